From an optimization exercise on the open Yosys and OpenROAD flow, aimed at small area, a short achievable clock period and few clock cycles per item; shortcuts taken in it are not production practice.
Where RTL was checked, it was by simulation tests only, not by an equivalence proof against the original.
Order is by start time. A run may have started before the one above it ended, and the first run may already hold edits.
Some runs may be left out. An edit can pass the tests and still lose a function that they never use.
Only the layout flow was run in runs 2 to 9, 11 to 13 and 26; the RTL was not checked for function there.
No activity file was given, so power comes from the tool's default toggle rates.

==> config.mk <==
export PLATFORM = sky130hd
export DESIGN_NAME = proc
export DESIGN_NICKNAME = proc
export VERILOG_FILES = /design/flow/design.v
export SDC_FILE = /design/flow/constraint.sdc
export NUM_CORES = 4
export LEC_CHECK = 0
export CAP_MARGIN = 20
export CORE_MARGIN = 2
export CORE_UTILIZATION = 40
export SLEW_MARGIN = 20
==> constraint.sdc <==
create_clock -name core_clock -period 11.0 [get_ports {i_clk}]
set_input_delay 2.2000 -clock core_clock [delete_from_list [all_inputs] [get_ports {i_clk}]]
set_output_delay 2.2000 -clock core_clock [all_outputs]
set_load 0.01 [all_outputs]
==> design.v <==
module simd_arr#(parameter width = 4, parameter operand_width = 32) (  
    opcode,  
    i_in1,  
    i_in2, 
    o_res
); 
    localparam ow = operand_width; 
    localparam w = width;
    localparam op_add = 2'b00 ; 
    localparam op_sub = 2'b01 ; 
    localparam op_mul = 2'b10 ; 
    input  logic [(w*ow-1):0] i_in1 ; 
    input  logic [(w*ow-1):0] i_in2 ;    
    input  logic [1:0] opcode;   
    output logic [(w*ow-1):0] o_res ;  
    logic signed [ow-1:0] w_adder_out [w-1:0];  
    logic signed [ow-1:0] w_mul_out   [w-1:0]; 
    logic signed [ow-1:0] operands_0 [w-1:0];  
    logic signed [ow-1:0] operands_1 [w-1:0]; 
    generate  
        for (genvar i = w-1 ;  i>=0; i--) begin 
            assign operands_0[i] = i_in1[((i+1)*ow-1):((i)*ow)] ;
            assign operands_1[i] = i_in2[((i+1)*ow-1):((i)*ow)] ;
        end
    endgenerate
    generate 
        for (genvar i = 0 ; i < w ; i++)begin 
            always_comb begin 
                if (opcode == op_add) begin 
                    w_adder_out[i] = operands_0[i] + operands_1[i]; 
                end else begin 
                    w_adder_out[i] = operands_0[i] - operands_1[i]; 
                end 
            end
        end
    endgenerate 
    assign w_mul_out[3]   = i_in1[(w*ow-1):((w-1)*ow)]     * i_in2[(w*ow-1):((w-1)*ow)]     ;  
    assign w_mul_out[2]   = i_in1[((w-1)*ow-1):((w-2)*ow)] * i_in2[((w-1)*ow-1):((w-2)*ow)] ; 
    assign w_mul_out[1]   = i_in1[((w-2)*ow-1):((w-3)*ow)] * i_in2[((w-2)*ow-1):((w-3)*ow)] ; 
    assign w_mul_out[0]   = i_in1[((w-3)*ow-1):((w-4)*ow)] * i_in2[((w-3)*ow-1):((w-4)*ow)] ; 
    assign o_res = (opcode==op_mul) ? {w_mul_out[3], w_mul_out[2], w_mul_out[1], w_mul_out[0]} : 
                                    {w_adder_out[3], w_adder_out[2], w_adder_out[1], w_adder_out[0]} ;   
endmodule 
module proc(
    i_clk    ,
    i_rstn   ,
    i_en     ,
    i_grant_rd  ,
    i_grant_wr  ,
    i_valid  ,
    i_instr ,
    i_data ,
    o_addr  ,
    o_finish ,
    o_req_rd,
    o_req_wr,
    o_ack    ,
    o_data   ,
    o_wr_size ,
    o_busy
);
    localparam IDLE      = 4'd0;
    localparam LD1       = 4'd1;
    localparam LD2       = 4'd2;
    localparam SET_INFO  = 4'd3 ;
    localparam STORE     = 4'd4;
    localparam FETCH1    = 4'd5;
    localparam FETCH2    = 4'd6;
    localparam WRITE     = 4'd7;
    localparam FINISHED  = 4'd8;
    localparam INSTR_LD    = 2'd0;
    localparam INSTR_INFO  = 2'd1;
    localparam INSTR_STORE = 2'd2;
    input  [25:0] i_instr;
    input i_clk  ;
    input i_rstn ;
    input i_en   ;
    input i_grant_rd ;
    input i_grant_wr ;
    input i_valid ;  
    output o_finish;
    output logic o_req_rd;
    output logic o_req_wr;
    output o_busy;
    output logic o_ack ;
    output logic [23:0] o_addr ;  
    output logic[2:0] o_wr_size;
    input logic [127:0] i_data  ;  
    output logic [127:0]  o_data;
logic [3:0] state ;
logic [23:0] addr_0 , addr_1 , next_addr_0 ,next_addr_1 , next_wr_addr , wr_addr ;
wire  [1:0]  instr_opcode  = i_instr[25:24];
wire  [23:0] instr_payload = i_instr[23:0];
logic [127:0] reg0 , reg1 ;
logic [21:0] info_count ;
logic [1:0]  info_op ;
simd_arr u_simd_arr (
    .i_in1                   ( reg0    ),
    .i_in2                   ( reg1 ),
    .opcode                  ( info_op  ),
    .o_res                   ( o_data )
);
always_comb begin
    next_addr_0  = addr_0 + 128 ;
    next_addr_1  = addr_1 + 128 ;
    next_wr_addr = wr_addr + 128 ;
end
    always_ff @(posedge i_clk or negedge i_rstn) begin
        if (!i_rstn) begin
            state <= IDLE;
            o_ack <= 0 ;
        end else begin
            case (state)
            IDLE: begin
                if (i_en) begin
                    state <= LD1 ;
                end
                o_ack <= 0 ;
            end
            LD1: begin
                if (instr_opcode == INSTR_LD && i_valid) begin
                    state <= LD2 ;
                    o_ack <= 1;
                end
                else  begin
                    state <= LD1;
                end
            end
            LD2: begin
                if (instr_opcode == INSTR_LD && i_valid) begin
                    state <= SET_INFO;
                    o_ack <= 1 ;
                end
                else begin
                    o_ack <= 0 ;
                    state <= LD2;
                end
            end
            SET_INFO: begin
                if (instr_opcode == INSTR_INFO && i_valid) begin
                    state <= STORE;
                    o_ack <= 1 ;
                end
                else begin
                    o_ack <= 0 ;
                    state <= SET_INFO;
                end
            end
            STORE: begin
                if(instr_opcode == INSTR_STORE && i_valid) begin
                    state <= FETCH1 ;
                    o_ack <= 1 ;
                end else begin
                    o_ack <= 0 ;
                    state <= STORE;
                end
            end
            FETCH1: begin
                if(i_grant_rd) begin
                        state <= FETCH2 ;
                end
            end
            FETCH2: begin
                    state <= WRITE;
            end
            WRITE: begin
                if (i_grant_wr)   begin
                        if(info_count <= 4) begin   
                            state <= FINISHED ;
                        end else  begin
                            state <= FETCH1;
                        end
                end
            end
            FINISHED: begin
                 if (i_valid) begin
                    state <= IDLE ;
                 end
            end
            default:
                state <= IDLE ;
            endcase
        end
    end
    always_ff @(posedge i_clk) begin
        if (i_rstn) begin
            case (state)
            LD1: begin
                if (instr_opcode == INSTR_LD && i_valid) begin
                    addr_0 <= instr_payload ;
                end
            end
            LD2: begin
                if (instr_opcode == INSTR_LD && i_valid) begin
                    addr_1 <= instr_payload ;
                end
            end
            SET_INFO: begin
                if (instr_opcode == INSTR_INFO && i_valid) begin
                    {info_count, info_op} <= instr_payload;
                end
            end
            STORE: begin
                if(instr_opcode == INSTR_STORE && i_valid) begin
                    wr_addr <= instr_payload;
                end
            end
            FETCH1: begin
                if(i_grant_rd) begin
                        reg0 <= i_data ;
                end
            end
            FETCH2: begin
                    reg1 <= i_data ;
            end
            WRITE: begin
                if (i_grant_wr)   begin
                        addr_0  <= next_addr_0;  
                        addr_1  <= next_addr_1;
                        wr_addr <= next_wr_addr;
                        if(info_count > 4) begin
                            info_count <= info_count - 4 ;  
                        end
                end
            end
            default: ;
            endcase
        end
    end
    assign o_addr   =  (state==FETCH1) ? addr_0 : ((state==FETCH2) ? addr_1 : wr_addr);
    assign o_req_rd =  ((state==FETCH1)|| (state==FETCH2) ) ? 1 : 0 ;
    assign o_req_wr =  (state==WRITE) ? 1 : 0 ;
    assign o_busy   =  (state==IDLE) ? 0 : 1 ;
    assign o_finish =  (state==FINISHED) ? 1 : 0 ;
    assign o_wr_size=  (info_count <= 4 ) ? info_count[2:0] : 3'd4;
endmodule
==> run.sh <==
#!/bin/bash
# synth_recipe.tcl (not shown) runs the flow's synth.tcl, then flattens the netlist and writes it again
# the make line also repeats each setting of config.mk as NAME=value (left out here)
make -C /OpenROAD-flow-scripts/flow DESIGN_CONFIG=/design/flow/config.mk WORK_HOME=/design/flow/orfs CLKGATE_MAP_FILE= SYNTH_SCRIPT=/design/flow/synth_recipe.tcl finish
==> impl_metrics.json, run 1 <==
{
  "status": "complete, no violations",
  "synth_area_um2": 85300,
  "drt_iter0_drc": 4737,
  "ys_warn_count": 6,
  "hold_viol_final": 0,
  "crit_path_start_kind": "flop",
  "fmax_mhz": 92.3,
  "drv_slew": 0,
  "fin_skew_ns": 0.0945,
  "cp_max_fo": 11,
  "tightest_slew_ns": 1.02,
  "grt_pass1_wl_um": 441000,
  "fin_util_pct": 45.4,
  "crit_arrival_ns": 8.63,
  "final_cell_mix": "fa_1, inv_1, nand2_1",
  "cts_made_buffers": 50,
  "clockBufferDepth": 3,
  "vias": 66106,
  "start_util_pct": 40.2,
  "tritoncts": "done",
  "synth-edff-count": 352,
  "row_count": 169,
  "clk_pin_slew_ns": 0.07,
  "clk_latency_ns": 0.73,
  "grt_max_degree": 99,
  "drc": 0,
  "core_um2": 212000,
  "gr-total-overflow": 0,
  "grt_pass1_vias": 71466,
  "syn_inst": 9233,
  "syn_avg_cell_area_um2": 9.24,
  "drt-wirelength-per-cell_um": 22.9,
  "fillerInstances": 20347,
  "synthToLayoutAreaGrowth_pct": 13.0,
  "clkSinkCount": 357,
  "maxCapViolations": 0,
  "cts_root_buffer": "clkbuf_16",
  "ys_seq_area_share_pct": 12.5,
  "dp_hpwl_um": 228000,
  "via_per_inst": 5.30,
  "layout_commonest_cell": "fa_1",
  "endpoint_kind": "primary output",
  "nets": 12027,
  "synthFlopType": "edfxtp_1",
  "ios": 320,
  "critPathRequiredTime_ns": 8.80,
  "fin_crit_sh_pct": 98.5,
  "cts_hold_buf": 0,
  "layout-drive-gt1-share_pct": 6.78,
  "die_x_um": 466,
  "antenna_found_initial": 23,
  "multiInputGateArea_um2": 67000,
  "ys_ff_latch": 357,
  "hp-class": "flop to flop",
  "synth_cell_types": 81,
  "wl_um": 286000,
  "place_congestion": 0.944,
  "regArea_um2": 10700,
  "min_period_ns": 10.83,
  "critical_path_class": "flop to primary output",
  "dr.pass1.iters": 31,
  "grtUsageTotal_pct": 26.7,
  "die-area_um2": 217000,
  "tns_ns": 0,
  "drtAntennaViolNets": 0,
  "setup_violations": 0,
  "reg2regPathDepth": 5,
  "async_flop_share_pct": 1.40,
  "h-tree-depth": 2,
  "holdPathStages": 2,
  "io_buffer_count": 319,
  "relSlewSlack_pct": 31.9,
  "die_h_um": 466
}
==> registers in the layout (all words and copies together), names as in the netlist <==
| signal | flops |
|---|---|
| reg0 | 128 |
| reg1 | 128 |
| addr_0 | 24 |
| addr_1 | 24 |
| wr_addr | 24 |
| info_count | 22 |
| state | 4 |
| info_op | 2 |
| o_ack | 1 |
==> cell families (layout without fill, tap and decap cells) <==
group / after synthesis / count (layout) / synth area share, %
adder cells (fa/ha/maj): 2261 / 2261 / 47.6
XOR/XNOR: 619 / 619 / 6.36
flip-flops: 357 / 357 / 12.5
AO/OA/AOI/OAI: 924 / 924 / 6.73
other: 0 / 15 / 0
multiplexers: 7 / 7 / 0.0851
AND/OR/NAND/NOR: 2989 / 2989 / 17.6
buffers and inverters: 2076 / 2489 / 9.16
==> cell type report <==
cell class,instances,share of cell area (%)
timing repair buffer,804,7.59
inverter,1593,6.20
clock buffer,55,1.34
multi-input combinational,6800,69.6
sequential,357,11.1
tap,2821,3.66
clock inverter,37,0.513
antenna,15,0.0389
==> cells in the mapped netlist, types with 8 or more instances <==
library cell | instances | area share (%)
nor2_1 | 242 | 1.1
or2_2 | 12 | 0.088
o21ai_0 | 203 | 1.2
or3_1 | 20 | 0.15
a21o_1 | 93 | 0.82
o21bai_1 | 39 | 0.34
xnor2_1 | 399 | 4.1
o21a_1 | 31 | 0.27
a31oi_1 | 29 | 0.21
ha_1 | 625 | 9.2
fa_1 | 1636 | 38
xor2_1 | 219 | 2.2
buf_1 | 9 | 0.040
nand2b_1 | 36 | 0.26
inv_1 | 1593 | 7.0
nand2_1 | 1229 | 5.4
o31ai_1 | 29 | 0.26
clkbuf_1 | 471 | 2.1
nor3_1 | 62 | 0.36
edfxtp_1 | 352 | 12
o211ai_1 | 15 | 0.13
nand4_1 | 22 | 0.16
o41ai_1 | 16 | 0.16
nor2b_1 | 24 | 0.18
and2_1 | 1182 | 8.7
a22oi_1 | 27 | 0.24
o31a_1 | 8 | 0.082
nor4_1 | 30 | 0.22
and3_1 | 28 | 0.21
a21oi_1 | 317 | 1.9
nand3_1 | 56 | 0.33
a211o_1 | 13 | 0.13
or4_1 | 8 | 0.070
a31o_2 | 11 | 0.11
and4_1 | 10 | 0.10
a211oi_1 | 34 | 0.30
==> worst max-delay path, stage by stage, from the launching register on <==
cell,delay [ns]
edfxtp_1,0.56
buf_4,0.28
and2_1,0.17
fa_1,0.50
fa_1,0.52
inv_1,0.05
fa_1,0.46
fa_1,0.50
fa_1,0.55
inv_1,0.07
fa_1,0.46
fa_1,0.52
fa_1,0.45
ha_1,0.36
a21o_1,0.19
a21o_1,0.23
nor3_2,0.17
o211ai_1,0.28
a31oi_2,0.32
buf_4,0.15
xnor2_1,0.10
nand2_1,0.07
o21ai_1,0.35
clkdlybuf4s50_1,0.67
==> metrics by stage <==
stage                     hold WS, ns  cells  cell area (um^2)  setup WS, ns
after floorplan                 0.580   9233             85300          1.67
after global placement          0.569  12144             92200         0.444
after detailed placement        0.548  12145             92200         0.317
after CTS                       0.574  12416             95700       0.00135
after global routing            0.628  12477             96400       -0.0594
final                           0.583  12482             96400         0.168
==> final timing paths <==
kind / startpoint / end / slack, ns
setup / recovery: reg0[74] / o_data[92] / 0.17
setup reg to reg: state[1] / reg0[2] / 7.42
hold reg to reg: o_ack / o_ack / 0.58
hold / removal: o_ack / o_ack / 0.58
min in group asynchronous: i_rstn / o_ack / 1.82
max in group asynchronous: i_rstn / state[1] / 8.82
==> routing by layer <==
layer,routed length [um],vias up,track usage [%],share of wire (%)
met2,139000,2418,45.8,49
met1,115000,33983,34.1,40
met5,23,-,0,0.0080
met4,15500,4,12.2,5.4
met3,15700,596,2.62,5.5
li1,-,29105,-,-
==> repair_timing <==
item / CTS / global route
gates resized for setup: 19 / 51
buffers inserted: 179 / 51
setup endpoints to repair: 18 / 28
pin swaps: 1 / 6
Testbench counts, summed over its fixed seeds: cycles 18,765, items 15,905.
Power of run 1 is not shown: default switching activity piles up to over one toggle a cycle in this logic, so the estimate is an artifact.
==> run 2: changes to the inputs <==
==> design.v (replaced) <==
module mul_tree(input [31:0] a, input [31:0] b, output [31:0] r0, r1);
wire p1;
wire p2;
wire p3;
wire p4;
wire p5;
wire p6;
wire p7;
wire p8;
wire p9;
wire p10;
wire p11;
wire p12;
wire p13;
wire p14;
wire p15;
wire p16;
wire p17;
wire p18;
wire p19;
wire p20;
wire p21;
wire p22;
wire p23;
wire p24;
wire p25;
wire p26;
wire p27;
wire p28;
wire p29;
wire p30;
wire p31;
wire p32;
wire p33;
wire p34;
wire p35;
wire p36;
wire p37;
wire p38;
wire p39;
wire p40;
wire p41;
wire p42;
wire p43;
wire p44;
wire p45;
wire p46;
wire p47;
wire p48;
wire p49;
wire p50;
wire p51;
wire p52;
wire p53;
wire p54;
wire p55;
wire p56;
wire p57;
wire p58;
wire p59;
wire p60;
wire p61;
wire p62;
wire p63;
wire p64;
wire p65;
wire p66;
wire p67;
wire p68;
wire p69;
wire p70;
wire p71;
wire p72;
wire p73;
wire p74;
wire p75;
wire p76;
wire p77;
wire p78;
wire p79;
wire p80;
wire p81;
wire p82;
wire p83;
wire p84;
wire p85;
wire p86;
wire p87;
wire p88;
wire p89;
wire p90;
wire p91;
wire p92;
wire p93;
wire p94;
wire p95;
wire p96;
wire p97;
wire p98;
wire p99;
wire p100;
wire p101;
wire p102;
wire p103;
wire p104;
wire p105;
wire p106;
wire p107;
wire p108;
wire p109;
wire p110;
wire p111;
wire p112;
wire p113;
wire p114;
wire p115;
wire p116;
wire p117;
wire p118;
wire p119;
wire p120;
wire p121;
wire p122;
wire p123;
wire p124;
wire p125;
wire p126;
wire p127;
wire p128;
wire p129;
wire p130;
wire p131;
wire p132;
wire p133;
wire p134;
wire p135;
wire p136;
wire p137;
wire p138;
wire p139;
wire p140;
wire p141;
wire p142;
wire p143;
wire p144;
wire p145;
wire p146;
wire p147;
wire p148;
wire p149;
wire p150;
wire p151;
wire p152;
wire p153;
wire p154;
wire p155;
wire p156;
wire p157;
wire p158;
wire p159;
wire p160;
wire p161;
wire p162;
wire p163;
wire p164;
wire p165;
wire p166;
wire p167;
wire p168;
wire p169;
wire p170;
wire p171;
wire p172;
wire p173;
wire p174;
wire p175;
wire p176;
wire p177;
wire p178;
wire p179;
wire p180;
wire p181;
wire p182;
wire p183;
wire p184;
wire p185;
wire p186;
wire p187;
wire p188;
wire p189;
wire p190;
wire p191;
wire p192;
wire p193;
wire p194;
wire p195;
wire p196;
wire p197;
wire p198;
wire p199;
wire p200;
wire p201;
wire p202;
wire p203;
wire p204;
wire p205;
wire p206;
wire p207;
wire p208;
wire p209;
wire p210;
wire p211;
wire p212;
wire p213;
wire p214;
wire p215;
wire p216;
wire p217;
wire p218;
wire p219;
wire p220;
wire p221;
wire p222;
wire p223;
wire p224;
wire p225;
wire p226;
wire p227;
wire p228;
wire p229;
wire p230;
wire p231;
wire p232;
wire p233;
wire p234;
wire p235;
wire p236;
wire p237;
wire p238;
wire p239;
wire p240;
wire p241;
wire p242;
wire p243;
wire p244;
wire p245;
wire p246;
wire p247;
wire p248;
wire p249;
wire p250;
wire p251;
wire p252;
wire p253;
wire p254;
wire p255;
wire p256;
wire p257;
wire p258;
wire p259;
wire p260;
wire p261;
wire p262;
wire p263;
wire p264;
wire p265;
wire p266;
wire p267;
wire p268;
wire p269;
wire p270;
wire p271;
wire p272;
wire s273;
wire c274;
wire s275;
wire c276;
wire s277;
wire c278;
wire s279;
wire c280;
wire s281;
wire c282;
wire s283;
wire c284;
wire s285;
wire c286;
wire s287;
wire c288;
wire s289;
wire c290;
wire s291;
wire c292;
wire s293;
wire c294;
wire s295;
wire c296;
wire s297;
wire c298;
wire s299;
wire c300;
wire s301;
wire c302;
wire s303;
wire c304;
wire s305;
wire c306;
wire s307;
wire c308;
wire s309;
wire c310;
wire s311;
wire c312;
wire s313;
wire c314;
wire s315;
wire c316;
wire s317;
wire c318;
wire s319;
wire c320;
wire s321;
wire c322;
wire s323;
wire c324;
wire s325;
wire c326;
wire s327;
wire c328;
wire s329;
wire c330;
wire s331;
wire c332;
wire s333;
wire c334;
wire s335;
wire c336;
wire s337;
wire c338;
wire s339;
wire c340;
wire s341;
wire c342;
wire s343;
wire c344;
wire s345;
wire c346;
wire s347;
wire c348;
wire s349;
wire c350;
wire s351;
wire c352;
wire s353;
wire c354;
wire s355;
wire c356;
wire s357;
wire c358;
wire s359;
wire c360;
wire s361;
wire c362;
wire s363;
wire c364;
wire s365;
wire c366;
wire s367;
wire c368;
wire s369;
wire c370;
wire s371;
wire c372;
wire s373;
wire c374;
wire s375;
wire c376;
wire s377;
wire c378;
wire s379;
wire c380;
wire s381;
wire c382;
wire s383;
wire c384;
wire s385;
wire c386;
wire s387;
wire c388;
wire s389;
wire c390;
wire s391;
wire c392;
wire s393;
wire c394;
wire s395;
wire c396;
wire s397;
wire c398;
wire s399;
wire c400;
wire s401;
wire c402;
wire s403;
wire c404;
wire s405;
wire c406;
wire s407;
wire c408;
wire s409;
wire c410;
wire s411;
wire c412;
wire s413;
wire c414;
wire s415;
wire c416;
wire s417;
wire c418;
wire s419;
wire c420;
wire s421;
wire c422;
wire s423;
wire c424;
wire s425;
wire c426;
wire s427;
wire c428;
wire s429;
wire c430;
wire s431;
wire c432;
wire s433;
wire c434;
wire s435;
wire c436;
wire s437;
wire c438;
wire s439;
wire c440;
wire s441;
wire c442;
wire s443;
wire c444;
wire s445;
wire c446;
wire s447;
wire c448;
wire s449;
wire c450;
wire s451;
wire c452;
wire s453;
wire c454;
wire s455;
wire c456;
wire s457;
wire c458;
wire s459;
wire c460;
wire s461;
wire c462;
wire s463;
wire c464;
wire s465;
wire c466;
wire s467;
wire c468;
wire s469;
wire c470;
wire s471;
wire c472;
wire s473;
wire c474;
wire s475;
wire c476;
wire s477;
wire c478;
wire s479;
wire c480;
wire s481;
wire c482;
wire s483;
wire c484;
wire s485;
wire c486;
wire s487;
wire c488;
wire s489;
wire c490;
wire s491;
wire c492;
wire s493;
wire c494;
wire s495;
wire c496;
wire s497;
wire c498;
wire s499;
wire c500;
wire s501;
wire c502;
wire s503;
wire c504;
wire s505;
wire c506;
wire s507;
wire c508;
wire s509;
wire c510;
wire s511;
wire c512;
wire s513;
wire c514;
wire s515;
wire c516;
wire s517;
wire c518;
wire s519;
wire c520;
wire s521;
wire c522;
wire s523;
wire c524;
wire s525;
wire c526;
wire s527;
wire c528;
wire s529;
wire c530;
wire s531;
wire c532;
wire s533;
wire c534;
wire s535;
wire c536;
wire s537;
wire c538;
wire s539;
wire c540;
wire s541;
wire c542;
wire s543;
wire c544;
wire s545;
wire c546;
wire s547;
wire c548;
wire s549;
wire c550;
wire s551;
wire c552;
wire s553;
wire c554;
wire s555;
wire c556;
wire s557;
wire c558;
wire s559;
wire c560;
wire s561;
wire c562;
wire s563;
wire c564;
wire s565;
wire c566;
wire s567;
wire c568;
wire s569;
wire c570;
wire s571;
wire c572;
wire s573;
wire c574;
wire s575;
wire c576;
wire s577;
wire c578;
wire s579;
wire c580;
wire s581;
wire c582;
wire s583;
wire c584;
wire s585;
wire c586;
wire s587;
wire c588;
wire s589;
wire c590;
wire s591;
wire c592;
wire s593;
wire c594;
wire s595;
wire c596;
wire s597;
wire c598;
wire s599;
wire c600;
wire s601;
wire c602;
wire s603;
wire c604;
wire s605;
wire c606;
wire s607;
wire c608;
wire s609;
wire c610;
wire s611;
wire c612;
wire s613;
wire c614;
wire s615;
wire c616;
wire s617;
wire c618;
wire s619;
wire c620;
wire s621;
wire c622;
wire s623;
wire c624;
wire s625;
wire c626;
wire s627;
wire c628;
wire s629;
wire c630;
wire s631;
wire c632;
wire s633;
wire c634;
wire s635;
wire c636;
wire s637;
wire c638;
wire s639;
wire c640;
wire s641;
wire c642;
wire s643;
wire c644;
wire s645;
wire c646;
wire s647;
wire c648;
wire s649;
wire c650;
wire s651;
wire c652;
wire s653;
wire c654;
wire s655;
wire c656;
wire s657;
wire c658;
wire s659;
wire c660;
wire s661;
wire c662;
wire s663;
wire c664;
wire s665;
wire c666;
wire s667;
wire c668;
wire s669;
wire c670;
wire s671;
wire c672;
wire s673;
wire c674;
wire s675;
wire c676;
wire s677;
wire c678;
wire s679;
wire c680;
wire s681;
wire c682;
wire s683;
wire c684;
wire s685;
wire c686;
wire s687;
wire c688;
wire s689;
wire c690;
wire s691;
wire c692;
wire s693;
wire c694;
wire s695;
wire c696;
wire s697;
wire c698;
wire s699;
wire c700;
wire s701;
wire c702;
wire s703;
wire c704;
wire s705;
wire c706;
wire s707;
wire c708;
wire s709;
wire c710;
wire s711;
wire c712;
wire s713;
wire c714;
wire s715;
wire c716;
wire s717;
wire c718;
wire s719;
wire c720;
wire s721;
wire c722;
wire x723;
wire x724;
wire x725;
wire x726;
wire x727;
wire x728;
wire x729;
wire x730;
wire x731;
wire x732;
wire x733;
wire x734;
wire x735;
wire x736;
wire x737;
wire one0 = b[0] ^ 1'b0;
wire two0 = (b[1] & ~b[0] & ~1'b0) | (~b[1] & b[0] & 1'b0);
wire neg0 = b[1];
bpp u_p1(.a1(a[0]), .a0(1'b0), .one(one0), .two(two0), .neg(neg0), .p(p1));
bpp u_p2(.a1(a[1]), .a0(a[0]), .one(one0), .two(two0), .neg(neg0), .p(p2));
bpp u_p3(.a1(a[2]), .a0(a[1]), .one(one0), .two(two0), .neg(neg0), .p(p3));
bpp u_p4(.a1(a[3]), .a0(a[2]), .one(one0), .two(two0), .neg(neg0), .p(p4));
bpp u_p5(.a1(a[4]), .a0(a[3]), .one(one0), .two(two0), .neg(neg0), .p(p5));
bpp u_p6(.a1(a[5]), .a0(a[4]), .one(one0), .two(two0), .neg(neg0), .p(p6));
bpp u_p7(.a1(a[6]), .a0(a[5]), .one(one0), .two(two0), .neg(neg0), .p(p7));
bpp u_p8(.a1(a[7]), .a0(a[6]), .one(one0), .two(two0), .neg(neg0), .p(p8));
bpp u_p9(.a1(a[8]), .a0(a[7]), .one(one0), .two(two0), .neg(neg0), .p(p9));
bpp u_p10(.a1(a[9]), .a0(a[8]), .one(one0), .two(two0), .neg(neg0), .p(p10));
bpp u_p11(.a1(a[10]), .a0(a[9]), .one(one0), .two(two0), .neg(neg0), .p(p11));
bpp u_p12(.a1(a[11]), .a0(a[10]), .one(one0), .two(two0), .neg(neg0), .p(p12));
bpp u_p13(.a1(a[12]), .a0(a[11]), .one(one0), .two(two0), .neg(neg0), .p(p13));
bpp u_p14(.a1(a[13]), .a0(a[12]), .one(one0), .two(two0), .neg(neg0), .p(p14));
bpp u_p15(.a1(a[14]), .a0(a[13]), .one(one0), .two(two0), .neg(neg0), .p(p15));
bpp u_p16(.a1(a[15]), .a0(a[14]), .one(one0), .two(two0), .neg(neg0), .p(p16));
bpp u_p17(.a1(a[16]), .a0(a[15]), .one(one0), .two(two0), .neg(neg0), .p(p17));
bpp u_p18(.a1(a[17]), .a0(a[16]), .one(one0), .two(two0), .neg(neg0), .p(p18));
bpp u_p19(.a1(a[18]), .a0(a[17]), .one(one0), .two(two0), .neg(neg0), .p(p19));
bpp u_p20(.a1(a[19]), .a0(a[18]), .one(one0), .two(two0), .neg(neg0), .p(p20));
bpp u_p21(.a1(a[20]), .a0(a[19]), .one(one0), .two(two0), .neg(neg0), .p(p21));
bpp u_p22(.a1(a[21]), .a0(a[20]), .one(one0), .two(two0), .neg(neg0), .p(p22));
bpp u_p23(.a1(a[22]), .a0(a[21]), .one(one0), .two(two0), .neg(neg0), .p(p23));
bpp u_p24(.a1(a[23]), .a0(a[22]), .one(one0), .two(two0), .neg(neg0), .p(p24));
bpp u_p25(.a1(a[24]), .a0(a[23]), .one(one0), .two(two0), .neg(neg0), .p(p25));
bpp u_p26(.a1(a[25]), .a0(a[24]), .one(one0), .two(two0), .neg(neg0), .p(p26));
bpp u_p27(.a1(a[26]), .a0(a[25]), .one(one0), .two(two0), .neg(neg0), .p(p27));
bpp u_p28(.a1(a[27]), .a0(a[26]), .one(one0), .two(two0), .neg(neg0), .p(p28));
bpp u_p29(.a1(a[28]), .a0(a[27]), .one(one0), .two(two0), .neg(neg0), .p(p29));
bpp u_p30(.a1(a[29]), .a0(a[28]), .one(one0), .two(two0), .neg(neg0), .p(p30));
bpp u_p31(.a1(a[30]), .a0(a[29]), .one(one0), .two(two0), .neg(neg0), .p(p31));
bpp u_p32(.a1(a[31]), .a0(a[30]), .one(one0), .two(two0), .neg(neg0), .p(p32));
wire one1 = b[2] ^ b[1];
wire two1 = (b[3] & ~b[2] & ~b[1]) | (~b[3] & b[2] & b[1]);
wire neg1 = b[3];
bpp u_p33(.a1(a[0]), .a0(1'b0), .one(one1), .two(two1), .neg(neg1), .p(p33));
bpp u_p34(.a1(a[1]), .a0(a[0]), .one(one1), .two(two1), .neg(neg1), .p(p34));
bpp u_p35(.a1(a[2]), .a0(a[1]), .one(one1), .two(two1), .neg(neg1), .p(p35));
bpp u_p36(.a1(a[3]), .a0(a[2]), .one(one1), .two(two1), .neg(neg1), .p(p36));
bpp u_p37(.a1(a[4]), .a0(a[3]), .one(one1), .two(two1), .neg(neg1), .p(p37));
bpp u_p38(.a1(a[5]), .a0(a[4]), .one(one1), .two(two1), .neg(neg1), .p(p38));
bpp u_p39(.a1(a[6]), .a0(a[5]), .one(one1), .two(two1), .neg(neg1), .p(p39));
bpp u_p40(.a1(a[7]), .a0(a[6]), .one(one1), .two(two1), .neg(neg1), .p(p40));
bpp u_p41(.a1(a[8]), .a0(a[7]), .one(one1), .two(two1), .neg(neg1), .p(p41));
bpp u_p42(.a1(a[9]), .a0(a[8]), .one(one1), .two(two1), .neg(neg1), .p(p42));
bpp u_p43(.a1(a[10]), .a0(a[9]), .one(one1), .two(two1), .neg(neg1), .p(p43));
bpp u_p44(.a1(a[11]), .a0(a[10]), .one(one1), .two(two1), .neg(neg1), .p(p44));
bpp u_p45(.a1(a[12]), .a0(a[11]), .one(one1), .two(two1), .neg(neg1), .p(p45));
bpp u_p46(.a1(a[13]), .a0(a[12]), .one(one1), .two(two1), .neg(neg1), .p(p46));
bpp u_p47(.a1(a[14]), .a0(a[13]), .one(one1), .two(two1), .neg(neg1), .p(p47));
bpp u_p48(.a1(a[15]), .a0(a[14]), .one(one1), .two(two1), .neg(neg1), .p(p48));
bpp u_p49(.a1(a[16]), .a0(a[15]), .one(one1), .two(two1), .neg(neg1), .p(p49));
bpp u_p50(.a1(a[17]), .a0(a[16]), .one(one1), .two(two1), .neg(neg1), .p(p50));
bpp u_p51(.a1(a[18]), .a0(a[17]), .one(one1), .two(two1), .neg(neg1), .p(p51));
bpp u_p52(.a1(a[19]), .a0(a[18]), .one(one1), .two(two1), .neg(neg1), .p(p52));
bpp u_p53(.a1(a[20]), .a0(a[19]), .one(one1), .two(two1), .neg(neg1), .p(p53));
bpp u_p54(.a1(a[21]), .a0(a[20]), .one(one1), .two(two1), .neg(neg1), .p(p54));
bpp u_p55(.a1(a[22]), .a0(a[21]), .one(one1), .two(two1), .neg(neg1), .p(p55));
bpp u_p56(.a1(a[23]), .a0(a[22]), .one(one1), .two(two1), .neg(neg1), .p(p56));
bpp u_p57(.a1(a[24]), .a0(a[23]), .one(one1), .two(two1), .neg(neg1), .p(p57));
bpp u_p58(.a1(a[25]), .a0(a[24]), .one(one1), .two(two1), .neg(neg1), .p(p58));
bpp u_p59(.a1(a[26]), .a0(a[25]), .one(one1), .two(two1), .neg(neg1), .p(p59));
bpp u_p60(.a1(a[27]), .a0(a[26]), .one(one1), .two(two1), .neg(neg1), .p(p60));
bpp u_p61(.a1(a[28]), .a0(a[27]), .one(one1), .two(two1), .neg(neg1), .p(p61));
bpp u_p62(.a1(a[29]), .a0(a[28]), .one(one1), .two(two1), .neg(neg1), .p(p62));
wire one2 = b[4] ^ b[3];
wire two2 = (b[5] & ~b[4] & ~b[3]) | (~b[5] & b[4] & b[3]);
wire neg2 = b[5];
bpp u_p63(.a1(a[0]), .a0(1'b0), .one(one2), .two(two2), .neg(neg2), .p(p63));
bpp u_p64(.a1(a[1]), .a0(a[0]), .one(one2), .two(two2), .neg(neg2), .p(p64));
bpp u_p65(.a1(a[2]), .a0(a[1]), .one(one2), .two(two2), .neg(neg2), .p(p65));
bpp u_p66(.a1(a[3]), .a0(a[2]), .one(one2), .two(two2), .neg(neg2), .p(p66));
bpp u_p67(.a1(a[4]), .a0(a[3]), .one(one2), .two(two2), .neg(neg2), .p(p67));
bpp u_p68(.a1(a[5]), .a0(a[4]), .one(one2), .two(two2), .neg(neg2), .p(p68));
bpp u_p69(.a1(a[6]), .a0(a[5]), .one(one2), .two(two2), .neg(neg2), .p(p69));
bpp u_p70(.a1(a[7]), .a0(a[6]), .one(one2), .two(two2), .neg(neg2), .p(p70));
bpp u_p71(.a1(a[8]), .a0(a[7]), .one(one2), .two(two2), .neg(neg2), .p(p71));
bpp u_p72(.a1(a[9]), .a0(a[8]), .one(one2), .two(two2), .neg(neg2), .p(p72));
bpp u_p73(.a1(a[10]), .a0(a[9]), .one(one2), .two(two2), .neg(neg2), .p(p73));
bpp u_p74(.a1(a[11]), .a0(a[10]), .one(one2), .two(two2), .neg(neg2), .p(p74));
bpp u_p75(.a1(a[12]), .a0(a[11]), .one(one2), .two(two2), .neg(neg2), .p(p75));
bpp u_p76(.a1(a[13]), .a0(a[12]), .one(one2), .two(two2), .neg(neg2), .p(p76));
bpp u_p77(.a1(a[14]), .a0(a[13]), .one(one2), .two(two2), .neg(neg2), .p(p77));
bpp u_p78(.a1(a[15]), .a0(a[14]), .one(one2), .two(two2), .neg(neg2), .p(p78));
bpp u_p79(.a1(a[16]), .a0(a[15]), .one(one2), .two(two2), .neg(neg2), .p(p79));
bpp u_p80(.a1(a[17]), .a0(a[16]), .one(one2), .two(two2), .neg(neg2), .p(p80));
bpp u_p81(.a1(a[18]), .a0(a[17]), .one(one2), .two(two2), .neg(neg2), .p(p81));
bpp u_p82(.a1(a[19]), .a0(a[18]), .one(one2), .two(two2), .neg(neg2), .p(p82));
bpp u_p83(.a1(a[20]), .a0(a[19]), .one(one2), .two(two2), .neg(neg2), .p(p83));
bpp u_p84(.a1(a[21]), .a0(a[20]), .one(one2), .two(two2), .neg(neg2), .p(p84));
bpp u_p85(.a1(a[22]), .a0(a[21]), .one(one2), .two(two2), .neg(neg2), .p(p85));
bpp u_p86(.a1(a[23]), .a0(a[22]), .one(one2), .two(two2), .neg(neg2), .p(p86));
bpp u_p87(.a1(a[24]), .a0(a[23]), .one(one2), .two(two2), .neg(neg2), .p(p87));
bpp u_p88(.a1(a[25]), .a0(a[24]), .one(one2), .two(two2), .neg(neg2), .p(p88));
bpp u_p89(.a1(a[26]), .a0(a[25]), .one(one2), .two(two2), .neg(neg2), .p(p89));
bpp u_p90(.a1(a[27]), .a0(a[26]), .one(one2), .two(two2), .neg(neg2), .p(p90));
wire one3 = b[6] ^ b[5];
wire two3 = (b[7] & ~b[6] & ~b[5]) | (~b[7] & b[6] & b[5]);
wire neg3 = b[7];
bpp u_p91(.a1(a[0]), .a0(1'b0), .one(one3), .two(two3), .neg(neg3), .p(p91));
bpp u_p92(.a1(a[1]), .a0(a[0]), .one(one3), .two(two3), .neg(neg3), .p(p92));
bpp u_p93(.a1(a[2]), .a0(a[1]), .one(one3), .two(two3), .neg(neg3), .p(p93));
bpp u_p94(.a1(a[3]), .a0(a[2]), .one(one3), .two(two3), .neg(neg3), .p(p94));
bpp u_p95(.a1(a[4]), .a0(a[3]), .one(one3), .two(two3), .neg(neg3), .p(p95));
bpp u_p96(.a1(a[5]), .a0(a[4]), .one(one3), .two(two3), .neg(neg3), .p(p96));
bpp u_p97(.a1(a[6]), .a0(a[5]), .one(one3), .two(two3), .neg(neg3), .p(p97));
bpp u_p98(.a1(a[7]), .a0(a[6]), .one(one3), .two(two3), .neg(neg3), .p(p98));
bpp u_p99(.a1(a[8]), .a0(a[7]), .one(one3), .two(two3), .neg(neg3), .p(p99));
bpp u_p100(.a1(a[9]), .a0(a[8]), .one(one3), .two(two3), .neg(neg3), .p(p100));
bpp u_p101(.a1(a[10]), .a0(a[9]), .one(one3), .two(two3), .neg(neg3), .p(p101));
bpp u_p102(.a1(a[11]), .a0(a[10]), .one(one3), .two(two3), .neg(neg3), .p(p102));
bpp u_p103(.a1(a[12]), .a0(a[11]), .one(one3), .two(two3), .neg(neg3), .p(p103));
bpp u_p104(.a1(a[13]), .a0(a[12]), .one(one3), .two(two3), .neg(neg3), .p(p104));
bpp u_p105(.a1(a[14]), .a0(a[13]), .one(one3), .two(two3), .neg(neg3), .p(p105));
bpp u_p106(.a1(a[15]), .a0(a[14]), .one(one3), .two(two3), .neg(neg3), .p(p106));
bpp u_p107(.a1(a[16]), .a0(a[15]), .one(one3), .two(two3), .neg(neg3), .p(p107));
bpp u_p108(.a1(a[17]), .a0(a[16]), .one(one3), .two(two3), .neg(neg3), .p(p108));
bpp u_p109(.a1(a[18]), .a0(a[17]), .one(one3), .two(two3), .neg(neg3), .p(p109));
bpp u_p110(.a1(a[19]), .a0(a[18]), .one(one3), .two(two3), .neg(neg3), .p(p110));
bpp u_p111(.a1(a[20]), .a0(a[19]), .one(one3), .two(two3), .neg(neg3), .p(p111));
bpp u_p112(.a1(a[21]), .a0(a[20]), .one(one3), .two(two3), .neg(neg3), .p(p112));
bpp u_p113(.a1(a[22]), .a0(a[21]), .one(one3), .two(two3), .neg(neg3), .p(p113));
bpp u_p114(.a1(a[23]), .a0(a[22]), .one(one3), .two(two3), .neg(neg3), .p(p114));
bpp u_p115(.a1(a[24]), .a0(a[23]), .one(one3), .two(two3), .neg(neg3), .p(p115));
bpp u_p116(.a1(a[25]), .a0(a[24]), .one(one3), .two(two3), .neg(neg3), .p(p116));
wire one4 = b[8] ^ b[7];
wire two4 = (b[9] & ~b[8] & ~b[7]) | (~b[9] & b[8] & b[7]);
wire neg4 = b[9];
bpp u_p117(.a1(a[0]), .a0(1'b0), .one(one4), .two(two4), .neg(neg4), .p(p117));
bpp u_p118(.a1(a[1]), .a0(a[0]), .one(one4), .two(two4), .neg(neg4), .p(p118));
bpp u_p119(.a1(a[2]), .a0(a[1]), .one(one4), .two(two4), .neg(neg4), .p(p119));
bpp u_p120(.a1(a[3]), .a0(a[2]), .one(one4), .two(two4), .neg(neg4), .p(p120));
bpp u_p121(.a1(a[4]), .a0(a[3]), .one(one4), .two(two4), .neg(neg4), .p(p121));
bpp u_p122(.a1(a[5]), .a0(a[4]), .one(one4), .two(two4), .neg(neg4), .p(p122));
bpp u_p123(.a1(a[6]), .a0(a[5]), .one(one4), .two(two4), .neg(neg4), .p(p123));
bpp u_p124(.a1(a[7]), .a0(a[6]), .one(one4), .two(two4), .neg(neg4), .p(p124));
bpp u_p125(.a1(a[8]), .a0(a[7]), .one(one4), .two(two4), .neg(neg4), .p(p125));
bpp u_p126(.a1(a[9]), .a0(a[8]), .one(one4), .two(two4), .neg(neg4), .p(p126));
bpp u_p127(.a1(a[10]), .a0(a[9]), .one(one4), .two(two4), .neg(neg4), .p(p127));
bpp u_p128(.a1(a[11]), .a0(a[10]), .one(one4), .two(two4), .neg(neg4), .p(p128));
bpp u_p129(.a1(a[12]), .a0(a[11]), .one(one4), .two(two4), .neg(neg4), .p(p129));
bpp u_p130(.a1(a[13]), .a0(a[12]), .one(one4), .two(two4), .neg(neg4), .p(p130));
bpp u_p131(.a1(a[14]), .a0(a[13]), .one(one4), .two(two4), .neg(neg4), .p(p131));
bpp u_p132(.a1(a[15]), .a0(a[14]), .one(one4), .two(two4), .neg(neg4), .p(p132));
bpp u_p133(.a1(a[16]), .a0(a[15]), .one(one4), .two(two4), .neg(neg4), .p(p133));
bpp u_p134(.a1(a[17]), .a0(a[16]), .one(one4), .two(two4), .neg(neg4), .p(p134));
bpp u_p135(.a1(a[18]), .a0(a[17]), .one(one4), .two(two4), .neg(neg4), .p(p135));
bpp u_p136(.a1(a[19]), .a0(a[18]), .one(one4), .two(two4), .neg(neg4), .p(p136));
bpp u_p137(.a1(a[20]), .a0(a[19]), .one(one4), .two(two4), .neg(neg4), .p(p137));
bpp u_p138(.a1(a[21]), .a0(a[20]), .one(one4), .two(two4), .neg(neg4), .p(p138));
bpp u_p139(.a1(a[22]), .a0(a[21]), .one(one4), .two(two4), .neg(neg4), .p(p139));
bpp u_p140(.a1(a[23]), .a0(a[22]), .one(one4), .two(two4), .neg(neg4), .p(p140));
wire one5 = b[10] ^ b[9];
wire two5 = (b[11] & ~b[10] & ~b[9]) | (~b[11] & b[10] & b[9]);
wire neg5 = b[11];
bpp u_p141(.a1(a[0]), .a0(1'b0), .one(one5), .two(two5), .neg(neg5), .p(p141));
bpp u_p142(.a1(a[1]), .a0(a[0]), .one(one5), .two(two5), .neg(neg5), .p(p142));
bpp u_p143(.a1(a[2]), .a0(a[1]), .one(one5), .two(two5), .neg(neg5), .p(p143));
bpp u_p144(.a1(a[3]), .a0(a[2]), .one(one5), .two(two5), .neg(neg5), .p(p144));
bpp u_p145(.a1(a[4]), .a0(a[3]), .one(one5), .two(two5), .neg(neg5), .p(p145));
bpp u_p146(.a1(a[5]), .a0(a[4]), .one(one5), .two(two5), .neg(neg5), .p(p146));
bpp u_p147(.a1(a[6]), .a0(a[5]), .one(one5), .two(two5), .neg(neg5), .p(p147));
bpp u_p148(.a1(a[7]), .a0(a[6]), .one(one5), .two(two5), .neg(neg5), .p(p148));
bpp u_p149(.a1(a[8]), .a0(a[7]), .one(one5), .two(two5), .neg(neg5), .p(p149));
bpp u_p150(.a1(a[9]), .a0(a[8]), .one(one5), .two(two5), .neg(neg5), .p(p150));
bpp u_p151(.a1(a[10]), .a0(a[9]), .one(one5), .two(two5), .neg(neg5), .p(p151));
bpp u_p152(.a1(a[11]), .a0(a[10]), .one(one5), .two(two5), .neg(neg5), .p(p152));
bpp u_p153(.a1(a[12]), .a0(a[11]), .one(one5), .two(two5), .neg(neg5), .p(p153));
bpp u_p154(.a1(a[13]), .a0(a[12]), .one(one5), .two(two5), .neg(neg5), .p(p154));
bpp u_p155(.a1(a[14]), .a0(a[13]), .one(one5), .two(two5), .neg(neg5), .p(p155));
bpp u_p156(.a1(a[15]), .a0(a[14]), .one(one5), .two(two5), .neg(neg5), .p(p156));
bpp u_p157(.a1(a[16]), .a0(a[15]), .one(one5), .two(two5), .neg(neg5), .p(p157));
bpp u_p158(.a1(a[17]), .a0(a[16]), .one(one5), .two(two5), .neg(neg5), .p(p158));
bpp u_p159(.a1(a[18]), .a0(a[17]), .one(one5), .two(two5), .neg(neg5), .p(p159));
bpp u_p160(.a1(a[19]), .a0(a[18]), .one(one5), .two(two5), .neg(neg5), .p(p160));
bpp u_p161(.a1(a[20]), .a0(a[19]), .one(one5), .two(two5), .neg(neg5), .p(p161));
bpp u_p162(.a1(a[21]), .a0(a[20]), .one(one5), .two(two5), .neg(neg5), .p(p162));
wire one6 = b[12] ^ b[11];
wire two6 = (b[13] & ~b[12] & ~b[11]) | (~b[13] & b[12] & b[11]);
wire neg6 = b[13];
bpp u_p163(.a1(a[0]), .a0(1'b0), .one(one6), .two(two6), .neg(neg6), .p(p163));
bpp u_p164(.a1(a[1]), .a0(a[0]), .one(one6), .two(two6), .neg(neg6), .p(p164));
bpp u_p165(.a1(a[2]), .a0(a[1]), .one(one6), .two(two6), .neg(neg6), .p(p165));
bpp u_p166(.a1(a[3]), .a0(a[2]), .one(one6), .two(two6), .neg(neg6), .p(p166));
bpp u_p167(.a1(a[4]), .a0(a[3]), .one(one6), .two(two6), .neg(neg6), .p(p167));
bpp u_p168(.a1(a[5]), .a0(a[4]), .one(one6), .two(two6), .neg(neg6), .p(p168));
bpp u_p169(.a1(a[6]), .a0(a[5]), .one(one6), .two(two6), .neg(neg6), .p(p169));
bpp u_p170(.a1(a[7]), .a0(a[6]), .one(one6), .two(two6), .neg(neg6), .p(p170));
bpp u_p171(.a1(a[8]), .a0(a[7]), .one(one6), .two(two6), .neg(neg6), .p(p171));
bpp u_p172(.a1(a[9]), .a0(a[8]), .one(one6), .two(two6), .neg(neg6), .p(p172));
bpp u_p173(.a1(a[10]), .a0(a[9]), .one(one6), .two(two6), .neg(neg6), .p(p173));
bpp u_p174(.a1(a[11]), .a0(a[10]), .one(one6), .two(two6), .neg(neg6), .p(p174));
bpp u_p175(.a1(a[12]), .a0(a[11]), .one(one6), .two(two6), .neg(neg6), .p(p175));
bpp u_p176(.a1(a[13]), .a0(a[12]), .one(one6), .two(two6), .neg(neg6), .p(p176));
bpp u_p177(.a1(a[14]), .a0(a[13]), .one(one6), .two(two6), .neg(neg6), .p(p177));
bpp u_p178(.a1(a[15]), .a0(a[14]), .one(one6), .two(two6), .neg(neg6), .p(p178));
bpp u_p179(.a1(a[16]), .a0(a[15]), .one(one6), .two(two6), .neg(neg6), .p(p179));
bpp u_p180(.a1(a[17]), .a0(a[16]), .one(one6), .two(two6), .neg(neg6), .p(p180));
bpp u_p181(.a1(a[18]), .a0(a[17]), .one(one6), .two(two6), .neg(neg6), .p(p181));
bpp u_p182(.a1(a[19]), .a0(a[18]), .one(one6), .two(two6), .neg(neg6), .p(p182));
wire one7 = b[14] ^ b[13];
wire two7 = (b[15] & ~b[14] & ~b[13]) | (~b[15] & b[14] & b[13]);
wire neg7 = b[15];
bpp u_p183(.a1(a[0]), .a0(1'b0), .one(one7), .two(two7), .neg(neg7), .p(p183));
bpp u_p184(.a1(a[1]), .a0(a[0]), .one(one7), .two(two7), .neg(neg7), .p(p184));
bpp u_p185(.a1(a[2]), .a0(a[1]), .one(one7), .two(two7), .neg(neg7), .p(p185));
bpp u_p186(.a1(a[3]), .a0(a[2]), .one(one7), .two(two7), .neg(neg7), .p(p186));
bpp u_p187(.a1(a[4]), .a0(a[3]), .one(one7), .two(two7), .neg(neg7), .p(p187));
bpp u_p188(.a1(a[5]), .a0(a[4]), .one(one7), .two(two7), .neg(neg7), .p(p188));
bpp u_p189(.a1(a[6]), .a0(a[5]), .one(one7), .two(two7), .neg(neg7), .p(p189));
bpp u_p190(.a1(a[7]), .a0(a[6]), .one(one7), .two(two7), .neg(neg7), .p(p190));
bpp u_p191(.a1(a[8]), .a0(a[7]), .one(one7), .two(two7), .neg(neg7), .p(p191));
bpp u_p192(.a1(a[9]), .a0(a[8]), .one(one7), .two(two7), .neg(neg7), .p(p192));
bpp u_p193(.a1(a[10]), .a0(a[9]), .one(one7), .two(two7), .neg(neg7), .p(p193));
bpp u_p194(.a1(a[11]), .a0(a[10]), .one(one7), .two(two7), .neg(neg7), .p(p194));
bpp u_p195(.a1(a[12]), .a0(a[11]), .one(one7), .two(two7), .neg(neg7), .p(p195));
bpp u_p196(.a1(a[13]), .a0(a[12]), .one(one7), .two(two7), .neg(neg7), .p(p196));
bpp u_p197(.a1(a[14]), .a0(a[13]), .one(one7), .two(two7), .neg(neg7), .p(p197));
bpp u_p198(.a1(a[15]), .a0(a[14]), .one(one7), .two(two7), .neg(neg7), .p(p198));
bpp u_p199(.a1(a[16]), .a0(a[15]), .one(one7), .two(two7), .neg(neg7), .p(p199));
bpp u_p200(.a1(a[17]), .a0(a[16]), .one(one7), .two(two7), .neg(neg7), .p(p200));
wire one8 = b[16] ^ b[15];
wire two8 = (b[17] & ~b[16] & ~b[15]) | (~b[17] & b[16] & b[15]);
wire neg8 = b[17];
bpp u_p201(.a1(a[0]), .a0(1'b0), .one(one8), .two(two8), .neg(neg8), .p(p201));
bpp u_p202(.a1(a[1]), .a0(a[0]), .one(one8), .two(two8), .neg(neg8), .p(p202));
bpp u_p203(.a1(a[2]), .a0(a[1]), .one(one8), .two(two8), .neg(neg8), .p(p203));
bpp u_p204(.a1(a[3]), .a0(a[2]), .one(one8), .two(two8), .neg(neg8), .p(p204));
bpp u_p205(.a1(a[4]), .a0(a[3]), .one(one8), .two(two8), .neg(neg8), .p(p205));
bpp u_p206(.a1(a[5]), .a0(a[4]), .one(one8), .two(two8), .neg(neg8), .p(p206));
bpp u_p207(.a1(a[6]), .a0(a[5]), .one(one8), .two(two8), .neg(neg8), .p(p207));
bpp u_p208(.a1(a[7]), .a0(a[6]), .one(one8), .two(two8), .neg(neg8), .p(p208));
bpp u_p209(.a1(a[8]), .a0(a[7]), .one(one8), .two(two8), .neg(neg8), .p(p209));
bpp u_p210(.a1(a[9]), .a0(a[8]), .one(one8), .two(two8), .neg(neg8), .p(p210));
bpp u_p211(.a1(a[10]), .a0(a[9]), .one(one8), .two(two8), .neg(neg8), .p(p211));
bpp u_p212(.a1(a[11]), .a0(a[10]), .one(one8), .two(two8), .neg(neg8), .p(p212));
bpp u_p213(.a1(a[12]), .a0(a[11]), .one(one8), .two(two8), .neg(neg8), .p(p213));
bpp u_p214(.a1(a[13]), .a0(a[12]), .one(one8), .two(two8), .neg(neg8), .p(p214));
bpp u_p215(.a1(a[14]), .a0(a[13]), .one(one8), .two(two8), .neg(neg8), .p(p215));
bpp u_p216(.a1(a[15]), .a0(a[14]), .one(one8), .two(two8), .neg(neg8), .p(p216));
wire one9 = b[18] ^ b[17];
wire two9 = (b[19] & ~b[18] & ~b[17]) | (~b[19] & b[18] & b[17]);
wire neg9 = b[19];
bpp u_p217(.a1(a[0]), .a0(1'b0), .one(one9), .two(two9), .neg(neg9), .p(p217));
bpp u_p218(.a1(a[1]), .a0(a[0]), .one(one9), .two(two9), .neg(neg9), .p(p218));
bpp u_p219(.a1(a[2]), .a0(a[1]), .one(one9), .two(two9), .neg(neg9), .p(p219));
bpp u_p220(.a1(a[3]), .a0(a[2]), .one(one9), .two(two9), .neg(neg9), .p(p220));
bpp u_p221(.a1(a[4]), .a0(a[3]), .one(one9), .two(two9), .neg(neg9), .p(p221));
bpp u_p222(.a1(a[5]), .a0(a[4]), .one(one9), .two(two9), .neg(neg9), .p(p222));
bpp u_p223(.a1(a[6]), .a0(a[5]), .one(one9), .two(two9), .neg(neg9), .p(p223));
bpp u_p224(.a1(a[7]), .a0(a[6]), .one(one9), .two(two9), .neg(neg9), .p(p224));
bpp u_p225(.a1(a[8]), .a0(a[7]), .one(one9), .two(two9), .neg(neg9), .p(p225));
bpp u_p226(.a1(a[9]), .a0(a[8]), .one(one9), .two(two9), .neg(neg9), .p(p226));
bpp u_p227(.a1(a[10]), .a0(a[9]), .one(one9), .two(two9), .neg(neg9), .p(p227));
bpp u_p228(.a1(a[11]), .a0(a[10]), .one(one9), .two(two9), .neg(neg9), .p(p228));
bpp u_p229(.a1(a[12]), .a0(a[11]), .one(one9), .two(two9), .neg(neg9), .p(p229));
bpp u_p230(.a1(a[13]), .a0(a[12]), .one(one9), .two(two9), .neg(neg9), .p(p230));
wire one10 = b[20] ^ b[19];
wire two10 = (b[21] & ~b[20] & ~b[19]) | (~b[21] & b[20] & b[19]);
wire neg10 = b[21];
bpp u_p231(.a1(a[0]), .a0(1'b0), .one(one10), .two(two10), .neg(neg10), .p(p231));
bpp u_p232(.a1(a[1]), .a0(a[0]), .one(one10), .two(two10), .neg(neg10), .p(p232));
bpp u_p233(.a1(a[2]), .a0(a[1]), .one(one10), .two(two10), .neg(neg10), .p(p233));
bpp u_p234(.a1(a[3]), .a0(a[2]), .one(one10), .two(two10), .neg(neg10), .p(p234));
bpp u_p235(.a1(a[4]), .a0(a[3]), .one(one10), .two(two10), .neg(neg10), .p(p235));
bpp u_p236(.a1(a[5]), .a0(a[4]), .one(one10), .two(two10), .neg(neg10), .p(p236));
bpp u_p237(.a1(a[6]), .a0(a[5]), .one(one10), .two(two10), .neg(neg10), .p(p237));
bpp u_p238(.a1(a[7]), .a0(a[6]), .one(one10), .two(two10), .neg(neg10), .p(p238));
bpp u_p239(.a1(a[8]), .a0(a[7]), .one(one10), .two(two10), .neg(neg10), .p(p239));
bpp u_p240(.a1(a[9]), .a0(a[8]), .one(one10), .two(two10), .neg(neg10), .p(p240));
bpp u_p241(.a1(a[10]), .a0(a[9]), .one(one10), .two(two10), .neg(neg10), .p(p241));
bpp u_p242(.a1(a[11]), .a0(a[10]), .one(one10), .two(two10), .neg(neg10), .p(p242));
wire one11 = b[22] ^ b[21];
wire two11 = (b[23] & ~b[22] & ~b[21]) | (~b[23] & b[22] & b[21]);
wire neg11 = b[23];
bpp u_p243(.a1(a[0]), .a0(1'b0), .one(one11), .two(two11), .neg(neg11), .p(p243));
bpp u_p244(.a1(a[1]), .a0(a[0]), .one(one11), .two(two11), .neg(neg11), .p(p244));
bpp u_p245(.a1(a[2]), .a0(a[1]), .one(one11), .two(two11), .neg(neg11), .p(p245));
bpp u_p246(.a1(a[3]), .a0(a[2]), .one(one11), .two(two11), .neg(neg11), .p(p246));
bpp u_p247(.a1(a[4]), .a0(a[3]), .one(one11), .two(two11), .neg(neg11), .p(p247));
bpp u_p248(.a1(a[5]), .a0(a[4]), .one(one11), .two(two11), .neg(neg11), .p(p248));
bpp u_p249(.a1(a[6]), .a0(a[5]), .one(one11), .two(two11), .neg(neg11), .p(p249));
bpp u_p250(.a1(a[7]), .a0(a[6]), .one(one11), .two(two11), .neg(neg11), .p(p250));
bpp u_p251(.a1(a[8]), .a0(a[7]), .one(one11), .two(two11), .neg(neg11), .p(p251));
bpp u_p252(.a1(a[9]), .a0(a[8]), .one(one11), .two(two11), .neg(neg11), .p(p252));
wire one12 = b[24] ^ b[23];
wire two12 = (b[25] & ~b[24] & ~b[23]) | (~b[25] & b[24] & b[23]);
wire neg12 = b[25];
bpp u_p253(.a1(a[0]), .a0(1'b0), .one(one12), .two(two12), .neg(neg12), .p(p253));
bpp u_p254(.a1(a[1]), .a0(a[0]), .one(one12), .two(two12), .neg(neg12), .p(p254));
bpp u_p255(.a1(a[2]), .a0(a[1]), .one(one12), .two(two12), .neg(neg12), .p(p255));
bpp u_p256(.a1(a[3]), .a0(a[2]), .one(one12), .two(two12), .neg(neg12), .p(p256));
bpp u_p257(.a1(a[4]), .a0(a[3]), .one(one12), .two(two12), .neg(neg12), .p(p257));
bpp u_p258(.a1(a[5]), .a0(a[4]), .one(one12), .two(two12), .neg(neg12), .p(p258));
bpp u_p259(.a1(a[6]), .a0(a[5]), .one(one12), .two(two12), .neg(neg12), .p(p259));
bpp u_p260(.a1(a[7]), .a0(a[6]), .one(one12), .two(two12), .neg(neg12), .p(p260));
wire one13 = b[26] ^ b[25];
wire two13 = (b[27] & ~b[26] & ~b[25]) | (~b[27] & b[26] & b[25]);
wire neg13 = b[27];
bpp u_p261(.a1(a[0]), .a0(1'b0), .one(one13), .two(two13), .neg(neg13), .p(p261));
bpp u_p262(.a1(a[1]), .a0(a[0]), .one(one13), .two(two13), .neg(neg13), .p(p262));
bpp u_p263(.a1(a[2]), .a0(a[1]), .one(one13), .two(two13), .neg(neg13), .p(p263));
bpp u_p264(.a1(a[3]), .a0(a[2]), .one(one13), .two(two13), .neg(neg13), .p(p264));
bpp u_p265(.a1(a[4]), .a0(a[3]), .one(one13), .two(two13), .neg(neg13), .p(p265));
bpp u_p266(.a1(a[5]), .a0(a[4]), .one(one13), .two(two13), .neg(neg13), .p(p266));
wire one14 = b[28] ^ b[27];
wire two14 = (b[29] & ~b[28] & ~b[27]) | (~b[29] & b[28] & b[27]);
wire neg14 = b[29];
bpp u_p267(.a1(a[0]), .a0(1'b0), .one(one14), .two(two14), .neg(neg14), .p(p267));
bpp u_p268(.a1(a[1]), .a0(a[0]), .one(one14), .two(two14), .neg(neg14), .p(p268));
bpp u_p269(.a1(a[2]), .a0(a[1]), .one(one14), .two(two14), .neg(neg14), .p(p269));
bpp u_p270(.a1(a[3]), .a0(a[2]), .one(one14), .two(two14), .neg(neg14), .p(p270));
wire one15 = b[30] ^ b[29];
wire two15 = (b[31] & ~b[30] & ~b[29]) | (~b[31] & b[30] & b[29]);
wire neg15 = b[31];
bpp u_p271(.a1(a[0]), .a0(1'b0), .one(one15), .two(two15), .neg(neg15), .p(p271));
bpp u_p272(.a1(a[1]), .a0(a[0]), .one(one15), .two(two15), .neg(neg15), .p(p272));
ha u_s273(.a(neg1), .b(p3), .s(s273), .co(c274));
ha u_s275(.a(p34), .b(p4), .s(s275), .co(c276));
fa u_s277(.a(neg2), .b(p35), .c(p5), .s(s277), .co(c278));
ha u_s279(.a(p63), .b(c276), .s(s279), .co(c280));
fa u_s281(.a(p36), .b(p6), .c(p64), .s(s281), .co(c282));
ha u_s283(.a(c278), .b(c280), .s(s283), .co(c284));
fa u_s285(.a(neg3), .b(p37), .c(p65), .s(s285), .co(c286));
fa u_s287(.a(p7), .b(p91), .c(c282), .s(s287), .co(c288));
ha u_s289(.a(s285), .b(c284), .s(s289), .co(c290));
fa u_s291(.a(p38), .b(p66), .c(p8), .s(s291), .co(c292));
fa u_s293(.a(p92), .b(c286), .c(s291), .s(s293), .co(c294));
ha u_s295(.a(c288), .b(c290), .s(s295), .co(c296));
fa u_s297(.a(neg4), .b(p117), .c(p39), .s(s297), .co(c298));
fa u_s299(.a(p67), .b(p9), .c(p93), .s(s299), .co(c300));
fa u_s301(.a(c292), .b(s297), .c(s299), .s(s301), .co(c302));
ha u_s303(.a(c294), .b(s301), .s(s303), .co(c304));
fa u_s305(.a(p10), .b(p118), .c(p40), .s(s305), .co(c306));
fa u_s307(.a(p68), .b(p94), .c(c298), .s(s307), .co(c308));
fa u_s309(.a(c300), .b(s305), .c(s307), .s(s309), .co(c310));
ha u_s311(.a(c302), .b(c304), .s(s311), .co(c312));
fa u_s313(.a(neg5), .b(p11), .c(p119), .s(s313), .co(c314));
fa u_s315(.a(p141), .b(p41), .c(p69), .s(s315), .co(c316));
fa u_s317(.a(p95), .b(c306), .c(s313), .s(s317), .co(c318));
fa u_s319(.a(s315), .b(c308), .c(s317), .s(s319), .co(c320));
ha u_s321(.a(c310), .b(c312), .s(s321), .co(c322));
fa u_s323(.a(p12), .b(p120), .c(p142), .s(s323), .co(c324));
fa u_s325(.a(p42), .b(p70), .c(p96), .s(s325), .co(c326));
fa u_s327(.a(c314), .b(c316), .c(s323), .s(s327), .co(c328));
fa u_s329(.a(s325), .b(c318), .c(s327), .s(s329), .co(c330));
ha u_s331(.a(c320), .b(s329), .s(s331), .co(c332));
fa u_s333(.a(neg6), .b(p121), .c(p13), .s(s333), .co(c334));
fa u_s335(.a(p143), .b(p163), .c(p43), .s(s335), .co(c336));
fa u_s337(.a(p71), .b(p97), .c(c324), .s(s337), .co(c338));
fa u_s339(.a(c326), .b(s333), .c(s335), .s(s339), .co(c340));
fa u_s341(.a(s337), .b(c328), .c(s339), .s(s341), .co(c342));
ha u_s343(.a(c330), .b(s341), .s(s343), .co(c344));
fa u_s345(.a(p122), .b(p14), .c(p144), .s(s345), .co(c346));
fa u_s347(.a(p164), .b(p44), .c(p72), .s(s347), .co(c348));
fa u_s349(.a(p98), .b(c334), .c(c336), .s(s349), .co(c350));
fa u_s351(.a(s345), .b(s347), .c(c338), .s(s351), .co(c352));
fa u_s353(.a(s349), .b(c340), .c(s351), .s(s353), .co(c354));
ha u_s355(.a(c342), .b(c344), .s(s355), .co(c356));
fa u_s357(.a(neg7), .b(p123), .c(p145), .s(s357), .co(c358));
fa u_s359(.a(p15), .b(p165), .c(p183), .s(s359), .co(c360));
fa u_s361(.a(p45), .b(p73), .c(p99), .s(s361), .co(c362));
fa u_s363(.a(c346), .b(c348), .c(s357), .s(s363), .co(c364));
fa u_s365(.a(s359), .b(s361), .c(c350), .s(s365), .co(c366));
fa u_s367(.a(s363), .b(c352), .c(s365), .s(s367), .co(c368));
ha u_s369(.a(c354), .b(s367), .s(s369), .co(c370));
fa u_s371(.a(p100), .b(p124), .c(p146), .s(s371), .co(c372));
fa u_s373(.a(p16), .b(p166), .c(p184), .s(s373), .co(c374));
fa u_s375(.a(p46), .b(p74), .c(c358), .s(s375), .co(c376));
fa u_s377(.a(c360), .b(c362), .c(s371), .s(s377), .co(c378));
fa u_s379(.a(s373), .b(s375), .c(c364), .s(s379), .co(c380));
fa u_s381(.a(s377), .b(c366), .c(s379), .s(s381), .co(c382));
ha u_s383(.a(c368), .b(s381), .s(s383), .co(c384));
fa u_s385(.a(neg8), .b(p101), .c(p125), .s(s385), .co(c386));
fa u_s387(.a(p147), .b(p167), .c(p17), .s(s387), .co(c388));
fa u_s389(.a(p185), .b(p201), .c(p47), .s(s389), .co(c390));
fa u_s391(.a(p75), .b(c372), .c(c374), .s(s391), .co(c392));
fa u_s393(.a(s385), .b(s387), .c(s389), .s(s393), .co(c394));
fa u_s395(.a(c376), .b(s391), .c(c378), .s(s395), .co(c396));
fa u_s397(.a(s393), .b(c380), .c(s395), .s(s397), .co(c398));
ha u_s399(.a(c382), .b(s397), .s(s399), .co(c400));
fa u_s401(.a(p102), .b(p126), .c(p148), .s(s401), .co(c402));
fa u_s403(.a(p168), .b(p18), .c(p186), .s(s403), .co(c404));
fa u_s405(.a(p202), .b(p48), .c(p76), .s(s405), .co(c406));
fa u_s407(.a(c386), .b(c388), .c(c390), .s(s407), .co(c408));
fa u_s409(.a(s401), .b(s403), .c(s405), .s(s409), .co(c410));
fa u_s411(.a(c392), .b(s407), .c(c394), .s(s411), .co(c412));
fa u_s413(.a(s409), .b(c396), .c(s411), .s(s413), .co(c414));
ha u_s415(.a(c398), .b(s413), .s(s415), .co(c416));
fa u_s417(.a(neg9), .b(p103), .c(p127), .s(s417), .co(c418));
fa u_s419(.a(p149), .b(p169), .c(p187), .s(s419), .co(c420));
fa u_s421(.a(p19), .b(p203), .c(p217), .s(s421), .co(c422));
fa u_s423(.a(p49), .b(p77), .c(c402), .s(s423), .co(c424));
fa u_s425(.a(c404), .b(c406), .c(s417), .s(s425), .co(c426));
fa u_s427(.a(s419), .b(s421), .c(c408), .s(s427), .co(c428));
fa u_s429(.a(s423), .b(c410), .c(s425), .s(s429), .co(c430));
fa u_s431(.a(c412), .b(s427), .c(s429), .s(s431), .co(c432));
ha u_s433(.a(c414), .b(s431), .s(s433), .co(c434));
fa u_s435(.a(p104), .b(p128), .c(p150), .s(s435), .co(c436));
fa u_s437(.a(p170), .b(p188), .c(p20), .s(s437), .co(c438));
fa u_s439(.a(p204), .b(p218), .c(p50), .s(s439), .co(c440));
fa u_s441(.a(p78), .b(c418), .c(c420), .s(s441), .co(c442));
fa u_s443(.a(c422), .b(s435), .c(s437), .s(s443), .co(c444));
fa u_s445(.a(s439), .b(c424), .c(s441), .s(s445), .co(c446));
fa u_s447(.a(c426), .b(s443), .c(c428), .s(s447), .co(c448));
fa u_s449(.a(c430), .b(s445), .c(s447), .s(s449), .co(c450));
ha u_s451(.a(c432), .b(c434), .s(s451), .co(c452));
fa u_s453(.a(neg10), .b(p105), .c(p129), .s(s453), .co(c454));
fa u_s455(.a(p151), .b(p171), .c(p189), .s(s455), .co(c456));
fa u_s457(.a(p205), .b(p21), .c(p219), .s(s457), .co(c458));
fa u_s459(.a(p231), .b(p51), .c(p79), .s(s459), .co(c460));
fa u_s461(.a(c436), .b(c438), .c(c440), .s(s461), .co(c462));
fa u_s463(.a(s453), .b(s455), .c(s457), .s(s463), .co(c464));
fa u_s465(.a(s459), .b(c442), .c(s461), .s(s465), .co(c466));
fa u_s467(.a(c444), .b(s463), .c(c446), .s(s467), .co(c468));
fa u_s469(.a(s465), .b(c448), .c(s467), .s(s469), .co(c470));
ha u_s471(.a(c450), .b(s469), .s(s471), .co(c472));
fa u_s473(.a(p106), .b(p130), .c(p152), .s(s473), .co(c474));
fa u_s475(.a(p172), .b(p190), .c(p206), .s(s475), .co(c476));
fa u_s477(.a(p22), .b(p220), .c(p232), .s(s477), .co(c478));
fa u_s479(.a(p52), .b(p80), .c(c454), .s(s479), .co(c480));
fa u_s481(.a(c456), .b(c458), .c(c460), .s(s481), .co(c482));
fa u_s483(.a(s473), .b(s475), .c(s477), .s(s483), .co(c484));
fa u_s485(.a(c462), .b(s479), .c(s481), .s(s485), .co(c486));
fa u_s487(.a(c464), .b(s483), .c(c466), .s(s487), .co(c488));
fa u_s489(.a(s485), .b(c468), .c(s487), .s(s489), .co(c490));
ha u_s491(.a(c470), .b(s489), .s(s491), .co(c492));
fa u_s493(.a(neg11), .b(p107), .c(p131), .s(s493), .co(c494));
fa u_s495(.a(p153), .b(p173), .c(p191), .s(s495), .co(c496));
fa u_s497(.a(p207), .b(p221), .c(p23), .s(s497), .co(c498));
fa u_s499(.a(p233), .b(p243), .c(p53), .s(s499), .co(c500));
fa u_s501(.a(p81), .b(c474), .c(c476), .s(s501), .co(c502));
fa u_s503(.a(c478), .b(s493), .c(s495), .s(s503), .co(c504));
fa u_s505(.a(s497), .b(s499), .c(c480), .s(s505), .co(c506));
fa u_s507(.a(c482), .b(s501), .c(c484), .s(s507), .co(c508));
fa u_s509(.a(s503), .b(c486), .c(s505), .s(s509), .co(c510));
fa u_s511(.a(s507), .b(c488), .c(s509), .s(s511), .co(c512));
ha u_s513(.a(c490), .b(s511), .s(s513), .co(c514));
fa u_s515(.a(p108), .b(p132), .c(p154), .s(s515), .co(c516));
fa u_s517(.a(p174), .b(p192), .c(p208), .s(s517), .co(c518));
fa u_s519(.a(p222), .b(p234), .c(p24), .s(s519), .co(c520));
fa u_s521(.a(p244), .b(p54), .c(p82), .s(s521), .co(c522));
fa u_s523(.a(c494), .b(c496), .c(c498), .s(s523), .co(c524));
fa u_s525(.a(c500), .b(s515), .c(s517), .s(s525), .co(c526));
fa u_s527(.a(s519), .b(s521), .c(c502), .s(s527), .co(c528));
fa u_s529(.a(s523), .b(c504), .c(s525), .s(s529), .co(c530));
fa u_s531(.a(c506), .b(c508), .c(s527), .s(s531), .co(c532));
fa u_s533(.a(s529), .b(c510), .c(s531), .s(s533), .co(c534));
ha u_s535(.a(c512), .b(s533), .s(s535), .co(c536));
fa u_s537(.a(neg12), .b(p109), .c(p133), .s(s537), .co(c538));
fa u_s539(.a(p155), .b(p175), .c(p193), .s(s539), .co(c540));
fa u_s541(.a(p209), .b(p223), .c(p235), .s(s541), .co(c542));
fa u_s543(.a(p245), .b(p25), .c(p253), .s(s543), .co(c544));
fa u_s545(.a(p55), .b(p83), .c(c516), .s(s545), .co(c546));
fa u_s547(.a(c518), .b(c520), .c(c522), .s(s547), .co(c548));
fa u_s549(.a(s537), .b(s539), .c(s541), .s(s549), .co(c550));
fa u_s551(.a(s543), .b(c524), .c(s545), .s(s551), .co(c552));
fa u_s553(.a(s547), .b(c526), .c(s549), .s(s553), .co(c554));
fa u_s555(.a(c528), .b(c530), .c(s551), .s(s555), .co(c556));
fa u_s557(.a(s553), .b(c532), .c(s555), .s(s557), .co(c558));
ha u_s559(.a(c534), .b(s557), .s(s559), .co(c560));
fa u_s561(.a(p110), .b(p134), .c(p156), .s(s561), .co(c562));
fa u_s563(.a(p176), .b(p194), .c(p210), .s(s563), .co(c564));
fa u_s565(.a(p224), .b(p236), .c(p246), .s(s565), .co(c566));
fa u_s567(.a(p254), .b(p26), .c(p56), .s(s567), .co(c568));
fa u_s569(.a(p84), .b(c538), .c(c540), .s(s569), .co(c570));
fa u_s571(.a(c542), .b(c544), .c(s561), .s(s571), .co(c572));
fa u_s573(.a(s563), .b(s565), .c(s567), .s(s573), .co(c574));
fa u_s575(.a(c546), .b(c548), .c(s569), .s(s575), .co(c576));
fa u_s577(.a(c550), .b(s571), .c(s573), .s(s577), .co(c578));
fa u_s579(.a(c552), .b(c554), .c(s575), .s(s579), .co(c580));
fa u_s581(.a(s577), .b(c556), .c(s579), .s(s581), .co(c582));
ha u_s583(.a(c558), .b(s581), .s(s583), .co(c584));
fa u_s585(.a(neg13), .b(p111), .c(p135), .s(s585), .co(c586));
fa u_s587(.a(p157), .b(p177), .c(p195), .s(s587), .co(c588));
fa u_s589(.a(p211), .b(p225), .c(p237), .s(s589), .co(c590));
fa u_s591(.a(p247), .b(p255), .c(p261), .s(s591), .co(c592));
fa u_s593(.a(p27), .b(p57), .c(p85), .s(s593), .co(c594));
fa u_s595(.a(c562), .b(c564), .c(c566), .s(s595), .co(c596));
fa u_s597(.a(c568), .b(s585), .c(s587), .s(s597), .co(c598));
fa u_s599(.a(s589), .b(s591), .c(s593), .s(s599), .co(c600));
fa u_s601(.a(c570), .b(s595), .c(c572), .s(s601), .co(c602));
fa u_s603(.a(c574), .b(s597), .c(s599), .s(s603), .co(c604));
fa u_s605(.a(c576), .b(c578), .c(s601), .s(s605), .co(c606));
fa u_s607(.a(s603), .b(c580), .c(s605), .s(s607), .co(c608));
ha u_s609(.a(c582), .b(s607), .s(s609), .co(c610));
fa u_s611(.a(p112), .b(p136), .c(p158), .s(s611), .co(c612));
fa u_s613(.a(p178), .b(p196), .c(p212), .s(s613), .co(c614));
fa u_s615(.a(p226), .b(p238), .c(p248), .s(s615), .co(c616));
fa u_s617(.a(p256), .b(p262), .c(p28), .s(s617), .co(c618));
fa u_s619(.a(p58), .b(p86), .c(c586), .s(s619), .co(c620));
fa u_s621(.a(c588), .b(c590), .c(c592), .s(s621), .co(c622));
fa u_s623(.a(c594), .b(s611), .c(s613), .s(s623), .co(c624));
fa u_s625(.a(s615), .b(s617), .c(c596), .s(s625), .co(c626));
fa u_s627(.a(s619), .b(s621), .c(c598), .s(s627), .co(c628));
fa u_s629(.a(c600), .b(s623), .c(c602), .s(s629), .co(c630));
fa u_s631(.a(s625), .b(c604), .c(s627), .s(s631), .co(c632));
fa u_s633(.a(c606), .b(s629), .c(s631), .s(s633), .co(c634));
ha u_s635(.a(c608), .b(s633), .s(s635), .co(c636));
fa u_s637(.a(neg14), .b(p113), .c(p137), .s(s637), .co(c638));
fa u_s639(.a(p159), .b(p179), .c(p197), .s(s639), .co(c640));
fa u_s641(.a(p213), .b(p227), .c(p239), .s(s641), .co(c642));
fa u_s643(.a(p249), .b(p257), .c(p263), .s(s643), .co(c644));
fa u_s645(.a(p267), .b(p29), .c(p59), .s(s645), .co(c646));
fa u_s647(.a(p87), .b(c612), .c(c614), .s(s647), .co(c648));
fa u_s649(.a(c616), .b(c618), .c(s637), .s(s649), .co(c650));
fa u_s651(.a(s639), .b(s641), .c(s643), .s(s651), .co(c652));
fa u_s653(.a(s645), .b(c620), .c(c622), .s(s653), .co(c654));
fa u_s655(.a(s647), .b(c624), .c(s649), .s(s655), .co(c656));
fa u_s657(.a(s651), .b(c626), .c(c628), .s(s657), .co(c658));
fa u_s659(.a(s653), .b(s655), .c(c630), .s(s659), .co(c660));
fa u_s661(.a(c632), .b(s657), .c(s659), .s(s661), .co(c662));
ha u_s663(.a(c634), .b(c636), .s(s663), .co(c664));
fa u_s665(.a(p114), .b(p138), .c(p160), .s(s665), .co(c666));
fa u_s667(.a(p180), .b(p198), .c(p214), .s(s667), .co(c668));
fa u_s669(.a(p228), .b(p240), .c(p250), .s(s669), .co(c670));
fa u_s671(.a(p258), .b(p264), .c(p268), .s(s671), .co(c672));
fa u_s673(.a(p30), .b(p60), .c(p88), .s(s673), .co(c674));
fa u_s675(.a(c638), .b(c640), .c(c642), .s(s675), .co(c676));
fa u_s677(.a(c644), .b(c646), .c(s665), .s(s677), .co(c678));
fa u_s679(.a(s667), .b(s669), .c(s671), .s(s679), .co(c680));
fa u_s681(.a(s673), .b(c648), .c(s675), .s(s681), .co(c682));
fa u_s683(.a(c650), .b(c652), .c(s677), .s(s683), .co(c684));
fa u_s685(.a(s679), .b(c654), .c(c656), .s(s685), .co(c686));
fa u_s687(.a(s681), .b(s683), .c(c658), .s(s687), .co(c688));
fa u_s689(.a(s685), .b(c660), .c(s687), .s(s689), .co(c690));
ha u_s691(.a(c662), .b(s689), .s(s691), .co(c692));
fa u_s693(.a(neg15), .b(p115), .c(p139), .s(s693), .co(c694));
fa u_s695(.a(p161), .b(p181), .c(p199), .s(s695), .co(c696));
fa u_s697(.a(p215), .b(p229), .c(p241), .s(s697), .co(c698));
fa u_s699(.a(p251), .b(p259), .c(p265), .s(s699), .co(c700));
fa u_s701(.a(p269), .b(p271), .c(p31), .s(s701), .co(c702));
fa u_s703(.a(p61), .b(p89), .c(c666), .s(s703), .co(c704));
fa u_s705(.a(c668), .b(c670), .c(c672), .s(s705), .co(c706));
fa u_s707(.a(c674), .b(s693), .c(s695), .s(s707), .co(c708));
fa u_s709(.a(s697), .b(s699), .c(s701), .s(s709), .co(c710));
fa u_s711(.a(c676), .b(s703), .c(s705), .s(s711), .co(c712));
fa u_s713(.a(c678), .b(c680), .c(s707), .s(s713), .co(c714));
fa u_s715(.a(s709), .b(c682), .c(c684), .s(s715), .co(c716));
fa u_s717(.a(s711), .b(s713), .c(c686), .s(s717), .co(c718));
fa u_s719(.a(s715), .b(c688), .c(s717), .s(s719), .co(c720));
ha u_s721(.a(c690), .b(s719), .s(s721), .co(c722));
assign x723 = p116 ^ p140 ^ p162;
assign x724 = p182 ^ p200 ^ p216;
assign x725 = p230 ^ p242 ^ p252;
assign x726 = p260 ^ p266 ^ p270;
assign x727 = p272 ^ p32 ^ p62;
assign x728 = p90 ^ c694 ^ c696;
assign x729 = c698 ^ c700 ^ c702;
assign x730 = x723 ^ x724 ^ x725;
assign x731 = x726 ^ x727 ^ c704;
assign x732 = c706 ^ x728 ^ x729;
assign x733 = x730 ^ c708 ^ c710;
assign x734 = x731 ^ x732 ^ c712;
assign x735 = x733 ^ c714 ^ x734;
assign x736 = c716 ^ x735 ^ c718;
assign x737 = x736 ^ c720;
assign r0 = {c722, c692, c664, s661, c610, c584, c560, c536, c514, c492, c472, c452, s449, c416, c400, c384, c370, c356, s353, c332, c322, s319, s309, c296, s293, s287, s281, s277, c274, p33, p2, neg0};
assign r1 = {x737, s721, s691, s663, s635, s609, s583, s559, s535, s513, s491, s471, s451, s433, s415, s399, s383, s369, s355, s343, s331, s321, s311, s303, s295, s289, s283, s279, s275, s273, 1'b0, p1};
endmodule
module fa(input a, input b, input c, output s, output co);
  assign s = a ^ b ^ c;
  assign co = (a & b) | (a & c) | (b & c);
endmodule
module bpp(input a1, input a0, input one, input two, input neg, output p);
  assign p = ((one & a1) | (two & a0)) ^ neg;
endmodule
module ha(input a, input b, output s, output co);
  assign s = a ^ b;
  assign co = a & b;
endmodule
module proc(
    i_clk    ,
    i_rstn   ,
    i_en     ,
    i_grant_rd  ,
    i_grant_wr  ,
    i_valid  ,
    i_instr ,
    i_data ,
    o_addr  ,
    o_finish ,
    o_req_rd,
    o_req_wr,
    o_ack    ,
    o_data   ,
    o_wr_size ,
    o_busy
);
    input  [25:0] i_instr;
    input i_clk  ;
    input i_rstn ;
    input i_en   ;
    input i_grant_rd ;
    input i_grant_wr ;
    input i_valid ;
    output o_finish;
    output o_req_rd;
    output o_req_wr;
    output o_busy;
    output o_ack ;
    output [23:0] o_addr ;
    output [2:0] o_wr_size;
    input  [127:0] i_data  ;
    output [127:0] o_data;
    localparam INSTR_LD    = 2'd0;
    localparam INSTR_INFO  = 2'd1;
    localparam INSTR_STORE = 2'd2;
    wire [1:0]  opc     = i_instr[25:24];
    wire [23:0] payload = i_instr[23:0];
    reg busy_r, fin_r, ack_r;
    reg s_ld1, s_ld2, s_info, s_store;    
    reg run;                              
    reg rq_rd, rq_wr;                     
    reg rb;                               
    reg rdperm;                           
    reg rd_done;                          
    reg [1:0] inflight;                   
    reg rfull;                            
    reg seq_act;                          
    reg [1:0] seq_lane;                   
    reg s1_v;                             
    reg [1:0] s1_lane;
    reg [23:0] addr_a, addr_b, addr_w;
    reg [19:0] rcnt;                      
    reg        rfrac;                     
    reg [2:0]  wsz_last;                  
    reg [1:0]  op;
    reg [127:0] areg, breg, rreg;
    reg [31:0]  ahold3;
    reg [31:0]  s1_r0, s1_r1;
    wire is_mul = (op == 2'd2);
    wire is_sub = op[0];
    wire acc_ld1   = s_ld1   & i_valid & (opc == INSTR_LD);
    wire acc_ld2   = s_ld2   & i_valid & (opc == INSTR_LD);
    wire acc_info  = s_info  & i_valid & (opc == INSTR_INFO);
    wire acc_store = s_store & i_valid & (opc == INSTR_STORE);
    wire rd_g = rq_rd & i_grant_rd;
    wire wr_g = rq_wr & i_grant_wr;
    wire commit  = s1_v & ~(s1_lane == 2'd0 & rfull & ~wr_g);
    wire rewind  = s1_v & ~commit;
    wire commit0 = commit & (s1_lane == 2'd0);
    wire commit3 = commit & (s1_lane == 2'd3);
    wire complete   = (rb & ~is_mul) | commit3;
    wire rfull_nx   = (rfull & ~wr_g) | complete;
    wire rdperm_nx  = (rdperm & ~rd_g) | (is_mul ? commit0 : wr_g);
    wire rz = (rcnt == 20'd0);
    wire r1 = (rcnt == 20'd1);
    wire rlast = rfrac ? rz : (rz | r1);              
    wire rd_done_nx = rd_done | (rb & rlast);
    wire wlast = rd_done & (inflight == 2'd1);        
    wire fin_now = wr_g & wlast;
    wire wr_nx = run & ~fin_now & rfull_nx & ~rd_g;
    wire rd_nx = run & ~fin_now & ~wr_nx & ~rd_done_nx & rdperm_nx & ~rd_g;
    always @(posedge i_clk or negedge i_rstn) begin
        if (!i_rstn) begin
            busy_r <= 1'b0; fin_r <= 1'b0; ack_r <= 1'b0;
            s_ld1 <= 1'b0; s_ld2 <= 1'b0; s_info <= 1'b0; s_store <= 1'b0;
            run <= 1'b0; rq_rd <= 1'b0; rq_wr <= 1'b0; rb <= 1'b0;
            rdperm <= 1'b0; rd_done <= 1'b0; inflight <= 2'd0; rfull <= 1'b0;
            seq_act <= 1'b0; seq_lane <= 2'd0; s1_v <= 1'b0; s1_lane <= 2'd0;
        end else begin
            ack_r <= acc_ld1 | acc_ld2 | acc_info | acc_store;
            if (!busy_r) begin
                if (i_en) begin
                    busy_r <= 1'b1;
                    s_ld1  <= 1'b1;
                end
            end
            if (acc_ld1)  begin s_ld1  <= 1'b0; s_ld2   <= 1'b1; end
            if (acc_ld2)  begin s_ld2  <= 1'b0; s_info  <= 1'b1; end
            if (acc_info) begin s_info <= 1'b0; s_store <= 1'b1; end
            if (acc_store) begin
                s_store  <= 1'b0;
                run      <= 1'b1;
                rq_rd    <= 1'b1;
                rdperm   <= 1'b1;
                rd_done  <= 1'b0;
                inflight <= 2'd0;
                rfull    <= 1'b0;
            end
            if (run) begin
                rq_rd    <= rd_nx;
                rq_wr    <= wr_nx;
                rb       <= rd_g;
                rdperm   <= rdperm_nx;
                rd_done  <= rd_done_nx;
                rfull    <= rfull_nx;
                inflight <= inflight + {1'b0, rb} - {1'b0, wr_g};
                if (fin_now) begin
                    run   <= 1'b0;
                    fin_r <= 1'b1;
                end
            end
            if (fin_r & i_valid) begin
                fin_r  <= 1'b0;
                busy_r <= 1'b0;
            end
            s1_v    <= seq_act & ~rewind;
            s1_lane <= seq_lane;
            if (rb & is_mul) begin
                seq_act  <= 1'b1;
                seq_lane <= 2'd0;
            end else if (rewind) begin
                seq_lane <= 2'd0;
            end else if (seq_act) begin
                seq_lane <= seq_lane + 2'd1;
                if (seq_lane == 2'd3) seq_act <= 1'b0;
            end
        end
    end
    reg [31:0] mul_a, mul_b;
    always @(*) begin
        case (seq_lane)
            2'd0: begin mul_a = areg[31:0];  mul_b = breg[31:0];   end
            2'd1: begin mul_a = areg[63:32]; mul_b = breg[63:32];  end
            2'd2: begin mul_a = areg[95:64]; mul_b = breg[95:64];  end
            default: begin mul_a = ahold3;   mul_b = breg[127:96]; end
        endcase
    end
    wire [31:0] t_r0, t_r1;
    mul_tree u_mul (.a(mul_a), .b(mul_b), .r0(t_r0), .r1(t_r1));
    wire [31:0] prod = s1_r0 + s1_r1;
    wire [127:0] addsub;
    genvar gi;
    generate
        for (gi = 0; gi < 4; gi = gi + 1) begin : g_as
            assign addsub[32*gi +: 32] = is_sub ? (areg[32*gi +: 32] - i_data[32*gi +: 32])
                                                : (areg[32*gi +: 32] + i_data[32*gi +: 32]);
        end
    endgenerate
    always @(posedge i_clk) begin
        if (s_ld1)   addr_a <= payload;
        if (s_ld2)   addr_b <= payload;
        if (s_info) begin
            rcnt     <= payload[23:4];
            rfrac    <= |payload[3:2];
            wsz_last <= (payload[3:2] != 2'd0) ? {1'b0, payload[3:2]}
                                               : ((payload[23:4] == 20'd0) ? 3'd0 : 3'd4);
            op       <= payload[1:0];
        end
        if (s_store) addr_w <= payload;
        if (run) begin
            if (rb) begin
                addr_a <= addr_a + 24'd128;
                addr_b <= addr_b + 24'd128;
                rcnt   <= rcnt - 20'd1;
            end
            if (wr_g) addr_w <= addr_w + 24'd128;
        end
        if (rq_rd) areg <= i_data;
        if (rb)    breg <= i_data;
        ahold3 <= areg[127:96];
        s1_r0 <= t_r0;
        s1_r1 <= t_r1;
        if (rb & ~is_mul) rreg <= addsub;
        else if (commit) begin
            case (s1_lane)
                2'd0: rreg[31:0]   <= prod;
                2'd1: rreg[63:32]  <= prod;
                2'd2: rreg[95:64]  <= prod;
                default: rreg[127:96] <= prod;
            endcase
        end
    end
    assign o_busy    = busy_r;
    assign o_finish  = fin_r;
    assign o_ack     = ack_r;
    assign o_req_rd  = rq_rd;
    assign o_req_wr  = rq_wr;
    assign o_data    = rreg;
    assign o_addr    = rb ? addr_b : (rq_wr ? addr_w : addr_a);
    assign o_wr_size = wlast ? wsz_last : 3'd4;
endmodule
--- a/config.mk
+++ b/config.mk
@@ -6,6 +6,8 @@
 export NUM_CORES = 4
 export LEC_CHECK = 0
+export ABC_CLOCK_PERIOD_IN_PS = 4000
 export CAP_MARGIN = 20
 export CORE_MARGIN = 2
-export CORE_UTILIZATION = 40
+export CORE_UTILIZATION = 50
 export SLEW_MARGIN = 20
+export SYNTH_HIERARCHICAL = 1
==> impl_metrics.json, run 2 <==
{
  "yosysMostFrequentCell": "xnor2_1",
  "crit_family": "adder cells",
  "synth_top_area_share_pct": 28.0,
  "relSlewSlack_pct": 19.3,
  "yosys.area.top_type": "edfxtp_1",
  "dr.pass1.iters": 10,
  "ys_ff_latch": 600,
  "drt-wirelength-per-cell_um": 27.6,
  "min_period_ns": 7.66,
  "antenna_found_initial": 13,
  "clockBufferDepth": 3,
  "synth_cell_types": 92,
  "status": "complete, no violations",
  "post_cts_buffers": 0,
  "synthFlopType": "edfxtp_1",
  "cp_slowest_stage_delay_ns": 0.83,
  "start_util_pct": 50.6,
  "critical_path_class": "flop to flop",
  "cp_max_fo": 34,
  "tightest_slew_ns": 1.21,
  "dp_hpwl_um": 116000,
  "tritoncts": "done",
  "drtAntennaViolNets": 0,
  "via_per_inst": 6.27,
  "layout_commonest_cell": "xnor2_1",
  "hp-class": "flop to flop",
  "drc": 0,
  "async_flop_share_pct": 3.67,
  "fin_crit_sh_pct": 69.7,
  "layout-drive-gt1-share_pct": 13.4,
  "core_um2": 87000,
  "maxCapViolations": 0,
  "grt_pass1_vias": 33611,
  "fin_skew_ns": 0.0428,
  "met2WireLength_um": 67000,
  "cts_hold_buf": 0,
  "clk_pin_slew_ns": 0.06,
  "clk_latency_ns": 0.64,
  "syn_avg_cell_area_um2": 10.8,
  "die_x_um": 301,
  "syn_inst": 4067,
  "wl_met3_um": 17000,
  "worstPathBufferInverterCount": 4,
  "synthToLayoutAreaGrowth_pct": 16.9,
  "crit_chain": "inv_1, ha_2, buf_4, a222oi_1, mux2i_4, buf_4, o21ai_4, buf_4, a22oi_2, xnor2_1, fa_1, fa_1, fa_1, fa_1, fa_1, fa_1, xor2_1, xnor2_1, xnor2_1, xnor3_1",
  "nets": 4951,
  "gr-total-overflow": 0,
  "die_h_um": 301,
  "cts_root_buffer": "clkbuf_16",
  "yosys-top-cells-area": "edfxtp_1, xnor2_1, fa_1",
  "crit_top_cell": "fa_1",
  "cts_made_buffers": 72,
  "grt_max_degree": 75,
  "met1_length_um": 66800,
  "io_buffer_count": 319,
  "setup_violations": 0,
  "crit_path_start_kind": "flop",
  "row_count": 108,
  "synth_area_um2": 44100,
  "clkSinkCount": 600,
  "endpoint_kind": "flop",
  "h-tree-depth": 3,
  "critPathRequiredTime_ns": 11.50,
  "wl_um": 155000,
  "cts_resized": 0,
  "place_congestion": 0.937,
  "ios": 320,
  "top_regs": "areg (128), breg (128), rreg (128)",
  "ys_warn_count": 7,
  "drv_slew": 0,
  "rsz0062_at_grt": "false",
  "hold_viol_final": 0,
  "ys_seq_area_share_pct": 36.8,
  "die-area_um2": 90500,
  "fillerInstances": 7486,
  "grt_pass1_wl_um": 225000,
  "fin_util_pct": 59.2,
  "final_cell_mix": "xnor2_1, edfxtp_1, clkdlybuf4s50_1",
  "vias": 35208,
  "synth-edff-count": 411,
  "crit_arrival_ns": 8.16,
  "fmax_mhz": 130,
  "slowest_stage": "mux2i_4",
  "drt_iter0_drc": 4284,
  "synth_commonest_cells": "xnor2_1, edfxtp_1, nor2_1",
  "topRoutingLayerUsed": "met5",
  "grtUsageTotal_pct": 33.7,
  "tns_ns": 0
}
## run 2: routing by layer
layer | GRT usage, % | up-vias
met4 | 9.31 | 6
met2 | 49.8 | 1745
li1 | - | 15702
met3 | 8.35 | 245
met5 | 0 | -
met1 | 49.0 | 17510
## run 2: path summary, 6_finish.rpt
| check | start | end | slack (ns) | cells past startpoint |
|---|---|---|---|---|
| worst max register to register | seq_lane[0] | s1_r1[31] | 3.34 | 20 |
| min in group asynchronous | i_rstn | run | 1.96 | 2 |
| worst min register to register | areg[106] | ahold3[10] | 0.38 | 0 |
| max in group asynchronous | i_rstn | rq_rd | 8.75 | 2 |
| worst max-delay path | seq_lane[0] | s1_r1[31] | 3.34 | 20 |
| worst min-delay path | areg[106] | ahold3[10] | 0.38 | 0 |
## run 2: cells by family (layout without fill, tap and decap cells)
logic type,Yosys count,after routing,synth area share [%]
AND/OR/NAND/NOR,845,845,9.32
XOR/XNOR,555,555,11.1
other,1,24,0.00851
flip-flops,600,600,36.8
multiplexers,127,127,2.90
AO/OA/AOI/OAI,1198,1198,21.5
adder cells (fa/ha/maj),400,400,14.8
buffers and inverters,341,708,3.45
## run 2: final cells by class
type                            instances  area (um^2)  area share (%)
Antenna cell                            7         17.5          0.0340
Clock inverter                         39          357           0.692
Tap cell                             1155         1450            2.81
Sequential cell                       600        16200            31.5
Multi-Input combinational cell       3142        26900            52.3
Inverter                              159          597            1.16
Timing Repair Buffer                  416         3930            7.63
Clock buffer                           94         1980            3.84
## run 2: per-module statistics from Yosys (local to each module, per instance)
module | cells | flops+latches | area, um^2 | times used
fa | 1 | 0 | 20.0 | 196
ha | 1 | 0 | 12.5 | 29
proc | 3145 | 600 | 32800 | 1
mul_tree | 153 | 0 | 1180 | 1
bpp | 2 | 0 | 21.3 | 272
## run 2: worst reg2reg max path, stage by stage (launching register included)
cell,delay (ns)
dfrtp_1,0.46
inv_1,0.13
ha_2,0.70
buf_4,0.51
a222oi_1,0.21
mux2i_4,0.83
buf_4,0.52
o21ai_4,0.09
buf_4,0.31
a22oi_2,0.26
xnor2_1,0.11
fa_1,0.45
fa_1,0.47
fa_1,0.42
fa_1,0.39
fa_1,0.45
fa_1,0.39
xor2_1,0.16
xnor2_1,0.20
xnor2_1,0.16
xnor3_1,0.32
## run 2: per-stage QoR
stage	hold WS (ns)	instances	setup WS, ns	cell area (um^2)
final	0.377	5612	3.34	51500
after global routing	0.381	5611	3.04	51500
after CTS	0.374	5600	3.39	51400
after detailed placement	0.361	5467	3.27	49100
after global placement	0.359	5467	3.28	49100
after floorplan	0.348	4083	0.340	44100
Power of run 2 is left out for the same reason.
==> run 3: changes to the inputs <==
--- a/config.mk
+++ b/config.mk
@@ -10,4 +10,5 @@
 export CORE_MARGIN = 2
 export CORE_UTILIZATION = 50
+export SETUP_SLACK_MARGIN = 5
 export SLEW_MARGIN = 20
 export SYNTH_HIERARCHICAL = 1
==> impl_metrics.json, run 3 <==
{
  "synth_area_um2": 44100,
  "nets": 5080,
  "maxCapViolations": 0,
  "ios": 320,
  "yosys.area.top_type": "edfxtp_1",
  "yosysMostFrequentCell": "xnor2_1",
  "place_congestion": 0.927,
  "drt-wirelength-per-cell_um": 28.7,
  "tns_ns": 0,
  "tightest_slew_ns": 1.26,
  "die_x_um": 301,
  "clkSinkCount": 600,
  "async_flop_share_pct": 3.67,
  "wl_um": 165000,
  "hold_viol_final": 0,
  "synth_top_area_share_pct": 28.0,
  "clk_latency_ns": 0.64,
  "tritoncts": "done",
  "die-area_um2": 90500,
  "crit_path_start_kind": "flop",
  "ys_seq_area_share_pct": 36.8,
  "start_util_pct": 50.6,
  "yosys-top-cells-area": "edfxtp_1, xnor2_1, fa_1",
  "relSlewSlack_pct": 13.9,
  "endpoint_kind": "flop",
  "crit_family": "adder cells",
  "min_period_ns": 6.46,
  "synthToLayoutAreaGrowth_pct": 23.5,
  "core_um2": 87000,
  "top_regs": "areg (128), breg (128), rreg (128)",
  "rsz0062_at_grt": "true",
  "cts_hold_buf": 0,
  "io_buffer_count": 319,
  "hp-class": "flop to flop",
  "status": "complete, no violations",
  "drc": 0,
  "synth-edff-count": 411,
  "setup_violations": 0,
  "grt_max_degree": 71,
  "via_per_inst": 6.34,
  "syn_inst": 4067,
  "vias": 36376,
  "clk_pin_slew_ns": 0.06,
  "cp_slowest_stage_delay_ns": 1.01,
  "crit_chain": "inv_4, ha_4, buf_12, a222oi_1, mux2i_4, buf_12, nand3b_1, o21ai_2, buf_12, buf_4, a22oi_2, xnor2_1, fa_1, fa_1, fa_1, fa_1, fa_2, xor2_1, xnor2_1, xnor2_1, xnor3_1",
  "final_cell_mix": "xnor2_1, edfxtp_1, clkdlybuf4s50_1",
  "slowest_stage": "a222oi_1",
  "synth_cell_types": 92,
  "die_h_um": 301,
  "fin_skew_ns": 0.0292,
  "grt_pass1_wl_um": 235000,
  "h-tree-depth": 3,
  "dr.pass1.iters": 10,
  "drv_slew": 0,
  "ys_warn_count": 7,
  "critical_path_class": "flop to flop",
  "layout-drive-gt1-share_pct": 20.3,
  "syn_avg_cell_area_um2": 10.8,
  "grtUsageTotal_pct": 35.2,
  "grt_pass1_vias": 35319,
  "gr-total-overflow": 0,
  "cp_max_fo": 7,
  "worstPathBufferInverterCount": 5,
  "synthFlopType": "edfxtp_1",
  "fillerInstances": 7164,
  "row_count": 108,
  "cts_root_buffer": "clkbuf_16",
  "antenna_found_initial": 14,
  "fin_crit_sh_pct": 58.7,
  "dp_hpwl_um": 118000,
  "layout_commonest_cell": "xnor2_1",
  "fmax_mhz": 155,
  "drtAntennaViolNets": 0,
  "drt_iter0_drc": 4627,
  "crit_arrival_ns": 6.97,
  "ys_ff_latch": 600,
  "critPathRequiredTime_ns": 11.51,
  "synth_commonest_cells": "xnor2_1, edfxtp_1, nor2_1",
  "crit_top_cell": "fa_1",
  "clockBufferDepth": 3,
  "cts_made_buffers": 71
}
[run 3: final timing paths]
kind	start	endpoint	slack [ns]	cells after the start
worst min-delay path	areg[101]	ahold3[5]	0.38	0
max in group asynchronous	i_rstn	rb	8.77	2
worst max register to register	seq_lane[0]	s1_r1[31]	4.54	21
worst max-delay path	seq_lane[0]	s1_r1[31]	4.54	21
worst min register to register	areg[101]	ahold3[5]	0.38	0
min in group asynchronous	i_rstn	rq_rd	1.94	2
[run 3: what timing repair did]
action | in CTS | in global routing
cloned | 7 | 10
pin swaps | 33 | 97
setup endpoints to repair | 82 | 67
buffers inserted | 75 | 46
resized for setup | 150 | 173
endpoints found under the hold margin | 0 | 0
[run 3: area by class of cell]
class                      instances  area, um^2  area share, %
antenna                            8        20.0         0.0368
clock buffer                      97        1980           3.64
clock inverter                    34         279          0.513
tap                             1155        1450           2.66
sequential                       600       16200           29.9
timing repair buffer             546        5760           10.6
multi-input combinational       3142       28100           51.6
inverter                         159         602           1.11
[run 3: worst register-to-register path, stage by stage, from the launching register on]
cell	delay (ns)
dfrtp_2	0.44
inv_4	0.07
ha_4	0.22
buf_12	0.17
a222oi_1	1.01
mux2i_4	0.17
buf_12	0.21
nand3b_1	0.17
o21ai_2	0.15
buf_12	0.18
buf_4	0.14
a22oi_2	0.06
xnor2_1	0.26
fa_1	0.48
fa_1	0.44
fa_1	0.59
fa_1	0.45
fa_2	0.35
xor2_1	0.16
xnor2_1	0.23
xnor2_1	0.16
xnor3_1	0.22
[run 3: cell families (layout without fill, tap and decap cells)]
group | count (synthesis) | in the layout | synth area share, %
compound gates | 1198 | 1198 | 21.5
xor+xnor | 555 | 555 | 11.1
fa+ha+maj | 400 | 400 | 14.8
buf+inv | 341 | 836 | 3.45
flops | 600 | 600 | 36.8
mux | 127 | 127 | 2.90
other cells | 1 | 25 | 0.00851
simple gates | 845 | 845 | 9.32
[run 3: routing by layer]
| layer | wire (um) | vias up | global-route usage [%] |
|---|---|---|---|
| met3 | 17900 | 325 | 8.02 |
| met5 | 64 | - | 0 |
| li1 | - | 15992 | - |
| met1 | 69000 | 18005 | 50.3 |
| met4 | 5730 | 12 | 12.6 |
| met2 | 72300 | 2042 | 52.5 |
[run 3: per-module statistics from Yosys (local to each module, per instance)]
module,cells,flip-flops and latches
bpp,2,0
fa,1,0
proc,3145,600
mul_tree,153,0
ha,1,0
[run 3: stage by stage]
| step | instance area [um^2] | utilization (%) | worst slack (ns) | hold WS (ns) | std cells |
|---|---|---|---|---|---|
| 2_1_floorplan | 44500 | - | 3.31 | 0.348 | 4083 |
| 3_3_place_gp | 49200 | 56.6 | 3.29 | 0.366 | 5463 |
| 3_5_place_dp | 49200 | 56.6 | 3.24 | 0.372 | 5463 |
| 4_1_cts | 53000 | 60.9 | 4.70 | 0.386 | 5676 |
| 5_1_grt | 54400 | 62.5 | 4.49 | 0.389 | 5738 |
| 6_report | 54400 | 62.5 | 4.54 | 0.384 | 5741 |
Power of run 3 is left out for the same reason.
==> run 4: changes to the inputs <==
--- a/design.v
+++ b/design.v
@@ -1,3 +1,3 @@
-module mul_tree(input [31:0] a, input [31:0] b, output [31:0] r0, r1);
+module mul_tree(input [31:0] a, input [15:0] one, input [15:0] two, input [15:0] neg, output [31:0] r0, r1, r2);
 wire p1;
 wire p2;
@@ -664,80 +664,21 @@
 wire s663;
 wire c664;
-wire s665;
-wire c666;
-wire s667;
-wire c668;
-wire s669;
-wire c670;
-wire s671;
-wire c672;
-wire s673;
-wire c674;
-wire s675;
-wire c676;
-wire s677;
-wire c678;
-wire s679;
-wire c680;
-wire s681;
-wire c682;
-wire s683;
-wire c684;
-wire s685;
-wire c686;
-wire s687;
-wire c688;
-wire s689;
-wire c690;
-wire s691;
-wire c692;
-wire s693;
-wire c694;
-wire s695;
-wire c696;
-wire s697;
-wire c698;
-wire s699;
-wire c700;
-wire s701;
-wire c702;
-wire s703;
-wire c704;
-wire s705;
-wire c706;
-wire s707;
-wire c708;
-wire s709;
-wire c710;
-wire s711;
-wire c712;
-wire s713;
-wire c714;
-wire s715;
-wire c716;
-wire s717;
-wire c718;
-wire s719;
-wire c720;
-wire s721;
-wire c722;
-wire x723;
-wire x724;
-wire x725;
-wire x726;
-wire x727;
-wire x728;
-wire x729;
-wire x730;
-wire x731;
-wire x732;
-wire x733;
-wire x734;
-wire x735;
-wire x736;
-wire x737;
-wire one0 = b[0] ^ 1'b0;
-wire two0 = (b[1] & ~b[0] & ~1'b0) | (~b[1] & b[0] & 1'b0);
-wire neg0 = b[1];
+wire x665;
+wire x666;
+wire x667;
+wire x668;
+wire x669;
+wire x670;
+wire x671;
+wire x672;
+wire x673;
+wire x674;
+wire x675;
+wire x676;
+wire x677;
+wire x678;
+wire one0 = one[0];
+wire two0 = two[0];
+wire neg0 = neg[0];
 bpp u_p1(.a1(a[0]), .a0(1'b0), .one(one0), .two(two0), .neg(neg0), .p(p1));
 bpp u_p2(.a1(a[1]), .a0(a[0]), .one(one0), .two(two0), .neg(neg0), .p(p2));
@@ -772,7 +713,7 @@
 bpp u_p31(.a1(a[30]), .a0(a[29]), .one(one0), .two(two0), .neg(neg0), .p(p31));
 bpp u_p32(.a1(a[31]), .a0(a[30]), .one(one0), .two(two0), .neg(neg0), .p(p32));
-wire one1 = b[2] ^ b[1];
-wire two1 = (b[3] & ~b[2] & ~b[1]) | (~b[3] & b[2] & b[1]);
-wire neg1 = b[3];
+wire one1 = one[1];
+wire two1 = two[1];
+wire neg1 = neg[1];
 bpp u_p33(.a1(a[0]), .a0(1'b0), .one(one1), .two(two1), .neg(neg1), .p(p33));
 bpp u_p34(.a1(a[1]), .a0(a[0]), .one(one1), .two(two1), .neg(neg1), .p(p34));
@@ -805,7 +746,7 @@
 bpp u_p61(.a1(a[28]), .a0(a[27]), .one(one1), .two(two1), .neg(neg1), .p(p61));
 bpp u_p62(.a1(a[29]), .a0(a[28]), .one(one1), .two(two1), .neg(neg1), .p(p62));
-wire one2 = b[4] ^ b[3];
-wire two2 = (b[5] & ~b[4] & ~b[3]) | (~b[5] & b[4] & b[3]);
-wire neg2 = b[5];
+wire one2 = one[2];
+wire two2 = two[2];
+wire neg2 = neg[2];
 bpp u_p63(.a1(a[0]), .a0(1'b0), .one(one2), .two(two2), .neg(neg2), .p(p63));
 bpp u_p64(.a1(a[1]), .a0(a[0]), .one(one2), .two(two2), .neg(neg2), .p(p64));
@@ -836,7 +777,7 @@
 bpp u_p89(.a1(a[26]), .a0(a[25]), .one(one2), .two(two2), .neg(neg2), .p(p89));
 bpp u_p90(.a1(a[27]), .a0(a[26]), .one(one2), .two(two2), .neg(neg2), .p(p90));
-wire one3 = b[6] ^ b[5];
-wire two3 = (b[7] & ~b[6] & ~b[5]) | (~b[7] & b[6] & b[5]);
-wire neg3 = b[7];
+wire one3 = one[3];
+wire two3 = two[3];
+wire neg3 = neg[3];
 bpp u_p91(.a1(a[0]), .a0(1'b0), .one(one3), .two(two3), .neg(neg3), .p(p91));
 bpp u_p92(.a1(a[1]), .a0(a[0]), .one(one3), .two(two3), .neg(neg3), .p(p92));
@@ -865,7 +806,7 @@
 bpp u_p115(.a1(a[24]), .a0(a[23]), .one(one3), .two(two3), .neg(neg3), .p(p115));
 bpp u_p116(.a1(a[25]), .a0(a[24]), .one(one3), .two(two3), .neg(neg3), .p(p116));
-wire one4 = b[8] ^ b[7];
-wire two4 = (b[9] & ~b[8] & ~b[7]) | (~b[9] & b[8] & b[7]);
-wire neg4 = b[9];
+wire one4 = one[4];
+wire two4 = two[4];
+wire neg4 = neg[4];
 bpp u_p117(.a1(a[0]), .a0(1'b0), .one(one4), .two(two4), .neg(neg4), .p(p117));
 bpp u_p118(.a1(a[1]), .a0(a[0]), .one(one4), .two(two4), .neg(neg4), .p(p118));
@@ -892,7 +833,7 @@
 bpp u_p139(.a1(a[22]), .a0(a[21]), .one(one4), .two(two4), .neg(neg4), .p(p139));
 bpp u_p140(.a1(a[23]), .a0(a[22]), .one(one4), .two(two4), .neg(neg4), .p(p140));
-wire one5 = b[10] ^ b[9];
-wire two5 = (b[11] & ~b[10] & ~b[9]) | (~b[11] & b[10] & b[9]);
-wire neg5 = b[11];
+wire one5 = one[5];
+wire two5 = two[5];
+wire neg5 = neg[5];
 bpp u_p141(.a1(a[0]), .a0(1'b0), .one(one5), .two(two5), .neg(neg5), .p(p141));
 bpp u_p142(.a1(a[1]), .a0(a[0]), .one(one5), .two(two5), .neg(neg5), .p(p142));
@@ -917,7 +858,7 @@
 bpp u_p161(.a1(a[20]), .a0(a[19]), .one(one5), .two(two5), .neg(neg5), .p(p161));
 bpp u_p162(.a1(a[21]), .a0(a[20]), .one(one5), .two(two5), .neg(neg5), .p(p162));
-wire one6 = b[12] ^ b[11];
-wire two6 = (b[13] & ~b[12] & ~b[11]) | (~b[13] & b[12] & b[11]);
-wire neg6 = b[13];
+wire one6 = one[6];
+wire two6 = two[6];
+wire neg6 = neg[6];
 bpp u_p163(.a1(a[0]), .a0(1'b0), .one(one6), .two(two6), .neg(neg6), .p(p163));
 bpp u_p164(.a1(a[1]), .a0(a[0]), .one(one6), .two(two6), .neg(neg6), .p(p164));
@@ -940,7 +881,7 @@
 bpp u_p181(.a1(a[18]), .a0(a[17]), .one(one6), .two(two6), .neg(neg6), .p(p181));
 bpp u_p182(.a1(a[19]), .a0(a[18]), .one(one6), .two(two6), .neg(neg6), .p(p182));
-wire one7 = b[14] ^ b[13];
-wire two7 = (b[15] & ~b[14] & ~b[13]) | (~b[15] & b[14] & b[13]);
-wire neg7 = b[15];
+wire one7 = one[7];
+wire two7 = two[7];
+wire neg7 = neg[7];
 bpp u_p183(.a1(a[0]), .a0(1'b0), .one(one7), .two(two7), .neg(neg7), .p(p183));
 bpp u_p184(.a1(a[1]), .a0(a[0]), .one(one7), .two(two7), .neg(neg7), .p(p184));
@@ -961,7 +902,7 @@
 bpp u_p199(.a1(a[16]), .a0(a[15]), .one(one7), .two(two7), .neg(neg7), .p(p199));
 bpp u_p200(.a1(a[17]), .a0(a[16]), .one(one7), .two(two7), .neg(neg7), .p(p200));
-wire one8 = b[16] ^ b[15];
-wire two8 = (b[17] & ~b[16] & ~b[15]) | (~b[17] & b[16] & b[15]);
-wire neg8 = b[17];
+wire one8 = one[8];
+wire two8 = two[8];
+wire neg8 = neg[8];
 bpp u_p201(.a1(a[0]), .a0(1'b0), .one(one8), .two(two8), .neg(neg8), .p(p201));
 bpp u_p202(.a1(a[1]), .a0(a[0]), .one(one8), .two(two8), .neg(neg8), .p(p202));
@@ -980,7 +921,7 @@
 bpp u_p215(.a1(a[14]), .a0(a[13]), .one(one8), .two(two8), .neg(neg8), .p(p215));
 bpp u_p216(.a1(a[15]), .a0(a[14]), .one(one8), .two(two8), .neg(neg8), .p(p216));
-wire one9 = b[18] ^ b[17];
-wire two9 = (b[19] & ~b[18] & ~b[17]) | (~b[19] & b[18] & b[17]);
-wire neg9 = b[19];
+wire one9 = one[9];
+wire two9 = two[9];
+wire neg9 = neg[9];
 bpp u_p217(.a1(a[0]), .a0(1'b0), .one(one9), .two(two9), .neg(neg9), .p(p217));
 bpp u_p218(.a1(a[1]), .a0(a[0]), .one(one9), .two(two9), .neg(neg9), .p(p218));
@@ -997,7 +938,7 @@
 bpp u_p229(.a1(a[12]), .a0(a[11]), .one(one9), .two(two9), .neg(neg9), .p(p229));
 bpp u_p230(.a1(a[13]), .a0(a[12]), .one(one9), .two(two9), .neg(neg9), .p(p230));
-wire one10 = b[20] ^ b[19];
-wire two10 = (b[21] & ~b[20] & ~b[19]) | (~b[21] & b[20] & b[19]);
-wire neg10 = b[21];
+wire one10 = one[10];
+wire two10 = two[10];
+wire neg10 = neg[10];
 bpp u_p231(.a1(a[0]), .a0(1'b0), .one(one10), .two(two10), .neg(neg10), .p(p231));
 bpp u_p232(.a1(a[1]), .a0(a[0]), .one(one10), .two(two10), .neg(neg10), .p(p232));
@@ -1012,7 +953,7 @@
 bpp u_p241(.a1(a[10]), .a0(a[9]), .one(one10), .two(two10), .neg(neg10), .p(p241));
 bpp u_p242(.a1(a[11]), .a0(a[10]), .one(one10), .two(two10), .neg(neg10), .p(p242));
-wire one11 = b[22] ^ b[21];
-wire two11 = (b[23] & ~b[22] & ~b[21]) | (~b[23] & b[22] & b[21]);
-wire neg11 = b[23];
+wire one11 = one[11];
+wire two11 = two[11];
+wire neg11 = neg[11];
 bpp u_p243(.a1(a[0]), .a0(1'b0), .one(one11), .two(two11), .neg(neg11), .p(p243));
 bpp u_p244(.a1(a[1]), .a0(a[0]), .one(one11), .two(two11), .neg(neg11), .p(p244));
@@ -1025,7 +966,7 @@
 bpp u_p251(.a1(a[8]), .a0(a[7]), .one(one11), .two(two11), .neg(neg11), .p(p251));
 bpp u_p252(.a1(a[9]), .a0(a[8]), .one(one11), .two(two11), .neg(neg11), .p(p252));
-wire one12 = b[24] ^ b[23];
-wire two12 = (b[25] & ~b[24] & ~b[23]) | (~b[25] & b[24] & b[23]);
-wire neg12 = b[25];
+wire one12 = one[12];
+wire two12 = two[12];
+wire neg12 = neg[12];
 bpp u_p253(.a1(a[0]), .a0(1'b0), .one(one12), .two(two12), .neg(neg12), .p(p253));
 bpp u_p254(.a1(a[1]), .a0(a[0]), .one(one12), .two(two12), .neg(neg12), .p(p254));
@@ -1036,7 +977,7 @@
 bpp u_p259(.a1(a[6]), .a0(a[5]), .one(one12), .two(two12), .neg(neg12), .p(p259));
 bpp u_p260(.a1(a[7]), .a0(a[6]), .one(one12), .two(two12), .neg(neg12), .p(p260));
-wire one13 = b[26] ^ b[25];
-wire two13 = (b[27] & ~b[26] & ~b[25]) | (~b[27] & b[26] & b[25]);
-wire neg13 = b[27];
+wire one13 = one[13];
+wire two13 = two[13];
+wire neg13 = neg[13];
 bpp u_p261(.a1(a[0]), .a0(1'b0), .one(one13), .two(two13), .neg(neg13), .p(p261));
 bpp u_p262(.a1(a[1]), .a0(a[0]), .one(one13), .two(two13), .neg(neg13), .p(p262));
@@ -1045,258 +986,229 @@
 bpp u_p265(.a1(a[4]), .a0(a[3]), .one(one13), .two(two13), .neg(neg13), .p(p265));
 bpp u_p266(.a1(a[5]), .a0(a[4]), .one(one13), .two(two13), .neg(neg13), .p(p266));
-wire one14 = b[28] ^ b[27];
-wire two14 = (b[29] & ~b[28] & ~b[27]) | (~b[29] & b[28] & b[27]);
-wire neg14 = b[29];
+wire one14 = one[14];
+wire two14 = two[14];
+wire neg14 = neg[14];
 bpp u_p267(.a1(a[0]), .a0(1'b0), .one(one14), .two(two14), .neg(neg14), .p(p267));
 bpp u_p268(.a1(a[1]), .a0(a[0]), .one(one14), .two(two14), .neg(neg14), .p(p268));
 bpp u_p269(.a1(a[2]), .a0(a[1]), .one(one14), .two(two14), .neg(neg14), .p(p269));
 bpp u_p270(.a1(a[3]), .a0(a[2]), .one(one14), .two(two14), .neg(neg14), .p(p270));
-wire one15 = b[30] ^ b[29];
-wire two15 = (b[31] & ~b[30] & ~b[29]) | (~b[31] & b[30] & b[29]);
-wire neg15 = b[31];
+wire one15 = one[15];
+wire two15 = two[15];
+wire neg15 = neg[15];
 bpp u_p271(.a1(a[0]), .a0(1'b0), .one(one15), .two(two15), .neg(neg15), .p(p271));
 bpp u_p272(.a1(a[1]), .a0(a[0]), .one(one15), .two(two15), .neg(neg15), .p(p272));
-ha u_s273(.a(neg1), .b(p3), .s(s273), .co(c274));
-ha u_s275(.a(p34), .b(p4), .s(s275), .co(c276));
-fa u_s277(.a(neg2), .b(p35), .c(p5), .s(s277), .co(c278));
-ha u_s279(.a(p63), .b(c276), .s(s279), .co(c280));
-fa u_s281(.a(p36), .b(p6), .c(p64), .s(s281), .co(c282));
-ha u_s283(.a(c278), .b(c280), .s(s283), .co(c284));
-fa u_s285(.a(neg3), .b(p37), .c(p65), .s(s285), .co(c286));
-fa u_s287(.a(p7), .b(p91), .c(c282), .s(s287), .co(c288));
-ha u_s289(.a(s285), .b(c284), .s(s289), .co(c290));
-fa u_s291(.a(p38), .b(p66), .c(p8), .s(s291), .co(c292));
-fa u_s293(.a(p92), .b(c286), .c(s291), .s(s293), .co(c294));
-ha u_s295(.a(c288), .b(c290), .s(s295), .co(c296));
-fa u_s297(.a(neg4), .b(p117), .c(p39), .s(s297), .co(c298));
-fa u_s299(.a(p67), .b(p9), .c(p93), .s(s299), .co(c300));
-fa u_s301(.a(c292), .b(s297), .c(s299), .s(s301), .co(c302));
-ha u_s303(.a(c294), .b(s301), .s(s303), .co(c304));
-fa u_s305(.a(p10), .b(p118), .c(p40), .s(s305), .co(c306));
-fa u_s307(.a(p68), .b(p94), .c(c298), .s(s307), .co(c308));
-fa u_s309(.a(c300), .b(s305), .c(s307), .s(s309), .co(c310));
-ha u_s311(.a(c302), .b(c304), .s(s311), .co(c312));
-fa u_s313(.a(neg5), .b(p11), .c(p119), .s(s313), .co(c314));
-fa u_s315(.a(p141), .b(p41), .c(p69), .s(s315), .co(c316));
-fa u_s317(.a(p95), .b(c306), .c(s313), .s(s317), .co(c318));
-fa u_s319(.a(s315), .b(c308), .c(s317), .s(s319), .co(c320));
-ha u_s321(.a(c310), .b(c312), .s(s321), .co(c322));
-fa u_s323(.a(p12), .b(p120), .c(p142), .s(s323), .co(c324));
-fa u_s325(.a(p42), .b(p70), .c(p96), .s(s325), .co(c326));
-fa u_s327(.a(c314), .b(c316), .c(s323), .s(s327), .co(c328));
-fa u_s329(.a(s325), .b(c318), .c(s327), .s(s329), .co(c330));
-ha u_s331(.a(c320), .b(s329), .s(s331), .co(c332));
-fa u_s333(.a(neg6), .b(p121), .c(p13), .s(s333), .co(c334));
-fa u_s335(.a(p143), .b(p163), .c(p43), .s(s335), .co(c336));
-fa u_s337(.a(p71), .b(p97), .c(c324), .s(s337), .co(c338));
-fa u_s339(.a(c326), .b(s333), .c(s335), .s(s339), .co(c340));
-fa u_s341(.a(s337), .b(c328), .c(s339), .s(s341), .co(c342));
-ha u_s343(.a(c330), .b(s341), .s(s343), .co(c344));
-fa u_s345(.a(p122), .b(p14), .c(p144), .s(s345), .co(c346));
-fa u_s347(.a(p164), .b(p44), .c(p72), .s(s347), .co(c348));
-fa u_s349(.a(p98), .b(c334), .c(c336), .s(s349), .co(c350));
-fa u_s351(.a(s345), .b(s347), .c(c338), .s(s351), .co(c352));
-fa u_s353(.a(s349), .b(c340), .c(s351), .s(s353), .co(c354));
-ha u_s355(.a(c342), .b(c344), .s(s355), .co(c356));
-fa u_s357(.a(neg7), .b(p123), .c(p145), .s(s357), .co(c358));
-fa u_s359(.a(p15), .b(p165), .c(p183), .s(s359), .co(c360));
-fa u_s361(.a(p45), .b(p73), .c(p99), .s(s361), .co(c362));
-fa u_s363(.a(c346), .b(c348), .c(s357), .s(s363), .co(c364));
-fa u_s365(.a(s359), .b(s361), .c(c350), .s(s365), .co(c366));
-fa u_s367(.a(s363), .b(c352), .c(s365), .s(s367), .co(c368));
-ha u_s369(.a(c354), .b(s367), .s(s369), .co(c370));
-fa u_s371(.a(p100), .b(p124), .c(p146), .s(s371), .co(c372));
-fa u_s373(.a(p16), .b(p166), .c(p184), .s(s373), .co(c374));
-fa u_s375(.a(p46), .b(p74), .c(c358), .s(s375), .co(c376));
-fa u_s377(.a(c360), .b(c362), .c(s371), .s(s377), .co(c378));
-fa u_s379(.a(s373), .b(s375), .c(c364), .s(s379), .co(c380));
-fa u_s381(.a(s377), .b(c366), .c(s379), .s(s381), .co(c382));
-ha u_s383(.a(c368), .b(s381), .s(s383), .co(c384));
-fa u_s385(.a(neg8), .b(p101), .c(p125), .s(s385), .co(c386));
-fa u_s387(.a(p147), .b(p167), .c(p17), .s(s387), .co(c388));
-fa u_s389(.a(p185), .b(p201), .c(p47), .s(s389), .co(c390));
-fa u_s391(.a(p75), .b(c372), .c(c374), .s(s391), .co(c392));
-fa u_s393(.a(s385), .b(s387), .c(s389), .s(s393), .co(c394));
-fa u_s395(.a(c376), .b(s391), .c(c378), .s(s395), .co(c396));
-fa u_s397(.a(s393), .b(c380), .c(s395), .s(s397), .co(c398));
-ha u_s399(.a(c382), .b(s397), .s(s399), .co(c400));
-fa u_s401(.a(p102), .b(p126), .c(p148), .s(s401), .co(c402));
-fa u_s403(.a(p168), .b(p18), .c(p186), .s(s403), .co(c404));
-fa u_s405(.a(p202), .b(p48), .c(p76), .s(s405), .co(c406));
-fa u_s407(.a(c386), .b(c388), .c(c390), .s(s407), .co(c408));
-fa u_s409(.a(s401), .b(s403), .c(s405), .s(s409), .co(c410));
-fa u_s411(.a(c392), .b(s407), .c(c394), .s(s411), .co(c412));
-fa u_s413(.a(s409), .b(c396), .c(s411), .s(s413), .co(c414));
-ha u_s415(.a(c398), .b(s413), .s(s415), .co(c416));
-fa u_s417(.a(neg9), .b(p103), .c(p127), .s(s417), .co(c418));
-fa u_s419(.a(p149), .b(p169), .c(p187), .s(s419), .co(c420));
-fa u_s421(.a(p19), .b(p203), .c(p217), .s(s421), .co(c422));
-fa u_s423(.a(p49), .b(p77), .c(c402), .s(s423), .co(c424));
-fa u_s425(.a(c404), .b(c406), .c(s417), .s(s425), .co(c426));
-fa u_s427(.a(s419), .b(s421), .c(c408), .s(s427), .co(c428));
-fa u_s429(.a(s423), .b(c410), .c(s425), .s(s429), .co(c430));
-fa u_s431(.a(c412), .b(s427), .c(s429), .s(s431), .co(c432));
-ha u_s433(.a(c414), .b(s431), .s(s433), .co(c434));
-fa u_s435(.a(p104), .b(p128), .c(p150), .s(s435), .co(c436));
-fa u_s437(.a(p170), .b(p188), .c(p20), .s(s437), .co(c438));
-fa u_s439(.a(p204), .b(p218), .c(p50), .s(s439), .co(c440));
-fa u_s441(.a(p78), .b(c418), .c(c420), .s(s441), .co(c442));
-fa u_s443(.a(c422), .b(s435), .c(s437), .s(s443), .co(c444));
-fa u_s445(.a(s439), .b(c424), .c(s441), .s(s445), .co(c446));
-fa u_s447(.a(c426), .b(s443), .c(c428), .s(s447), .co(c448));
-fa u_s449(.a(c430), .b(s445), .c(s447), .s(s449), .co(c450));
-ha u_s451(.a(c432), .b(c434), .s(s451), .co(c452));
-fa u_s453(.a(neg10), .b(p105), .c(p129), .s(s453), .co(c454));
-fa u_s455(.a(p151), .b(p171), .c(p189), .s(s455), .co(c456));
-fa u_s457(.a(p205), .b(p21), .c(p219), .s(s457), .co(c458));
-fa u_s459(.a(p231), .b(p51), .c(p79), .s(s459), .co(c460));
-fa u_s461(.a(c436), .b(c438), .c(c440), .s(s461), .co(c462));
-fa u_s463(.a(s453), .b(s455), .c(s457), .s(s463), .co(c464));
-fa u_s465(.a(s459), .b(c442), .c(s461), .s(s465), .co(c466));
-fa u_s467(.a(c444), .b(s463), .c(c446), .s(s467), .co(c468));
-fa u_s469(.a(s465), .b(c448), .c(s467), .s(s469), .co(c470));
-ha u_s471(.a(c450), .b(s469), .s(s471), .co(c472));
-fa u_s473(.a(p106), .b(p130), .c(p152), .s(s473), .co(c474));
-fa u_s475(.a(p172), .b(p190), .c(p206), .s(s475), .co(c476));
-fa u_s477(.a(p22), .b(p220), .c(p232), .s(s477), .co(c478));
-fa u_s479(.a(p52), .b(p80), .c(c454), .s(s479), .co(c480));
-fa u_s481(.a(c456), .b(c458), .c(c460), .s(s481), .co(c482));
-fa u_s483(.a(s473), .b(s475), .c(s477), .s(s483), .co(c484));
-fa u_s485(.a(c462), .b(s479), .c(s481), .s(s485), .co(c486));
-fa u_s487(.a(c464), .b(s483), .c(c466), .s(s487), .co(c488));
-fa u_s489(.a(s485), .b(c468), .c(s487), .s(s489), .co(c490));
-ha u_s491(.a(c470), .b(s489), .s(s491), .co(c492));
-fa u_s493(.a(neg11), .b(p107), .c(p131), .s(s493), .co(c494));
-fa u_s495(.a(p153), .b(p173), .c(p191), .s(s495), .co(c496));
-fa u_s497(.a(p207), .b(p221), .c(p23), .s(s497), .co(c498));
-fa u_s499(.a(p233), .b(p243), .c(p53), .s(s499), .co(c500));
-fa u_s501(.a(p81), .b(c474), .c(c476), .s(s501), .co(c502));
-fa u_s503(.a(c478), .b(s493), .c(s495), .s(s503), .co(c504));
-fa u_s505(.a(s497), .b(s499), .c(c480), .s(s505), .co(c506));
-fa u_s507(.a(c482), .b(s501), .c(c484), .s(s507), .co(c508));
-fa u_s509(.a(s503), .b(c486), .c(s505), .s(s509), .co(c510));
-fa u_s511(.a(s507), .b(c488), .c(s509), .s(s511), .co(c512));
-ha u_s513(.a(c490), .b(s511), .s(s513), .co(c514));
-fa u_s515(.a(p108), .b(p132), .c(p154), .s(s515), .co(c516));
-fa u_s517(.a(p174), .b(p192), .c(p208), .s(s517), .co(c518));
-fa u_s519(.a(p222), .b(p234), .c(p24), .s(s519), .co(c520));
-fa u_s521(.a(p244), .b(p54), .c(p82), .s(s521), .co(c522));
-fa u_s523(.a(c494), .b(c496), .c(c498), .s(s523), .co(c524));
-fa u_s525(.a(c500), .b(s515), .c(s517), .s(s525), .co(c526));
-fa u_s527(.a(s519), .b(s521), .c(c502), .s(s527), .co(c528));
-fa u_s529(.a(s523), .b(c504), .c(s525), .s(s529), .co(c530));
-fa u_s531(.a(c506), .b(c508), .c(s527), .s(s531), .co(c532));
-fa u_s533(.a(s529), .b(c510), .c(s531), .s(s533), .co(c534));
-ha u_s535(.a(c512), .b(s533), .s(s535), .co(c536));
-fa u_s537(.a(neg12), .b(p109), .c(p133), .s(s537), .co(c538));
-fa u_s539(.a(p155), .b(p175), .c(p193), .s(s539), .co(c540));
-fa u_s541(.a(p209), .b(p223), .c(p235), .s(s541), .co(c542));
-fa u_s543(.a(p245), .b(p25), .c(p253), .s(s543), .co(c544));
-fa u_s545(.a(p55), .b(p83), .c(c516), .s(s545), .co(c546));
-fa u_s547(.a(c518), .b(c520), .c(c522), .s(s547), .co(c548));
-fa u_s549(.a(s537), .b(s539), .c(s541), .s(s549), .co(c550));
-fa u_s551(.a(s543), .b(c524), .c(s545), .s(s551), .co(c552));
-fa u_s553(.a(s547), .b(c526), .c(s549), .s(s553), .co(c554));
-fa u_s555(.a(c528), .b(c530), .c(s551), .s(s555), .co(c556));
-fa u_s557(.a(s553), .b(c532), .c(s555), .s(s557), .co(c558));
-ha u_s559(.a(c534), .b(s557), .s(s559), .co(c560));
-fa u_s561(.a(p110), .b(p134), .c(p156), .s(s561), .co(c562));
-fa u_s563(.a(p176), .b(p194), .c(p210), .s(s563), .co(c564));
-fa u_s565(.a(p224), .b(p236), .c(p246), .s(s565), .co(c566));
-fa u_s567(.a(p254), .b(p26), .c(p56), .s(s567), .co(c568));
-fa u_s569(.a(p84), .b(c538), .c(c540), .s(s569), .co(c570));
-fa u_s571(.a(c542), .b(c544), .c(s561), .s(s571), .co(c572));
-fa u_s573(.a(s563), .b(s565), .c(s567), .s(s573), .co(c574));
-fa u_s575(.a(c546), .b(c548), .c(s569), .s(s575), .co(c576));
-fa u_s577(.a(c550), .b(s571), .c(s573), .s(s577), .co(c578));
-fa u_s579(.a(c552), .b(c554), .c(s575), .s(s579), .co(c580));
-fa u_s581(.a(s577), .b(c556), .c(s579), .s(s581), .co(c582));
-ha u_s583(.a(c558), .b(s581), .s(s583), .co(c584));
-fa u_s585(.a(neg13), .b(p111), .c(p135), .s(s585), .co(c586));
-fa u_s587(.a(p157), .b(p177), .c(p195), .s(s587), .co(c588));
-fa u_s589(.a(p211), .b(p225), .c(p237), .s(s589), .co(c590));
-fa u_s591(.a(p247), .b(p255), .c(p261), .s(s591), .co(c592));
-fa u_s593(.a(p27), .b(p57), .c(p85), .s(s593), .co(c594));
-fa u_s595(.a(c562), .b(c564), .c(c566), .s(s595), .co(c596));
-fa u_s597(.a(c568), .b(s585), .c(s587), .s(s597), .co(c598));
-fa u_s599(.a(s589), .b(s591), .c(s593), .s(s599), .co(c600));
-fa u_s601(.a(c570), .b(s595), .c(c572), .s(s601), .co(c602));
-fa u_s603(.a(c574), .b(s597), .c(s599), .s(s603), .co(c604));
-fa u_s605(.a(c576), .b(c578), .c(s601), .s(s605), .co(c606));
-fa u_s607(.a(s603), .b(c580), .c(s605), .s(s607), .co(c608));
-ha u_s609(.a(c582), .b(s607), .s(s609), .co(c610));
-fa u_s611(.a(p112), .b(p136), .c(p158), .s(s611), .co(c612));
-fa u_s613(.a(p178), .b(p196), .c(p212), .s(s613), .co(c614));
-fa u_s615(.a(p226), .b(p238), .c(p248), .s(s615), .co(c616));
-fa u_s617(.a(p256), .b(p262), .c(p28), .s(s617), .co(c618));
-fa u_s619(.a(p58), .b(p86), .c(c586), .s(s619), .co(c620));
-fa u_s621(.a(c588), .b(c590), .c(c592), .s(s621), .co(c622));
-fa u_s623(.a(c594), .b(s611), .c(s613), .s(s623), .co(c624));
-fa u_s625(.a(s615), .b(s617), .c(c596), .s(s625), .co(c626));
-fa u_s627(.a(s619), .b(s621), .c(c598), .s(s627), .co(c628));
-fa u_s629(.a(c600), .b(s623), .c(c602), .s(s629), .co(c630));
-fa u_s631(.a(s625), .b(c604), .c(s627), .s(s631), .co(c632));
-fa u_s633(.a(c606), .b(s629), .c(s631), .s(s633), .co(c634));
-ha u_s635(.a(c608), .b(s633), .s(s635), .co(c636));
-fa u_s637(.a(neg14), .b(p113), .c(p137), .s(s637), .co(c638));
-fa u_s639(.a(p159), .b(p179), .c(p197), .s(s639), .co(c640));
-fa u_s641(.a(p213), .b(p227), .c(p239), .s(s641), .co(c642));
-fa u_s643(.a(p249), .b(p257), .c(p263), .s(s643), .co(c644));
-fa u_s645(.a(p267), .b(p29), .c(p59), .s(s645), .co(c646));
-fa u_s647(.a(p87), .b(c612), .c(c614), .s(s647), .co(c648));
-fa u_s649(.a(c616), .b(c618), .c(s637), .s(s649), .co(c650));
-fa u_s651(.a(s639), .b(s641), .c(s643), .s(s651), .co(c652));
-fa u_s653(.a(s645), .b(c620), .c(c622), .s(s653), .co(c654));
-fa u_s655(.a(s647), .b(c624), .c(s649), .s(s655), .co(c656));
-fa u_s657(.a(s651), .b(c626), .c(c628), .s(s657), .co(c658));
-fa u_s659(.a(s653), .b(s655), .c(c630), .s(s659), .co(c660));
-fa u_s661(.a(c632), .b(s657), .c(s659), .s(s661), .co(c662));
-ha u_s663(.a(c634), .b(c636), .s(s663), .co(c664));
-fa u_s665(.a(p114), .b(p138), .c(p160), .s(s665), .co(c666));
-fa u_s667(.a(p180), .b(p198), .c(p214), .s(s667), .co(c668));
-fa u_s669(.a(p228), .b(p240), .c(p250), .s(s669), .co(c670));
-fa u_s671(.a(p258), .b(p264), .c(p268), .s(s671), .co(c672));
-fa u_s673(.a(p30), .b(p60), .c(p88), .s(s673), .co(c674));
-fa u_s675(.a(c638), .b(c640), .c(c642), .s(s675), .co(c676));
-fa u_s677(.a(c644), .b(c646), .c(s665), .s(s677), .co(c678));
-fa u_s679(.a(s667), .b(s669), .c(s671), .s(s679), .co(c680));
-fa u_s681(.a(s673), .b(c648), .c(s675), .s(s681), .co(c682));
-fa u_s683(.a(c650), .b(c652), .c(s677), .s(s683), .co(c684));
-fa u_s685(.a(s679), .b(c654), .c(c656), .s(s685), .co(c686));
-fa u_s687(.a(s681), .b(s683), .c(c658), .s(s687), .co(c688));
-fa u_s689(.a(s685), .b(c660), .c(s687), .s(s689), .co(c690));
-ha u_s691(.a(c662), .b(s689), .s(s691), .co(c692));
-fa u_s693(.a(neg15), .b(p115), .c(p139), .s(s693), .co(c694));
-fa u_s695(.a(p161), .b(p181), .c(p199), .s(s695), .co(c696));
-fa u_s697(.a(p215), .b(p229), .c(p241), .s(s697), .co(c698));
-fa u_s699(.a(p251), .b(p259), .c(p265), .s(s699), .co(c700));
-fa u_s701(.a(p269), .b(p271), .c(p31), .s(s701), .co(c702));
-fa u_s703(.a(p61), .b(p89), .c(c666), .s(s703), .co(c704));
-fa u_s705(.a(c668), .b(c670), .c(c672), .s(s705), .co(c706));
-fa u_s707(.a(c674), .b(s693), .c(s695), .s(s707), .co(c708));
-fa u_s709(.a(s697), .b(s699), .c(s701), .s(s709), .co(c710));
-fa u_s711(.a(c676), .b(s703), .c(s705), .s(s711), .co(c712));
-fa u_s713(.a(c678), .b(c680), .c(s707), .s(s713), .co(c714));
-fa u_s715(.a(s709), .b(c682), .c(c684), .s(s715), .co(c716));
-fa u_s717(.a(s711), .b(s713), .c(c686), .s(s717), .co(c718));
-fa u_s719(.a(s715), .b(c688), .c(s717), .s(s719), .co(c720));
-ha u_s721(.a(c690), .b(s719), .s(s721), .co(c722));
-assign x723 = p116 ^ p140 ^ p162;
-assign x724 = p182 ^ p200 ^ p216;
-assign x725 = p230 ^ p242 ^ p252;
-assign x726 = p260 ^ p266 ^ p270;
-assign x727 = p272 ^ p32 ^ p62;
-assign x728 = p90 ^ c694 ^ c696;
-assign x729 = c698 ^ c700 ^ c702;
-assign x730 = x723 ^ x724 ^ x725;
-assign x731 = x726 ^ x727 ^ c704;
-assign x732 = c706 ^ x728 ^ x729;
-assign x733 = x730 ^ c708 ^ c710;
-assign x734 = x731 ^ x732 ^ c712;
-assign x735 = x733 ^ c714 ^ x734;
-assign x736 = c716 ^ x735 ^ c718;
-assign x737 = x736 ^ c720;
-assign r0 = {c722, c692, c664, s661, c610, c584, c560, c536, c514, c492, c472, c452, s449, c416, c400, c384, c370, c356, s353, c332, c322, s319, s309, c296, s293, s287, s281, s277, c274, p33, p2, neg0};
-assign r1 = {x737, s721, s691, s663, s635, s609, s583, s559, s535, s513, s491, s471, s451, s433, s415, s399, s383, s369, s355, s343, s331, s321, s311, s303, s295, s289, s283, s279, s275, s273, 1'b0, p1};
+ha u_s273(.a(neg2), .b(p35), .s(s273), .co(c274));
+ha u_s275(.a(p36), .b(p6), .s(s275), .co(c276));
+fa u_s277(.a(neg3), .b(p37), .c(p65), .s(s277), .co(c278));
+ha u_s279(.a(p7), .b(p91), .s(s279), .co(c280));
+fa u_s281(.a(p38), .b(p66), .c(p8), .s(s281), .co(c282));
+ha u_s283(.a(p92), .b(c280), .s(s283), .co(c284));
+fa u_s285(.a(neg4), .b(p117), .c(p39), .s(s285), .co(c286));
+fa u_s287(.a(p67), .b(p9), .c(p93), .s(s287), .co(c288));
+ha u_s289(.a(c282), .b(c284), .s(s289), .co(c290));
+fa u_s291(.a(p10), .b(p118), .c(p40), .s(s291), .co(c292));
+fa u_s293(.a(p68), .b(p94), .c(c286), .s(s293), .co(c294));
+ha u_s295(.a(c288), .b(s291), .s(s295), .co(c296));
+fa u_s297(.a(neg5), .b(p11), .c(p119), .s(s297), .co(c298));
+fa u_s299(.a(p141), .b(p41), .c(p69), .s(s299), .co(c300));
+fa u_s301(.a(p95), .b(c292), .c(s297), .s(s301), .co(c302));
+ha u_s303(.a(s299), .b(c296), .s(s303), .co(c304));
+fa u_s305(.a(p12), .b(p120), .c(p142), .s(s305), .co(c306));
+fa u_s307(.a(p42), .b(p70), .c(p96), .s(s307), .co(c308));
+fa u_s309(.a(c298), .b(c300), .c(s305), .s(s309), .co(c310));
+ha u_s311(.a(s307), .b(c302), .s(s311), .co(c312));
+fa u_s313(.a(neg6), .b(p121), .c(p13), .s(s313), .co(c314));
+fa u_s315(.a(p143), .b(p163), .c(p43), .s(s315), .co(c316));
+fa u_s317(.a(p71), .b(p97), .c(c306), .s(s317), .co(c318));
+fa u_s319(.a(c308), .b(s313), .c(s315), .s(s319), .co(c320));
+ha u_s321(.a(c310), .b(s317), .s(s321), .co(c322));
+fa u_s323(.a(p122), .b(p14), .c(p144), .s(s323), .co(c324));
+fa u_s325(.a(p164), .b(p44), .c(p72), .s(s325), .co(c326));
+fa u_s327(.a(p98), .b(c314), .c(c316), .s(s327), .co(c328));
+fa u_s329(.a(s323), .b(s325), .c(c318), .s(s329), .co(c330));
+ha u_s331(.a(c320), .b(s327), .s(s331), .co(c332));
+fa u_s333(.a(neg7), .b(p123), .c(p145), .s(s333), .co(c334));
+fa u_s335(.a(p15), .b(p165), .c(p183), .s(s335), .co(c336));
+fa u_s337(.a(p45), .b(p73), .c(p99), .s(s337), .co(c338));
+fa u_s339(.a(c324), .b(c326), .c(s333), .s(s339), .co(c340));
+fa u_s341(.a(s335), .b(s337), .c(c328), .s(s341), .co(c342));
+ha u_s343(.a(s339), .b(c332), .s(s343), .co(c344));
+fa u_s345(.a(p100), .b(p124), .c(p146), .s(s345), .co(c346));
+fa u_s347(.a(p16), .b(p166), .c(p184), .s(s347), .co(c348));
+fa u_s349(.a(p46), .b(p74), .c(c334), .s(s349), .co(c350));
+fa u_s351(.a(c336), .b(c338), .c(s345), .s(s351), .co(c352));
+fa u_s353(.a(s347), .b(c340), .c(s349), .s(s353), .co(c354));
+ha u_s355(.a(s351), .b(c342), .s(s355), .co(c356));
+fa u_s357(.a(neg8), .b(p101), .c(p125), .s(s357), .co(c358));
+fa u_s359(.a(p147), .b(p167), .c(p17), .s(s359), .co(c360));
+fa u_s361(.a(p185), .b(p201), .c(p47), .s(s361), .co(c362));
+fa u_s363(.a(p75), .b(c346), .c(c348), .s(s363), .co(c364));
+fa u_s365(.a(s357), .b(s359), .c(s361), .s(s365), .co(c366));
+fa u_s367(.a(c350), .b(c352), .c(s363), .s(s367), .co(c368));
+ha u_s369(.a(s365), .b(c354), .s(s369), .co(c370));
+fa u_s371(.a(p102), .b(p126), .c(p148), .s(s371), .co(c372));
+fa u_s373(.a(p168), .b(p18), .c(p186), .s(s373), .co(c374));
+fa u_s375(.a(p202), .b(p48), .c(p76), .s(s375), .co(c376));
+fa u_s377(.a(c358), .b(c360), .c(c362), .s(s377), .co(c378));
+fa u_s379(.a(s371), .b(s373), .c(s375), .s(s379), .co(c380));
+fa u_s381(.a(c364), .b(c366), .c(s377), .s(s381), .co(c382));
+ha u_s383(.a(s379), .b(c368), .s(s383), .co(c384));
+fa u_s385(.a(neg9), .b(p103), .c(p127), .s(s385), .co(c386));
+fa u_s387(.a(p149), .b(p169), .c(p187), .s(s387), .co(c388));
+fa u_s389(.a(p19), .b(p203), .c(p217), .s(s389), .co(c390));
+fa u_s391(.a(p49), .b(p77), .c(c372), .s(s391), .co(c392));
+fa u_s393(.a(c374), .b(c376), .c(s385), .s(s393), .co(c394));
+fa u_s395(.a(s387), .b(s389), .c(c378), .s(s395), .co(c396));
+fa u_s397(.a(c380), .b(s391), .c(s393), .s(s397), .co(c398));
+ha u_s399(.a(c382), .b(s395), .s(s399), .co(c400));
+fa u_s401(.a(p104), .b(p128), .c(p150), .s(s401), .co(c402));
+fa u_s403(.a(p170), .b(p188), .c(p20), .s(s403), .co(c404));
+fa u_s405(.a(p204), .b(p218), .c(p50), .s(s405), .co(c406));
+fa u_s407(.a(p78), .b(c386), .c(c388), .s(s407), .co(c408));
+fa u_s409(.a(c390), .b(s401), .c(s403), .s(s409), .co(c410));
+fa u_s411(.a(s405), .b(c392), .c(c394), .s(s411), .co(c412));
+fa u_s413(.a(s407), .b(s409), .c(c396), .s(s413), .co(c414));
+ha u_s415(.a(c398), .b(s411), .s(s415), .co(c416));
+fa u_s417(.a(neg10), .b(p105), .c(p129), .s(s417), .co(c418));
+fa u_s419(.a(p151), .b(p171), .c(p189), .s(s419), .co(c420));
+fa u_s421(.a(p205), .b(p21), .c(p219), .s(s421), .co(c422));
+fa u_s423(.a(p231), .b(p51), .c(p79), .s(s423), .co(c424));
+fa u_s425(.a(c402), .b(c404), .c(c406), .s(s425), .co(c426));
+fa u_s427(.a(s417), .b(s419), .c(s421), .s(s427), .co(c428));
+fa u_s429(.a(s423), .b(c408), .c(c410), .s(s429), .co(c430));
+fa u_s431(.a(s425), .b(s427), .c(c412), .s(s431), .co(c432));
+ha u_s433(.a(s429), .b(c416), .s(s433), .co(c434));
+fa u_s435(.a(p106), .b(p130), .c(p152), .s(s435), .co(c436));
+fa u_s437(.a(p172), .b(p190), .c(p206), .s(s437), .co(c438));
+fa u_s439(.a(p22), .b(p220), .c(p232), .s(s439), .co(c440));
+fa u_s441(.a(p52), .b(p80), .c(c418), .s(s441), .co(c442));
+fa u_s443(.a(c420), .b(c422), .c(c424), .s(s443), .co(c444));
+fa u_s445(.a(s435), .b(s437), .c(s439), .s(s445), .co(c446));
+fa u_s447(.a(c426), .b(c428), .c(s441), .s(s447), .co(c448));
+fa u_s449(.a(s443), .b(s445), .c(c430), .s(s449), .co(c450));
+ha u_s451(.a(s447), .b(c432), .s(s451), .co(c452));
+fa u_s453(.a(neg11), .b(p107), .c(p131), .s(s453), .co(c454));
+fa u_s455(.a(p153), .b(p173), .c(p191), .s(s455), .co(c456));
+fa u_s457(.a(p207), .b(p221), .c(p23), .s(s457), .co(c458));
+fa u_s459(.a(p233), .b(p243), .c(p53), .s(s459), .co(c460));
+fa u_s461(.a(p81), .b(c436), .c(c438), .s(s461), .co(c462));
+fa u_s463(.a(c440), .b(s453), .c(s455), .s(s463), .co(c464));
+fa u_s465(.a(s457), .b(s459), .c(c442), .s(s465), .co(c466));
+fa u_s467(.a(c444), .b(c446), .c(s461), .s(s467), .co(c468));
+fa u_s469(.a(s463), .b(c448), .c(s465), .s(s469), .co(c470));
+ha u_s471(.a(s467), .b(c450), .s(s471), .co(c472));
+fa u_s473(.a(p108), .b(p132), .c(p154), .s(s473), .co(c474));
+fa u_s475(.a(p174), .b(p192), .c(p208), .s(s475), .co(c476));
+fa u_s477(.a(p222), .b(p234), .c(p24), .s(s477), .co(c478));
+fa u_s479(.a(p244), .b(p54), .c(p82), .s(s479), .co(c480));
+fa u_s481(.a(c454), .b(c456), .c(c458), .s(s481), .co(c482));
+fa u_s483(.a(c460), .b(s473), .c(s475), .s(s483), .co(c484));
+fa u_s485(.a(s477), .b(s479), .c(c462), .s(s485), .co(c486));
+fa u_s487(.a(c464), .b(s481), .c(s483), .s(s487), .co(c488));
+fa u_s489(.a(c466), .b(c468), .c(s485), .s(s489), .co(c490));
+ha u_s491(.a(s487), .b(c470), .s(s491), .co(c492));
+fa u_s493(.a(neg12), .b(p109), .c(p133), .s(s493), .co(c494));
+fa u_s495(.a(p155), .b(p175), .c(p193), .s(s495), .co(c496));
+fa u_s497(.a(p209), .b(p223), .c(p235), .s(s497), .co(c498));
+fa u_s499(.a(p245), .b(p25), .c(p253), .s(s499), .co(c500));
+fa u_s501(.a(p55), .b(p83), .c(c474), .s(s501), .co(c502));
+fa u_s503(.a(c476), .b(c478), .c(c480), .s(s503), .co(c504));
+fa u_s505(.a(s493), .b(s495), .c(s497), .s(s505), .co(c506));
+fa u_s507(.a(s499), .b(c482), .c(c484), .s(s507), .co(c508));
+fa u_s509(.a(s501), .b(s503), .c(s505), .s(s509), .co(c510));
+fa u_s511(.a(c486), .b(c488), .c(s507), .s(s511), .co(c512));
+ha u_s513(.a(s509), .b(c490), .s(s513), .co(c514));
+fa u_s515(.a(p110), .b(p134), .c(p156), .s(s515), .co(c516));
+fa u_s517(.a(p176), .b(p194), .c(p210), .s(s517), .co(c518));
+fa u_s519(.a(p224), .b(p236), .c(p246), .s(s519), .co(c520));
+fa u_s521(.a(p254), .b(p26), .c(p56), .s(s521), .co(c522));
+fa u_s523(.a(p84), .b(c494), .c(c496), .s(s523), .co(c524));
+fa u_s525(.a(c498), .b(c500), .c(s515), .s(s525), .co(c526));
+fa u_s527(.a(s517), .b(s519), .c(s521), .s(s527), .co(c528));
+fa u_s529(.a(c502), .b(c504), .c(c506), .s(s529), .co(c530));
+fa u_s531(.a(s523), .b(s525), .c(s527), .s(s531), .co(c532));
+fa u_s533(.a(c508), .b(c510), .c(s529), .s(s533), .co(c534));
+ha u_s535(.a(s531), .b(c512), .s(s535), .co(c536));
+fa u_s537(.a(neg13), .b(p111), .c(p135), .s(s537), .co(c538));
+fa u_s539(.a(p157), .b(p177), .c(p195), .s(s539), .co(c540));
+fa u_s541(.a(p211), .b(p225), .c(p237), .s(s541), .co(c542));
+fa u_s543(.a(p247), .b(p255), .c(p261), .s(s543), .co(c544));
+fa u_s545(.a(p27), .b(p57), .c(p85), .s(s545), .co(c546));
+fa u_s547(.a(c516), .b(c518), .c(c520), .s(s547), .co(c548));
+fa u_s549(.a(c522), .b(s537), .c(s539), .s(s549), .co(c550));
+fa u_s551(.a(s541), .b(s543), .c(s545), .s(s551), .co(c552));
+fa u_s553(.a(c524), .b(c526), .c(c528), .s(s553), .co(c554));
+fa u_s555(.a(s547), .b(s549), .c(s551), .s(s555), .co(c556));
+fa u_s557(.a(c530), .b(c532), .c(s553), .s(s557), .co(c558));
+ha u_s559(.a(s555), .b(c534), .s(s559), .co(c560));
+fa u_s561(.a(p112), .b(p136), .c(p158), .s(s561), .co(c562));
+fa u_s563(.a(p178), .b(p196), .c(p212), .s(s563), .co(c564));
+fa u_s565(.a(p226), .b(p238), .c(p248), .s(s565), .co(c566));
+fa u_s567(.a(p256), .b(p262), .c(p28), .s(s567), .co(c568));
+fa u_s569(.a(p58), .b(p86), .c(c538), .s(s569), .co(c570));
+fa u_s571(.a(c540), .b(c542), .c(c544), .s(s571), .co(c572));
+fa u_s573(.a(c546), .b(s561), .c(s563), .s(s573), .co(c574));
+fa u_s575(.a(s565), .b(s567), .c(c548), .s(s575), .co(c576));
+fa u_s577(.a(c550), .b(c552), .c(s569), .s(s577), .co(c578));
+fa u_s579(.a(s571), .b(s573), .c(c554), .s(s579), .co(c580));
+fa u_s581(.a(s575), .b(c556), .c(s577), .s(s581), .co(c582));
+ha u_s583(.a(c558), .b(s579), .s(s583), .co(c584));
+fa u_s585(.a(neg14), .b(p113), .c(p137), .s(s585), .co(c586));
+fa u_s587(.a(p159), .b(p179), .c(p197), .s(s587), .co(c588));
+fa u_s589(.a(p213), .b(p227), .c(p239), .s(s589), .co(c590));
+fa u_s591(.a(p249), .b(p257), .c(p263), .s(s591), .co(c592));
+fa u_s593(.a(p267), .b(p29), .c(p59), .s(s593), .co(c594));
+fa u_s595(.a(p87), .b(c562), .c(c564), .s(s595), .co(c596));
+fa u_s597(.a(c566), .b(c568), .c(s585), .s(s597), .co(c598));
+fa u_s599(.a(s587), .b(s589), .c(s591), .s(s599), .co(c600));
+fa u_s601(.a(s593), .b(c570), .c(c572), .s(s601), .co(c602));
+fa u_s603(.a(c574), .b(s595), .c(s597), .s(s603), .co(c604));
+fa u_s605(.a(s599), .b(c576), .c(c578), .s(s605), .co(c606));
+fa u_s607(.a(s601), .b(s603), .c(c580), .s(s607), .co(c608));
+ha u_s609(.a(c582), .b(s605), .s(s609), .co(c610));
+fa u_s611(.a(p114), .b(p138), .c(p160), .s(s611), .co(c612));
+fa u_s613(.a(p180), .b(p198), .c(p214), .s(s613), .co(c614));
+fa u_s615(.a(p228), .b(p240), .c(p250), .s(s615), .co(c616));
+fa u_s617(.a(p258), .b(p264), .c(p268), .s(s617), .co(c618));
+fa u_s619(.a(p30), .b(p60), .c(p88), .s(s619), .co(c620));
+fa u_s621(.a(c586), .b(c588), .c(c590), .s(s621), .co(c622));
+fa u_s623(.a(c592), .b(c594), .c(s611), .s(s623), .co(c624));
+fa u_s625(.a(s613), .b(s615), .c(s617), .s(s625), .co(c626));
+fa u_s627(.a(s619), .b(c596), .c(c598), .s(s627), .co(c628));
+fa u_s629(.a(c600), .b(s621), .c(s623), .s(s629), .co(c630));
+fa u_s631(.a(s625), .b(c602), .c(c604), .s(s631), .co(c632));
+fa u_s633(.a(s627), .b(s629), .c(c606), .s(s633), .co(c634));
+ha u_s635(.a(s631), .b(c610), .s(s635), .co(c636));
+fa u_s637(.a(neg15), .b(p115), .c(p139), .s(s637), .co(c638));
+fa u_s639(.a(p161), .b(p181), .c(p199), .s(s639), .co(c640));
+fa u_s641(.a(p215), .b(p229), .c(p241), .s(s641), .co(c642));
+fa u_s643(.a(p251), .b(p259), .c(p265), .s(s643), .co(c644));
+fa u_s645(.a(p269), .b(p271), .c(p31), .s(s645), .co(c646));
+fa u_s647(.a(p61), .b(p89), .c(c612), .s(s647), .co(c648));
+fa u_s649(.a(c614), .b(c616), .c(c618), .s(s649), .co(c650));
+fa u_s651(.a(c620), .b(s637), .c(s639), .s(s651), .co(c652));
+fa u_s653(.a(s641), .b(s643), .c(s645), .s(s653), .co(c654));
+fa u_s655(.a(c622), .b(c624), .c(c626), .s(s655), .co(c656));
+fa u_s657(.a(s647), .b(s649), .c(s651), .s(s657), .co(c658));
+fa u_s659(.a(s653), .b(c628), .c(c630), .s(s659), .co(c660));
+fa u_s661(.a(s655), .b(s657), .c(c632), .s(s661), .co(c662));
+ha u_s663(.a(s659), .b(c634), .s(s663), .co(c664));
+assign x665 = p116 ^ p140 ^ p162;
+assign x666 = p182 ^ p200 ^ p216;
+assign x667 = p230 ^ p242 ^ p252;
+assign x668 = p260 ^ p266 ^ p270;
+assign x669 = p272 ^ p32 ^ p62;
+assign x670 = p90 ^ c638 ^ c640;
+assign x671 = c642 ^ c644 ^ c646;
+assign x672 = x665 ^ x666 ^ x667;
+assign x673 = x668 ^ x669 ^ c648;
+assign x674 = c650 ^ x670 ^ x671;
+assign x675 = x672 ^ c652 ^ c654;
+assign x676 = x673 ^ x674 ^ c656;
+assign x677 = x675 ^ c658 ^ x676;
+assign x678 = c660 ^ x677;
+assign r0 = {c662, c636, c608, c584, s581, s557, s533, s511, s489, s469, s449, c414, c400, s397, s381, s367, c344, c330, c322, s319, c304, c294, c290, s285, c278, c276, p64, p5, p34, neg1, p2, neg0};
+assign r1 = {c664, s661, s633, s609, c560, c536, c514, c492, c472, c452, c434, s431, s415, c384, c370, c356, s353, s341, s331, c312, s309, s301, s295, s287, s281, s279, c274, p63, p4, p3, 1'b0, p1};
+assign r2 = {x678, s663, s635, s607, s583, s559, s535, s513, s491, s471, s451, s433, s413, s399, s383, s369, s355, s343, s329, s321, s311, s303, s293, s289, s283, s277, s275, s273, 1'b0, p33, 1'b0, 1'b0};
 endmodule
 module fa(input a, input b, input c, output s, output co);
@@ -1361,6 +1273,6 @@
     reg seq_act;                          
     reg [1:0] seq_lane;                   
-    reg s1_v;                             
-    reg [1:0] s1_lane;
+    reg s0_v, s1_v;                       
+    reg [1:0] s0_lane, s1_lane;
     reg [23:0] addr_a, addr_b, addr_w;
     reg [19:0] rcnt;                      
@@ -1369,6 +1281,7 @@
     reg [1:0]  op;
     reg [127:0] areg, breg, rreg;
-    reg [31:0]  ahold3;
-    reg [31:0]  s1_r0, s1_r1;
+    reg [31:0]  s0_a;                     
+    reg [15:0]  s0_one, s0_two, s0_neg;   
+    reg [31:0]  s1_r0, s1_r1, s1_r2;
     wire is_mul = (op == 2'd2);
     wire is_sub = op[0];
@@ -1401,4 +1314,5 @@
             rdperm <= 1'b0; rd_done <= 1'b0; inflight <= 2'd0; rfull <= 1'b0;
             seq_act <= 1'b0; seq_lane <= 2'd0; s1_v <= 1'b0; s1_lane <= 2'd0;
+            s0_v <= 1'b0; s0_lane <= 2'd0;
         end else begin
             ack_r <= acc_ld1 | acc_ld2 | acc_info | acc_store;
@@ -1438,29 +1352,45 @@
                 busy_r <= 1'b0;
             end
-            s1_v    <= seq_act & ~rewind;
-            s1_lane <= seq_lane;
+            s1_v    <= s0_v & ~rewind;
+            s1_lane <= s0_lane;
             if (rb & is_mul) begin
-                seq_act  <= 1'b1;
-                seq_lane <= 2'd0;
+                s0_v <= 1'b1; s0_lane <= 2'd0;
+                seq_act <= 1'b1; seq_lane <= 2'd1;
             end else if (rewind) begin
-                seq_lane <= 2'd0;
+                s0_v <= 1'b1; s0_lane <= 2'd0;
+                seq_act <= 1'b1; seq_lane <= 2'd1;
             end else if (seq_act) begin
+                s0_v <= 1'b1; s0_lane <= seq_lane;
                 seq_lane <= seq_lane + 2'd1;
                 if (seq_lane == 2'd3) seq_act <= 1'b0;
+            end else begin
+                s0_v <= 1'b0;
             end
         end
     end
-    reg [31:0] mul_a, mul_b;
+    wire [1:0] ld_lane = (rb | rewind) ? 2'd0 : seq_lane;
+    reg [31:0] ld_a, ld_b;
     always @(*) begin
-        case (seq_lane)
-            2'd0: begin mul_a = areg[31:0];  mul_b = breg[31:0];   end
-            2'd1: begin mul_a = areg[63:32]; mul_b = breg[63:32];  end
-            2'd2: begin mul_a = areg[95:64]; mul_b = breg[95:64];  end
-            default: begin mul_a = ahold3;   mul_b = breg[127:96]; end
+        case (ld_lane)
+            2'd0: begin ld_a = areg[31:0];   ld_b = breg[31:0];   end
+            2'd1: begin ld_a = areg[63:32];  ld_b = breg[63:32];  end
+            2'd2: begin ld_a = areg[95:64];  ld_b = breg[95:64];  end
+            default: begin ld_a = areg[127:96]; ld_b = breg[127:96]; end
         endcase
+        if (rb) ld_b = i_data[31:0];
     end
-    wire [31:0] t_r0, t_r1;
-    mul_tree u_mul (.a(mul_a), .b(mul_b), .r0(t_r0), .r1(t_r1));
-    wire [31:0] prod = s1_r0 + s1_r1;
+    wire [32:0] bx = {ld_b, 1'b0};
+    reg [15:0] enc_one, enc_two, enc_neg;
+    integer ej;
+    always @(*) begin
+        for (ej = 0; ej < 16; ej = ej + 1) begin
+            enc_one[ej] = bx[2*ej+1] ^ bx[2*ej];
+            enc_two[ej] = (bx[2*ej+2] & ~bx[2*ej+1] & ~bx[2*ej]) | (~bx[2*ej+2] & bx[2*ej+1] & bx[2*ej]);
+            enc_neg[ej] = bx[2*ej+2];
+        end
+    end
+    wire [31:0] t_r0, t_r1, t_r2;
+    mul_tree u_mul (.a(s0_a), .one(s0_one), .two(s0_two), .neg(s0_neg), .r0(t_r0), .r1(t_r1), .r2(t_r2));
+    wire [31:0] prod = s1_r0 + s1_r1 + s1_r2;
     wire [127:0] addsub;
     genvar gi;
@@ -1492,7 +1422,11 @@
         if (rq_rd) areg <= i_data;
         if (rb)    breg <= i_data;
-        ahold3 <= areg[127:96];
+        s0_a   <= ld_a;
+        s0_one <= enc_one;
+        s0_two <= enc_two;
+        s0_neg <= enc_neg;
         s1_r0 <= t_r0;
         s1_r1 <= t_r1;
+        s1_r2 <= t_r2;
         if (rb & ~is_mul) rreg <= addsub;
         else if (commit) begin
--- a/config.mk
+++ b/config.mk
@@ -6,9 +6,8 @@
 export NUM_CORES = 4
 export LEC_CHECK = 0
-export ABC_CLOCK_PERIOD_IN_PS = 4000
+export ABC_CLOCK_PERIOD_IN_PS = 3500
 export CAP_MARGIN = 20
 export CORE_MARGIN = 2
-export CORE_UTILIZATION = 50
-export SETUP_SLACK_MARGIN = 5
+export CORE_UTILIZATION = 55
 export SLEW_MARGIN = 20
 export SYNTH_HIERARCHICAL = 1
==> impl_metrics.json, run 4 <==
{
  "drtAntennaViolNets": 0,
  "ys_warn_count": 7,
  "critical_path_class": "primary input to flop",
  "core_um2": 83600,
  "drt_iter0_drc": 3753,
  "clk_pin_slew_ns": 0.06,
  "die_h_um": 295,
  "die_x_um": 295,
  "tritoncts": "done",
  "min_period_ns": 6.60,
  "crit_family": "simple AND/OR/NAND/NOR gates",
  "nets": 5188,
  "clockBufferDepth": 3,
  "wl_um": 155000,
  "grtUsageTotal_pct": 35.4,
  "ios": 320,
  "fmax_mhz": 151,
  "synth_area_um2": 46400,
  "h-tree-depth": 3,
  "grt_pass1_vias": 34328,
  "hold_ws_ns": 0.389,
  "final_cell_mix": "xnor2_1, edfxtp_1, clkdlybuf4s50_1",
  "yosysMostFrequentCell": "xnor2_1",
  "layout-drive-gt1-share_pct": 11.6,
  "relSlewSlack_pct": 13.0,
  "start_util_pct": 55.6,
  "layout_commonest_cell": "xnor2_1",
  "grt_max_degree": 126,
  "cts_root_buffer": "clkbuf_16",
  "clkSinkCount": 683,
  "crit_chain": "clkdlybuf4s50_1, or4_4, or4_4, nor2_2, nand4_1, nor3b_1, a21oi_1, xnor2_1, ha_1, a2111oi_0, o21ai_0, a41o_1, a31oi_1, o21ai_0, xnor2_1, o21ai_2",
  "row_count": 106,
  "tightest_slew_ns": 1.27,
  "synthFlopType": "edfxtp_1",
  "place_congestion": 0.994,
  "hold_viol_final": 0,
  "rsz0062_at_grt": "false",
  "grt_pass1_wl_um": 226000,
  "slowest_stage": "or4_4",
  "hp-class": "flop to flop",
  "syn_avg_cell_area_um2": 10.7,
  "cts_made_buffers": 78,
  "drt-wirelength-per-cell_um": 26.8,
  "cp_max_fo": 6,
  "fin_crit_sh_pct": 60.0,
  "antenna_found_initial": 19,
  "synth_cell_types": 88,
  "endpoint_kind": "flop",
  "yosys.area.top_type": "edfxtp_1",
  "synth_commonest_cells": "xnor2_1, edfxtp_1, nand2_1",
  "drv_slew": 0,
  "ys_ff_latch": 683,
  "status": "complete, no violations",
  "crit_path_start_kind": "primary input",
  "die-area_um2": 86700,
  "tns_ns": 0,
  "crit_arrival_ns": 6.99,
  "critPathRequiredTime_ns": 11.39,
  "dp_hpwl_um": 115000,
  "cp_slowest_stage_delay_ns": 0.61,
  "vias": 36518,
  "drc": 0,
  "via_per_inst": 6.31,
  "maxCapViolations": 0,
  "ys_seq_area_share_pct": 38.6,
  "syn_inst": 4356,
  "gr-total-overflow": 0,
  "synth_top_area_share_pct": 26.6,
  "cts_resized": 0,
  "fin_skew_ns": 0.0224,
  "yosys-top-cells-area": "edfxtp_1, dfxtp_1, xnor2_1",
  "dr.pass1.iters": 5,
  "fin_util_pct": 63.6,
  "setup_violations": 0,
  "io_buffer_count": 319,
  "post_cts_buffers": 0,
  "synthToLayoutAreaGrowth_pct": 14.4,
  "async_flop_share_pct": 3.66,
  "top_regs": "areg (128), breg (128), rreg (128)",
  "cts_hold_buf": 0,
  "synth-edff-count": 411,
  "clk_latency_ns": 0.65,
  "worstPathBufferInverterCount": 1
}
run 4: cell types whose count changed in the layout (fill, tap and decap cells not counted), moves of 35 or more:
cell,previous run,this run
nand2_1,188,313
fa_1,105,205
fa_2,96,0
o21ai_0,211,305
buf_4,160,80
inv_1,156,81
dfxtp_1,167,237
a222oi_1,64,0
nor2b_1,19,60
a21oi_1,232,269
a211oi_1,39,74
run 4: layer usage:
layer,global-route usage [%],wire (um),share of wire (%),vias to the layer above
met5,0,110,0.071,-
met4,13.0,5280,3.4,20
met3,7.63,15500,10,289
met2,51.3,66000,43,1829
met1,52.0,68200,44,17892
li1,-,-,-,16488
run 4: path summary, 6_finish.rpt:
check                      startpoint    endpoint  slack, ns  depth (start not counted)
min                        s0_lane[0]  s1_lane[0]       0.39                          0
max in group asynchronous      i_rstn       rq_rd       8.72                          2
max reg2reg                        rb    rreg[15]       5.64                          7
min reg2reg                s0_lane[0]  s1_lane[0]       0.39                          0
max                        i_data[37]    rreg[63]       4.40                         16
min in group asynchronous      i_rstn      busy_r       1.95                          2
run 4: cells by family after synthesis:
kind of cell | synth area share, %
fa+ha+maj | 14.0
compound gates | 20.6
mux | 2.06
simple gates | 10.6
other cells | 0.00808
flops | 38.6
xor+xnor | 10.8
buf+inv | 3.30
run 4: area by class of cell:
cell class / count / area [um^2]
tap: 1080 / 1350
sequential: 683 / 17900
fill: 6883 / 30400
inverter: 83 / 312
clock buffer: 110 / 2270
timing repair buffer: 400 / 3810
antenna: 12 / 30.0
clock inverter: 31 / 313
multi-input combinational: 3384 / 27100
run 4: metrics by stage:
step           area, um^2  worst slack, ns  instances
6_report            53100             4.40       5783
3_3_place_gp        50500             3.77       5630
2_1_floorplan       46500             4.09       4375
5_1_grt             53100             4.04       5780
4_1_cts             53100             4.43       5771
3_5_place_dp        50500             3.77       5630
run 4: Yosys stat by module, one instance, submodules excluded:
module / area (um^2) / copies in the design / flip-flops and latches
fa: 20.0 / 169 / 0
mul_tree: 978 / 1 / 0
ha: 12.5 / 27 / 0
bpp: 21.3 / 272 / 0
proc: 35900 / 1 / 683
Power of run 4 is left out for the same reason.
==> run 5: changes to the inputs <==
--- a/config.mk
+++ b/config.mk
@@ -10,4 +10,5 @@
 export CORE_MARGIN = 2
 export CORE_UTILIZATION = 55
+export SETUP_SLACK_MARGIN = 5
 export SLEW_MARGIN = 20
 export SYNTH_HIERARCHICAL = 1
==> impl_metrics.json, run 5 <==
{
  "grt_max_degree": 126,
  "die_h_um": 295,
  "use_met3_pct": 6.80,
  "tns_ns": 0,
  "drt-wirelength-per-cell_um": 26.7,
  "vias": 36908,
  "grt_pass1_wl_um": 226000,
  "grt-busiest-layer": "met1",
  "antenna_found_initial": 28,
  "ios": 320,
  "synth-edff-count": 411,
  "yosys.area.top_type": "edfxtp_1",
  "start_util_pct": 55.6,
  "cp_max_fo": 5,
  "core_um2": 83600,
  "grt_pass1_vias": 34556,
  "place_congestion": 0.994,
  "fin_skew_ns": 0.0400,
  "cts_made_buffers": 78,
  "slowest_stage": "a2111oi_0",
  "critical_path_class": "primary input to flop",
  "synth_area_um2": 46400,
  "yosys-top-cells-area": "edfxtp_1, dfxtp_1, xnor2_1",
  "rsz0062_at_grt": "true",
  "crit_path_start_kind": "primary input",
  "final_cells": 5813,
  "io_buffer_count": 319,
  "tritoncts": "done",
  "dp_hpwl_um": 114000,
  "crit_family": "compound AO/OA/AOI/OAI gates",
  "gr-total-overflow": 0,
  "die-area_um2": 86700,
  "relSlewSlack_pct": 21.3,
  "worstPathBufferInverterCount": 4,
  "layout_commonest_cell": "xnor2_1",
  "synth_commonest_cells": "xnor2_1, edfxtp_1, nand2_1",
  "dp_slack_ns": 3.81,
  "row_count": 106,
  "wl_um": 155000,
  "top_regs": "areg (128), breg (128), rreg (128)",
  "clk_latency_ns": 0.65,
  "h-tree-depth": 3,
  "syn_avg_cell_area_um2": 10.7,
  "met2_usage_pct": 50.4,
  "synthToLayoutAreaGrowth_pct": 15.8,
  "synthFlopType": "edfxtp_1",
  "nets": 5210,
  "via_per_inst": 6.35,
  "async_flop_share_pct": 3.66,
  "setup_slack_ns": 5.03,
  "syn_inst": 4356,
  "yosysMostFrequentCell": "xnor2_1",
  "min_period_ns": 5.97,
  "drtAntennaViolNets": 0,
  "clkSinkCount": 683,
  "endpoint_kind": "flop",
  "critPathRequiredTime_ns": 11.34,
  "cts_root_buffer": "clkbuf_16",
  "tightest_slew_ns": 1.15,
  "grtUsageTotal_pct": 35.3,
  "ys_warn_count": 7,
  "synth_cell_types": 88,
  "cts_hold_buf": 0,
  "status": "complete, no violations",
  "fin_crit_sh_pct": 54.2,
  "hold_viol_final": 0,
  "die_x_um": 295,
  "layout-drive-gt1-share_pct": 13.5,
  "hold_ws_ns": 0.375,
  "cp_slowest_stage_delay_ns": 0.55,
  "reg2reg_slack_ns": 5.55,
  "drt_iter0_drc": 4136,
  "drc": 0,
  "clockBufferDepth": 3,
  "drv_slew": 0,
  "maxCapViolations": 0,
  "grt_util_met1_pct": 53.0,
  "setup_violations": 0,
  "fmax_mhz": 168,
  "final_cell_mix": "xnor2_1, edfxtp_1, nand2_1",
  "synth_top_area_share_pct": 26.6,
  "crit_chain": "clkdlybuf4s50_1, inv_1, ha_1, nand2b_1, nor3_2, nand2b_1, buf_4, buf_4, nor2_1, nor2_1, xnor2_1, ha_1, a21o_1, a2111oi_0, a31oi_1, a21oi_2, o41ai_2, o31ai_1, xnor2_1, o21ai_0",
  "fillerInstances": 6792,
  "dr.pass1.iters": 5,
  "dp_cells": 5628,
  "hp-class": "flop to flop",
  "clk_pin_slew_ns": 0.05,
  "ys_seq_area_share_pct": 38.6,
  "ys_ff_latch": 683,
  "crit_arrival_ns": 6.30
}
## run 5: changes by cell type in the layout (fill, tap and decap cells not counted), sizes merged, moves of 2 or more
cell           delta
clkinvlp          +4
diode             +4
clkinv            +8
buf              +26
inv               -4
dlygate4sd2       +2
clkbuf            -5
dlymetal6s2s     +15
clkdlybuf4s50    -21
## run 5: cells by family (layout without fill, tap and decap cells)
group,count (synthesis),count (layout),share of synthesized area [%]
DFF,683,683,38.6
muxes,94,94,2.06
xor gates and xnor gates,567,567,10.8
buffers and inverters,308,650,3.30
adders and majority gates,398,398,14.0
other,1,36,0.00808
AOI/OAI and AO/OA,1269,1269,20.6
and+or+nand+nor,1036,1036,10.6
## run 5: stage by stage
step	util (%)	cell area, um^2
floorplan	-	46500
global placement	60.4	50500
detailed placement	60.4	50500
CTS	63.9	53400
global route	64.3	53800
finish	64.3	53800
## run 5: modules after synthesis (local to each module, per instance)
module | cells | flops+latches | copies in the design | area, um^2
mul_tree | 122 | 0 | 1 | 978
bpp | 2 | 0 | 272 | 21.3
fa | 1 | 0 | 169 | 20.0
proc | 3494 | 683 | 1 | 35900
ha | 1 | 0 | 27 | 12.5
## run 5: final timing paths
kind                            startpoint         end  cells past startpoint
worst max-delay path            i_data[96]   rreg[127]                     20
worst min-delay path            s0_lane[0]  s1_lane[0]                      0
worst max register to register    s1_r0[0]   rreg[127]                     15
worst min register to register  s0_lane[0]  s1_lane[0]                      0
max in group asynchronous           i_rstn          rb                      2
min in group asynchronous           i_rstn       ack_r                      2
## run 5: final cells by class
cell class                 count  area [um^2]  share of cell area [%]
antenna                       16         40.0                  0.0745
clock buffer                 105         2210                    4.10
clock inverter                40          437                   0.812
inverter                      83          312                   0.579
multi-input combinational   3384        27500                    51.1
sequential                   683        17900                    33.4
tap                         1080         1350                    2.51
timing repair buffer         422         4010                    7.45
## run 5: routing by layer
metal | up-vias | part of all wire, %
li1 | 16523 | -
met1 | 18065 | 44
met2 | 1967 | 42
met3 | 327 | 10
met4 | 26 | 3.6
met5 | - | 0.11
## run 5: timing repair
action / CTS / global route
cloned: 0 / 0
pin swaps: 19 / 26
setup endpoints to repair: 33 / 39
gates resized for setup: 52 / 72
buffers inserted: 15 / 9
Power of run 5 is left out for the same reason.
==> run 6: changes to the inputs <==
--- a/design.v
+++ b/design.v
@@ -1,3 +1,3 @@
-module mul_tree(input [31:0] a, input [15:0] one, input [15:0] two, input [15:0] neg, output [31:0] r0, r1, r2);
+module mul_tree(input [31:0] a, input [15:0] one, input [15:0] two, input [15:0] neg, output [31:0] r0, r1, r2, r3);
 wire p1;
 wire p2;
@@ -677,5 +677,4 @@
 wire x676;
 wire x677;
-wire x678;
 wire one0 = one[0];
 wire two0 = two[0];
@@ -1153,5 +1152,5 @@
 fa u_s579(.a(s571), .b(s573), .c(c554), .s(s579), .co(c580));
 fa u_s581(.a(s575), .b(c556), .c(s577), .s(s581), .co(c582));
-ha u_s583(.a(c558), .b(s579), .s(s583), .co(c584));
+ha u_s583(.a(s579), .b(c558), .s(s583), .co(c584));
 fa u_s585(.a(neg14), .b(p113), .c(p137), .s(s585), .co(c586));
 fa u_s587(.a(p159), .b(p179), .c(p197), .s(s587), .co(c588));
@@ -1207,8 +1206,8 @@
 assign x676 = x673 ^ x674 ^ c656;
 assign x677 = x675 ^ c658 ^ x676;
-assign x678 = c660 ^ x677;
-assign r0 = {c662, c636, c608, c584, s581, s557, s533, s511, s489, s469, s449, c414, c400, s397, s381, s367, c344, c330, c322, s319, c304, c294, c290, s285, c278, c276, p64, p5, p34, neg1, p2, neg0};
-assign r1 = {c664, s661, s633, s609, c560, c536, c514, c492, c472, c452, c434, s431, s415, c384, c370, c356, s353, s341, s331, c312, s309, s301, s295, s287, s281, s279, c274, p63, p4, p3, 1'b0, p1};
-assign r2 = {x678, s663, s635, s607, s583, s559, s535, s513, s491, s471, s451, s433, s413, s399, s383, s369, s355, s343, s329, s321, s311, s303, s293, s289, s283, s277, s275, s273, 1'b0, p33, 1'b0, 1'b0};
+assign r0 = {c660, c636, c608, c584, s581, s557, s533, s511, s489, s469, s449, c414, c400, s397, s381, s367, c344, c330, c322, s319, c304, c294, c290, s285, c278, c276, p64, p5, p34, neg1, p2, neg0};
+assign r1 = {x677, s661, s633, s609, c560, c536, c514, c492, c472, c452, c434, s431, s415, c384, c370, c356, s353, s341, s331, c312, s309, s301, s295, s287, s281, s279, c274, p63, p4, p3, 1'b0, p1};
+assign r2 = {c662, s663, s635, s607, s583, s559, s535, s513, s491, s471, s451, s433, s413, s399, s383, s369, s355, s343, s329, s321, s311, s303, s293, s289, s283, s277, s275, s273, 1'b0, p33, 1'b0, 1'b0};
+assign r3 = {c664, 1'b0, 1'b0, 1'b0, 1'b0, 1'b0, 1'b0, 1'b0, 1'b0, 1'b0, 1'b0, 1'b0, 1'b0, 1'b0, 1'b0, 1'b0, 1'b0, 1'b0, 1'b0, 1'b0, 1'b0, 1'b0, 1'b0, 1'b0, 1'b0, 1'b0, 1'b0, 1'b0, 1'b0, 1'b0, 1'b0, 1'b0};
 endmodule
 module fa(input a, input b, input c, output s, output co);
@@ -1216,11 +1215,11 @@
   assign co = (a & b) | (a & c) | (b & c);
 endmodule
-module bpp(input a1, input a0, input one, input two, input neg, output p);
-  assign p = ((one & a1) | (two & a0)) ^ neg;
-endmodule
 module ha(input a, input b, output s, output co);
   assign s = a ^ b;
   assign co = a & b;
 endmodule
+module bpp(input a1, input a0, input one, input two, input neg, output p);
+  assign p = ((one & a1) | (two & a0)) ^ neg;
+endmodule
 module proc(
     i_clk    ,
@@ -1267,4 +1266,5 @@
     reg rq_rd, rq_wr;                     
     reg rb;                               
+    reg rb_o;                             
     reg rdperm;                           
     reg rd_done;                          
@@ -1284,4 +1284,5 @@
     reg [15:0]  s0_one, s0_two, s0_neg;   
     reg [31:0]  s1_r0, s1_r1, s1_r2;
+    reg         s1_r3;
     wire is_mul = (op == 2'd2);
     wire is_sub = op[0];
@@ -1311,5 +1312,5 @@
             busy_r <= 1'b0; fin_r <= 1'b0; ack_r <= 1'b0;
             s_ld1 <= 1'b0; s_ld2 <= 1'b0; s_info <= 1'b0; s_store <= 1'b0;
-            run <= 1'b0; rq_rd <= 1'b0; rq_wr <= 1'b0; rb <= 1'b0;
+            run <= 1'b0; rq_rd <= 1'b0; rq_wr <= 1'b0; rb <= 1'b0; rb_o <= 1'b0;
             rdperm <= 1'b0; rd_done <= 1'b0; inflight <= 2'd0; rfull <= 1'b0;
             seq_act <= 1'b0; seq_lane <= 2'd0; s1_v <= 1'b0; s1_lane <= 2'd0;
@@ -1339,4 +1340,5 @@
                 rq_wr    <= wr_nx;
                 rb       <= rd_g;
+                rb_o     <= rd_g & run;
                 rdperm   <= rdperm_nx;
                 rd_done  <= rd_done_nx;
@@ -1358,6 +1360,6 @@
                 seq_act <= 1'b1; seq_lane <= 2'd1;
             end else if (rewind) begin
-                s0_v <= 1'b1; s0_lane <= 2'd0;
-                seq_act <= 1'b1; seq_lane <= 2'd1;
+                s0_v <= 1'b0;
+                seq_act <= 1'b1; seq_lane <= 2'd0;
             end else if (seq_act) begin
                 s0_v <= 1'b1; s0_lane <= seq_lane;
@@ -1369,5 +1371,5 @@
         end
     end
-    wire [1:0] ld_lane = (rb | rewind) ? 2'd0 : seq_lane;
+    wire [1:0] ld_lane = rb ? 2'd0 : seq_lane;
     reg [31:0] ld_a, ld_b;
     always @(*) begin
@@ -1390,13 +1392,14 @@
         end
     end
-    wire [31:0] t_r0, t_r1, t_r2;
-    mul_tree u_mul (.a(s0_a), .one(s0_one), .two(s0_two), .neg(s0_neg), .r0(t_r0), .r1(t_r1), .r2(t_r2));
-    wire [31:0] prod = s1_r0 + s1_r1 + s1_r2;
+    wire [31:0] t_r0, t_r1, t_r2, t_r3;
+    mul_tree u_mul (.a(s0_a), .one(s0_one), .two(s0_two), .neg(s0_neg), .r0(t_r0), .r1(t_r1), .r2(t_r2),
+                    .r3(t_r3));
+    wire [31:0] prod = s1_r0 + s1_r1 + s1_r2 + {s1_r3, 31'd0};
     wire [127:0] addsub;
     genvar gi;
     generate
         for (gi = 0; gi < 4; gi = gi + 1) begin : g_as
-            assign addsub[32*gi +: 32] = is_sub ? (areg[32*gi +: 32] - i_data[32*gi +: 32])
-                                                : (areg[32*gi +: 32] + i_data[32*gi +: 32]);
+            addsub32 u_as (.a(areg[32*gi +: 32]), .b(i_data[32*gi +: 32]), .sub(is_sub),
+                           .y(addsub[32*gi +: 32]));
         end
     endgenerate
@@ -1429,4 +1432,5 @@
         s1_r1 <= t_r1;
         s1_r2 <= t_r2;
+        s1_r3 <= t_r3[31];
         if (rb & ~is_mul) rreg <= addsub;
         else if (commit) begin
@@ -1445,5 +1449,29 @@
     assign o_req_wr  = rq_wr;
     assign o_data    = rreg;
-    assign o_addr    = rb ? addr_b : (rq_wr ? addr_w : addr_a);
+    assign o_addr    = rb_o ? addr_b : (rq_wr ? addr_w : addr_a);
     assign o_wr_size = wlast ? wsz_last : 3'd4;
 endmodule
+module addsub32(input [31:0] a, input [31:0] b, input sub, output [31:0] y);
+    wire [31:0] bx = b ^ {32{sub}};
+    wire [31:0] p0 = a ^ bx;
+    wire [31:0] g [0:5];
+    wire [31:0] p [0:5];
+    assign g[0] = {a[30:0] & bx[30:0], sub};
+    assign p[0] = {p0[30:0], 1'b0};
+    genvar l, q;
+    generate
+        for (l = 0; l < 5; l = l + 1) begin : g_lvl
+            for (q = 0; q < 32; q = q + 1) begin : g_pos
+                if ((q >> l) & 1) begin : g_join
+                    localparam integer J = ((q >> l) << l) - 1;
+                    assign g[l+1][q] = g[l][q] | (p[l][q] & g[l][J]);
+                    assign p[l+1][q] = p[l][q] & p[l][J];
+                end else begin : g_pass
+                    assign g[l+1][q] = g[l][q];
+                    assign p[l+1][q] = p[l][q];
+                end
+            end
+        end
+    endgenerate
+    assign y = p0 ^ g[5];
+endmodule
==> flow/run.sh (new file) <==
#!/bin/bash
# Own flow: the standard ORFS flow (standard.sh, unchanged synthesis), with
#  - the port buffers made as sky130_fd_sc_hd__buf_1 instead of the default delay buffer,
#  - timing repair (floorplan, CTS, global route) aiming at extra setup slack.
# The make output goes to make.log; ORFS writes each step's log under orfs/logs/.
set -euo pipefail
export BUFFER_PORTS_ARGS="-buffer_cell sky130_fd_sc_hd__buf_1"
export SETUP_SLACK_MARGIN=7
bash standard.sh > make.log 2>&1
==> standard.sh (new file) <==
#!/bin/bash
# synth_recipe.tcl (not shown) runs the flow's synth.tcl, then flattens the netlist and writes it again
# the make line also repeats each setting of config.mk as NAME=value (left out here)
make -C /OpenROAD-flow-scripts/flow DESIGN_CONFIG=/design/flow/config.mk WORK_HOME=/design/flow/orfs CLKGATE_MAP_FILE= SYNTH_SCRIPT=/design/flow/synth_recipe.tcl "${@:-finish}"
--- a/config.mk
+++ b/config.mk
@@ -10,5 +10,4 @@
 export CORE_MARGIN = 2
 export CORE_UTILIZATION = 55
-export SETUP_SLACK_MARGIN = 5
 export SLEW_MARGIN = 20
 export SYNTH_HIERARCHICAL = 1
removed: run.sh
==> impl_metrics.json, run 6 <==
{
  "status": "complete, no violations",
  "endpoint_kind": "flop",
  "hold_ws_ns": 0.380,
  "ios": 320,
  "h-tree-depth": 3,
  "via_per_inst": 6.21,
  "r2r-end": "rreg[57]",
  "layout-drive-gt1-share_pct": 24.0,
  "vias": 34473,
  "placed_area_um2": 47600,
  "cts_made_buffers": 78,
  "start_util_pct": 55.5,
  "grt_pass1_vias": 33431,
  "min-delay-start": "s0_lane[1]",
  "drv_slew": 0,
  "setup_violations": 0,
  "core_um2": 82000,
  "fin_crit_sh_pct": 41.1,
  "reg2reg_slack_ns": 6.68,
  "clockBufferDepth": 3,
  "relSlewSlack_pct": 19.3,
  "regArea_um2": 18000,
  "tightest_slew_ns": 1.20,
  "tritoncts": "done",
  "holdPathStages": 0,
  "maxCapViolations": 0,
  "cts_root_buffer": "clkbuf_16",
  "place_congestion": 0.968,
  "die_x_um": 292,
  "grtUsageTotal_pct": 35.8,
  "die-area_um2": 85100,
  "clk_pin_slew_ns": 0.06,
  "clk_latency_ns": 0.66,
  "drtAntennaViolNets": 0,
  "critPathRequiredTime_ns": 11.39,
  "row_count": 105,
  "drt_iter0_drc": 3472,
  "fillerInstances": 6530,
  "antenna_found_initial": 31,
  "final_area_um2": 53500,
  "drc": 0,
  "layout_commonest_cell": "edfxtp_1",
  "reg2regPathDepth": 16,
  "drt-wirelength-per-cell_um": 27.9,
  "fmax_mhz": 221,
  "min_period_ns": 4.52,
  "crit_path_start_kind": "primary input",
  "synth_area_um2": 45500,
  "syn_inst": 3973,
  "crit_arrival_ns": 4.91,
  "critical_path_class": "primary input to flop",
  "die_h_um": 292,
  "clkSinkCount": 685,
  "synthToLayoutAreaGrowth_pct": 17.5,
  "cp_max_fo": 3,
  "hp-class": "flop to flop",
  "dr.pass1.iters": 6,
  "tns_ns": 0,
  "min_to": "s1_lane[1]",
  "syn_avg_cell_area_um2": 11.5,
  "io_buffer_count": 319,
  "dp_hpwl_um": 108000,
  "top_regs": "areg (128), breg (128), rreg (128)",
  "cts_hold_buf": 0,
  "ys_warn_count": 8,
  "wl_um": 155000,
  "rsz0062_at_grt": "true",
  "nets": 4996,
  "fin_skew_ns": 0.0408,
  "final_cell_mix": "edfxtp_1, xnor2_1, a22oi_2",
  "rr_startpoint": "op[0]",
  "multiInputGateArea_um2": 27100,
  "gr-total-overflow": 0,
  "grt_pass1_wl_um": 225000,
  "grt_max_degree": 68,
  "hold_viol_final": 0
}
[run 6: cell types whose count changed in the layout (fill, tap and decap cells not counted), moves of 97 or more]
| cell | before | now |
|---|---|---|
| clkdlybuf4s50_1 | 298 | 0 |
| buf_1 | 0 | 253 |
| a21oi_1 | 263 | 106 |
| o21ai_0 | 298 | 106 |
| nor2_1 | 290 | 193 |
| xnor2_1 | 477 | 365 |
| inv_1 | 80 | 215 |
[run 6: worst max-delay path by stage]
stage | from | slack [ns] | end
floorplan | i_data[106] | 6.46 | rreg[125]
global placement | i_data[97] | 5.79 | rreg[125]
detailed placement | i_data[97] | 5.70 | rreg[125]
CTS | i_data[72] | 6.65 | rreg[89]
global route | i_data[98] | 6.43 | rreg[127]
finish | i_data[98] | 6.48 | rreg[127]
[run 6: metrics by stage]
step | instances | setup slack, ns | utilization, %
final | 5555 | 6.48 | 65.2
after detailed placement | 5243 | 5.70 | 58.0
after global routing | 5552 | 6.43 | 65.2
after CTS | 5488 | 6.65 | 63.6
after floorplan | 3992 | 6.46 | -
after global placement | 5243 | 5.79 | 58.0
[run 6: cell type report]
cell class	instances	area share, %
antenna	15	0.0702
clock buffer	103	4.08
clock inverter	43	1.00
inverter	227	1.62
multi-input combinational	2866	50.7
sequential	685	33.7
tap	1070	2.50
timing repair buffer	546	6.39
[run 6: worst max-delay path, stage by stage]
cell,delay (ns)
buf_6,0.09
xor2_1,0.14
ha_1,0.36
a21o_1,0.19
a32o_2,0.33
a21oi_4,0.26
o21a_4,0.25
inv_6,0.06
a311oi_4,0.41
buf_4,0.18
o21ai_1,0.07
xnor2_1,0.16
o22ai_1,0.16
nor2_1,0.05
[run 6: what timing repair did]
item	CTS	global route
buffers inserted	96	52
pin swaps	122	99
setup endpoints to repair	116	124
gates cloned	3	0
resized for setup	267	215
[run 6: routing by layer]
| metal | global-route usage [%] | up-vias | share of wire (%) |
|---|---|---|---|
| li1 | - | 15160 | - |
| met1 | 52.3 | 17255 | 43 |
| met2 | 52.6 | 1723 | 44 |
| met3 | 8.08 | 303 | 9.6 |
| met4 | 12.2 | 32 | 3.3 |
| met5 | 0 | - | 0.13 |
Power of run 6 is left out for the same reason.
==> run 7: changes to the inputs <==
==> run.sh (new file) <==
#!/bin/bash
# synth_recipe.tcl (not shown) runs the flow's synth.tcl, then flattens the netlist and writes it again
# the make line also repeats each setting of config.mk as NAME=value (left out here)
make -C /OpenROAD-flow-scripts/flow DESIGN_CONFIG=/design/flow/config.mk WORK_HOME=/design/flow/orfs CLKGATE_MAP_FILE= SYNTH_SCRIPT=/design/flow/synth_recipe.tcl finish
--- a/config.mk
+++ b/config.mk
@@ -10,4 +10,5 @@
 export CORE_MARGIN = 2
 export CORE_UTILIZATION = 55
+export SETUP_SLACK_MARGIN = 5
 export SLEW_MARGIN = 20
 export SYNTH_HIERARCHICAL = 1
removed: flow/run.sh
removed: standard.sh
==> impl_metrics.json, run 7 <==
{
  "die_x_um": 292,
  "dr.pass1.iters": 5,
  "fin_skew_ns": 0.0611,
  "grt_max_degree": 150,
  "drtAntennaViolNets": 0,
  "worstPathBufferInverterCount": 2,
  "placed_area_um2": 49500,
  "critPathRequiredTime_ns": 11.46,
  "min_period_ns": 5.20,
  "setup_violations": 0,
  "drv_slew": 0,
  "ios": 320,
  "cp_max_fo": 4,
  "crit_family": "compound AO/OA/AOI/OAI gates",
  "cts_root_buffer": "clkbuf_16",
  "maxCapViolations": 0,
  "core_um2": 82000,
  "cts_hold_buf": 0,
  "fillerInstances": 6675,
  "ys_warn_count": 8,
  "cts_made_buffers": 78,
  "h-tree-depth": 3,
  "fin_crit_sh_pct": 47.3,
  "drc": 0,
  "tightest_slew_ns": 1.14,
  "row_count": 105,
  "vias": 33718,
  "grt_pass1_wl_um": 220000,
  "top_regs": "areg (128), breg (128), rreg (128)",
  "layout_commonest_cell": "edfxtp_1",
  "crit_chain": "clkdlybuf4s50_1, xor2_1, ha_1, a21oi_1, o21bai_1, a311oi_1, o21a_2, inv_2, a311oi_4, o21ai_0, xnor2_1, o22ai_1, nor2_1",
  "final_area_um2": 52100,
  "die-area_um2": 85100,
  "tns_ns": 0,
  "relSlewSlack_pct": 23.7,
  "clockBufferDepth": 3,
  "die_h_um": 292,
  "slowest_stage": "clkdlybuf4s50_1",
  "hold_viol_final": 0,
  "syn_inst": 3973,
  "cp_slowest_stage_delay_ns": 0.51,
  "rsz0062_at_grt": "false",
  "wl_um": 150000,
  "setup_slack_ns": 5.80,
  "synth_area_um2": 45500,
  "clkSinkCount": 685,
  "nets": 4841,
  "clk_pin_slew_ns": 0.06,
  "syn_avg_cell_area_um2": 11.5,
  "tritoncts": "done",
  "grt_pass1_vias": 32925,
  "post_cts_buffers": 0,
  "hp-class": "flop to flop",
  "final_cell_mix": "edfxtp_1, xnor2_1, clkdlybuf4s50_1",
  "via_per_inst": 6.25,
  "critical_path_class": "primary input to flop",
  "antenna_found_initial": 20,
  "io_buffer_count": 319,
  "dp_slack_ns": 5.24,
  "crit_arrival_ns": 5.67,
  "crit_path_start_kind": "primary input",
  "clk_latency_ns": 0.66,
  "fmax_mhz": 192,
  "gr-total-overflow": 0,
  "endpoint_kind": "flop",
  "drt-wirelength-per-cell_um": 27.8,
  "synthToLayoutAreaGrowth_pct": 14.6,
  "start_util_pct": 55.5,
  "dp_hpwl_um": 106000,
  "status": "complete, no violations",
  "cts_resized": 0,
  "drt_iter0_drc": 3434,
  "place_congestion": 0.983,
  "grtUsageTotal_pct": 35.1,
  "layout-drive-gt1-share_pct": 14.3
}
-- run 7: cell count changes in the layout (fill, tap and decap cells not counted), moves of 48 or more --
| cell | change |
|---|---|
| clkdlybuf4s50_1 | +319 |
| buf_4 | -108 |
| o21ai_0 | +55 |
| buf_1 | -253 |
| buf_6 | -52 |
| o21ai_1 | -48 |
-- run 7: cell type report --
type | instances | area [um^2] | share of cell area, %
clock buffers | 105 | 2080 | 4.00
multi-input cells | 2866 | 25500 | 49.0
well taps | 1070 | 1340 | 2.57
diodes | 8 | 20.0 | 0.0384
clock inverters | 41 | 566 | 1.08
inverters | 227 | 852 | 1.63
flip-flops and latches | 685 | 18000 | 34.5
repair buffers | 391 | 3750 | 7.20
-- run 7: stage by stage --
step,cells,utilization [%],hold slack [ns]
after floorplan,3992,-,0.354
after detailed placement,5238,60.3,0.363
after global routing,5393,63.6,0.390
after global placement,5238,60.3,0.363
final,5393,63.6,0.374
after CTS,5384,63.6,0.374
-- run 7: path summary, 6_finish.rpt --
path | start | to | slack [ns] | depth (start not counted)
worst max-delay path | i_data[72] | rreg[95] | 5.80 | 13
worst min-delay path | s0_lane[1] | s1_lane[1] | 0.37 | 0
worst max register to register | op[0] | rreg[29] | 6.13 | 15
worst min register to register | s0_lane[1] | s1_lane[1] | 0.37 | 0
max in group asynchronous | i_rstn | seq_lane[0] | 8.78 | 2
min in group asynchronous | i_rstn | seq_lane[1] | 1.93 | 2
-- run 7: per-layer routing --
metal	GRT usage, %	share of wire [%]	up-vias
met3	7.82	9.9	300
li1	-	-	14844
met1	51.5	44	16844
met5	0	0.076	-
met2	51.2	43	1712
met4	12.1	3.5	18
Power of run 7 is left out for the same reason.
==> run 8: changes to the inputs <==
--- a/design.v
+++ b/design.v
@@ -1266,5 +1266,5 @@
     reg rq_rd, rq_wr;                     
     reg rb;                               
-    reg rb_o;                             
+    reg hold_a;                           
     reg rdperm;                           
     reg rd_done;                          
@@ -1276,13 +1276,16 @@
     reg [1:0] s0_lane, s1_lane;
     reg [23:0] addr_a, addr_b, addr_w;
+    reg [23:0] oaddr;                     
+    reg [2:0]  wsz;                       
     reg [19:0] rcnt;                      
     reg        rfrac;                     
     reg [2:0]  wsz_last;                  
     reg [1:0]  op;
-    reg [127:0] areg, breg, rreg;
+    reg [127:0] areg, rreg;
+    reg [127:32] breg;                    
     reg [31:0]  s0_a;                     
     reg [15:0]  s0_one, s0_two, s0_neg;   
-    reg [31:0]  s1_r0, s1_r1, s1_r2;
-    reg         s1_r3;
+    reg [31:0]  s1_r0, s1_r1, s1_r2;      
+    reg         s1_r3;                    
     wire is_mul = (op == 2'd2);
     wire is_sub = op[0];
@@ -1294,33 +1297,34 @@
     wire wr_g = rq_wr & i_grant_wr;
     wire commit  = s1_v & ~(s1_lane == 2'd0 & rfull & ~wr_g);
-    wire rewind  = s1_v & ~commit;
+    wire replay  = s1_v & ~commit;
     wire commit0 = commit & (s1_lane == 2'd0);
     wire commit3 = commit & (s1_lane == 2'd3);
-    wire complete   = (rb & ~is_mul) | commit3;
+    wire confirm    = is_mul ? commit0 : rb;           
+    wire complete   = (rb & ~is_mul) | commit3;        
     wire rfull_nx   = (rfull & ~wr_g) | complete;
-    wire rdperm_nx  = (rdperm & ~rd_g) | (is_mul ? commit0 : wr_g);
+    wire rdperm_nx  = (rdperm & ~rd_g) | (is_mul ? (commit0 | replay) : wr_g);
     wire rz = (rcnt == 20'd0);
     wire r1 = (rcnt == 20'd1);
-    wire rlast = rfrac ? rz : (rz | r1);              
-    wire rd_done_nx = rd_done | (rb & rlast);
-    wire wlast = rd_done & (inflight == 2'd1);        
+    wire rlast = rfrac ? rz : (rz | r1);               
+    wire rd_done_nx = rd_done | (confirm & rlast);
+    wire [1:0] inflight_nx = inflight + {1'b0, confirm} - {1'b0, wr_g};
+    wire wlast = rd_done & (inflight == 2'd1);         
     wire fin_now = wr_g & wlast;
-    wire wr_nx = run & ~fin_now & rfull_nx & ~rd_g;
-    wire rd_nx = run & ~fin_now & ~wr_nx & ~rd_done_nx & rdperm_nx & ~rd_g;
+    wire wr_nx = ~fin_now & rfull_nx & ~rd_g;
+    wire rd_nx = ~fin_now & ~wr_nx & ~rd_done_nx & rdperm_nx & ~rd_g;
+    wire hold_a_nx = rd_g | (hold_a & ~((rb & ~is_mul) | (seq_act & seq_lane == 2'd2) | replay));
     always @(posedge i_clk or negedge i_rstn) begin
         if (!i_rstn) begin
             busy_r <= 1'b0; fin_r <= 1'b0; ack_r <= 1'b0;
             s_ld1 <= 1'b0; s_ld2 <= 1'b0; s_info <= 1'b0; s_store <= 1'b0;
-            run <= 1'b0; rq_rd <= 1'b0; rq_wr <= 1'b0; rb <= 1'b0; rb_o <= 1'b0;
+            run <= 1'b0; rq_rd <= 1'b0; rq_wr <= 1'b0; rb <= 1'b0; hold_a <= 1'b0;
             rdperm <= 1'b0; rd_done <= 1'b0; inflight <= 2'd0; rfull <= 1'b0;
-            seq_act <= 1'b0; seq_lane <= 2'd0; s1_v <= 1'b0; s1_lane <= 2'd0;
-            s0_v <= 1'b0; s0_lane <= 2'd0;
+            seq_act <= 1'b0; seq_lane <= 2'd0;
+            s0_v <= 1'b0; s0_lane <= 2'd0; s1_v <= 1'b0; s1_lane <= 2'd0;
         end else begin
             ack_r <= acc_ld1 | acc_ld2 | acc_info | acc_store;
-            if (!busy_r) begin
-                if (i_en) begin
-                    busy_r <= 1'b1;
-                    s_ld1  <= 1'b1;
-                end
+            if (!busy_r && i_en) begin
+                busy_r <= 1'b1;
+                s_ld1  <= 1'b1;
             end
             if (acc_ld1)  begin s_ld1  <= 1'b0; s_ld2   <= 1'b1; end
@@ -1335,4 +1339,5 @@
                 inflight <= 2'd0;
                 rfull    <= 1'b0;
+                hold_a   <= 1'b0;
             end
             if (run) begin
@@ -1340,9 +1345,9 @@
                 rq_wr    <= wr_nx;
                 rb       <= rd_g;
-                rb_o     <= rd_g & run;
+                hold_a   <= hold_a_nx;
                 rdperm   <= rdperm_nx;
                 rd_done  <= rd_done_nx;
                 rfull    <= rfull_nx;
-                inflight <= inflight + {1'b0, rb} - {1'b0, wr_g};
+                inflight <= inflight_nx;
                 if (fin_now) begin
                     run   <= 1'b0;
@@ -1354,12 +1359,12 @@
                 busy_r <= 1'b0;
             end
-            s1_v    <= s0_v & ~rewind;
+            s1_v    <= s0_v & ~replay;
             s1_lane <= s0_lane;
-            if (rb & is_mul) begin
+            if (replay) begin
+                s0_v <= 1'b0;
+                seq_act <= 1'b0;
+            end else if (rb & is_mul) begin
                 s0_v <= 1'b1; s0_lane <= 2'd0;
                 seq_act <= 1'b1; seq_lane <= 2'd1;
-            end else if (rewind) begin
-                s0_v <= 1'b0;
-                seq_act <= 1'b1; seq_lane <= 2'd0;
             end else if (seq_act) begin
                 s0_v <= 1'b1; s0_lane <= seq_lane;
@@ -1371,12 +1376,16 @@
         end
     end
-    wire [1:0] ld_lane = rb ? 2'd0 : seq_lane;
     reg [31:0] ld_a, ld_b;
     always @(*) begin
-        case (ld_lane)
-            2'd0: begin ld_a = areg[31:0];   ld_b = breg[31:0];   end
-            2'd1: begin ld_a = areg[63:32];  ld_b = breg[63:32];  end
-            2'd2: begin ld_a = areg[95:64];  ld_b = breg[95:64];  end
-            default: begin ld_a = areg[127:96]; ld_b = breg[127:96]; end
+        case (rb ? 2'd0 : seq_lane)
+            2'd0: ld_a = areg[31:0];
+            2'd1: ld_a = areg[63:32];
+            2'd2: ld_a = areg[95:64];
+            default: ld_a = areg[127:96];
+        endcase
+        case (seq_lane)
+            2'd2: ld_b = breg[95:64];
+            2'd3: ld_b = breg[127:96];
+            default: ld_b = breg[63:32];
         endcase
         if (rb) ld_b = i_data[31:0];
@@ -1404,6 +1413,13 @@
         end
     endgenerate
+    wire [23:0] addr_a_nx = confirm ? addr_a + 24'd128 : addr_a;
+    wire [23:0] addr_w_nx = wr_g ? addr_w + 24'd128 : addr_w;
+    wire [23:0] oaddr_nx  = rd_g ? addr_b : (wr_nx ? addr_w_nx : addr_a_nx);
+    wire [2:0]  wsz_nx    = (rd_done_nx & inflight_nx == 2'd1) ? wsz_last : 3'd4;
     always @(posedge i_clk) begin
-        if (s_ld1)   addr_a <= payload;
+        if (s_ld1) begin
+            addr_a <= payload;
+            oaddr  <= payload;
+        end
         if (s_ld2)   addr_b <= payload;
         if (s_info) begin
@@ -1416,13 +1432,15 @@
         if (s_store) addr_w <= payload;
         if (run) begin
-            if (rb) begin
-                addr_a <= addr_a + 24'd128;
+            addr_a <= addr_a_nx;
+            addr_w <= addr_w_nx;
+            oaddr  <= oaddr_nx;
+            wsz    <= wsz_nx;
+            if (confirm) begin
                 addr_b <= addr_b + 24'd128;
                 rcnt   <= rcnt - 20'd1;
             end
-            if (wr_g) addr_w <= addr_w + 24'd128;
         end
-        if (rq_rd) areg <= i_data;
-        if (rb)    breg <= i_data;
+        if (!hold_a) areg <= i_data;
+        if (rb)      breg <= i_data[127:32];
         s0_a   <= ld_a;
         s0_one <= enc_one;
@@ -1449,13 +1467,16 @@
     assign o_req_wr  = rq_wr;
     assign o_data    = rreg;
-    assign o_addr    = rb_o ? addr_b : (rq_wr ? addr_w : addr_a);
-    assign o_wr_size = wlast ? wsz_last : 3'd4;
+    assign o_addr    = oaddr;
+    assign o_wr_size = wsz;
 endmodule
 module addsub32(input [31:0] a, input [31:0] b, input sub, output [31:0] y);
-    wire [31:0] bx = b ^ {32{sub}};
-    wire [31:0] p0 = a ^ bx;
+    wire [31:0] as = a ^ {32{sub}};
+    wire [31:0] ga = a & {32{~sub}};       
+    wire [31:0] gb = a & {32{sub}};        
+    wire [31:0] p0 = as ^ b;               
+    wire [31:0] g0 = (b & ga) | (~b & gb);  
     wire [31:0] g [0:5];
     wire [31:0] p [0:5];
-    assign g[0] = {a[30:0] & bx[30:0], sub};
+    assign g[0] = {g0[30:0], sub};
     assign p[0] = {p0[30:0], 1'b0};
     genvar l, q;
==> flow/run.sh (new file) <==
#!/bin/bash
# Own flow: the standard ORFS flow (standard.sh, unchanged synthesis), with
#  - the port buffers made as sky130_fd_sc_hd__buf_1 instead of the default delay buffer,
#  - timing repair (floorplan, CTS, global route) aiming at extra setup slack.
# The make output goes to make.log; ORFS writes each step's log under orfs/logs/.
set -euo pipefail
export BUFFER_PORTS_ARGS="-buffer_cell sky130_fd_sc_hd__buf_1"
export SETUP_SLACK_MARGIN=7
bash standard.sh > make.log 2>&1
==> standard.sh (new file) <==
#!/bin/bash
# synth_recipe.tcl (not shown) runs the flow's synth.tcl, then flattens the netlist and writes it again
# the make line also repeats each setting of config.mk as NAME=value (left out here)
make -C /OpenROAD-flow-scripts/flow DESIGN_CONFIG=/design/flow/config.mk WORK_HOME=/design/flow/orfs CLKGATE_MAP_FILE= SYNTH_SCRIPT=/design/flow/synth_recipe.tcl "${@:-finish}"
--- a/config.mk
+++ b/config.mk
@@ -10,5 +10,5 @@
 export CORE_MARGIN = 2
 export CORE_UTILIZATION = 55
-export SETUP_SLACK_MARGIN = 5
+export CTS_BUF_LIST = sky130_fd_sc_hd__clkbuf_4 sky130_fd_sc_hd__clkbuf_8
 export SLEW_MARGIN = 20
 export SYNTH_HIERARCHICAL = 1
removed: run.sh
==> impl_metrics.json, run 8 <==
{
  "die_h_um": 302,
  "crit_chain": "buf_8, xor2_4, or2_4, or4_4, nor3_4, a32oi_4, a211oi_4, a21oi_2, xnor2_1, a211o_1",
  "hp-class": "flop to flop",
  "r2r-end": "rreg[76]",
  "crit_arrival_ns": 4.59,
  "cp_slowest_stage_delay_ns": 0.57,
  "grt_pass1_vias": 36049,
  "clk_pin_slew_ns": 0.06,
  "crit_end": "rreg[31]",
  "dp_hpwl_um": 116000,
  "dp_cells": 5855,
  "hold_viol_final": 0,
  "place_congestion": 0.999,
  "syn_avg_cell_area_um2": 10.9,
  "ys_warn_count": 8,
  "crit_path_start_kind": "primary input",
  "synthToLayoutAreaGrowth_pct": 15.3,
  "grt_max_degree": 76,
  "start_util_pct": 55.4,
  "cp_max_fo": 4,
  "grt_pass1_wl_um": 240000,
  "fin_skew_ns": 0.0636,
  "nets": 5584,
  "die-area_um2": 91200,
  "rr_startpoint": "s1_r0[2]",
  "tns_ns": 0,
  "clk_latency_ns": 0.84,
  "reg2regPathDepth": 13,
  "ios": 320,
  "slowest_stage": "or4_4",
  "clkSinkCount": 680,
  "tightest_slew_ns": 1.13,
  "fin_crit_sh_pct": 36.7,
  "synth_area_um2": 48900,
  "core_um2": 88200,
  "drt_iter0_drc": 3970,
  "status": "complete, no violations",
  "syn_inst": 4469,
  "layout_commonest_cell": "edfxtp_1",
  "vias": 37924,
  "row_count": 109,
  "endpoint_kind": "flop",
  "h-tree-depth": 3,
  "maxCapViolations": 0,
  "cts_made_buffers": 120,
  "dp_slack_ns": 5.69,
  "dr.pass1.iters": 5,
  "critical_path_class": "primary input to flop",
  "reg2reg_slack_ns": 7.05,
  "fin_util_pct": 63.8,
  "setup_violations": 0,
  "fmax_mhz": 248,
  "final_cell_mix": "edfxtp_1, xnor2_1, ha_1",
  "antenna_found_initial": 30,
  "relSlewSlack_pct": 24.5,
  "wl_um": 167000,
  "gr-total-overflow": 0,
  "via_per_inst": 6.16,
  "min_period_ns": 4.04,
  "critPathLaunch": "i_data[12]",
  "critPathRequiredTime_ns": 11.55,
  "final_cells": 6156,
  "holdPathStages": 0,
  "drv_slew": 0,
  "setup_slack_ns": 6.96,
  "drc": 0,
  "grtUsageTotal_pct": 35.8,
  "drtAntennaViolNets": 0,
  "layout-drive-gt1-share_pct": 21.0,
  "cts_root_buffer": "clkbuf_8",
  "clockBufferDepth": 3,
  "top_regs": "areg (128), rreg (128), breg (96)",
  "rsz0062_at_grt": "true",
  "io_buffer_count": 319,
  "tritoncts": "done",
  "die_x_um": 302,
  "drt-wirelength-per-cell_um": 27.1
}
-- run 8: changes by cell type in the layout (fill, tap and decap cells not counted), sizes merged, moves of 51 or more --
cell           previous run  this run
ha                      215       352
o21ai                   165       218
xor2                    170       119
clkdlybuf4s50           319         0
buf                      72       416
xnor2                   379       476
clkbuf                  105       209
nand2                   258       324
-- run 8: worst min-delay path by stage --
stage                  to  startpoint  slack (ns)
2_1_floorplan  s1_lane[0]  s0_lane[0]        0.35
3_3_place_gp   s1_lane[0]  s0_lane[0]        0.36
3_5_place_dp   s1_lane[0]  s0_lane[0]        0.36
4_1_cts        s1_lane[0]  s0_lane[0]        0.38
5_1_grt        s1_lane[0]  s0_lane[0]        0.38
6_report       s1_lane[0]  s0_lane[0]        0.38
-- run 8: metal layers --
metal	wire [um]	up-vias	GRT usage (%)
met5	132	-	0
met4	6870	22	13.9
met3	16600	366	8.83
met2	71100	1846	51.8
met1	72000	18760	51.6
li1	-	16930	-
-- run 8: layout make-up --
cell class                 instances  area, um^2
antenna                           13        32.5
clock buffer                     171        2140
clock inverter                    58         470
fill                            7284       31900
inverter                         241         923
multi-input combinational       3370       30500
sequential                       680       18200
tap                             1165        1460
timing repair buffer             458        2630
-- run 8: critical path: cells and delay by family --
kind,cells,cell delay (ns)
buffers and inverters,1,0.11
XOR/XNOR,2,0.28
AND/OR/NAND/NOR,3,1.04
AO/OA/AOI/OAI,4,0.95
-- run 8: through the flow --
step	area, um^2	hold slack (ns)
2_1_floorplan	49700	0.354
3_3_place_gp	51800	0.359
3_5_place_dp	51800	0.361
4_1_cts	55000	0.377
5_1_grt	56300	0.383
6_report	56300	0.377
-- run 8: what timing repair did --
item,CTS,global route
pin swaps,21,78
resized for setup,73,235
hold buffers,0,0
gates cloned,5,2
buffers inserted,21,31
setup endpoints to repair,79,95
Power of run 8 is left out for the same reason.
==> run 9: changes to the inputs <==
--- a/config.mk
+++ b/config.mk
@@ -10,5 +10,4 @@
 export CORE_MARGIN = 2
 export CORE_UTILIZATION = 55
-export CTS_BUF_LIST = sky130_fd_sc_hd__clkbuf_4 sky130_fd_sc_hd__clkbuf_8
 export SLEW_MARGIN = 20
 export SYNTH_HIERARCHICAL = 1
==> impl_metrics.json, run 9 <==
{
  "status": "complete, no violations",
  "r2r-end": "s1_r1[31]",
  "clk_latency_ns": 0.67,
  "start_util_pct": 55.4,
  "reg2reg_slack_ns": 7.02,
  "layout_commonest_cell": "edfxtp_1",
  "synthToLayoutAreaGrowth_pct": 17.1,
  "grt_pass1_wl_um": 241000,
  "final_area_um2": 57200,
  "reg2regPathDepth": 10,
  "drtAntennaViolNets": 0,
  "top_regs": "areg (128), rreg (128), breg (96)",
  "grt_max_degree": 76,
  "ios": 320,
  "die_x_um": 302,
  "tritoncts": "done",
  "worstPathBufferInverterCount": 1,
  "slowest_stage": "mux2i_1",
  "h-tree-depth": 3,
  "crit_end": "rreg[95]",
  "fin_crit_sh_pct": 37.9,
  "crit_arrival_ns": 4.59,
  "cts_made_buffers": 79,
  "rsz0062_at_grt": "true",
  "die_h_um": 302,
  "critPathLaunch": "i_data[87]",
  "setup_violations": 0,
  "place_congestion": 0.999,
  "drt-wirelength-per-cell_um": 27.5,
  "relSlewSlack_pct": 24.9,
  "syn_inst": 4469,
  "fin_skew_ns": 0.0332,
  "gr-total-overflow": 0,
  "synth_area_um2": 48900,
  "dp_hpwl_um": 116000,
  "min_period_ns": 4.17,
  "clockBufferDepth": 3,
  "critical_path_class": "primary input to flop",
  "wl_um": 168000,
  "io_buffer_count": 319,
  "clkSinkCount": 680,
  "nets": 5572,
  "ys_warn_count": 8,
  "syn_avg_cell_area_um2": 10.9,
  "grt_pass1_vias": 36157,
  "crit_cells": 10,
  "die-area_um2": 91200,
  "rr_startpoint": "s0_a[1]",
  "cp_slowest_stage_delay_ns": 0.57,
  "cts_root_buffer": "clkbuf_16",
  "row_count": 109,
  "hold_viol_final": 0,
  "hp-class": "flop to flop",
  "critPathRequiredTime_ns": 11.42,
  "dr.pass1.iters": 6,
  "crit_family": "compound AO/OA/AOI/OAI gates",
  "tns_ns": 0,
  "tightest_slew_ns": 1.13,
  "cts_hold_buf": 0,
  "layout-drive-gt1-share_pct": 21.5,
  "drt_iter0_drc": 4118,
  "grtUsageTotal_pct": 36.0,
  "maxCapViolations": 0,
  "antenna_found_initial": 29,
  "final_cell_mix": "edfxtp_1, xnor2_1, ha_1",
  "drv_slew": 0,
  "crit_path_start_kind": "primary input",
  "core_um2": 88200,
  "placed_area_um2": 51800,
  "holdPathStages": 0,
  "fmax_mhz": 240,
  "vias": 37991,
  "via_per_inst": 6.23,
  "drc": 0,
  "clk_pin_slew_ns": 0.07,
  "cp_max_fo": 4,
  "crit_chain": "buf_1, mux2i_1, a2111oi_0, a21oi_1, o221ai_1, nand2_1, o211ai_1, a21oi_2, xnor2_1, a211o_1",
  "endpoint_kind": "flop"
}
-- run 9: changes by cell type in the layout (fill, tap and decap cells not counted), moves of 10 or more --
cell       change
clkinv_1      -18
mux2_2        -12
buf_1         -15
clkbuf_1      +17
mux2_4        +12
clkbuf_16     +82
buf_4         +19
clkbuf_2      -18
xnor2_1       -10
clkbuf_4      -33
buf_6         +20
clkbuf_8     -132
buf_2         +12
-- run 9: routing by layer --
layer / global-route usage (%) / vias to the layer above / part of all wire (%)
li1: - / 16882 / -
met1: 51.6 / 18921 / 43
met2: 52.0 / 1805 / 43
met3: 8.84 / 369 / 10
met4: 14.5 / 14 / 4.1
met5: 0 / - / 0.056
-- run 9: worst min path at each step --
stage                     slack [ns]  startpoint         end
after detailed placement        0.36  s0_lane[0]  s1_lane[0]
after global routing            0.38  s0_lane[0]  s1_lane[0]
final                           0.38  s0_lane[0]  s1_lane[0]
after CTS                       0.38  s0_lane[0]  s1_lane[0]
after global placement          0.36  s0_lane[0]  s1_lane[0]
after floorplan                 0.35  s0_lane[0]  s1_lane[0]
-- run 9: cell type report --
type / instances / area [um^2]
diodes: 12 / 30.0
clock buffers: 106 / 2230
clock inverters: 39 / 367
fillers: 7166 / 31000
inverters: 241 / 916
multi-input cells: 3370 / 31000
flip-flops and latches: 680 / 18200
well taps: 1165 / 1460
repair buffers: 487 / 3060
-- run 9: what timing repair did --
action,CTS,global route
setup endpoints to repair,90,96
buffers inserted,49,34
cloned,4,1
gates resized for setup,241,235
pin swaps,97,130
hold endpoints to repair,0,0
-- run 9: stage by stage --
step	setup WS [ns]	hold slack, ns	util, %	std cells
after global placement	5.72	0.359	58.7	5855
after CTS	6.92	0.375	63.3	6053
final	6.83	0.378	64.8	6100
after detailed placement	5.69	0.361	58.7	5855
after global routing	6.78	0.382	64.8	6097
after floorplan	4.11	0.354	-	4488
Power of run 9 is left out for the same reason.
==> run 10: changes to the inputs <==
--- a/design.v
+++ b/design.v
@@ -1068,5 +1068,5 @@
 fa u_s411(.a(s405), .b(c392), .c(c394), .s(s411), .co(c412));
 fa u_s413(.a(s407), .b(s409), .c(c396), .s(s413), .co(c414));
-ha u_s415(.a(c398), .b(s411), .s(s415), .co(c416));
+ha u_s415(.a(s411), .b(c398), .s(s415), .co(c416));
 fa u_s417(.a(neg10), .b(p105), .c(p129), .s(s417), .co(c418));
 fa u_s419(.a(p151), .b(p171), .c(p189), .s(s419), .co(c420));
@@ -1116,5 +1116,5 @@
 fa u_s507(.a(s499), .b(c482), .c(c484), .s(s507), .co(c508));
 fa u_s509(.a(s501), .b(s503), .c(s505), .s(s509), .co(c510));
-fa u_s511(.a(c486), .b(c488), .c(s507), .s(s511), .co(c512));
+fa u_s511(.a(c486), .b(s507), .c(c488), .s(s511), .co(c512));
 ha u_s513(.a(s509), .b(c490), .s(s513), .co(c514));
 fa u_s515(.a(p110), .b(p134), .c(p156), .s(s515), .co(c516));
@@ -1127,5 +1127,5 @@
 fa u_s529(.a(c502), .b(c504), .c(c506), .s(s529), .co(c530));
 fa u_s531(.a(s523), .b(s525), .c(s527), .s(s531), .co(c532));
-fa u_s533(.a(c508), .b(c510), .c(s529), .s(s533), .co(c534));
+fa u_s533(.a(c508), .b(s529), .c(c510), .s(s533), .co(c534));
 ha u_s535(.a(s531), .b(c512), .s(s535), .co(c536));
 fa u_s537(.a(neg13), .b(p111), .c(p135), .s(s537), .co(c538));
@@ -1139,5 +1139,5 @@
 fa u_s553(.a(c524), .b(c526), .c(c528), .s(s553), .co(c554));
 fa u_s555(.a(s547), .b(s549), .c(s551), .s(s555), .co(c556));
-fa u_s557(.a(c530), .b(c532), .c(s553), .s(s557), .co(c558));
+fa u_s557(.a(c530), .b(s553), .c(c532), .s(s557), .co(c558));
 ha u_s559(.a(s555), .b(c534), .s(s559), .co(c560));
 fa u_s561(.a(p112), .b(p136), .c(p158), .s(s561), .co(c562));
@@ -1151,5 +1151,5 @@
 fa u_s577(.a(c550), .b(c552), .c(s569), .s(s577), .co(c578));
 fa u_s579(.a(s571), .b(s573), .c(c554), .s(s579), .co(c580));
-fa u_s581(.a(s575), .b(c556), .c(s577), .s(s581), .co(c582));
+fa u_s581(.a(s575), .b(s577), .c(c556), .s(s581), .co(c582));
 ha u_s583(.a(s579), .b(c558), .s(s583), .co(c584));
 fa u_s585(.a(neg14), .b(p113), .c(p137), .s(s585), .co(c586));
@@ -1165,5 +1165,5 @@
 fa u_s605(.a(s599), .b(c576), .c(c578), .s(s605), .co(c606));
 fa u_s607(.a(s601), .b(s603), .c(c580), .s(s607), .co(c608));
-ha u_s609(.a(c582), .b(s605), .s(s609), .co(c610));
+ha u_s609(.a(s605), .b(c582), .s(s609), .co(c610));
 fa u_s611(.a(p114), .b(p138), .c(p160), .s(s611), .co(c612));
 fa u_s613(.a(p180), .b(p198), .c(p214), .s(s613), .co(c614));
@@ -1176,6 +1176,6 @@
 fa u_s627(.a(s619), .b(c596), .c(c598), .s(s627), .co(c628));
 fa u_s629(.a(c600), .b(s621), .c(s623), .s(s629), .co(c630));
-fa u_s631(.a(s625), .b(c602), .c(c604), .s(s631), .co(c632));
-fa u_s633(.a(s627), .b(s629), .c(c606), .s(s633), .co(c634));
+fa u_s631(.a(s625), .b(c602), .c(s627), .s(s631), .co(c632));
+fa u_s633(.a(c604), .b(s629), .c(c606), .s(s633), .co(c634));
 ha u_s635(.a(s631), .b(c610), .s(s635), .co(c636));
 fa u_s637(.a(neg15), .b(p115), .c(p139), .s(s637), .co(c638));
@@ -1190,6 +1190,6 @@
 fa u_s655(.a(c622), .b(c624), .c(c626), .s(s655), .co(c656));
 fa u_s657(.a(s647), .b(s649), .c(s651), .s(s657), .co(c658));
-fa u_s659(.a(s653), .b(c628), .c(c630), .s(s659), .co(c660));
-fa u_s661(.a(s655), .b(s657), .c(c632), .s(s661), .co(c662));
+fa u_s659(.a(s653), .b(c628), .c(s655), .s(s659), .co(c660));
+fa u_s661(.a(c630), .b(s657), .c(c632), .s(s661), .co(c662));
 ha u_s663(.a(s659), .b(c634), .s(s663), .co(c664));
 assign x665 = p116 ^ p140 ^ p162;
@@ -1220,5 +1220,10 @@
 endmodule
 module bpp(input a1, input a0, input one, input two, input neg, output p);
-  assign p = ((one & a1) | (two & a0)) ^ neg;
+  wire s;
+  ao22 u_s(.a(one), .b(a1), .c(two), .d(a0), .y(s));
+  assign p = s ^ neg;
+endmodule
+module ao22(input a, input b, input c, input d, output y);
+  assign y = (a & b) | (c & d);
 endmodule
 module proc(
@@ -1471,12 +1476,9 @@
 endmodule
 module addsub32(input [31:0] a, input [31:0] b, input sub, output [31:0] y);
-    wire [31:0] as = a ^ {32{sub}};
-    wire [31:0] ga = a & {32{~sub}};       
-    wire [31:0] gb = a & {32{sub}};        
-    wire [31:0] p0 = as ^ b;               
-    wire [31:0] g0 = (b & ga) | (~b & gb);  
+    wire [31:0] bx = b ^ {32{sub}};
+    wire [31:0] p0 = a ^ bx;
     wire [31:0] g [0:5];
     wire [31:0] p [0:5];
-    assign g[0] = {g0[30:0], sub};
+    assign g[0] = {a[30:0] & bx[30:0], sub};
     assign p[0] = {p0[30:0], 1'b0};
     genvar l, q;
--- a/flow/run.sh
+++ b/flow/run.sh
@@ -6,4 +6,4 @@
 set -euo pipefail
 export BUFFER_PORTS_ARGS="-buffer_cell sky130_fd_sc_hd__buf_1"
-export SETUP_SLACK_MARGIN=7
+export SETUP_SLACK_MARGIN=7.3
 bash standard.sh > make.log 2>&1
--- a/config.mk
+++ b/config.mk
@@ -6,8 +6,8 @@
 export NUM_CORES = 4
 export LEC_CHECK = 0
-export ABC_CLOCK_PERIOD_IN_PS = 3500
 export CAP_MARGIN = 20
 export CORE_MARGIN = 2
-export CORE_UTILIZATION = 55
+export CORE_UTILIZATION = 65
+export CTS_BUF_LIST = sky130_fd_sc_hd__clkbuf_4 sky130_fd_sc_hd__clkbuf_8
 export SLEW_MARGIN = 20
 export SYNTH_HIERARCHICAL = 1
==> impl_metrics.json, run 10 <==
{
  "status": "complete, no violations",
  "crit_path_start_kind": "primary input",
  "via_per_inst": 6.51,
  "grt_max_degree": 126,
  "wl_um": 148000,
  "drt-wirelength-per-cell_um": 27.3,
  "grt_pass1_wl_um": 210000,
  "die_x_um": 264,
  "crit_top_cell": "a21oi_1",
  "row_count": 95,
  "hp-class": "flop to flop",
  "die-area_um2": 69900,
  "io_buffer_count": 319,
  "fillerInstances": 4366,
  "grt_pass1_vias": 33667,
  "dp_hpwl_um": 99400,
  "drc": 0,
  "worstPathBufferInverterCount": 3,
  "gr-total-overflow": 0,
  "hold_ws_ns": 0.389,
  "layout_commonest_cell": "edfxtp_1",
  "cts_root_buffer": "clkbuf_8",
  "final_area_um2": 52000,
  "antenna_found_initial": 30,
  "tns_ns": 0,
  "fmax_mhz": 239,
  "clkSinkCount": 680,
  "crit_arrival_ns": 4.64,
  "drv_slew": 0,
  "drt_iter0_drc": 4803,
  "die_h_um": 264,
  "syn_inst": 3990,
  "relSlewSlack_pct": 17.1,
  "endpoint_kind": "flop",
  "setup_violations": 0,
  "cp_slowest_stage_delay_ns": 0.34,
  "maxCapViolations": 0,
  "h-tree-depth": 3,
  "min_period_ns": 4.19,
  "cp_max_fo": 6,
  "synthToLayoutAreaGrowth_pct": 18.0,
  "final_cell_mix": "edfxtp_1, xor2_1, nand2_1, a22o_1, buf_1",
  "synth_area_um2": 44100,
  "core_um2": 67200,
  "place_congestion": 0.986,
  "critPathRequiredTime_ns": 11.45,
  "layout-drive-gt1-share_pct": 18.7,
  "ios": 320,
  "clk_latency_ns": 0.76,
  "tightest_slew_ns": 1.23,
  "clockBufferDepth": 3,
  "grtUsageTotal_pct": 40.5,
  "drtAntennaViolNets": 0,
  "tritoncts": "done",
  "fin_crit_sh_pct": 38.1,
  "fin_skew_ns": 0.0540,
  "top_regs": "areg (128), rreg (128), breg (96)",
  "critical_path_class": "primary input to flop",
  "cts_made_buffers": 111,
  "ys_warn_count": 8,
  "vias": 35444,
  "regArea_um2": 18200,
  "crit_family": "compound AO/OA/AOI/OAI gates",
  "placed_area_um2": 46100,
  "dr.pass1.iters": 8,
  "start_util_pct": 65.6,
  "fin_util_pct": 77.5,
  "clk_pin_slew_ns": 0.06,
  "nets": 5051,
  "crit_chain": "buf_1, xor2_1, ha_1, a21oi_2, a21oi_1, a311oi_2, o21a_4, inv_4, a311oi_4, buf_4, o21ai_2, xnor2_1, a21oi_1, nand2_1",
  "syn_avg_cell_area_um2": 11.0,
  "slowest_stage": "ha_1",
  "cts_hold_buf": 0,
  "rsz0062_at_grt": "true",
  "hold_viol_final": 0,
  "multiInputGateArea_um2": 25800
}
-- run 10: changes by cell type in the layout (fill, tap and decap cells not counted), moves of 34 or more --
cell       previous run  this run
xnor2_1             429       116
a21oi_1             163       119
xor2_1              102       437
clkbuf_8              5       127
clkbuf_16            85         2
ha_1                335       194
a22oi_2             273         0
buf_6                27        65
mux2i_1              65        14
o21ai_0             162       122
a22o_1                4       275
nor2_1              203       158
mux2_4               35         1
-- run 10: per-stage QoR --
stage / setup WS (ns) / instances
3_5_place_dp: 5.88 / 5057
6_report: 6.81 / 5442
5_1_grt: 6.73 / 5438
2_1_floorplan: 6.47 / 4009
4_1_cts: 6.87 / 5361
3_3_place_gp: 5.97 / 5057
-- run 10: routing by layer --
metal / global-route usage [%] / wire, um / up-vias
met5: 0 / 191 / -
met2: 59.4 / 64700 / 2593
met1: 56.9 / 57200 / 17042
li1: - / - / 15247
met3: 11.4 / 19200 / 532
met4: 16.4 / 7070 / 30
-- run 10: final timing paths --
check	endpoint	from	depth (start not counted)	slack (ns)
setup / recovery	rreg[31]	i_data[13]	14	6.81
hold / removal	s1_lane[0]	s0_lane[0]	0	0.39
setup reg to reg	rreg[31]	op[0]	16	7.01
hold reg to reg	s1_lane[0]	s0_lane[0]	0	0.39
max in group asynchronous	rb	i_rstn	2	9.22
min in group asynchronous	s_ld2	i_rstn	2	1.45
-- run 10: area by class of cell --
class                      instances  share of cell area, %
clock buffer                     160                   3.84
inverter                         217                   1.60
antenna                           17                 0.0818
multi-input combinational       2896                   49.5
tap                              873                   2.10
timing repair buffer             552                   7.18
sequential                       680                   35.0
clock inverter                    47                  0.702
-- run 10: timing repair --
| item | in CTS | in global routing |
|---|---|---|
| setup endpoints to repair | 291 | 130 |
| setup buffers | 96 | 62 |
| cloned | 1 | 2 |
| gates resized for setup | 255 | 284 |
| pin swaps | 144 | 144 |
Testbench counts for the RTL of run 10, summed over its fixed seeds: cycles 21,430, items 15,905.
Power of run 10 is left out for the same reason.
==> run 11: changes to the inputs <==
--- a/design.v
+++ b/design.v
@@ -1,3 +1,3 @@
-module mul_tree(input [31:0] a, input [15:0] one, input [15:0] two, input [15:0] neg, output [31:0] r0, r1, r2, r3);
+module mul_tree(input [31:0] a, input [15:0] one, input [15:0] two, input [15:0] neg, output [31:0] r0, r1, r2, r3, r4, r5);
 wire p1;
 wire p2;
@@ -676,5 +676,4 @@
 wire x675;
 wire x676;
-wire x677;
 wire one0 = one[0];
 wire two0 = two[0];
@@ -1205,9 +1204,10 @@
 assign x675 = x672 ^ c652 ^ c654;
 assign x676 = x673 ^ x674 ^ c656;
-assign x677 = x675 ^ c658 ^ x676;
-assign r0 = {c660, c636, c608, c584, s581, s557, s533, s511, s489, s469, s449, c414, c400, s397, s381, s367, c344, c330, c322, s319, c304, c294, c290, s285, c278, c276, p64, p5, p34, neg1, p2, neg0};
-assign r1 = {x677, s661, s633, s609, c560, c536, c514, c492, c472, c452, c434, s431, s415, c384, c370, c356, s353, s341, s331, c312, s309, s301, s295, s287, s281, s279, c274, p63, p4, p3, 1'b0, p1};
-assign r2 = {c662, s663, s635, s607, s583, s559, s535, s513, s491, s471, s451, s433, s413, s399, s383, s369, s355, s343, s329, s321, s311, s303, s293, s289, s283, s277, s275, s273, 1'b0, p33, 1'b0, 1'b0};
-assign r3 = {c664, 1'b0, 1'b0, 1'b0, 1'b0, 1'b0, 1'b0, 1'b0, 1'b0, 1'b0, 1'b0, 1'b0, 1'b0, 1'b0, 1'b0, 1'b0, 1'b0, 1'b0, 1'b0, 1'b0, 1'b0, 1'b0, 1'b0, 1'b0, 1'b0, 1'b0, 1'b0, 1'b0, 1'b0, 1'b0, 1'b0, 1'b0};
+assign r0 = {x675, c636, c608, c584, s581, s557, s533, s511, s489, s469, s449, c414, c400, s397, s381, s367, c344, c330, c322, s319, c304, c294, c290, s285, c278, c276, p64, p5, p34, neg1, p2, neg0};
+assign r1 = {c658, s661, s633, s609, c560, c536, c514, c492, c472, c452, c434, s431, s415, c384, c370, c356, s353, s341, s331, c312, s309, s301, s295, s287, s281, s279, c274, p63, p4, p3, 1'b0, p1};
+assign r2 = {x676, s663, s635, s607, s583, s559, s535, s513, s491, s471, s451, s433, s413, s399, s383, s369, s355, s343, s329, s321, s311, s303, s293, s289, s283, s277, s275, s273, 1'b0, p33, 1'b0, 1'b0};
+assign r3 = {c660, 1'b0, 1'b0, 1'b0, 1'b0, 1'b0, 1'b0, 1'b0, 1'b0, 1'b0, 1'b0, 1'b0, 1'b0, 1'b0, 1'b0, 1'b0, 1'b0, 1'b0, 1'b0, 1'b0, 1'b0, 1'b0, 1'b0, 1'b0, 1'b0, 1'b0, 1'b0, 1'b0, 1'b0, 1'b0, 1'b0, 1'b0};
+assign r4 = {c662, 1'b0, 1'b0, 1'b0, 1'b0, 1'b0, 1'b0, 1'b0, 1'b0, 1'b0, 1'b0, 1'b0, 1'b0, 1'b0, 1'b0, 1'b0, 1'b0, 1'b0, 1'b0, 1'b0, 1'b0, 1'b0, 1'b0, 1'b0, 1'b0, 1'b0, 1'b0, 1'b0, 1'b0, 1'b0, 1'b0, 1'b0};
+assign r5 = {c664, 1'b0, 1'b0, 1'b0, 1'b0, 1'b0, 1'b0, 1'b0, 1'b0, 1'b0, 1'b0, 1'b0, 1'b0, 1'b0, 1'b0, 1'b0, 1'b0, 1'b0, 1'b0, 1'b0, 1'b0, 1'b0, 1'b0, 1'b0, 1'b0, 1'b0, 1'b0, 1'b0, 1'b0, 1'b0, 1'b0, 1'b0};
 endmodule
 module fa(input a, input b, input c, output s, output co);
@@ -1292,5 +1292,5 @@
     reg [15:0]  s0_one, s0_two, s0_neg;   
     reg [31:0]  s1_r0, s1_r1, s1_r2;      
-    reg         s1_r3;                    
+    reg [2:0]   s1_r3;                    
     wire is_mul = (op == 2'd2);
     wire is_sub = op[0];
@@ -1406,8 +1406,8 @@
         end
     end
-    wire [31:0] t_r0, t_r1, t_r2, t_r3;
+    wire [31:0] t_r0, t_r1, t_r2, t_r3, t_r4, t_r5;
     mul_tree u_mul (.a(s0_a), .one(s0_one), .two(s0_two), .neg(s0_neg), .r0(t_r0), .r1(t_r1), .r2(t_r2),
-                    .r3(t_r3));
-    wire [31:0] prod = s1_r0 + s1_r1 + s1_r2 + {s1_r3, 31'd0};
+                    .r3(t_r3), .r4(t_r4), .r5(t_r5));
+    wire [31:0] prod = s1_r0 + s1_r1 + s1_r2 + {^s1_r3, 31'd0};
     wire [127:0] addsub;
     genvar gi;
@@ -1455,5 +1455,5 @@
         s1_r1 <= t_r1;
         s1_r2 <= t_r2;
-        s1_r3 <= t_r3[31];
+        s1_r3 <= {t_r5[31], t_r4[31], t_r3[31]};
         if (rb & ~is_mul) rreg <= addsub;
         else if (commit) begin
@@ -1476,10 +1476,11 @@
 endmodule
 module addsub32(input [31:0] a, input [31:0] b, input sub, output [31:0] y);
-    wire [31:0] bx = b ^ {32{sub}};
-    wire [31:0] p0 = a ^ bx;
+    wire [31:0] ap = a ^ {32{sub}};
+    wire [31:0] p0 = ap ^ b;
+    wire [31:0] q0 = p0 ^ {32{sub}};       
     wire [31:0] g [0:5];
     wire [31:0] p [0:5];
-    assign g[0] = {a[30:0] & bx[30:0], sub};
-    assign p[0] = {p0[30:0], 1'b0};
+    assign g[0] = ap & b;
+    assign p[0] = p0;
     genvar l, q;
     generate
@@ -1497,4 +1498,4 @@
         end
     endgenerate
-    assign y = p0 ^ g[5];
+    assign y = q0 ^ {g[5][30:0], 1'b0};
 endmodule
--- a/config.mk
+++ b/config.mk
@@ -8,5 +8,5 @@
 export CAP_MARGIN = 20
 export CORE_MARGIN = 2
-export CORE_UTILIZATION = 65
+export CORE_UTILIZATION = 55
 export CTS_BUF_LIST = sky130_fd_sc_hd__clkbuf_4 sky130_fd_sc_hd__clkbuf_8
 export SLEW_MARGIN = 20
==> impl_metrics.json, run 11 <==
{
  "fin_crit_sh_pct": 34.8,
  "cts_root_buffer": "clkbuf_8",
  "critPathRequiredTime_ns": 11.51,
  "drtAntennaViolNets": 0,
  "dr.pass1.iters": 6,
  "core_um2": 81700,
  "h-tree-depth": 3,
  "antenna_found_initial": 29,
  "crit_arrival_ns": 4.34,
  "die-area_um2": 84600,
  "start_util_pct": 55.4,
  "tritoncts": "done",
  "reg2reg_slack_ns": 7.25,
  "tightest_slew_ns": 1.02,
  "final_area_um2": 53000,
  "gr-total-overflow": 0,
  "rr_startpoint": "op[0]",
  "hold_viol_final": 0,
  "maxCapViolations": 0,
  "grt_pass1_wl_um": 219000,
  "nets": 5114,
  "slowest_stage": "ha_1",
  "clk_latency_ns": 0.80,
  "drt-wirelength-per-cell_um": 26.6,
  "crit_path_start_kind": "primary input",
  "holdPathStages": 0,
  "critical_path_class": "primary input to flop",
  "r2r-end": "rreg[121]",
  "min-delay-start": "s0_lane[1]",
  "grt_pass1_vias": 33411,
  "endpoint_kind": "flop",
  "fin_skew_ns": 0.0392,
  "min_to": "s1_lane[1]",
  "setup_violations": 0,
  "layout_commonest_cell": "xor2_1",
  "fmax_mhz": 261,
  "drt_iter0_drc": 3276,
  "place_congestion": 0.941,
  "wl_um": 152000,
  "synthToLayoutAreaGrowth_pct": 17.1,
  "layout-drive-gt1-share_pct": 16.5,
  "row_count": 105,
  "reg2regPathDepth": 15,
  "tns_ns": 0,
  "ios": 320,
  "final_cells": 5721,
  "via_per_inst": 6.10,
  "fillerInstances": 6711,
  "cp_max_fo": 5,
  "relSlewSlack_pct": 31.7,
  "clockBufferDepth": 3,
  "dp_cells": 5401,
  "syn_inst": 4144,
  "clkSinkCount": 682,
  "clk_pin_slew_ns": 0.06,
  "hp-class": "flop to flop",
  "fin_util_pct": 64.9,
  "dp_hpwl_um": 104000,
  "rsz0062_at_grt": "true",
  "status": "complete, no violations",
  "die_x_um": 291,
  "grtUsageTotal_pct": 34.9,
  "top_regs": "areg (128), rreg (128), breg (96)",
  "min_period_ns": 3.83,
  "cp_slowest_stage_delay_ns": 0.36,
  "synth_area_um2": 45300,
  "cts_made_buffers": 119,
  "crit_chain": "buf_1, ha_1, and3_1, a221oi_1, o21ai_1, a21oi_2, buf_4, o21ai_4, a211oi_1, nor3_1, nor2_1, o21ai_0",
  "vias": 34922,
  "io_buffer_count": 319,
  "ys_warn_count": 8,
  "final_cell_mix": "xor2_1, edfxtp_1, nand2_1",
  "drv_slew": 0,
  "drc": 0,
  "die_h_um": 291,
  "grt_max_degree": 81,
  "syn_avg_cell_area_um2": 10.9,
  "placed_area_um2": 47800
}
[run 11: what timing repair did]
item	4_1_cts	5_1_grt
gates cloned	3	3
gates resized for setup	138	278
setup endpoints to repair	135	114
buffers inserted	43	32
hold buffers	0	0
pin swaps	62	87
[run 11: how the worst max path moves through the flow]
stage | slack, ns | end | start
after global routing | 7.05 | rreg[31] | i_data[20]
after detailed placement | 6.00 | rreg[83] | i_data[71]
after global placement | 6.10 | rreg[92] | i_data[71]
after CTS | 7.22 | o_data[121] | rreg[121]
after floorplan | 6.60 | rreg[115] | i_data[97]
final | 7.17 | rreg[31] | i_data[20]
[run 11: metal layers]
| metal | GRT usage [%] | wire, um | vias to the layer above |
|---|---|---|---|
| met5 | 0 | 163 | - |
| li1 | - | - | 15644 |
| met4 | 14.3 | 6030 | 28 |
| met3 | 10.6 | 17500 | 386 |
| met1 | 50.7 | 65600 | 17038 |
| met2 | 48.2 | 62800 | 1826 |
[run 11: worst max-delay path: cells and delay by family]
kind,cells,cell delay (ns)
fa+ha+maj,1,0.36
simple gates,3,0.38
buf+inv,2,0.29
compound gates,6,1.12
[run 11: area by class of cell]
type	instances	area [um^2]	area share, %
Inverter	187	714	1.35
Antenna cell	15	37.5	0.0708
Clock buffer	171	2150	4.05
Timing Repair Buffer	477	3000	5.65
Sequential cell	682	18200	34.4
Multi-Input combinational cell	3066	27000	51.0
Tap cell	1070	1340	2.53
Clock inverter	53	495	0.935
[run 11: stage by stage]
step	hold WS (ns)	setup slack [ns]
2_1_floorplan	0.354	6.60
3_3_place_gp	0.365	6.10
3_5_place_dp	0.366	6.00
4_1_cts	0.388	7.22
5_1_grt	0.403	7.05
6_report	0.385	7.17
Power of run 11 is left out for the same reason.
==> run 12: changes to the inputs <==
--- a/design.v
+++ b/design.v
@@ -1271,5 +1271,4 @@
     reg rq_rd, rq_wr;                     
     reg rb;                               
-    reg hold_a;                           
     reg rdperm;                           
     reg rd_done;                          
@@ -1287,5 +1286,5 @@
     reg [2:0]  wsz_last;                  
     reg [1:0]  op;
-    reg [127:0] areg, rreg;
+    reg [127:0] areg, rreg;               
     reg [127:32] breg;                    
     reg [31:0]  s0_a;                     
@@ -1318,10 +1317,10 @@
     wire wr_nx = ~fin_now & rfull_nx & ~rd_g;
     wire rd_nx = ~fin_now & ~wr_nx & ~rd_done_nx & rdperm_nx & ~rd_g;
-    wire hold_a_nx = rd_g | (hold_a & ~((rb & ~is_mul) | (seq_act & seq_lane == 2'd2) | replay));
+    wire shift_a = (rb & is_mul) | (seq_act & (seq_lane != 2'd3));
     always @(posedge i_clk or negedge i_rstn) begin
         if (!i_rstn) begin
             busy_r <= 1'b0; fin_r <= 1'b0; ack_r <= 1'b0;
             s_ld1 <= 1'b0; s_ld2 <= 1'b0; s_info <= 1'b0; s_store <= 1'b0;
-            run <= 1'b0; rq_rd <= 1'b0; rq_wr <= 1'b0; rb <= 1'b0; hold_a <= 1'b0;
+            run <= 1'b0; rq_rd <= 1'b0; rq_wr <= 1'b0; rb <= 1'b0;
             rdperm <= 1'b0; rd_done <= 1'b0; inflight <= 2'd0; rfull <= 1'b0;
             seq_act <= 1'b0; seq_lane <= 2'd0;
@@ -1344,5 +1343,4 @@
                 inflight <= 2'd0;
                 rfull    <= 1'b0;
-                hold_a   <= 1'b0;
             end
             if (run) begin
@@ -1350,5 +1348,4 @@
                 rq_wr    <= wr_nx;
                 rb       <= rd_g;
-                hold_a   <= hold_a_nx;
                 rdperm   <= rdperm_nx;
                 rd_done  <= rd_done_nx;
@@ -1381,19 +1378,6 @@
         end
     end
-    reg [31:0] ld_a, ld_b;
-    always @(*) begin
-        case (rb ? 2'd0 : seq_lane)
-            2'd0: ld_a = areg[31:0];
-            2'd1: ld_a = areg[63:32];
-            2'd2: ld_a = areg[95:64];
-            default: ld_a = areg[127:96];
-        endcase
-        case (seq_lane)
-            2'd2: ld_b = breg[95:64];
-            2'd3: ld_b = breg[127:96];
-            default: ld_b = breg[63:32];
-        endcase
-        if (rb) ld_b = i_data[31:0];
-    end
+    wire [31:0] ld_a = areg[31:0];
+    wire [31:0] ld_b = rb ? i_data[31:0] : breg[63:32];
     wire [32:0] bx = {ld_b, 1'b0};
     reg [15:0] enc_one, enc_two, enc_neg;
@@ -1446,6 +1430,8 @@
             end
         end
-        if (!hold_a) areg <= i_data;
-        if (rb)      breg <= i_data[127:32];
+        areg[127:96] <= i_data[127:96];
+        areg[95:0]   <= shift_a ? areg[127:32] : i_data[95:0];
+        breg[127:96] <= i_data[127:96];
+        breg[95:32]  <= rb ? i_data[95:32] : breg[127:64];
         s0_a   <= ld_a;
         s0_one <= enc_one;
==> impl_metrics.json, run 12 <==
{
  "holdPathStages": 0,
  "core_um2": 77200,
  "maxCapViolations": 0,
  "largest_reg_flops": 128,
  "cts_root_buffer": "clkbuf_8",
  "worstPathBufferInverterCount": 4,
  "grtUsageTotal_pct": 34.3,
  "final_area_um2": 50500,
  "critical_path_class": "primary input to flop",
  "clockBufferDepth": 3,
  "cp_max_fo": 3,
  "clk_pin_slew_ns": 0.06,
  "tightest_slew_ns": 0.971,
  "vias": 32723,
  "rsz0062_at_grt": "true",
  "drtAntennaViolNets": 0,
  "dp_hpwl_um": 96100,
  "die-area_um2": 80000,
  "ios": 320,
  "p_leak_uw": 0.0207,
  "regMostFlops": "rreg",
  "min-delay-start": "areg[6]",
  "syn_avg_cell_area_um2": 10.6,
  "top_regs": "rreg (128), areg (97), breg (95)",
  "die_h_um": 283,
  "final_cell_mix": "xor2_1, dfxtp_1, buf_1",
  "ys_warn_count": 8,
  "cp_slowest_stage_delay_ns": 0.44,
  "drt_iter0_drc": 2822,
  "fin_crit_sh_pct": 35.8,
  "min_period_ns": 3.94,
  "tns_ns": 0,
  "drc": 0,
  "crit_arrival_ns": 4.45,
  "relSlewSlack_pct": 35.3,
  "via_per_inst": 5.87,
  "status": "complete, no violations",
  "fmax_mhz": 254,
  "place_congestion": 0.928,
  "layout-drive-gt1-share_pct": 19.5,
  "reg2reg_slack_ns": 7.19,
  "drt-wirelength-per-cell_um": 25.0,
  "antenna_found_initial": 36,
  "nets": 5005,
  "setup_slack_ns": 7.06,
  "cts_hold_buf": 0,
  "grt_pass1_wl_um": 203000,
  "clk_latency_ns": 0.76,
  "critPathRequiredTime_ns": 11.51,
  "grt_max_degree": 108,
  "synth_area_um2": 42800,
  "layout_commonest_cell": "xor2_1",
  "start_util_pct": 55.4,
  "hp-class": "flop to flop",
  "h-tree-depth": 3,
  "placed_area_um2": 45400,
  "min_to": "s0_a[6]",
  "grt_pass1_vias": 31744,
  "io_buffer_count": 319,
  "reg2regPathDepth": 15,
  "tritoncts": "done",
  "cts_made_buffers": 111,
  "clkSinkCount": 649,
  "row_count": 102,
  "syn_inst": 4021,
  "endpoint_kind": "flop",
  "crit_chain": "buf_8, ha_4, a21oi_4, o21ai_4, a31o_4, a2111oi_4, buf_4, buf_6, buf_6, o21ai_4, a31oi_1, xnor2_1, o21a_1",
  "r2r-end": "rreg[86]",
  "die_x_um": 283,
  "crit_path_start_kind": "primary input",
  "powerDensity_nw_per_um2": 335,
  "dr.pass1.iters": 5,
  "fin_skew_ns": 0.0569,
  "peakVddDrop_mv": 0.459,
  "gr-total-overflow": 0,
  "setup_violations": 0,
  "wl_um": 140000,
  "hold_viol_final": 0,
  "crit_family": "compound AO/OA/AOI/OAI gates",
  "synthToLayoutAreaGrowth_pct": 18.2,
  "slowest_stage": "a2111oi_4",
  "dp_slack_ns": 6.11,
  "rr_startpoint": "op[0]",
  "drv_slew": 0
}
-- run 12: worst max path at each step --
stage | cells after the start | slack, ns | from | endpoint
after floorplan | 10 | 6.61 | i_data[97] | rreg[115]
after global placement | 11 | 6.15 | i_data[1] | rreg[19]
after detailed placement | 11 | 6.11 | i_data[65] | rreg[83]
after CTS | 12 | 7.15 | i_data[65] | rreg[90]
after global routing | 13 | 7.04 | i_data[67] | rreg[86]
final | 13 | 7.06 | i_data[67] | rreg[86]
-- run 12: timing repair --
action	CTS	global route
pin swaps	78	89
setup buffers	70	23
setup endpoints to repair	278	132
resized for setup	162	220
endpoints found under the hold margin	0	0
cloned	3	1
-- run 12: layout make-up --
cell class,instances,area [um^2]
Multi-Input combinational cell,2973,27500
Clock inverter,33,399
Fill cell,6296,26700
Tap cell,1040,1300
Timing Repair Buffer,487,3060
Antenna cell,14,35.0
Clock buffer,178,2170
Inverter,203,766
Sequential cell,649,15300
-- run 12: per-stage QoR --
step           utilization (%)  power [uW]  hold slack, ns  std cells
6_report                  65.4       16900           0.348       5577
5_1_grt                   65.4       18000           0.357       5573
4_1_cts                   63.7       16000           0.355       5537
3_5_place_dp              58.7       12500           0.349       5253
3_3_place_gp              58.7       12500           0.344       5253
2_1_floorplan                -       10400           0.342       4040
-- run 12: power breakdown --
part,leakage (uW),internal [uW],switching [uW]
Combinational,0.0135,4440,6380
Sequential,0.00579,3410,192
Clock,0.00137,1430,1070
-- run 12: routing by layer --
layer / routed length, um / GRT usage [%] / up-vias / share of wire, %
li1: - / - / 14980 / -
met4: 5420 / 13.2 / 44 / 3.9
met2: 58600 / 49.2 / 1470 / 42
met5: 276 / 0 / - / 0.20
met3: 13200 / 9.67 / 390 / 9.5
met1: 62000 / 48.7 / 15839 / 44
==> run 13: changes to the inputs <==
--- a/design.v
+++ b/design.v
@@ -1462,11 +1462,10 @@
 endmodule
 module addsub32(input [31:0] a, input [31:0] b, input sub, output [31:0] y);
-    wire [31:0] ap = a ^ {32{sub}};
-    wire [31:0] p0 = ap ^ b;
-    wire [31:0] q0 = p0 ^ {32{sub}};       
+    wire [31:0] bx = b ^ {32{sub}};
+    wire [31:0] p0 = a ^ bx;
     wire [31:0] g [0:5];
     wire [31:0] p [0:5];
-    assign g[0] = ap & b;
-    assign p[0] = p0;
+    assign g[0] = {a[30:0] & bx[30:0], sub};
+    assign p[0] = {p0[30:0], 1'b0};
     genvar l, q;
     generate
@@ -1484,4 +1483,4 @@
         end
     endgenerate
-    assign y = q0 ^ {g[5][30:0], 1'b0};
+    assign y = p0 ^ g[5];
 endmodule
==> impl_metrics.json, run 13 <==
{
  "largest_reg_flops": 128,
  "cts_hold_buf": 0,
  "grt_max_degree": 82,
  "place_congestion": 0.938,
  "rsz0062_at_grt": "true",
  "critical_path_class": "primary input to flop",
  "ys_warn_count": 8,
  "grtUsageTotal_pct": 34.3,
  "nets": 4939,
  "drt-wirelength-per-cell_um": 25.3,
  "antenna_found_initial": 17,
  "grt_pass1_vias": 32180,
  "clk_latency_ns": 0.77,
  "clk_pin_slew_ns": 0.06,
  "via_per_inst": 5.97,
  "layout-drive-gt1-share_pct": 20.5,
  "clockBufferDepth": 3,
  "synth_area_um2": 41900,
  "syn_inst": 3891,
  "setup_violations": 0,
  "cts_root_buffer": "clkbuf_8",
  "fin_skew_ns": 0.0491,
  "cp_max_fo": 4,
  "power.total_uw": 15900,
  "core_um2": 75700,
  "min_period_ns": 4.20,
  "tritoncts": "done",
  "crit_path_start_kind": "primary input",
  "endpoint_kind": "flop",
  "ios": 320,
  "cts_made_buffers": 112,
  "die-area_um2": 78300,
  "tns_ns": 0,
  "layout_commonest_cell": "xor2_1",
  "fin_crit_sh_pct": 38.2,
  "clkSinkCount": 649,
  "synthToLayoutAreaGrowth_pct": 17.8,
  "syn_avg_cell_area_um2": 10.8,
  "dp_hpwl_um": 95300,
  "wl_um": 137000,
  "top_regs": "rreg (128), areg (97), breg (95)",
  "fmax_mhz": 238,
  "start_util_pct": 55.3,
  "dr.pass1.iters": 6,
  "tightest_slew_ns": 1.09,
  "hp-class": "flop to flop",
  "grt_pass1_wl_um": 201000,
  "vias": 32436,
  "drv_slew": 0,
  "drtAntennaViolNets": 0,
  "drt_iter0_drc": 2566,
  "status": "complete, no violations",
  "maxCapViolations": 0,
  "relSlewSlack_pct": 27.4,
  "h-tree-depth": 3,
  "drc": 0,
  "powerDensity_nw_per_um2": 322,
  "gr-total-overflow": 0,
  "regMostFlops": "rreg",
  "hold_viol_final": 0,
  "fillerInstances": 6209,
  "p_leak_uw": 0.0205,
  "crit_arrival_ns": 4.67,
  "io_buffer_count": 319,
  "die_h_um": 280,
  "row_count": 101,
  "die_x_um": 280,
  "peakVddDrop_mv": 0.387,
  "critPathRequiredTime_ns": 11.47,
  "final_cell_mix": "xor2_1, dfxtp_1, buf_1"
}
## run 13: cell types whose count changed in the layout (fill, tap and decap cells not counted), sizes merged, moves of 12 or more
cell	before	now
a21oi	194	177
a311oi	3	15
buf	472	503
fa	201	217
inv	207	229
nand2	225	197
nand3	51	68
nor2	145	180
o21ai	140	116
xnor2	222	133
xor2	499	443
## run 13: per-stage QoR
step           area, um^2  utilization, %  setup slack [ns]  instances  hold WS [ns]
2_1_floorplan       42100               -              6.51       3910         0.334
3_3_place_gp        43900            58.0              5.90       5071         0.345
3_5_place_dp        43900            58.0              5.87       5071         0.350
4_1_cts             47800            63.2              6.81       5355         0.333
5_1_grt             49300            65.1              6.76       5427         0.341
6_report            49300            65.1              6.80       5430         0.343
## run 13: timing repair
item | in CTS | in global routing
pin swaps | 107 | 160
buffers inserted | 74 | 66
resized for setup | 194 | 262
endpoints found under the setup margin | 127 | 130
## run 13: per-layer routing
metal | vias up | track usage, % | part of all wire [%]
met5 | - | 0 | 0.067
met4 | 14 | 12.5 | 3.7
met1 | 16158 | 45.4 | 42
met3 | 296 | 7.28 | 7.3
li1 | 14738 | - | -
met2 | 1230 | 55.5 | 47
## run 13: final timing paths
| path | cells past startpoint | startpoint | end | slack [ns] |
|---|---|---|---|---|
| min in group asynchronous | 2 | i_rstn | ack_r | 1.42 |
| setup reg to reg | 15 | op[0] | rreg[31] | 7.01 |
| hold / removal | 0 | areg[14] | s0_a[14] | 0.34 |
| hold reg to reg | 0 | areg[14] | s0_a[14] | 0.34 |
| setup / recovery | 16 | i_data[66] | rreg[86] | 6.80 |
| max in group asynchronous | 2 | i_rstn | rb | 9.29 |
## run 13: layout make-up
type	instances	area, um^2	share of cell area [%]
clock buffer	180	2230	4.52
inverter	226	876	1.78
tap	978	1220	2.48
timing repair buffer	520	3310	6.71
sequential	649	15300	31.1
multi-input combinational	2838	26000	52.8
clock inverter	30	300	0.609
antenna	9	22.5	0.0457
## run 13: power breakdown
group          switching (uW)  leakage [uW]  internal, uW
combinational            5960        0.0134          3840
clock                    1080       0.00135          1380
sequential                207       0.00580          3380
## run 13: critical path, cell delays in order
cell      delay (ns)
buf_8           0.10
xor2_1          0.13
ha_1            0.33
a21o_1          0.18
a32o_2          0.30
a21oi_4         0.18
o21a_4          0.21
buf_12          0.13
clkinv_8        0.04
buf_6           0.11
a41oi_4         0.16
inv_2           0.09
a21o_1          0.19
xor2_1          0.14
nand2_1         0.07
nand3_1         0.08
==> run 14: changes to the inputs <==
--- a/design.v
+++ b/design.v
@@ -1286,5 +1286,6 @@
     reg [2:0]  wsz_last;                  
     reg [1:0]  op;
-    reg [127:0] areg, rreg;               
+    reg [127:0] areg;                     
+    reg [127:0] rreg;                     
     reg [127:32] breg;                    
     reg [31:0]  s0_a;                     
@@ -1402,16 +1403,34 @@
         end
     endgenerate
+    wire       ld_add = rb & ~is_mul;
+    wire [3:0] ld_mul = {4{commit}} & {s1_lane == 2'd3, s1_lane == 2'd2, s1_lane == 2'd1, s1_lane == 2'd0};
+    wire [3:0] keep   = ~(ld_mul | {4{ld_add}});
+    wire [127:0] rreg_nx;
+    generate
+        for (gi = 0; gi < 4; gi = gi + 1) begin : g_r
+            assign rreg_nx[32*gi +: 32] = ({32{keep[gi]}} & rreg[32*gi +: 32])
+                                        | ({32{ld_add}} & addsub[32*gi +: 32])
+                                        | ({32{ld_mul[gi]}} & prod);
+        end
+    endgenerate
     wire [23:0] addr_a_nx = confirm ? addr_a + 24'd128 : addr_a;
     wire [23:0] addr_w_nx = wr_g ? addr_w + 24'd128 : addr_w;
     wire [23:0] oaddr_nx  = rd_g ? addr_b : (wr_nx ? addr_w_nx : addr_a_nx);
     wire [2:0]  wsz_nx    = (rd_done_nx & inflight_nx == 2'd1) ? wsz_last : 3'd4;
+    wire        hold_a = ~s_ld1 & ~confirm;
+    wire        hold_b = ~s_ld2 & ~confirm;
+    wire        hold_w = ~s_store & ~wr_g;
+    wire        hold_c = ~s_info & ~confirm;
+    wire [23:0] addr_a_d = ({24{s_ld1}} & payload) | ({24{confirm}} & (addr_a + 24'd128)) | ({24{hold_a}} & addr_a);
+    wire [23:0] addr_b_d = ({24{s_ld2}} & payload) | ({24{confirm}} & (addr_b + 24'd128)) | ({24{hold_b}} & addr_b);
+    wire [23:0] addr_w_d = ({24{s_store}} & payload) | ({24{wr_g}} & (addr_w + 24'd128)) | ({24{hold_w}} & addr_w);
+    wire [19:0] rcnt_d   = ({20{s_info}} & payload[23:4]) | ({20{confirm}} & (rcnt - 20'd1)) | ({20{hold_c}} & rcnt);
     always @(posedge i_clk) begin
-        if (s_ld1) begin
-            addr_a <= payload;
-            oaddr  <= payload;
-        end
-        if (s_ld2)   addr_b <= payload;
+        addr_a <= addr_a_d;
+        addr_b <= addr_b_d;
+        addr_w <= addr_w_d;
+        rcnt   <= rcnt_d;
+        oaddr  <= run ? oaddr_nx : addr_a;
         if (s_info) begin
-            rcnt     <= payload[23:4];
             rfrac    <= |payload[3:2];
             wsz_last <= (payload[3:2] != 2'd0) ? {1'b0, payload[3:2]}
@@ -1419,15 +1438,5 @@
             op       <= payload[1:0];
         end
-        if (s_store) addr_w <= payload;
-        if (run) begin
-            addr_a <= addr_a_nx;
-            addr_w <= addr_w_nx;
-            oaddr  <= oaddr_nx;
-            wsz    <= wsz_nx;
-            if (confirm) begin
-                addr_b <= addr_b + 24'd128;
-                rcnt   <= rcnt - 20'd1;
-            end
-        end
+        if (run) wsz <= wsz_nx;
         areg[127:96] <= i_data[127:96];
         areg[95:0]   <= shift_a ? areg[127:32] : i_data[95:0];
@@ -1442,13 +1451,5 @@
         s1_r2 <= t_r2;
         s1_r3 <= {t_r5[31], t_r4[31], t_r3[31]};
-        if (rb & ~is_mul) rreg <= addsub;
-        else if (commit) begin
-            case (s1_lane)
-                2'd0: rreg[31:0]   <= prod;
-                2'd1: rreg[63:32]  <= prod;
-                2'd2: rreg[95:64]  <= prod;
-                default: rreg[127:96] <= prod;
-            endcase
-        end
+        rreg <= rreg_nx;
     end
     assign o_busy    = busy_r;
@@ -1462,10 +1463,11 @@
 endmodule
 module addsub32(input [31:0] a, input [31:0] b, input sub, output [31:0] y);
-    wire [31:0] bx = b ^ {32{sub}};
-    wire [31:0] p0 = a ^ bx;
+    wire [31:0] ap = a ^ {32{sub}};
+    wire [31:0] p0 = ap ^ b;
+    wire [31:0] q0 = p0 ^ {32{sub}};       
     wire [31:0] g [0:5];
     wire [31:0] p [0:5];
-    assign g[0] = {a[30:0] & bx[30:0], sub};
-    assign p[0] = {p0[30:0], 1'b0};
+    assign g[0] = ap & b;
+    assign p[0] = p0;
     genvar l, q;
     generate
@@ -1483,4 +1485,4 @@
         end
     endgenerate
-    assign y = p0 ^ g[5];
+    assign y = q0 ^ {g[5][30:0], 1'b0};
 endmodule
==> flow/run.sh (replaced) <==
#!/bin/bash
# Own flow: the standard ORFS flow (standard.sh, unchanged synthesis), with
#  - the port buffers made as sky130_fd_sc_hd__buf_1 instead of the default delay buffer,
#  - timing repair (floorplan, CTS, global route) aiming at extra setup slack,
#  - clock tree synthesis without dummy loads.
# The make output goes to make.log; ORFS writes each step's log under orfs/logs/.
set -euo pipefail
export BUFFER_PORTS_ARGS="-buffer_cell sky130_fd_sc_hd__buf_1"
export SETUP_SLACK_MARGIN=7.3
export CTS_ARGS="-sink_clustering_enable -repair_clock_nets -sink_clustering_size 12 -sink_clustering_max_diameter 60 -buf_list {sky130_fd_sc_hd__clkbuf_8 sky130_fd_sc_hd__clkbuf_16} -dont_use_dummy_load"
bash standard.sh > make.log 2>&1
--- a/config.mk
+++ b/config.mk
@@ -9,5 +9,4 @@
 export CORE_MARGIN = 2
 export CORE_UTILIZATION = 55
-export CTS_BUF_LIST = sky130_fd_sc_hd__clkbuf_4 sky130_fd_sc_hd__clkbuf_8
 export SLEW_MARGIN = 20
 export SYNTH_HIERARCHICAL = 1
==> impl_metrics.json, run 14 <==
{
  "syn_inst": 4217,
  "synthToLayoutAreaGrowth_pct": 18.9,
  "layout-drive-gt1-share_pct": 19.0,
  "start_util_pct": 55.3,
  "die_h_um": 280,
  "clockBufferDepth": 3,
  "layout_commonest_cell": "dfxtp_1",
  "fillerInstances": 6221,
  "drt-wirelength-per-cell_um": 25.9,
  "relSlewSlack_pct": 33.0,
  "top_regs": "rreg (128), areg (97), breg (95)",
  "hold_viol_final": 0,
  "via_per_inst": 6.16,
  "hp-class": "flop to flop",
  "cts_made_buffers": 72,
  "setup_violations": 0,
  "tritoncts": "done",
  "dp_hpwl_um": 97900,
  "grt_pass1_vias": 33344,
  "ys_warn_count": 8,
  "endpoint_kind": "flop",
  "tightest_slew_ns": 1.00,
  "wl_um": 145000,
  "fin_crit_sh_pct": 35.7,
  "critical_path_class": "primary input to flop",
  "crit_arrival_ns": 4.37,
  "rsz0062_at_grt": "true",
  "multiInputGateArea_um2": 29000,
  "gr-total-overflow": 0,
  "cts_root_buffer": "clkbuf_16",
  "regMostFlops": "rreg",
  "drt_iter0_drc": 3015,
  "antenna_found_initial": 13,
  "regArea_um2": 13300,
  "drc": 0,
  "clk_pin_slew_ns": 0.06,
  "synth_area_um2": 41900,
  "drtAntennaViolNets": 0,
  "tns_ns": 0,
  "row_count": 101,
  "nets": 5177,
  "grtUsageTotal_pct": 35.3,
  "cp_max_fo": 3,
  "clk_latency_ns": 0.63,
  "vias": 34352,
  "die-area_um2": 78400,
  "holdPathStages": 0,
  "final_cell_mix": "dfxtp_1, xor2_1, a22o_1",
  "ios": 320,
  "crit_path_start_kind": "primary input",
  "critPathRequiredTime_ns": 11.45,
  "die_x_um": 280,
  "largest_reg_flops": 128,
  "dr.pass1.iters": 6,
  "min_period_ns": 3.92,
  "reg2regPathDepth": 16,
  "grt_pass1_wl_um": 210000,
  "drv_slew": 0,
  "io_buffer_count": 319,
  "core_um2": 75700,
  "syn_avg_cell_area_um2": 9.93,
  "fin_skew_ns": 0.0932,
  "place_congestion": 0.928,
  "status": "complete, no violations",
  "clkSinkCount": 649,
  "grt_max_degree": 73,
  "h-tree-depth": 3,
  "fmax_mhz": 255,
  "maxCapViolations": 0
}
-- run 14: critical path, stage by stage --
cell and delay (ns):
buf_8 0.10, ha_4 0.21, buf_4 0.13, and3_1 0.20
a31oi_4 0.23, nand3_4 0.17, buf_6 0.15, buf_6 0.10
a21o_1 0.19, a2111oi_2 0.32, nor3_1 0.10, a22oi_1 0.16
o21ai_1 0.10
-- run 14: metrics by stage --
stage	hold slack, ns	std cells	instance area (um^2)	setup WS (ns)	util, %
after floorplan	0.342	4236	43100	6.80	-
after global placement	0.346	5346	44700	6.06	59.1
after detailed placement	0.348	5346	44700	6.01	59.1
after CTS	0.348	5485	48000	7.09	63.4
after global routing	0.358	5576	49800	7.01	65.8
final	0.347	5578	49800	7.08	65.8
-- run 14: area by class of cell --
type / instances / share of cell area (%)
Multi-Input combinational cell: 3138 / 58.3
Antenna cell: 7 / 0.0352
Inverter: 200 / 1.52
Sequential cell: 649 / 26.7
Clock buffer: 72 / 3.62
Timing Repair Buffer: 533 / 7.41
Timing Repair inverter: 1 / 0.0100
Tap cell: 978 / 2.46
-- run 14: timing repair --
action | CTS | global route
buffers inserted | 62 | 80
gates resized for setup | 207 | 245
endpoints found under the setup margin | 234 | 111
hold buffers | 0 | 0
pin swaps | 114 | 158
cloned | 5 | 6
-- run 14: path summary, 6_finish.rpt --
check | startpoint | to | slack, ns
setup reg to reg | op[0] | rreg[83] | 7.25
setup / recovery | i_data[77] | rreg[83] | 7.08
hold / removal | areg[17] | s0_a[17] | 0.35
min in group asynchronous | i_rstn | s0_lane[1] | 1.55
hold reg to reg | areg[17] | s0_a[17] | 0.35
max in group asynchronous | i_rstn | rb | 9.16
-- run 14: routing by layer --
layer / vias to the layer above / share of wire (%) / track usage (%)
li1: 15669 / - / -
met1: 16900 / 42 / 46.2
met2: 1425 / 46 / 56.9
met4: 12 / 4.3 / 14.2
met3: 346 / 7.6 / 7.42
met5: - / 0.050 / 0
Testbench counts for the RTL of run 14, summed over its fixed seeds: cycles 21,430, items 15,905.
Power of run 14 is not shown: default switching activity piles up to over one toggle a cycle in this logic, so the estimate is an artifact.
==> run 15: changes to the inputs <==
==> flow/run.sh (replaced) <==
#!/bin/bash
# Own flow: the standard ORFS flow (standard.sh, unchanged synthesis), with
#  - the port buffers made as sky130_fd_sc_hd__buf_1 instead of the default delay buffer,
#  - timing repair (floorplan, CTS, global route) aiming at extra setup slack.
# The make output goes to make.log; ORFS writes each step's log under orfs/logs/.
set -euo pipefail
export BUFFER_PORTS_ARGS="-buffer_cell sky130_fd_sc_hd__buf_1"
export SETUP_SLACK_MARGIN=7.3
bash standard.sh > make.log 2>&1
--- a/config.mk
+++ b/config.mk
@@ -9,4 +9,5 @@
 export CORE_MARGIN = 2
 export CORE_UTILIZATION = 55
+export CTS_BUF_LIST = sky130_fd_sc_hd__clkbuf_4 sky130_fd_sc_hd__clkbuf_8
 export SLEW_MARGIN = 20
 export SYNTH_HIERARCHICAL = 1
==> impl_metrics.json, run 15 <==
{
  "status": "complete, no violations",
  "cts_root_buffer": "clkbuf_8",
  "endpoint_kind": "flop",
  "largest_reg_flops": 128,
  "synth_area_um2": 41900,
  "nets": 5134,
  "tritoncts": "done",
  "layout-drive-gt1-share_pct": 19.3,
  "wl_um": 144000,
  "core_um2": 75700,
  "clk_latency_ns": 0.76,
  "grtUsageTotal_pct": 35.4,
  "regMostFlops": "rreg",
  "cp_max_fo": 7,
  "tightest_slew_ns": 0.992,
  "dp_hpwl_um": 97900,
  "grt_max_degree": 73,
  "gr-total-overflow": 0,
  "grt_pass1_wl_um": 211000,
  "ios": 320,
  "drt-wirelength-per-cell_um": 25.6,
  "clk_pin_slew_ns": 0.06,
  "critical_path_class": "primary input to flop",
  "dr.pass1.iters": 6,
  "fin_util_pct": 65.4,
  "relSlewSlack_pct": 33.8,
  "cts_hold_buf": 0,
  "clkSinkCount": 649,
  "place_congestion": 0.928,
  "clockBufferDepth": 3,
  "die_x_um": 280,
  "top_regs": "rreg (128), areg (97), breg (95)",
  "io_buffer_count": 319,
  "tns_ns": 0,
  "row_count": 101,
  "rsz0062_at_grt": "true",
  "ys_warn_count": 8,
  "h-tree-depth": 3,
  "crit_path_start_kind": "primary input",
  "fmax_mhz": 262,
  "fin_skew_ns": 0.0569,
  "maxCapViolations": 0,
  "hp-class": "flop to flop",
  "hold_viol_final": 0,
  "fin_crit_sh_pct": 34.6,
  "die_h_um": 280,
  "syn_inst": 4217,
  "via_per_inst": 6.11,
  "drt_iter0_drc": 2770,
  "vias": 34376,
  "grt_pass1_vias": 33450,
  "drv_slew": 0,
  "drc": 0,
  "critPathRequiredTime_ns": 11.60,
  "antenna_found_initial": 14,
  "min_period_ns": 3.81,
  "cts_made_buffers": 113,
  "drtAntennaViolNets": 0,
  "synthToLayoutAreaGrowth_pct": 18.2,
  "final_cell_mix": "dfxtp_1, xor2_1, a22o_1",
  "syn_avg_cell_area_um2": 9.93,
  "start_util_pct": 55.3,
  "die-area_um2": 78400,
  "layout_commonest_cell": "dfxtp_1",
  "crit_arrival_ns": 4.41,
  "setup_violations": 0
}
-- run 15: through the flow --
stage                     cells  cell area [um^2]  hold WS (ns)  setup WS (ns)
after floorplan            4236             43100         0.342           6.80
after global placement     5346             44700         0.346           6.06
after detailed placement   5346             44700         0.348           6.01
after CTS                  5582             48100         0.353           7.25
after global routing       5624             49500         0.360           7.15
final                      5625             49500         0.356           7.19
-- run 15: timing repair --
| action | CTS | global route |
|---|---|---|
| gates resized for setup | 127 | 243 |
| gates cloned | 7 | 2 |
| endpoints found under the setup margin | 226 | 93 |
| pin swaps | 51 | 111 |
| buffers inserted | 23 | 37 |
-- run 15: path summary, 6_finish.rpt --
check,startpoint,end,slack (ns),cells after the start
hold / removal,areg[6],s0_a[6],0.36,0
hold reg to reg,areg[6],s0_a[6],0.36,0
max in group asynchronous,i_rstn,rb,9.30,2
setup / recovery,i_data[39],rreg[57],7.19,11
min in group asynchronous,i_rstn,fin_r,1.42,2
setup reg to reg,op[0],rreg[57],7.36,14
-- run 15: layout make-up --
class                      instances  area [um^2]
antenna                            4         10.0
clock buffer                     172         2200
clock inverter                    34          338
fill                            6259        26200
inverter                         200          756
multi-input combinational       3138        28900
sequential                       649        13300
tap                              978         1220
timing repair buffer             449         2860
timing repair inverter             1         7.51
-- run 15: per-layer routing --
metal  up-vias  share of wire (%)  track usage, %  wire, um
met4        20                4.0            14.0      5810
li1      15640                  -               -         -
met5         -              0.075               0       108
met2      1378                 46            56.8     66500
met3       313                7.4            7.49     10700
met1     17025                 42            46.5     60800
-- run 15: worst max-delay path: stages --
cell	delay, ns
buf_2	0.13
ha_4	0.27
a21oi_4	0.17
o21ai_4	0.09
a22oi_2	0.23
nand3_4	0.18
a221oi_4	0.48
and2_4	0.25
xnor2_2	0.07
a221oi_2	0.23
o21ai_1	0.09
Power of run 15 is left out for the same reason.
==> run 16: changes to the inputs <==
==> flow/run.sh (replaced) <==
#!/bin/bash
# Own flow: the standard ORFS flow (standard.sh, unchanged synthesis), with
#  - the port buffers made as sky130_fd_sc_hd__buf_1 instead of the default delay buffer,
#  - timing repair (floorplan, CTS, global route) aiming at extra setup slack,
#  - clock tree synthesis without dummy loads.
# The make output goes to make.log; ORFS writes each step's log under orfs/logs/.
set -euo pipefail
export BUFFER_PORTS_ARGS="-buffer_cell sky130_fd_sc_hd__buf_1"
export SETUP_SLACK_MARGIN=7.3
export CTS_ARGS="-sink_clustering_enable -repair_clock_nets -sink_clustering_size 10 -sink_clustering_max_diameter 50 -buf_list {sky130_fd_sc_hd__clkbuf_4} -dont_use_dummy_load"
bash standard.sh > make.log 2>&1
--- a/config.mk
+++ b/config.mk
@@ -9,5 +9,4 @@
 export CORE_MARGIN = 2
 export CORE_UTILIZATION = 55
-export CTS_BUF_LIST = sky130_fd_sc_hd__clkbuf_4 sky130_fd_sc_hd__clkbuf_8
 export SLEW_MARGIN = 20
 export SYNTH_HIERARCHICAL = 1
==> impl_metrics.json, run 16 <==
{
  "crit_path_start_kind": "flop",
  "gr-total-overflow": 0,
  "endpoint_kind": "primary output",
  "core_um2": 75700,
  "nets": 5100,
  "clkSinkCount": 649,
  "clk_pin_slew_ns": 0.12,
  "wl_um": 143000,
  "place_congestion": 0.928,
  "tightest_slew_ns": 1.12,
  "grt_max_degree": 73,
  "grtUsageTotal_pct": 35.3,
  "slowest_stage": "edfxtp_1",
  "drt-wirelength-per-cell_um": 26.0,
  "die-area_um2": 78400,
  "clk_latency_ns": 0.95,
  "synthToLayoutAreaGrowth_pct": 13.2,
  "start_util_pct": 55.3,
  "hp-class": "flop to flop",
  "layout_commonest_cell": "dfxtp_1",
  "top_regs": "rreg (128), areg (97), breg (95)",
  "hold_viol_final": 0,
  "cts_hold_buf": 0,
  "grt_pass1_wl_um": 208000,
  "synth_area_um2": 41900,
  "grt_pass1_vias": 32983,
  "via_per_inst": 6.15,
  "status": "complete, no violations",
  "fmax_mhz": 268,
  "cts_made_buffers": 93,
  "regMostFlops": "rreg",
  "cp_max_fo": 1,
  "ios": 320,
  "row_count": 101,
  "layout-drive-gt1-share_pct": 18.5,
  "cp_slowest_stage_delay_ns": 0.45,
  "tritoncts": "done",
  "min_period_ns": 3.73,
  "relSlewSlack_pct": 25.2,
  "worstPathBufferInverterCount": 1,
  "die_x_um": 280,
  "largest_reg_flops": 128,
  "clockBufferDepth": 3,
  "die_h_um": 280,
  "critPathRequiredTime_ns": 8.80,
  "io_buffer_count": 319,
  "crit_chain": "clkbuf_2",
  "syn_inst": 4217,
  "h-tree-depth": 3,
  "crit_arrival_ns": 1.53,
  "dp_hpwl_um": 97900,
  "crit_family": "flip-flops",
  "drc": 0,
  "drt_iter0_drc": 3007,
  "syn_avg_cell_area_um2": 9.93,
  "dr.pass1.iters": 5,
  "final_cell_mix": "dfxtp_1, xor2_1, a22o_1",
  "critical_path_class": "flop to primary output",
  "maxCapViolations": 0,
  "fin_crit_sh_pct": 33.9,
  "cts_root_buffer": "clkbuf_4",
  "setup_violations": 0,
  "ys_warn_count": 8,
  "antenna_found_initial": 19,
  "drtAntennaViolNets": 0,
  "tns_ns": 0,
  "fin_skew_ns": 0.161,
  "drv_slew": 0,
  "rsz0062_at_grt": "true",
  "vias": 33855
}
-- run 16: timing repair --
item | CTS | global route
cloned | 8 | 7
buffers inserted | 13 | 27
hold endpoints to repair | 0 | 0
gates resized for setup | 213 | 212
endpoints found under the setup margin | 305 | 188
pin swaps | 9 | 35
-- run 16: metal layers --
metal  global-route usage (%)  part of all wire [%]
met5                        0                 0.087
met4                     16.2                   4.8
met3                     8.73                   8.4
met2                     55.2                    45
met1                     46.0                    42
-- run 16: final timing paths --
kind	startpoint	endpoint	slack [ns]	cells after the start
max reg2reg	s0_two[0]	s1_r2[30]	7.36	9
min in group asynchronous	i_rstn	s0_lane[1]	1.22	2
min	areg[8]	s0_a[8]	0.36	0
min reg2reg	areg[8]	s0_a[8]	0.36	0
max	wsz[0]	o_wr_size[0]	7.27	1
max in group asynchronous	i_rstn	rq_wr	9.48	2
-- run 16: stage by stage --
step	worst slack (ns)	hold WS (ns)	cell area [um^2]	utilization, %	instances
after floorplan	6.80	0.342	43100	-	4236
after global placement	6.06	0.346	44700	59.1	5346
after detailed placement	6.01	0.348	44700	59.1	5346
after CTS	7.22	0.358	46300	61.2	5460
after global routing	7.19	0.336	47400	62.6	5500
final	7.27	0.358	47400	62.7	5504
-- run 16: final cells by class --
| type | count | area [um^2] |
|---|---|---|
| inverters | 200 | 758 |
| well taps | 978 | 1220 |
| clock buffers | 93 | 698 |
| multi-input cells | 3137 | 28300 |
| repair inverters | 1 | 5.00 |
| diodes | 10 | 25.0 |
| repair buffers | 436 | 3060 |
| flip-flops and latches | 649 | 13400 |
| fillers | 6528 | 28300 |
Power of run 16 is left out for the same reason.
==> run 17: changes to the inputs <==
==> flow/run.sh (replaced) <==
#!/bin/bash
# Own flow: the standard ORFS flow (standard.sh, unchanged synthesis), with
#  - the port buffers made as sky130_fd_sc_hd__buf_1 instead of the default delay buffer,
#  - timing repair (floorplan, CTS, global route) aiming at extra setup slack.
# The make output goes to make.log; ORFS writes each step's log under orfs/logs/.
set -euo pipefail
export BUFFER_PORTS_ARGS="-buffer_cell sky130_fd_sc_hd__buf_1"
export SETUP_SLACK_MARGIN=7.3
bash standard.sh > make.log 2>&1
--- a/config.mk
+++ b/config.mk
@@ -8,5 +8,6 @@
 export CAP_MARGIN = 20
 export CORE_MARGIN = 2
-export CORE_UTILIZATION = 55
+export CORE_UTILIZATION = 65
+export CTS_BUF_LIST = sky130_fd_sc_hd__clkbuf_4 sky130_fd_sc_hd__clkbuf_8
 export SLEW_MARGIN = 20
 export SYNTH_HIERARCHICAL = 1
==> impl_metrics.json, run 17 <==
{
  "grt_pass1_vias": 33655,
  "grt_pass1_wl_um": 203000,
  "die_h_um": 258,
  "clk_pin_slew_ns": 0.07,
  "vias": 35022,
  "hp-class": "flop to flop",
  "final_area_um2": 49100,
  "endpoint_kind": "flop",
  "die-area_um2": 66500,
  "setup_violations": 0,
  "grtUsageTotal_pct": 39.8,
  "io_buffer_count": 319,
  "hold_viol_final": 0,
  "crit_path_start_kind": "primary input",
  "syn_avg_cell_area_um2": 9.93,
  "drv_slew": 0,
  "dp_hpwl_um": 94600,
  "min_period_ns": 3.78,
  "clkSinkCount": 649,
  "placed_area_um2": 44500,
  "dr.pass1.iters": 8,
  "clk_latency_ns": 0.75,
  "drt_iter0_drc": 3705,
  "cts_root_buffer": "clkbuf_8",
  "fillerInstances": 4548,
  "die_x_um": 258,
  "h-tree-depth": 3,
  "place_congestion": 0.971,
  "wl_um": 140000,
  "cts_made_buffers": 109,
  "synthToLayoutAreaGrowth_pct": 17.2,
  "core_um2": 64100,
  "status": "complete, no violations",
  "syn_inst": 4217,
  "start_util_pct": 65.3,
  "grt_max_degree": 71,
  "crit_chain": "buf_4, ha_4, nand4_1, nor2_4, nand4_1, nand3_4, a221oi_4, buf_6, or3_1, and4_1, a22oi_1, o21ai_1",
  "critical_path_class": "primary input to flop",
  "via_per_inst": 6.37,
  "layout-drive-gt1-share_pct": 18.6,
  "largest_reg_flops": 128,
  "fmax_mhz": 265,
  "drt-wirelength-per-cell_um": 25.4,
  "crit_top_cell": "nand4_1",
  "regMostFlops": "rreg",
  "slowest_stage": "or3_1",
  "clockBufferDepth": 3,
  "antenna_found_initial": 18,
  "critPathRequiredTime_ns": 11.60,
  "ios": 320,
  "synth_area_um2": 41900,
  "row_count": 93,
  "cp_slowest_stage_delay_ns": 0.30,
  "drtAntennaViolNets": 0,
  "gr-total-overflow": 0,
  "layout_commonest_cell": "dfxtp_1",
  "cts_hold_buf": 0,
  "relSlewSlack_pct": 32.7,
  "cp_max_fo": 7,
  "fin_skew_ns": 0.0466,
  "crit_arrival_ns": 4.38,
  "ys_warn_count": 8,
  "drc": 0,
  "final_cell_mix": "dfxtp_1, xor2_1, a22o_1",
  "tritoncts": "done",
  "tns_ns": 0,
  "rsz0062_at_grt": "true",
  "maxCapViolations": 0,
  "fin_crit_sh_pct": 34.4,
  "tightest_slew_ns": 1.01,
  "nets": 5132,
  "top_regs": "rreg (128), areg (97), breg (95)"
}
run 17: changes by cell type in the layout (fill, tap and decap cells not counted), moves of 15 or more:
| cell | delta |
|---|---|
| dfxtp_1 | +65 |
| clkbuf_4 | -70 |
| buf_4 | +23 |
| dfxtp_2 | -60 |
| clkinv_2 | +18 |
| ha_1 | -15 |
| buf_2 | -50 |
| buf_1 | +70 |
| clkbuf_8 | +135 |
run 17: routing by layer:
metal | part of all wire (%) | vias up | GRT usage, %
met2 | 46 | 2031 | 63.3
met1 | 39 | 16918 | 52.1
li1 | - | 15633 | -
met5 | 0.079 | - | 0
met4 | 4.9 | 16 | 17.5
met3 | 10 | 424 | 9.07
run 17: cell type report:
| class | count | area (um^2) | area share (%) |
|---|---|---|---|
| multi-input combinational | 3138 | 28700 | 58.4 |
| sequential | 649 | 13300 | 27.1 |
| timing repair buffer | 452 | 2800 | 5.71 |
| clock buffer | 159 | 2040 | 4.16 |
| tap | 855 | 1070 | 2.18 |
| inverter | 200 | 752 | 1.53 |
| clock inverter | 35 | 429 | 0.874 |
| antenna | 13 | 32.5 | 0.0663 |
run 17: worst max-delay path: cells and delay by family:
kind | cells | cell delay [ns]
compound gates | 3 | 0.37
simple gates | 6 | 1.24
fa+ha+maj | 1 | 0.27
buf+inv | 2 | 0.29
run 17: what timing repair did:
item	CTS	global route
pin swaps	49	89
gates resized for setup	119	209
buffers inserted	32	31
gates cloned	1	6
setup endpoints to repair	230	165
hold endpoints to repair	0	0
run 17: worst paths after layout:
| path | from | slack [ns] | endpoint | cells past startpoint |
|---|---|---|---|---|
| max in group asynchronous | i_rstn | 9.29 | rb | 2 |
| worst min register to register | areg[16] | 0.34 | s0_a[16] | 0 |
| worst max-delay path | i_data[74] | 7.22 | rreg[95] | 12 |
| min in group asynchronous | i_rstn | 1.43 | busy_r | 2 |
| worst min-delay path | areg[16] | 0.34 | s0_a[16] | 0 |
| worst max register to register | op[0] | 7.29 | oaddr[2] | 10 |
run 17: through the flow:
stage | setup slack [ns] | hold WS (ns) | utilization [%] | instances
final | 7.22 | 0.344 | 76.6 | 5501
after global routing | 7.11 | 0.360 | 76.5 | 5495
after CTS | 7.24 | 0.351 | 74.6 | 5450
after detailed placement | 5.96 | 0.350 | 69.5 | 5223
after global placement | 6.07 | 0.347 | 69.5 | 5223
after floorplan | 6.80 | 0.342 | - | 4236
Power of run 17 is left out for the same reason.
==> run 18: changes to the inputs <==
==> flow/run.sh (replaced) <==
#!/bin/bash
# Own flow: the standard ORFS flow (standard.sh, unchanged synthesis), with
#  - the port buffers made as sky130_fd_sc_hd__buf_1 instead of the default delay buffer,
#  - timing repair (floorplan, CTS, global route) aiming at extra setup slack,
#  - clock tree synthesis without dummy loads.
# The make output goes to make.log; ORFS writes each step's log under orfs/logs/.
set -euo pipefail
export BUFFER_PORTS_ARGS="-buffer_cell sky130_fd_sc_hd__buf_1"
export SETUP_SLACK_MARGIN=7.3
export CTS_ARGS="-sink_clustering_enable -repair_clock_nets -sink_clustering_size 8 -sink_clustering_max_diameter 40 -buf_list {sky130_fd_sc_hd__clkbuf_4} -dont_use_dummy_load"
bash standard.sh > make.log 2>&1
--- a/config.mk
+++ b/config.mk
@@ -8,6 +8,5 @@
 export CAP_MARGIN = 20
 export CORE_MARGIN = 2
-export CORE_UTILIZATION = 65
-export CTS_BUF_LIST = sky130_fd_sc_hd__clkbuf_4 sky130_fd_sc_hd__clkbuf_8
+export CORE_UTILIZATION = 55
 export SLEW_MARGIN = 20
 export SYNTH_HIERARCHICAL = 1
==> impl_metrics.json, run 18 <==
{
  "via_per_inst": 6.17,
  "grt_pass1_vias": 33152,
  "drt-wirelength-per-cell_um": 25.8,
  "synthToLayoutAreaGrowth_pct": 13.3,
  "regMostFlops": "rreg",
  "tns_ns": 0,
  "tightest_slew_ns": 1.18,
  "min_period_ns": 3.70,
  "die-area_um2": 78400,
  "hold_viol_final": 0,
  "grt_max_degree": 73,
  "drc": 0,
  "nets": 5107,
  "fillerInstances": 6533,
  "final_cells": 5509,
  "clockBufferDepth": 3,
  "core_um2": 75700,
  "dp_cells": 5346,
  "gr-total-overflow": 0,
  "fin_crit_sh_pct": 33.6,
  "syn_inst": 4217,
  "final_cell_mix": "dfxtp_1, xor2_1, a22o_1",
  "drtAntennaViolNets": 0,
  "status": "complete, no violations",
  "ys_warn_count": 8,
  "fin_skew_ns": 0.130,
  "start_util_pct": 55.3,
  "hold_ws_ns": 0.335,
  "drt_iter0_drc": 3032,
  "row_count": 101,
  "largest_reg_flops": 128,
  "hp-class": "flop to flop",
  "clk_latency_ns": 0.96,
  "grt_pass1_wl_um": 209000,
  "drv_slew": 0,
  "dr.pass1.iters": 7,
  "layout_commonest_cell": "dfxtp_1",
  "h-tree-depth": 3,
  "critPathRequiredTime_ns": 11.75,
  "tritoncts": "done",
  "clkSinkCount": 649,
  "crit_chain": "inv_2, fa_1, inv_1, ha_1, ha_2, inv_2, fa_2, nor2b_2, o2111ai_2, a21o_1, nand3_4, nand2_4, o41ai_4, xnor2_4, o211ai_1",
  "synth_area_um2": 41900,
  "top_regs": "rreg (128), areg (97), breg (95)",
  "die_x_um": 280,
  "maxCapViolations": 0,
  "crit_arrival_ns": 4.44,
  "io_buffer_count": 319,
  "setup_violations": 0,
  "cts_made_buffers": 113,
  "wl_um": 142000,
  "multiInputGateArea_um2": 28200,
  "layout-drive-gt1-share_pct": 19.4,
  "die_h_um": 280,
  "clk_pin_slew_ns": 0.09,
  "syn_avg_cell_area_um2": 9.93,
  "cts_root_buffer": "clkbuf_4",
  "vias": 33963,
  "cts_hold_buf": 0,
  "ios": 320,
  "relSlewSlack_pct": 21.5,
  "cp_max_fo": 5,
  "grtUsageTotal_pct": 35.1,
  "critical_path_class": "flop to flop",
  "regArea_um2": 13400,
  "place_congestion": 0.928,
  "crit_path_start_kind": "flop",
  "crit_top_cell": "inv_2",
  "endpoint_kind": "flop",
  "rsz0062_at_grt": "true",
  "dp_hpwl_um": 97900,
  "slowest_stage": "fa_1",
  "antenna_found_initial": 19,
  "fmax_mhz": 270,
  "cp_slowest_stage_delay_ns": 0.53
}
-- run 18: final timing paths --
| check | startpoint | end | slack [ns] | cells past startpoint |
|---|---|---|---|---|
| max | s1_r2[2] | rreg[30] | 7.30 | 15 |
| min | areg[17] | s0_a[17] | 0.33 | 0 |
| max reg2reg | s1_r2[2] | rreg[30] | 7.30 | 15 |
| min reg2reg | areg[17] | s0_a[17] | 0.33 | 0 |
| max in group asynchronous | i_rstn | rb | 9.40 | 2 |
| min in group asynchronous | i_rstn | s0_lane[1] | 1.27 | 2 |
-- run 18: what timing repair did --
item | CTS | global route
setup endpoints to repair | 280 | 165
pin swaps | 8 | 27
buffers inserted | 8 | 23
gates resized for setup | 333 | 159
gates cloned | 6 | 5
-- run 18: final cells by class --
class                           instances  area share [%]
Multi-Input combinational cell       3138            59.3
Sequential cell                       649            28.2
Timing Repair Buffer                  423            6.47
Tap cell                              978            2.58
Clock buffer                          113            1.79
Inverter                              200            1.59
Antenna cell                            8          0.0422
-- run 18: layer usage --
layer | global-route usage (%) | wire [um]
met2 | 56.9 | 65700
met3 | 7.73 | 12000
met4 | 13.3 | 5300
met5 | 0 | 118
met1 | 45.8 | 59200
-- run 18: worst max-delay path: cells and delay by family (launching register included) --
kind	cells	cell delay [ns]
fa+ha+maj	4	1.39
xor+xnor	1	0.26
buf+inv	3	0.13
simple gates	3	0.36
compound gates	4	1.07
flops	1	0.34
-- run 18: through the flow --
| stage | area [um^2] | util [%] | setup WS (ns) |
|---|---|---|---|
| CTS | 46700 | 61.7 | 7.25 |
| global placement | 44700 | 59.1 | 6.06 |
| global route | 47500 | 62.7 | 7.20 |
| floorplan | 43100 | - | 6.80 |
| finish | 47500 | 62.7 | 7.30 |
| detailed placement | 44700 | 59.1 | 6.01 |
Power of run 18 is left out for the same reason.
==> run 19: changes to the inputs <==
--- a/flow/run.sh
+++ b/flow/run.sh
@@ -7,5 +7,5 @@
 set -euo pipefail
 export BUFFER_PORTS_ARGS="-buffer_cell sky130_fd_sc_hd__buf_1"
-export SETUP_SLACK_MARGIN=7.3
+export SETUP_SLACK_MARGIN=7.6
 export CTS_ARGS="-sink_clustering_enable -repair_clock_nets -sink_clustering_size 8 -sink_clustering_max_diameter 40 -buf_list {sky130_fd_sc_hd__clkbuf_4} -dont_use_dummy_load"
 bash standard.sh > make.log 2>&1
--- a/config.mk
+++ b/config.mk
@@ -8,5 +8,5 @@
 export CAP_MARGIN = 20
 export CORE_MARGIN = 2
-export CORE_UTILIZATION = 55
+export CORE_UTILIZATION = 65
 export SLEW_MARGIN = 20
 export SYNTH_HIERARCHICAL = 1
==> impl_metrics.json, run 19 <==
{
  "drt-wirelength-per-cell_um": 27.6,
  "syn_inst": 4217,
  "crit_path_start_kind": "flop",
  "endpoint_kind": "primary output",
  "grtUsageTotal_pct": 43.3,
  "min_period_ns": 3.74,
  "drv_slew": 0,
  "h-tree-depth": 3,
  "regArea_um2": 13700,
  "top_regs": "rreg (128), areg (97), breg (95)",
  "slowest_stage": "dfrtp_1",
  "drt_iter0_drc": 4560,
  "multiInputGateArea_um2": 29500,
  "start_util_pct": 65.3,
  "critPathRequiredTime_ns": 8.80,
  "syn_avg_cell_area_um2": 9.93,
  "ios": 320,
  "synth_area_um2": 41900,
  "cts_hold_buf": 0,
  "tightest_slew_ns": 1.25,
  "hp-class": "flop to flop",
  "layout_commonest_cell": "xor2_1",
  "nets": 5343,
  "row_count": 93,
  "dr.pass1.iters": 13,
  "antenna_found_initial": 21,
  "clk_latency_ns": 0.99,
  "die_x_um": 258,
  "fin_skew_ns": 0.138,
  "maxCapViolations": 0,
  "layout-drive-gt1-share_pct": 30.5,
  "vias": 37506,
  "cts_made_buffers": 109,
  "clk_pin_slew_ns": 0.09,
  "grt_pass1_vias": 35984,
  "drtAntennaViolNets": 0,
  "drc": 0,
  "die-area_um2": 66500,
  "regMostFlops": "rreg",
  "cp_slowest_stage_delay_ns": 0.43,
  "io_buffer_count": 319,
  "via_per_inst": 6.67,
  "relSlewSlack_pct": 16.6,
  "critical_path_class": "flop to primary output",
  "fillerInstances": 4044,
  "core_um2": 64100,
  "setup_violations": 0,
  "crit_chain": "buf_2",
  "hold_viol_final": 0,
  "die_h_um": 258,
  "status": "complete, no violations",
  "grt_max_degree": 67,
  "ys_warn_count": 8,
  "dp_hpwl_um": 93300,
  "synthToLayoutAreaGrowth_pct": 23.6,
  "grt_pass1_wl_um": 220000,
  "worstPathBufferInverterCount": 1,
  "crit_arrival_ns": 1.54,
  "final_cell_mix": "xor2_1, dfxtp_1, a22o_1",
  "clkSinkCount": 649,
  "tns_ns": 0,
  "clockBufferDepth": 3,
  "fmax_mhz": 268,
  "tritoncts": "done",
  "largest_reg_flops": 128,
  "cp_max_fo": 3,
  "gr-total-overflow": 0,
  "fin_crit_sh_pct": 34.0,
  "place_congestion": 0.965,
  "crit_family": "flip-flops",
  "rsz0062_at_grt": "true",
  "cts_root_buffer": "clkbuf_4",
  "wl_um": 155000
}
==> run 19: path summary, 6_finish.rpt <==
check                          start  endpoint  slack (ns)  depth (start not counted)
max in group asynchronous     i_rstn        rb        9.46                          2
min                          areg[4]   s0_a[4]        0.27                          0
max                            rq_rd  o_req_rd        7.26                          1
max reg2reg                s1_r0[21]  rreg[31]        7.35                         14
min in group asynchronous     i_rstn      s1_v        1.22                          2
min reg2reg                  areg[4]   s0_a[4]        0.27                          0
==> run 19: per-layer routing <==
layer  part of all wire (%)  vias to the layer above  track usage (%)
li1                       -                    15992                -
met1                     36                    18031             53.4
met5                   0.10                        -            0.712
met3                     12                      882             12.0
met4                    8.1                       16             26.6
met2                     44                     2585             67.6
==> run 19: timing repair <==
| item | CTS | global route |
|---|---|---|
| cloned | 10 | 4 |
| setup buffers | 175 | 131 |
| setup endpoints to repair | 425 | 290 |
| hold endpoints to repair | 0 | 0 |
| resized for setup | 707 | 271 |
| pin swaps | 104 | 163 |
==> run 19: through the flow <==
step / cell area (um^2) / util (%) / hold WS, ns / worst slack [ns] / std cells
after floorplan: 43300 / - / 0.339 / 6.80 / 4236
after global placement: 44500 / 69.4 / 0.342 / 5.78 / 5185
after detailed placement: 44500 / 69.4 / 0.343 / 5.80 / 5185
after CTS: 49500 / 77.2 / 0.288 / 7.17 / 5479
after global routing: 51800 / 80.7 / 0.278 / 7.22 / 5623
final: 51800 / 80.8 / 0.267 / 7.26 / 5627
==> run 19: layout make-up <==
| class | count | area share, % |
|---|---|---|
| antenna | 13 | 0.0628 |
| clock buffer | 109 | 1.58 |
| inverter | 200 | 1.46 |
| multi-input combinational | 3139 | 57.0 |
| sequential | 649 | 26.4 |
| tap | 855 | 2.07 |
| timing repair buffer | 661 | 11.4 |
| timing repair inverter | 1 | 0.0145 |
Power of run 19 is left out for the same reason.
==> run 20: changes to the inputs <==
--- a/flow/run.sh
+++ b/flow/run.sh
@@ -7,5 +7,5 @@
 set -euo pipefail
 export BUFFER_PORTS_ARGS="-buffer_cell sky130_fd_sc_hd__buf_1"
-export SETUP_SLACK_MARGIN=7.6
+export SETUP_SLACK_MARGIN=7.3
 export CTS_ARGS="-sink_clustering_enable -repair_clock_nets -sink_clustering_size 8 -sink_clustering_max_diameter 40 -buf_list {sky130_fd_sc_hd__clkbuf_4} -dont_use_dummy_load"
 bash standard.sh > make.log 2>&1
--- a/config.mk
+++ b/config.mk
@@ -6,7 +6,7 @@
 export NUM_CORES = 4
 export LEC_CHECK = 0
-export CAP_MARGIN = 20
+export CAP_MARGIN = 10
 export CORE_MARGIN = 2
 export CORE_UTILIZATION = 65
-export SLEW_MARGIN = 20
+export SLEW_MARGIN = 10
 export SYNTH_HIERARCHICAL = 1
==> impl_metrics.json, run 20 <==
{
  "crit_chain": "clkbuf_2",
  "ios": 320,
  "h-tree-depth": 3,
  "final_cells": 5401,
  "antenna_found_initial": 16,
  "layout-drive-gt1-share_pct": 18.3,
  "syn_inst": 4217,
  "critPathRequiredTime_ns": 8.80,
  "grt_pass1_vias": 33165,
  "hold_viol_final": 0,
  "drt_iter0_drc": 3407,
  "top_regs": "rreg (128), areg (97), breg (95)",
  "nets": 5117,
  "row_count": 93,
  "rsz0062_at_grt": "true",
  "die_x_um": 258,
  "clockBufferDepth": 3,
  "tritoncts": "done",
  "start_util_pct": 65.3,
  "crit_arrival_ns": 1.54,
  "cts_made_buffers": 112,
  "ys_warn_count": 8,
  "wl_um": 136000,
  "die-area_um2": 66500,
  "drc": 0,
  "synth_area_um2": 41900,
  "min_period_ns": 3.74,
  "regMostFlops": "rreg",
  "final_area_um2": 47200,
  "core_um2": 64100,
  "gr-total-overflow": 0,
  "cp_slowest_stage_delay_ns": 0.45,
  "slowest_stage": "edfxtp_1",
  "clkSinkCount": 649,
  "fin_crit_sh_pct": 34.0,
  "cts_root_buffer": "clkbuf_4",
  "drv_slew": 0,
  "layout_commonest_cell": "dfxtp_1",
  "maxCapViolations": 0,
  "crit_path_start_kind": "flop",
  "critical_path_class": "flop to primary output",
  "dr.pass1.iters": 5,
  "setup_violations": 0,
  "vias": 34643,
  "dp_hpwl_um": 94600,
  "largest_reg_flops": 128,
  "drt-wirelength-per-cell_um": 25.2,
  "tightest_slew_ns": 1.25,
  "syn_avg_cell_area_um2": 9.93,
  "clk_latency_ns": 0.95,
  "worstPathBufferInverterCount": 1,
  "place_congestion": 0.971,
  "grt_pass1_wl_um": 200000,
  "via_per_inst": 6.41,
  "hp-class": "flop to flop",
  "cts_hold_buf": 0,
  "fin_util_pct": 73.6,
  "status": "complete, no violations",
  "clk_pin_slew_ns": 0.09,
  "relSlewSlack_pct": 16.4,
  "fmax_mhz": 268,
  "io_buffer_count": 319,
  "die_h_um": 258,
  "grt_max_degree": 71,
  "tns_ns": 0,
  "synthToLayoutAreaGrowth_pct": 12.6,
  "placed_area_um2": 44500,
  "fin_skew_ns": 0.152,
  "grtUsageTotal_pct": 39.3,
  "drtAntennaViolNets": 0,
  "endpoint_kind": "primary output",
  "dp_cells": 5223,
  "crit_family": "flip-flops",
  "cp_max_fo": 1,
  "final_cell_mix": "dfxtp_1, xor2_1, a22o_1"
}
==> run 20: path summary, 6_finish.rpt <==
check	start	end	slack [ns]	cells after the start
min in group asynchronous	i_rstn	s1_v	1.24	2
max	wsz[0]	o_wr_size[0]	7.26	1
max in group asynchronous	i_rstn	s_ld2	9.46	2
max reg2reg	s1_r1[10]	rreg[29]	7.37	14
min reg2reg	areg[13]	s0_a[13]	0.33	0
min	areg[13]	s0_a[13]	0.33	0
==> run 20: area by class of cell <==
type                       count  area [um^2]
fill                        4862        17000
timing repair buffer         436         2810
multi-input combinational   3136        28300
antenna                       13         32.5
tap                          855         1070
sequential                   649        13400
clock buffer                 112          841
inverter                     200          758
==> run 20: per-layer routing <==
layer | part of all wire [%] | vias to the layer above | routed length (um) | global-route usage (%)
met5 | 0.080 | - | 109 | 0
met4 | 4.8 | 16 | 6580 | 16.9
met3 | 9.8 | 421 | 13400 | 9.15
met2 | 45 | 1925 | 61700 | 62.3
met1 | 40 | 16738 | 54100 | 51.5
li1 | - | 15543 | - | -
==> run 20: repair_timing <==
action | in CTS | in global routing
setup buffers | 17 | 31
hold endpoints to repair | 0 | 0
endpoints found under the setup margin | 314 | 196
cloned | 2 | 3
pin swaps | 8 | 48
resized for setup | 185 | 203
==> run 20: stage by stage <==
step                      hold slack [ns]  worst slack [ns]
after floorplan                     0.342              6.80
after detailed placement            0.350              5.96
after global routing                0.320              7.17
after global placement              0.347              6.07
after CTS                           0.326              7.20
final                               0.329              7.26
Power of run 20 is left out for the same reason.
==> run 21: changes to the inputs <==
--- a/flow/run.sh
+++ b/flow/run.sh
@@ -7,5 +7,5 @@
 set -euo pipefail
 export BUFFER_PORTS_ARGS="-buffer_cell sky130_fd_sc_hd__buf_1"
-export SETUP_SLACK_MARGIN=7.3
+export SETUP_SLACK_MARGIN=7.0
 export CTS_ARGS="-sink_clustering_enable -repair_clock_nets -sink_clustering_size 8 -sink_clustering_max_diameter 40 -buf_list {sky130_fd_sc_hd__clkbuf_4} -dont_use_dummy_load"
 bash standard.sh > make.log 2>&1
--- a/config.mk
+++ b/config.mk
@@ -6,7 +6,7 @@
 export NUM_CORES = 4
 export LEC_CHECK = 0
-export CAP_MARGIN = 10
+export CAP_MARGIN = 20
 export CORE_MARGIN = 2
 export CORE_UTILIZATION = 65
-export SLEW_MARGIN = 10
+export SLEW_MARGIN = 20
 export SYNTH_HIERARCHICAL = 1
==> impl_metrics.json, run 21 <==
{
  "min_period_ns": 4.00,
  "crit_path_start_kind": "flop",
  "synth_area_um2": 41900,
  "cts_root_buffer": "clkbuf_4",
  "antenna_found_initial": 12,
  "grt_max_degree": 78,
  "ys_warn_count": 8,
  "dp_hpwl_um": 92500,
  "tightest_slew_ns": 1.04,
  "hp-class": "flop to flop",
  "fin_crit_sh_pct": 36.3,
  "clockBufferDepth": 3,
  "multiInputGateArea_um2": 27400,
  "ios": 320,
  "row_count": 93,
  "hold_viol_final": 0,
  "tns_ns": 0,
  "core_um2": 64100,
  "place_congestion": 0.944,
  "dp_cells": 5223,
  "grtUsageTotal_pct": 38.6,
  "h-tree-depth": 3,
  "maxCapViolations": 0,
  "fin_util_pct": 70.6,
  "layout_commonest_cell": "dfxtp_1",
  "vias": 33794,
  "critPathRequiredTime_ns": 11.78,
  "syn_avg_cell_area_um2": 9.93,
  "grt_pass1_wl_um": 198000,
  "gr-total-overflow": 0,
  "dr.pass1.iters": 6,
  "drt-wirelength-per-cell_um": 24.5,
  "drtAntennaViolNets": 0,
  "wl_um": 131000,
  "top_regs": "rreg (128), areg (97), breg (95)",
  "fin_skew_ns": 0.126,
  "fillerInstances": 5116,
  "critical_path_class": "flop to flop",
  "clk_latency_ns": 0.96,
  "die-area_um2": 66500,
  "drt_iter0_drc": 3089,
  "final_cell_mix": "dfxtp_1, xor2_1, buf_1",
  "relSlewSlack_pct": 30.4,
  "grt_pass1_vias": 33134,
  "cp_max_fo": 18,
  "fmax_mhz": 250,
  "die_x_um": 258,
  "regArea_um2": 13200,
  "nets": 5075,
  "syn_inst": 4217,
  "regMostFlops": "rreg",
  "drv_slew": 0,
  "layout-drive-gt1-share_pct": 11.1,
  "largest_reg_flops": 128,
  "rsz0062_at_grt": "false",
  "start_util_pct": 65.3,
  "final_cells": 5357,
  "tritoncts": "done",
  "cts_made_buffers": 111,
  "drc": 0,
  "die_h_um": 258,
  "clkSinkCount": 649,
  "status": "complete, no violations",
  "via_per_inst": 6.31,
  "endpoint_kind": "flop",
  "io_buffer_count": 319,
  "clk_pin_slew_ns": 0.09,
  "setup_violations": 0,
  "crit_arrival_ns": 4.78,
  "synthToLayoutAreaGrowth_pct": 8.01
}
-- run 21: what timing repair did --
item | in CTS | in global routing
setup endpoints to repair | 100 | 81
gates cloned | 5 | 0
setup buffers | 0 | 7
gates resized for setup | 10 | 12
hold buffers | 0 | 0
pin swaps | 0 | 5
-- run 21: routing by layer --
metal | global-route usage, % | part of all wire, % | up-vias
met2 | 61.8 | 46 | 1604
met3 | 7.99 | 8.4 | 420
li1 | - | - | 15457
met4 | 18.8 | 5.0 | 14
met5 | 0 | 0.071 | -
met1 | 50.0 | 40 | 16299
-- run 21: final cells by class --
class | instances | share of cell area, %
repair buffers | 394 | 4.29
clock buffers | 111 | 1.84
inverters | 200 | 1.67
diodes | 11 | 0.0608
repair inverters | 1 | 0.0111
well taps | 855 | 2.36
multi-input cells | 3136 | 60.5
flip-flops and latches | 649 | 29.2
-- run 21: worst max-delay path, cell delays in order, from the launching register on --
cell     delay [ns]
dfxtp_1        0.96
a22o_1         0.28
xor2_1         0.18
fa_1           0.48
fa_1           0.41
fa_1           0.44
fa_1           0.43
fa_1           0.38
ha_1           0.27
-- run 21: final timing paths --
path                       startpoint        end  slack (ns)  cells after the start
min in group asynchronous      i_rstn      rq_wr        1.20                      2
max in group asynchronous      i_rstn    seq_act        9.51                      2
setup reg to reg            s0_one[7]  s1_r2[30]        7.00                      8
hold reg to reg               areg[5]    s0_a[5]        0.36                      0
setup / recovery            s0_one[7]  s1_r2[30]        7.00                      8
hold / removal                areg[5]    s0_a[5]        0.36                      0
-- run 21: per-stage QoR --
stage / setup WS [ns] / hold slack (ns) / instance area (um^2)
CTS: 7.03 / 0.354 / 45100
floorplan: 6.80 / 0.349 / 42600
global route: 7.00 / 0.364 / 45200
finish: 7.00 / 0.356 / 45200
global placement: 5.81 / 0.343 / 44000
detailed placement: 5.76 / 0.347 / 44000
Power of run 21 is left out for the same reason.
==> run 22: changes to the inputs <==
--- a/flow/run.sh
+++ b/flow/run.sh
@@ -7,5 +7,5 @@
 set -euo pipefail
 export BUFFER_PORTS_ARGS="-buffer_cell sky130_fd_sc_hd__buf_1"
-export SETUP_SLACK_MARGIN=7.0
+export SETUP_SLACK_MARGIN=6.7
 export CTS_ARGS="-sink_clustering_enable -repair_clock_nets -sink_clustering_size 8 -sink_clustering_max_diameter 40 -buf_list {sky130_fd_sc_hd__clkbuf_4} -dont_use_dummy_load"
 bash standard.sh > make.log 2>&1
==> impl_metrics.json, run 22 <==
{
  "status": "complete, no violations",
  "hold_viol_final": 0,
  "layout-drive-gt1-share_pct": 9.19,
  "maxCapViolations": 0,
  "antenna_found_initial": 12,
  "h-tree-depth": 3,
  "nets": 5069,
  "tritoncts": "done",
  "core_um2": 64100,
  "multiInputGateArea_um2": 26700,
  "die-area_um2": 66500,
  "grtUsageTotal_pct": 37.9,
  "top_regs": "rreg (128), areg (97), breg (95)",
  "regArea_um2": 13200,
  "regMostFlops": "rreg",
  "clkSinkCount": 649,
  "cp_max_fo": 5,
  "dp_hpwl_um": 91500,
  "hp-class": "flop to flop",
  "syn_avg_cell_area_um2": 9.93,
  "start_util_pct": 65.3,
  "largest_reg_flops": 128,
  "die_x_um": 258,
  "tns_ns": 0,
  "via_per_inst": 6.36,
  "fin_crit_sh_pct": 37.9,
  "grt-busiest-layer": "met2",
  "ys_warn_count": 8,
  "wl_um": 130000,
  "fillerInstances": 5274,
  "place_congestion": 0.960,
  "grt_pass1_wl_um": 195000,
  "relSlewSlack_pct": 27.8,
  "row_count": 93,
  "layout_commonest_cell": "dfxtp_1",
  "drtAntennaViolNets": 0,
  "drt_iter0_drc": 3070,
  "syn_inst": 4217,
  "crit_path_start_kind": "flop",
  "cts_hold_buf": 0,
  "grt_pass1_vias": 32835,
  "vias": 33994,
  "die_h_um": 258,
  "io_buffer_count": 319,
  "ios": 320,
  "grt_util_met1_pct": 48.1,
  "fmax_mhz": 240,
  "fin_skew_ns": 0.209,
  "min_period_ns": 4.17,
  "critical_path_class": "flop to flop",
  "grt_max_degree": 71,
  "clockBufferDepth": 3,
  "drc": 0,
  "drt-wirelength-per-cell_um": 24.3,
  "final_cell_mix": "dfxtp_1, xor2_1, buf_1",
  "met2_usage_pct": 62.4,
  "synth_area_um2": 41900,
  "setup_violations": 0,
  "synthToLayoutAreaGrowth_pct": 6.16,
  "tightest_slew_ns": 1.08,
  "rsz0062_at_grt": "false",
  "clk_latency_ns": 0.98,
  "cts_made_buffers": 112,
  "fin_util_pct": 69.4,
  "cts_root_buffer": "clkbuf_4",
  "gr-total-overflow": 0,
  "endpoint_kind": "flop",
  "clk_pin_slew_ns": 0.09,
  "critPathRequiredTime_ns": 11.80,
  "use_met3_pct": 6.57,
  "crit_arrival_ns": 4.97,
  "dr.pass1.iters": 7,
  "drv_slew": 0
}
-- run 22: changes by cell type in the layout (fill, tap and decap cells not counted), moves of 5 or more --
cell     previous run  this run
buf_4              65        60
diode_2            11         6
ha_1              180       221
ha_4               41         0
nor2_1            115       120
nor2_2              8         3
o21ai_0           208       235
o21ai_1            43        20
-- run 22: worst max-delay path: stages (launching register included) --
cell and delay, ns:
dfxtp_1 0.32, inv_1 0.05, fa_1 0.55, inv_1 0.05
ha_1 0.27, ha_1 0.33, a2111oi_0 0.49, o21ai_0 0.20
o21a_1 0.17, o2111ai_1 0.27, nand3b_1 0.18, a31oi_1 0.28
xor2_1 0.73, o21ai_0 0.20
-- run 22: path summary, 6_finish.rpt --
kind                            startpoint        to  slack [ns]  cells past startpoint
worst max register to register   s1_r0[10]  rreg[59]        6.83                     13
max in group asynchronous           i_rstn        rb        9.49                      2
worst max-delay path             s1_r0[10]  rreg[59]        6.83                     13
worst min-delay path               areg[5]   s0_a[5]        0.35                      0
worst min register to register     areg[5]   s0_a[5]        0.35                      0
min in group asynchronous           i_rstn      s0_v        1.21                      2
-- run 22: per-layer routing --
layer	vias to the layer above	share of wire, %	wire length, um
li1	15445	-	-
met1	16442	39	51300
met2	1654	47	61300
met3	441	8.0	10400
met4	12	5.5	7100
met5	-	0.058	76
-- run 22: final cells by class --
| cell class | count | area share [%] |
|---|---|---|
| Antenna cell | 6 | 0.0338 |
| Clock buffer | 112 | 1.89 |
| Multi-Input combinational cell | 3137 | 60.1 |
| Tap cell | 855 | 2.41 |
| Sequential cell | 649 | 29.7 |
| Inverter | 200 | 1.69 |
| Timing Repair Buffer | 387 | 4.19 |
-- run 22: what timing repair did --
action                                 in CTS  in global routing
gates cloned                                3                  2
setup endpoints to repair                  60                 29
resized for setup                           2                  4
endpoints found under the hold margin       0                  0
pin swaps                                   0                  4
buffers inserted                            0                  3
-- run 22: per-stage QoR --
stage | setup slack, ns | hold slack [ns] | instances | cell area (um^2)
after floorplan | 6.71 | 0.349 | 4236 | 42000
after global placement | 6.08 | 0.352 | 5219 | 43400
after detailed placement | 6.03 | 0.354 | 5219 | 43400
after CTS | 6.74 | 0.359 | 5334 | 44400
after global routing | 6.73 | 0.361 | 5345 | 44500
final | 6.83 | 0.354 | 5346 | 44500
Power of run 22 is left out for the same reason.
==> run 23: changes to the inputs <==
--- a/flow/run.sh
+++ b/flow/run.sh
@@ -7,5 +7,5 @@
 set -euo pipefail
 export BUFFER_PORTS_ARGS="-buffer_cell sky130_fd_sc_hd__buf_1"
-export SETUP_SLACK_MARGIN=6.7
+export SETUP_SLACK_MARGIN=7.3
 export CTS_ARGS="-sink_clustering_enable -repair_clock_nets -sink_clustering_size 8 -sink_clustering_max_diameter 40 -buf_list {sky130_fd_sc_hd__clkbuf_4} -dont_use_dummy_load"
 bash standard.sh > make.log 2>&1
--- a/config.mk
+++ b/config.mk
@@ -11,2 +11,3 @@
 export SLEW_MARGIN = 20
 export SYNTH_HIERARCHICAL = 1
+export TNS_END_PERCENT = 10
==> impl_metrics.json, run 23 <==
{
  "synthToLayoutAreaGrowth_pct": 9.19,
  "rsz0062_at_grt": "true",
  "clockBufferDepth": 3,
  "vias": 34216,
  "synth_area_um2": 41900,
  "ys_warn_count": 8,
  "core_um2": 64100,
  "final_cell_mix": "dfxtp_1, xor2_1, buf_1",
  "fin_skew_ns": 0.138,
  "drtAntennaViolNets": 0,
  "wl_um": 133000,
  "critPathRequiredTime_ns": 11.80,
  "dr.pass1.iters": 6,
  "drc": 0,
  "cts_root_buffer": "clkbuf_4",
  "die_h_um": 258,
  "fmax_mhz": 262,
  "relSlewSlack_pct": 26.5,
  "crit_path_start_kind": "primary input",
  "regMostFlops": "rreg",
  "row_count": 93,
  "fin_util_pct": 71.3,
  "clk_latency_ns": 0.95,
  "die-area_um2": 66500,
  "dp_slack_ns": 6.11,
  "cp_max_fo": 8,
  "hp-class": "flop to flop",
  "drt_iter0_drc": 3001,
  "dp_hpwl_um": 92100,
  "maxCapViolations": 0,
  "grt_pass1_vias": 33439,
  "min_period_ns": 3.82,
  "reg2reg_slack_ns": 7.25,
  "place_congestion": 0.959,
  "largest_reg_flops": 128,
  "fin_crit_sh_pct": 34.7,
  "layout-drive-gt1-share_pct": 12.3,
  "nets": 5085,
  "tightest_slew_ns": 1.10,
  "gr-total-overflow": 0,
  "antenna_found_initial": 16,
  "hold_viol_final": 0,
  "critical_path_class": "primary input to flop",
  "setup_slack_ns": 7.18,
  "crit_arrival_ns": 4.61,
  "cts_made_buffers": 110,
  "start_util_pct": 65.3,
  "clk_pin_slew_ns": 0.09,
  "syn_inst": 4217,
  "ios": 320,
  "die_x_um": 258,
  "drt-wirelength-per-cell_um": 24.7,
  "io_buffer_count": 319,
  "tritoncts": "done",
  "grt_max_degree": 75,
  "status": "complete, no violations",
  "hold_ws_ns": 0.354,
  "top_regs": "rreg (128), areg (97), breg (95)",
  "h-tree-depth": 3,
  "setup_violations": 0,
  "clkSinkCount": 649,
  "drv_slew": 0,
  "grtUsageTotal_pct": 38.7,
  "endpoint_kind": "flop",
  "syn_avg_cell_area_um2": 9.93,
  "via_per_inst": 6.38,
  "grt_pass1_wl_um": 198000,
  "layout_commonest_cell": "dfxtp_1",
  "tns_ns": 0
}
[run 23: metrics by stage]
| stage | instances | cell area, um^2 |
|---|---|---|
| 3_3_place_gp | 5222 | 43900 |
| 5_1_grt | 5362 | 45700 |
| 3_5_place_dp | 5222 | 43900 |
| 4_1_cts | 5348 | 45200 |
| 6_report | 5366 | 45700 |
| 2_1_floorplan | 4236 | 42500 |
[run 23: path summary, 6_finish.rpt]
kind | from | endpoint | cells after the start
min in group asynchronous | i_rstn | s_store | 2
hold reg to reg | areg[2] | s0_a[2] | 0
setup / recovery | i_data[106] | rreg[127] | 12
max in group asynchronous | i_rstn | inflight[1] | 2
setup reg to reg | s1_r0[2] | rreg[52] | 14
hold / removal | areg[2] | s0_a[2] | 0
[run 23: repair_timing]
action | CTS | global route
gates resized for setup | 36 | 110
setup buffers | 10 | 8
cloned | 6 | 0
pin swaps | 9 | 28
hold buffers | 0 | 0
endpoints found under the setup margin | 263 | 236
[run 23: final cells by class]
type | count | area (um^2)
Sequential cell | 649 | 13300
Timing Repair Buffer | 404 | 2170
Clock buffer | 110 | 826
Inverter | 200 | 758
Tap cell | 855 | 1070
Fill cell | 5104 | 18400
Multi-Input combinational cell | 3138 | 27600
Antenna cell | 10 | 25.0
[run 23: metal layers]
layer	vias up	routed length [um]	global-route usage [%]
met3	434	11800	7.92
met4	14	6890	20.7
met5	-	97	0
met1	16542	52300	49.6
li1	15490	-	-
met2	1736	61500	61.8
[run 23: critical path, cell delays in order]
cell	delay [ns]
buf_1	0.10
ha_1	0.36
nand2_1	0.06
o21ai_0	0.39
a31oi_1	0.21
nand3_2	0.22
a221oi_4	0.08
buf_4	0.18
or3_1	0.36
and4_1	0.18
a22oi_1	0.16
o21ai_0	0.11
Power of run 23 is left out for the same reason.
==> run 24: changes to the inputs <==
--- a/config.mk
+++ b/config.mk
@@ -11,3 +11,3 @@
 export SLEW_MARGIN = 20
 export SYNTH_HIERARCHICAL = 1
-export TNS_END_PERCENT = 10
+export TNS_END_PERCENT = 30
==> impl_metrics.json, run 24 <==
{
  "status": "complete, no violations",
  "drt_iter0_drc": 3095,
  "h-tree-depth": 3,
  "rsz0062_at_grt": "true",
  "fin_util_pct": 72.5,
  "crit_family": "simple AND/OR/NAND/NOR gates",
  "ios": 320,
  "place_congestion": 0.945,
  "holdPathStages": 0,
  "cp_max_fo": 5,
  "clk_latency_ns": 0.97,
  "gr-total-overflow": 0,
  "fillerInstances": 5000,
  "layout_commonest_cell": "dfxtp_1",
  "row_count": 93,
  "met2WireLength_um": 61500,
  "crit_chain": "buf_1, ha_1, nand4_1, nor2_2, nand4_1, nand3_4, a221oi_4, buf_4, buf_4, or3_1, and4_1, nand2_1, o211ai_1",
  "grt_max_degree": 74,
  "dp_slack_ns": 5.80,
  "tightest_slew_ns": 0.908,
  "multiInputGateArea_um2": 28000,
  "maxCapViolations": 0,
  "via_per_inst": 6.41,
  "grt_pass1_vias": 33263,
  "reg2regPathDepth": 14,
  "nets": 5110,
  "critPathRequiredTime_ns": 11.83,
  "endpoint_kind": "flop",
  "cts_made_buffers": 107,
  "top_regs": "rreg (128), areg (97), breg (95)",
  "final_cells": 5388,
  "min_period_ns": 3.83,
  "syn_avg_cell_area_um2": 9.93,
  "clkSinkCount": 649,
  "crit_cells": 13,
  "antenna_found_initial": 13,
  "drv_slew": 0,
  "setup_slack_ns": 7.17,
  "vias": 34523,
  "tritoncts": "done",
  "synthToLayoutAreaGrowth_pct": 11.0,
  "met1_length_um": 53400,
  "fin_skew_ns": 0.147,
  "crit_arrival_ns": 4.66,
  "topRoutingLayerUsed": "met5",
  "wl_um": 134000,
  "grt_pass1_wl_um": 198000,
  "cts_root_buffer": "clkbuf_4",
  "final_cell_mix": "dfxtp_1, xor2_1, buf_1",
  "drtAntennaViolNets": 0,
  "die_x_um": 258,
  "wl_met3_um": 11700,
  "tns_ns": 0,
  "dp_hpwl_um": 93400,
  "core_um2": 64100,
  "setup_violations": 0,
  "crit_path_start_kind": "primary input",
  "die_h_um": 258,
  "slowest_stage": "ha_1",
  "drc": 0,
  "cp_slowest_stage_delay_ns": 0.45,
  "dr.pass1.iters": 7,
  "regMostFlops": "rreg",
  "fmax_mhz": 261,
  "clockBufferDepth": 3,
  "relSlewSlack_pct": 39.3,
  "largest_reg_flops": 128,
  "worstPathBufferInverterCount": 3,
  "io_buffer_count": 319,
  "fin_crit_sh_pct": 34.8,
  "regArea_um2": 13300,
  "drt-wirelength-per-cell_um": 24.8,
  "grtUsageTotal_pct": 38.7,
  "hp-class": "flop to flop",
  "layout-drive-gt1-share_pct": 13.7,
  "start_util_pct": 65.3,
  "synth_area_um2": 41900,
  "syn_inst": 4217,
  "die-area_um2": 66500,
  "clk_pin_slew_ns": 0.09,
  "critical_path_class": "primary input to flop",
  "dp_cells": 5224,
  "ys_warn_count": 8,
  "hold_viol_final": 0
}
==> run 24: worst paths after layout <==
path	start	to	slack (ns)
setup / recovery	i_data[15]	rreg[31]	7.17
hold / removal	areg[3]	s0_a[3]	0.32
setup reg to reg	s1_r0[6]	rreg[89]	7.35
hold reg to reg	areg[3]	s0_a[3]	0.32
max in group asynchronous	i_rstn	rb	9.43
min in group asynchronous	i_rstn	ack_r	1.21
==> run 24: repair_timing <==
action / in CTS / in global routing
setup buffers: 14 / 24
resized for setup: 48 / 137
setup endpoints to repair: 332 / 241
cloned: 5 / 6
pin swaps: 8 / 34
hold buffers: 0 / 0
==> run 24: stage by stage <==
| step | hold slack [ns] | area (um^2) |
|---|---|---|
| after floorplan | 0.349 | 42800 |
| after global placement | 0.353 | 44200 |
| after detailed placement | 0.348 | 44200 |
| after CTS | 0.281 | 45600 |
| after global routing | 0.287 | 46500 |
| final | 0.321 | 46500 |
==> run 24: area by class of cell <==
cell class	count	share of cell area, %
Multi-Input combinational cell	3136	60.2
Sequential cell	649	28.5
Timing Repair Buffer	433	5.59
Tap cell	855	2.30
Clock buffer	107	1.73
Inverter	200	1.63
Antenna cell	7	0.0377
Timing Repair inverter	1	0.0162
==> run 24: layer usage <==
| layer | global-route usage [%] | up-vias |
|---|---|---|
| met1 | 49.9 | 16756 |
| met4 | 18.5 | 12 |
| met3 | 7.96 | 450 |
| met2 | 62.1 | 1774 |
| li1 | - | 15531 |
| met5 | 0 | - |
==> run 24: worst register-to-register path, cell delays in order, from the launching register on <==
cell and delay [ns]:
dfxtp_2 0.34, inv_1 0.05, fa_1 0.58, inv_1 0.08, ha_4 0.27, ha_4 0.21
a21o_1 0.18, a31o_1 0.23, o2111a_2 0.29, buf_4 0.14, nand3_1 0.08, o211ai_1 0.20
a21oi_1 0.27, mux2_4 0.40, o21ai_1 0.18
Power of run 24 is left out for the same reason.
==> run 25: changes to the inputs <==
--- a/config.mk
+++ b/config.mk
@@ -8,6 +8,5 @@
 export CAP_MARGIN = 20
 export CORE_MARGIN = 2
-export CORE_UTILIZATION = 65
+export CORE_UTILIZATION = 75
 export SLEW_MARGIN = 20
 export SYNTH_HIERARCHICAL = 1
-export TNS_END_PERCENT = 30
==> impl_metrics.json, run 25 <==
{
  "min_period_ns": 3.80,
  "antenna_found_initial": 15,
  "critPathLaunch": "wsz[2]",
  "fin_skew_ns": 0.128,
  "grt_pass1_wl_um": 203000,
  "fmax_mhz": 263,
  "slowest_stage": "edfxtp_1",
  "grt-busiest-layer": "met2",
  "hp-class": "flop to flop",
  "final_cell_mix": "dfxtp_1, xor2_1, a22o_1",
  "regMostFlops": "rreg",
  "use_met3_pct": 12.6,
  "grt_pass1_vias": 35243,
  "dp_cells": 5114,
  "drt_iter0_drc": 4288,
  "layout-drive-gt1-share_pct": 17.5,
  "row_count": 86,
  "crit_path_start_kind": "flop",
  "critPathRequiredTime_ns": 8.80,
  "rsz0062_at_grt": "true",
  "place_congestion": 0.987,
  "dr.pass1.iters": 7,
  "maxCapViolations": 0,
  "dp_hpwl_um": 93600,
  "fin_crit_sh_pct": 34.5,
  "die-area_um2": 57800,
  "rr_startpoint": "s0_a[5]",
  "clk_latency_ns": 0.95,
  "fillerInstances": 3232,
  "core_um2": 55200,
  "die_h_um": 240,
  "nets": 5100,
  "crit_arrival_ns": 1.60,
  "via_per_inst": 6.87,
  "placed_area_um2": 44400,
  "largest_reg_flops": 128,
  "ys_warn_count": 8,
  "crit_family": "flip-flops",
  "status": "complete, no violations",
  "tritoncts": "done",
  "tightest_slew_ns": 1.07,
  "critical_path_class": "flop to primary output",
  "wl_um": 139000,
  "min-delay-start": "areg[15]",
  "final_cells": 5277,
  "die_x_um": 240,
  "relSlewSlack_pct": 28.5,
  "hold_ws_ns": 0.314,
  "hold_viol_final": 0,
  "gr-total-overflow": 0,
  "syn_inst": 4217,
  "worstPathBufferInverterCount": 1,
  "met2_usage_pct": 70.9,
  "cp_slowest_stage_delay_ns": 0.50,
  "synthToLayoutAreaGrowth_pct": 11.4,
  "ios": 320,
  "cp_max_fo": 1,
  "drtAntennaViolNets": 0,
  "grt_max_degree": 70,
  "layout_commonest_cell": "dfxtp_1",
  "clkSinkCount": 649,
  "h-tree-depth": 3,
  "drc": 0,
  "synth_area_um2": 41900,
  "final_area_um2": 46700,
  "start_util_pct": 75.9,
  "tns_ns": 0,
  "cts_root_buffer": "clkbuf_4",
  "io_buffer_count": 319,
  "grtUsageTotal_pct": 46.3,
  "vias": 36276,
  "top_regs": "rreg (128), areg (97), breg (95)",
  "syn_avg_cell_area_um2": 9.93,
  "crit_chain": "clkbuf_2",
  "drv_slew": 0,
  "drt-wirelength-per-cell_um": 26.2,
  "cts_made_buffers": 102,
  "cts_hold_buf": 0,
  "endpoint_kind": "primary output",
  "setup_violations": 0,
  "clk_pin_slew_ns": 0.09,
  "grt_util_met1_pct": 57.2,
  "clockBufferDepth": 3
}
run 25: what timing repair did:
| action | 4_1_cts | 5_1_grt |
|---|---|---|
| setup endpoints to repair | 217 | 107 |
| setup buffers | 13 | 26 |
| cloned | 5 | 4 |
| pin swaps | 11 | 39 |
| gates resized for setup | 175 | 148 |
| endpoints found under the hold margin | 0 | 0 |
run 25: routing by layer:
layer | part of all wire (%) | up-vias | routed length [um]
li1 | - | 15521 | -
met1 | 36 | 17270 | 49800
met2 | 44 | 2685 | 61500
met3 | 12 | 788 | 16500
met4 | 7.7 | 12 | 10600
met5 | 0.054 | - | 75
run 25: final cells by class:
type | instances | area, um^2 | area share, %
antenna | 13 | 32.5 | 0.0697
tap | 748 | 936 | 2.01
multi-input combinational | 3139 | 28200 | 60.5
clock buffer | 102 | 766 | 1.64
inverter | 200 | 758 | 1.62
timing repair buffer | 426 | 2610 | 5.60
sequential | 649 | 13300 | 28.5
run 25: worst register-to-register path, delay by kind of cell, from the launching register on:
family                   cells  cell delay (ns)
AO/OA/AOI/OAI                1             0.23
XOR/XNOR                     1             0.21
flip-flops                   1             0.35
buffers and inverters        1             0.30
adder cells (fa/ha/maj)      6             2.47
run 25: final timing paths:
check | end | slack (ns) | cells past startpoint
worst max-delay path | o_wr_size[2] | 7.20 | 1
worst min-delay path | s0_a[15] | 0.31 | 0
worst max register to register | s1_r2[30] | 7.33 | 9
worst min register to register | s0_a[15] | 0.31 | 0
max in group asynchronous | rd_done | 9.44 | 2
min in group asynchronous | s_ld1 | 1.25 | 2
run 25: through the flow:
step	worst slack, ns	util (%)
2_1_floorplan	6.80	-
3_3_place_gp	6.22	80.4
3_5_place_dp	6.03	80.4
4_1_cts	7.16	83.0
5_1_grt	7.16	84.5
6_report	7.20	84.5
Power of run 25 is left out for the same reason.
==> run 26: changes to the inputs <==
--- a/design.v
+++ b/design.v
@@ -1,3 +1,3 @@
-module mul_tree(input [31:0] a, input [15:0] one, input [15:0] two, input [15:0] neg, output [31:0] r0, r1, r2, r3, r4, r5);
+module mul_tree(input [31:0] a, input [15:0] one, input [15:0] two, input [15:0] neg, output [31:0] r0, r1, r2, r3, r4, r5, r6);
 wire p1;
 wire p2;
@@ -610,70 +610,15 @@
 wire s609;
 wire c610;
-wire s611;
-wire c612;
-wire s613;
-wire c614;
-wire s615;
-wire c616;
-wire s617;
-wire c618;
-wire s619;
-wire c620;
-wire s621;
-wire c622;
-wire s623;
-wire c624;
-wire s625;
-wire c626;
-wire s627;
-wire c628;
-wire s629;
-wire c630;
-wire s631;
-wire c632;
-wire s633;
-wire c634;
-wire s635;
-wire c636;
-wire s637;
-wire c638;
-wire s639;
-wire c640;
-wire s641;
-wire c642;
-wire s643;
-wire c644;
-wire s645;
-wire c646;
-wire s647;
-wire c648;
-wire s649;
-wire c650;
-wire s651;
-wire c652;
-wire s653;
-wire c654;
-wire s655;
-wire c656;
-wire s657;
-wire c658;
-wire s659;
-wire c660;
-wire s661;
-wire c662;
-wire s663;
-wire c664;
-wire x665;
-wire x666;
-wire x667;
-wire x668;
-wire x669;
-wire x670;
-wire x671;
-wire x672;
-wire x673;
-wire x674;
-wire x675;
-wire x676;
+wire x611;
+wire x612;
+wire x613;
+wire x614;
+wire x615;
+wire x616;
+wire x617;
+wire x618;
+wire x619;
+wire x620;
+wire x621;
 wire one0 = one[0];
 wire two0 = two[0];
@@ -996,218 +941,191 @@
 bpp u_p271(.a1(a[0]), .a0(1'b0), .one(one15), .two(two15), .neg(neg15), .p(p271));
 bpp u_p272(.a1(a[1]), .a0(a[0]), .one(one15), .two(two15), .neg(neg15), .p(p272));
-ha u_s273(.a(neg2), .b(p35), .s(s273), .co(c274));
-ha u_s275(.a(p36), .b(p6), .s(s275), .co(c276));
-fa u_s277(.a(neg3), .b(p37), .c(p65), .s(s277), .co(c278));
-ha u_s279(.a(p7), .b(p91), .s(s279), .co(c280));
-fa u_s281(.a(p38), .b(p66), .c(p8), .s(s281), .co(c282));
-ha u_s283(.a(p92), .b(c280), .s(s283), .co(c284));
-fa u_s285(.a(neg4), .b(p117), .c(p39), .s(s285), .co(c286));
-fa u_s287(.a(p67), .b(p9), .c(p93), .s(s287), .co(c288));
-ha u_s289(.a(c282), .b(c284), .s(s289), .co(c290));
-fa u_s291(.a(p10), .b(p118), .c(p40), .s(s291), .co(c292));
-fa u_s293(.a(p68), .b(p94), .c(c286), .s(s293), .co(c294));
-ha u_s295(.a(c288), .b(s291), .s(s295), .co(c296));
-fa u_s297(.a(neg5), .b(p11), .c(p119), .s(s297), .co(c298));
-fa u_s299(.a(p141), .b(p41), .c(p69), .s(s299), .co(c300));
-fa u_s301(.a(p95), .b(c292), .c(s297), .s(s301), .co(c302));
-ha u_s303(.a(s299), .b(c296), .s(s303), .co(c304));
-fa u_s305(.a(p12), .b(p120), .c(p142), .s(s305), .co(c306));
-fa u_s307(.a(p42), .b(p70), .c(p96), .s(s307), .co(c308));
-fa u_s309(.a(c298), .b(c300), .c(s305), .s(s309), .co(c310));
-ha u_s311(.a(s307), .b(c302), .s(s311), .co(c312));
-fa u_s313(.a(neg6), .b(p121), .c(p13), .s(s313), .co(c314));
-fa u_s315(.a(p143), .b(p163), .c(p43), .s(s315), .co(c316));
-fa u_s317(.a(p71), .b(p97), .c(c306), .s(s317), .co(c318));
-fa u_s319(.a(c308), .b(s313), .c(s315), .s(s319), .co(c320));
-ha u_s321(.a(c310), .b(s317), .s(s321), .co(c322));
-fa u_s323(.a(p122), .b(p14), .c(p144), .s(s323), .co(c324));
-fa u_s325(.a(p164), .b(p44), .c(p72), .s(s325), .co(c326));
-fa u_s327(.a(p98), .b(c314), .c(c316), .s(s327), .co(c328));
-fa u_s329(.a(s323), .b(s325), .c(c318), .s(s329), .co(c330));
-ha u_s331(.a(c320), .b(s327), .s(s331), .co(c332));
-fa u_s333(.a(neg7), .b(p123), .c(p145), .s(s333), .co(c334));
-fa u_s335(.a(p15), .b(p165), .c(p183), .s(s335), .co(c336));
-fa u_s337(.a(p45), .b(p73), .c(p99), .s(s337), .co(c338));
-fa u_s339(.a(c324), .b(c326), .c(s333), .s(s339), .co(c340));
-fa u_s341(.a(s335), .b(s337), .c(c328), .s(s341), .co(c342));
-ha u_s343(.a(s339), .b(c332), .s(s343), .co(c344));
-fa u_s345(.a(p100), .b(p124), .c(p146), .s(s345), .co(c346));
-fa u_s347(.a(p16), .b(p166), .c(p184), .s(s347), .co(c348));
-fa u_s349(.a(p46), .b(p74), .c(c334), .s(s349), .co(c350));
-fa u_s351(.a(c336), .b(c338), .c(s345), .s(s351), .co(c352));
-fa u_s353(.a(s347), .b(c340), .c(s349), .s(s353), .co(c354));
-ha u_s355(.a(s351), .b(c342), .s(s355), .co(c356));
-fa u_s357(.a(neg8), .b(p101), .c(p125), .s(s357), .co(c358));
-fa u_s359(.a(p147), .b(p167), .c(p17), .s(s359), .co(c360));
-fa u_s361(.a(p185), .b(p201), .c(p47), .s(s361), .co(c362));
-fa u_s363(.a(p75), .b(c346), .c(c348), .s(s363), .co(c364));
-fa u_s365(.a(s357), .b(s359), .c(s361), .s(s365), .co(c366));
-fa u_s367(.a(c350), .b(c352), .c(s363), .s(s367), .co(c368));
-ha u_s369(.a(s365), .b(c354), .s(s369), .co(c370));
-fa u_s371(.a(p102), .b(p126), .c(p148), .s(s371), .co(c372));
-fa u_s373(.a(p168), .b(p18), .c(p186), .s(s373), .co(c374));
-fa u_s375(.a(p202), .b(p48), .c(p76), .s(s375), .co(c376));
-fa u_s377(.a(c358), .b(c360), .c(c362), .s(s377), .co(c378));
-fa u_s379(.a(s371), .b(s373), .c(s375), .s(s379), .co(c380));
-fa u_s381(.a(c364), .b(c366), .c(s377), .s(s381), .co(c382));
-ha u_s383(.a(s379), .b(c368), .s(s383), .co(c384));
-fa u_s385(.a(neg9), .b(p103), .c(p127), .s(s385), .co(c386));
-fa u_s387(.a(p149), .b(p169), .c(p187), .s(s387), .co(c388));
-fa u_s389(.a(p19), .b(p203), .c(p217), .s(s389), .co(c390));
-fa u_s391(.a(p49), .b(p77), .c(c372), .s(s391), .co(c392));
-fa u_s393(.a(c374), .b(c376), .c(s385), .s(s393), .co(c394));
-fa u_s395(.a(s387), .b(s389), .c(c378), .s(s395), .co(c396));
-fa u_s397(.a(c380), .b(s391), .c(s393), .s(s397), .co(c398));
-ha u_s399(.a(c382), .b(s395), .s(s399), .co(c400));
-fa u_s401(.a(p104), .b(p128), .c(p150), .s(s401), .co(c402));
-fa u_s403(.a(p170), .b(p188), .c(p20), .s(s403), .co(c404));
-fa u_s405(.a(p204), .b(p218), .c(p50), .s(s405), .co(c406));
-fa u_s407(.a(p78), .b(c386), .c(c388), .s(s407), .co(c408));
-fa u_s409(.a(c390), .b(s401), .c(s403), .s(s409), .co(c410));
-fa u_s411(.a(s405), .b(c392), .c(c394), .s(s411), .co(c412));
-fa u_s413(.a(s407), .b(s409), .c(c396), .s(s413), .co(c414));
-ha u_s415(.a(s411), .b(c398), .s(s415), .co(c416));
-fa u_s417(.a(neg10), .b(p105), .c(p129), .s(s417), .co(c418));
-fa u_s419(.a(p151), .b(p171), .c(p189), .s(s419), .co(c420));
-fa u_s421(.a(p205), .b(p21), .c(p219), .s(s421), .co(c422));
-fa u_s423(.a(p231), .b(p51), .c(p79), .s(s423), .co(c424));
-fa u_s425(.a(c402), .b(c404), .c(c406), .s(s425), .co(c426));
-fa u_s427(.a(s417), .b(s419), .c(s421), .s(s427), .co(c428));
-fa u_s429(.a(s423), .b(c408), .c(c410), .s(s429), .co(c430));
-fa u_s431(.a(s425), .b(s427), .c(c412), .s(s431), .co(c432));
-ha u_s433(.a(s429), .b(c416), .s(s433), .co(c434));
-fa u_s435(.a(p106), .b(p130), .c(p152), .s(s435), .co(c436));
-fa u_s437(.a(p172), .b(p190), .c(p206), .s(s437), .co(c438));
-fa u_s439(.a(p22), .b(p220), .c(p232), .s(s439), .co(c440));
-fa u_s441(.a(p52), .b(p80), .c(c418), .s(s441), .co(c442));
-fa u_s443(.a(c420), .b(c422), .c(c424), .s(s443), .co(c444));
-fa u_s445(.a(s435), .b(s437), .c(s439), .s(s445), .co(c446));
-fa u_s447(.a(c426), .b(c428), .c(s441), .s(s447), .co(c448));
-fa u_s449(.a(s443), .b(s445), .c(c430), .s(s449), .co(c450));
-ha u_s451(.a(s447), .b(c432), .s(s451), .co(c452));
-fa u_s453(.a(neg11), .b(p107), .c(p131), .s(s453), .co(c454));
-fa u_s455(.a(p153), .b(p173), .c(p191), .s(s455), .co(c456));
-fa u_s457(.a(p207), .b(p221), .c(p23), .s(s457), .co(c458));
-fa u_s459(.a(p233), .b(p243), .c(p53), .s(s459), .co(c460));
-fa u_s461(.a(p81), .b(c436), .c(c438), .s(s461), .co(c462));
-fa u_s463(.a(c440), .b(s453), .c(s455), .s(s463), .co(c464));
-fa u_s465(.a(s457), .b(s459), .c(c442), .s(s465), .co(c466));
-fa u_s467(.a(c444), .b(c446), .c(s461), .s(s467), .co(c468));
-fa u_s469(.a(s463), .b(c448), .c(s465), .s(s469), .co(c470));
-ha u_s471(.a(s467), .b(c450), .s(s471), .co(c472));
-fa u_s473(.a(p108), .b(p132), .c(p154), .s(s473), .co(c474));
-fa u_s475(.a(p174), .b(p192), .c(p208), .s(s475), .co(c476));
-fa u_s477(.a(p222), .b(p234), .c(p24), .s(s477), .co(c478));
-fa u_s479(.a(p244), .b(p54), .c(p82), .s(s479), .co(c480));
-fa u_s481(.a(c454), .b(c456), .c(c458), .s(s481), .co(c482));
-fa u_s483(.a(c460), .b(s473), .c(s475), .s(s483), .co(c484));
-fa u_s485(.a(s477), .b(s479), .c(c462), .s(s485), .co(c486));
-fa u_s487(.a(c464), .b(s481), .c(s483), .s(s487), .co(c488));
-fa u_s489(.a(c466), .b(c468), .c(s485), .s(s489), .co(c490));
-ha u_s491(.a(s487), .b(c470), .s(s491), .co(c492));
-fa u_s493(.a(neg12), .b(p109), .c(p133), .s(s493), .co(c494));
-fa u_s495(.a(p155), .b(p175), .c(p193), .s(s495), .co(c496));
-fa u_s497(.a(p209), .b(p223), .c(p235), .s(s497), .co(c498));
-fa u_s499(.a(p245), .b(p25), .c(p253), .s(s499), .co(c500));
-fa u_s501(.a(p55), .b(p83), .c(c474), .s(s501), .co(c502));
-fa u_s503(.a(c476), .b(c478), .c(c480), .s(s503), .co(c504));
-fa u_s505(.a(s493), .b(s495), .c(s497), .s(s505), .co(c506));
-fa u_s507(.a(s499), .b(c482), .c(c484), .s(s507), .co(c508));
-fa u_s509(.a(s501), .b(s503), .c(s505), .s(s509), .co(c510));
-fa u_s511(.a(c486), .b(s507), .c(c488), .s(s511), .co(c512));
-ha u_s513(.a(s509), .b(c490), .s(s513), .co(c514));
-fa u_s515(.a(p110), .b(p134), .c(p156), .s(s515), .co(c516));
-fa u_s517(.a(p176), .b(p194), .c(p210), .s(s517), .co(c518));
-fa u_s519(.a(p224), .b(p236), .c(p246), .s(s519), .co(c520));
-fa u_s521(.a(p254), .b(p26), .c(p56), .s(s521), .co(c522));
-fa u_s523(.a(p84), .b(c494), .c(c496), .s(s523), .co(c524));
-fa u_s525(.a(c498), .b(c500), .c(s515), .s(s525), .co(c526));
-fa u_s527(.a(s517), .b(s519), .c(s521), .s(s527), .co(c528));
-fa u_s529(.a(c502), .b(c504), .c(c506), .s(s529), .co(c530));
-fa u_s531(.a(s523), .b(s525), .c(s527), .s(s531), .co(c532));
-fa u_s533(.a(c508), .b(s529), .c(c510), .s(s533), .co(c534));
-ha u_s535(.a(s531), .b(c512), .s(s535), .co(c536));
-fa u_s537(.a(neg13), .b(p111), .c(p135), .s(s537), .co(c538));
-fa u_s539(.a(p157), .b(p177), .c(p195), .s(s539), .co(c540));
-fa u_s541(.a(p211), .b(p225), .c(p237), .s(s541), .co(c542));
-fa u_s543(.a(p247), .b(p255), .c(p261), .s(s543), .co(c544));
-fa u_s545(.a(p27), .b(p57), .c(p85), .s(s545), .co(c546));
-fa u_s547(.a(c516), .b(c518), .c(c520), .s(s547), .co(c548));
-fa u_s549(.a(c522), .b(s537), .c(s539), .s(s549), .co(c550));
-fa u_s551(.a(s541), .b(s543), .c(s545), .s(s551), .co(c552));
-fa u_s553(.a(c524), .b(c526), .c(c528), .s(s553), .co(c554));
-fa u_s555(.a(s547), .b(s549), .c(s551), .s(s555), .co(c556));
-fa u_s557(.a(c530), .b(s553), .c(c532), .s(s557), .co(c558));
-ha u_s559(.a(s555), .b(c534), .s(s559), .co(c560));
-fa u_s561(.a(p112), .b(p136), .c(p158), .s(s561), .co(c562));
-fa u_s563(.a(p178), .b(p196), .c(p212), .s(s563), .co(c564));
-fa u_s565(.a(p226), .b(p238), .c(p248), .s(s565), .co(c566));
-fa u_s567(.a(p256), .b(p262), .c(p28), .s(s567), .co(c568));
-fa u_s569(.a(p58), .b(p86), .c(c538), .s(s569), .co(c570));
-fa u_s571(.a(c540), .b(c542), .c(c544), .s(s571), .co(c572));
-fa u_s573(.a(c546), .b(s561), .c(s563), .s(s573), .co(c574));
-fa u_s575(.a(s565), .b(s567), .c(c548), .s(s575), .co(c576));
-fa u_s577(.a(c550), .b(c552), .c(s569), .s(s577), .co(c578));
-fa u_s579(.a(s571), .b(s573), .c(c554), .s(s579), .co(c580));
-fa u_s581(.a(s575), .b(s577), .c(c556), .s(s581), .co(c582));
-ha u_s583(.a(s579), .b(c558), .s(s583), .co(c584));
-fa u_s585(.a(neg14), .b(p113), .c(p137), .s(s585), .co(c586));
-fa u_s587(.a(p159), .b(p179), .c(p197), .s(s587), .co(c588));
-fa u_s589(.a(p213), .b(p227), .c(p239), .s(s589), .co(c590));
-fa u_s591(.a(p249), .b(p257), .c(p263), .s(s591), .co(c592));
-fa u_s593(.a(p267), .b(p29), .c(p59), .s(s593), .co(c594));
-fa u_s595(.a(p87), .b(c562), .c(c564), .s(s595), .co(c596));
-fa u_s597(.a(c566), .b(c568), .c(s585), .s(s597), .co(c598));
-fa u_s599(.a(s587), .b(s589), .c(s591), .s(s599), .co(c600));
-fa u_s601(.a(s593), .b(c570), .c(c572), .s(s601), .co(c602));
-fa u_s603(.a(c574), .b(s595), .c(s597), .s(s603), .co(c604));
-fa u_s605(.a(s599), .b(c576), .c(c578), .s(s605), .co(c606));
-fa u_s607(.a(s601), .b(s603), .c(c580), .s(s607), .co(c608));
-ha u_s609(.a(s605), .b(c582), .s(s609), .co(c610));
-fa u_s611(.a(p114), .b(p138), .c(p160), .s(s611), .co(c612));
-fa u_s613(.a(p180), .b(p198), .c(p214), .s(s613), .co(c614));
-fa u_s615(.a(p228), .b(p240), .c(p250), .s(s615), .co(c616));
-fa u_s617(.a(p258), .b(p264), .c(p268), .s(s617), .co(c618));
-fa u_s619(.a(p30), .b(p60), .c(p88), .s(s619), .co(c620));
-fa u_s621(.a(c586), .b(c588), .c(c590), .s(s621), .co(c622));
-fa u_s623(.a(c592), .b(c594), .c(s611), .s(s623), .co(c624));
-fa u_s625(.a(s613), .b(s615), .c(s617), .s(s625), .co(c626));
-fa u_s627(.a(s619), .b(c596), .c(c598), .s(s627), .co(c628));
-fa u_s629(.a(c600), .b(s621), .c(s623), .s(s629), .co(c630));
-fa u_s631(.a(s625), .b(c602), .c(s627), .s(s631), .co(c632));
-fa u_s633(.a(c604), .b(s629), .c(c606), .s(s633), .co(c634));
-ha u_s635(.a(s631), .b(c610), .s(s635), .co(c636));
-fa u_s637(.a(neg15), .b(p115), .c(p139), .s(s637), .co(c638));
-fa u_s639(.a(p161), .b(p181), .c(p199), .s(s639), .co(c640));
-fa u_s641(.a(p215), .b(p229), .c(p241), .s(s641), .co(c642));
-fa u_s643(.a(p251), .b(p259), .c(p265), .s(s643), .co(c644));
-fa u_s645(.a(p269), .b(p271), .c(p31), .s(s645), .co(c646));
-fa u_s647(.a(p61), .b(p89), .c(c612), .s(s647), .co(c648));
-fa u_s649(.a(c614), .b(c616), .c(c618), .s(s649), .co(c650));
-fa u_s651(.a(c620), .b(s637), .c(s639), .s(s651), .co(c652));
-fa u_s653(.a(s641), .b(s643), .c(s645), .s(s653), .co(c654));
-fa u_s655(.a(c622), .b(c624), .c(c626), .s(s655), .co(c656));
-fa u_s657(.a(s647), .b(s649), .c(s651), .s(s657), .co(c658));
-fa u_s659(.a(s653), .b(c628), .c(s655), .s(s659), .co(c660));
-fa u_s661(.a(c630), .b(s657), .c(c632), .s(s661), .co(c662));
-ha u_s663(.a(s659), .b(c634), .s(s663), .co(c664));
-assign x665 = p116 ^ p140 ^ p162;
-assign x666 = p182 ^ p200 ^ p216;
-assign x667 = p230 ^ p242 ^ p252;
-assign x668 = p260 ^ p266 ^ p270;
-assign x669 = p272 ^ p32 ^ p62;
-assign x670 = p90 ^ c638 ^ c640;
-assign x671 = c642 ^ c644 ^ c646;
-assign x672 = x665 ^ x666 ^ x667;
-assign x673 = x668 ^ x669 ^ c648;
-assign x674 = c650 ^ x670 ^ x671;
-assign x675 = x672 ^ c652 ^ c654;
-assign x676 = x673 ^ x674 ^ c656;
-assign r0 = {x675, c636, c608, c584, s581, s557, s533, s511, s489, s469, s449, c414, c400, s397, s381, s367, c344, c330, c322, s319, c304, c294, c290, s285, c278, c276, p64, p5, p34, neg1, p2, neg0};
-assign r1 = {c658, s661, s633, s609, c560, c536, c514, c492, c472, c452, c434, s431, s415, c384, c370, c356, s353, s341, s331, c312, s309, s301, s295, s287, s281, s279, c274, p63, p4, p3, 1'b0, p1};
-assign r2 = {x676, s663, s635, s607, s583, s559, s535, s513, s491, s471, s451, s433, s413, s399, s383, s369, s355, s343, s329, s321, s311, s303, s293, s289, s283, s277, s275, s273, 1'b0, p33, 1'b0, 1'b0};
-assign r3 = {c660, 1'b0, 1'b0, 1'b0, 1'b0, 1'b0, 1'b0, 1'b0, 1'b0, 1'b0, 1'b0, 1'b0, 1'b0, 1'b0, 1'b0, 1'b0, 1'b0, 1'b0, 1'b0, 1'b0, 1'b0, 1'b0, 1'b0, 1'b0, 1'b0, 1'b0, 1'b0, 1'b0, 1'b0, 1'b0, 1'b0, 1'b0};
-assign r4 = {c662, 1'b0, 1'b0, 1'b0, 1'b0, 1'b0, 1'b0, 1'b0, 1'b0, 1'b0, 1'b0, 1'b0, 1'b0, 1'b0, 1'b0, 1'b0, 1'b0, 1'b0, 1'b0, 1'b0, 1'b0, 1'b0, 1'b0, 1'b0, 1'b0, 1'b0, 1'b0, 1'b0, 1'b0, 1'b0, 1'b0, 1'b0};
-assign r5 = {c664, 1'b0, 1'b0, 1'b0, 1'b0, 1'b0, 1'b0, 1'b0, 1'b0, 1'b0, 1'b0, 1'b0, 1'b0, 1'b0, 1'b0, 1'b0, 1'b0, 1'b0, 1'b0, 1'b0, 1'b0, 1'b0, 1'b0, 1'b0, 1'b0, 1'b0, 1'b0, 1'b0, 1'b0, 1'b0, 1'b0, 1'b0};
+ha u_s273(.a(neg3), .b(p37), .s(s273), .co(c274));
+ha u_s275(.a(p38), .b(p66), .s(s275), .co(c276));
+fa u_s277(.a(neg4), .b(p117), .c(p39), .s(s277), .co(c278));
+ha u_s279(.a(p67), .b(p9), .s(s279), .co(c280));
+fa u_s281(.a(p10), .b(p118), .c(p40), .s(s281), .co(c282));
+ha u_s283(.a(p68), .b(p94), .s(s283), .co(c284));
+fa u_s285(.a(neg5), .b(p11), .c(p119), .s(s285), .co(c286));
+fa u_s287(.a(p141), .b(p41), .c(p69), .s(s287), .co(c288));
+ha u_s289(.a(p95), .b(c284), .s(s289), .co(c290));
+fa u_s291(.a(p12), .b(p120), .c(p142), .s(s291), .co(c292));
+fa u_s293(.a(p42), .b(p70), .c(p96), .s(s293), .co(c294));
+ha u_s295(.a(c286), .b(c288), .s(s295), .co(c296));
+fa u_s297(.a(neg6), .b(p121), .c(p13), .s(s297), .co(c298));
+fa u_s299(.a(p143), .b(p163), .c(p43), .s(s299), .co(c300));
+fa u_s301(.a(p71), .b(p97), .c(c292), .s(s301), .co(c302));
+ha u_s303(.a(c294), .b(s297), .s(s303), .co(c304));
+fa u_s305(.a(p122), .b(p14), .c(p144), .s(s305), .co(c306));
+fa u_s307(.a(p164), .b(p44), .c(p72), .s(s307), .co(c308));
+fa u_s309(.a(p98), .b(c298), .c(c300), .s(s309), .co(c310));
+ha u_s311(.a(s305), .b(s307), .s(s311), .co(c312));
+fa u_s313(.a(neg7), .b(p123), .c(p145), .s(s313), .co(c314));
+fa u_s315(.a(p15), .b(p165), .c(p183), .s(s315), .co(c316));
+fa u_s317(.a(p45), .b(p73), .c(p99), .s(s317), .co(c318));
+fa u_s319(.a(c306), .b(c308), .c(s313), .s(s319), .co(c320));
+ha u_s321(.a(s315), .b(s317), .s(s321), .co(c322));
+fa u_s323(.a(p100), .b(p124), .c(p146), .s(s323), .co(c324));
+fa u_s325(.a(p16), .b(p166), .c(p184), .s(s325), .co(c326));
+fa u_s327(.a(p46), .b(p74), .c(c314), .s(s327), .co(c328));
+fa u_s329(.a(c316), .b(c318), .c(s323), .s(s329), .co(c330));
+ha u_s331(.a(s325), .b(c322), .s(s331), .co(c332));
+fa u_s333(.a(neg8), .b(p101), .c(p125), .s(s333), .co(c334));
+fa u_s335(.a(p147), .b(p167), .c(p17), .s(s335), .co(c336));
+fa u_s337(.a(p185), .b(p201), .c(p47), .s(s337), .co(c338));
+fa u_s339(.a(p75), .b(c324), .c(c326), .s(s339), .co(c340));
+fa u_s341(.a(s333), .b(s335), .c(s337), .s(s341), .co(c342));
+ha u_s343(.a(c328), .b(c330), .s(s343), .co(c344));
+fa u_s345(.a(p102), .b(p126), .c(p148), .s(s345), .co(c346));
+fa u_s347(.a(p168), .b(p18), .c(p186), .s(s347), .co(c348));
+fa u_s349(.a(p202), .b(p48), .c(p76), .s(s349), .co(c350));
+fa u_s351(.a(c334), .b(c336), .c(c338), .s(s351), .co(c352));
+fa u_s353(.a(s345), .b(s347), .c(s349), .s(s353), .co(c354));
+ha u_s355(.a(c340), .b(c342), .s(s355), .co(c356));
+fa u_s357(.a(neg9), .b(p103), .c(p127), .s(s357), .co(c358));
+fa u_s359(.a(p149), .b(p169), .c(p187), .s(s359), .co(c360));
+fa u_s361(.a(p19), .b(p203), .c(p217), .s(s361), .co(c362));
+fa u_s363(.a(p49), .b(p77), .c(c346), .s(s363), .co(c364));
+fa u_s365(.a(c348), .b(c350), .c(s357), .s(s365), .co(c366));
+fa u_s367(.a(s359), .b(s361), .c(c352), .s(s367), .co(c368));
+ha u_s369(.a(c354), .b(s363), .s(s369), .co(c370));
+fa u_s371(.a(p104), .b(p128), .c(p150), .s(s371), .co(c372));
+fa u_s373(.a(p170), .b(p188), .c(p20), .s(s373), .co(c374));
+fa u_s375(.a(p204), .b(p218), .c(p50), .s(s375), .co(c376));
+fa u_s377(.a(p78), .b(c358), .c(c360), .s(s377), .co(c378));
+fa u_s379(.a(c362), .b(s371), .c(s373), .s(s379), .co(c380));
+fa u_s381(.a(s375), .b(c364), .c(c366), .s(s381), .co(c382));
+ha u_s383(.a(s377), .b(s379), .s(s383), .co(c384));
+fa u_s385(.a(neg10), .b(p105), .c(p129), .s(s385), .co(c386));
+fa u_s387(.a(p151), .b(p171), .c(p189), .s(s387), .co(c388));
+fa u_s389(.a(p205), .b(p21), .c(p219), .s(s389), .co(c390));
+fa u_s391(.a(p231), .b(p51), .c(p79), .s(s391), .co(c392));
+fa u_s393(.a(c372), .b(c374), .c(c376), .s(s393), .co(c394));
+fa u_s395(.a(s385), .b(s387), .c(s389), .s(s395), .co(c396));
+fa u_s397(.a(s391), .b(c378), .c(c380), .s(s397), .co(c398));
+ha u_s399(.a(s393), .b(s395), .s(s399), .co(c400));
+fa u_s401(.a(p106), .b(p130), .c(p152), .s(s401), .co(c402));
+fa u_s403(.a(p172), .b(p190), .c(p206), .s(s403), .co(c404));
+fa u_s405(.a(p22), .b(p220), .c(p232), .s(s405), .co(c406));
+fa u_s407(.a(p52), .b(p80), .c(c386), .s(s407), .co(c408));
+fa u_s409(.a(c388), .b(c390), .c(c392), .s(s409), .co(c410));
+fa u_s411(.a(s401), .b(s403), .c(s405), .s(s411), .co(c412));
+fa u_s413(.a(c394), .b(c396), .c(s407), .s(s413), .co(c414));
+ha u_s415(.a(s409), .b(s411), .s(s415), .co(c416));
+fa u_s417(.a(neg11), .b(p107), .c(p131), .s(s417), .co(c418));
+fa u_s419(.a(p153), .b(p173), .c(p191), .s(s419), .co(c420));
+fa u_s421(.a(p207), .b(p221), .c(p23), .s(s421), .co(c422));
+fa u_s423(.a(p233), .b(p243), .c(p53), .s(s423), .co(c424));
+fa u_s425(.a(p81), .b(c402), .c(c404), .s(s425), .co(c426));
+fa u_s427(.a(c406), .b(s417), .c(s419), .s(s427), .co(c428));
+fa u_s429(.a(s421), .b(s423), .c(c408), .s(s429), .co(c430));
+fa u_s431(.a(c410), .b(c412), .c(s425), .s(s431), .co(c432));
+ha u_s433(.a(s427), .b(c416), .s(s433), .co(c434));
+fa u_s435(.a(p108), .b(p132), .c(p154), .s(s435), .co(c436));
+fa u_s437(.a(p174), .b(p192), .c(p208), .s(s437), .co(c438));
+fa u_s439(.a(p222), .b(p234), .c(p24), .s(s439), .co(c440));
+fa u_s441(.a(p244), .b(p54), .c(p82), .s(s441), .co(c442));
+fa u_s443(.a(c418), .b(c420), .c(c422), .s(s443), .co(c444));
+fa u_s445(.a(c424), .b(s435), .c(s437), .s(s445), .co(c446));
+fa u_s447(.a(s439), .b(s441), .c(c426), .s(s447), .co(c448));
+fa u_s449(.a(c428), .b(s443), .c(s445), .s(s449), .co(c450));
+ha u_s451(.a(c430), .b(c432), .s(s451), .co(c452));
+fa u_s453(.a(neg12), .b(p109), .c(p133), .s(s453), .co(c454));
+fa u_s455(.a(p155), .b(p175), .c(p193), .s(s455), .co(c456));
+fa u_s457(.a(p209), .b(p223), .c(p235), .s(s457), .co(c458));
+fa u_s459(.a(p245), .b(p25), .c(p253), .s(s459), .co(c460));
+fa u_s461(.a(p55), .b(p83), .c(c436), .s(s461), .co(c462));
+fa u_s463(.a(c438), .b(c440), .c(c442), .s(s463), .co(c464));
+fa u_s465(.a(s453), .b(s455), .c(s457), .s(s465), .co(c466));
+fa u_s467(.a(s459), .b(c444), .c(c446), .s(s467), .co(c468));
+fa u_s469(.a(s461), .b(s463), .c(s465), .s(s469), .co(c470));
+ha u_s471(.a(c448), .b(s467), .s(s471), .co(c472));
+fa u_s473(.a(p110), .b(p134), .c(p156), .s(s473), .co(c474));
+fa u_s475(.a(p176), .b(p194), .c(p210), .s(s475), .co(c476));
+fa u_s477(.a(p224), .b(p236), .c(p246), .s(s477), .co(c478));
+fa u_s479(.a(p254), .b(p26), .c(p56), .s(s479), .co(c480));
+fa u_s481(.a(p84), .b(c454), .c(c456), .s(s481), .co(c482));
+fa u_s483(.a(c458), .b(c460), .c(s473), .s(s483), .co(c484));
+fa u_s485(.a(s475), .b(s477), .c(s479), .s(s485), .co(c486));
+fa u_s487(.a(c462), .b(c464), .c(c466), .s(s487), .co(c488));
+fa u_s489(.a(s481), .b(s483), .c(s485), .s(s489), .co(c490));
+ha u_s491(.a(c468), .b(s487), .s(s491), .co(c492));
+fa u_s493(.a(neg13), .b(p111), .c(p135), .s(s493), .co(c494));
+fa u_s495(.a(p157), .b(p177), .c(p195), .s(s495), .co(c496));
+fa u_s497(.a(p211), .b(p225), .c(p237), .s(s497), .co(c498));
+fa u_s499(.a(p247), .b(p255), .c(p261), .s(s499), .co(c500));
+fa u_s501(.a(p27), .b(p57), .c(p85), .s(s501), .co(c502));
+fa u_s503(.a(c474), .b(c476), .c(c478), .s(s503), .co(c504));
+fa u_s505(.a(c480), .b(s493), .c(s495), .s(s505), .co(c506));
+fa u_s507(.a(s497), .b(s499), .c(s501), .s(s507), .co(c508));
+fa u_s509(.a(c482), .b(c484), .c(c486), .s(s509), .co(c510));
+fa u_s511(.a(s503), .b(s505), .c(s507), .s(s511), .co(c512));
+ha u_s513(.a(c488), .b(s509), .s(s513), .co(c514));
+fa u_s515(.a(p112), .b(p136), .c(p158), .s(s515), .co(c516));
+fa u_s517(.a(p178), .b(p196), .c(p212), .s(s517), .co(c518));
+fa u_s519(.a(p226), .b(p238), .c(p248), .s(s519), .co(c520));
+fa u_s521(.a(p256), .b(p262), .c(p28), .s(s521), .co(c522));
+fa u_s523(.a(p58), .b(p86), .c(c494), .s(s523), .co(c524));
+fa u_s525(.a(c496), .b(c498), .c(c500), .s(s525), .co(c526));
+fa u_s527(.a(c502), .b(s515), .c(s517), .s(s527), .co(c528));
+fa u_s529(.a(s519), .b(s521), .c(c504), .s(s529), .co(c530));
+fa u_s531(.a(c506), .b(c508), .c(s523), .s(s531), .co(c532));
+fa u_s533(.a(s525), .b(s527), .c(c510), .s(s533), .co(c534));
+ha u_s535(.a(s529), .b(s531), .s(s535), .co(c536));
+fa u_s537(.a(neg14), .b(p113), .c(p137), .s(s537), .co(c538));
+fa u_s539(.a(p159), .b(p179), .c(p197), .s(s539), .co(c540));
+fa u_s541(.a(p213), .b(p227), .c(p239), .s(s541), .co(c542));
+fa u_s543(.a(p249), .b(p257), .c(p263), .s(s543), .co(c544));
+fa u_s545(.a(p267), .b(p29), .c(p59), .s(s545), .co(c546));
+fa u_s547(.a(p87), .b(c516), .c(c518), .s(s547), .co(c548));
+fa u_s549(.a(c520), .b(c522), .c(s537), .s(s549), .co(c550));
+fa u_s551(.a(s539), .b(s541), .c(s543), .s(s551), .co(c552));
+fa u_s553(.a(s545), .b(c524), .c(c526), .s(s553), .co(c554));
+fa u_s555(.a(c528), .b(s547), .c(s549), .s(s555), .co(c556));
+fa u_s557(.a(s551), .b(c530), .c(c532), .s(s557), .co(c558));
+ha u_s559(.a(s553), .b(s555), .s(s559), .co(c560));
+fa u_s561(.a(p114), .b(p138), .c(p160), .s(s561), .co(c562));
+fa u_s563(.a(p180), .b(p198), .c(p214), .s(s563), .co(c564));
+fa u_s565(.a(p228), .b(p240), .c(p250), .s(s565), .co(c566));
+fa u_s567(.a(p258), .b(p264), .c(p268), .s(s567), .co(c568));
+fa u_s569(.a(p30), .b(p60), .c(p88), .s(s569), .co(c570));
+fa u_s571(.a(c538), .b(c540), .c(c542), .s(s571), .co(c572));
+fa u_s573(.a(c544), .b(c546), .c(s561), .s(s573), .co(c574));
+fa u_s575(.a(s563), .b(s565), .c(s567), .s(s575), .co(c576));
+fa u_s577(.a(s569), .b(c548), .c(c550), .s(s577), .co(c578));
+fa u_s579(.a(c552), .b(s571), .c(s573), .s(s579), .co(c580));
+fa u_s581(.a(s575), .b(c554), .c(s577), .s(s581), .co(c582));
+ha u_s583(.a(c556), .b(s579), .s(s583), .co(c584));
+fa u_s585(.a(neg15), .b(p115), .c(p139), .s(s585), .co(c586));
+fa u_s587(.a(p161), .b(p181), .c(p199), .s(s587), .co(c588));
+fa u_s589(.a(p215), .b(p229), .c(p241), .s(s589), .co(c590));
+fa u_s591(.a(p251), .b(p259), .c(p265), .s(s591), .co(c592));
+fa u_s593(.a(p269), .b(p271), .c(p31), .s(s593), .co(c594));
+fa u_s595(.a(p61), .b(p89), .c(c562), .s(s595), .co(c596));
+fa u_s597(.a(c564), .b(c566), .c(c568), .s(s597), .co(c598));
+fa u_s599(.a(c570), .b(s585), .c(s587), .s(s599), .co(c600));
+fa u_s601(.a(s589), .b(s591), .c(s593), .s(s601), .co(c602));
+fa u_s603(.a(c572), .b(c574), .c(c576), .s(s603), .co(c604));
+fa u_s605(.a(s595), .b(s597), .c(s599), .s(s605), .co(c606));
+fa u_s607(.a(s601), .b(c578), .c(s603), .s(s607), .co(c608));
+ha u_s609(.a(c580), .b(s605), .s(s609), .co(c610));
+assign x611 = p116 ^ p140 ^ p162;
+assign x612 = p182 ^ p200 ^ p216;
+assign x613 = p230 ^ p242 ^ p252;
+assign x614 = p260 ^ p266 ^ p270;
+assign x615 = p272 ^ p32 ^ p62;
+assign x616 = p90 ^ c586 ^ c588;
+assign x617 = c590 ^ c592 ^ c594;
+assign x618 = x611 ^ x612 ^ x613;
+assign x619 = x614 ^ x615 ^ c596;
+assign x620 = c598 ^ x616 ^ x617;
+assign x621 = x618 ^ c600 ^ c602;
+assign r0 = {x619, c584, c560, c536, c512, c490, c470, c450, s447, c414, c400, c384, c370, s365, s351, s339, c320, c312, c304, s299, c290, c282, c280, p93, p8, p65, p36, neg2, p34, neg1, p2, neg0};
+assign r1 = {x620, s609, s583, s559, c514, s511, s489, s469, c434, s429, s415, s399, s383, c356, s353, c332, s327, s321, s311, c296, s291, s285, s283, c276, p92, p7, p6, p35, p4, p3, 1'b0, p1};
+assign r2 = {c604, c582, c558, c534, s535, c492, c472, c452, s449, s431, c398, c382, c368, s369, c344, s341, s329, c310, c302, s303, s293, s287, c278, s279, c274, p91, p64, p5, 1'b0, p33, 1'b0, 1'b0};
+assign r3 = {x621, s607, s581, s557, s533, s513, s491, s471, s451, s433, s413, s397, s381, s367, s355, s343, s331, s319, s309, s301, s295, s289, s281, s277, s275, s273, 1'b0, p63, 1'b0, 1'b0, 1'b0, 1'b0};
+assign r4 = {c606, 1'b0, 1'b0, 1'b0, 1'b0, 1'b0, 1'b0, 1'b0, 1'b0, 1'b0, 1'b0, 1'b0, 1'b0, 1'b0, 1'b0, 1'b0, 1'b0, 1'b0, 1'b0, 1'b0, 1'b0, 1'b0, 1'b0, 1'b0, 1'b0, 1'b0, 1'b0, 1'b0, 1'b0, 1'b0, 1'b0, 1'b0};
+assign r5 = {c610, 1'b0, 1'b0, 1'b0, 1'b0, 1'b0, 1'b0, 1'b0, 1'b0, 1'b0, 1'b0, 1'b0, 1'b0, 1'b0, 1'b0, 1'b0, 1'b0, 1'b0, 1'b0, 1'b0, 1'b0, 1'b0, 1'b0, 1'b0, 1'b0, 1'b0, 1'b0, 1'b0, 1'b0, 1'b0, 1'b0, 1'b0};
+assign r6 = {c608, 1'b0, 1'b0, 1'b0, 1'b0, 1'b0, 1'b0, 1'b0, 1'b0, 1'b0, 1'b0, 1'b0, 1'b0, 1'b0, 1'b0, 1'b0, 1'b0, 1'b0, 1'b0, 1'b0, 1'b0, 1'b0, 1'b0, 1'b0, 1'b0, 1'b0, 1'b0, 1'b0, 1'b0, 1'b0, 1'b0, 1'b0};
 endmodule
 module fa(input a, input b, input c, output s, output co);
@@ -1291,6 +1209,6 @@
     reg [31:0]  s0_a;                     
     reg [15:0]  s0_one, s0_two, s0_neg;   
-    reg [31:0]  s1_r0, s1_r1, s1_r2;      
-    reg [2:0]   s1_r3;                    
+    reg [31:0]  s1_r0, s1_r1, s1_r2, s1_r3;  
+    reg [2:0]   s1_rx;                    
     wire is_mul = (op == 2'd2);
     wire is_sub = op[0];
@@ -1391,8 +1309,8 @@
         end
     end
-    wire [31:0] t_r0, t_r1, t_r2, t_r3, t_r4, t_r5;
+    wire [31:0] t_r0, t_r1, t_r2, t_r3, t_r4, t_r5, t_r6;
     mul_tree u_mul (.a(s0_a), .one(s0_one), .two(s0_two), .neg(s0_neg), .r0(t_r0), .r1(t_r1), .r2(t_r2),
-                    .r3(t_r3), .r4(t_r4), .r5(t_r5));
-    wire [31:0] prod = s1_r0 + s1_r1 + s1_r2 + {^s1_r3, 31'd0};
+                    .r3(t_r3), .r4(t_r4), .r5(t_r5), .r6(t_r6));
+    wire [31:0] prod = s1_r0 + s1_r1 + s1_r2 + s1_r3 + {^s1_rx, 31'd0};
     wire [127:0] addsub;
     genvar gi;
@@ -1450,5 +1368,6 @@
         s1_r1 <= t_r1;
         s1_r2 <= t_r2;
-        s1_r3 <= {t_r5[31], t_r4[31], t_r3[31]};
+        s1_r3 <= t_r3;
+        s1_rx <= {t_r6[31], t_r5[31], t_r4[31]};
         rreg <= rreg_nx;
     end
--- a/config.mk
+++ b/config.mk
@@ -8,5 +8,5 @@
 export CAP_MARGIN = 20
 export CORE_MARGIN = 2
-export CORE_UTILIZATION = 75
+export CORE_UTILIZATION = 65
 export SLEW_MARGIN = 20
 export SYNTH_HIERARCHICAL = 1
==> impl_metrics.json, run 26 <==
{
  "tightest_slew_ns": 1.13,
  "regMostFlops": "rreg",
  "critical_path_class": "flop to flop",
  "grt_pass1_wl_um": 207000,
  "grt_max_degree": 72,
  "drtAntennaViolNets": 0,
  "setup_violations": 0,
  "io_buffer_count": 319,
  "layout-drive-gt1-share_pct": 21.2,
  "hp-class": "flop to flop",
  "wl_um": 141000,
  "critPathRequiredTime_ns": 11.86,
  "clkSinkCount": 681,
  "status": "complete, no violations",
  "die-area_um2": 68200,
  "start_util_pct": 65.5,
  "endpoint_kind": "flop",
  "top_regs": "rreg (128), areg (97), breg (95)",
  "grt_pass1_vias": 34108,
  "vias": 35305,
  "crit_arrival_ns": 4.97,
  "cts_made_buffers": 112,
  "cts_hold_buf": 0,
  "grtUsageTotal_pct": 40.1,
  "dr.pass1.iters": 13,
  "fin_skew_ns": 0.0975,
  "antenna_found_initial": 37,
  "relSlewSlack_pct": 24.8,
  "row_count": 94,
  "die_x_um": 261,
  "reg2reg_slack_ns": 6.90,
  "h-tree-depth": 3,
  "drc": 0,
  "layout_commonest_cell": "dfxtp_1",
  "crit_path_start_kind": "flop",
  "core_um2": 65600,
  "fmax_mhz": 244,
  "cp_max_fo": 4,
  "maxCapViolations": 0,
  "min_period_ns": 4.10,
  "synthToLayoutAreaGrowth_pct": 13.9,
  "ios": 320,
  "die_h_um": 261,
  "cts_root_buffer": "clkbuf_4",
  "tritoncts": "done",
  "largest_reg_flops": 128,
  "final_cell_mix": "dfxtp_1, xor2_1, a22o_1",
  "place_congestion": 0.977,
  "clk_latency_ns": 0.95,
  "clk_pin_slew_ns": 0.09,
  "final_area_um2": 49000,
  "ys_warn_count": 8,
  "synth_area_um2": 43000,
  "clockBufferDepth": 3,
  "gr-total-overflow": 0,
  "syn_avg_cell_area_um2": 10.0,
  "placed_area_um2": 45700,
  "rsz0062_at_grt": "true",
  "dp_hpwl_um": 95500,
  "fin_crit_sh_pct": 37.3,
  "via_per_inst": 6.43,
  "tns_ns": 0,
  "syn_inst": 4297,
  "hold_viol_final": 0,
  "drv_slew": 0,
  "drt-wirelength-per-cell_um": 25.7,
  "nets": 5190,
  "drt_iter0_drc": 4126
}
[run 26: worst max-delay path: stages (launching register included)]
cell and delay [ns]:
dfxtp_1 0.32, inv_1 0.05, fa_1 0.54, inv_1 0.06, fa_1 0.51, ha_1 0.37
ha_4 0.24, nor2b_1 0.12, o21a_1 0.17, o211ai_1 0.18, buf_4 0.19, a21oi_4 0.08
or2_4 0.27, a311o_1 0.41, mux2i_4 0.21, buf_12 0.15, o21ai_1 0.15
[run 26: worst paths after layout]
check | depth (start not counted) | endpoint | start
max | 16 | rreg[18] | s1_r0[4]
min | 0 | s0_a[0] | areg[0]
max reg2reg | 16 | rreg[18] | s1_r0[4]
min reg2reg | 0 | s0_a[0] | areg[0]
max in group asynchronous | 2 | rdperm | i_rstn
min in group asynchronous | 2 | rq_rd | i_rstn
[run 26: cell type report]
| type | count | area [um^2] |
|---|---|---|
| multi-input combinational | 3131 | 29200 |
| fill | 4801 | 16700 |
| sequential | 681 | 14000 |
| timing repair buffer | 450 | 2880 |
| tap | 864 | 1080 |
| inverter | 228 | 862 |
| clock buffer | 112 | 841 |
| antenna | 24 | 60.1 |
| timing repair inverter | 1 | 5.00 |
[run 26: metrics by stage]
stage	worst slack (ns)	utilization [%]	instances	hold WS (ns)
6_report	6.90	74.6	5491	0.331
4_1_cts	6.97	73.6	5443	0.314
3_3_place_gp	6.00	69.6	5292	0.353
5_1_grt	6.76	74.6	5483	0.334
3_5_place_dp	5.93	69.6	5292	0.353
2_1_floorplan	6.51	-	4321	0.349
[run 26: timing repair]
action / in CTS / in global routing
setup buffers: 36 / 22
cloned: 3 / 2
endpoints found under the setup margin: 285 / 126
resized for setup: 383 / 104
pin swaps: 70 / 64
[run 26: per-layer routing]
metal	track usage [%]	part of all wire, %
met5	0	0.15
met4	19.6	4.8
met3	11.5	12
met2	59.1	43
met1	54.2	41
Power of run 26 is left out for the same reason.
==> run 27: changes to the inputs <==
==> design.v: back to that of run 14 <==
==> impl_metrics.json, run 27 <==
{
  "synth_area_um2": 41900,
  "crit_family": "flip-flops",
  "critPathRequiredTime_ns": 8.80,
  "place_congestion": 0.971,
  "top_regs": "rreg (128), areg (97), breg (95)",
  "relSlewSlack_pct": 33.3,
  "wl_um": 136000,
  "cp_max_fo": 1,
  "fillerInstances": 4860,
  "grt_pass1_vias": 33165,
  "largest_reg_flops": 128,
  "synthToLayoutAreaGrowth_pct": 12.6,
  "drv_slew": 0,
  "maxCapViolations": 0,
  "syn_inst": 4217,
  "start_util_pct": 65.3,
  "hp-class": "flop to flop",
  "h-tree-depth": 3,
  "clockBufferDepth": 3,
  "drt-wirelength-per-cell_um": 25.1,
  "ys_warn_count": 8,
  "drtAntennaViolNets": 0,
  "io_buffer_count": 319,
  "grt_pass1_wl_um": 200000,
  "critical_path_class": "flop to primary output",
  "dp_hpwl_um": 94600,
  "vias": 34547,
  "via_per_inst": 6.40,
  "die_h_um": 258,
  "clk_latency_ns": 0.96,
  "hold_viol_final": 0,
  "antenna_found_initial": 16,
  "fin_skew_ns": 0.152,
  "clkSinkCount": 649,
  "min_period_ns": 3.73,
  "die-area_um2": 66500,
  "syn_avg_cell_area_um2": 9.93,
  "drt_iter0_drc": 3588,
  "crit_path_start_kind": "flop",
  "cts_made_buffers": 112,
  "endpoint_kind": "primary output",
  "cts_root_buffer": "clkbuf_4",
  "slowest_stage": "edfxtp_1",
  "rsz0062_at_grt": "true",
  "clk_pin_slew_ns": 0.09,
  "crit_chain": "clkbuf_2",
  "tritoncts": "done",
  "reg2reg_slack_ns": 7.36,
  "layout-drive-gt1-share_pct": 18.3,
  "grtUsageTotal_pct": 39.3,
  "nets": 5118,
  "drc": 0,
  "cp_slowest_stage_delay_ns": 0.45,
  "core_um2": 64100,
  "regMostFlops": "rreg",
  "crit_arrival_ns": 1.53,
  "fmax_mhz": 268,
  "grt_max_degree": 71,
  "die_x_um": 258,
  "layout_commonest_cell": "dfxtp_1",
  "tns_ns": 0,
  "row_count": 93,
  "setup_violations": 0,
  "status": "complete, no violations",
  "worstPathBufferInverterCount": 1,
  "gr-total-overflow": 0,
  "fin_crit_sh_pct": 33.9,
  "dr.pass1.iters": 5,
  "ios": 320,
  "final_cell_mix": "dfxtp_1, xor2_1, a22o_1",
  "tightest_slew_ns": 0.993
}
run 27: final cells by class:
| type | instances | area, um^2 | area share, % |
|---|---|---|---|
| Clock buffer | 112 | 841 | 1.78 |
| Timing Repair Buffer | 437 | 2840 | 6.02 |
| Antenna cell | 13 | 32.5 | 0.0689 |
| Multi-Input combinational cell | 3136 | 28300 | 59.9 |
| Inverter | 200 | 758 | 1.61 |
| Sequential cell | 649 | 13400 | 28.4 |
| Tap cell | 855 | 1070 | 2.27 |
run 27: repair_timing:
| action | CTS | global route |
|---|---|---|
| hold buffers | 0 | 0 |
| gates resized for setup | 185 | 203 |
| buffers inserted | 17 | 31 |
| setup endpoints to repair | 314 | 145 |
| cloned | 2 | 3 |
| pin swaps | 8 | 48 |
run 27: final timing paths:
kind	startpoint	cells after the start	endpoint
worst min-delay path	areg[13]	0	s0_a[13]
max in group asynchronous	i_rstn	2	s_ld2
worst max register to register	s1_r1[10]	14	rreg[29]
min in group asynchronous	i_rstn	2	seq_lane[1]
worst max-delay path	wsz[0]	1	o_wr_size[0]
worst min register to register	areg[13]	0	s0_a[13]
run 27: per-stage QoR:
step           hold slack, ns  utilization, %  worst slack (ns)  cells  area [um^2]
3_3_place_gp            0.347            69.5              6.07   5223        44500
3_5_place_dp            0.350            69.5              5.96   5223        44500
5_1_grt                 0.320            73.6              7.17   5401        47200
2_1_floorplan           0.342               -              6.80   4236        43100
6_report                0.328            73.6              7.27   5402        47200
4_1_cts                 0.326            71.9              7.20   5354        46100
run 27: metal layers:
| layer | GRT usage [%] | vias to the layer above | wire length, um |
|---|---|---|---|
| li1 | - | 15551 | - |
| met1 | 51.5 | 16639 | 53900 |
| met2 | 62.3 | 1956 | 62000 |
| met3 | 9.15 | 385 | 13500 |
| met4 | 16.9 | 16 | 6270 |
| met5 | 0 | - | 100 |
Testbench counts for the RTL of run 27, summed over its fixed seeds: cycles 21,430, items 15,905.
Power of run 27 is left out for the same reason.
==> run 28: changes to the inputs <==
--- a/flow/run.sh
+++ b/flow/run.sh
@@ -7,5 +7,5 @@
 set -euo pipefail
 export BUFFER_PORTS_ARGS="-buffer_cell sky130_fd_sc_hd__buf_1"
-export SETUP_SLACK_MARGIN=7.3
+export SETUP_SLACK_MARGIN=7.4
 export CTS_ARGS="-sink_clustering_enable -repair_clock_nets -sink_clustering_size 8 -sink_clustering_max_diameter 40 -buf_list {sky130_fd_sc_hd__clkbuf_4} -dont_use_dummy_load"
 bash standard.sh > make.log 2>&1
--- a/config.mk
+++ b/config.mk
@@ -11,2 +11,3 @@
 export SLEW_MARGIN = 20
 export SYNTH_HIERARCHICAL = 1
+export TNS_END_PERCENT = 10
==> impl_metrics.json, run 28 <==
{
  "vias": 34926,
  "min-delay-start": "areg[23]",
  "grtUsageTotal_pct": 39.3,
  "syn_inst": 4217,
  "worstPathBufferInverterCount": 1,
  "rr_startpoint": "s1_r0[20]",
  "fin_skew_ns": 0.126,
  "cts_made_buffers": 107,
  "grt_pass1_vias": 33585,
  "die_h_um": 258,
  "regMostFlops": "rreg",
  "tns_ns": 0,
  "r2r-end": "rreg[31]",
  "fmax_mhz": 263,
  "core_um2": 64100,
  "largest_reg_flops": 128,
  "reg2regPathDepth": 13,
  "cts_hold_buf": 0,
  "crit_end": "o_data[20]",
  "clockBufferDepth": 3,
  "layout_commonest_cell": "dfxtp_1",
  "relSlewSlack_pct": 29.6,
  "antenna_found_initial": 19,
  "crit_arrival_ns": 1.60,
  "nets": 5111,
  "top_regs": "rreg (128), areg (97), breg (95)",
  "gr-total-overflow": 0,
  "ios": 320,
  "tightest_slew_ns": 1.06,
  "cts_root_buffer": "clkbuf_4",
  "critical_path_class": "flop to primary output",
  "die-area_um2": 66500,
  "crit_cells": 1,
  "die_x_um": 258,
  "dr.pass1.iters": 7,
  "drt_iter0_drc": 3633,
  "h-tree-depth": 3,
  "drt-wirelength-per-cell_um": 25.6,
  "maxCapViolations": 0,
  "via_per_inst": 6.47,
  "slowest_stage": "dfxtp_1",
  "fillerInstances": 4979,
  "fin_crit_sh_pct": 34.6,
  "critPathRequiredTime_ns": 8.80,
  "grt_max_degree": 72,
  "crit_family": "flip-flops",
  "syn_avg_cell_area_um2": 9.93,
  "critPathLaunch": "rreg[20]",
  "synth_area_um2": 41900,
  "rsz0062_at_grt": "true",
  "hp-class": "flop to flop",
  "min_period_ns": 3.80,
  "cp_slowest_stage_delay_ns": 0.50,
  "layout-drive-gt1-share_pct": 14.0,
  "cp_max_fo": 2,
  "crit_chain": "buf_1",
  "io_buffer_count": 319,
  "clk_pin_slew_ns": 0.08,
  "start_util_pct": 65.3,
  "drc": 0,
  "drv_slew": 0,
  "final_cell_mix": "dfxtp_1, xor2_1, buf_1",
  "dp_hpwl_um": 93100,
  "grt_pass1_wl_um": 201000,
  "crit_path_start_kind": "flop",
  "clk_latency_ns": 0.95,
  "reg2reg_slack_ns": 7.33,
  "holdPathStages": 0,
  "status": "complete, no violations",
  "synthToLayoutAreaGrowth_pct": 11.5,
  "clkSinkCount": 649,
  "row_count": 93,
  "setup_violations": 0,
  "ys_warn_count": 8,
  "endpoint_kind": "primary output",
  "drtAntennaViolNets": 0,
  "tritoncts": "done",
  "place_congestion": 0.945,
  "hold_viol_final": 0,
  "wl_um": 138000
}
run 28: layer usage:
layer	track usage, %	up-vias	share of wire [%]
met2	61.7	1966	45
met4	20.8	12	5.7
met3	8.00	479	10
li1	-	15555	-
met1	51.4	16914	39
met5	0	-	0.054
run 28: worst min-delay path by stage:
stage	end	slack (ns)
floorplan	s0_a[0]	0.35
global placement	s0_a[3]	0.35
detailed placement	s0_a[3]	0.35
CTS	s0_a[23]	0.29
global route	s0_a[23]	0.29
finish	s0_a[23]	0.30
run 28: final cells by class:
| class | count | area (um^2) | area share [%] |
|---|---|---|---|
| multi-input combinational | 3139 | 28000 | 59.8 |
| sequential | 649 | 13300 | 28.5 |
| timing repair buffer | 431 | 2790 | 5.98 |
| tap | 855 | 1070 | 2.29 |
| clock buffer | 107 | 803 | 1.72 |
| inverter | 200 | 758 | 1.62 |
| antenna | 13 | 32.5 | 0.0696 |
| timing repair inverter | 1 | 7.51 | 0.0161 |
run 28: repair_timing:
item	CTS	global route
hold endpoints to repair	0	0
pin swaps	19	40
setup endpoints to repair	387	367
gates resized for setup	66	221
setup buffers	19	16
cloned	7	11
run 28: through the flow:
| stage | worst slack, ns | util [%] | instances | hold slack, ns | cell area, um^2 |
|---|---|---|---|---|---|
| final | 7.20 | 72.9 | 5395 | 0.300 | 46700 |
| after global routing | 7.17 | 72.8 | 5390 | 0.287 | 46700 |
| after CTS | 7.07 | 71.0 | 5354 | 0.291 | 45500 |
| after detailed placement | 5.73 | 68.6 | 5221 | 0.347 | 44000 |
| after global placement | 5.73 | 68.6 | 5221 | 0.346 | 44000 |
| after floorplan | 6.80 | - | 4236 | 0.349 | 42500 |
Power of run 28 is left out for the same reason.
==> run 29: changes to the inputs <==
--- a/flow/run.sh
+++ b/flow/run.sh
@@ -7,5 +7,5 @@
 set -euo pipefail
 export BUFFER_PORTS_ARGS="-buffer_cell sky130_fd_sc_hd__buf_1"
-export SETUP_SLACK_MARGIN=7.4
+export SETUP_SLACK_MARGIN=7.6
 export CTS_ARGS="-sink_clustering_enable -repair_clock_nets -sink_clustering_size 8 -sink_clustering_max_diameter 40 -buf_list {sky130_fd_sc_hd__clkbuf_4} -dont_use_dummy_load"
 bash standard.sh > make.log 2>&1
==> impl_metrics.json, run 29 <==
{
  "min_period_ns": 3.74,
  "cp_max_fo": 1,
  "die-area_um2": 66500,
  "holdPathStages": 0,
  "layout-drive-gt1-share_pct": 18.9,
  "hold_ws_ns": 0.355,
  "clockBufferDepth": 3,
  "row_count": 93,
  "grt_pass1_vias": 34601,
  "place_congestion": 0.956,
  "fin_crit_sh_pct": 34.0,
  "antenna_found_initial": 19,
  "wl_um": 143000,
  "clkSinkCount": 649,
  "crit_chain": "buf_1",
  "reg2regPathDepth": 13,
  "reg2reg_slack_ns": 7.38,
  "top_regs": "rreg (128), areg (97), breg (95)",
  "status": "complete, no violations",
  "fmax_mhz": 267,
  "endpoint_kind": "primary output",
  "tritoncts": "done",
  "tns_ns": 0,
  "drt_iter0_drc": 3529,
  "cp_slowest_stage_delay_ns": 0.46,
  "clk_pin_slew_ns": 0.09,
  "hold_viol_final": 0,
  "cts_root_buffer": "clkbuf_4",
  "dp_cells": 5221,
  "setup_slack_ns": 7.26,
  "vias": 35707,
  "dp_slack_ns": 5.86,
  "nets": 5186,
  "grtUsageTotal_pct": 40.5,
  "fin_skew_ns": 0.128,
  "grt_pass1_wl_um": 207000,
  "drtAntennaViolNets": 0,
  "r2r-end": "rreg[75]",
  "start_util_pct": 65.3,
  "ys_warn_count": 8,
  "drt-wirelength-per-cell_um": 26.2,
  "io_buffer_count": 319,
  "drc": 0,
  "critical_path_class": "flop to primary output",
  "die_x_um": 258,
  "largest_reg_flops": 128,
  "min_to": "s0_a[7]",
  "critPathRequiredTime_ns": 8.80,
  "crit_path_start_kind": "flop",
  "final_cells": 5474,
  "min-delay-start": "areg[7]",
  "rsz0062_at_grt": "true",
  "cts_hold_buf": 0,
  "dr.pass1.iters": 8,
  "ios": 320,
  "die_h_um": 258,
  "grt_max_degree": 76,
  "gr-total-overflow": 0,
  "dp_hpwl_um": 93800,
  "tightest_slew_ns": 1.28,
  "maxCapViolations": 0,
  "slowest_stage": "edfxtp_1",
  "relSlewSlack_pct": 15.0,
  "h-tree-depth": 3,
  "drv_slew": 0,
  "syn_inst": 4217,
  "final_cell_mix": "dfxtp_1, xor2_1, a22o_1",
  "hp-class": "flop to flop",
  "synthToLayoutAreaGrowth_pct": 15.6,
  "crit_arrival_ns": 1.54,
  "rr_startpoint": "op[0]",
  "setup_violations": 0,
  "cts_made_buffers": 112,
  "via_per_inst": 6.52,
  "synth_area_um2": 41900,
  "worstPathBufferInverterCount": 1,
  "core_um2": 64100,
  "regMostFlops": "rreg",
  "layout_commonest_cell": "dfxtp_1",
  "crit_family": "flip-flops",
  "clk_latency_ns": 0.94,
  "syn_avg_cell_area_um2": 9.93
}
## run 29: worst max path at each step
stage | from | end | slack, ns | cells past startpoint
floorplan | i_grant_wr | wsz[2] | 6.80 | 12
global placement | op[0] | rreg[121] | 5.93 | 14
detailed placement | op[0] | rreg[89] | 5.86 | 14
CTS | rq_wr | o_req_wr | 7.18 | 1
global route | wsz[2] | o_wr_size[2] | 7.20 | 1
finish | wsz[0] | o_wr_size[0] | 7.26 | 1
## run 29: layout make-up
class                      instances  area [um^2]
sequential                       649        13400
timing repair buffer             502         3900
multi-input combinational       3139        28400
antenna                           17         42.5
inverter                         200          756
tap                              855         1070
fill                            4654        15700
clock buffer                     112          841
## run 29: per-stage QoR
stage                     area (um^2)  utilization [%]
after CTS                       46900             73.1
final                           48400             75.5
after global routing            48400             75.5
after floorplan                 42600                -
after detailed placement        44000             68.6
after global placement          44000             68.6
## run 29: repair_timing
| action | 4_1_cts | 5_1_grt |
|---|---|---|
| pin swaps | 126 | 28 |
| hold endpoints to repair | 0 | 0 |
| endpoints found under the setup margin | 506 | 356 |
| cloned | 10 | 16 |
| gates resized for setup | 274 | 298 |
| setup buffers | 68 | 30 |
## run 29: routing by layer
metal	vias to the layer above	GRT usage [%]	routed length, um
li1	15710	-	-
met1	17193	51.8	54500
met2	2194	63.4	63600
met3	600	9.35	15600
met4	10	23.1	9660
met5	-	0	62
Power of run 29 is left out for the same reason.
==> run 30: changes to the inputs <==
--- a/flow/run.sh
+++ b/flow/run.sh
@@ -7,5 +7,5 @@
 set -euo pipefail
 export BUFFER_PORTS_ARGS="-buffer_cell sky130_fd_sc_hd__buf_1"
-export SETUP_SLACK_MARGIN=7.6
-export CTS_ARGS="-sink_clustering_enable -repair_clock_nets -sink_clustering_size 8 -sink_clustering_max_diameter 40 -buf_list {sky130_fd_sc_hd__clkbuf_4} -dont_use_dummy_load"
+export SETUP_SLACK_MARGIN=7.3
+export CTS_ARGS="-sink_clustering_enable -repair_clock_nets -sink_clustering_size 8 -sink_clustering_max_diameter 40 -buf_list {sky130_fd_sc_hd__clkbuf_4 sky130_fd_sc_hd__clkbuf_8} -sink_clustering_buffer sky130_fd_sc_hd__clkbuf_4 -dont_use_dummy_load"
 bash standard.sh > make.log 2>&1
--- a/config.mk
+++ b/config.mk
@@ -11,3 +11,2 @@
 export SLEW_MARGIN = 20
 export SYNTH_HIERARCHICAL = 1
-export TNS_END_PERCENT = 10
==> impl_metrics.json, run 30 <==
{
  "critical_path_class": "primary input to flop",
  "core_um2": 64100,
  "antenna_found_initial": 18,
  "dr.pass1.iters": 6,
  "layout-drive-gt1-share_pct": 18.1,
  "drc": 0,
  "regArea_um2": 13300,
  "start_util_pct": 65.3,
  "tns_ns": 0,
  "use_met3_pct": 8.93,
  "clk_latency_ns": 0.71,
  "crit_path_start_kind": "primary input",
  "tightest_slew_ns": 0.975,
  "via_per_inst": 6.43,
  "crit_arrival_ns": 4.38,
  "status": "complete, no violations",
  "endpoint_kind": "flop",
  "ys_warn_count": 8,
  "die-area_um2": 66500,
  "worstPathBufferInverterCount": 2,
  "regMostFlops": "rreg",
  "io_buffer_count": 319,
  "tritoncts": "done",
  "clk_pin_slew_ns": 0.08,
  "drv_slew": 0,
  "layout_commonest_cell": "dfxtp_1",
  "min_period_ns": 3.86,
  "fin_skew_ns": 0.0898,
  "largest_reg_flops": 128,
  "rsz0062_at_grt": "true",
  "grtUsageTotal_pct": 39.8,
  "grt_pass1_wl_um": 204000,
  "setup_violations": 0,
  "dp_hpwl_um": 94600,
  "top_regs": "rreg (128), areg (97), breg (95)",
  "row_count": 93,
  "maxCapViolations": 0,
  "crit_chain": "buf_8, ha_4, a21o_1, a21o_1, a22oi_2, nand3_4, buf_4, a21o_4, a2111oi_4, nor3_1, a22oi_1, o21ai_1",
  "vias": 35003,
  "grt_max_degree": 69,
  "die_h_um": 258,
  "grt_pass1_vias": 33760,
  "fin_crit_sh_pct": 35.1,
  "ios": 320,
  "multiInputGateArea_um2": 28800,
  "wl_um": 138000,
  "cp_max_fo": 4,
  "fmax_mhz": 259,
  "slowest_stage": "a2111oi_4",
  "cts_hold_buf": 0,
  "hp-class": "flop to flop",
  "drt-wirelength-per-cell_um": 25.4,
  "crit_family": "compound AO/OA/AOI/OAI gates",
  "crit_top_cell": "a21o_1",
  "grt-busiest-layer": "met2",
  "synthToLayoutAreaGrowth_pct": 14.7,
  "hold_viol_final": 0,
  "fillerInstances": 4678,
  "syn_avg_cell_area_um2": 9.93,
  "clkSinkCount": 649,
  "gr-total-overflow": 0,
  "cts_root_buffer": "clkbuf_8",
  "syn_inst": 4217,
  "cp_slowest_stage_delay_ns": 0.30,
  "die_x_um": 258,
  "place_congestion": 0.971,
  "nets": 5164,
  "clockBufferDepth": 3,
  "drt_iter0_drc": 3676,
  "drtAntennaViolNets": 0,
  "synth_area_um2": 41900,
  "final_cell_mix": "dfxtp_1, xor2_1, a22o_1",
  "cts_made_buffers": 112,
  "critPathRequiredTime_ns": 11.52,
  "h-tree-depth": 3,
  "met2_usage_pct": 63.0,
  "grt_util_met1_pct": 52.1,
  "relSlewSlack_pct": 35.0
}
## run 30: per-layer routing
metal,up-vias,part of all wire [%]
li1,15647,-
met1,16963,39
met2,1930,45
met3,447,9.9
met4,16,5.1
met5,-,0.081
## run 30: layout make-up
| type | instances | area share (%) |
|---|---|---|
| antenna | 9 | 0.0469 |
| clock buffer | 112 | 1.87 |
| inverter | 200 | 1.57 |
| multi-input combinational | 3137 | 60.0 |
| sequential | 649 | 27.6 |
| tap | 855 | 2.23 |
| timing repair buffer | 482 | 6.63 |
## run 30: through the flow
step                area [um^2]  cells  setup WS, ns  hold slack (ns)  util (%)
floorplan                 43100   4236          6.80            0.342         -
global placement          44500   5223          6.07            0.347      69.5
detailed placement        44500   5223          5.96            0.350      69.5
CTS                       46600   5389          7.25            0.326      72.7
global route              48000   5442          7.07            0.321      74.9
finish                    48000   5444          7.14            0.322      74.9
## run 30: timing repair
| action | 4_1_cts | 5_1_grt |
|---|---|---|
| cloned | 3 | 3 |
| gates resized for setup | 155 | 220 |
| buffers inserted | 51 | 42 |
| endpoints found under the setup margin | 234 | 86 |
| pin swaps | 61 | 95 |
## run 30: path summary, 6_finish.rpt
path	end	slack, ns	cells past startpoint	from
min in group asynchronous	s1_v	1.47	2	i_rstn
setup reg to reg	rreg[31]	7.31	13	s1_r0[17]
hold reg to reg	s0_a[13]	0.32	0	areg[13]
setup / recovery	rreg[83]	7.14	12	i_data[77]
max in group asynchronous	s_ld2	9.24	2	i_rstn
hold / removal	s0_a[13]	0.32	0	areg[13]
Power of run 30 is left out for the same reason.
==> run 31: changes to the inputs <==
--- a/flow/run.sh
+++ b/flow/run.sh
@@ -8,4 +8,4 @@
 export BUFFER_PORTS_ARGS="-buffer_cell sky130_fd_sc_hd__buf_1"
 export SETUP_SLACK_MARGIN=7.3
-export CTS_ARGS="-sink_clustering_enable -repair_clock_nets -sink_clustering_size 8 -sink_clustering_max_diameter 40 -buf_list {sky130_fd_sc_hd__clkbuf_4 sky130_fd_sc_hd__clkbuf_8} -sink_clustering_buffer sky130_fd_sc_hd__clkbuf_4 -dont_use_dummy_load"
+export CTS_ARGS="-sink_clustering_enable -repair_clock_nets -sink_clustering_size 8 -sink_clustering_max_diameter 40 -buf_list {sky130_fd_sc_hd__clkbuf_4} -dont_use_dummy_load -root_buf sky130_fd_sc_hd__clkbuf_16"
 bash standard.sh > make.log 2>&1
==> impl_metrics.json, run 31 <==
{
  "layout_commonest_cell": "dfxtp_1",
  "grt-busiest-layer": "met2",
  "crit_arrival_ns": 4.38,
  "syn_inst": 4217,
  "cp_max_fo": 6,
  "met2_usage_pct": 63.4,
  "ys_warn_count": 8,
  "drt-wirelength-per-cell_um": 25.4,
  "endpoint_kind": "flop",
  "hp-class": "flop to flop",
  "layout-drive-gt1-share_pct": 18.3,
  "tns_ns": 0,
  "antenna_found_initial": 18,
  "row_count": 93,
  "clk_latency_ns": 0.62,
  "die_x_um": 258,
  "cts_hold_buf": 0,
  "drtAntennaViolNets": 0,
  "relSlewSlack_pct": 34.8,
  "grt_pass1_vias": 33992,
  "grtUsageTotal_pct": 40.0,
  "fin_crit_sh_pct": 35.4,
  "clkSinkCount": 649,
  "dr.pass1.iters": 6,
  "critical_path_class": "primary input to flop",
  "regMostFlops": "rreg",
  "drc": 0,
  "clockBufferDepth": 3,
  "synthToLayoutAreaGrowth_pct": 15.1,
  "cts_made_buffers": 112,
  "synth_area_um2": 41900,
  "top_regs": "rreg (128), areg (97), breg (95)",
  "final_cell_mix": "dfxtp_1, xor2_1, a22o_1",
  "drv_slew": 0,
  "tritoncts": "done",
  "wl_um": 138000,
  "setup_violations": 0,
  "worstPathBufferInverterCount": 3,
  "hold_viol_final": 0,
  "fin_skew_ns": 0.0766,
  "nets": 5173,
  "drt_iter0_drc": 3350,
  "critPathRequiredTime_ns": 11.48,
  "io_buffer_count": 319,
  "gr-total-overflow": 0,
  "use_met3_pct": 8.75,
  "dp_hpwl_um": 94600,
  "h-tree-depth": 3,
  "maxCapViolations": 0,
  "grt_util_met1_pct": 52.3,
  "tightest_slew_ns": 0.977,
  "vias": 35092,
  "grt_max_degree": 69,
  "cp_slowest_stage_delay_ns": 0.38,
  "die-area_um2": 66500,
  "clk_pin_slew_ns": 0.09,
  "rsz0062_at_grt": "true",
  "ios": 320,
  "largest_reg_flops": 128,
  "cts_root_buffer": "clkbuf_16",
  "core_um2": 64100,
  "fmax_mhz": 257,
  "crit_path_start_kind": "primary input",
  "via_per_inst": 6.43,
  "syn_avg_cell_area_um2": 9.93,
  "crit_chain": "buf_6, ha_4, a21o_1, a21o_1, a22oi_2, nand3_4, a221oi_4, buf_12, buf_6, o31ai_2, xnor2_1, a22oi_1, o21ai_1",
  "start_util_pct": 65.3,
  "place_congestion": 0.971,
  "crit_family": "compound AO/OA/AOI/OAI gates",
  "grt_pass1_wl_um": 205000,
  "status": "complete, no violations",
  "slowest_stage": "a221oi_4",
  "min_period_ns": 3.89,
  "die_h_um": 258
}
[run 31: timing repair]
| action | in CTS | in global routing |
|---|---|---|
| pin swaps | 115 | 89 |
| buffers inserted | 69 | 32 |
| resized for setup | 214 | 172 |
| gates cloned | 3 | 4 |
| endpoints found under the setup margin | 247 | 88 |
[run 31: metal layers]
metal,up-vias,wire [um],share of wire [%]
met1,17064,54700,40
li1,15656,-,-
met4,14,6980,5.0
met3,452,13200,9.5
met2,1906,63400,46
met5,-,103,0.074
[run 31: metrics by stage]
| step | hold WS [ns] | area, um^2 | cells | setup WS, ns | utilization (%) |
|---|---|---|---|---|---|
| floorplan | 0.342 | 43100 | 4236 | 6.80 | - |
| global placement | 0.347 | 44500 | 5223 | 6.07 | 69.5 |
| detailed placement | 0.350 | 44500 | 5223 | 5.96 | 69.5 |
| CTS | 0.326 | 47100 | 5407 | 7.18 | 73.5 |
| global route | 0.321 | 48200 | 5452 | 7.03 | 75.2 |
| finish | 0.332 | 48200 | 5454 | 7.11 | 75.2 |
[run 31: cell type report]
class / count / area [um^2]
multi-input cells: 3137 / 28800
fillers: 4652 / 15900
flip-flops and latches: 649 / 13300
repair buffers: 491 / 3290
well taps: 855 / 1070
clock buffers: 112 / 998
inverters: 200 / 756
diodes: 10 / 25.0
[run 31: path summary, 6_finish.rpt]
check / slack (ns) / depth (start not counted) / start / endpoint
min in group asynchronous: 1.55 / 2 / i_rstn / s1_v
worst min-delay path: 0.33 / 0 / areg[13] / s0_a[13]
worst max register to register: 7.24 / 15 / op[0] / rreg[126]
max in group asynchronous: 9.15 / 2 / i_rstn / s_ld2
worst min register to register: 0.33 / 0 / areg[13] / s0_a[13]
worst max-delay path: 7.11 / 13 / i_data[109] / rreg[126]
[run 31: worst reg2reg max path: cells and delay by family, from the launching register on]
family / cells / cell delay, ns
adders and majority gates: 1 / 0.26
DFF: 1 / 0.51
and+or+nand+nor: 2 / 0.30
buffers and inverters: 4 / 1.12
AOI/OAI and AO/OA: 6 / 1.03
xor gates and xnor gates: 2 / 0.42
Power of run 31 is left out for the same reason.
==> run 32: changes to the inputs <==
--- a/flow/run.sh
+++ b/flow/run.sh
@@ -8,4 +8,4 @@
 export BUFFER_PORTS_ARGS="-buffer_cell sky130_fd_sc_hd__buf_1"
 export SETUP_SLACK_MARGIN=7.3
-export CTS_ARGS="-sink_clustering_enable -repair_clock_nets -sink_clustering_size 8 -sink_clustering_max_diameter 40 -buf_list {sky130_fd_sc_hd__clkbuf_4} -dont_use_dummy_load -root_buf sky130_fd_sc_hd__clkbuf_16"
+export CTS_ARGS="-sink_clustering_enable -repair_clock_nets -sink_clustering_size 8 -sink_clustering_max_diameter 40 -buf_list {sky130_fd_sc_hd__clkbuf_4} -dont_use_dummy_load"
 bash standard.sh > make.log 2>&1
--- a/config.mk
+++ b/config.mk
@@ -9,4 +9,5 @@
 export CORE_MARGIN = 2
 export CORE_UTILIZATION = 65
+export PLACE_DENSITY = 0.85
 export SLEW_MARGIN = 20
 export SYNTH_HIERARCHICAL = 1
==> impl_metrics.json, run 32 <==
{
  "grt_max_degree": 74,
  "drt_iter0_drc": 4250,
  "wl_um": 137000,
  "regMostFlops": "rreg",
  "dr.pass1.iters": 9,
  "critPathRequiredTime_ns": 11.78,
  "drtAntennaViolNets": 0,
  "row_count": 93,
  "syn_inst": 4217,
  "maxCapViolations": 0,
  "clk_pin_slew_ns": 0.09,
  "final_cell_mix": "dfxtp_1, xor2_1, a22o_1",
  "die_x_um": 258,
  "clk_latency_ns": 0.94,
  "h-tree-depth": 3,
  "drv_slew": 0,
  "fillerInstances": 4440,
  "cts_hold_buf": 0,
  "endpoint_kind": "flop",
  "synth_area_um2": 41900,
  "top_regs": "rreg (128), areg (97), breg (95)",
  "setup_violations": 0,
  "io_buffer_count": 319,
  "synthToLayoutAreaGrowth_pct": 12.2,
  "status": "complete, no violations",
  "drt-wirelength-per-cell_um": 25.4,
  "ios": 320,
  "largest_reg_flops": 128,
  "relSlewSlack_pct": 25.9,
  "tritoncts": "done",
  "vias": 36202,
  "cts_root_buffer": "clkbuf_4",
  "grt_pass1_vias": 35462,
  "hp-class": "flop to flop",
  "drc": 0,
  "layout-drive-gt1-share_pct": 17.7,
  "final_area_um2": 47000,
  "crit_path_start_kind": "primary input",
  "fin_skew_ns": 0.0766,
  "fmax_mhz": 263,
  "die-area_um2": 66500,
  "core_um2": 64100,
  "grtUsageTotal_pct": 38.9,
  "dp_hpwl_um": 93000,
  "grt_pass1_wl_um": 201000,
  "placed_area_um2": 44500,
  "gr-total-overflow": 0,
  "die_h_um": 258,
  "antenna_found_initial": 24,
  "tns_ns": 0,
  "critical_path_class": "primary input to flop",
  "rsz0062_at_grt": "true",
  "start_util_pct": 65.3,
  "nets": 5113,
  "layout_commonest_cell": "dfxtp_1",
  "tightest_slew_ns": 1.11,
  "via_per_inst": 6.71,
  "clkSinkCount": 649,
  "clockBufferDepth": 3,
  "cts_made_buffers": 104,
  "hold_viol_final": 0,
  "fin_crit_sh_pct": 34.6,
  "ys_warn_count": 8,
  "min_period_ns": 3.80,
  "syn_avg_cell_area_um2": 9.93,
  "cp_max_fo": 5,
  "place_congestion": 0.955,
  "crit_arrival_ns": 4.58
}
[run 32: timing repair]
action,CTS,global route
gates resized for setup,132,213
pin swaps,10,57
cloned,5,4
endpoints found under the setup margin,204,130
buffers inserted,19,31
[run 32: layout make-up]
class / count / area [um^2] / area share, %
multi-input combinational: 3136 / 28200 / 60.0
sequential: 649 / 13300 / 28.4
timing repair buffer: 439 / 2820 / 5.99
tap: 855 / 1070 / 2.28
clock buffer: 104 / 781 / 1.66
inverter: 200 / 756 / 1.61
antenna: 12 / 30.0 / 0.0639
timing repair inverter: 1 / 7.51 / 0.0160
[run 32: path summary, 6_finish.rpt]
| path | depth (start not counted) | startpoint | slack (ns) | endpoint |
|---|---|---|---|---|
| min in group asynchronous | 2 | i_rstn | 1.26 | ack_r |
| worst max-delay path | 12 | i_data[15] | 7.20 | rreg[31] |
| worst min register to register | 0 | areg[12] | 0.34 | s0_a[12] |
| max in group asynchronous | 2 | i_rstn | 9.44 | rb |
| worst min-delay path | 0 | areg[12] | 0.34 | s0_a[12] |
| worst max register to register | 9 | s0_one[2] | 7.31 | s1_r2[30] |
[run 32: critical path, cell delays in order]
cell	delay [ns]
buf_1	0.14
ha_1	0.45
nand4_1	0.18
nor2_1	0.23
nand4_1	0.21
nand3_4	0.23
a221oi_4	0.11
buf_4	0.18
or3_1	0.29
and4_1	0.18
nand2_1	0.05
o211ai_1	0.09
[run 32: metal layers]
layer	routed length (um)	vias to the layer above	global-route usage [%]	part of all wire, %
met4	10900	22	26.5	8.0
met2	61000	2591	60.1	44
li1	-	15561	-	-
met3	15500	795	11.2	11
met5	151	-	0	0.11
met1	49600	17233	47.1	36
[run 32: per-stage QoR]
step	instances	hold WS [ns]	utilization, %	worst slack (ns)
2_1_floorplan	4236	0.342	-	6.80
3_3_place_gp	5221	0.343	69.4	5.88
3_5_place_dp	5221	0.347	69.4	5.83
4_1_cts	5349	0.352	71.7	7.28
5_1_grt	5394	0.345	73.3	7.12
6_report	5396	0.341	73.3	7.20
Power of run 32 is left out for the same reason.

what the ideal ports hide:
No port has a modelled driver above. Below, the same layouts with a new extraction and two added sets of constraints. Step 1, drivers: a clkbuf_16 drives i_clk and a buf_2 each remaining input, both assumed. Step 2 times the ports against the registers' clock, not the clock port: input delays grow and output delays shrink by t, the midpoint of the rising clock arrivals with the driver on. Slacks: no drivers / after step 1 / after step 2; pairs: no drivers / after step 1.
run	shift t [ns]	setup WS [ns]	worst data-port slew with drivers (ns)	pins driven straight from the clock port
run 1	0.756	0.168 / 0.100 / 0.856	0.25	1
run 2	0.693	3.337 / 3.337 / 3.199	0.14	1
run 3	0.702	4.543 / 4.543 / 4.427	0.14	1
run 4	0.713	4.397 / 4.443 / 3.730	0.14	1
run 5	0.704	5.035 / 5.081 / 4.377	0.14	1
run 6	0.714	6.477 / 6.513 / 5.799	0.10	1
run 7	0.708	5.795 / 5.840 / 5.133	0.12	1
run 8	0.880	6.963 / 6.951 / 6.071	0.17	1
run 9	0.726	6.826 / 6.874 / 6.149	0.16	1
run 10	0.802	6.812 / 6.785 / 5.983	0.16	1
run 11	0.843	7.168 / 7.126 / 6.283	0.16	1
run 12	0.805	7.065 / 7.077 / 6.271	0.18	1
run 13	0.814	6.803 / 6.829 / 6.015	0.19	1
run 14	0.661	7.078 / 7.104 / 6.442	0.15	1
run 15	0.801	7.190 / 7.203 / 6.402	0.15	1
run 16	0.938	7.268 / 7.199 / 6.392	0.15	1
run 17	0.789	7.220 / 7.223 / 6.434	0.14	1
run 18	0.959	7.303 / 7.254 / 6.356	0.16	1
run 19	0.987	7.264 / 7.197 / 6.387	0.15	1
run 20	0.945	7.262 / 7.195 / 6.385	0.20	1
run 21	0.965	7.002 / 7.002 / 6.125	0.15	1
run 22	0.937	6.828 / 6.828 / 6.063	0.15	1
run 23	0.942	7.185 / 7.152 / 6.283	0.18	1
run 24	0.960	7.170 / 7.150 / 6.251	0.13	1
run 25	0.950	7.202 / 7.140 / 6.374	0.14	1
run 26	0.960	6.898 / 6.898 / 6.318	0.16	1
run 27	0.952	7.266 / 7.198 / 6.388	0.20	1
run 28	0.957	7.198 / 7.130 / 6.329	0.15	1
run 29	0.947	7.260 / 7.192 / 6.347	0.14	1
run 30	0.736	7.136 / 7.155 / 6.419	0.16	1
run 31	0.649	7.107 / 7.144 / 6.495	0.14	1
run 32	0.966	7.199 / 7.234 / 6.280	0.16	1
After both steps every run listed still meets setup and hold. For run 18, which loses most, drivers alone change the setup slack by -0.049 ns; drivers and shift together by -0.947 ns.
